This design comes from an exercise in tuning for small area, a short achievable clock period and few clock cycles on the open sky130 flow, not from production work. RTL that was checked went through simulation tests only; none was proved equivalent to the original. Runs are listed by start time; runs that overlapped did not see each other's results, and the first one shown may already differ from the original design. The series may have gaps, and a smaller design here may also do less where the tests do not look. Only the layout flow was run in runs 10, 12 to 14, 17, 23, 26 and 27; the RTL was not checked for function there.

==> design/flow/design.v <==
`timescale 1ns / 1ps
module MTX_MUL( MP, ready, m1, m2, load, clk );
	input[7:0] m1, m2;
	input load, clk;
	output[17:0] MP;
	output ready;
	reg[1:0] current_state, current_col, current_row;
	reg[1:0] next_state;
	reg[127:0] A, B;
	reg[7:0] counter1, counter2;
	wire[7:0] row_1, row_2, row_3, row_4, col_1, col_2, col_3, col_4;
	reg[17:0] mp11, mp12, mp13, mp14, mp21, mp22, mp23, mp24;  
	reg[17:0] mp31, mp32, mp33, mp34, mp41, mp42, mp43, mp44;  
	reg[17:0] mp_sel;
	wire[17:0] rc_product;
	wire AB_load, mm_done, mp_sent;
	assign AB_load = ( counter1 == 8'h10 );
	assign mm_done = current_row[1] & current_row[0] & current_col[1] & current_col[0];
	assign mp_sent = ( counter2 == 8'h0F );
	always@( * )begin
		if( load ) next_state = 2'b00;
		else if( current_state == 2'b00 && AB_load ) next_state = 2'b01;
		else if( current_state == 2'b01 && mm_done ) next_state = 2'b10;
		else if( current_state == 2'b10 && mp_sent ) next_state = 2'b11;
		else next_state = current_state;
	end
	always@( posedge clk ) current_state <= next_state;
	always@( posedge clk )begin
		if( load ) begin  
			A <= { A[119:0], m1 };
			B <= { B[119:0], m2 };
			counter1 <= counter1 + 8'h01;
		end
		else begin
			counter1 <= 8'h00;
		end
	end
	always@( posedge clk )begin
		if( current_state != 2'b01 )begin
			current_row <= 2'b00;
			current_col <= 2'b00;
		end
		else begin
			current_col <= current_col + 2'b01;
			if( current_col == 2'b11 ) current_row <= current_row + 2'b01;
		end
	end
	assign row_1 = ( current_row == 2'b00 )? A[127:120] : ( current_row == 2'b01 )? A[95:88] :
	               ( current_row == 2'b10 )? A[63:56]   : A[31:24];
	assign row_2 = ( current_row == 2'b00 )? A[119:112] : ( current_row == 2'b01 )? A[87:80] :
	               ( current_row == 2'b10 )? A[55:48]   : A[23:16];
	assign row_3 = ( current_row == 2'b00 )? A[111:104] : ( current_row == 2'b01 )? A[79:72] :
	               ( current_row == 2'b10 )? A[47:40]   : A[15:8];
	assign row_4 = ( current_row == 2'b00 )? A[103:96]  : ( current_row == 2'b01 )? A[71:64] :
	               ( current_row == 2'b10 )? A[39:32]   : A[7:0];
	assign col_1 = ( current_col == 2'b00 )? B[127:120] : ( current_col == 2'b01 )? B[119:112] :
	               ( current_col == 2'b10 )? B[111:104] : B[103:96];
	assign col_2 = ( current_col == 2'b00 )? B[95:88]   : ( current_col == 2'b01 )? B[87:80] :
	               ( current_col == 2'b10 )? B[79:72]   : B[71:64];
	assign col_3 = ( current_col == 2'b00 )? B[63:56]   : ( current_col == 2'b01 )? B[55:48] :
	               ( current_col == 2'b10 )? B[47:40]   : B[39:32];
	assign col_4 = ( current_col == 2'b00 )? B[31:24]   : ( current_col == 2'b01 )? B[23:16] :
	               ( current_col == 2'b10 )? B[15:8]    : B[7:0];
	assign  rc_product = row_1*col_1 + row_2*col_2 + row_3*col_3 + row_4*col_4;
	always@( posedge clk )begin
		if( current_state == 2'b01 )begin
			case( { current_row, current_col } )
			4'b0000:  mp11 <= rc_product;
			4'b0001:  mp12 <= rc_product;
			4'b0010:  mp13 <= rc_product;
			4'b0011:  mp14 <= rc_product;
			4'b0100:  mp21 <= rc_product;
			4'b0101:  mp22 <= rc_product;
			4'b0110:  mp23 <= rc_product;
			4'b0111:  mp24 <= rc_product;
			4'b1000:  mp31 <= rc_product;
			4'b1001:  mp32 <= rc_product;
			4'b1010:  mp33 <= rc_product;
			4'b1011:  mp34 <= rc_product;
			4'b1100:  mp41 <= rc_product;
			4'b1101:  mp42 <= rc_product;
			4'b1110:  mp43 <= rc_product;
			default:  mp44 <= rc_product;
			endcase
		end
	end
	always@( posedge clk )begin
		if( current_state != 2'b10 ) counter2 <= 8'h00;
		else counter2 <= counter2 + 8'h01;
	end
	always@( * )begin
		case( counter2[3:0] )
		4'h0: mp_sel = mp11;
		4'h1: mp_sel = mp12;
		4'h2: mp_sel = mp13;
		4'h3: mp_sel = mp14;
		4'h4: mp_sel = mp21;
		4'h5: mp_sel = mp22;
		4'h6: mp_sel = mp23;
		4'h7: mp_sel = mp24;
		4'h8: mp_sel = mp31;
		4'h9: mp_sel = mp32;
		4'hA: mp_sel = mp33;
		4'hB: mp_sel = mp34;
		4'hC: mp_sel = mp41;
		4'hD: mp_sel = mp42;
		4'hE: mp_sel = mp43;
		default: mp_sel = mp44;
		endcase
	end
	assign ready = ( current_state == 2'b10 ) & ~load;
	assign MP = ready ? mp_sel : 18'h3FFFF;  
endmodule
==> design/flow/run.sh <==
#!/bin/bash
# synth_recipe.tcl (not shown) runs the flow's synth.tcl, then flattens the netlist and writes it again
# the make line also repeats each setting of config.mk as NAME=value (left out here)
make -C /OpenROAD-flow-scripts/flow DESIGN_CONFIG=/design/flow/config.mk WORK_HOME=/design/flow/orfs CLKGATE_MAP_FILE= SYNTH_SCRIPT=/design/flow/synth_recipe.tcl finish
==> design/flow/config.mk <==
export PLATFORM = sky130hd
export DESIGN_NAME = MTX_MUL
export DESIGN_NICKNAME = MTX_MUL
export VERILOG_FILES = /design/flow/design.v
export SDC_FILE = /design/flow/constraint.sdc
export NUM_CORES = 4
export LEC_CHECK = 0
export CAP_MARGIN = 20
export CORE_MARGIN = 2
export CORE_UTILIZATION = 40
export SLEW_MARGIN = 20
==> design/flow/constraint.sdc <==
create_clock -name core_clock -period 9.0 [get_ports {clk}]
set_input_delay 1.8000 -clock core_clock [delete_from_list [all_inputs] [get_ports {clk}]]
set_output_delay 1.8000 -clock core_clock [all_outputs]
set_load 0.01 [all_outputs]
==> results.sh, run 1 <==
export IMPL_grt_pass1_wl_mm=114
export IMPL_grt_use_total=0.191
export IMPL_drc=0
export IMPL_final_common_cell="edfxtp_1"
export IMPL_drive_above_1_share=0.117
export IMPL_worst_path_max_fanout=24
export IMPL_fin_hold_ws_ns=0.439
export IMPL_synth_area_um2=30800
export IMPL_crit_required_ns=9.23
export IMPL_holdPathEnd="A[18]"
export IMPL_die_x_um=282
export IMPL_skew_ns=0.0189
export IMPL_wl_met2_mm=36.5
export IMPL_grt_setup_unrepaired="true"
export IMPL_critical_path_slowest_cell="mux2i_1"
export IMPL_grt_antenna_before_repair=0
export IMPL_yosys_area_top_type_share=0.530
export IMPL_dp_hpwl_mm=50.6
export IMPL_drt_first_iter_violations=1637
export IMPL_clkTransAtPathRegs_ns=0.06
export IMPL_wl_per_cell_um=21.3
export IMPL_crit_type="flip-flop to flip-flop"
export IMPL_async_flop_share=0
export IMPL_die_height_um=282
export IMPL_highest_layer="met4"
export IMPL_synth_seq_cells=566
export IMPL_holdCritStartpoint="A[10]"
export IMPL_post_drt_via_cell_ratio=5.23
export IMPL_worst_hold_path_type="flip-flop to flip-flop"
export IMPL_r2r_slack_ns=0.40
export IMPL_cts_num_sinks=566
export IMPL_r2r_end="mp21[16]"
export IMPL_placed_cells=3379
export IMPL_first_pass_iters=5
export IMPL_tightest_slew_ns=1.07
export IMPL_cts_htree_levels=2
export IMPL_fin_crit_sh=0.955
export IMPL_cp_end_kind="flip-flop"
export IMPL_crit_arrival_ns=8.82
export IMPL_yosysWarnings=1
export IMPL_grt_max_degree=86
export IMPL_gp_congestion=0.896
export IMPL_clk_insertion_delay_late_ns=0.63
export IMPL_overflow=0
export IMPL_drv_slew=0
export IMPL_synthesis_instances=2310
export IMPL_die_area_um2=79300
export IMPL_clockRootBuffer="clkbuf_16"
export IMPL_antenna_violating_nets_post_route=0
export IMPL_core_rowCount=101
export IMPL_reg_largest_list="A (128), B (128)"
export IMPL_status="finished clean"
export IMPL_seq_area_frac_synth=0.545
export IMPL_synth_distinct_cells=67
export IMPL_synth_avg_cell_area_um2=13.3
export IMPL_cts_buffers_inserted=60
export IMPL_start_util=0.405
export IMPL_synth_area_top_cells="edfxtp_1 53%, fa_1 15%, ha_1 5.8%"
export IMPL_layout_common_cells="544 x edfxtp_1, 305 x inv_1, 224 x fa_1"
export IMPL_cts_tree="yes"
export IMPL_r2r_start="current_col[0]"
export IMPL_clock_path_buffers=3
export IMPL_pin_count=37
export IMPL_nFillCells=6885
export IMPL_wl_met3_mm=4.42
export IMPL_vias=18236
export IMPL_setup_viol=0
export IMPL_antenna_cells_inserted=0
export IMPL_whs_path_depth=0
export IMPL_wl_met1_mm=31.1
export IMPL_final_area_um2=34700
export IMPL_cts_hold_buf=0
export IMPL_fmax_ghz=0.116
export IMPL_io_buffers=36
export IMPL_finalCriticalPeriod_ns=8.60
export IMPL_fin_cells=3490
export IMPL_hold_violations=0
export IMPL_cp_cell_sequence="inv_1 > ha_2 > buf_12 > mux2i_1 > nor2_1 > fa_1 > fa_1 > inv_1 > fa_1 > fa_1 > inv_1 > fa_1 > fa_1 > fa_1 > fa_1 > ha_1 > o21ai_0 > o21ai_0 > nand3_1 > a221oi_1 > nand2_1"
export IMPL_ys_flop_type="edfxtp_1"
export IMPL_relSlewSlack=0.267
export IMPL_area_delta_synth_final_pct=12.6
export IMPL_worst_path_largest_cell_delay_ns=0.85
export IMPL_synth_top_cell_by_area="edfxtp_1"
export IMPL_grt_pass1_vias=19093
export IMPL_drt_total_wl_mm=74.4
export IMPL_coreArea_um2=76100
export IMPL_synth_edf_count=544
export IMPL_maxCapViolations=0
export IMPL_reg2reg_depth=21
export IMPL_final_nets=2796
export IMPL_post_dp_cell_area_um2=32800
export IMPL_path_common_cell="fa_1"
export IMPL_startpoint_type="flip-flop"
## metrics by stage
stage | TNS (ns) | utilization | setup WS (ns)
global route | -0.000867 | 0.456 | -0.000536
CTS | 0 | 0.456 | 0.197
floorplan | 0 | - | 0.206
detailed placement | 0 | 0.431 | 0.241
global placement | 0 | 0.431 | 0.435
finish | 0 | 0.456 | 0.405
## layout make-up
type	instances	area (µm²)	share of cell area
Tap cell	1030	1290	0.0372
Sequential cell	566	16800	0.484
Timing Repair Buffer	125	1070	0.0309
Multi-Input combinational cell	1352	12500	0.360
Inverter	306	1150	0.0331
Clock buffer	77	1570	0.0451
Clock inverter	34	333	0.00960
## synth_stat cells (all sizes together), types with 20 or more instances
cell type / instances
a21oi: 54
a221oi: 20
a22oi: 34
and3: 20
buf: 55
clkbuf: 31
dfxtp: 22
edfxtp: 544
fa: 224
ha: 143
inv: 305
mux2i: 122
nand2: 114
nand2b: 22
nand3: 25
nor2: 214
nor2b: 22
o21ai: 80
or2: 73
## layer usage
metal / global-route usage / vias to the layer above
li1: - / 8283
met4: 0.0618 / 0
met5: 0 / -
met1: 0.254 / 9291
met3: 0.0277 / 109
met2: 0.325 / 553
## critical path, delay by kind of cell (launching register included)
family,cells,cell delay (ns)
AO/OA/AOI/OAI,3,0.65
adder cells (fa/ha/maj),10,5.05
buffers and inverters,4,0.49
flip-flops,1,0.36
multiplexers,1,0.85
AND/OR/NAND/NOR,3,0.76
## worst max path at each step
| stage | to | slack [ns] | depth (start not counted) | start |
|---|---|---|---|---|
| after global placement | mp33[17] | 0.44 | 22 | current_col[0] |
| final | mp21[16] | 0.40 | 21 | current_col[0] |
| after floorplan | mp11[14] | 0.21 | 26 | current_col[0] |
| after global routing | mp23[16] | -0.0005 | 21 | current_col[0] |
| after CTS | mp23[17] | 0.20 | 21 | current_col[0] |
| after detailed placement | mp12[17] | 0.24 | 21 | current_col[0] |
## timing repair
item,CTS,global route
buffers inserted,0,0
setup endpoints to repair,0,16
resized for setup,0,4
## cell families after synthesis
group,after synthesis,synth area share
xor gates and xnor gates,22,0.00625
and+or+nand+nor,523,0.0791
adders and majority gates,367,0.204
DFF,566,0.545
buffers and inverters,392,0.0517
muxes,142,0.0473
AOI/OAI and AO/OA,298,0.0674
Testbench counts, summed over its fixed seeds: cycles 9,408.
Power of run 1 is not shown: default switching activity piles up to over one toggle a cycle in this logic, so the estimate is an artifact.
==> run 2: changes to the inputs <==
==> design/flow/design.v (replaced) <==
`timescale 1ns / 1ps
module MTX_MUL( MP, ready, m1, m2, load, clk );
	input[7:0] m1, m2;
	input load, clk;
	output[17:0] MP;
	output ready;
	reg [4:0] cnt;
	reg pl, run, rdy;
	wire [4:0] idx = ( load & ~pl ) ? 5'd0 : cnt;
	always @( posedge clk ) begin
		pl  <= load;
		cnt <= idx + 5'd1;
		run <= load | ( run & ( idx != 5'd31 ) );
		rdy <= run & ( idx >= 5'd15 ) & ( idx != 5'd31 );
	end
	reg [7:0] a [0:13];
	integer k;
	always @( posedge clk ) begin
		a[0] <= m1;
		for( k = 1; k < 14; k = k + 1 ) a[k] <= a[k-1];
	end
	reg [7:0] ar0, ar1, ar2, ar3;
	always @( posedge clk ) if( idx[1:0] == 2'b10 ) begin
		ar0 <= a[13];
		ar1 <= a[12];
		ar2 <= a[11];
		ar3 <= a[10];
	end
	reg [7:0] b0 [0:3];
	reg [7:0] b1 [0:3];
	reg [7:0] b2 [0:3];
	reg [7:0] b3 [0:3];
	wire ld = load;
	always @( posedge clk ) begin
		b0[0] <= ( ld && idx[3:2] == 2'd0 ) ? m2 : b0[3];
		b1[0] <= ( ld && idx[3:2] == 2'd1 ) ? m2 : b1[3];
		b2[0] <= ( ld && idx[3:2] == 2'd2 ) ? m2 : b2[3];
		b3[0] <= ( ld && idx[3:2] == 2'd3 ) ? m2 : b3[3];
		for( k = 1; k < 4; k = k + 1 ) begin
			b0[k] <= b0[k-1];
			b1[k] <= b1[k-1];
			b2[k] <= b2[k-1];
			b3[k] <= b3[k-1];
		end
	end
	reg [17:0] mp;
	always @( posedge clk )
		mp <= ar0 * b0[2] + ar1 * b1[2] + ar2 * b2[2] + ar3 * b3[2];
	assign ready = rdy & ~load;
	assign MP = mp;
endmodule
==> run 2 against run 1 <==
Net effect: utilization fell by 0.10 points; highest routed layer unchanged; critical path type unchanged; setup slack improved by 1.9 ns; critical endpoint is now mp[17]; flip-flop and latch count fell by 268; synthesized cell count fell by 42%; cell area fell by 48%; clock skew fell by 0.0045 ns; via count fell by 52%; first-iteration DRC count fell by 81%; wire length fell by 59%; sequential share of layout area fell by 13 points; clock-buffer cell count fell by 35.
==> results.sh, run 2 <==
export IMPL_status="finished clean"
export IMPL_finalCriticalPeriod_ns=6.74
export IMPL_synthAdderAreaFrac=0.387
export IMPL_die_x_um=203
export IMPL_synth_compound_area_frac=0.0136
export IMPL_final_common_cell="inv_1"
export IMPL_start_util=0.403
export IMPL_synth_area_um2=15900
export IMPL_synth_top_cell_by_area="dfxtp_1"
export IMPL_final_nets=1787
export IMPL_startpoint_type="flip-flop"
export IMPL_synthesis_instances=1344
export IMPL_area_delta_synth_final_pct=12.9
export IMPL_clock_path_buffers=3
export IMPL_synth_distinct_cells=31
export IMPL_worst_hold_path_type="flip-flop to flip-flop"
export IMPL_synth_xor_area_share=0.00881
export IMPL_clkTransAtPathRegs_ns=0.06
export IMPL_synth_most_common_cell="inv_1"
export IMPL_path_common_cell="fa_1"
export IMPL_antenna_violating_nets_post_route=0
export IMPL_cts_num_sinks=298
export IMPL_cp_end_kind="flip-flop"
export IMPL_setup_viol=0
export IMPL_synth_avg_cell_area_um2=11.8
export IMPL_core_rowCount=73
export IMPL_critical_path_slowest_cell="fa_1"
export IMPL_layout_common_cells="304 x inv_1, 266 x dfxtp_1, 224 x fa_1"
export IMPL_cp_cell_sequence="nand2_1 > fa_1 > inv_1 > fa_1 > inv_1 > fa_1 > inv_1 > fa_1 > fa_1 > fa_1 > fa_1 > fa_1 > ha_1 > o211ai_1 > a21oi_1 > nor2b_1 > o21ai_0 > nand3_1 > a21oi_1"
export IMPL_endpoint="mp[17]"
export IMPL_cpLargestDelayFamily="adder cells"
export IMPL_yosys_area_top_type_share=0.335
export IMPL_worst_path_max_fanout=9
export IMPL_crit_required_ns=9.49
export IMPL_reg2reg_depth=19
export IMPL_drt_total_wl_mm=30.6
export IMPL_crit_type="flip-flop to flip-flop"
export IMPL_die_area_um2=41400
export IMPL_r2r_start="b3[2][3]"
export IMPL_async_flop_share=0
export IMPL_maxCapViolations=0
export IMPL_tightest_slew_ns=0.673
export IMPL_dp_hpwl_mm=24.6
export IMPL_cts_hold_buf=0
export IMPL_synthTopCellsByCount="304 x inv_1, 266 x dfxtp_1, 224 x fa_1"
export IMPL_nFillCells=3685
export IMPL_antenna_cells_inserted=0
export IMPL_die_height_um=203
export IMPL_multi_input_area_um2=8470
export IMPL_tns_ns=0
export IMPL_r2r_end="mp[17]"
export IMPL_post_drt_via_cell_ratio=4.44
export IMPL_skew_ns=0.0144
export IMPL_crit_buf_inv=3
export IMPL_largest_register="a"
export IMPL_drive_above_1_share=0.0612
export IMPL_drc=0
export IMPL_crit_start="b3[2][3]"
export IMPL_regArea_um2=6290
export IMPL_r2r_slack_ns=2.26
export IMPL_wl_per_cell_um=15.6
export IMPL_cts_htree_levels=1
export IMPL_grt_setup_unrepaired="false"
export IMPL_cts_buffers_inserted=31
export IMPL_drt_first_iter_violations=317
export IMPL_synth_seq_cells=298
export IMPL_synth_simple_area_share=0.101
export IMPL_fin_crit_sh=0.748
export IMPL_first_pass_iters=5
export IMPL_synthMuxAreaShare=0.0227
export IMPL_largest_register_ffs=112
export IMPL_cts_resized=0
export IMPL_pin_count=37
export IMPL_io_buffers=36
export IMPL_yosysWarnings=6
export IMPL_hold_violations=0
export IMPL_cp_depth=19
export IMPL_grt_pass1_wl_mm=50.5
export IMPL_clockRootBuffer="clkbuf_16"
export IMPL_grt_use_total=0.158
export IMPL_worst_path_largest_cell_delay_ns=0.61
export IMPL_synth_top_family_by_area="adder cells"
export IMPL_fmax_ghz=0.148
export IMPL_drv_slew=0
export IMPL_grt_antenna_before_repair=0
export IMPL_cts_tree="yes"
export IMPL_relSlewSlack=0.550
export IMPL_seq_area_frac_synth=0.395
export IMPL_overflow=0
export IMPL_crit_arrival_ns=7.22
export IMPL_grt_max_degree=33
export IMPL_grt_pass1_vias=9384
export IMPL_cts_setup_buffers=0
export IMPL_vias=8716
export IMPL_ys_flop_type="dfxtp_1"
export IMPL_coreArea_um2=39500
export IMPL_gp_congestion=0.837
export IMPL_synth_area_top_cells="dfxtp_1 33%, fa_1 28%, ha_1 10%"
export IMPL_synth_edf_count=32
export IMPL_clk_insertion_delay_late_ns=0.57
[run 2: cell count changes in the layout (fill, tap and decap cells not counted), moves of 19 or more]
| cell | before | now |
|---|---|---|
| nand3_1 | 25 | 3 |
| or2_2 | 72 | 1 |
| a21oi_1 | 53 | 13 |
| buf_4 | 86 | 1 |
| a22o_1 | 19 | 0 |
| o21ai_0 | 80 | 8 |
| mux2i_1 | 119 | 0 |
| nor2_1 | 213 | 8 |
| dfxtp_1 | 20 | 266 |
| a221oi_1 | 19 | 0 |
| a22oi_1 | 34 | 0 |
| and2_1 | 11 | 166 |
| edfxtp_1 | 544 | 32 |
| clkbuf_16 | 60 | 33 |
[run 2: layout make-up]
type / instances / share of cell area
multi-input combinational: 740 / 0.472
sequential: 298 / 0.350
inverter: 304 / 0.0636
clock buffer: 42 / 0.0496
tap: 525 / 0.0366
timing repair buffer: 37 / 0.0205
clock inverter: 16 / 0.00767
[run 2: worst min path at each step]
stage | start | to | depth (start not counted)
3_3_place_gp | b1[0][4] | b1[1][4] | 0
3_5_place_dp | b0[1][3] | b0[2][3] | 0
4_1_cts | a[7][0] | a[8][0] | 0
5_1_grt | a[0][6] | a[1][6] | 0
6_report | a[7][0] | a[8][0] | 0
2_1_floorplan | a[9][0] | a[10][0] | 0
[run 2: stage by stage]
step           hold WS [ns]  cells  setup slack, ns   util  area (µm²)
6_report              0.318   1962             2.26  0.455       17900
5_1_grt               0.326   1962             1.91  0.455       17900
4_1_cts               0.323   1962             2.29  0.455       17900
3_5_place_dp          0.312   1904             2.32  0.429       16900
3_3_place_gp          0.310   1904             2.38  0.429       16900
2_1_floorplan         0.310   1344             2.95      -       15900
[run 2: per-layer routing]
layer  vias up  wire [µm]  GRT usage
li1       4168          -          -
met1      4371      13400      0.210
met2       139      15300      0.271
met3        38       1180     0.0236
met4         0        723     0.0394
met5         -          0          0
[run 2: logic make-up (layout without fill, tap and decap cells)]
family / count (synthesis) / count (layout)
mux: 32 / 32
xor+xnor: 16 / 16
simple gates: 300 / 300
buf+inv: 306 / 399
compound gates: 35 / 35
flops: 298 / 298
fa+ha+maj: 357 / 357
Testbench counts for the RTL of run 2, summed over its fixed seeds: cycles 6,144.
Power of run 2 is left out for the same reason.
==> run 3: changes to the inputs <==
==> design/flow/design.v (replaced) <==
`timescale 1ns / 1ps
module MTX_MUL( MP, ready, m1, m2, load, clk );
	input[7:0] m1, m2;
	input load, clk;
	output[17:0] MP;
	output ready;
	reg [4:0] cnt;
	reg pl, run, rdy;
	wire [4:0] idx = ( load & ~pl ) ? 5'd0 : cnt;
	always @( posedge clk ) begin
		pl  <= load;
		cnt <= idx + 5'd1;
		run <= load | ( run & ( idx != 5'd31 ) );
		rdy <= run & ( idx >= 5'd15 ) & ( idx != 5'd31 );
	end
	reg [7:0] a [0:11];
	integer k;
	always @( posedge clk ) begin
		a[0] <= m1;
		for( k = 1; k < 12; k = k + 1 ) a[k] <= a[k-1];
	end
	reg [7:0] ar0, ar1, ar2, ar3;
	always @( posedge clk ) begin
		if( idx[1:0] == 2'b00 ) begin
			ar0 <= a[11];
			ar1 <= a[10];
		end
		if( idx[1:0] == 2'b01 ) begin
			ar2 <= a[10];
			ar3 <= a[9];
		end
	end
	reg [7:0] b0 [0:3];
	reg [7:0] b1 [0:3];
	reg [7:0] b2 [0:3];
	reg [7:0] b3 [0:3];
	always @( posedge clk ) begin
		b0[0] <= ( load && idx[3:2] == 2'd0 ) ? m2 : b0[3];
		b1[0] <= ( load && idx[3:2] == 2'd1 ) ? m2 : b1[3];
		b2[0] <= ( load && idx[3:2] == 2'd2 ) ? m2 : b2[3];
		b3[0] <= ( load && idx[3:2] == 2'd3 ) ? m2 : b3[3];
		for( k = 1; k < 4; k = k + 1 ) begin
			b0[k] <= b0[k-1];
			b1[k] <= b1[k-1];
			b2[k] <= b2[k-1];
			b3[k] <= b3[k-1];
		end
	end
	wire [7:0] b0t = b0[0];
	wire [7:0] b1t = b1[0];
	wire [7:0] b2t = b2[1];
	wire [7:0] b3t = b3[1];
	reg [16:0] cs1a, cs1b;
	reg [17:0] cs2a, cs2b;
	reg [17:0] mp;
	wire s1_1, s1_2, s1_3, s1_4, s1_5, s1_6, s1_7, s1_8, s1_9, s1_10, s1_11, s1_12, s1_13, s1_14, s1_15, s1_16, s1_17, s1_18, s1_19, s1_20, s1_21, s1_22, s1_23, s1_24, s1_25, s1_26, s1_27, s1_28, s1_29, s1_30, s1_31, s1_32, s1_33, s1_34, s1_35, s1_36, s1_37, s1_38, s1_39, s1_40, s1_41, s1_42, s1_43, s1_44, s1_45, s1_46, s1_47, s1_48, s1_49, s1_50, s1_51, s1_52, s1_53, s1_54, s1_55, s1_56, s1_57, s1_58, s1_59, s1_60, s1_61, s1_62, s1_63, s1_64, s1_65, s1_66, s1_67, s1_68, s1_69, s1_70, s1_71, s1_72, s1_73, s1_74, s1_75, s1_76, s1_77, s1_78, s1_79, s1_80, s1_81, s1_82, s1_83, s1_84, s1_85, s1_86, s1_87, s1_88, s1_89, s1_90, s1_91, s1_92, s1_93, s1_94, s1_95, s1_96, s1_97, s1_98, s1_99, s1_100, s1_101, s1_102, s1_103, s1_104, s1_105, s1_106, s1_107, s1_108, s1_109, s1_110, s1_111, s1_112, s1_113, s1_114, s1_115, s1_116, s1_117, s1_118, s1_119, s1_120, s1_121, s1_122, s1_123, s1_124, s1_125, s1_126, s1_127, s1_128, s1_129, s1_130, s1_131, s1_132, s1_133, s1_134, s1_135, s1_136, s1_137, s1_138, s1_139, s1_140, s1_141, s1_142, s1_143, s1_144, s1_145, s1_146, s1_147, s1_148, s1_149, s1_150, s1_151, s1_152, s1_153, s1_154, s1_155, s1_156, s1_157, s1_158, s1_159, s1_160, s1_161, s1_162, s1_163, s1_164, s1_165, s1_166, s1_167, s1_168, s1_169, s1_170, s1_171, s1_172, s1_173, s1_174, s1_175, s1_176, s1_177, s1_178, s1_179, s1_180, s1_181, s1_182, s1_183, s1_184, s1_185, s1_186, s1_187, s1_188, s1_189, s1_190, s1_191, s1_192, s1_193, s1_194, s1_195, s1_196, s1_197, s1_198, s1_199, s1_200, s1_201, s1_202, s1_203, s1_204, s1_205, s1_206, s1_207, s1_208, s1_209, s1_210, s1_211, s1_212, s1_213, s1_214, s1_215, s1_216, s1_217, s1_218, s1_219, s1_220, s1_221, s1_222, s1_223, s1_224, s1_225, s1_226, s1_227, s1_228, s1_229, s1_230, s1_231, s1_232, s1_233, s1_234, s1_235, s1_236, s1_237, s1_238, s1_239, s1_240, s1_241, s1_242, s1_243, s1_244, s1_245, s1_246, s1_247, s1_248, s1_249, s1_250, s1_251, s1_252, s1_253, s1_254, s1_255, s1_256, s1_257, s1_258, s1_259, s1_260, s1_261, s1_262, s1_263, s1_264, s1_265, s1_266, s1_267, s1_268, s1_269, s1_270, s1_271, s1_272, s1_273, s1_274, s1_275, s1_276;
	assign s1_1 = (ar0[0] & b0t[6]) ^ (ar0[1] & b0t[5]);
	assign s1_2 = (ar0[0] & b0t[6]) & (ar0[1] & b0t[5]);
	assign s1_3 = (ar0[2] & b0t[4]) ^ (ar0[3] & b0t[3]);
	assign s1_4 = (ar0[2] & b0t[4]) & (ar0[3] & b0t[3]);
	assign s1_5 = (ar0[4] & b0t[2]) ^ (ar0[5] & b0t[1]);
	assign s1_6 = (ar0[4] & b0t[2]) & (ar0[5] & b0t[1]);
	assign s1_7 = (ar0[6] & b0t[0]) ^ (ar1[0] & b1t[6]);
	assign s1_8 = (ar0[6] & b0t[0]) & (ar1[0] & b1t[6]);
	assign s1_9 = (ar1[1] & b1t[5]) ^ (ar1[2] & b1t[4]);
	assign s1_10 = (ar1[1] & b1t[5]) & (ar1[2] & b1t[4]);
	assign s1_11 = (ar1[3] & b1t[3]) ^ (ar1[4] & b1t[2]);
	assign s1_12 = (ar1[3] & b1t[3]) & (ar1[4] & b1t[2]);
	assign s1_13 = (ar1[5] & b1t[1]) ^ (ar1[6] & b1t[0]);
	assign s1_14 = (ar1[5] & b1t[1]) & (ar1[6] & b1t[0]);
	assign s1_15 = (ar0[0] & b0t[7]) ^ (ar0[1] & b0t[6]) ^ (ar0[2] & b0t[5]);
	assign s1_16 = ((ar0[0] & b0t[7]) & (ar0[1] & b0t[6])) | ((ar0[0] & b0t[7]) & (ar0[2] & b0t[5])) | ((ar0[1] & b0t[6]) & (ar0[2] & b0t[5]));
	assign s1_17 = (ar0[3] & b0t[4]) ^ (ar0[4] & b0t[3]) ^ (ar0[5] & b0t[2]);
	assign s1_18 = ((ar0[3] & b0t[4]) & (ar0[4] & b0t[3])) | ((ar0[3] & b0t[4]) & (ar0[5] & b0t[2])) | ((ar0[4] & b0t[3]) & (ar0[5] & b0t[2]));
	assign s1_19 = (ar0[6] & b0t[1]) ^ (ar0[7] & b0t[0]) ^ (ar1[0] & b1t[7]);
	assign s1_20 = ((ar0[6] & b0t[1]) & (ar0[7] & b0t[0])) | ((ar0[6] & b0t[1]) & (ar1[0] & b1t[7])) | ((ar0[7] & b0t[0]) & (ar1[0] & b1t[7]));
	assign s1_21 = (ar1[1] & b1t[6]) ^ (ar1[2] & b1t[5]) ^ (ar1[3] & b1t[4]);
	assign s1_22 = ((ar1[1] & b1t[6]) & (ar1[2] & b1t[5])) | ((ar1[1] & b1t[6]) & (ar1[3] & b1t[4])) | ((ar1[2] & b1t[5]) & (ar1[3] & b1t[4]));
	assign s1_23 = (ar1[4] & b1t[3]) ^ (ar1[5] & b1t[2]) ^ (ar1[6] & b1t[1]);
	assign s1_24 = ((ar1[4] & b1t[3]) & (ar1[5] & b1t[2])) | ((ar1[4] & b1t[3]) & (ar1[6] & b1t[1])) | ((ar1[5] & b1t[2]) & (ar1[6] & b1t[1]));
	assign s1_25 = (ar0[1] & b0t[7]) ^ (ar0[2] & b0t[6]) ^ (ar0[3] & b0t[5]);
	assign s1_26 = ((ar0[1] & b0t[7]) & (ar0[2] & b0t[6])) | ((ar0[1] & b0t[7]) & (ar0[3] & b0t[5])) | ((ar0[2] & b0t[6]) & (ar0[3] & b0t[5]));
	assign s1_27 = (ar0[4] & b0t[4]) ^ (ar0[5] & b0t[3]) ^ (ar0[6] & b0t[2]);
	assign s1_28 = ((ar0[4] & b0t[4]) & (ar0[5] & b0t[3])) | ((ar0[4] & b0t[4]) & (ar0[6] & b0t[2])) | ((ar0[5] & b0t[3]) & (ar0[6] & b0t[2]));
	assign s1_29 = (ar0[7] & b0t[1]) ^ (ar1[1] & b1t[7]) ^ (ar1[2] & b1t[6]);
	assign s1_30 = ((ar0[7] & b0t[1]) & (ar1[1] & b1t[7])) | ((ar0[7] & b0t[1]) & (ar1[2] & b1t[6])) | ((ar1[1] & b1t[7]) & (ar1[2] & b1t[6]));
	assign s1_31 = (ar1[3] & b1t[5]) ^ (ar1[4] & b1t[4]) ^ (ar1[5] & b1t[3]);
	assign s1_32 = ((ar1[3] & b1t[5]) & (ar1[4] & b1t[4])) | ((ar1[3] & b1t[5]) & (ar1[5] & b1t[3])) | ((ar1[4] & b1t[4]) & (ar1[5] & b1t[3]));
	assign s1_33 = (ar1[6] & b1t[2]) ^ (ar1[7] & b1t[1]);
	assign s1_34 = (ar1[6] & b1t[2]) & (ar1[7] & b1t[1]);
	assign s1_35 = (ar0[2] & b0t[7]) ^ (ar0[3] & b0t[6]) ^ (ar0[4] & b0t[5]);
	assign s1_36 = ((ar0[2] & b0t[7]) & (ar0[3] & b0t[6])) | ((ar0[2] & b0t[7]) & (ar0[4] & b0t[5])) | ((ar0[3] & b0t[6]) & (ar0[4] & b0t[5]));
	assign s1_37 = (ar0[5] & b0t[4]) ^ (ar0[6] & b0t[3]) ^ (ar0[7] & b0t[2]);
	assign s1_38 = ((ar0[5] & b0t[4]) & (ar0[6] & b0t[3])) | ((ar0[5] & b0t[4]) & (ar0[7] & b0t[2])) | ((ar0[6] & b0t[3]) & (ar0[7] & b0t[2]));
	assign s1_39 = (ar1[2] & b1t[7]) ^ (ar1[3] & b1t[6]) ^ (ar1[4] & b1t[5]);
	assign s1_40 = ((ar1[2] & b1t[7]) & (ar1[3] & b1t[6])) | ((ar1[2] & b1t[7]) & (ar1[4] & b1t[5])) | ((ar1[3] & b1t[6]) & (ar1[4] & b1t[5]));
	assign s1_41 = (ar1[5] & b1t[4]) ^ (ar1[6] & b1t[3]);
	assign s1_42 = (ar1[5] & b1t[4]) & (ar1[6] & b1t[3]);
	assign s1_43 = (ar0[3] & b0t[7]) ^ (ar0[4] & b0t[6]);
	assign s1_44 = (ar0[3] & b0t[7]) & (ar0[4] & b0t[6]);
	assign s1_45 = (ar0[5] & b0t[5]) ^ (ar0[6] & b0t[4]);
	assign s1_46 = (ar0[5] & b0t[5]) & (ar0[6] & b0t[4]);
	assign s1_47 = (ar0[7] & b0t[3]) ^ (ar1[3] & b1t[7]);
	assign s1_48 = (ar0[7] & b0t[3]) & (ar1[3] & b1t[7]);
	assign s1_49 = (ar1[4] & b1t[6]) ^ (ar1[5] & b1t[5]);
	assign s1_50 = (ar1[4] & b1t[6]) & (ar1[5] & b1t[5]);
	assign s1_51 = (ar1[6] & b1t[4]) ^ (ar1[7] & b1t[3]);
	assign s1_52 = (ar1[6] & b1t[4]) & (ar1[7] & b1t[3]);
	assign s1_53 = (ar0[0] & b0t[4]) ^ (ar0[1] & b0t[3]);
	assign s1_54 = (ar0[0] & b0t[4]) & (ar0[1] & b0t[3]);
	assign s1_55 = (ar0[2] & b0t[2]) ^ (ar0[3] & b0t[1]);
	assign s1_56 = (ar0[2] & b0t[2]) & (ar0[3] & b0t[1]);
	assign s1_57 = (ar0[4] & b0t[0]) ^ (ar1[0] & b1t[4]);
	assign s1_58 = (ar0[4] & b0t[0]) & (ar1[0] & b1t[4]);
	assign s1_59 = (ar1[1] & b1t[3]) ^ (ar1[2] & b1t[2]);
	assign s1_60 = (ar1[1] & b1t[3]) & (ar1[2] & b1t[2]);
	assign s1_61 = (ar1[3] & b1t[1]) ^ (ar1[4] & b1t[0]);
	assign s1_62 = (ar1[3] & b1t[1]) & (ar1[4] & b1t[0]);
	assign s1_63 = (ar0[0] & b0t[5]) ^ (ar0[1] & b0t[4]) ^ (ar0[2] & b0t[3]);
	assign s1_64 = ((ar0[0] & b0t[5]) & (ar0[1] & b0t[4])) | ((ar0[0] & b0t[5]) & (ar0[2] & b0t[3])) | ((ar0[1] & b0t[4]) & (ar0[2] & b0t[3]));
	assign s1_65 = (ar0[3] & b0t[2]) ^ (ar0[4] & b0t[1]) ^ (ar0[5] & b0t[0]);
	assign s1_66 = ((ar0[3] & b0t[2]) & (ar0[4] & b0t[1])) | ((ar0[3] & b0t[2]) & (ar0[5] & b0t[0])) | ((ar0[4] & b0t[1]) & (ar0[5] & b0t[0]));
	assign s1_67 = (ar1[0] & b1t[5]) ^ (ar1[1] & b1t[4]) ^ (ar1[2] & b1t[3]);
	assign s1_68 = ((ar1[0] & b1t[5]) & (ar1[1] & b1t[4])) | ((ar1[0] & b1t[5]) & (ar1[2] & b1t[3])) | ((ar1[1] & b1t[4]) & (ar1[2] & b1t[3]));
	assign s1_69 = (ar1[3] & b1t[2]) ^ (ar1[4] & b1t[1]) ^ (ar1[5] & b1t[0]);
	assign s1_70 = ((ar1[3] & b1t[2]) & (ar1[4] & b1t[1])) | ((ar1[3] & b1t[2]) & (ar1[5] & b1t[0])) | ((ar1[4] & b1t[1]) & (ar1[5] & b1t[0]));
	assign s1_71 = s1_1 ^ s1_11 ^ s1_13;
	assign s1_72 = (s1_1 & s1_11) | (s1_1 & s1_13) | (s1_11 & s1_13);
	assign s1_73 = s1_3 ^ s1_5;
	assign s1_74 = s1_3 & s1_5;
	assign s1_75 = s1_7 ^ s1_9;
	assign s1_76 = s1_7 & s1_9;
	assign s1_77 = (ar1[7] & b1t[0]) ^ s1_10 ^ s1_12;
	assign s1_78 = ((ar1[7] & b1t[0]) & s1_10) | ((ar1[7] & b1t[0]) & s1_12) | (s1_10 & s1_12);
	assign s1_79 = s1_14 ^ s1_15 ^ s1_17;
	assign s1_80 = (s1_14 & s1_15) | (s1_14 & s1_17) | (s1_15 & s1_17);
	assign s1_81 = s1_19 ^ s1_2 ^ s1_21;
	assign s1_82 = (s1_19 & s1_2) | (s1_19 & s1_21) | (s1_2 & s1_21);
	assign s1_83 = s1_23 ^ s1_4 ^ s1_6;
	assign s1_84 = (s1_23 & s1_4) | (s1_23 & s1_6) | (s1_4 & s1_6);
	assign s1_85 = s1_16 ^ s1_18 ^ s1_20;
	assign s1_86 = (s1_16 & s1_18) | (s1_16 & s1_20) | (s1_18 & s1_20);
	assign s1_87 = s1_22 ^ s1_24 ^ s1_25;
	assign s1_88 = (s1_22 & s1_24) | (s1_22 & s1_25) | (s1_24 & s1_25);
	assign s1_89 = s1_27 ^ s1_29 ^ s1_31;
	assign s1_90 = (s1_27 & s1_29) | (s1_27 & s1_31) | (s1_29 & s1_31);
	assign s1_91 = (ar1[7] & b1t[2]) ^ s1_26 ^ s1_28;
	assign s1_92 = ((ar1[7] & b1t[2]) & s1_26) | ((ar1[7] & b1t[2]) & s1_28) | (s1_26 & s1_28);
	assign s1_93 = s1_30 ^ s1_32 ^ s1_34;
	assign s1_94 = (s1_30 & s1_32) | (s1_30 & s1_34) | (s1_32 & s1_34);
	assign s1_95 = s1_35 ^ s1_37 ^ s1_39;
	assign s1_96 = (s1_35 & s1_37) | (s1_35 & s1_39) | (s1_37 & s1_39);
	assign s1_97 = s1_36 ^ s1_38 ^ s1_40;
	assign s1_98 = (s1_36 & s1_38) | (s1_36 & s1_40) | (s1_38 & s1_40);
	assign s1_99 = s1_42 ^ s1_43 ^ s1_45;
	assign s1_100 = (s1_42 & s1_43) | (s1_42 & s1_45) | (s1_43 & s1_45);
	assign s1_101 = s1_47 ^ s1_49;
	assign s1_102 = s1_47 & s1_49;
	assign s1_103 = (ar0[4] & b0t[7]) ^ (ar0[5] & b0t[6]) ^ (ar0[6] & b0t[5]);
	assign s1_104 = ((ar0[4] & b0t[7]) & (ar0[5] & b0t[6])) | ((ar0[4] & b0t[7]) & (ar0[6] & b0t[5])) | ((ar0[5] & b0t[6]) & (ar0[6] & b0t[5]));
	assign s1_105 = (ar0[7] & b0t[4]) ^ (ar1[4] & b1t[7]) ^ (ar1[5] & b1t[6]);
	assign s1_106 = ((ar0[7] & b0t[4]) & (ar1[4] & b1t[7])) | ((ar0[7] & b0t[4]) & (ar1[5] & b1t[6])) | ((ar1[4] & b1t[7]) & (ar1[5] & b1t[6]));
	assign s1_107 = (ar1[6] & b1t[5]) ^ (ar1[7] & b1t[4]) ^ s1_44;
	assign s1_108 = ((ar1[6] & b1t[5]) & (ar1[7] & b1t[4])) | ((ar1[6] & b1t[5]) & s1_44) | ((ar1[7] & b1t[4]) & s1_44);
	assign s1_109 = s1_46 ^ s1_48 ^ s1_50;
	assign s1_110 = (s1_46 & s1_48) | (s1_46 & s1_50) | (s1_48 & s1_50);
	assign s1_111 = (ar0[5] & b0t[7]) ^ (ar0[6] & b0t[6]);
	assign s1_112 = (ar0[5] & b0t[7]) & (ar0[6] & b0t[6]);
	assign s1_113 = (ar0[7] & b0t[5]) ^ (ar1[5] & b1t[7]);
	assign s1_114 = (ar0[7] & b0t[5]) & (ar1[5] & b1t[7]);
	assign s1_115 = (ar1[6] & b1t[6]) ^ (ar1[7] & b1t[5]);
	assign s1_116 = (ar1[6] & b1t[6]) & (ar1[7] & b1t[5]);
	assign s1_117 = (ar0[0] & b0t[3]) ^ (ar0[1] & b0t[2]) ^ (ar0[2] & b0t[1]);
	assign s1_118 = ((ar0[0] & b0t[3]) & (ar0[1] & b0t[2])) | ((ar0[0] & b0t[3]) & (ar0[2] & b0t[1])) | ((ar0[1] & b0t[2]) & (ar0[2] & b0t[1]));
	assign s1_119 = (ar0[3] & b0t[0]) ^ (ar1[0] & b1t[3]);
	assign s1_120 = (ar0[3] & b0t[0]) & (ar1[0] & b1t[3]);
	assign s1_121 = (ar1[1] & b1t[2]) ^ (ar1[2] & b1t[1]);
	assign s1_122 = (ar1[1] & b1t[2]) & (ar1[2] & b1t[1]);
	assign s1_123 = s1_53 ^ s1_55 ^ s1_57;
	assign s1_124 = (s1_53 & s1_55) | (s1_53 & s1_57) | (s1_55 & s1_57);
	assign s1_125 = s1_59 ^ s1_61;
	assign s1_126 = s1_59 & s1_61;
	assign s1_127 = s1_54 ^ s1_56 ^ s1_58;
	assign s1_128 = (s1_54 & s1_56) | (s1_54 & s1_58) | (s1_56 & s1_58);
	assign s1_129 = s1_60 ^ s1_62 ^ s1_63;
	assign s1_130 = (s1_60 & s1_62) | (s1_60 & s1_63) | (s1_62 & s1_63);
	assign s1_131 = s1_65 ^ s1_67 ^ s1_69;
	assign s1_132 = (s1_65 & s1_67) | (s1_65 & s1_69) | (s1_67 & s1_69);
	assign s1_133 = s1_64 ^ s1_66 ^ s1_68;
	assign s1_134 = (s1_64 & s1_66) | (s1_64 & s1_68) | (s1_66 & s1_68);
	assign s1_135 = s1_70 ^ s1_71 ^ s1_73;
	assign s1_136 = (s1_70 & s1_71) | (s1_70 & s1_73) | (s1_71 & s1_73);
	assign s1_137 = s1_8 ^ s1_72 ^ s1_74;
	assign s1_138 = (s1_8 & s1_72) | (s1_8 & s1_74) | (s1_72 & s1_74);
	assign s1_139 = s1_76 ^ s1_77 ^ s1_79;
	assign s1_140 = (s1_76 & s1_77) | (s1_76 & s1_79) | (s1_77 & s1_79);
	assign s1_141 = s1_81 ^ s1_83;
	assign s1_142 = s1_81 & s1_83;
	assign s1_143 = s1_33 ^ s1_78 ^ s1_80;
	assign s1_144 = (s1_33 & s1_78) | (s1_33 & s1_80) | (s1_78 & s1_80);
	assign s1_145 = s1_82 ^ s1_84 ^ s1_85;
	assign s1_146 = (s1_82 & s1_84) | (s1_82 & s1_85) | (s1_84 & s1_85);
	assign s1_147 = s1_87 ^ s1_89;
	assign s1_148 = s1_87 & s1_89;
	assign s1_149 = s1_41 ^ s1_86 ^ s1_88;
	assign s1_150 = (s1_41 & s1_86) | (s1_41 & s1_88) | (s1_86 & s1_88);
	assign s1_151 = s1_90 ^ s1_91 ^ s1_93;
	assign s1_152 = (s1_90 & s1_91) | (s1_90 & s1_93) | (s1_91 & s1_93);
	assign s1_153 = s1_51 ^ s1_101 ^ s1_92;
	assign s1_154 = (s1_51 & s1_101) | (s1_51 & s1_92) | (s1_101 & s1_92);
	assign s1_155 = s1_94 ^ s1_96 ^ s1_97;
	assign s1_156 = (s1_94 & s1_96) | (s1_94 & s1_97) | (s1_96 & s1_97);
	assign s1_157 = s1_103 ^ s1_105 ^ s1_52;
	assign s1_158 = (s1_103 & s1_105) | (s1_103 & s1_52) | (s1_105 & s1_52);
	assign s1_159 = s1_100 ^ s1_102 ^ s1_107;
	assign s1_160 = (s1_100 & s1_102) | (s1_100 & s1_107) | (s1_102 & s1_107);
	assign s1_161 = s1_109 ^ s1_98;
	assign s1_162 = s1_109 & s1_98;
	assign s1_163 = s1_104 ^ s1_106 ^ s1_111;
	assign s1_164 = (s1_104 & s1_106) | (s1_104 & s1_111) | (s1_106 & s1_111);
	assign s1_165 = s1_113 ^ s1_115 ^ s1_108;
	assign s1_166 = (s1_113 & s1_115) | (s1_113 & s1_108) | (s1_115 & s1_108);
	assign s1_167 = (ar0[6] & b0t[7]) ^ (ar0[7] & b0t[6]) ^ (ar1[6] & b1t[7]);
	assign s1_168 = ((ar0[6] & b0t[7]) & (ar0[7] & b0t[6])) | ((ar0[6] & b0t[7]) & (ar1[6] & b1t[7])) | ((ar0[7] & b0t[6]) & (ar1[6] & b1t[7]));
	assign s1_169 = (ar1[7] & b1t[6]) ^ s1_112 ^ s1_114;
	assign s1_170 = ((ar1[7] & b1t[6]) & s1_112) | ((ar1[7] & b1t[6]) & s1_114) | (s1_112 & s1_114);
	assign s1_171 = (ar0[0] & b0t[2]) ^ (ar0[1] & b0t[1]) ^ (ar0[2] & b0t[0]);
	assign s1_172 = ((ar0[0] & b0t[2]) & (ar0[1] & b0t[1])) | ((ar0[0] & b0t[2]) & (ar0[2] & b0t[0])) | ((ar0[1] & b0t[1]) & (ar0[2] & b0t[0]));
	assign s1_173 = (ar1[0] & b1t[2]) ^ (ar1[1] & b1t[1]);
	assign s1_174 = (ar1[0] & b1t[2]) & (ar1[1] & b1t[1]);
	assign s1_175 = (ar1[3] & b1t[0]) ^ s1_117 ^ s1_119;
	assign s1_176 = ((ar1[3] & b1t[0]) & s1_117) | ((ar1[3] & b1t[0]) & s1_119) | (s1_117 & s1_119);
	assign s1_177 = s1_118 ^ s1_120 ^ s1_122;
	assign s1_178 = (s1_118 & s1_120) | (s1_118 & s1_122) | (s1_120 & s1_122);
	assign s1_179 = s1_123 ^ s1_125;
	assign s1_180 = s1_123 & s1_125;
	assign s1_181 = s1_124 ^ s1_126 ^ s1_127;
	assign s1_182 = (s1_124 & s1_126) | (s1_124 & s1_127) | (s1_126 & s1_127);
	assign s1_183 = s1_129 ^ s1_131;
	assign s1_184 = s1_129 & s1_131;
	assign s1_185 = s1_128 ^ s1_130 ^ s1_132;
	assign s1_186 = (s1_128 & s1_130) | (s1_128 & s1_132) | (s1_130 & s1_132);
	assign s1_187 = s1_133 ^ s1_75 ^ s1_135;
	assign s1_188 = (s1_133 & s1_75) | (s1_133 & s1_135) | (s1_75 & s1_135);
	assign s1_189 = s1_134 ^ s1_136 ^ s1_137;
	assign s1_190 = (s1_134 & s1_136) | (s1_134 & s1_137) | (s1_136 & s1_137);
	assign s1_191 = s1_139 ^ s1_141;
	assign s1_192 = s1_139 & s1_141;
	assign s1_193 = s1_138 ^ s1_140 ^ s1_142;
	assign s1_194 = (s1_138 & s1_140) | (s1_138 & s1_142) | (s1_140 & s1_142);
	assign s1_195 = s1_143 ^ s1_145 ^ s1_147;
	assign s1_196 = (s1_143 & s1_145) | (s1_143 & s1_147) | (s1_145 & s1_147);
	assign s1_197 = s1_95 ^ s1_144 ^ s1_146;
	assign s1_198 = (s1_95 & s1_144) | (s1_95 & s1_146) | (s1_144 & s1_146);
	assign s1_199 = s1_148 ^ s1_149 ^ s1_151;
	assign s1_200 = (s1_148 & s1_149) | (s1_148 & s1_151) | (s1_149 & s1_151);
	assign s1_201 = s1_99 ^ s1_150 ^ s1_152;
	assign s1_202 = (s1_99 & s1_150) | (s1_99 & s1_152) | (s1_150 & s1_152);
	assign s1_203 = s1_153 ^ s1_155;
	assign s1_204 = s1_153 & s1_155;
	assign s1_205 = s1_157 ^ s1_154 ^ s1_156;
	assign s1_206 = (s1_157 & s1_154) | (s1_157 & s1_156) | (s1_154 & s1_156);
	assign s1_207 = s1_159 ^ s1_161;
	assign s1_208 = s1_159 & s1_161;
	assign s1_209 = s1_110 ^ s1_158 ^ s1_163;
	assign s1_210 = (s1_110 & s1_158) | (s1_110 & s1_163) | (s1_158 & s1_163);
	assign s1_211 = s1_160 ^ s1_162 ^ s1_165;
	assign s1_212 = (s1_160 & s1_162) | (s1_160 & s1_165) | (s1_162 & s1_165);
	assign s1_213 = s1_116 ^ s1_167 ^ s1_164;
	assign s1_214 = (s1_116 & s1_167) | (s1_116 & s1_164) | (s1_167 & s1_164);
	assign s1_215 = s1_169 ^ s1_166;
	assign s1_216 = s1_169 & s1_166;
	assign s1_217 = (ar0[7] & b0t[7]) ^ (ar1[7] & b1t[7]) ^ s1_168;
	assign s1_218 = ((ar0[7] & b0t[7]) & (ar1[7] & b1t[7])) | ((ar0[7] & b0t[7]) & s1_168) | ((ar1[7] & b1t[7]) & s1_168);
	assign s1_219 = (ar0[0] & b0t[1]) ^ (ar0[1] & b0t[0]);
	assign s1_220 = (ar0[0] & b0t[1]) & (ar0[1] & b0t[0]);
	assign s1_221 = (ar1[0] & b1t[1]) ^ (ar1[1] & b1t[0]);
	assign s1_222 = (ar1[0] & b1t[1]) & (ar1[1] & b1t[0]);
	assign s1_223 = (ar1[2] & b1t[0]) ^ s1_171 ^ s1_173;
	assign s1_224 = ((ar1[2] & b1t[0]) & s1_171) | ((ar1[2] & b1t[0]) & s1_173) | (s1_171 & s1_173);
	assign s1_225 = s1_121 ^ s1_172 ^ s1_174;
	assign s1_226 = (s1_121 & s1_172) | (s1_121 & s1_174) | (s1_172 & s1_174);
	assign s1_227 = s1_176 ^ s1_177;
	assign s1_228 = s1_176 & s1_177;
	assign s1_229 = s1_178 ^ s1_180 ^ s1_181;
	assign s1_230 = (s1_178 & s1_180) | (s1_178 & s1_181) | (s1_180 & s1_181);
	assign s1_231 = s1_182 ^ s1_184 ^ s1_185;
	assign s1_232 = (s1_182 & s1_184) | (s1_182 & s1_185) | (s1_184 & s1_185);
	assign s1_233 = s1_186 ^ s1_188 ^ s1_189;
	assign s1_234 = (s1_186 & s1_188) | (s1_186 & s1_189) | (s1_188 & s1_189);
	assign s1_235 = s1_190 ^ s1_192 ^ s1_193;
	assign s1_236 = (s1_190 & s1_192) | (s1_190 & s1_193) | (s1_192 & s1_193);
	assign s1_237 = s1_194 ^ s1_196 ^ s1_197;
	assign s1_238 = (s1_194 & s1_196) | (s1_194 & s1_197) | (s1_196 & s1_197);
	assign s1_239 = s1_198 ^ s1_200 ^ s1_201;
	assign s1_240 = (s1_198 & s1_200) | (s1_198 & s1_201) | (s1_200 & s1_201);
	assign s1_241 = s1_202 ^ s1_204 ^ s1_205;
	assign s1_242 = (s1_202 & s1_204) | (s1_202 & s1_205) | (s1_204 & s1_205);
	assign s1_243 = s1_209 ^ s1_206 ^ s1_208;
	assign s1_244 = (s1_209 & s1_206) | (s1_209 & s1_208) | (s1_206 & s1_208);
	assign s1_245 = s1_210 ^ s1_213 ^ s1_212;
	assign s1_246 = (s1_210 & s1_213) | (s1_210 & s1_212) | (s1_213 & s1_212);
	assign s1_247 = s1_170 ^ s1_217 ^ s1_214;
	assign s1_248 = (s1_170 & s1_217) | (s1_170 & s1_214) | (s1_217 & s1_214);
	assign s1_249 = s1_220 ^ s1_222;
	assign s1_250 = s1_220 & s1_222;
	assign s1_251 = s1_175 ^ s1_224 ^ s1_225;
	assign s1_252 = (s1_175 & s1_224) | (s1_175 & s1_225) | (s1_224 & s1_225);
	assign s1_253 = s1_226 ^ s1_179 ^ s1_227;
	assign s1_254 = (s1_226 & s1_179) | (s1_226 & s1_227) | (s1_179 & s1_227);
	assign s1_255 = s1_183 ^ s1_228 ^ s1_229;
	assign s1_256 = (s1_183 & s1_228) | (s1_183 & s1_229) | (s1_228 & s1_229);
	assign s1_257 = s1_187 ^ s1_230 ^ s1_231;
	assign s1_258 = (s1_187 & s1_230) | (s1_187 & s1_231) | (s1_230 & s1_231);
	assign s1_259 = s1_191 ^ s1_232 ^ s1_233;
	assign s1_260 = (s1_191 & s1_232) | (s1_191 & s1_233) | (s1_232 & s1_233);
	assign s1_261 = s1_195 ^ s1_234 ^ s1_235;
	assign s1_262 = (s1_195 & s1_234) | (s1_195 & s1_235) | (s1_234 & s1_235);
	assign s1_263 = s1_199 ^ s1_236 ^ s1_237;
	assign s1_264 = (s1_199 & s1_236) | (s1_199 & s1_237) | (s1_236 & s1_237);
	assign s1_265 = s1_203 ^ s1_238 ^ s1_239;
	assign s1_266 = (s1_203 & s1_238) | (s1_203 & s1_239) | (s1_238 & s1_239);
	assign s1_267 = s1_207 ^ s1_240 ^ s1_241;
	assign s1_268 = (s1_207 & s1_240) | (s1_207 & s1_241) | (s1_240 & s1_241);
	assign s1_269 = s1_211 ^ s1_242 ^ s1_243;
	assign s1_270 = (s1_211 & s1_242) | (s1_211 & s1_243) | (s1_242 & s1_243);
	assign s1_271 = s1_215 ^ s1_244 ^ s1_245;
	assign s1_272 = (s1_215 & s1_244) | (s1_215 & s1_245) | (s1_244 & s1_245);
	assign s1_273 = s1_216 ^ s1_247 ^ s1_246;
	assign s1_274 = (s1_216 & s1_247) | (s1_216 & s1_246) | (s1_247 & s1_246);
	assign s1_275 = s1_218 ^ s1_248;
	assign s1_276 = s1_218 & s1_248;
	wire [16:0] s1a = {s1_276, s1_275, s1_272, s1_270, s1_268, s1_266, s1_264, s1_262, s1_260, s1_258, s1_256, s1_254, s1_252, s1_250, s1_223, s1_219, (ar0[0] & b0t[0])};
	wire [16:0] s1b = {1'b0, s1_274, s1_273, s1_271, s1_269, s1_267, s1_265, s1_263, s1_261, s1_259, s1_257, s1_255, s1_253, s1_251, s1_249, s1_221, (ar1[0] & b1t[0])};
	wire s2_1, s2_2, s2_3, s2_4, s2_5, s2_6, s2_7, s2_8, s2_9, s2_10, s2_11, s2_12, s2_13, s2_14, s2_15, s2_16, s2_17, s2_18, s2_19, s2_20, s2_21, s2_22, s2_23, s2_24, s2_25, s2_26, s2_27, s2_28, s2_29, s2_30, s2_31, s2_32, s2_33, s2_34, s2_35, s2_36, s2_37, s2_38, s2_39, s2_40, s2_41, s2_42, s2_43, s2_44, s2_45, s2_46, s2_47, s2_48, s2_49, s2_50, s2_51, s2_52, s2_53, s2_54, s2_55, s2_56, s2_57, s2_58, s2_59, s2_60, s2_61, s2_62, s2_63, s2_64, s2_65, s2_66, s2_67, s2_68, s2_69, s2_70, s2_71, s2_72, s2_73, s2_74, s2_75, s2_76, s2_77, s2_78, s2_79, s2_80, s2_81, s2_82, s2_83, s2_84, s2_85, s2_86, s2_87, s2_88, s2_89, s2_90, s2_91, s2_92, s2_93, s2_94, s2_95, s2_96, s2_97, s2_98, s2_99, s2_100, s2_101, s2_102, s2_103, s2_104, s2_105, s2_106, s2_107, s2_108, s2_109, s2_110, s2_111, s2_112, s2_113, s2_114, s2_115, s2_116, s2_117, s2_118, s2_119, s2_120, s2_121, s2_122, s2_123, s2_124, s2_125, s2_126, s2_127, s2_128, s2_129, s2_130, s2_131, s2_132, s2_133, s2_134, s2_135, s2_136, s2_137, s2_138, s2_139, s2_140, s2_141, s2_142, s2_143, s2_144, s2_145, s2_146, s2_147, s2_148, s2_149, s2_150, s2_151, s2_152, s2_153, s2_154, s2_155, s2_156, s2_157, s2_158, s2_159, s2_160, s2_161, s2_162, s2_163, s2_164, s2_165, s2_166, s2_167, s2_168, s2_169, s2_170, s2_171, s2_172, s2_173, s2_174, s2_175, s2_176, s2_177, s2_178, s2_179, s2_180, s2_181, s2_182, s2_183, s2_184, s2_185, s2_186, s2_187, s2_188, s2_189, s2_190, s2_191, s2_192, s2_193, s2_194, s2_195, s2_196, s2_197, s2_198, s2_199, s2_200, s2_201, s2_202, s2_203, s2_204, s2_205, s2_206, s2_207, s2_208, s2_209, s2_210, s2_211, s2_212, s2_213, s2_214, s2_215, s2_216, s2_217, s2_218, s2_219, s2_220, s2_221, s2_222, s2_223, s2_224, s2_225, s2_226, s2_227, s2_228, s2_229, s2_230, s2_231, s2_232, s2_233, s2_234, s2_235, s2_236, s2_237, s2_238, s2_239, s2_240, s2_241, s2_242, s2_243, s2_244, s2_245, s2_246, s2_247, s2_248, s2_249, s2_250, s2_251, s2_252, s2_253, s2_254, s2_255, s2_256, s2_257, s2_258, s2_259, s2_260, s2_261, s2_262, s2_263, s2_264, s2_265, s2_266, s2_267, s2_268, s2_269, s2_270, s2_271, s2_272, s2_273, s2_274, s2_275, s2_276, s2_277, s2_278, s2_279, s2_280, s2_281, s2_282, s2_283, s2_284, s2_285, s2_286, s2_287, s2_288, s2_289, s2_290, s2_291, s2_292, s2_293, s2_294, s2_295, s2_296, s2_297, s2_298, s2_299, s2_300, s2_301, s2_302, s2_303, s2_304, s2_305, s2_306, s2_307, s2_308, s2_309, s2_310, s2_311, s2_312, s2_313, s2_314, s2_315, s2_316, s2_317, s2_318, s2_319, s2_320, s2_321, s2_322, s2_323, s2_324, s2_325, s2_326, s2_327, s2_328, s2_329, s2_330, s2_331, s2_332, s2_333, s2_334, s2_335, s2_336, s2_337, s2_338, s2_339, s2_340, s2_341, s2_342, s2_343, s2_344;
	assign s2_1 = (ar2[0] & b2t[5]) ^ (ar2[1] & b2t[4]);
	assign s2_2 = (ar2[0] & b2t[5]) & (ar2[1] & b2t[4]);
	assign s2_3 = (ar2[2] & b2t[3]) ^ (ar2[3] & b2t[2]);
	assign s2_4 = (ar2[2] & b2t[3]) & (ar2[3] & b2t[2]);
	assign s2_5 = (ar2[4] & b2t[1]) ^ (ar2[5] & b2t[0]);
	assign s2_6 = (ar2[4] & b2t[1]) & (ar2[5] & b2t[0]);
	assign s2_7 = (ar3[0] & b3t[5]) ^ (ar3[1] & b3t[4]);
	assign s2_8 = (ar3[0] & b3t[5]) & (ar3[1] & b3t[4]);
	assign s2_9 = (ar3[2] & b3t[3]) ^ (ar3[3] & b3t[2]);
	assign s2_10 = (ar3[2] & b3t[3]) & (ar3[3] & b3t[2]);
	assign s2_11 = (ar3[4] & b3t[1]) ^ (ar3[5] & b3t[0]);
	assign s2_12 = (ar3[4] & b3t[1]) & (ar3[5] & b3t[0]);
	assign s2_13 = cs1a[5] ^ cs1b[5];
	assign s2_14 = cs1a[5] & cs1b[5];
	assign s2_15 = (ar2[0] & b2t[6]) ^ (ar2[1] & b2t[5]) ^ (ar2[2] & b2t[4]);
	assign s2_16 = ((ar2[0] & b2t[6]) & (ar2[1] & b2t[5])) | ((ar2[0] & b2t[6]) & (ar2[2] & b2t[4])) | ((ar2[1] & b2t[5]) & (ar2[2] & b2t[4]));
	assign s2_17 = (ar2[3] & b2t[3]) ^ (ar2[4] & b2t[2]) ^ (ar2[5] & b2t[1]);
	assign s2_18 = ((ar2[3] & b2t[3]) & (ar2[4] & b2t[2])) | ((ar2[3] & b2t[3]) & (ar2[5] & b2t[1])) | ((ar2[4] & b2t[2]) & (ar2[5] & b2t[1]));
	assign s2_19 = (ar2[6] & b2t[0]) ^ (ar3[0] & b3t[6]) ^ (ar3[1] & b3t[5]);
	assign s2_20 = ((ar2[6] & b2t[0]) & (ar3[0] & b3t[6])) | ((ar2[6] & b2t[0]) & (ar3[1] & b3t[5])) | ((ar3[0] & b3t[6]) & (ar3[1] & b3t[5]));
	assign s2_21 = (ar3[2] & b3t[4]) ^ (ar3[3] & b3t[3]) ^ (ar3[4] & b3t[2]);
	assign s2_22 = ((ar3[2] & b3t[4]) & (ar3[3] & b3t[3])) | ((ar3[2] & b3t[4]) & (ar3[4] & b3t[2])) | ((ar3[3] & b3t[3]) & (ar3[4] & b3t[2]));
	assign s2_23 = (ar3[5] & b3t[1]) ^ (ar3[6] & b3t[0]) ^ cs1a[6];
	assign s2_24 = ((ar3[5] & b3t[1]) & (ar3[6] & b3t[0])) | ((ar3[5] & b3t[1]) & cs1a[6]) | ((ar3[6] & b3t[0]) & cs1a[6]);
	assign s2_25 = (ar2[0] & b2t[7]) ^ (ar2[1] & b2t[6]) ^ (ar2[2] & b2t[5]);
	assign s2_26 = ((ar2[0] & b2t[7]) & (ar2[1] & b2t[6])) | ((ar2[0] & b2t[7]) & (ar2[2] & b2t[5])) | ((ar2[1] & b2t[6]) & (ar2[2] & b2t[5]));
	assign s2_27 = (ar2[3] & b2t[4]) ^ (ar2[4] & b2t[3]) ^ (ar2[5] & b2t[2]);
	assign s2_28 = ((ar2[3] & b2t[4]) & (ar2[4] & b2t[3])) | ((ar2[3] & b2t[4]) & (ar2[5] & b2t[2])) | ((ar2[4] & b2t[3]) & (ar2[5] & b2t[2]));
	assign s2_29 = (ar2[6] & b2t[1]) ^ (ar2[7] & b2t[0]) ^ (ar3[0] & b3t[7]);
	assign s2_30 = ((ar2[6] & b2t[1]) & (ar2[7] & b2t[0])) | ((ar2[6] & b2t[1]) & (ar3[0] & b3t[7])) | ((ar2[7] & b2t[0]) & (ar3[0] & b3t[7]));
	assign s2_31 = (ar3[1] & b3t[6]) ^ (ar3[2] & b3t[5]) ^ (ar3[3] & b3t[4]);
	assign s2_32 = ((ar3[1] & b3t[6]) & (ar3[2] & b3t[5])) | ((ar3[1] & b3t[6]) & (ar3[3] & b3t[4])) | ((ar3[2] & b3t[5]) & (ar3[3] & b3t[4]));
	assign s2_33 = (ar3[4] & b3t[3]) ^ (ar3[5] & b3t[2]) ^ (ar3[6] & b3t[1]);
	assign s2_34 = ((ar3[4] & b3t[3]) & (ar3[5] & b3t[2])) | ((ar3[4] & b3t[3]) & (ar3[6] & b3t[1])) | ((ar3[5] & b3t[2]) & (ar3[6] & b3t[1]));
	assign s2_35 = (ar3[7] & b3t[0]) ^ cs1a[7] ^ cs1b[7];
	assign s2_36 = ((ar3[7] & b3t[0]) & cs1a[7]) | ((ar3[7] & b3t[0]) & cs1b[7]) | (cs1a[7] & cs1b[7]);
	assign s2_37 = (ar2[1] & b2t[7]) ^ (ar2[2] & b2t[6]) ^ (ar2[3] & b2t[5]);
	assign s2_38 = ((ar2[1] & b2t[7]) & (ar2[2] & b2t[6])) | ((ar2[1] & b2t[7]) & (ar2[3] & b2t[5])) | ((ar2[2] & b2t[6]) & (ar2[3] & b2t[5]));
	assign s2_39 = (ar2[4] & b2t[4]) ^ (ar2[5] & b2t[3]) ^ (ar2[6] & b2t[2]);
	assign s2_40 = ((ar2[4] & b2t[4]) & (ar2[5] & b2t[3])) | ((ar2[4] & b2t[4]) & (ar2[6] & b2t[2])) | ((ar2[5] & b2t[3]) & (ar2[6] & b2t[2]));
	assign s2_41 = (ar2[7] & b2t[1]) ^ (ar3[1] & b3t[7]) ^ (ar3[2] & b3t[6]);
	assign s2_42 = ((ar2[7] & b2t[1]) & (ar3[1] & b3t[7])) | ((ar2[7] & b2t[1]) & (ar3[2] & b3t[6])) | ((ar3[1] & b3t[7]) & (ar3[2] & b3t[6]));
	assign s2_43 = (ar3[3] & b3t[5]) ^ (ar3[4] & b3t[4]) ^ (ar3[5] & b3t[3]);
	assign s2_44 = ((ar3[3] & b3t[5]) & (ar3[4] & b3t[4])) | ((ar3[3] & b3t[5]) & (ar3[5] & b3t[3])) | ((ar3[4] & b3t[4]) & (ar3[5] & b3t[3]));
	assign s2_45 = (ar3[6] & b3t[2]) ^ (ar3[7] & b3t[1]) ^ cs1a[8];
	assign s2_46 = ((ar3[6] & b3t[2]) & (ar3[7] & b3t[1])) | ((ar3[6] & b3t[2]) & cs1a[8]) | ((ar3[7] & b3t[1]) & cs1a[8]);
	assign s2_47 = (ar2[2] & b2t[7]) ^ (ar2[3] & b2t[6]) ^ (ar2[4] & b2t[5]);
	assign s2_48 = ((ar2[2] & b2t[7]) & (ar2[3] & b2t[6])) | ((ar2[2] & b2t[7]) & (ar2[4] & b2t[5])) | ((ar2[3] & b2t[6]) & (ar2[4] & b2t[5]));
	assign s2_49 = (ar2[5] & b2t[4]) ^ (ar2[6] & b2t[3]) ^ (ar2[7] & b2t[2]);
	assign s2_50 = ((ar2[5] & b2t[4]) & (ar2[6] & b2t[3])) | ((ar2[5] & b2t[4]) & (ar2[7] & b2t[2])) | ((ar2[6] & b2t[3]) & (ar2[7] & b2t[2]));
	assign s2_51 = (ar3[2] & b3t[7]) ^ (ar3[3] & b3t[6]) ^ (ar3[4] & b3t[5]);
	assign s2_52 = ((ar3[2] & b3t[7]) & (ar3[3] & b3t[6])) | ((ar3[2] & b3t[7]) & (ar3[4] & b3t[5])) | ((ar3[3] & b3t[6]) & (ar3[4] & b3t[5]));
	assign s2_53 = (ar3[5] & b3t[4]) ^ (ar3[6] & b3t[3]) ^ (ar3[7] & b3t[2]);
	assign s2_54 = ((ar3[5] & b3t[4]) & (ar3[6] & b3t[3])) | ((ar3[5] & b3t[4]) & (ar3[7] & b3t[2])) | ((ar3[6] & b3t[3]) & (ar3[7] & b3t[2]));
	assign s2_55 = cs1a[9] ^ cs1b[9];
	assign s2_56 = cs1a[9] & cs1b[9];
	assign s2_57 = (ar2[3] & b2t[7]) ^ (ar2[4] & b2t[6]) ^ (ar2[5] & b2t[5]);
	assign s2_58 = ((ar2[3] & b2t[7]) & (ar2[4] & b2t[6])) | ((ar2[3] & b2t[7]) & (ar2[5] & b2t[5])) | ((ar2[4] & b2t[6]) & (ar2[5] & b2t[5]));
	assign s2_59 = (ar2[6] & b2t[4]) ^ (ar2[7] & b2t[3]) ^ (ar3[3] & b3t[7]);
	assign s2_60 = ((ar2[6] & b2t[4]) & (ar2[7] & b2t[3])) | ((ar2[6] & b2t[4]) & (ar3[3] & b3t[7])) | ((ar2[7] & b2t[3]) & (ar3[3] & b3t[7]));
	assign s2_61 = (ar3[4] & b3t[6]) ^ (ar3[5] & b3t[5]) ^ (ar3[6] & b3t[4]);
	assign s2_62 = ((ar3[4] & b3t[6]) & (ar3[5] & b3t[5])) | ((ar3[4] & b3t[6]) & (ar3[6] & b3t[4])) | ((ar3[5] & b3t[5]) & (ar3[6] & b3t[4]));
	assign s2_63 = (ar3[7] & b3t[3]) ^ cs1a[10];
	assign s2_64 = (ar3[7] & b3t[3]) & cs1a[10];
	assign s2_65 = (ar2[4] & b2t[7]) ^ (ar2[5] & b2t[6]);
	assign s2_66 = (ar2[4] & b2t[7]) & (ar2[5] & b2t[6]);
	assign s2_67 = (ar2[6] & b2t[5]) ^ (ar2[7] & b2t[4]);
	assign s2_68 = (ar2[6] & b2t[5]) & (ar2[7] & b2t[4]);
	assign s2_69 = (ar3[4] & b3t[7]) ^ (ar3[5] & b3t[6]);
	assign s2_70 = (ar3[4] & b3t[7]) & (ar3[5] & b3t[6]);
	assign s2_71 = (ar3[6] & b3t[5]) ^ (ar3[7] & b3t[4]);
	assign s2_72 = (ar3[6] & b3t[5]) & (ar3[7] & b3t[4]);
	assign s2_73 = cs1a[11] ^ cs1b[11];
	assign s2_74 = cs1a[11] & cs1b[11];
	assign s2_75 = (ar2[0] & b2t[3]) ^ (ar2[1] & b2t[2]);
	assign s2_76 = (ar2[0] & b2t[3]) & (ar2[1] & b2t[2]);
	assign s2_77 = (ar2[2] & b2t[1]) ^ (ar2[3] & b2t[0]);
	assign s2_78 = (ar2[2] & b2t[1]) & (ar2[3] & b2t[0]);
	assign s2_79 = (ar3[0] & b3t[3]) ^ (ar3[1] & b3t[2]);
	assign s2_80 = (ar3[0] & b3t[3]) & (ar3[1] & b3t[2]);
	assign s2_81 = (ar3[2] & b3t[1]) ^ (ar3[3] & b3t[0]);
	assign s2_82 = (ar3[2] & b3t[1]) & (ar3[3] & b3t[0]);
	assign s2_83 = cs1a[3] ^ cs1b[3];
	assign s2_84 = cs1a[3] & cs1b[3];
	assign s2_85 = (ar2[0] & b2t[4]) ^ (ar2[1] & b2t[3]) ^ (ar2[2] & b2t[2]);
	assign s2_86 = ((ar2[0] & b2t[4]) & (ar2[1] & b2t[3])) | ((ar2[0] & b2t[4]) & (ar2[2] & b2t[2])) | ((ar2[1] & b2t[3]) & (ar2[2] & b2t[2]));
	assign s2_87 = (ar2[3] & b2t[1]) ^ (ar2[4] & b2t[0]) ^ (ar3[0] & b3t[4]);
	assign s2_88 = ((ar2[3] & b2t[1]) & (ar2[4] & b2t[0])) | ((ar2[3] & b2t[1]) & (ar3[0] & b3t[4])) | ((ar2[4] & b2t[0]) & (ar3[0] & b3t[4]));
	assign s2_89 = (ar3[1] & b3t[3]) ^ (ar3[2] & b3t[2]) ^ (ar3[3] & b3t[1]);
	assign s2_90 = ((ar3[1] & b3t[3]) & (ar3[2] & b3t[2])) | ((ar3[1] & b3t[3]) & (ar3[3] & b3t[1])) | ((ar3[2] & b3t[2]) & (ar3[3] & b3t[1]));
	assign s2_91 = (ar3[4] & b3t[0]) ^ cs1a[4] ^ cs1b[4];
	assign s2_92 = ((ar3[4] & b3t[0]) & cs1a[4]) | ((ar3[4] & b3t[0]) & cs1b[4]) | (cs1a[4] & cs1b[4]);
	assign s2_93 = s2_1 ^ s2_11 ^ s2_13;
	assign s2_94 = (s2_1 & s2_11) | (s2_1 & s2_13) | (s2_11 & s2_13);
	assign s2_95 = s2_3 ^ s2_5;
	assign s2_96 = s2_3 & s2_5;
	assign s2_97 = s2_7 ^ s2_9;
	assign s2_98 = s2_7 & s2_9;
	assign s2_99 = cs1b[6] ^ s2_10 ^ s2_12;
	assign s2_100 = (cs1b[6] & s2_10) | (cs1b[6] & s2_12) | (s2_10 & s2_12);
	assign s2_101 = s2_14 ^ s2_15 ^ s2_17;
	assign s2_102 = (s2_14 & s2_15) | (s2_14 & s2_17) | (s2_15 & s2_17);
	assign s2_103 = s2_19 ^ s2_2 ^ s2_21;
	assign s2_104 = (s2_19 & s2_2) | (s2_19 & s2_21) | (s2_2 & s2_21);
	assign s2_105 = s2_23 ^ s2_4 ^ s2_6;
	assign s2_106 = (s2_23 & s2_4) | (s2_23 & s2_6) | (s2_4 & s2_6);
	assign s2_107 = s2_16 ^ s2_18 ^ s2_20;
	assign s2_108 = (s2_16 & s2_18) | (s2_16 & s2_20) | (s2_18 & s2_20);
	assign s2_109 = s2_22 ^ s2_24 ^ s2_25;
	assign s2_110 = (s2_22 & s2_24) | (s2_22 & s2_25) | (s2_24 & s2_25);
	assign s2_111 = s2_27 ^ s2_29 ^ s2_31;
	assign s2_112 = (s2_27 & s2_29) | (s2_27 & s2_31) | (s2_29 & s2_31);
	assign s2_113 = s2_33 ^ s2_35;
	assign s2_114 = s2_33 & s2_35;
	assign s2_115 = cs1b[8] ^ s2_26 ^ s2_28;
	assign s2_116 = (cs1b[8] & s2_26) | (cs1b[8] & s2_28) | (s2_26 & s2_28);
	assign s2_117 = s2_30 ^ s2_32 ^ s2_34;
	assign s2_118 = (s2_30 & s2_32) | (s2_30 & s2_34) | (s2_32 & s2_34);
	assign s2_119 = s2_36 ^ s2_37 ^ s2_39;
	assign s2_120 = (s2_36 & s2_37) | (s2_36 & s2_39) | (s2_37 & s2_39);
	assign s2_121 = s2_41 ^ s2_43 ^ s2_45;
	assign s2_122 = (s2_41 & s2_43) | (s2_41 & s2_45) | (s2_43 & s2_45);
	assign s2_123 = s2_38 ^ s2_40 ^ s2_42;
	assign s2_124 = (s2_38 & s2_40) | (s2_38 & s2_42) | (s2_40 & s2_42);
	assign s2_125 = s2_44 ^ s2_46 ^ s2_47;
	assign s2_126 = (s2_44 & s2_46) | (s2_44 & s2_47) | (s2_46 & s2_47);
	assign s2_127 = s2_49 ^ s2_51 ^ s2_53;
	assign s2_128 = (s2_49 & s2_51) | (s2_49 & s2_53) | (s2_51 & s2_53);
	assign s2_129 = cs1b[10] ^ s2_48 ^ s2_50;
	assign s2_130 = (cs1b[10] & s2_48) | (cs1b[10] & s2_50) | (s2_48 & s2_50);
	assign s2_131 = s2_52 ^ s2_54 ^ s2_56;
	assign s2_132 = (s2_52 & s2_54) | (s2_52 & s2_56) | (s2_54 & s2_56);
	assign s2_133 = s2_57 ^ s2_59 ^ s2_61;
	assign s2_134 = (s2_57 & s2_59) | (s2_57 & s2_61) | (s2_59 & s2_61);
	assign s2_135 = s2_58 ^ s2_60 ^ s2_62;
	assign s2_136 = (s2_58 & s2_60) | (s2_58 & s2_62) | (s2_60 & s2_62);
	assign s2_137 = s2_64 ^ s2_65 ^ s2_67;
	assign s2_138 = (s2_64 & s2_65) | (s2_64 & s2_67) | (s2_65 & s2_67);
	assign s2_139 = s2_69 ^ s2_71;
	assign s2_140 = s2_69 & s2_71;
	assign s2_141 = (ar2[5] & b2t[7]) ^ (ar2[6] & b2t[6]) ^ (ar2[7] & b2t[5]);
	assign s2_142 = ((ar2[5] & b2t[7]) & (ar2[6] & b2t[6])) | ((ar2[5] & b2t[7]) & (ar2[7] & b2t[5])) | ((ar2[6] & b2t[6]) & (ar2[7] & b2t[5]));
	assign s2_143 = (ar3[5] & b3t[7]) ^ (ar3[6] & b3t[6]) ^ (ar3[7] & b3t[5]);
	assign s2_144 = ((ar3[5] & b3t[7]) & (ar3[6] & b3t[6])) | ((ar3[5] & b3t[7]) & (ar3[7] & b3t[5])) | ((ar3[6] & b3t[6]) & (ar3[7] & b3t[5]));
	assign s2_145 = cs1a[12] ^ cs1b[12] ^ s2_66;
	assign s2_146 = (cs1a[12] & cs1b[12]) | (cs1a[12] & s2_66) | (cs1b[12] & s2_66);
	assign s2_147 = s2_68 ^ s2_70 ^ s2_72;
	assign s2_148 = (s2_68 & s2_70) | (s2_68 & s2_72) | (s2_70 & s2_72);
	assign s2_149 = (ar2[6] & b2t[7]) ^ (ar2[7] & b2t[6]);
	assign s2_150 = (ar2[6] & b2t[7]) & (ar2[7] & b2t[6]);
	assign s2_151 = (ar3[6] & b3t[7]) ^ (ar3[7] & b3t[6]);
	assign s2_152 = (ar3[6] & b3t[7]) & (ar3[7] & b3t[6]);
	assign s2_153 = cs1a[13] ^ cs1b[13];
	assign s2_154 = cs1a[13] & cs1b[13];
	assign s2_155 = (ar2[0] & b2t[2]) ^ (ar2[1] & b2t[1]) ^ (ar2[2] & b2t[0]);
	assign s2_156 = ((ar2[0] & b2t[2]) & (ar2[1] & b2t[1])) | ((ar2[0] & b2t[2]) & (ar2[2] & b2t[0])) | ((ar2[1] & b2t[1]) & (ar2[2] & b2t[0]));
	assign s2_157 = (ar3[0] & b3t[2]) ^ (ar3[1] & b3t[1]);
	assign s2_158 = (ar3[0] & b3t[2]) & (ar3[1] & b3t[1]);
	assign s2_159 = (ar3[2] & b3t[0]) ^ cs1a[2];
	assign s2_160 = (ar3[2] & b3t[0]) & cs1a[2];
	assign s2_161 = s2_75 ^ s2_77 ^ s2_79;
	assign s2_162 = (s2_75 & s2_77) | (s2_75 & s2_79) | (s2_77 & s2_79);
	assign s2_163 = s2_81 ^ s2_83;
	assign s2_164 = s2_81 & s2_83;
	assign s2_165 = s2_76 ^ s2_78 ^ s2_80;
	assign s2_166 = (s2_76 & s2_78) | (s2_76 & s2_80) | (s2_78 & s2_80);
	assign s2_167 = s2_82 ^ s2_84 ^ s2_85;
	assign s2_168 = (s2_82 & s2_84) | (s2_82 & s2_85) | (s2_84 & s2_85);
	assign s2_169 = s2_87 ^ s2_89 ^ s2_91;
	assign s2_170 = (s2_87 & s2_89) | (s2_87 & s2_91) | (s2_89 & s2_91);
	assign s2_171 = s2_86 ^ s2_88 ^ s2_90;
	assign s2_172 = (s2_86 & s2_88) | (s2_86 & s2_90) | (s2_88 & s2_90);
	assign s2_173 = s2_92 ^ s2_93 ^ s2_95;
	assign s2_174 = (s2_92 & s2_93) | (s2_92 & s2_95) | (s2_93 & s2_95);
	assign s2_175 = s2_8 ^ s2_101 ^ s2_103;
	assign s2_176 = (s2_8 & s2_101) | (s2_8 & s2_103) | (s2_101 & s2_103);
	assign s2_177 = s2_105 ^ s2_94 ^ s2_96;
	assign s2_178 = (s2_105 & s2_94) | (s2_105 & s2_96) | (s2_94 & s2_96);
	assign s2_179 = s2_98 ^ s2_99;
	assign s2_180 = s2_98 & s2_99;
	assign s2_181 = s2_100 ^ s2_102 ^ s2_104;
	assign s2_182 = (s2_100 & s2_102) | (s2_100 & s2_104) | (s2_102 & s2_104);
	assign s2_183 = s2_106 ^ s2_107 ^ s2_109;
	assign s2_184 = (s2_106 & s2_107) | (s2_106 & s2_109) | (s2_107 & s2_109);
	assign s2_185 = s2_111 ^ s2_113;
	assign s2_186 = s2_111 & s2_113;
	assign s2_187 = s2_108 ^ s2_110 ^ s2_112;
	assign s2_188 = (s2_108 & s2_110) | (s2_108 & s2_112) | (s2_110 & s2_112);
	assign s2_189 = s2_114 ^ s2_115 ^ s2_117;
	assign s2_190 = (s2_114 & s2_115) | (s2_114 & s2_117) | (s2_115 & s2_117);
	assign s2_191 = s2_119 ^ s2_121;
	assign s2_192 = s2_119 & s2_121;
	assign s2_193 = s2_55 ^ s2_116 ^ s2_118;
	assign s2_194 = (s2_55 & s2_116) | (s2_55 & s2_118) | (s2_116 & s2_118);
	assign s2_195 = s2_120 ^ s2_122 ^ s2_123;
	assign s2_196 = (s2_120 & s2_122) | (s2_120 & s2_123) | (s2_122 & s2_123);
	assign s2_197 = s2_125 ^ s2_127;
	assign s2_198 = s2_125 & s2_127;
	assign s2_199 = s2_63 ^ s2_124 ^ s2_126;
	assign s2_200 = (s2_63 & s2_124) | (s2_63 & s2_126) | (s2_124 & s2_126);
	assign s2_201 = s2_128 ^ s2_129 ^ s2_131;
	assign s2_202 = (s2_128 & s2_129) | (s2_128 & s2_131) | (s2_129 & s2_131);
	assign s2_203 = s2_73 ^ s2_130 ^ s2_132;
	assign s2_204 = (s2_73 & s2_130) | (s2_73 & s2_132) | (s2_130 & s2_132);
	assign s2_205 = s2_134 ^ s2_135 ^ s2_137;
	assign s2_206 = (s2_134 & s2_135) | (s2_134 & s2_137) | (s2_135 & s2_137);
	assign s2_207 = s2_141 ^ s2_143 ^ s2_74;
	assign s2_208 = (s2_141 & s2_143) | (s2_141 & s2_74) | (s2_143 & s2_74);
	assign s2_209 = s2_136 ^ s2_138 ^ s2_140;
	assign s2_210 = (s2_136 & s2_138) | (s2_136 & s2_140) | (s2_138 & s2_140);
	assign s2_211 = s2_145 ^ s2_147;
	assign s2_212 = s2_145 & s2_147;
	assign s2_213 = s2_142 ^ s2_144 ^ s2_149;
	assign s2_214 = (s2_142 & s2_144) | (s2_142 & s2_149) | (s2_144 & s2_149);
	assign s2_215 = s2_151 ^ s2_153 ^ s2_146;
	assign s2_216 = (s2_151 & s2_153) | (s2_151 & s2_146) | (s2_153 & s2_146);
	assign s2_217 = (ar2[7] & b2t[7]) ^ (ar3[7] & b3t[7]) ^ cs1a[14];
	assign s2_218 = ((ar2[7] & b2t[7]) & (ar3[7] & b3t[7])) | ((ar2[7] & b2t[7]) & cs1a[14]) | ((ar3[7] & b3t[7]) & cs1a[14]);
	assign s2_219 = cs1b[14] ^ s2_150 ^ s2_152;
	assign s2_220 = (cs1b[14] & s2_150) | (cs1b[14] & s2_152) | (s2_150 & s2_152);
	assign s2_221 = (ar2[0] & b2t[1]) ^ (ar2[1] & b2t[0]) ^ (ar3[0] & b3t[1]);
	assign s2_222 = ((ar2[0] & b2t[1]) & (ar2[1] & b2t[0])) | ((ar2[0] & b2t[1]) & (ar3[0] & b3t[1])) | ((ar2[1] & b2t[0]) & (ar3[0] & b3t[1]));
	assign s2_223 = (ar3[1] & b3t[0]) ^ cs1a[1];
	assign s2_224 = (ar3[1] & b3t[0]) & cs1a[1];
	assign s2_225 = cs1b[2] ^ s2_155 ^ s2_157;
	assign s2_226 = (cs1b[2] & s2_155) | (cs1b[2] & s2_157) | (s2_155 & s2_157);
	assign s2_227 = s2_156 ^ s2_158 ^ s2_160;
	assign s2_228 = (s2_156 & s2_158) | (s2_156 & s2_160) | (s2_158 & s2_160);
	assign s2_229 = s2_161 ^ s2_163;
	assign s2_230 = s2_161 & s2_163;
	assign s2_231 = s2_162 ^ s2_164 ^ s2_165;
	assign s2_232 = (s2_162 & s2_164) | (s2_162 & s2_165) | (s2_164 & s2_165);
	assign s2_233 = s2_167 ^ s2_169;
	assign s2_234 = s2_167 & s2_169;
	assign s2_235 = s2_166 ^ s2_168 ^ s2_170;
	assign s2_236 = (s2_166 & s2_168) | (s2_166 & s2_170) | (s2_168 & s2_170);
	assign s2_237 = s2_171 ^ s2_97 ^ s2_173;
	assign s2_238 = (s2_171 & s2_97) | (s2_171 & s2_173) | (s2_97 & s2_173);
	assign s2_239 = s2_172 ^ s2_174 ^ s2_175;
	assign s2_240 = (s2_172 & s2_174) | (s2_172 & s2_175) | (s2_174 & s2_175);
	assign s2_241 = s2_177 ^ s2_179;
	assign s2_242 = s2_177 & s2_179;
	assign s2_243 = s2_176 ^ s2_178 ^ s2_180;
	assign s2_244 = (s2_176 & s2_178) | (s2_176 & s2_180) | (s2_178 & s2_180);
	assign s2_245 = s2_181 ^ s2_183 ^ s2_185;
	assign s2_246 = (s2_181 & s2_183) | (s2_181 & s2_185) | (s2_183 & s2_185);
	assign s2_247 = s2_182 ^ s2_184 ^ s2_186;
	assign s2_248 = (s2_182 & s2_184) | (s2_182 & s2_186) | (s2_184 & s2_186);
	assign s2_249 = s2_187 ^ s2_189 ^ s2_191;
	assign s2_250 = (s2_187 & s2_189) | (s2_187 & s2_191) | (s2_189 & s2_191);
	assign s2_251 = s2_188 ^ s2_190 ^ s2_192;
	assign s2_252 = (s2_188 & s2_190) | (s2_188 & s2_192) | (s2_190 & s2_192);
	assign s2_253 = s2_193 ^ s2_195 ^ s2_197;
	assign s2_254 = (s2_193 & s2_195) | (s2_193 & s2_197) | (s2_195 & s2_197);
	assign s2_255 = s2_133 ^ s2_194 ^ s2_196;
	assign s2_256 = (s2_133 & s2_194) | (s2_133 & s2_196) | (s2_194 & s2_196);
	assign s2_257 = s2_198 ^ s2_199 ^ s2_201;
	assign s2_258 = (s2_198 & s2_199) | (s2_198 & s2_201) | (s2_199 & s2_201);
	assign s2_259 = s2_139 ^ s2_200 ^ s2_202;
	assign s2_260 = (s2_139 & s2_200) | (s2_139 & s2_202) | (s2_200 & s2_202);
	assign s2_261 = s2_203 ^ s2_205;
	assign s2_262 = s2_203 & s2_205;
	assign s2_263 = s2_207 ^ s2_204 ^ s2_206;
	assign s2_264 = (s2_207 & s2_204) | (s2_207 & s2_206) | (s2_204 & s2_206);
	assign s2_265 = s2_209 ^ s2_211;
	assign s2_266 = s2_209 & s2_211;
	assign s2_267 = s2_148 ^ s2_208 ^ s2_213;
	assign s2_268 = (s2_148 & s2_208) | (s2_148 & s2_213) | (s2_208 & s2_213);
	assign s2_269 = s2_210 ^ s2_212 ^ s2_215;
	assign s2_270 = (s2_210 & s2_212) | (s2_210 & s2_215) | (s2_212 & s2_215);
	assign s2_271 = s2_154 ^ s2_217 ^ s2_214;
	assign s2_272 = (s2_154 & s2_217) | (s2_154 & s2_214) | (s2_217 & s2_214);
	assign s2_273 = s2_219 ^ s2_216;
	assign s2_274 = s2_219 & s2_216;
	assign s2_275 = cs1a[15] ^ cs1b[15] ^ s2_218;
	assign s2_276 = (cs1a[15] & cs1b[15]) | (cs1a[15] & s2_218) | (cs1b[15] & s2_218);
	assign s2_277 = (ar2[0] & b2t[0]) ^ (ar3[0] & b3t[0]);
	assign s2_278 = (ar2[0] & b2t[0]) & (ar3[0] & b3t[0]);
	assign s2_279 = cs1a[0] ^ cs1b[0];
	assign s2_280 = cs1a[0] & cs1b[0];
	assign s2_281 = cs1b[1] ^ s2_221 ^ s2_223;
	assign s2_282 = (cs1b[1] & s2_221) | (cs1b[1] & s2_223) | (s2_221 & s2_223);
	assign s2_283 = s2_159 ^ s2_222 ^ s2_224;
	assign s2_284 = (s2_159 & s2_222) | (s2_159 & s2_224) | (s2_222 & s2_224);
	assign s2_285 = s2_226 ^ s2_227;
	assign s2_286 = s2_226 & s2_227;
	assign s2_287 = s2_228 ^ s2_230 ^ s2_231;
	assign s2_288 = (s2_228 & s2_230) | (s2_228 & s2_231) | (s2_230 & s2_231);
	assign s2_289 = s2_232 ^ s2_234 ^ s2_235;
	assign s2_290 = (s2_232 & s2_234) | (s2_232 & s2_235) | (s2_234 & s2_235);
	assign s2_291 = s2_236 ^ s2_238 ^ s2_239;
	assign s2_292 = (s2_236 & s2_238) | (s2_236 & s2_239) | (s2_238 & s2_239);
	assign s2_293 = s2_240 ^ s2_242 ^ s2_243;
	assign s2_294 = (s2_240 & s2_242) | (s2_240 & s2_243) | (s2_242 & s2_243);
	assign s2_295 = s2_244 ^ s2_246 ^ s2_247;
	assign s2_296 = (s2_244 & s2_246) | (s2_244 & s2_247) | (s2_246 & s2_247);
	assign s2_297 = s2_248 ^ s2_250 ^ s2_251;
	assign s2_298 = (s2_248 & s2_250) | (s2_248 & s2_251) | (s2_250 & s2_251);
	assign s2_299 = s2_252 ^ s2_254 ^ s2_255;
	assign s2_300 = (s2_252 & s2_254) | (s2_252 & s2_255) | (s2_254 & s2_255);
	assign s2_301 = s2_256 ^ s2_258 ^ s2_259;
	assign s2_302 = (s2_256 & s2_258) | (s2_256 & s2_259) | (s2_258 & s2_259);
	assign s2_303 = s2_260 ^ s2_262 ^ s2_263;
	assign s2_304 = (s2_260 & s2_262) | (s2_260 & s2_263) | (s2_262 & s2_263);
	assign s2_305 = s2_267 ^ s2_264 ^ s2_266;
	assign s2_306 = (s2_267 & s2_264) | (s2_267 & s2_266) | (s2_264 & s2_266);
	assign s2_307 = s2_268 ^ s2_271 ^ s2_270;
	assign s2_308 = (s2_268 & s2_271) | (s2_268 & s2_270) | (s2_271 & s2_270);
	assign s2_309 = s2_220 ^ s2_275 ^ s2_272;
	assign s2_310 = (s2_220 & s2_275) | (s2_220 & s2_272) | (s2_275 & s2_272);
	assign s2_311 = cs1a[16] ^ cs1b[16];
	assign s2_312 = cs1a[16] & cs1b[16];
	assign s2_313 = s2_278 ^ s2_280;
	assign s2_314 = s2_278 & s2_280;
	assign s2_315 = s2_225 ^ s2_282 ^ s2_283;
	assign s2_316 = (s2_225 & s2_282) | (s2_225 & s2_283) | (s2_282 & s2_283);
	assign s2_317 = s2_284 ^ s2_229 ^ s2_285;
	assign s2_318 = (s2_284 & s2_229) | (s2_284 & s2_285) | (s2_229 & s2_285);
	assign s2_319 = s2_233 ^ s2_286 ^ s2_287;
	assign s2_320 = (s2_233 & s2_286) | (s2_233 & s2_287) | (s2_286 & s2_287);
	assign s2_321 = s2_237 ^ s2_288 ^ s2_289;
	assign s2_322 = (s2_237 & s2_288) | (s2_237 & s2_289) | (s2_288 & s2_289);
	assign s2_323 = s2_241 ^ s2_290 ^ s2_291;
	assign s2_324 = (s2_241 & s2_290) | (s2_241 & s2_291) | (s2_290 & s2_291);
	assign s2_325 = s2_245 ^ s2_292 ^ s2_293;
	assign s2_326 = (s2_245 & s2_292) | (s2_245 & s2_293) | (s2_292 & s2_293);
	assign s2_327 = s2_249 ^ s2_294 ^ s2_295;
	assign s2_328 = (s2_249 & s2_294) | (s2_249 & s2_295) | (s2_294 & s2_295);
	assign s2_329 = s2_253 ^ s2_296 ^ s2_297;
	assign s2_330 = (s2_253 & s2_296) | (s2_253 & s2_297) | (s2_296 & s2_297);
	assign s2_331 = s2_257 ^ s2_298 ^ s2_299;
	assign s2_332 = (s2_257 & s2_298) | (s2_257 & s2_299) | (s2_298 & s2_299);
	assign s2_333 = s2_261 ^ s2_300 ^ s2_301;
	assign s2_334 = (s2_261 & s2_300) | (s2_261 & s2_301) | (s2_300 & s2_301);
	assign s2_335 = s2_265 ^ s2_302 ^ s2_303;
	assign s2_336 = (s2_265 & s2_302) | (s2_265 & s2_303) | (s2_302 & s2_303);
	assign s2_337 = s2_269 ^ s2_304 ^ s2_305;
	assign s2_338 = (s2_269 & s2_304) | (s2_269 & s2_305) | (s2_304 & s2_305);
	assign s2_339 = s2_273 ^ s2_306 ^ s2_307;
	assign s2_340 = (s2_273 & s2_306) | (s2_273 & s2_307) | (s2_306 & s2_307);
	assign s2_341 = s2_274 ^ s2_309 ^ s2_308;
	assign s2_342 = (s2_274 & s2_309) | (s2_274 & s2_308) | (s2_309 & s2_308);
	assign s2_343 = s2_311 ^ s2_276 ^ s2_310;
	assign s2_344 = (s2_311 & s2_276) | (s2_311 & s2_310) | (s2_276 & s2_310);
	wire [17:0] s2a = {s2_312, s2_343, s2_340, s2_338, s2_336, s2_334, s2_332, s2_330, s2_328, s2_326, s2_324, s2_322, s2_320, s2_318, s2_316, s2_314, s2_281, s2_277};
	wire [17:0] s2b = {s2_344, s2_342, s2_341, s2_339, s2_337, s2_335, s2_333, s2_331, s2_329, s2_327, s2_325, s2_323, s2_321, s2_319, s2_317, s2_315, s2_313, s2_279};
	always @( posedge clk ) begin
		cs1a <= s1a;
		cs1b <= s1b;
		cs2a <= s2a;
		cs2b <= s2b;
		mp <= cs2a + cs2b;
	end
	assign ready = rdy & ~load;
	assign MP = mp;
endmodule
==> run 3 against run 2 <==
Net effect: still clean on timing, DRC and antenna; critical path depth down 16; hold slack got worse by 0.0025 ns; clock-buffer cell count increased by 5; register-to-register slack gained 2.7 ns; cell area increased by 5.3%; setup slack improved by 1.9 ns; die area is 4.9% higher; via count increased by 4.4%; wire length rose by 3.6%; flip-flop and latch count increased by 52; first-iteration DRC count up 25%.
==> results.sh, run 3 <==
export IMPL_grt_max_degree=17
export IMPL_r2r_start="ar0[2]"
export IMPL_synthesis_instances=1372
export IMPL_grt_setup_unrepaired="false"
export IMPL_synth_area_um2=16700
export IMPL_placed_cells=1935
export IMPL_skew_ns=0.0142
export IMPL_synth_seq_cells=350
export IMPL_vias=9098
export IMPL_crit_required_ns=7.20
export IMPL_synthTopCellsByCount="318 x dfxtp_1, 284 x inv_1, 222 x fa_1"
export IMPL_async_flop_share=0
export IMPL_startpoint_type="primary input"
export IMPL_synth_most_common_cell="dfxtp_1"
export IMPL_drc=0
export IMPL_fin_crit_sh=0.540
export IMPL_area_delta_synth_final_pct=13.2
export IMPL_post_dp_cell_area_um2=17700
export IMPL_path_common_cell="clkdlybuf4s50_1"
export IMPL_cts_tree="yes"
export IMPL_setup_viol=0
export IMPL_regArea_um2=7330
export IMPL_holdCritStartpoint="b3[0][3]"
export IMPL_cts_setup_buffers=0
export IMPL_fin_cells=2000
export IMPL_post_drt_via_cell_ratio=4.55
export IMPL_synth_avg_cell_area_um2=12.2
export IMPL_hold_violations=0
export IMPL_cpLargestDelayFamily="buffers and inverters"
export IMPL_cp_end_kind="output port"
export IMPL_synth_distinct_cells=41
export IMPL_status="finished clean"
export IMPL_crit_buf_inv=2
export IMPL_drv_slew=0
export IMPL_post_route_util=0.461
export IMPL_multi_input_area_um2=8280
export IMPL_coreArea_um2=41000
export IMPL_grt_antenna_before_repair=0
export IMPL_cts_num_sinks=350
export IMPL_drive_above_1_share=0.0634
export IMPL_synth_edf_count=32
export IMPL_final_common_cell="dfxtp_1"
export IMPL_yosys_area_top_type_share=0.381
export IMPL_maxCapViolations=0
export IMPL_tns_ns=0
export IMPL_synth_area_top_cells="dfxtp_1 38%, fa_1 27%, ha_1 8.2%"
export IMPL_first_pass_iters=4
export IMPL_final_area_um2=18900
export IMPL_start_util=0.407
export IMPL_worst_hold_path_type="flip-flop to flip-flop"
export IMPL_critical_path_slowest_cell="clkdlybuf4s50_1"
export IMPL_grt_pass1_wl_mm=53.5
export IMPL_worst_path_max_fanout=8
export IMPL_cp_cell_sequence="clkdlybuf4s50_1 > nor2b_1 > clkdlybuf4s50_1"
export IMPL_wl_per_cell_um=15.9
export IMPL_tightest_slew_ns=0.835
export IMPL_yosysWarnings=6
export IMPL_core_rowCount=74
export IMPL_synth_top_cell_by_area="dfxtp_1"
export IMPL_die_x_um=208
export IMPL_layout_common_cells="318 x dfxtp_1, 284 x inv_1, 222 x fa_1"
export IMPL_relSlewSlack=0.444
export IMPL_nFillCells=3774
export IMPL_crit_arrival_ns=3.06
export IMPL_overflow=0
export IMPL_antenna_violating_nets_post_route=0
export IMPL_die_area_um2=43400
export IMPL_antenna_cells_inserted=0
export IMPL_crit_type="primary input to output port"
export IMPL_die_height_um=208
export IMPL_worst_path_largest_cell_delay_ns=0.55
export IMPL_cts_htree_levels=2
export IMPL_final_nets=1791
export IMPL_grt_use_total=0.159
export IMPL_grt_pass1_vias=10318
export IMPL_pin_count=37
export IMPL_clockRootBuffer="clkbuf_16"
export IMPL_largest_register="a"
export IMPL_clkTransAtPathRegs_ns=0.07
export IMPL_finalCriticalPeriod_ns=4.86
export IMPL_crit_start="load"
export IMPL_cts_resized=0
export IMPL_cts_buffers_inserted=36
export IMPL_largest_register_ffs=96
export IMPL_dp_hpwl_mm=24.4
export IMPL_fmax_ghz=0.206
export IMPL_seq_area_frac_synth=0.439
export IMPL_io_buffers=36
export IMPL_drt_first_iter_violations=397
export IMPL_clock_path_buffers=3
export IMPL_cts_hold_buf=0
export IMPL_drt_total_wl_mm=31.7
export IMPL_clk_insertion_delay_late_ns=0.53
export IMPL_gp_congestion=0.849
export IMPL_ys_flop_type="dfxtp_1"
==> run 3: changes by cell type in the layout (fill, tap and decap cells not counted), moves of 3 or more <==
cell / change
clkbuf_16: +3
nand2_1: -4
bufinv_16: +3
and2_1: +10
a21oi_1: +3
inv_6: -3
dfxtp_1: +52
nor2_1: +5
ha_1: -23
inv_1: -20
==> run 3: per-layer routing <==
layer  routed length, µm  share of wire  vias up  track usage
met5                   0              0        -            0
met4                 771          0.024        0       0.0437
met3                1290          0.041       48       0.0284
met2               15900           0.50      151        0.282
met1               13800           0.44     4619        0.198
li1                    -              -     4280            -
==> run 3: logic make-up (layout without fill, tap and decap cells) <==
family | count (synthesis) | in the layout | share of synthesized area
flip-flops | 350 | 350 | 0.439
adder cells (fa/ha/maj) | 332 | 332 | 0.349
multiplexers | 33 | 33 | 0.0222
XOR/XNOR | 15 | 15 | 0.00787
AO/OA/AOI/OAI | 37 | 37 | 0.0146
buffers and inverters | 289 | 385 | 0.0654
AND/OR/NAND/NOR | 316 | 316 | 0.103
==> run 3: area by class of cell <==
type | instances | area share
Sequential cell | 350 | 0.388
Multi-Input combinational cell | 733 | 0.438
Clock inverter | 18 | 0.0117
Timing Repair Buffer | 36 | 0.0191
Clock buffer | 47 | 0.0520
Inverter | 284 | 0.0564
Tap cell | 532 | 0.0352
==> run 3: worst paths after layout <==
check / end / depth (start not counted) / slack (ns)
hold / removal: b3[1][3] / 0 / 0.32
hold reg to reg: b3[1][3] / 0 / 0.32
setup / recovery: ready / 3 / 4.14
setup reg to reg: cs1b[8] / 11 / 4.93
==> run 3: stage by stage <==
step	hold slack, ns	setup slack [ns]
after detailed placement	0.312	4.16
after floorplan	0.310	5.06
final	0.315	4.14
after global routing	0.323	4.06
after global placement	0.310	4.19
after CTS	0.311	4.13
==> run 3: worst register-to-register path: stages (launching register included) <==
cell and delay (ns):
edfxtp_1 0.52, and2_1 0.22, fa_1 0.54, inv_1 0.05, fa_1 0.51, inv_1 0.07
fa_1 0.45, fa_1 0.51, inv_1 0.05, fa_1 0.53, inv_1 0.06, fa_1 0.46
Testbench counts for the RTL of run 3, summed over its fixed seeds: cycles 6,144.
Power of run 3 is not shown: the default activity estimate is doubtful for this run.
==> run 4: changes to the inputs <==
--- a/design/flow/config.mk
+++ b/design/flow/config.mk
@@ -7,2 +7,3 @@
 export LEC_CHECK = 0
+export ABC_CLOCK_PERIOD_IN_PS = 4000
 export CAP_MARGIN = 20
@@ -10,2 +11,3 @@
 export CORE_UTILIZATION = 40
+export SETUP_SLACK_MARGIN = 4.9
 export SLEW_MARGIN = 20
==> run 4 against run 3 <==
Net effect: still clean; global-route usage hardly changed; hold slack hardly changed; register-to-register slack better by 0.13 ns; final cell count is 0.65% higher; wire length is 0.30% higher; highest routed layer unchanged.
==> results.sh, run 4 <==
export IMPL_synth_area_um2=16700
export IMPL_grt_max_degree=17
export IMPL_synth_edf_count=32
export IMPL_drive_above_1_share=0.0763
export IMPL_synth_most_common_cell="dfxtp_1"
export IMPL_fin_crit_sh=0.444
export IMPL_die_area_um2=43400
export IMPL_cts_tree="yes"
export IMPL_worst_path_max_fanout=8
export IMPL_grt_pass1_wl_mm=53.6
export IMPL_synth_top_cell_by_area="dfxtp_1"
export IMPL_yosys_area_top_type_share=0.381
export IMPL_drt_first_iter_violations=369
export IMPL_synthesis_instances=1372
export IMPL_seq_area_frac_synth=0.439
export IMPL_grt_setup_unrepaired="true"
export IMPL_final_common_cell="dfxtp_1"
export IMPL_setup_viol=0
export IMPL_r2r_start="ar0[5]"
export IMPL_crit_required_ns=7.20
export IMPL_vias=9194
export IMPL_clkTransAtPathRegs_ns=0.07
export IMPL_drc=0
export IMPL_yosysWarnings=6
export IMPL_final_nets=1804
export IMPL_die_x_um=208
export IMPL_startpoint_type="primary input"
export IMPL_clockRootBuffer="clkbuf_16"
export IMPL_worst_hold_path_type="flip-flop to flip-flop"
export IMPL_die_height_um=208
export IMPL_start_util=0.407
export IMPL_overflow=0
export IMPL_clk_insertion_delay_late_ns=0.53
export IMPL_largest_register="a"
export IMPL_grt_antenna_before_repair=0
export IMPL_crit_start="load"
export IMPL_ys_flop_type="dfxtp_1"
export IMPL_crit_type="primary input to output port"
export IMPL_antenna_violating_nets_post_route=0
export IMPL_skew_ns=0.0147
export IMPL_gp_congestion=0.849
export IMPL_synth_seq_cells=350
export IMPL_tightest_slew_ns=0.816
export IMPL_synth_avg_cell_area_um2=12.2
export IMPL_hold_violations=0
export IMPL_tns_ns=0
export IMPL_cts_buffers_inserted=36
export IMPL_fmax_ghz=0.250
export IMPL_cts_hold_buf=0
export IMPL_post_drt_via_cell_ratio=4.57
export IMPL_core_rowCount=74
export IMPL_cp_end_kind="output port"
export IMPL_relSlewSlack=0.456
export IMPL_synth_area_top_cells="dfxtp_1 38%, fa_1 27%, ha_1 8.2%"
export IMPL_drt_total_wl_mm=31.8
export IMPL_wl_per_cell_um=15.8
export IMPL_antenna_cells_inserted=0
export IMPL_synthTopCellsByCount="318 x dfxtp_1, 284 x inv_1, 222 x fa_1"
export IMPL_coreArea_um2=41000
export IMPL_grt_pass1_vias=10327
export IMPL_area_delta_synth_final_pct=13.8
export IMPL_finalCriticalPeriod_ns=4.00
export IMPL_largest_register_ffs=96
export IMPL_async_flop_share=0
export IMPL_io_buffers=36
export IMPL_crit_arrival_ns=2.20
export IMPL_grt_use_total=0.159
export IMPL_first_pass_iters=6
export IMPL_drv_slew=0
export IMPL_clock_path_buffers=3
export IMPL_layout_common_cells="314 x dfxtp_1, 284 x inv_1, 222 x fa_1"
export IMPL_maxCapViolations=0
export IMPL_dp_hpwl_mm=24.4
export IMPL_status="finished clean"
export IMPL_holdCritStartpoint="b3[0][3]"
export IMPL_synth_distinct_cells=41
export IMPL_cts_num_sinks=350
export IMPL_cts_htree_levels=2
export IMPL_pin_count=37
-- run 4: cell counts after synthesis --
Identical to the previous run, type by type.
-- run 4: cell type report --
cell class / instances / area, µm²
clock buffers: 47 / 982
clock inverters: 18 / 221
fillers: 3761 / 22000
inverters: 284 / 1070
multi-input cells: 733 / 8280
flip-flops and latches: 350 / 7330
well taps: 532 / 666
repair buffers: 49 / 448
-- run 4: metal layers --
layer	track usage	routed length, µm
met1	0.198	13800
met2	0.282	15900
met3	0.0284	1300
met4	0.0437	799
met5	0	0
-- run 4: kinds of logic (layout without fill, tap and decap cells) --
kind of cell | after synthesis | in the layout | synth area share
xor+xnor | 15 | 15 | 0.00787
fa+ha+maj | 332 | 332 | 0.349
compound gates | 37 | 37 | 0.0146
buf+inv | 289 | 398 | 0.0654
simple gates | 316 | 316 | 0.103
flops | 350 | 350 | 0.439
mux | 33 | 33 | 0.0222
-- run 4: through the flow --
step	std cells	hold WS (ns)	area [µm²]	setup slack, ns	utilization
final	2013	0.315	19000	5.00	0.463
after global routing	2013	0.323	19000	4.89	0.463
after CTS	2001	0.311	18900	4.91	0.461
after detailed placement	1935	0.312	17700	4.16	0.431
after global placement	1935	0.310	17700	4.19	0.431
after floorplan	1372	0.310	16700	5.06	-
-- run 4: timing repair --
action	4_1_cts	5_1_grt
cloned	0	0
resized for setup	8	5
buffers inserted	1	12
pin swaps	0	1
endpoints found under the setup margin	2	3
-- run 4: critical path, cell delays in order --
cell	delay, ns
buf_2	0.14
nor2b_1	0.12
buf_2	0.14
-- run 4: path summary, 6_finish.rpt --
path / to / slack (ns) / depth (start not counted)
max: ready / 5.00 / 3
min: b3[1][3] / 0.32 / 0
max reg2reg: cs1b[8] / 5.06 / 10
min reg2reg: b3[1][3] / 0.32 / 0
Power of run 4 is not shown: the default activity estimate is doubtful for this run.
==> run 5: changes to the inputs <==
==> design/flow/design.v (replaced) <==
`timescale 1ns / 1ps
module MTX_MUL( MP, ready, m1, m2, load, clk );
	input[7:0] m1, m2;
	input load, clk;
	output[17:0] MP;
	output ready;
	reg [4:0] cnt;
	reg pl, run, rdy;
	wire [4:0] idx = ( load & ~pl ) ? 5'd0 : cnt;
	always @( posedge clk ) begin
		pl  <= load;
		cnt <= idx + 5'd1;
		run <= load | ( run & ( idx != 5'd31 ) );
		rdy <= run & ( idx >= 5'd15 ) & ( idx != 5'd31 );
	end
	reg [7:0] a [0:11];
	integer k;
	always @( posedge clk ) begin
		a[0] <= m1;
		for( k = 1; k < 12; k = k + 1 ) a[k] <= a[k-1];
	end
	reg [7:0] ar0, ar1, ar2, ar3;
	always @( posedge clk ) begin
		if( idx[1:0] == 2'b00 ) begin
			ar0 <= a[11];
			ar1 <= a[10];
		end
		if( idx[1:0] == 2'b01 ) begin
			ar2 <= a[10];
			ar3 <= a[9];
		end
	end
	reg [7:0] b0 [0:3];
	reg [7:0] b1 [0:3];
	reg [7:0] b2 [0:3];
	reg [7:0] b3 [0:3];
	always @( posedge clk ) begin
		b0[0] <= ( load && idx[3:2] == 2'd0 ) ? m2 : b0[3];
		b1[0] <= ( load && idx[3:2] == 2'd1 ) ? m2 : b1[3];
		b2[0] <= ( load && idx[3:2] == 2'd2 ) ? m2 : b2[3];
		b3[0] <= ( load && idx[3:2] == 2'd3 ) ? m2 : b3[3];
		for( k = 1; k < 4; k = k + 1 ) begin
			b0[k] <= b0[k-1];
			b1[k] <= b1[k-1];
			b2[k] <= b2[k-1];
			b3[k] <= b3[k-1];
		end
	end
	wire [7:0] b0t = b0[0];
	wire [7:0] b1t = b1[0];
	wire [7:0] b2t = b2[1];
	wire [7:0] b3t = b3[1];
	reg [16:0] cs1a, cs1b;
	reg [17:0] cs2a, cs2b;
	reg [17:0] mp;
	wire s1_1, s1_2, s1_3, s1_4, s1_5, s1_6, s1_7, s1_8, s1_9, s1_10, s1_11, s1_12, s1_13, s1_14, s1_15, s1_16, s1_17, s1_18, s1_19, s1_20, s1_21, s1_22, s1_23, s1_24, s1_25, s1_26, s1_27, s1_28, s1_29, s1_30, s1_31, s1_32, s1_33, s1_34, s1_35, s1_36, s1_37, s1_38, s1_39, s1_40, s1_41, s1_42, s1_43, s1_44, s1_45, s1_46, s1_47, s1_48, s1_49, s1_50, s1_51, s1_52, s1_53, s1_54, s1_55, s1_56, s1_57, s1_58, s1_59, s1_60, s1_61, s1_62, s1_63, s1_64, s1_65, s1_66, s1_67, s1_68, s1_69, s1_70, s1_71, s1_72, s1_73, s1_74, s1_75, s1_76, s1_77, s1_78, s1_79, s1_80, s1_81, s1_82, s1_83, s1_84, s1_85, s1_86, s1_87, s1_88, s1_89, s1_90, s1_91, s1_92, s1_93, s1_94, s1_95, s1_96, s1_97, s1_98, s1_99, s1_100, s1_101, s1_102, s1_103, s1_104, s1_105, s1_106, s1_107, s1_108, s1_109, s1_110, s1_111, s1_112, s1_113, s1_114, s1_115, s1_116, s1_117, s1_118, s1_119, s1_120, s1_121, s1_122, s1_123, s1_124, s1_125, s1_126, s1_127, s1_128, s1_129, s1_130, s1_131, s1_132, s1_133, s1_134, s1_135, s1_136, s1_137, s1_138, s1_139, s1_140, s1_141, s1_142, s1_143, s1_144, s1_145, s1_146, s1_147, s1_148, s1_149, s1_150, s1_151, s1_152, s1_153, s1_154, s1_155, s1_156, s1_157, s1_158, s1_159, s1_160, s1_161, s1_162, s1_163, s1_164, s1_165, s1_166, s1_167, s1_168, s1_169, s1_170, s1_171, s1_172, s1_173, s1_174, s1_175, s1_176, s1_177, s1_178, s1_179, s1_180, s1_181, s1_182, s1_183, s1_184, s1_185, s1_186, s1_187, s1_188, s1_189, s1_190, s1_191, s1_192, s1_193, s1_194, s1_195, s1_196, s1_197, s1_198, s1_199, s1_200, s1_201, s1_202, s1_203, s1_204, s1_205, s1_206, s1_207, s1_208, s1_209, s1_210;
	MTX_FA u_s1_1 ( .a( ~( ar0[0] & b0t[6] ) ), .b( ~( ar0[1] & b0t[5] ) ), .c( 1'b1 ), .s( s1_1 ), .co( s1_2 ) );
	MTX_FA u_s1_3 ( .a( ~( ar0[0] & b0t[7] ) ), .b( ~( ar0[1] & b0t[6] ) ), .c( ~( ar0[2] & b0t[5] ) ), .s( s1_3 ), .co( s1_4 ) );
	MTX_FA u_s1_5 ( .a( ~( ar0[3] & b0t[4] ) ), .b( ~( ar0[4] & b0t[3] ) ), .c( ~( ar0[5] & b0t[2] ) ), .s( s1_5 ), .co( s1_6 ) );
	MTX_FA u_s1_7 ( .a( ~( ar0[1] & b0t[7] ) ), .b( ~( ar0[2] & b0t[6] ) ), .c( ~( ar0[3] & b0t[5] ) ), .s( s1_7 ), .co( s1_8 ) );
	MTX_FA u_s1_9 ( .a( ~( ar0[4] & b0t[4] ) ), .b( ~( ar0[5] & b0t[3] ) ), .c( 1'b1 ), .s( s1_9 ), .co( s1_10 ) );
	MTX_FA u_s1_11 ( .a( ~( ar0[2] & b0t[7] ) ), .b( ~( ar0[3] & b0t[6] ) ), .c( 1'b1 ), .s( s1_11 ), .co( s1_12 ) );
	MTX_FA u_s1_13 ( .a( ~( ar0[0] & b0t[4] ) ), .b( ~( ar0[1] & b0t[3] ) ), .c( 1'b1 ), .s( s1_13 ), .co( s1_14 ) );
	MTX_FA u_s1_15 ( .a( ~( ar0[0] & b0t[5] ) ), .b( ~( ar0[1] & b0t[4] ) ), .c( ~( ar0[2] & b0t[3] ) ), .s( s1_15 ), .co( s1_16 ) );
	MTX_FA u_s1_17 ( .a( ~( ar0[3] & b0t[2] ) ), .b( ~( ar0[4] & b0t[1] ) ), .c( ~( ar0[5] & b0t[0] ) ), .s( s1_17 ), .co( s1_18 ) );
	MTX_FA u_s1_19 ( .a( ~( ar0[2] & b0t[4] ) ), .b( ~( ar0[3] & b0t[3] ) ), .c( ~( ar0[4] & b0t[2] ) ), .s( s1_19 ), .co( s1_20 ) );
	MTX_FA u_s1_21 ( .a( ~( ar0[5] & b0t[1] ) ), .b( ~( ar0[6] & b0t[0] ) ), .c( ~( ar1[0] & b1t[6] ) ), .s( s1_21 ), .co( s1_22 ) );
	MTX_FA u_s1_23 ( .a( ~( ar1[1] & b1t[5] ) ), .b( ~( ar1[2] & b1t[4] ) ), .c( ~( ar1[3] & b1t[3] ) ), .s( s1_23 ), .co( s1_24 ) );
	MTX_FA u_s1_25 ( .a( ~( ar0[6] & b0t[1] ) ), .b( ~( ar0[7] & b0t[0] ) ), .c( ~( ar1[0] & b1t[7] ) ), .s( s1_25 ), .co( s1_26 ) );
	MTX_FA u_s1_27 ( .a( ~( ar1[1] & b1t[6] ) ), .b( ~( ar1[2] & b1t[5] ) ), .c( ~( ar1[3] & b1t[4] ) ), .s( s1_27 ), .co( s1_28 ) );
	MTX_FA u_s1_29 ( .a( ~( ar1[4] & b1t[3] ) ), .b( ~( ar1[5] & b1t[2] ) ), .c( ~( ar1[6] & b1t[1] ) ), .s( s1_29 ), .co( s1_30 ) );
	MTX_FA u_s1_31 ( .a( ~( ar1[7] & b1t[0] ) ), .b( s1_2 ), .c( 1'b1 ), .s( s1_31 ), .co( s1_32 ) );
	MTX_FA u_s1_33 ( .a( ~( ar0[6] & b0t[2] ) ), .b( ~( ar0[7] & b0t[1] ) ), .c( ~( ar1[1] & b1t[7] ) ), .s( s1_33 ), .co( s1_34 ) );
	MTX_FA u_s1_35 ( .a( ~( ar1[2] & b1t[6] ) ), .b( ~( ar1[3] & b1t[5] ) ), .c( ~( ar1[4] & b1t[4] ) ), .s( s1_35 ), .co( s1_36 ) );
	MTX_FA u_s1_37 ( .a( ~( ar1[5] & b1t[3] ) ), .b( ~( ar1[6] & b1t[2] ) ), .c( ~( ar1[7] & b1t[1] ) ), .s( s1_37 ), .co( s1_38 ) );
	MTX_FA u_s1_39 ( .a( s1_4 ), .b( s1_6 ), .c( s1_7 ), .s( s1_39 ), .co( s1_40 ) );
	MTX_FA u_s1_41 ( .a( ~( ar0[4] & b0t[5] ) ), .b( ~( ar0[5] & b0t[4] ) ), .c( ~( ar0[6] & b0t[3] ) ), .s( s1_41 ), .co( s1_42 ) );
	MTX_FA u_s1_43 ( .a( ~( ar0[7] & b0t[2] ) ), .b( ~( ar1[2] & b1t[7] ) ), .c( ~( ar1[3] & b1t[6] ) ), .s( s1_43 ), .co( s1_44 ) );
	MTX_FA u_s1_45 ( .a( ~( ar1[4] & b1t[5] ) ), .b( ~( ar1[5] & b1t[4] ) ), .c( ~( ar1[6] & b1t[3] ) ), .s( s1_45 ), .co( s1_46 ) );
	MTX_FA u_s1_47 ( .a( ~( ar1[7] & b1t[2] ) ), .b( s1_10 ), .c( s1_11 ), .s( s1_47 ), .co( s1_48 ) );
	MTX_FA u_s1_49 ( .a( ~( ar0[3] & b0t[7] ) ), .b( ~( ar0[4] & b0t[6] ) ), .c( ~( ar0[5] & b0t[5] ) ), .s( s1_49 ), .co( s1_50 ) );
	MTX_FA u_s1_51 ( .a( ~( ar0[6] & b0t[4] ) ), .b( ~( ar0[7] & b0t[3] ) ), .c( ~( ar1[3] & b1t[7] ) ), .s( s1_51 ), .co( s1_52 ) );
	MTX_FA u_s1_53 ( .a( ~( ar1[4] & b1t[6] ) ), .b( ~( ar1[5] & b1t[5] ) ), .c( ~( ar1[6] & b1t[4] ) ), .s( s1_53 ), .co( s1_54 ) );
	MTX_FA u_s1_55 ( .a( ~( ar0[4] & b0t[7] ) ), .b( ~( ar0[5] & b0t[6] ) ), .c( ~( ar0[6] & b0t[5] ) ), .s( s1_55 ), .co( s1_56 ) );
	MTX_FA u_s1_57 ( .a( ~( ar0[0] & b0t[3] ) ), .b( ~( ar0[1] & b0t[2] ) ), .c( ~( ar0[2] & b0t[1] ) ), .s( s1_57 ), .co( s1_58 ) );
	MTX_FA u_s1_59 ( .a( ~( ar0[2] & b0t[2] ) ), .b( ~( ar0[3] & b0t[1] ) ), .c( ~( ar0[4] & b0t[0] ) ), .s( s1_59 ), .co( s1_60 ) );
	MTX_FA u_s1_61 ( .a( ~( ar1[0] & b1t[4] ) ), .b( ~( ar1[1] & b1t[3] ) ), .c( ~( ar1[2] & b1t[2] ) ), .s( s1_61 ), .co( s1_62 ) );
	MTX_FA u_s1_63 ( .a( ~( ar1[0] & b1t[5] ) ), .b( ~( ar1[1] & b1t[4] ) ), .c( ~( ar1[2] & b1t[3] ) ), .s( s1_63 ), .co( s1_64 ) );
	MTX_FA u_s1_65 ( .a( ~( ar1[3] & b1t[2] ) ), .b( ~( ar1[4] & b1t[1] ) ), .c( ~( ar1[5] & b1t[0] ) ), .s( s1_65 ), .co( s1_66 ) );
	MTX_FA u_s1_67 ( .a( s1_14 ), .b( s1_15 ), .c( 1'b1 ), .s( s1_67 ), .co( s1_68 ) );
	MTX_FA u_s1_69 ( .a( ~( ar1[4] & b1t[2] ) ), .b( ~( ar1[5] & b1t[1] ) ), .c( ~( ar1[6] & b1t[0] ) ), .s( s1_69 ), .co( s1_70 ) );
	MTX_FA u_s1_71 ( .a( s1_1 ), .b( s1_16 ), .c( s1_18 ), .s( s1_71 ), .co( s1_72 ) );
	MTX_FA u_s1_73 ( .a( s1_19 ), .b( s1_21 ), .c( s1_23 ), .s( s1_73 ), .co( s1_74 ) );
	MTX_FA u_s1_75 ( .a( s1_20 ), .b( s1_22 ), .c( s1_24 ), .s( s1_75 ), .co( s1_76 ) );
	MTX_FA u_s1_77 ( .a( s1_25 ), .b( s1_27 ), .c( s1_29 ), .s( s1_77 ), .co( s1_78 ) );
	MTX_FA u_s1_79 ( .a( s1_3 ), .b( s1_5 ), .c( s1_31 ), .s( s1_79 ), .co( s1_80 ) );
	MTX_FA u_s1_81 ( .a( s1_26 ), .b( s1_28 ), .c( s1_30 ), .s( s1_81 ), .co( s1_82 ) );
	MTX_FA u_s1_83 ( .a( s1_33 ), .b( s1_35 ), .c( s1_37 ), .s( s1_83 ), .co( s1_84 ) );
	MTX_FA u_s1_85 ( .a( s1_9 ), .b( s1_32 ), .c( s1_39 ), .s( s1_85 ), .co( s1_86 ) );
	MTX_FA u_s1_87 ( .a( s1_34 ), .b( s1_36 ), .c( s1_38 ), .s( s1_87 ), .co( s1_88 ) );
	MTX_FA u_s1_89 ( .a( s1_41 ), .b( s1_43 ), .c( s1_45 ), .s( s1_89 ), .co( s1_90 ) );
	MTX_FA u_s1_91 ( .a( s1_8 ), .b( s1_40 ), .c( s1_47 ), .s( s1_91 ), .co( s1_92 ) );
	MTX_FA u_s1_93 ( .a( ~( ar1[7] & b1t[3] ) ), .b( s1_12 ), .c( s1_42 ), .s( s1_93 ), .co( s1_94 ) );
	MTX_FA u_s1_95 ( .a( s1_44 ), .b( s1_46 ), .c( s1_49 ), .s( s1_95 ), .co( s1_96 ) );
	MTX_FA u_s1_97 ( .a( s1_51 ), .b( s1_53 ), .c( s1_48 ), .s( s1_97 ), .co( s1_98 ) );
	MTX_FA u_s1_99 ( .a( ~( ar0[7] & b0t[4] ) ), .b( ~( ar1[4] & b1t[7] ) ), .c( ~( ar1[5] & b1t[6] ) ), .s( s1_99 ), .co( s1_100 ) );
	MTX_FA u_s1_101 ( .a( ~( ar1[6] & b1t[5] ) ), .b( ~( ar1[7] & b1t[4] ) ), .c( s1_50 ), .s( s1_101 ), .co( s1_102 ) );
	MTX_FA u_s1_103 ( .a( s1_52 ), .b( s1_54 ), .c( s1_55 ), .s( s1_103 ), .co( s1_104 ) );
	MTX_FA u_s1_105 ( .a( ~( ar0[5] & b0t[7] ) ), .b( ~( ar0[6] & b0t[6] ) ), .c( ~( ar0[7] & b0t[5] ) ), .s( s1_105 ), .co( s1_106 ) );
	MTX_FA u_s1_107 ( .a( ~( ar1[5] & b1t[7] ) ), .b( ~( ar1[6] & b1t[6] ) ), .c( ~( ar1[7] & b1t[5] ) ), .s( s1_107 ), .co( s1_108 ) );
	MTX_FA u_s1_109 ( .a( ~( ar0[0] & b0t[2] ) ), .b( ~( ar0[1] & b0t[1] ) ), .c( ~( ar0[2] & b0t[0] ) ), .s( s1_109 ), .co( s1_110 ) );
	MTX_FA u_s1_111 ( .a( ~( ar0[3] & b0t[0] ) ), .b( ~( ar1[0] & b1t[3] ) ), .c( ~( ar1[1] & b1t[2] ) ), .s( s1_111 ), .co( s1_112 ) );
	MTX_FA u_s1_113 ( .a( ~( ar1[2] & b1t[1] ) ), .b( ~( ar1[3] & b1t[0] ) ), .c( 1'b1 ), .s( s1_113 ), .co( s1_114 ) );
	MTX_FA u_s1_115 ( .a( ~( ar1[3] & b1t[1] ) ), .b( ~( ar1[4] & b1t[0] ) ), .c( s1_13 ), .s( s1_115 ), .co( s1_116 ) );
	MTX_FA u_s1_117 ( .a( s1_58 ), .b( s1_59 ), .c( s1_61 ), .s( s1_117 ), .co( s1_118 ) );
	MTX_FA u_s1_119 ( .a( s1_17 ), .b( s1_60 ), .c( s1_62 ), .s( s1_119 ), .co( s1_120 ) );
	MTX_FA u_s1_121 ( .a( s1_63 ), .b( s1_65 ), .c( s1_67 ), .s( s1_121 ), .co( s1_122 ) );
	MTX_FA u_s1_123 ( .a( s1_64 ), .b( s1_66 ), .c( s1_69 ), .s( s1_123 ), .co( s1_124 ) );
	MTX_FA u_s1_125 ( .a( s1_68 ), .b( s1_71 ), .c( s1_73 ), .s( s1_125 ), .co( s1_126 ) );
	MTX_FA u_s1_127 ( .a( s1_70 ), .b( s1_72 ), .c( s1_74 ), .s( s1_127 ), .co( s1_128 ) );
	MTX_FA u_s1_129 ( .a( s1_75 ), .b( s1_77 ), .c( s1_79 ), .s( s1_129 ), .co( s1_130 ) );
	MTX_FA u_s1_131 ( .a( s1_76 ), .b( s1_78 ), .c( s1_81 ), .s( s1_131 ), .co( s1_132 ) );
	MTX_FA u_s1_133 ( .a( s1_83 ), .b( s1_80 ), .c( s1_85 ), .s( s1_133 ), .co( s1_134 ) );
	MTX_FA u_s1_135 ( .a( s1_82 ), .b( s1_84 ), .c( s1_87 ), .s( s1_135 ), .co( s1_136 ) );
	MTX_FA u_s1_137 ( .a( s1_89 ), .b( s1_86 ), .c( s1_91 ), .s( s1_137 ), .co( s1_138 ) );
	MTX_FA u_s1_139 ( .a( s1_88 ), .b( s1_90 ), .c( s1_93 ), .s( s1_139 ), .co( s1_140 ) );
	MTX_FA u_s1_141 ( .a( s1_95 ), .b( s1_92 ), .c( s1_97 ), .s( s1_141 ), .co( s1_142 ) );
	MTX_FA u_s1_143 ( .a( s1_99 ), .b( s1_101 ), .c( s1_103 ), .s( s1_143 ), .co( s1_144 ) );
	MTX_FA u_s1_145 ( .a( s1_94 ), .b( s1_96 ), .c( s1_98 ), .s( s1_145 ), .co( s1_146 ) );
	MTX_FA u_s1_147 ( .a( s1_100 ), .b( s1_105 ), .c( s1_107 ), .s( s1_147 ), .co( s1_148 ) );
	MTX_FA u_s1_149 ( .a( s1_56 ), .b( s1_102 ), .c( s1_104 ), .s( s1_149 ), .co( s1_150 ) );
	MTX_FA u_s1_151 ( .a( ~( ar0[6] & b0t[7] ) ), .b( ~( ar0[7] & b0t[6] ) ), .c( ~( ar1[6] & b1t[7] ) ), .s( s1_151 ), .co( s1_152 ) );
	MTX_FA u_s1_153 ( .a( ~( ar1[7] & b1t[6] ) ), .b( s1_106 ), .c( s1_108 ), .s( s1_153 ), .co( s1_154 ) );
	MTX_FA u_s1_155 ( .a( ~( ar0[0] & b0t[1] ) ), .b( ~( ar0[1] & b0t[0] ) ), .c( 1'b1 ), .s( s1_155 ), .co( s1_156 ) );
	MTX_FA u_s1_157 ( .a( ~( ar1[0] & b1t[2] ) ), .b( ~( ar1[1] & b1t[1] ) ), .c( ~( ar1[2] & b1t[0] ) ), .s( s1_157 ), .co( s1_158 ) );
	MTX_FA u_s1_159 ( .a( s1_110 ), .b( s1_111 ), .c( s1_113 ), .s( s1_159 ), .co( s1_160 ) );
	MTX_FA u_s1_161 ( .a( s1_112 ), .b( s1_114 ), .c( s1_115 ), .s( s1_161 ), .co( s1_162 ) );
	MTX_FA u_s1_163 ( .a( s1_116 ), .b( s1_118 ), .c( s1_119 ), .s( s1_163 ), .co( s1_164 ) );
	MTX_FA u_s1_165 ( .a( s1_120 ), .b( s1_123 ), .c( s1_122 ), .s( s1_165 ), .co( s1_166 ) );
	MTX_FA u_s1_167 ( .a( s1_124 ), .b( s1_126 ), .c( s1_127 ), .s( s1_167 ), .co( s1_168 ) );
	MTX_FA u_s1_169 ( .a( s1_128 ), .b( s1_131 ), .c( s1_130 ), .s( s1_169 ), .co( s1_170 ) );
	MTX_FA u_s1_171 ( .a( s1_132 ), .b( s1_135 ), .c( s1_134 ), .s( s1_171 ), .co( s1_172 ) );
	MTX_FA u_s1_173 ( .a( s1_136 ), .b( s1_139 ), .c( s1_138 ), .s( s1_173 ), .co( s1_174 ) );
	MTX_FA u_s1_175 ( .a( s1_140 ), .b( s1_143 ), .c( s1_142 ), .s( s1_175 ), .co( s1_176 ) );
	MTX_FA u_s1_177 ( .a( s1_147 ), .b( s1_144 ), .c( s1_149 ), .s( s1_177 ), .co( s1_178 ) );
	MTX_FA u_s1_179 ( .a( s1_151 ), .b( s1_148 ), .c( s1_153 ), .s( s1_179 ), .co( s1_180 ) );
	MTX_FA u_s1_181 ( .a( ~( ar0[7] & b0t[7] ) ), .b( ~( ar1[7] & b1t[7] ) ), .c( s1_152 ), .s( s1_181 ), .co( s1_182 ) );
	MTX_FA u_s1_183 ( .a( ~( ar1[0] & b1t[1] ) ), .b( ~( ar1[1] & b1t[0] ) ), .c( 1'b1 ), .s( s1_183 ), .co( s1_184 ) );
	MTX_FA u_s1_185 ( .a( s1_109 ), .b( s1_156 ), .c( s1_157 ), .s( s1_185 ), .co( s1_186 ) );
	MTX_FA u_s1_187 ( .a( s1_158 ), .b( s1_57 ), .c( s1_159 ), .s( s1_187 ), .co( s1_188 ) );
	MTX_FA u_s1_189 ( .a( s1_117 ), .b( s1_160 ), .c( s1_161 ), .s( s1_189 ), .co( s1_190 ) );
	MTX_FA u_s1_191 ( .a( s1_121 ), .b( s1_162 ), .c( s1_163 ), .s( s1_191 ), .co( s1_192 ) );
	MTX_FA u_s1_193 ( .a( s1_125 ), .b( s1_164 ), .c( s1_165 ), .s( s1_193 ), .co( s1_194 ) );
	MTX_FA u_s1_195 ( .a( s1_129 ), .b( s1_166 ), .c( s1_167 ), .s( s1_195 ), .co( s1_196 ) );
	MTX_FA u_s1_197 ( .a( s1_133 ), .b( s1_168 ), .c( s1_169 ), .s( s1_197 ), .co( s1_198 ) );
	MTX_FA u_s1_199 ( .a( s1_137 ), .b( s1_170 ), .c( s1_171 ), .s( s1_199 ), .co( s1_200 ) );
	MTX_FA u_s1_201 ( .a( s1_141 ), .b( s1_172 ), .c( s1_173 ), .s( s1_201 ), .co( s1_202 ) );
	MTX_FA u_s1_203 ( .a( s1_145 ), .b( s1_174 ), .c( s1_175 ), .s( s1_203 ), .co( s1_204 ) );
	MTX_FA u_s1_205 ( .a( s1_146 ), .b( s1_177 ), .c( s1_176 ), .s( s1_205 ), .co( s1_206 ) );
	MTX_FA u_s1_207 ( .a( s1_150 ), .b( s1_179 ), .c( s1_178 ), .s( s1_207 ), .co( s1_208 ) );
	MTX_FA u_s1_209 ( .a( s1_154 ), .b( s1_181 ), .c( s1_180 ), .s( s1_209 ), .co( s1_210 ) );
	wire [16:0] s1a = { 1'b1, s1_182, s1_209, s1_207, s1_205, s1_203, s1_201, s1_199, s1_197, s1_195, s1_193, s1_191, s1_189, s1_187, s1_185, s1_155, ~( ar0[0] & b0t[0] ) };
	wire [16:0] s1b = { 1'b1, s1_210, s1_208, s1_206, s1_204, s1_202, s1_200, s1_198, s1_196, s1_194, s1_192, s1_190, s1_188, s1_186, s1_184, s1_183, ~( ar1[0] & b1t[0] ) };
	wire s2_1, s2_2, s2_3, s2_4, s2_5, s2_6, s2_7, s2_8, s2_9, s2_10, s2_11, s2_12, s2_13, s2_14, s2_15, s2_16, s2_17, s2_18, s2_19, s2_20, s2_21, s2_22, s2_23, s2_24, s2_25, s2_26, s2_27, s2_28, s2_29, s2_30, s2_31, s2_32, s2_33, s2_34, s2_35, s2_36, s2_37, s2_38, s2_39, s2_40, s2_41, s2_42, s2_43, s2_44, s2_45, s2_46, s2_47, s2_48, s2_49, s2_50, s2_51, s2_52, s2_53, s2_54, s2_55, s2_56, s2_57, s2_58, s2_59, s2_60, s2_61, s2_62, s2_63, s2_64, s2_65, s2_66, s2_67, s2_68, s2_69, s2_70, s2_71, s2_72, s2_73, s2_74, s2_75, s2_76, s2_77, s2_78, s2_79, s2_80, s2_81, s2_82, s2_83, s2_84, s2_85, s2_86, s2_87, s2_88, s2_89, s2_90, s2_91, s2_92, s2_93, s2_94, s2_95, s2_96, s2_97, s2_98, s2_99, s2_100, s2_101, s2_102, s2_103, s2_104, s2_105, s2_106, s2_107, s2_108, s2_109, s2_110, s2_111, s2_112, s2_113, s2_114, s2_115, s2_116, s2_117, s2_118, s2_119, s2_120, s2_121, s2_122, s2_123, s2_124, s2_125, s2_126, s2_127, s2_128, s2_129, s2_130, s2_131, s2_132, s2_133, s2_134, s2_135, s2_136, s2_137, s2_138, s2_139, s2_140, s2_141, s2_142, s2_143, s2_144, s2_145, s2_146, s2_147, s2_148, s2_149, s2_150, s2_151, s2_152, s2_153, s2_154, s2_155, s2_156, s2_157, s2_158, s2_159, s2_160, s2_161, s2_162, s2_163, s2_164, s2_165, s2_166, s2_167, s2_168, s2_169, s2_170, s2_171, s2_172, s2_173, s2_174, s2_175, s2_176, s2_177, s2_178, s2_179, s2_180, s2_181, s2_182, s2_183, s2_184, s2_185, s2_186, s2_187, s2_188, s2_189, s2_190, s2_191, s2_192, s2_193, s2_194, s2_195, s2_196, s2_197, s2_198, s2_199, s2_200, s2_201, s2_202, s2_203, s2_204, s2_205, s2_206, s2_207, s2_208, s2_209, s2_210, s2_211, s2_212, s2_213, s2_214, s2_215, s2_216, s2_217, s2_218, s2_219, s2_220, s2_221, s2_222, s2_223, s2_224, s2_225, s2_226, s2_227, s2_228, s2_229, s2_230, s2_231, s2_232, s2_233, s2_234, s2_235, s2_236, s2_237, s2_238, s2_239, s2_240, s2_241, s2_242, s2_243, s2_244, s2_245, s2_246, s2_247, s2_248, s2_249, s2_250, s2_251, s2_252, s2_253, s2_254, s2_255, s2_256, s2_257, s2_258, s2_259, s2_260, s2_261, s2_262, s2_263, s2_264, s2_265, s2_266, s2_267, s2_268, s2_269, s2_270, s2_271, s2_272, s2_273, s2_274;
	MTX_FA u_s2_1 ( .a( cs1a[5] ), .b( cs1b[5] ), .c( 1'b1 ), .s( s2_1 ), .co( s2_2 ) );
	MTX_FA u_s2_3 ( .a( cs1a[6] ), .b( cs1b[6] ), .c( ~( ar2[0] & b2t[6] ) ), .s( s2_3 ), .co( s2_4 ) );
	MTX_FA u_s2_5 ( .a( ~( ar2[1] & b2t[5] ) ), .b( ~( ar2[2] & b2t[4] ) ), .c( ~( ar2[3] & b2t[3] ) ), .s( s2_5 ), .co( s2_6 ) );
	MTX_FA u_s2_7 ( .a( cs1a[7] ), .b( cs1b[7] ), .c( ~( ar2[0] & b2t[7] ) ), .s( s2_7 ), .co( s2_8 ) );
	MTX_FA u_s2_9 ( .a( ~( ar2[1] & b2t[6] ) ), .b( ~( ar2[2] & b2t[5] ) ), .c( ~( ar2[3] & b2t[4] ) ), .s( s2_9 ), .co( s2_10 ) );
	MTX_FA u_s2_11 ( .a( ~( ar2[4] & b2t[3] ) ), .b( ~( ar2[5] & b2t[2] ) ), .c( ~( ar2[6] & b2t[1] ) ), .s( s2_11 ), .co( s2_12 ) );
	MTX_FA u_s2_13 ( .a( ~( ar2[7] & b2t[0] ) ), .b( ~( ar3[0] & b3t[7] ) ), .c( 1'b1 ), .s( s2_13 ), .co( s2_14 ) );
	MTX_FA u_s2_15 ( .a( cs1a[8] ), .b( cs1b[8] ), .c( ~( ar2[1] & b2t[7] ) ), .s( s2_15 ), .co( s2_16 ) );
	MTX_FA u_s2_17 ( .a( ~( ar2[2] & b2t[6] ) ), .b( ~( ar2[3] & b2t[5] ) ), .c( ~( ar2[4] & b2t[4] ) ), .s( s2_17 ), .co( s2_18 ) );
	MTX_FA u_s2_19 ( .a( ~( ar2[5] & b2t[3] ) ), .b( ~( ar2[6] & b2t[2] ) ), .c( ~( ar2[7] & b2t[1] ) ), .s( s2_19 ), .co( s2_20 ) );
	MTX_FA u_s2_21 ( .a( ~( ar3[1] & b3t[7] ) ), .b( ~( ar3[2] & b3t[6] ) ), .c( 1'b1 ), .s( s2_21 ), .co( s2_22 ) );
	MTX_FA u_s2_23 ( .a( cs1a[9] ), .b( cs1b[9] ), .c( ~( ar2[2] & b2t[7] ) ), .s( s2_23 ), .co( s2_24 ) );
	MTX_FA u_s2_25 ( .a( ~( ar2[3] & b2t[6] ) ), .b( ~( ar2[4] & b2t[5] ) ), .c( ~( ar2[5] & b2t[4] ) ), .s( s2_25 ), .co( s2_26 ) );
	MTX_FA u_s2_27 ( .a( ~( ar2[6] & b2t[3] ) ), .b( ~( ar2[7] & b2t[2] ) ), .c( 1'b1 ), .s( s2_27 ), .co( s2_28 ) );
	MTX_FA u_s2_29 ( .a( cs1a[10] ), .b( cs1b[10] ), .c( ~( ar2[3] & b2t[7] ) ), .s( s2_29 ), .co( s2_30 ) );
	MTX_FA u_s2_31 ( .a( cs1a[3] ), .b( cs1b[3] ), .c( 1'b1 ), .s( s2_31 ), .co( s2_32 ) );
	MTX_FA u_s2_33 ( .a( cs1a[4] ), .b( cs1b[4] ), .c( ~( ar2[0] & b2t[4] ) ), .s( s2_33 ), .co( s2_34 ) );
	MTX_FA u_s2_35 ( .a( ~( ar2[1] & b2t[3] ) ), .b( ~( ar2[2] & b2t[2] ) ), .c( ~( ar2[3] & b2t[1] ) ), .s( s2_35 ), .co( s2_36 ) );
	MTX_FA u_s2_37 ( .a( ~( ar2[0] & b2t[5] ) ), .b( ~( ar2[1] & b2t[4] ) ), .c( ~( ar2[2] & b2t[3] ) ), .s( s2_37 ), .co( s2_38 ) );
	MTX_FA u_s2_39 ( .a( ~( ar2[3] & b2t[2] ) ), .b( ~( ar2[4] & b2t[1] ) ), .c( ~( ar2[5] & b2t[0] ) ), .s( s2_39 ), .co( s2_40 ) );
	MTX_FA u_s2_41 ( .a( ~( ar3[0] & b3t[5] ) ), .b( ~( ar3[1] & b3t[4] ) ), .c( ~( ar3[2] & b3t[3] ) ), .s( s2_41 ), .co( s2_42 ) );
	MTX_FA u_s2_43 ( .a( ~( ar2[4] & b2t[2] ) ), .b( ~( ar2[5] & b2t[1] ) ), .c( ~( ar2[6] & b2t[0] ) ), .s( s2_43 ), .co( s2_44 ) );
	MTX_FA u_s2_45 ( .a( ~( ar3[0] & b3t[6] ) ), .b( ~( ar3[1] & b3t[5] ) ), .c( ~( ar3[2] & b3t[4] ) ), .s( s2_45 ), .co( s2_46 ) );
	MTX_FA u_s2_47 ( .a( ~( ar3[3] & b3t[3] ) ), .b( ~( ar3[4] & b3t[2] ) ), .c( ~( ar3[5] & b3t[1] ) ), .s( s2_47 ), .co( s2_48 ) );
	MTX_FA u_s2_49 ( .a( ~( ar3[6] & b3t[0] ) ), .b( s2_2 ), .c( 1'b1 ), .s( s2_49 ), .co( s2_50 ) );
	MTX_FA u_s2_51 ( .a( ~( ar3[1] & b3t[6] ) ), .b( ~( ar3[2] & b3t[5] ) ), .c( ~( ar3[3] & b3t[4] ) ), .s( s2_51 ), .co( s2_52 ) );
	MTX_FA u_s2_53 ( .a( ~( ar3[4] & b3t[3] ) ), .b( ~( ar3[5] & b3t[2] ) ), .c( ~( ar3[6] & b3t[1] ) ), .s( s2_53 ), .co( s2_54 ) );
	MTX_FA u_s2_55 ( .a( ~( ar3[7] & b3t[0] ) ), .b( s2_11 ), .c( s2_13 ), .s( s2_55 ), .co( s2_56 ) );
	MTX_FA u_s2_57 ( .a( s2_4 ), .b( s2_6 ), .c( s2_7 ), .s( s2_57 ), .co( s2_58 ) );
	MTX_FA u_s2_59 ( .a( ~( ar3[3] & b3t[5] ) ), .b( ~( ar3[4] & b3t[4] ) ), .c( ~( ar3[5] & b3t[3] ) ), .s( s2_59 ), .co( s2_60 ) );
	MTX_FA u_s2_61 ( .a( ~( ar3[6] & b3t[2] ) ), .b( ~( ar3[7] & b3t[1] ) ), .c( s2_10 ), .s( s2_61 ), .co( s2_62 ) );
	MTX_FA u_s2_63 ( .a( s2_12 ), .b( s2_14 ), .c( s2_15 ), .s( s2_63 ), .co( s2_64 ) );
	MTX_FA u_s2_65 ( .a( s2_17 ), .b( s2_19 ), .c( s2_21 ), .s( s2_65 ), .co( s2_66 ) );
	MTX_FA u_s2_67 ( .a( ~( ar3[2] & b3t[7] ) ), .b( ~( ar3[3] & b3t[6] ) ), .c( ~( ar3[4] & b3t[5] ) ), .s( s2_67 ), .co( s2_68 ) );
	MTX_FA u_s2_69 ( .a( ~( ar3[5] & b3t[4] ) ), .b( ~( ar3[6] & b3t[3] ) ), .c( ~( ar3[7] & b3t[2] ) ), .s( s2_69 ), .co( s2_70 ) );
	MTX_FA u_s2_71 ( .a( s2_16 ), .b( s2_18 ), .c( s2_20 ), .s( s2_71 ), .co( s2_72 ) );
	MTX_FA u_s2_73 ( .a( s2_22 ), .b( s2_23 ), .c( s2_25 ), .s( s2_73 ), .co( s2_74 ) );
	MTX_FA u_s2_75 ( .a( ~( ar2[4] & b2t[6] ) ), .b( ~( ar2[5] & b2t[5] ) ), .c( ~( ar2[6] & b2t[4] ) ), .s( s2_75 ), .co( s2_76 ) );
	MTX_FA u_s2_77 ( .a( ~( ar2[7] & b2t[3] ) ), .b( ~( ar3[3] & b3t[7] ) ), .c( ~( ar3[4] & b3t[6] ) ), .s( s2_77 ), .co( s2_78 ) );
	MTX_FA u_s2_79 ( .a( ~( ar3[5] & b3t[5] ) ), .b( ~( ar3[6] & b3t[4] ) ), .c( ~( ar3[7] & b3t[3] ) ), .s( s2_79 ), .co( s2_80 ) );
	MTX_FA u_s2_81 ( .a( s2_24 ), .b( s2_26 ), .c( s2_28 ), .s( s2_81 ), .co( s2_82 ) );
	MTX_FA u_s2_83 ( .a( cs1a[11] ), .b( cs1b[11] ), .c( ~( ar2[4] & b2t[7] ) ), .s( s2_83 ), .co( s2_84 ) );
	MTX_FA u_s2_85 ( .a( ~( ar2[5] & b2t[6] ) ), .b( ~( ar2[6] & b2t[5] ) ), .c( ~( ar2[7] & b2t[4] ) ), .s( s2_85 ), .co( s2_86 ) );
	MTX_FA u_s2_87 ( .a( ~( ar3[4] & b3t[7] ) ), .b( ~( ar3[5] & b3t[6] ) ), .c( ~( ar3[6] & b3t[5] ) ), .s( s2_87 ), .co( s2_88 ) );
	MTX_FA u_s2_89 ( .a( cs1a[12] ), .b( cs1b[12] ), .c( ~( ar2[5] & b2t[7] ) ), .s( s2_89 ), .co( s2_90 ) );
	MTX_FA u_s2_91 ( .a( cs1a[2] ), .b( cs1b[2] ), .c( ~( ar2[0] & b2t[2] ) ), .s( s2_91 ), .co( s2_92 ) );
	MTX_FA u_s2_93 ( .a( ~( ar2[0] & b2t[3] ) ), .b( ~( ar2[1] & b2t[2] ) ), .c( ~( ar2[2] & b2t[1] ) ), .s( s2_93 ), .co( s2_94 ) );
	MTX_FA u_s2_95 ( .a( ~( ar2[3] & b2t[0] ) ), .b( ~( ar3[0] & b3t[3] ) ), .c( ~( ar3[1] & b3t[2] ) ), .s( s2_95 ), .co( s2_96 ) );
	MTX_FA u_s2_97 ( .a( ~( ar2[4] & b2t[0] ) ), .b( ~( ar3[0] & b3t[4] ) ), .c( ~( ar3[1] & b3t[3] ) ), .s( s2_97 ), .co( s2_98 ) );
	MTX_FA u_s2_99 ( .a( ~( ar3[2] & b3t[2] ) ), .b( ~( ar3[3] & b3t[1] ) ), .c( ~( ar3[4] & b3t[0] ) ), .s( s2_99 ), .co( s2_100 ) );
	MTX_FA u_s2_101 ( .a( s2_32 ), .b( s2_33 ), .c( 1'b1 ), .s( s2_101 ), .co( s2_102 ) );
	MTX_FA u_s2_103 ( .a( ~( ar3[3] & b3t[2] ) ), .b( ~( ar3[4] & b3t[1] ) ), .c( ~( ar3[5] & b3t[0] ) ), .s( s2_103 ), .co( s2_104 ) );
	MTX_FA u_s2_105 ( .a( s2_1 ), .b( s2_34 ), .c( s2_36 ), .s( s2_105 ), .co( s2_106 ) );
	MTX_FA u_s2_107 ( .a( s2_37 ), .b( s2_39 ), .c( s2_41 ), .s( s2_107 ), .co( s2_108 ) );
	MTX_FA u_s2_109 ( .a( s2_3 ), .b( s2_38 ), .c( s2_40 ), .s( s2_109 ), .co( s2_110 ) );
	MTX_FA u_s2_111 ( .a( s2_42 ), .b( s2_43 ), .c( s2_45 ), .s( s2_111 ), .co( s2_112 ) );
	MTX_FA u_s2_113 ( .a( s2_47 ), .b( s2_5 ), .c( s2_49 ), .s( s2_113 ), .co( s2_114 ) );
	MTX_FA u_s2_115 ( .a( s2_44 ), .b( s2_46 ), .c( s2_48 ), .s( s2_115 ), .co( s2_116 ) );
	MTX_FA u_s2_117 ( .a( s2_51 ), .b( s2_53 ), .c( s2_9 ), .s( s2_117 ), .co( s2_118 ) );
	MTX_FA u_s2_119 ( .a( s2_50 ), .b( s2_55 ), .c( s2_57 ), .s( s2_119 ), .co( s2_120 ) );
	MTX_FA u_s2_121 ( .a( s2_52 ), .b( s2_54 ), .c( s2_59 ), .s( s2_121 ), .co( s2_122 ) );
	MTX_FA u_s2_123 ( .a( s2_8 ), .b( s2_56 ), .c( s2_58 ), .s( s2_123 ), .co( s2_124 ) );
	MTX_FA u_s2_125 ( .a( s2_61 ), .b( s2_63 ), .c( s2_65 ), .s( s2_125 ), .co( s2_126 ) );
	MTX_FA u_s2_127 ( .a( s2_27 ), .b( s2_60 ), .c( s2_67 ), .s( s2_127 ), .co( s2_128 ) );
	MTX_FA u_s2_129 ( .a( s2_69 ), .b( s2_62 ), .c( s2_64 ), .s( s2_129 ), .co( s2_130 ) );
	MTX_FA u_s2_131 ( .a( s2_66 ), .b( s2_71 ), .c( s2_73 ), .s( s2_131 ), .co( s2_132 ) );
	MTX_FA u_s2_133 ( .a( s2_29 ), .b( s2_68 ), .c( s2_70 ), .s( s2_133 ), .co( s2_134 ) );
	MTX_FA u_s2_135 ( .a( s2_75 ), .b( s2_77 ), .c( s2_79 ), .s( s2_135 ), .co( s2_136 ) );
	MTX_FA u_s2_137 ( .a( s2_72 ), .b( s2_74 ), .c( s2_81 ), .s( s2_137 ), .co( s2_138 ) );
	MTX_FA u_s2_139 ( .a( ~( ar3[7] & b3t[4] ) ), .b( s2_30 ), .c( s2_76 ), .s( s2_139 ), .co( s2_140 ) );
	MTX_FA u_s2_141 ( .a( s2_78 ), .b( s2_80 ), .c( s2_83 ), .s( s2_141 ), .co( s2_142 ) );
	MTX_FA u_s2_143 ( .a( s2_85 ), .b( s2_87 ), .c( s2_82 ), .s( s2_143 ), .co( s2_144 ) );
	MTX_FA u_s2_145 ( .a( ~( ar2[6] & b2t[6] ) ), .b( ~( ar2[7] & b2t[5] ) ), .c( ~( ar3[5] & b3t[7] ) ), .s( s2_145 ), .co( s2_146 ) );
	MTX_FA u_s2_147 ( .a( ~( ar3[6] & b3t[6] ) ), .b( ~( ar3[7] & b3t[5] ) ), .c( s2_84 ), .s( s2_147 ), .co( s2_148 ) );
	MTX_FA u_s2_149 ( .a( s2_86 ), .b( s2_88 ), .c( s2_89 ), .s( s2_149 ), .co( s2_150 ) );
	MTX_FA u_s2_151 ( .a( cs1a[13] ), .b( cs1b[13] ), .c( ~( ar2[6] & b2t[7] ) ), .s( s2_151 ), .co( s2_152 ) );
	MTX_FA u_s2_153 ( .a( ~( ar2[7] & b2t[6] ) ), .b( ~( ar3[6] & b3t[7] ) ), .c( ~( ar3[7] & b3t[6] ) ), .s( s2_153 ), .co( s2_154 ) );
	MTX_FA u_s2_155 ( .a( cs1a[1] ), .b( cs1b[1] ), .c( ~( ar2[0] & b2t[1] ) ), .s( s2_155 ), .co( s2_156 ) );
	MTX_FA u_s2_157 ( .a( ~( ar2[1] & b2t[1] ) ), .b( ~( ar2[2] & b2t[0] ) ), .c( ~( ar3[0] & b3t[2] ) ), .s( s2_157 ), .co( s2_158 ) );
	MTX_FA u_s2_159 ( .a( ~( ar3[1] & b3t[1] ) ), .b( ~( ar3[2] & b3t[0] ) ), .c( 1'b1 ), .s( s2_159 ), .co( s2_160 ) );
	MTX_FA u_s2_161 ( .a( ~( ar3[2] & b3t[1] ) ), .b( ~( ar3[3] & b3t[0] ) ), .c( s2_31 ), .s( s2_161 ), .co( s2_162 ) );
	MTX_FA u_s2_163 ( .a( s2_92 ), .b( s2_93 ), .c( s2_95 ), .s( s2_163 ), .co( s2_164 ) );
	MTX_FA u_s2_165 ( .a( s2_35 ), .b( s2_94 ), .c( s2_96 ), .s( s2_165 ), .co( s2_166 ) );
	MTX_FA u_s2_167 ( .a( s2_97 ), .b( s2_99 ), .c( s2_101 ), .s( s2_167 ), .co( s2_168 ) );
	MTX_FA u_s2_169 ( .a( s2_100 ), .b( s2_103 ), .c( s2_98 ), .s( s2_169 ), .co( s2_170 ) );
	MTX_FA u_s2_171 ( .a( s2_102 ), .b( s2_105 ), .c( s2_107 ), .s( s2_171 ), .co( s2_172 ) );
	MTX_FA u_s2_173 ( .a( s2_104 ), .b( s2_106 ), .c( s2_108 ), .s( s2_173 ), .co( s2_174 ) );
	MTX_FA u_s2_175 ( .a( s2_109 ), .b( s2_111 ), .c( s2_113 ), .s( s2_175 ), .co( s2_176 ) );
	MTX_FA u_s2_177 ( .a( s2_110 ), .b( s2_112 ), .c( s2_115 ), .s( s2_177 ), .co( s2_178 ) );
	MTX_FA u_s2_179 ( .a( s2_117 ), .b( s2_114 ), .c( s2_119 ), .s( s2_179 ), .co( s2_180 ) );
	MTX_FA u_s2_181 ( .a( s2_116 ), .b( s2_118 ), .c( s2_121 ), .s( s2_181 ), .co( s2_182 ) );
	MTX_FA u_s2_183 ( .a( s2_120 ), .b( s2_123 ), .c( s2_125 ), .s( s2_183 ), .co( s2_184 ) );
	MTX_FA u_s2_185 ( .a( s2_122 ), .b( s2_127 ), .c( s2_124 ), .s( s2_185 ), .co( s2_186 ) );
	MTX_FA u_s2_187 ( .a( s2_126 ), .b( s2_129 ), .c( s2_131 ), .s( s2_187 ), .co( s2_188 ) );
	MTX_FA u_s2_189 ( .a( s2_128 ), .b( s2_133 ), .c( s2_135 ), .s( s2_189 ), .co( s2_190 ) );
	MTX_FA u_s2_191 ( .a( s2_130 ), .b( s2_132 ), .c( s2_137 ), .s( s2_191 ), .co( s2_192 ) );
	MTX_FA u_s2_193 ( .a( s2_134 ), .b( s2_136 ), .c( s2_139 ), .s( s2_193 ), .co( s2_194 ) );
	MTX_FA u_s2_195 ( .a( s2_141 ), .b( s2_138 ), .c( s2_143 ), .s( s2_195 ), .co( s2_196 ) );
	MTX_FA u_s2_197 ( .a( s2_145 ), .b( s2_140 ), .c( s2_142 ), .s( s2_197 ), .co( s2_198 ) );
	MTX_FA u_s2_199 ( .a( s2_147 ), .b( s2_149 ), .c( s2_144 ), .s( s2_199 ), .co( s2_200 ) );
	MTX_FA u_s2_201 ( .a( s2_146 ), .b( s2_151 ), .c( s2_153 ), .s( s2_201 ), .co( s2_202 ) );
	MTX_FA u_s2_203 ( .a( s2_90 ), .b( s2_148 ), .c( s2_150 ), .s( s2_203 ), .co( s2_204 ) );
	MTX_FA u_s2_205 ( .a( cs1a[14] ), .b( cs1b[14] ), .c( ~( ar2[7] & b2t[7] ) ), .s( s2_205 ), .co( s2_206 ) );
	MTX_FA u_s2_207 ( .a( ~( ar3[7] & b3t[7] ) ), .b( s2_152 ), .c( s2_154 ), .s( s2_207 ), .co( s2_208 ) );
	MTX_FA u_s2_209 ( .a( cs1a[0] ), .b( cs1b[0] ), .c( 1'b1 ), .s( s2_209 ), .co( s2_210 ) );
	MTX_FA u_s2_211 ( .a( ~( ar2[1] & b2t[0] ) ), .b( ~( ar3[0] & b3t[1] ) ), .c( ~( ar3[1] & b3t[0] ) ), .s( s2_211 ), .co( s2_212 ) );
	MTX_FA u_s2_213 ( .a( s2_156 ), .b( s2_157 ), .c( s2_159 ), .s( s2_213 ), .co( s2_214 ) );
	MTX_FA u_s2_215 ( .a( s2_158 ), .b( s2_160 ), .c( s2_161 ), .s( s2_215 ), .co( s2_216 ) );
	MTX_FA u_s2_217 ( .a( s2_162 ), .b( s2_164 ), .c( s2_165 ), .s( s2_217 ), .co( s2_218 ) );
	MTX_FA u_s2_219 ( .a( s2_166 ), .b( s2_169 ), .c( s2_168 ), .s( s2_219 ), .co( s2_220 ) );
	MTX_FA u_s2_221 ( .a( s2_170 ), .b( s2_172 ), .c( s2_173 ), .s( s2_221 ), .co( s2_222 ) );
	MTX_FA u_s2_223 ( .a( s2_174 ), .b( s2_177 ), .c( s2_176 ), .s( s2_223 ), .co( s2_224 ) );
	MTX_FA u_s2_225 ( .a( s2_178 ), .b( s2_181 ), .c( s2_180 ), .s( s2_225 ), .co( s2_226 ) );
	MTX_FA u_s2_227 ( .a( s2_182 ), .b( s2_184 ), .c( s2_185 ), .s( s2_227 ), .co( s2_228 ) );
	MTX_FA u_s2_229 ( .a( s2_189 ), .b( s2_186 ), .c( s2_188 ), .s( s2_229 ), .co( s2_230 ) );
	MTX_FA u_s2_231 ( .a( s2_190 ), .b( s2_193 ), .c( s2_192 ), .s( s2_231 ), .co( s2_232 ) );
	MTX_FA u_s2_233 ( .a( s2_194 ), .b( s2_197 ), .c( s2_196 ), .s( s2_233 ), .co( s2_234 ) );
	MTX_FA u_s2_235 ( .a( s2_201 ), .b( s2_198 ), .c( s2_203 ), .s( s2_235 ), .co( s2_236 ) );
	MTX_FA u_s2_237 ( .a( s2_205 ), .b( s2_202 ), .c( s2_207 ), .s( s2_237 ), .co( s2_238 ) );
	MTX_FA u_s2_239 ( .a( cs1a[15] ), .b( cs1b[15] ), .c( s2_206 ), .s( s2_239 ), .co( s2_240 ) );
	MTX_FA u_s2_241 ( .a( ~( ar2[0] & b2t[0] ) ), .b( ~( ar3[0] & b3t[0] ) ), .c( 1'b1 ), .s( s2_241 ), .co( s2_242 ) );
	MTX_FA u_s2_243 ( .a( s2_155 ), .b( s2_210 ), .c( s2_211 ), .s( s2_243 ), .co( s2_244 ) );
	MTX_FA u_s2_245 ( .a( s2_212 ), .b( s2_91 ), .c( s2_213 ), .s( s2_245 ), .co( s2_246 ) );
	MTX_FA u_s2_247 ( .a( s2_163 ), .b( s2_214 ), .c( s2_215 ), .s( s2_247 ), .co( s2_248 ) );
	MTX_FA u_s2_249 ( .a( s2_167 ), .b( s2_216 ), .c( s2_217 ), .s( s2_249 ), .co( s2_250 ) );
	MTX_FA u_s2_251 ( .a( s2_171 ), .b( s2_218 ), .c( s2_219 ), .s( s2_251 ), .co( s2_252 ) );
	MTX_FA u_s2_253 ( .a( s2_175 ), .b( s2_220 ), .c( s2_221 ), .s( s2_253 ), .co( s2_254 ) );
	MTX_FA u_s2_255 ( .a( s2_179 ), .b( s2_222 ), .c( s2_223 ), .s( s2_255 ), .co( s2_256 ) );
	MTX_FA u_s2_257 ( .a( s2_183 ), .b( s2_224 ), .c( s2_225 ), .s( s2_257 ), .co( s2_258 ) );
	MTX_FA u_s2_259 ( .a( s2_187 ), .b( s2_226 ), .c( s2_227 ), .s( s2_259 ), .co( s2_260 ) );
	MTX_FA u_s2_261 ( .a( s2_191 ), .b( s2_228 ), .c( s2_229 ), .s( s2_261 ), .co( s2_262 ) );
	MTX_FA u_s2_263 ( .a( s2_195 ), .b( s2_230 ), .c( s2_231 ), .s( s2_263 ), .co( s2_264 ) );
	MTX_FA u_s2_265 ( .a( s2_199 ), .b( s2_232 ), .c( s2_233 ), .s( s2_265 ), .co( s2_266 ) );
	MTX_FA u_s2_267 ( .a( s2_200 ), .b( s2_235 ), .c( s2_234 ), .s( s2_267 ), .co( s2_268 ) );
	MTX_FA u_s2_269 ( .a( s2_204 ), .b( s2_237 ), .c( s2_236 ), .s( s2_269 ), .co( s2_270 ) );
	MTX_FA u_s2_271 ( .a( s2_208 ), .b( s2_239 ), .c( s2_238 ), .s( s2_271 ), .co( s2_272 ) );
	MTX_FA u_s2_273 ( .a( cs1a[16] ), .b( cs1b[16] ), .c( s2_240 ), .s( s2_273 ), .co( s2_274 ) );
	wire [17:0] s2a = { s2_274, s2_273, s2_271, s2_269, s2_267, s2_265, s2_263, s2_261, s2_259, s2_257, s2_255, s2_253, s2_251, s2_249, s2_247, s2_245, s2_243, s2_209 };
	wire [17:0] s2b = { 1'b1, s2_272, s2_270, s2_268, s2_266, s2_264, s2_262, s2_260, s2_258, s2_256, s2_254, s2_252, s2_250, s2_248, s2_246, s2_244, s2_242, s2_241 };
	always @( posedge clk ) begin
		cs1a <= s1a;
		cs1b <= s1b;
		cs2a <= s2a;
		cs2b <= s2b;
		mp <= ~( cs2a + cs2b + 18'd1 );
	end
	assign ready = rdy & ~load;
	assign MP = mp;
endmodule
module MTX_FA( a, b, c, s, co );
	input a, b, c;
	output s, co;
	assign s = a ^ b ^ c;
	assign co = ( a & b ) | ( a & c ) | ( b & c );
endmodule
module MTX_HAN( a, b, s, co );
	input a, b;
	output s, co;
	assign s = ~( a ^ b );
	assign co = a | b;
endmodule
--- a/design/flow/config.mk
+++ b/design/flow/config.mk
@@ -13 +13,3 @@
 export SLEW_MARGIN = 20
+export SYNTH_HIERARCHICAL = 1
+export SYNTH_MINIMUM_KEEP_SIZE = 0
==> run 5 against run 4 <==
Net effect: critical path type unchanged; setup slack better by 0.022 ns; flip-flop and latch count shrank 1; via count is 16% lower; maximum frequency rose by 0.55%.
==> results.sh, run 5 <==
export IMPL_post_place_ws_ns=4.17
export IMPL_drv_slew=0
export IMPL_worst_path_max_fanout=8
export IMPL_synthesis_instances=1087
export IMPL_synth_area_top_cells="dfxtp_1 43%, fa_1 33%, nand2_1 6.8%"
export IMPL_finalCriticalPeriod_ns=3.98
export IMPL_grt_max_degree=17
export IMPL_path_common_cell="buf_2"
export IMPL_vias=7732
export IMPL_drt_total_wl_mm=27.9
export IMPL_cp_cell_sequence="buf_2 > nor2b_1 > buf_2"
export IMPL_placed_cells=1542
export IMPL_synth_top_cell_by_area="dfxtp_1"
export IMPL_area_delta_synth_final_pct=13.8
export IMPL_synth_area_um2=14800
export IMPL_coreArea_um2=36500
export IMPL_status="finished clean"
export IMPL_cts_tree="yes"
export IMPL_async_flop_share=0
export IMPL_drt_first_iter_violations=302
export IMPL_die_area_um2=38500
export IMPL_synth_seq_cells=349
export IMPL_yosysWarnings=12
export IMPL_ys_flop_type="dfxtp_1"
export IMPL_grt_antenna_before_repair=0
export IMPL_first_pass_iters=5
export IMPL_clock_path_buffers=3
export IMPL_post_route_util=0.460
export IMPL_critical_path_slowest_cell="buf_2"
export IMPL_startpoint_type="primary input"
export IMPL_worst_path_largest_cell_delay_ns=0.14
export IMPL_overflow=0
export IMPL_setup_viol=0
export IMPL_relSlewSlack=0.360
export IMPL_cts_htree_levels=2
export IMPL_tns_ns=0
export IMPL_wl_per_cell_um=17.3
export IMPL_reg2reg_depth=7
export IMPL_crit_arrival_ns=2.18
export IMPL_gp_congestion=0.843
export IMPL_cts_hold_buf=0
export IMPL_synth_distinct_cells=43
export IMPL_fin_crit_sh=0.442
export IMPL_clk_insertion_delay_late_ns=0.53
export IMPL_crit_type="primary input to output port"
export IMPL_drive_above_1_share=0.0876
export IMPL_grt_pass1_vias=8907
export IMPL_cts_num_sinks=349
export IMPL_setup_ws_ns=5.02
export IMPL_drc=0
export IMPL_post_drt_via_cell_ratio=4.81
export IMPL_whs_path_depth=0
export IMPL_grt_setup_unrepaired="false"
export IMPL_pin_count=37
export IMPL_skew_ns=0.0198
export IMPL_maxCapViolations=0
export IMPL_die_x_um=196
export IMPL_clkTransAtPathRegs_ns=0.06
export IMPL_seq_area_frac_synth=0.495
export IMPL_largest_register_ffs=96
export IMPL_crit_required_ns=7.20
export IMPL_synth_edf_count=32
export IMPL_start_util=0.404
export IMPL_antenna_cells_inserted=0
export IMPL_cp_end_kind="output port"
export IMPL_grt_pass1_wl_mm=46.4
export IMPL_worst_hold_path_type="flip-flop to flip-flop"
export IMPL_die_height_um=196
export IMPL_synth_avg_cell_area_um2=13.6
export IMPL_antenna_violating_nets_post_route=0
export IMPL_grt_use_total=0.158
export IMPL_yosys_area_top_type_share=0.430
export IMPL_dp_hpwl_mm=20.6
export IMPL_synth_most_common_cell="dfxtp_1"
export IMPL_tightest_slew_ns=0.957
export IMPL_synthTopCellsByCount="317 x dfxtp_1, 268 x nand2_1, 243 x fa_1"
export IMPL_largest_register="a"
export IMPL_hold_violations=0
export IMPL_clockRootBuffer="clkbuf_16"
export IMPL_fmax_ghz=0.251
export IMPL_layout_common_cells="317 x dfxtp_1, 268 x nand2_1, 243 x fa_1"
export IMPL_final_nets=1396
export IMPL_core_rowCount=70
export IMPL_cts_buffers_inserted=37
export IMPL_io_buffers=36
export IMPL_fin_cells=1609
export IMPL_final_common_cell="dfxtp_1"
run 5: cell types whose count changed after synthesis, moves of 4 or more:
cell / delta
nor2_1: -8
a21oi_1: -5
ha_1: -88
nand2_1: +169
and2_1: -175
fa_1: +21
inv_1: -274
clkbuf_1: +64
a21o_1: +4
run 5: Yosys stat by module (local to each module, per instance):
module	area [µm²]	flip-flops and latches	copies in the design
MTX_FA	20.0	0	242
MTX_MUL	9930	349	1
run 5: final timing paths:
path | from | to | slack (ns)
worst max register to register | b3[1][6] | cs2a[9] | 5.20
worst min-delay path | a[3][2] | a[4][2] | 0.32
worst max-delay path | load | ready | 5.02
worst min register to register | a[3][2] | a[4][2] | 0.32
run 5: worst max-delay path: cells and delay by family:
family	cells	cell delay [ns]
and+or+nand+nor	1	0.11
buffers and inverters	2	0.27
run 5: per-layer routing:
layer  up-vias  GRT usage  part of all wire
li1       3441          -                 -
met1      4049      0.186              0.40
met2       192      0.284              0.52
met3        50     0.0328             0.048
met4         0     0.0578             0.028
met5         -          0                 0
run 5: timing repair:
item | CTS | global route
setup endpoints to repair | 1 | 1
setup buffers | 0 | 0
gates resized for setup | 7 | 1
pin swaps | 0 | 0
run 5: cell type report:
cell class | instances | area (µm²)
multi-input cells | 679 | 7240
clock inverters | 18 | 240
well taps | 468 | 586
flip-flops and latches | 349 | 7310
fillers | 3236 | 19700
clock buffers | 49 | 1050
repair buffers | 36 | 350
inverters | 10 | 37.5
run 5: cell families (layout without fill, tap and decap cells):
kind of cell | after synthesis | count (layout) | share of synthesized area
compound gates | 46 | 46 | 0.0225
xor+xnor | 15 | 15 | 0.00889
fa+ha+maj | 265 | 265 | 0.348
buf+inv | 79 | 113 | 0.0202
flops | 349 | 349 | 0.495
mux | 33 | 33 | 0.0251
other cells | 1 | 21 | 0.000254
simple gates | 299 | 299 | 0.0803
run 5: through the flow:
stage / hold WS (ns) / cell area [µm²]
after floorplan: 0.310 / 14800
after global placement: 0.310 / 15500
after detailed placement: 0.312 / 15500
after CTS: 0.323 / 16800
after global routing: 0.324 / 16800
final: 0.323 / 16800
Testbench counts for the RTL of run 5, summed over its fixed seeds: cycles 6,144.
Power of run 5 is not shown: the default activity estimate is doubtful for this run.
==> run 6: changes to the inputs <==
==> design/flow/design.v (replaced) <==
`timescale 1ns / 1ps
module MTX_MUL( MP, ready, m1, m2, load, clk );
	input[7:0] m1, m2;
	input load, clk;
	output[17:0] MP;
	output ready;
	reg [4:0] cnt;
	reg pl, run, rdy;
	wire [4:0] idx = ( load & ~pl ) ? 5'd0 : cnt;
	always @( posedge clk ) begin
		pl  <= load;
		cnt <= idx + 5'd1;
		run <= load | ( run & ( idx != 5'd31 ) );
		rdy <= run & ( idx >= 5'd15 ) & ( idx != 5'd31 );
	end
	reg [7:0] a [0:11];
	integer k;
	always @( posedge clk ) begin
		a[0] <= m1;
		for( k = 1; k < 12; k = k + 1 ) a[k] <= a[k-1];
	end
	reg [7:0] ar0, ar1, ar2, ar3;
	always @( posedge clk ) begin
		if( idx[1:0] == 2'b00 ) begin
			ar0 <= a[11];
			ar1 <= a[10];
		end
		if( idx[1:0] == 2'b01 ) begin
			ar2 <= a[10];
			ar3 <= a[9];
		end
	end
	reg [7:0] b0 [0:3];
	reg [7:0] b1 [0:3];
	reg [7:0] b2 [0:3];
	reg [7:0] b3 [0:3];
	always @( posedge clk ) begin
		b0[0] <= ( load && idx[3:2] == 2'd0 ) ? m2 : b0[3];
		b1[0] <= ( load && idx[3:2] == 2'd1 ) ? m2 : b1[3];
		b2[0] <= ( load && idx[3:2] == 2'd2 ) ? m2 : b2[3];
		b3[0] <= ( load && idx[3:2] == 2'd3 ) ? m2 : b3[3];
		for( k = 1; k < 4; k = k + 1 ) begin
			b0[k] <= b0[k-1];
			b1[k] <= b1[k-1];
			b2[k] <= b2[k-1];
			b3[k] <= b3[k-1];
		end
	end
	wire [7:0] b0t = b0[0];
	wire [7:0] b1t = b1[0];
	wire [7:0] b2t = b2[1];
	wire [7:0] b3t = b3[1];
	reg [16:0] cs1a, cs1b;
	reg [17:0] cs2a, cs2b;
	reg [17:0] mp;
	wire s1_1, s1_2, s1_3, s1_4, s1_5, s1_6, s1_7, s1_8, s1_9, s1_10, s1_11, s1_12, s1_13, s1_14, s1_15, s1_16, s1_17, s1_18, s1_19, s1_20, s1_21, s1_22, s1_23, s1_24, s1_25, s1_26, s1_27, s1_28, s1_29, s1_30, s1_31, s1_32, s1_33, s1_34, s1_35, s1_36, s1_37, s1_38, s1_39, s1_40, s1_41, s1_42, s1_43, s1_44, s1_45, s1_46, s1_47, s1_48, s1_49, s1_50, s1_51, s1_52, s1_53, s1_54, s1_55, s1_56, s1_57, s1_58, s1_59, s1_60, s1_61, s1_62, s1_63, s1_64, s1_65, s1_66, s1_67, s1_68, s1_69, s1_70, s1_71, s1_72, s1_73, s1_74, s1_75, s1_76, s1_77, s1_78, s1_79, s1_80, s1_81, s1_82, s1_83, s1_84, s1_85, s1_86, s1_87, s1_88, s1_89, s1_90, s1_91, s1_92, s1_93, s1_94, s1_95, s1_96, s1_97, s1_98, s1_99, s1_100, s1_101, s1_102, s1_103, s1_104, s1_105, s1_106, s1_107, s1_108, s1_109, s1_110, s1_111, s1_112, s1_113, s1_114, s1_115, s1_116, s1_117, s1_118, s1_119, s1_120, s1_121, s1_122, s1_123, s1_124, s1_125, s1_126, s1_127, s1_128, s1_129, s1_130, s1_131, s1_132, s1_133, s1_134, s1_135, s1_136, s1_137, s1_138, s1_139, s1_140, s1_141, s1_142, s1_143, s1_144, s1_145, s1_146, s1_147, s1_148, s1_149, s1_150, s1_151, s1_152, s1_153, s1_154, s1_155, s1_156, s1_157, s1_158, s1_159, s1_160, s1_161, s1_162, s1_163, s1_164, s1_165, s1_166, s1_167, s1_168, s1_169, s1_170, s1_171, s1_172, s1_173, s1_174, s1_175, s1_176, s1_177, s1_178, s1_179, s1_180, s1_181, s1_182, s1_183, s1_184, s1_185, s1_186, s1_187, s1_188, s1_189, s1_190, s1_191, s1_192, s1_193, s1_194, s1_195, s1_196, s1_197, s1_198, s1_199, s1_200, s1_201, s1_202, s1_203, s1_204, s1_205, s1_206, s1_207, s1_208, s1_209, s1_210;
	MTX_HA u_s1_1 ( .a( ( ar0[0] & b0t[6] ) ), .b( ( ar0[1] & b0t[5] ) ), .s( s1_1 ), .co( s1_2 ) );
	MTX_FA u_s1_3 ( .a( ( ar0[0] & b0t[7] ) ), .b( ( ar0[1] & b0t[6] ) ), .c( ( ar0[2] & b0t[5] ) ), .s( s1_3 ), .co( s1_4 ) );
	MTX_FA u_s1_5 ( .a( ( ar0[3] & b0t[4] ) ), .b( ( ar0[4] & b0t[3] ) ), .c( ( ar0[5] & b0t[2] ) ), .s( s1_5 ), .co( s1_6 ) );
	MTX_FA u_s1_7 ( .a( ( ar0[1] & b0t[7] ) ), .b( ( ar0[2] & b0t[6] ) ), .c( ( ar0[3] & b0t[5] ) ), .s( s1_7 ), .co( s1_8 ) );
	MTX_HA u_s1_9 ( .a( ( ar0[4] & b0t[4] ) ), .b( ( ar0[5] & b0t[3] ) ), .s( s1_9 ), .co( s1_10 ) );
	MTX_HA u_s1_11 ( .a( ( ar0[2] & b0t[7] ) ), .b( ( ar0[3] & b0t[6] ) ), .s( s1_11 ), .co( s1_12 ) );
	MTX_HA u_s1_13 ( .a( ( ar0[0] & b0t[4] ) ), .b( ( ar0[1] & b0t[3] ) ), .s( s1_13 ), .co( s1_14 ) );
	MTX_FA u_s1_15 ( .a( ( ar0[0] & b0t[5] ) ), .b( ( ar0[1] & b0t[4] ) ), .c( ( ar0[2] & b0t[3] ) ), .s( s1_15 ), .co( s1_16 ) );
	MTX_FA u_s1_17 ( .a( ( ar0[3] & b0t[2] ) ), .b( ( ar0[4] & b0t[1] ) ), .c( ( ar0[5] & b0t[0] ) ), .s( s1_17 ), .co( s1_18 ) );
	MTX_FA u_s1_19 ( .a( ( ar0[2] & b0t[4] ) ), .b( ( ar0[3] & b0t[3] ) ), .c( ( ar0[4] & b0t[2] ) ), .s( s1_19 ), .co( s1_20 ) );
	MTX_FA u_s1_21 ( .a( ( ar0[5] & b0t[1] ) ), .b( ( ar0[6] & b0t[0] ) ), .c( ( ar1[0] & b1t[6] ) ), .s( s1_21 ), .co( s1_22 ) );
	MTX_FA u_s1_23 ( .a( ( ar1[1] & b1t[5] ) ), .b( ( ar1[2] & b1t[4] ) ), .c( ( ar1[3] & b1t[3] ) ), .s( s1_23 ), .co( s1_24 ) );
	MTX_FA u_s1_25 ( .a( ( ar0[6] & b0t[1] ) ), .b( ( ar0[7] & b0t[0] ) ), .c( ( ar1[0] & b1t[7] ) ), .s( s1_25 ), .co( s1_26 ) );
	MTX_FA u_s1_27 ( .a( ( ar1[1] & b1t[6] ) ), .b( ( ar1[2] & b1t[5] ) ), .c( ( ar1[3] & b1t[4] ) ), .s( s1_27 ), .co( s1_28 ) );
	MTX_FA u_s1_29 ( .a( ( ar1[4] & b1t[3] ) ), .b( ( ar1[5] & b1t[2] ) ), .c( ( ar1[6] & b1t[1] ) ), .s( s1_29 ), .co( s1_30 ) );
	MTX_HA u_s1_31 ( .a( ( ar1[7] & b1t[0] ) ), .b( s1_2 ), .s( s1_31 ), .co( s1_32 ) );
	MTX_FA u_s1_33 ( .a( ( ar0[6] & b0t[2] ) ), .b( ( ar0[7] & b0t[1] ) ), .c( ( ar1[1] & b1t[7] ) ), .s( s1_33 ), .co( s1_34 ) );
	MTX_FA u_s1_35 ( .a( ( ar1[2] & b1t[6] ) ), .b( ( ar1[3] & b1t[5] ) ), .c( ( ar1[4] & b1t[4] ) ), .s( s1_35 ), .co( s1_36 ) );
	MTX_FA u_s1_37 ( .a( ( ar1[5] & b1t[3] ) ), .b( ( ar1[6] & b1t[2] ) ), .c( ( ar1[7] & b1t[1] ) ), .s( s1_37 ), .co( s1_38 ) );
	MTX_FA u_s1_39 ( .a( s1_4 ), .b( s1_6 ), .c( s1_7 ), .s( s1_39 ), .co( s1_40 ) );
	MTX_FA u_s1_41 ( .a( ( ar0[4] & b0t[5] ) ), .b( ( ar0[5] & b0t[4] ) ), .c( ( ar0[6] & b0t[3] ) ), .s( s1_41 ), .co( s1_42 ) );
	MTX_FA u_s1_43 ( .a( ( ar0[7] & b0t[2] ) ), .b( ( ar1[2] & b1t[7] ) ), .c( ( ar1[3] & b1t[6] ) ), .s( s1_43 ), .co( s1_44 ) );
	MTX_FA u_s1_45 ( .a( ( ar1[4] & b1t[5] ) ), .b( ( ar1[5] & b1t[4] ) ), .c( ( ar1[6] & b1t[3] ) ), .s( s1_45 ), .co( s1_46 ) );
	MTX_FA u_s1_47 ( .a( ( ar1[7] & b1t[2] ) ), .b( s1_10 ), .c( s1_11 ), .s( s1_47 ), .co( s1_48 ) );
	MTX_FA u_s1_49 ( .a( ( ar0[3] & b0t[7] ) ), .b( ( ar0[4] & b0t[6] ) ), .c( ( ar0[5] & b0t[5] ) ), .s( s1_49 ), .co( s1_50 ) );
	MTX_FA u_s1_51 ( .a( ( ar0[6] & b0t[4] ) ), .b( ( ar0[7] & b0t[3] ) ), .c( ( ar1[3] & b1t[7] ) ), .s( s1_51 ), .co( s1_52 ) );
	MTX_FA u_s1_53 ( .a( ( ar1[4] & b1t[6] ) ), .b( ( ar1[5] & b1t[5] ) ), .c( ( ar1[6] & b1t[4] ) ), .s( s1_53 ), .co( s1_54 ) );
	MTX_FA u_s1_55 ( .a( ( ar0[4] & b0t[7] ) ), .b( ( ar0[5] & b0t[6] ) ), .c( ( ar0[6] & b0t[5] ) ), .s( s1_55 ), .co( s1_56 ) );
	MTX_FA u_s1_57 ( .a( ( ar0[0] & b0t[3] ) ), .b( ( ar0[1] & b0t[2] ) ), .c( ( ar0[2] & b0t[1] ) ), .s( s1_57 ), .co( s1_58 ) );
	MTX_FA u_s1_59 ( .a( ( ar0[2] & b0t[2] ) ), .b( ( ar0[3] & b0t[1] ) ), .c( ( ar0[4] & b0t[0] ) ), .s( s1_59 ), .co( s1_60 ) );
	MTX_FA u_s1_61 ( .a( ( ar1[0] & b1t[4] ) ), .b( ( ar1[1] & b1t[3] ) ), .c( ( ar1[2] & b1t[2] ) ), .s( s1_61 ), .co( s1_62 ) );
	MTX_FA u_s1_63 ( .a( ( ar1[0] & b1t[5] ) ), .b( ( ar1[1] & b1t[4] ) ), .c( ( ar1[2] & b1t[3] ) ), .s( s1_63 ), .co( s1_64 ) );
	MTX_FA u_s1_65 ( .a( ( ar1[3] & b1t[2] ) ), .b( ( ar1[4] & b1t[1] ) ), .c( ( ar1[5] & b1t[0] ) ), .s( s1_65 ), .co( s1_66 ) );
	MTX_HA u_s1_67 ( .a( s1_14 ), .b( s1_15 ), .s( s1_67 ), .co( s1_68 ) );
	MTX_FA u_s1_69 ( .a( ( ar1[4] & b1t[2] ) ), .b( ( ar1[5] & b1t[1] ) ), .c( ( ar1[6] & b1t[0] ) ), .s( s1_69 ), .co( s1_70 ) );
	MTX_FA u_s1_71 ( .a( s1_1 ), .b( s1_16 ), .c( s1_18 ), .s( s1_71 ), .co( s1_72 ) );
	MTX_FA u_s1_73 ( .a( s1_19 ), .b( s1_21 ), .c( s1_23 ), .s( s1_73 ), .co( s1_74 ) );
	MTX_FA u_s1_75 ( .a( s1_20 ), .b( s1_22 ), .c( s1_24 ), .s( s1_75 ), .co( s1_76 ) );
	MTX_FA u_s1_77 ( .a( s1_25 ), .b( s1_27 ), .c( s1_29 ), .s( s1_77 ), .co( s1_78 ) );
	MTX_FA u_s1_79 ( .a( s1_3 ), .b( s1_5 ), .c( s1_31 ), .s( s1_79 ), .co( s1_80 ) );
	MTX_FA u_s1_81 ( .a( s1_26 ), .b( s1_28 ), .c( s1_30 ), .s( s1_81 ), .co( s1_82 ) );
	MTX_FA u_s1_83 ( .a( s1_33 ), .b( s1_35 ), .c( s1_37 ), .s( s1_83 ), .co( s1_84 ) );
	MTX_FA u_s1_85 ( .a( s1_9 ), .b( s1_32 ), .c( s1_39 ), .s( s1_85 ), .co( s1_86 ) );
	MTX_FA u_s1_87 ( .a( s1_34 ), .b( s1_36 ), .c( s1_38 ), .s( s1_87 ), .co( s1_88 ) );
	MTX_FA u_s1_89 ( .a( s1_41 ), .b( s1_43 ), .c( s1_45 ), .s( s1_89 ), .co( s1_90 ) );
	MTX_FA u_s1_91 ( .a( s1_8 ), .b( s1_40 ), .c( s1_47 ), .s( s1_91 ), .co( s1_92 ) );
	MTX_FA u_s1_93 ( .a( ( ar1[7] & b1t[3] ) ), .b( s1_12 ), .c( s1_42 ), .s( s1_93 ), .co( s1_94 ) );
	MTX_FA u_s1_95 ( .a( s1_44 ), .b( s1_46 ), .c( s1_49 ), .s( s1_95 ), .co( s1_96 ) );
	MTX_FA u_s1_97 ( .a( s1_51 ), .b( s1_53 ), .c( s1_48 ), .s( s1_97 ), .co( s1_98 ) );
	MTX_FA u_s1_99 ( .a( ( ar0[7] & b0t[4] ) ), .b( ( ar1[4] & b1t[7] ) ), .c( ( ar1[5] & b1t[6] ) ), .s( s1_99 ), .co( s1_100 ) );
	MTX_FA u_s1_101 ( .a( ( ar1[6] & b1t[5] ) ), .b( ( ar1[7] & b1t[4] ) ), .c( s1_50 ), .s( s1_101 ), .co( s1_102 ) );
	MTX_FA u_s1_103 ( .a( s1_52 ), .b( s1_54 ), .c( s1_55 ), .s( s1_103 ), .co( s1_104 ) );
	MTX_FA u_s1_105 ( .a( ( ar0[5] & b0t[7] ) ), .b( ( ar0[6] & b0t[6] ) ), .c( ( ar0[7] & b0t[5] ) ), .s( s1_105 ), .co( s1_106 ) );
	MTX_FA u_s1_107 ( .a( ( ar1[5] & b1t[7] ) ), .b( ( ar1[6] & b1t[6] ) ), .c( ( ar1[7] & b1t[5] ) ), .s( s1_107 ), .co( s1_108 ) );
	MTX_FA u_s1_109 ( .a( ( ar0[0] & b0t[2] ) ), .b( ( ar0[1] & b0t[1] ) ), .c( ( ar0[2] & b0t[0] ) ), .s( s1_109 ), .co( s1_110 ) );
	MTX_FA u_s1_111 ( .a( ( ar0[3] & b0t[0] ) ), .b( ( ar1[0] & b1t[3] ) ), .c( ( ar1[1] & b1t[2] ) ), .s( s1_111 ), .co( s1_112 ) );
	MTX_HA u_s1_113 ( .a( ( ar1[2] & b1t[1] ) ), .b( ( ar1[3] & b1t[0] ) ), .s( s1_113 ), .co( s1_114 ) );
	MTX_FA u_s1_115 ( .a( ( ar1[3] & b1t[1] ) ), .b( ( ar1[4] & b1t[0] ) ), .c( s1_13 ), .s( s1_115 ), .co( s1_116 ) );
	MTX_FA u_s1_117 ( .a( s1_58 ), .b( s1_59 ), .c( s1_61 ), .s( s1_117 ), .co( s1_118 ) );
	MTX_FA u_s1_119 ( .a( s1_17 ), .b( s1_60 ), .c( s1_62 ), .s( s1_119 ), .co( s1_120 ) );
	MTX_FA u_s1_121 ( .a( s1_63 ), .b( s1_65 ), .c( s1_67 ), .s( s1_121 ), .co( s1_122 ) );
	MTX_FA u_s1_123 ( .a( s1_64 ), .b( s1_66 ), .c( s1_69 ), .s( s1_123 ), .co( s1_124 ) );
	MTX_FA u_s1_125 ( .a( s1_68 ), .b( s1_71 ), .c( s1_73 ), .s( s1_125 ), .co( s1_126 ) );
	MTX_FA u_s1_127 ( .a( s1_70 ), .b( s1_72 ), .c( s1_74 ), .s( s1_127 ), .co( s1_128 ) );
	MTX_FA u_s1_129 ( .a( s1_75 ), .b( s1_77 ), .c( s1_79 ), .s( s1_129 ), .co( s1_130 ) );
	MTX_FA u_s1_131 ( .a( s1_76 ), .b( s1_78 ), .c( s1_81 ), .s( s1_131 ), .co( s1_132 ) );
	MTX_FA u_s1_133 ( .a( s1_83 ), .b( s1_80 ), .c( s1_85 ), .s( s1_133 ), .co( s1_134 ) );
	MTX_FA u_s1_135 ( .a( s1_82 ), .b( s1_84 ), .c( s1_87 ), .s( s1_135 ), .co( s1_136 ) );
	MTX_FA u_s1_137 ( .a( s1_89 ), .b( s1_86 ), .c( s1_91 ), .s( s1_137 ), .co( s1_138 ) );
	MTX_FA u_s1_139 ( .a( s1_88 ), .b( s1_90 ), .c( s1_93 ), .s( s1_139 ), .co( s1_140 ) );
	MTX_FA u_s1_141 ( .a( s1_95 ), .b( s1_92 ), .c( s1_97 ), .s( s1_141 ), .co( s1_142 ) );
	MTX_FA u_s1_143 ( .a( s1_99 ), .b( s1_101 ), .c( s1_103 ), .s( s1_143 ), .co( s1_144 ) );
	MTX_FA u_s1_145 ( .a( s1_94 ), .b( s1_96 ), .c( s1_98 ), .s( s1_145 ), .co( s1_146 ) );
	MTX_FA u_s1_147 ( .a( s1_100 ), .b( s1_105 ), .c( s1_107 ), .s( s1_147 ), .co( s1_148 ) );
	MTX_FA u_s1_149 ( .a( s1_56 ), .b( s1_102 ), .c( s1_104 ), .s( s1_149 ), .co( s1_150 ) );
	MTX_FA u_s1_151 ( .a( ( ar0[6] & b0t[7] ) ), .b( ( ar0[7] & b0t[6] ) ), .c( ( ar1[6] & b1t[7] ) ), .s( s1_151 ), .co( s1_152 ) );
	MTX_FA u_s1_153 ( .a( ( ar1[7] & b1t[6] ) ), .b( s1_106 ), .c( s1_108 ), .s( s1_153 ), .co( s1_154 ) );
	MTX_HA u_s1_155 ( .a( ( ar0[0] & b0t[1] ) ), .b( ( ar0[1] & b0t[0] ) ), .s( s1_155 ), .co( s1_156 ) );
	MTX_FA u_s1_157 ( .a( ( ar1[0] & b1t[2] ) ), .b( ( ar1[1] & b1t[1] ) ), .c( ( ar1[2] & b1t[0] ) ), .s( s1_157 ), .co( s1_158 ) );
	MTX_FA u_s1_159 ( .a( s1_110 ), .b( s1_111 ), .c( s1_113 ), .s( s1_159 ), .co( s1_160 ) );
	MTX_FA u_s1_161 ( .a( s1_112 ), .b( s1_114 ), .c( s1_115 ), .s( s1_161 ), .co( s1_162 ) );
	MTX_FA u_s1_163 ( .a( s1_116 ), .b( s1_118 ), .c( s1_119 ), .s( s1_163 ), .co( s1_164 ) );
	MTX_FA u_s1_165 ( .a( s1_120 ), .b( s1_123 ), .c( s1_122 ), .s( s1_165 ), .co( s1_166 ) );
	MTX_FA u_s1_167 ( .a( s1_124 ), .b( s1_126 ), .c( s1_127 ), .s( s1_167 ), .co( s1_168 ) );
	MTX_FA u_s1_169 ( .a( s1_128 ), .b( s1_131 ), .c( s1_130 ), .s( s1_169 ), .co( s1_170 ) );
	MTX_FA u_s1_171 ( .a( s1_132 ), .b( s1_135 ), .c( s1_134 ), .s( s1_171 ), .co( s1_172 ) );
	MTX_FA u_s1_173 ( .a( s1_136 ), .b( s1_139 ), .c( s1_138 ), .s( s1_173 ), .co( s1_174 ) );
	MTX_FA u_s1_175 ( .a( s1_140 ), .b( s1_143 ), .c( s1_142 ), .s( s1_175 ), .co( s1_176 ) );
	MTX_FA u_s1_177 ( .a( s1_147 ), .b( s1_144 ), .c( s1_149 ), .s( s1_177 ), .co( s1_178 ) );
	MTX_FA u_s1_179 ( .a( s1_151 ), .b( s1_148 ), .c( s1_153 ), .s( s1_179 ), .co( s1_180 ) );
	MTX_FA u_s1_181 ( .a( ( ar0[7] & b0t[7] ) ), .b( ( ar1[7] & b1t[7] ) ), .c( s1_152 ), .s( s1_181 ), .co( s1_182 ) );
	MTX_HA u_s1_183 ( .a( ( ar1[0] & b1t[1] ) ), .b( ( ar1[1] & b1t[0] ) ), .s( s1_183 ), .co( s1_184 ) );
	MTX_FA u_s1_185 ( .a( s1_109 ), .b( s1_156 ), .c( s1_157 ), .s( s1_185 ), .co( s1_186 ) );
	MTX_FA u_s1_187 ( .a( s1_158 ), .b( s1_57 ), .c( s1_159 ), .s( s1_187 ), .co( s1_188 ) );
	MTX_FA u_s1_189 ( .a( s1_117 ), .b( s1_160 ), .c( s1_161 ), .s( s1_189 ), .co( s1_190 ) );
	MTX_FA u_s1_191 ( .a( s1_121 ), .b( s1_162 ), .c( s1_163 ), .s( s1_191 ), .co( s1_192 ) );
	MTX_FA u_s1_193 ( .a( s1_125 ), .b( s1_164 ), .c( s1_165 ), .s( s1_193 ), .co( s1_194 ) );
	MTX_FA u_s1_195 ( .a( s1_129 ), .b( s1_166 ), .c( s1_167 ), .s( s1_195 ), .co( s1_196 ) );
	MTX_FA u_s1_197 ( .a( s1_133 ), .b( s1_168 ), .c( s1_169 ), .s( s1_197 ), .co( s1_198 ) );
	MTX_FA u_s1_199 ( .a( s1_137 ), .b( s1_170 ), .c( s1_171 ), .s( s1_199 ), .co( s1_200 ) );
	MTX_FA u_s1_201 ( .a( s1_141 ), .b( s1_172 ), .c( s1_173 ), .s( s1_201 ), .co( s1_202 ) );
	MTX_FA u_s1_203 ( .a( s1_145 ), .b( s1_174 ), .c( s1_175 ), .s( s1_203 ), .co( s1_204 ) );
	MTX_FA u_s1_205 ( .a( s1_146 ), .b( s1_177 ), .c( s1_176 ), .s( s1_205 ), .co( s1_206 ) );
	MTX_FA u_s1_207 ( .a( s1_150 ), .b( s1_179 ), .c( s1_178 ), .s( s1_207 ), .co( s1_208 ) );
	MTX_FA u_s1_209 ( .a( s1_154 ), .b( s1_181 ), .c( s1_180 ), .s( s1_209 ), .co( s1_210 ) );
	wire [16:0] s1a = { 1'b0, s1_182, s1_209, s1_207, s1_205, s1_203, s1_201, s1_199, s1_197, s1_195, s1_193, s1_191, s1_189, s1_187, s1_185, s1_155, ( ar0[0] & b0t[0] ) };
	wire [16:0] s1b = { 1'b0, s1_210, s1_208, s1_206, s1_204, s1_202, s1_200, s1_198, s1_196, s1_194, s1_192, s1_190, s1_188, s1_186, s1_184, s1_183, ( ar1[0] & b1t[0] ) };
	wire s2_1, s2_2, s2_3, s2_4, s2_5, s2_6, s2_7, s2_8, s2_9, s2_10, s2_11, s2_12, s2_13, s2_14, s2_15, s2_16, s2_17, s2_18, s2_19, s2_20, s2_21, s2_22, s2_23, s2_24, s2_25, s2_26, s2_27, s2_28, s2_29, s2_30, s2_31, s2_32, s2_33, s2_34, s2_35, s2_36, s2_37, s2_38, s2_39, s2_40, s2_41, s2_42, s2_43, s2_44, s2_45, s2_46, s2_47, s2_48, s2_49, s2_50, s2_51, s2_52, s2_53, s2_54, s2_55, s2_56, s2_57, s2_58, s2_59, s2_60, s2_61, s2_62, s2_63, s2_64, s2_65, s2_66, s2_67, s2_68, s2_69, s2_70, s2_71, s2_72, s2_73, s2_74, s2_75, s2_76, s2_77, s2_78, s2_79, s2_80, s2_81, s2_82, s2_83, s2_84, s2_85, s2_86, s2_87, s2_88, s2_89, s2_90, s2_91, s2_92, s2_93, s2_94, s2_95, s2_96, s2_97, s2_98, s2_99, s2_100, s2_101, s2_102, s2_103, s2_104, s2_105, s2_106, s2_107, s2_108, s2_109, s2_110, s2_111, s2_112, s2_113, s2_114, s2_115, s2_116, s2_117, s2_118, s2_119, s2_120, s2_121, s2_122, s2_123, s2_124, s2_125, s2_126, s2_127, s2_128, s2_129, s2_130, s2_131, s2_132, s2_133, s2_134, s2_135, s2_136, s2_137, s2_138, s2_139, s2_140, s2_141, s2_142, s2_143, s2_144, s2_145, s2_146, s2_147, s2_148, s2_149, s2_150, s2_151, s2_152, s2_153, s2_154, s2_155, s2_156, s2_157, s2_158, s2_159, s2_160, s2_161, s2_162, s2_163, s2_164, s2_165, s2_166, s2_167, s2_168, s2_169, s2_170, s2_171, s2_172, s2_173, s2_174, s2_175, s2_176, s2_177, s2_178, s2_179, s2_180, s2_181, s2_182, s2_183, s2_184, s2_185, s2_186, s2_187, s2_188, s2_189, s2_190, s2_191, s2_192, s2_193, s2_194, s2_195, s2_196, s2_197, s2_198, s2_199, s2_200, s2_201, s2_202, s2_203, s2_204, s2_205, s2_206, s2_207, s2_208, s2_209, s2_210, s2_211, s2_212, s2_213, s2_214, s2_215, s2_216, s2_217, s2_218, s2_219, s2_220, s2_221, s2_222, s2_223, s2_224, s2_225, s2_226, s2_227, s2_228, s2_229, s2_230, s2_231, s2_232, s2_233, s2_234, s2_235, s2_236, s2_237, s2_238, s2_239, s2_240, s2_241, s2_242, s2_243, s2_244, s2_245, s2_246, s2_247, s2_248, s2_249, s2_250, s2_251, s2_252, s2_253, s2_254, s2_255, s2_256, s2_257, s2_258, s2_259, s2_260, s2_261, s2_262, s2_263, s2_264, s2_265, s2_266, s2_267, s2_268, s2_269, s2_270, s2_271, s2_272, s2_273, s2_274;
	MTX_HA u_s2_1 ( .a( ( ar2[0] & b2t[5] ) ), .b( ( ar2[1] & b2t[4] ) ), .s( s2_1 ), .co( s2_2 ) );
	MTX_FA u_s2_3 ( .a( ( ar2[0] & b2t[6] ) ), .b( ( ar2[1] & b2t[5] ) ), .c( ( ar2[2] & b2t[4] ) ), .s( s2_3 ), .co( s2_4 ) );
	MTX_FA u_s2_5 ( .a( ( ar2[3] & b2t[3] ) ), .b( ( ar2[4] & b2t[2] ) ), .c( ( ar2[5] & b2t[1] ) ), .s( s2_5 ), .co( s2_6 ) );
	MTX_FA u_s2_7 ( .a( ( ar2[0] & b2t[7] ) ), .b( ( ar2[1] & b2t[6] ) ), .c( ( ar2[2] & b2t[5] ) ), .s( s2_7 ), .co( s2_8 ) );
	MTX_FA u_s2_9 ( .a( ( ar2[3] & b2t[4] ) ), .b( ( ar2[4] & b2t[3] ) ), .c( ( ar2[5] & b2t[2] ) ), .s( s2_9 ), .co( s2_10 ) );
	MTX_FA u_s2_11 ( .a( ( ar2[6] & b2t[1] ) ), .b( ( ar2[7] & b2t[0] ) ), .c( ( ar3[0] & b3t[7] ) ), .s( s2_11 ), .co( s2_12 ) );
	MTX_HA u_s2_13 ( .a( ( ar3[1] & b3t[6] ) ), .b( ( ar3[2] & b3t[5] ) ), .s( s2_13 ), .co( s2_14 ) );
	MTX_FA u_s2_15 ( .a( ( ar2[1] & b2t[7] ) ), .b( ( ar2[2] & b2t[6] ) ), .c( ( ar2[3] & b2t[5] ) ), .s( s2_15 ), .co( s2_16 ) );
	MTX_FA u_s2_17 ( .a( ( ar2[4] & b2t[4] ) ), .b( ( ar2[5] & b2t[3] ) ), .c( ( ar2[6] & b2t[2] ) ), .s( s2_17 ), .co( s2_18 ) );
	MTX_FA u_s2_19 ( .a( ( ar2[7] & b2t[1] ) ), .b( ( ar3[1] & b3t[7] ) ), .c( ( ar3[2] & b3t[6] ) ), .s( s2_19 ), .co( s2_20 ) );
	MTX_HA u_s2_21 ( .a( ( ar3[3] & b3t[5] ) ), .b( ( ar3[4] & b3t[4] ) ), .s( s2_21 ), .co( s2_22 ) );
	MTX_FA u_s2_23 ( .a( ( ar2[2] & b2t[7] ) ), .b( ( ar2[3] & b2t[6] ) ), .c( ( ar2[4] & b2t[5] ) ), .s( s2_23 ), .co( s2_24 ) );
	MTX_FA u_s2_25 ( .a( ( ar2[5] & b2t[4] ) ), .b( ( ar2[6] & b2t[3] ) ), .c( ( ar2[7] & b2t[2] ) ), .s( s2_25 ), .co( s2_26 ) );
	MTX_HA u_s2_27 ( .a( ( ar3[2] & b3t[7] ) ), .b( ( ar3[3] & b3t[6] ) ), .s( s2_27 ), .co( s2_28 ) );
	MTX_FA u_s2_29 ( .a( ( ar2[3] & b2t[7] ) ), .b( ( ar2[4] & b2t[6] ) ), .c( ( ar2[5] & b2t[5] ) ), .s( s2_29 ), .co( s2_30 ) );
	MTX_HA u_s2_31 ( .a( ( ar2[0] & b2t[3] ) ), .b( ( ar2[1] & b2t[2] ) ), .s( s2_31 ), .co( s2_32 ) );
	MTX_FA u_s2_33 ( .a( ( ar2[0] & b2t[4] ) ), .b( ( ar2[1] & b2t[3] ) ), .c( ( ar2[2] & b2t[2] ) ), .s( s2_33 ), .co( s2_34 ) );
	MTX_FA u_s2_35 ( .a( ( ar2[3] & b2t[1] ) ), .b( ( ar2[4] & b2t[0] ) ), .c( ( ar3[0] & b3t[4] ) ), .s( s2_35 ), .co( s2_36 ) );
	MTX_FA u_s2_37 ( .a( ( ar2[2] & b2t[3] ) ), .b( ( ar2[3] & b2t[2] ) ), .c( ( ar2[4] & b2t[1] ) ), .s( s2_37 ), .co( s2_38 ) );
	MTX_FA u_s2_39 ( .a( ( ar2[5] & b2t[0] ) ), .b( ( ar3[0] & b3t[5] ) ), .c( ( ar3[1] & b3t[4] ) ), .s( s2_39 ), .co( s2_40 ) );
	MTX_FA u_s2_41 ( .a( ( ar3[2] & b3t[3] ) ), .b( ( ar3[3] & b3t[2] ) ), .c( ( ar3[4] & b3t[1] ) ), .s( s2_41 ), .co( s2_42 ) );
	MTX_FA u_s2_43 ( .a( ( ar2[6] & b2t[0] ) ), .b( ( ar3[0] & b3t[6] ) ), .c( ( ar3[1] & b3t[5] ) ), .s( s2_43 ), .co( s2_44 ) );
	MTX_FA u_s2_45 ( .a( ( ar3[2] & b3t[4] ) ), .b( ( ar3[3] & b3t[3] ) ), .c( ( ar3[4] & b3t[2] ) ), .s( s2_45 ), .co( s2_46 ) );
	MTX_FA u_s2_47 ( .a( ( ar3[5] & b3t[1] ) ), .b( ( ar3[6] & b3t[0] ) ), .c( cs1a[6] ), .s( s2_47 ), .co( s2_48 ) );
	MTX_HA u_s2_49 ( .a( cs1b[6] ), .b( s2_2 ), .s( s2_49 ), .co( s2_50 ) );
	MTX_FA u_s2_51 ( .a( ( ar3[3] & b3t[4] ) ), .b( ( ar3[4] & b3t[3] ) ), .c( ( ar3[5] & b3t[2] ) ), .s( s2_51 ), .co( s2_52 ) );
	MTX_FA u_s2_53 ( .a( ( ar3[6] & b3t[1] ) ), .b( ( ar3[7] & b3t[0] ) ), .c( cs1a[7] ), .s( s2_53 ), .co( s2_54 ) );
	MTX_FA u_s2_55 ( .a( cs1b[7] ), .b( s2_11 ), .c( s2_13 ), .s( s2_55 ), .co( s2_56 ) );
	MTX_FA u_s2_57 ( .a( s2_4 ), .b( s2_6 ), .c( s2_7 ), .s( s2_57 ), .co( s2_58 ) );
	MTX_FA u_s2_59 ( .a( ( ar3[5] & b3t[3] ) ), .b( ( ar3[6] & b3t[2] ) ), .c( ( ar3[7] & b3t[1] ) ), .s( s2_59 ), .co( s2_60 ) );
	MTX_FA u_s2_61 ( .a( cs1a[8] ), .b( cs1b[8] ), .c( s2_10 ), .s( s2_61 ), .co( s2_62 ) );
	MTX_FA u_s2_63 ( .a( s2_12 ), .b( s2_14 ), .c( s2_15 ), .s( s2_63 ), .co( s2_64 ) );
	MTX_FA u_s2_65 ( .a( s2_17 ), .b( s2_19 ), .c( s2_21 ), .s( s2_65 ), .co( s2_66 ) );
	MTX_FA u_s2_67 ( .a( ( ar3[4] & b3t[5] ) ), .b( ( ar3[5] & b3t[4] ) ), .c( ( ar3[6] & b3t[3] ) ), .s( s2_67 ), .co( s2_68 ) );
	MTX_FA u_s2_69 ( .a( ( ar3[7] & b3t[2] ) ), .b( cs1a[9] ), .c( cs1b[9] ), .s( s2_69 ), .co( s2_70 ) );
	MTX_FA u_s2_71 ( .a( s2_16 ), .b( s2_18 ), .c( s2_20 ), .s( s2_71 ), .co( s2_72 ) );
	MTX_FA u_s2_73 ( .a( s2_22 ), .b( s2_23 ), .c( s2_25 ), .s( s2_73 ), .co( s2_74 ) );
	MTX_FA u_s2_75 ( .a( ( ar2[6] & b2t[4] ) ), .b( ( ar2[7] & b2t[3] ) ), .c( ( ar3[3] & b3t[7] ) ), .s( s2_75 ), .co( s2_76 ) );
	MTX_FA u_s2_77 ( .a( ( ar3[4] & b3t[6] ) ), .b( ( ar3[5] & b3t[5] ) ), .c( ( ar3[6] & b3t[4] ) ), .s( s2_77 ), .co( s2_78 ) );
	MTX_FA u_s2_79 ( .a( ( ar3[7] & b3t[3] ) ), .b( cs1a[10] ), .c( cs1b[10] ), .s( s2_79 ), .co( s2_80 ) );
	MTX_FA u_s2_81 ( .a( s2_24 ), .b( s2_26 ), .c( s2_28 ), .s( s2_81 ), .co( s2_82 ) );
	MTX_FA u_s2_83 ( .a( ( ar2[4] & b2t[7] ) ), .b( ( ar2[5] & b2t[6] ) ), .c( ( ar2[6] & b2t[5] ) ), .s( s2_83 ), .co( s2_84 ) );
	MTX_FA u_s2_85 ( .a( ( ar2[7] & b2t[4] ) ), .b( ( ar3[4] & b3t[7] ) ), .c( ( ar3[5] & b3t[6] ) ), .s( s2_85 ), .co( s2_86 ) );
	MTX_FA u_s2_87 ( .a( ( ar3[6] & b3t[5] ) ), .b( ( ar3[7] & b3t[4] ) ), .c( cs1a[11] ), .s( s2_87 ), .co( s2_88 ) );
	MTX_FA u_s2_89 ( .a( ( ar2[5] & b2t[7] ) ), .b( ( ar2[6] & b2t[6] ) ), .c( ( ar2[7] & b2t[5] ) ), .s( s2_89 ), .co( s2_90 ) );
	MTX_FA u_s2_91 ( .a( ( ar2[0] & b2t[2] ) ), .b( ( ar2[1] & b2t[1] ) ), .c( ( ar2[2] & b2t[0] ) ), .s( s2_91 ), .co( s2_92 ) );
	MTX_FA u_s2_93 ( .a( ( ar2[2] & b2t[1] ) ), .b( ( ar2[3] & b2t[0] ) ), .c( ( ar3[0] & b3t[3] ) ), .s( s2_93 ), .co( s2_94 ) );
	MTX_FA u_s2_95 ( .a( ( ar3[1] & b3t[2] ) ), .b( ( ar3[2] & b3t[1] ) ), .c( ( ar3[3] & b3t[0] ) ), .s( s2_95 ), .co( s2_96 ) );
	MTX_FA u_s2_97 ( .a( ( ar3[1] & b3t[3] ) ), .b( ( ar3[2] & b3t[2] ) ), .c( ( ar3[3] & b3t[1] ) ), .s( s2_97 ), .co( s2_98 ) );
	MTX_FA u_s2_99 ( .a( ( ar3[4] & b3t[0] ) ), .b( cs1a[4] ), .c( cs1b[4] ), .s( s2_99 ), .co( s2_100 ) );
	MTX_HA u_s2_101 ( .a( s2_32 ), .b( s2_33 ), .s( s2_101 ), .co( s2_102 ) );
	MTX_FA u_s2_103 ( .a( ( ar3[5] & b3t[0] ) ), .b( cs1a[5] ), .c( cs1b[5] ), .s( s2_103 ), .co( s2_104 ) );
	MTX_FA u_s2_105 ( .a( s2_1 ), .b( s2_34 ), .c( s2_36 ), .s( s2_105 ), .co( s2_106 ) );
	MTX_FA u_s2_107 ( .a( s2_37 ), .b( s2_39 ), .c( s2_41 ), .s( s2_107 ), .co( s2_108 ) );
	MTX_FA u_s2_109 ( .a( s2_3 ), .b( s2_38 ), .c( s2_40 ), .s( s2_109 ), .co( s2_110 ) );
	MTX_FA u_s2_111 ( .a( s2_42 ), .b( s2_43 ), .c( s2_45 ), .s( s2_111 ), .co( s2_112 ) );
	MTX_FA u_s2_113 ( .a( s2_47 ), .b( s2_5 ), .c( s2_49 ), .s( s2_113 ), .co( s2_114 ) );
	MTX_FA u_s2_115 ( .a( s2_44 ), .b( s2_46 ), .c( s2_48 ), .s( s2_115 ), .co( s2_116 ) );
	MTX_FA u_s2_117 ( .a( s2_51 ), .b( s2_53 ), .c( s2_9 ), .s( s2_117 ), .co( s2_118 ) );
	MTX_FA u_s2_119 ( .a( s2_50 ), .b( s2_55 ), .c( s2_57 ), .s( s2_119 ), .co( s2_120 ) );
	MTX_FA u_s2_121 ( .a( s2_52 ), .b( s2_54 ), .c( s2_59 ), .s( s2_121 ), .co( s2_122 ) );
	MTX_FA u_s2_123 ( .a( s2_8 ), .b( s2_56 ), .c( s2_58 ), .s( s2_123 ), .co( s2_124 ) );
	MTX_FA u_s2_125 ( .a( s2_61 ), .b( s2_63 ), .c( s2_65 ), .s( s2_125 ), .co( s2_126 ) );
	MTX_FA u_s2_127 ( .a( s2_27 ), .b( s2_60 ), .c( s2_67 ), .s( s2_127 ), .co( s2_128 ) );
	MTX_FA u_s2_129 ( .a( s2_69 ), .b( s2_62 ), .c( s2_64 ), .s( s2_129 ), .co( s2_130 ) );
	MTX_FA u_s2_131 ( .a( s2_66 ), .b( s2_71 ), .c( s2_73 ), .s( s2_131 ), .co( s2_132 ) );
	MTX_FA u_s2_133 ( .a( s2_29 ), .b( s2_68 ), .c( s2_70 ), .s( s2_133 ), .co( s2_134 ) );
	MTX_FA u_s2_135 ( .a( s2_75 ), .b( s2_77 ), .c( s2_79 ), .s( s2_135 ), .co( s2_136 ) );
	MTX_FA u_s2_137 ( .a( s2_72 ), .b( s2_74 ), .c( s2_81 ), .s( s2_137 ), .co( s2_138 ) );
	MTX_FA u_s2_139 ( .a( cs1b[11] ), .b( s2_30 ), .c( s2_76 ), .s( s2_139 ), .co( s2_140 ) );
	MTX_FA u_s2_141 ( .a( s2_78 ), .b( s2_80 ), .c( s2_83 ), .s( s2_141 ), .co( s2_142 ) );
	MTX_FA u_s2_143 ( .a( s2_85 ), .b( s2_87 ), .c( s2_82 ), .s( s2_143 ), .co( s2_144 ) );
	MTX_FA u_s2_145 ( .a( ( ar3[5] & b3t[7] ) ), .b( ( ar3[6] & b3t[6] ) ), .c( ( ar3[7] & b3t[5] ) ), .s( s2_145 ), .co( s2_146 ) );
	MTX_FA u_s2_147 ( .a( cs1a[12] ), .b( cs1b[12] ), .c( s2_84 ), .s( s2_147 ), .co( s2_148 ) );
	MTX_FA u_s2_149 ( .a( s2_86 ), .b( s2_88 ), .c( s2_89 ), .s( s2_149 ), .co( s2_150 ) );
	MTX_FA u_s2_151 ( .a( ( ar2[6] & b2t[7] ) ), .b( ( ar2[7] & b2t[6] ) ), .c( ( ar3[6] & b3t[7] ) ), .s( s2_151 ), .co( s2_152 ) );
	MTX_FA u_s2_153 ( .a( ( ar3[7] & b3t[6] ) ), .b( cs1a[13] ), .c( cs1b[13] ), .s( s2_153 ), .co( s2_154 ) );
	MTX_FA u_s2_155 ( .a( ( ar2[0] & b2t[1] ) ), .b( ( ar2[1] & b2t[0] ) ), .c( ( ar3[0] & b3t[1] ) ), .s( s2_155 ), .co( s2_156 ) );
	MTX_FA u_s2_157 ( .a( ( ar3[0] & b3t[2] ) ), .b( ( ar3[1] & b3t[1] ) ), .c( ( ar3[2] & b3t[0] ) ), .s( s2_157 ), .co( s2_158 ) );
	MTX_HA u_s2_159 ( .a( cs1a[2] ), .b( cs1b[2] ), .s( s2_159 ), .co( s2_160 ) );
	MTX_FA u_s2_161 ( .a( cs1a[3] ), .b( cs1b[3] ), .c( s2_31 ), .s( s2_161 ), .co( s2_162 ) );
	MTX_FA u_s2_163 ( .a( s2_92 ), .b( s2_93 ), .c( s2_95 ), .s( s2_163 ), .co( s2_164 ) );
	MTX_FA u_s2_165 ( .a( s2_35 ), .b( s2_94 ), .c( s2_96 ), .s( s2_165 ), .co( s2_166 ) );
	MTX_FA u_s2_167 ( .a( s2_97 ), .b( s2_99 ), .c( s2_101 ), .s( s2_167 ), .co( s2_168 ) );
	MTX_FA u_s2_169 ( .a( s2_100 ), .b( s2_103 ), .c( s2_98 ), .s( s2_169 ), .co( s2_170 ) );
	MTX_FA u_s2_171 ( .a( s2_102 ), .b( s2_105 ), .c( s2_107 ), .s( s2_171 ), .co( s2_172 ) );
	MTX_FA u_s2_173 ( .a( s2_104 ), .b( s2_106 ), .c( s2_108 ), .s( s2_173 ), .co( s2_174 ) );
	MTX_FA u_s2_175 ( .a( s2_109 ), .b( s2_111 ), .c( s2_113 ), .s( s2_175 ), .co( s2_176 ) );
	MTX_FA u_s2_177 ( .a( s2_110 ), .b( s2_112 ), .c( s2_115 ), .s( s2_177 ), .co( s2_178 ) );
	MTX_FA u_s2_179 ( .a( s2_117 ), .b( s2_114 ), .c( s2_119 ), .s( s2_179 ), .co( s2_180 ) );
	MTX_FA u_s2_181 ( .a( s2_116 ), .b( s2_118 ), .c( s2_121 ), .s( s2_181 ), .co( s2_182 ) );
	MTX_FA u_s2_183 ( .a( s2_120 ), .b( s2_123 ), .c( s2_125 ), .s( s2_183 ), .co( s2_184 ) );
	MTX_FA u_s2_185 ( .a( s2_122 ), .b( s2_127 ), .c( s2_124 ), .s( s2_185 ), .co( s2_186 ) );
	MTX_FA u_s2_187 ( .a( s2_126 ), .b( s2_129 ), .c( s2_131 ), .s( s2_187 ), .co( s2_188 ) );
	MTX_FA u_s2_189 ( .a( s2_128 ), .b( s2_133 ), .c( s2_135 ), .s( s2_189 ), .co( s2_190 ) );
	MTX_FA u_s2_191 ( .a( s2_130 ), .b( s2_132 ), .c( s2_137 ), .s( s2_191 ), .co( s2_192 ) );
	MTX_FA u_s2_193 ( .a( s2_134 ), .b( s2_136 ), .c( s2_139 ), .s( s2_193 ), .co( s2_194 ) );
	MTX_FA u_s2_195 ( .a( s2_141 ), .b( s2_138 ), .c( s2_143 ), .s( s2_195 ), .co( s2_196 ) );
	MTX_FA u_s2_197 ( .a( s2_145 ), .b( s2_140 ), .c( s2_142 ), .s( s2_197 ), .co( s2_198 ) );
	MTX_FA u_s2_199 ( .a( s2_147 ), .b( s2_149 ), .c( s2_144 ), .s( s2_199 ), .co( s2_200 ) );
	MTX_FA u_s2_201 ( .a( s2_146 ), .b( s2_151 ), .c( s2_153 ), .s( s2_201 ), .co( s2_202 ) );
	MTX_FA u_s2_203 ( .a( s2_90 ), .b( s2_148 ), .c( s2_150 ), .s( s2_203 ), .co( s2_204 ) );
	MTX_FA u_s2_205 ( .a( ( ar2[7] & b2t[7] ) ), .b( ( ar3[7] & b3t[7] ) ), .c( cs1a[14] ), .s( s2_205 ), .co( s2_206 ) );
	MTX_FA u_s2_207 ( .a( cs1b[14] ), .b( s2_152 ), .c( s2_154 ), .s( s2_207 ), .co( s2_208 ) );
	MTX_HA u_s2_209 ( .a( ( ar2[0] & b2t[0] ) ), .b( ( ar3[0] & b3t[0] ) ), .s( s2_209 ), .co( s2_210 ) );
	MTX_FA u_s2_211 ( .a( ( ar3[1] & b3t[0] ) ), .b( cs1a[1] ), .c( cs1b[1] ), .s( s2_211 ), .co( s2_212 ) );
	MTX_FA u_s2_213 ( .a( s2_156 ), .b( s2_157 ), .c( s2_159 ), .s( s2_213 ), .co( s2_214 ) );
	MTX_FA u_s2_215 ( .a( s2_158 ), .b( s2_160 ), .c( s2_161 ), .s( s2_215 ), .co( s2_216 ) );
	MTX_FA u_s2_217 ( .a( s2_162 ), .b( s2_164 ), .c( s2_165 ), .s( s2_217 ), .co( s2_218 ) );
	MTX_FA u_s2_219 ( .a( s2_166 ), .b( s2_169 ), .c( s2_168 ), .s( s2_219 ), .co( s2_220 ) );
	MTX_FA u_s2_221 ( .a( s2_170 ), .b( s2_172 ), .c( s2_173 ), .s( s2_221 ), .co( s2_222 ) );
	MTX_FA u_s2_223 ( .a( s2_174 ), .b( s2_177 ), .c( s2_176 ), .s( s2_223 ), .co( s2_224 ) );
	MTX_FA u_s2_225 ( .a( s2_178 ), .b( s2_181 ), .c( s2_180 ), .s( s2_225 ), .co( s2_226 ) );
	MTX_FA u_s2_227 ( .a( s2_182 ), .b( s2_184 ), .c( s2_185 ), .s( s2_227 ), .co( s2_228 ) );
	MTX_FA u_s2_229 ( .a( s2_189 ), .b( s2_186 ), .c( s2_188 ), .s( s2_229 ), .co( s2_230 ) );
	MTX_FA u_s2_231 ( .a( s2_190 ), .b( s2_193 ), .c( s2_192 ), .s( s2_231 ), .co( s2_232 ) );
	MTX_FA u_s2_233 ( .a( s2_194 ), .b( s2_197 ), .c( s2_196 ), .s( s2_233 ), .co( s2_234 ) );
	MTX_FA u_s2_235 ( .a( s2_201 ), .b( s2_198 ), .c( s2_203 ), .s( s2_235 ), .co( s2_236 ) );
	MTX_FA u_s2_237 ( .a( s2_205 ), .b( s2_202 ), .c( s2_207 ), .s( s2_237 ), .co( s2_238 ) );
	MTX_FA u_s2_239 ( .a( cs1a[15] ), .b( cs1b[15] ), .c( s2_206 ), .s( s2_239 ), .co( s2_240 ) );
	MTX_HA u_s2_241 ( .a( cs1a[0] ), .b( cs1b[0] ), .s( s2_241 ), .co( s2_242 ) );
	MTX_FA u_s2_243 ( .a( s2_155 ), .b( s2_210 ), .c( s2_211 ), .s( s2_243 ), .co( s2_244 ) );
	MTX_FA u_s2_245 ( .a( s2_212 ), .b( s2_91 ), .c( s2_213 ), .s( s2_245 ), .co( s2_246 ) );
	MTX_FA u_s2_247 ( .a( s2_163 ), .b( s2_214 ), .c( s2_215 ), .s( s2_247 ), .co( s2_248 ) );
	MTX_FA u_s2_249 ( .a( s2_167 ), .b( s2_216 ), .c( s2_217 ), .s( s2_249 ), .co( s2_250 ) );
	MTX_FA u_s2_251 ( .a( s2_171 ), .b( s2_218 ), .c( s2_219 ), .s( s2_251 ), .co( s2_252 ) );
	MTX_FA u_s2_253 ( .a( s2_175 ), .b( s2_220 ), .c( s2_221 ), .s( s2_253 ), .co( s2_254 ) );
	MTX_FA u_s2_255 ( .a( s2_179 ), .b( s2_222 ), .c( s2_223 ), .s( s2_255 ), .co( s2_256 ) );
	MTX_FA u_s2_257 ( .a( s2_183 ), .b( s2_224 ), .c( s2_225 ), .s( s2_257 ), .co( s2_258 ) );
	MTX_FA u_s2_259 ( .a( s2_187 ), .b( s2_226 ), .c( s2_227 ), .s( s2_259 ), .co( s2_260 ) );
	MTX_FA u_s2_261 ( .a( s2_191 ), .b( s2_228 ), .c( s2_229 ), .s( s2_261 ), .co( s2_262 ) );
	MTX_FA u_s2_263 ( .a( s2_195 ), .b( s2_230 ), .c( s2_231 ), .s( s2_263 ), .co( s2_264 ) );
	MTX_FA u_s2_265 ( .a( s2_199 ), .b( s2_232 ), .c( s2_233 ), .s( s2_265 ), .co( s2_266 ) );
	MTX_FA u_s2_267 ( .a( s2_200 ), .b( s2_235 ), .c( s2_234 ), .s( s2_267 ), .co( s2_268 ) );
	MTX_FA u_s2_269 ( .a( s2_204 ), .b( s2_237 ), .c( s2_236 ), .s( s2_269 ), .co( s2_270 ) );
	MTX_FA u_s2_271 ( .a( s2_208 ), .b( s2_239 ), .c( s2_238 ), .s( s2_271 ), .co( s2_272 ) );
	MTX_FA u_s2_273 ( .a( cs1a[16] ), .b( cs1b[16] ), .c( s2_240 ), .s( s2_273 ), .co( s2_274 ) );
	wire [17:0] s2a = { s2_274, s2_273, s2_271, s2_269, s2_267, s2_265, s2_263, s2_261, s2_259, s2_257, s2_255, s2_253, s2_251, s2_249, s2_247, s2_245, s2_243, s2_209 };
	wire [17:0] s2b = { 1'b0, s2_272, s2_270, s2_268, s2_266, s2_264, s2_262, s2_260, s2_258, s2_256, s2_254, s2_252, s2_250, s2_248, s2_246, s2_244, s2_242, s2_241 };
	always @( posedge clk ) begin
		cs1a <= s1a;
		cs1b <= s1b;
		cs2a <= s2a;
		cs2b <= s2b;
		mp <= cs2a + cs2b;
	end
	assign ready = rdy & ~load;
	assign MP = mp;
endmodule
module MTX_FA( a, b, c, s, co );
	input a, b, c;
	output s, co;
	assign s = a ^ b ^ c;
	assign co = ( a & b ) | ( a & c ) | ( b & c );
endmodule
module MTX_HA( a, b, s, co );
	input a, b;
	output s, co;
	assign s = a ^ b;
	assign co = a & b;
endmodule
==> run 6 against run 5 <==
Net effect: hold slack lost 0.0051 ns; clock skew fell by 0.0057 ns; setup slack gained 0.0054 ns; critical path depth unchanged; wire length increased by 2.2%; utilization is 0.78 points higher; cell area grew 2.4%; sequential share of layout area decreased by 1.0 points; final cell count decreased by 1.1%; critical endpoint unchanged; highest routed layer unchanged.
==> results.sh, run 6 <==
export IMPL_status="finished clean"
export IMPL_yosys_area_top_type_share=0.423
export IMPL_grt_use_total=0.156
export IMPL_ys_flop_type="dfxtp_1"
export IMPL_seq_area_frac_synth=0.488
export IMPL_cts_tree="yes"
export IMPL_setup_viol=0
export IMPL_start_util=0.407
export IMPL_area_delta_synth_final_pct=14.9
export IMPL_io_buffers=36
export IMPL_die_x_um=198
export IMPL_coreArea_um2=36800
export IMPL_cts_htree_levels=2
export IMPL_cts_buffers_inserted=37
export IMPL_synth_most_common_cell="dfxtp_1"
export IMPL_grt_pass1_wl_mm=45.5
export IMPL_first_pass_iters=4
export IMPL_overflow=0
export IMPL_wl_met2_mm=14.1
export IMPL_synthTopCellsByCount="317 x dfxtp_1, 256 x and2_1, 224 x fa_1"
export IMPL_synth_edf_count=32
export IMPL_cts_num_sinks=349
export IMPL_tightest_slew_ns=0.845
export IMPL_regArea_um2=7310
export IMPL_yosysWarnings=12
export IMPL_cp_end_kind="output port"
export IMPL_antenna_cells_inserted=0
export IMPL_maxCapViolations=0
export IMPL_fmax_ghz=0.252
export IMPL_grt_antenna_before_repair=0
export IMPL_crit_type="primary input to output port"
export IMPL_antenna_violating_nets_post_route=0
export IMPL_wl_per_cell_um=17.9
export IMPL_pin_count=37
export IMPL_drt_first_iter_violations=342
export IMPL_startpoint_type="primary input"
export IMPL_wl_met1_mm=12.3
export IMPL_clk_insertion_delay_late_ns=0.55
export IMPL_cp_cell_sequence="buf_2 > nor2b_1 > buf_2"
export IMPL_async_flop_share=0
export IMPL_final_common_cell="dfxtp_1"
export IMPL_worst_hold_path_type="flip-flop to flip-flop"
export IMPL_clockRootBuffer="clkbuf_16"
export IMPL_grt_max_degree=17
export IMPL_largest_register_ffs=96
export IMPL_drive_above_1_share=0.0917
export IMPL_multi_input_area_um2=7640
export IMPL_cts_setup_buffers=0
export IMPL_drt_total_wl_mm=28.5
export IMPL_final_nets=1378
export IMPL_nFillCells=3253
export IMPL_grt_pass1_vias=8121
export IMPL_die_height_um=198
export IMPL_synth_area_um2=15000
export IMPL_cts_hold_buf=0
export IMPL_largest_register="a"
export IMPL_synthesis_instances=1022
export IMPL_clkTransAtPathRegs_ns=0.06
export IMPL_synth_top_cell_by_area="dfxtp_1"
export IMPL_tns_ns=0
export IMPL_post_drt_via_cell_ratio=4.75
export IMPL_skew_ns=0.0141
export IMPL_finalCriticalPeriod_ns=3.97
export IMPL_synth_distinct_cells=42
export IMPL_crit_required_ns=7.20
export IMPL_path_common_cell="buf_2"
export IMPL_wl_met3_mm=1.27
export IMPL_highest_layer="met4"
export IMPL_synth_seq_cells=349
export IMPL_relSlewSlack=0.437
export IMPL_worst_path_max_fanout=8
export IMPL_worst_path_largest_cell_delay_ns=0.14
export IMPL_crit_buf_inv=2
export IMPL_die_area_um2=39000
export IMPL_drv_slew=0
export IMPL_grt_setup_unrepaired="false"
export IMPL_fin_hold_ws_ns=0.318
export IMPL_clock_path_buffers=3
export IMPL_crit_arrival_ns=2.17
export IMPL_drc=0
export IMPL_layout_common_cells="317 x dfxtp_1, 256 x and2_1, 224 x fa_1"
export IMPL_cpLargestDelayFamily="buffers and inverters"
export IMPL_fin_crit_sh=0.441
export IMPL_synth_avg_cell_area_um2=14.7
export IMPL_vias=7551
export IMPL_critical_path_slowest_cell="buf_2"
export IMPL_dp_hpwl_mm=21.6
export IMPL_hold_violations=0
export IMPL_gp_congestion=0.843
export IMPL_core_rowCount=70
export IMPL_synth_area_top_cells="dfxtp_1 42%, fa_1 30%, and2_1 11%"
[run 6: final cells by class]
cell class,count,area share
clock buffers,46,0.0593
clock inverters,21,0.0166
inverters,10,0.00218
multi-input cells,661,0.443
flip-flops and latches,349,0.424
well taps,468,0.0340
repair buffers,36,0.0203
[run 6: through the flow]
stage | instances | cell area, µm² | utilization | setup slack [ns]
global route | 1591 | 17200 | 0.468 | 5.00
detailed placement | 1524 | 15900 | 0.433 | 4.18
global placement | 1524 | 15900 | 0.433 | 4.18
CTS | 1591 | 17200 | 0.468 | 4.91
finish | 1591 | 17200 | 0.468 | 5.03
floorplan | 1023 | 15000 | - | 5.06
[run 6: logic make-up (layout without fill, tap and decap cells)]
group / count (synthesis) / in the layout / share of synthesized area
simple gates: 296 / 296 / 0.121
flops: 349 / 349 / 0.488
buf+inv: 13 / 113 / 0.00326
compound gates: 50 / 50 / 0.0212
other cells: 1 / 2 / 0.000250
xor+xnor: 16 / 16 / 0.00935
fa+ha+maj: 265 / 265 / 0.333
mux: 32 / 32 / 0.0240
[run 6: timing repair]
item,4_1_cts,5_1_grt
endpoints found under the setup margin,1,1
hold endpoints to repair,0,0
resized for setup,7,1
[run 6: final timing paths]
kind                 start        to  depth (start not counted)  slack (ns)
setup reg to reg    ar2[4]   cs2a[9]                          7        5.27
hold reg to reg   b3[0][2]  b3[1][2]                          0        0.32
hold / removal    b3[0][2]  b3[1][2]                          0        0.32
setup / recovery      load     ready                          3        5.03
[run 6: per-layer routing]
metal / vias up / global-route usage
met1: 3921 / 0.202
met4: 0 / 0.0596
met5: - / 0
met3: 50 / 0.0348
li1: 3442 / -
met2: 138 / 0.257
[run 6: Yosys stat by module, one instance, submodules excluded]
module,cell area [µm²],flops+latches,times used,cells inside
MTX_MUL,10300,349,1,780
MTX_HA,12.5,0,19,1
MTX_FA,20.0,0,223,1
Testbench counts for the RTL of run 6, summed over its fixed seeds: cycles 6,144.
Power of run 6 is not shown: the default activity estimate is doubtful for this run.
==> run 7: changes to the inputs <==
==> design/flow/design.v: back to that of run 5 <==
--- a/design/flow/config.mk
+++ b/design/flow/config.mk
@@ -10,3 +10,3 @@
 export CORE_MARGIN = 2
-export CORE_UTILIZATION = 40
+export CORE_UTILIZATION = 65
 export SETUP_SLACK_MARGIN = 4.9
==> run 7 against run 6 <==
Net effect: still clean on timing, DRC and antenna; clock-buffer cell count is 2 higher; clock skew is 0.012 ns higher; synthesized area is 1.5% lower; setup slack better by 0.0023 ns; utilization is 26 points higher; highest routed layer unchanged; wire length is 4.7% lower; critical path type unchanged; final cell count is 11% lower.
==> results.sh, run 7 <==
export IMPL_status="finished clean"
export IMPL_cp_end_kind="output port"
export IMPL_gp_congestion=0.896
export IMPL_antenna_violating_nets_post_route=0
export IMPL_async_flop_share=0
export IMPL_pin_count=37
export IMPL_coreArea_um2=22500
export IMPL_drt_total_wl_mm=27.2
export IMPL_synth_top_cell_by_area="dfxtp_1"
export IMPL_die_area_um2=23900
export IMPL_overflow=0
export IMPL_cts_tree="yes"
export IMPL_post_place_ws_ns=4.17
export IMPL_synth_area_um2=14800
export IMPL_setup_ws_ns=5.03
export IMPL_drive_above_1_share=0.0829
export IMPL_die_x_um=155
export IMPL_post_dp_cell_area_um2=15300
export IMPL_worst_path_max_fanout=8
export IMPL_worst_hold_path_type="flip-flop to flip-flop"
export IMPL_relSlewSlack=0.419
export IMPL_antenna_cells_inserted=0
export IMPL_tightest_slew_ns=0.866
export IMPL_start_util=0.656
export IMPL_area_delta_synth_final_pct=11.3
export IMPL_grt_setup_unrepaired="false"
export IMPL_clockRootBuffer="clkbuf_16"
export IMPL_cts_hold_buf=0
export IMPL_maxCapViolations=0
export IMPL_wl_per_cell_um=19.2
export IMPL_synthTopCellsByCount="317 x dfxtp_1, 268 x nand2_1, 243 x fa_1"
export IMPL_crit_arrival_ns=2.17
export IMPL_cts_buffers_inserted=34
export IMPL_io_buffers=36
export IMPL_clock_path_buffers=3
export IMPL_crit_required_ns=7.20
export IMPL_synth_avg_cell_area_um2=13.6
export IMPL_placed_cells=1359
export IMPL_first_pass_iters=5
export IMPL_yosys_area_top_type_share=0.430
export IMPL_finalCriticalPeriod_ns=3.97
export IMPL_hold_violations=0
export IMPL_final_nets=1393
export IMPL_drc=0
export IMPL_synth_seq_cells=349
export IMPL_grt_pass1_vias=8611
export IMPL_reg2reg_depth=7
export IMPL_setup_viol=0
export IMPL_dp_hpwl_mm=19.8
export IMPL_largest_register_ffs=96
export IMPL_grt_max_degree=18
export IMPL_tns_ns=0
export IMPL_synth_most_common_cell="dfxtp_1"
export IMPL_post_drt_via_cell_ratio=5.44
export IMPL_seq_area_frac_synth=0.495
export IMPL_clkTransAtPathRegs_ns=0.06
export IMPL_ys_flop_type="dfxtp_1"
export IMPL_synthesis_instances=1087
export IMPL_clk_insertion_delay_late_ns=0.52
export IMPL_final_area_um2=16400
export IMPL_yosysWarnings=12
export IMPL_synth_area_top_cells="dfxtp_1 43%, fa_1 33%, nand2_1 6.8%"
export IMPL_startpoint_type="primary input"
export IMPL_grt_pass1_wl_mm=45.0
export IMPL_cts_num_sinks=349
export IMPL_grt_use_total=0.248
export IMPL_skew_ns=0.0260
export IMPL_largest_register="a"
export IMPL_vias=7717
export IMPL_fin_crit_sh=0.441
export IMPL_core_rowCount=55
export IMPL_synth_distinct_cells=43
export IMPL_final_common_cell="dfxtp_1"
export IMPL_whs_path_depth=0
export IMPL_crit_type="primary input to output port"
export IMPL_fmax_ghz=0.252
export IMPL_die_height_um=155
export IMPL_cts_htree_levels=2
export IMPL_grt_antenna_before_repair=0
export IMPL_synth_edf_count=32
export IMPL_fin_cells=1419
export IMPL_drv_slew=0
export IMPL_drt_first_iter_violations=368
export IMPL_layout_common_cells="317 x dfxtp_1, 268 x nand2_1, 243 x fa_1"
-- run 7: changes by cell type after synthesis, sizes merged, moves of 5 or more --
cell and delta:
and2 -255, nand2 +255, clkbuf +64, fa +19, ha -19, a21o +7, a21oi -6, o21ai -5
-- run 7: through the flow --
| step | hold WS (ns) | utilization |
|---|---|---|
| after global routing | 0.328 | 0.730 |
| after detailed placement | 0.312 | 0.680 |
| after floorplan | 0.310 | - |
| after CTS | 0.319 | 0.731 |
| after global placement | 0.310 | 0.680 |
| final | 0.319 | 0.730 |
-- run 7: cells by family after synthesis --
group / after synthesis / synth area share
adder cells (fa/ha/maj): 265 / 0.348
other: 1 / 0.000254
AND/OR/NAND/NOR: 299 / 0.0803
buffers and inverters: 79 / 0.0202
flip-flops: 349 / 0.495
XOR/XNOR: 15 / 0.00889
AO/OA/AOI/OAI: 46 / 0.0225
multiplexers: 33 / 0.0251
-- run 7: Yosys stat by module (local to each module, per instance) --
| module | flip-flops and latches | times used |
|---|---|---|
| MTX_FA | 0 | 242 |
| MTX_MUL | 349 | 1 |
-- run 7: worst paths after layout --
path,startpoint,endpoint,slack (ns)
max,load,ready,5.03
min,b3[0][3],b3[1][3],0.32
max reg2reg,b2[1][6],cs2a[9],5.21
min reg2reg,b3[0][3],b3[1][3],0.32
-- run 7: area by class of cell --
type	instances	area, µm²
multi-input cells	679	7240
inverters	10	37.5
flip-flops and latches	349	7310
well taps	285	357
clock buffers	48	1010
clock inverters	12	141
repair buffers	36	350
fillers	1522	6060
-- run 7: critical path, cell delays in order --
cell and delay, ns:
buf_2 0.14, nor2b_1 0.10, buf_2 0.13
-- run 7: repair_timing --
| item | CTS | global route |
|---|---|---|
| resized for setup | 7 | 1 |
| setup buffers | 0 | 0 |
| endpoints found under the setup margin | 1 | 1 |
-- run 7: per-layer routing --
| metal | share of wire | track usage | vias up |
|---|---|---|---|
| met3 | 0.051 | 0.0412 | 69 |
| met4 | 0.035 | 0.0930 | 0 |
| met1 | 0.40 | 0.313 | 3995 |
| met2 | 0.52 | 0.436 | 232 |
| met5 | 0 | 0 | - |
| li1 | - | - | 3421 |
Testbench counts for the RTL of run 7, summed over its fixed seeds: cycles 6,144.
Power of run 7 is not shown: the default activity estimate is doubtful for this run.
==> run 8: changes to the inputs <==
--- a/design/flow/config.mk
+++ b/design/flow/config.mk
@@ -10,3 +10,6 @@
 export CORE_MARGIN = 2
-export CORE_UTILIZATION = 65
+export CORE_UTILIZATION = 75
+export CTS_BUF_LIST = sky130_fd_sc_hd__clkbuf_8
+export CTS_CLUSTER_DIAMETER = 50
+export CTS_CLUSTER_SIZE = 20
 export SETUP_SLACK_MARGIN = 4.9
==> run 8 against run 7 <==
Net effect: still clean; die area decreased by 13%; flip-flop and latch count stayed put; hold slack lost 0.0067 ns; synthesized cell count unchanged; global-route usage grew 4.1 points; non-clock buffer count is the same; maximum frequency fell by 2.4%; wire length grew 2.1%; critical endpoint unchanged; largest cell class unchanged.
==> results.sh, run 8 <==
export IMPL_cts_hold_buf=0
export IMPL_cts_resized=7
export IMPL_clk_insertion_delay_late_ns=0.62
export IMPL_largest_register_ffs=96
export IMPL_r2r_slack_ns=5.20
export IMPL_cts_num_sinks=349
export IMPL_drt_first_iter_violations=583
export IMPL_synthTopCellsByCount="317 x dfxtp_1, 268 x nand2_1, 243 x fa_1"
export IMPL_worst_hold_path_type="flip-flop to flip-flop"
export IMPL_grt_pass1_vias=8685
export IMPL_crit_arrival_ns=2.27
export IMPL_die_height_um=144
export IMPL_vias=7871
export IMPL_final_area_um2=15800
export IMPL_fmax_ghz=0.246
export IMPL_yosys_area_top_type_share=0.430
export IMPL_drt_total_wl_mm=27.7
export IMPL_wl_per_cell_um=20.0
export IMPL_area_delta_synth_final_pct=7.24
export IMPL_drv_slew=0
export IMPL_pin_count=37
export IMPL_r2r_start="b2[1][5]"
export IMPL_holdCritStartpoint="b0[2][1]"
export IMPL_finalCriticalPeriod_ns=4.07
export IMPL_synth_avg_cell_area_um2=13.6
export IMPL_synth_area_um2=14800
export IMPL_final_common_cell="dfxtp_1"
export IMPL_antenna_violating_nets_post_route=0
export IMPL_synth_most_common_cell="dfxtp_1"
export IMPL_startpoint_type="primary input"
export IMPL_fin_crit_sh=0.452
export IMPL_cts_tree="yes"
export IMPL_core_rowCount=51
export IMPL_nFillCells=1115
export IMPL_gp_congestion=0.889
export IMPL_drc=0
export IMPL_final_nets=1386
export IMPL_cts_setup_buffers=0
export IMPL_hold_violations=0
export IMPL_reg2reg_depth=7
export IMPL_synth_top_cell_by_area="dfxtp_1"
export IMPL_synth_seq_cells=349
export IMPL_whs_path_depth=0
export IMPL_crit_required_ns=7.20
export IMPL_skew_ns=0.0499
export IMPL_async_flop_share=0
export IMPL_synth_edf_count=32
export IMPL_io_buffers=36
export IMPL_regArea_um2=7310
export IMPL_maxCapViolations=0
export IMPL_holdPathEnd="b0[3][1]"
export IMPL_cts_buffers_inserted=27
export IMPL_post_dp_cell_area_um2=15300
export IMPL_synthesis_instances=1087
export IMPL_relSlewSlack=0.445
export IMPL_dp_hpwl_mm=21.1
export IMPL_clock_path_buffers=3
export IMPL_tns_ns=0
export IMPL_ys_flop_type="dfxtp_1"
export IMPL_setup_viol=0
export IMPL_tightest_slew_ns=0.833
export IMPL_drive_above_1_share=0.0723
export IMPL_synth_area_top_cells="dfxtp_1 43%, fa_1 33%, nand2_1 6.8%"
export IMPL_crit_type="primary input to output port"
export IMPL_first_pass_iters=6
export IMPL_cts_htree_levels=1
export IMPL_die_x_um=144
export IMPL_cp_end_kind="output port"
export IMPL_clockRootBuffer="clkbuf_8"
export IMPL_status="finished clean"
export IMPL_grt_use_total=0.289
export IMPL_grt_max_degree=22
export IMPL_clkTransAtPathRegs_ns=0.11
export IMPL_r2r_end="cs2a[9]"
export IMPL_coreArea_um2=19400
export IMPL_worst_path_max_fanout=8
export IMPL_grt_pass1_wl_mm=44.5
export IMPL_multi_input_area_um2=7240
export IMPL_die_area_um2=20800
export IMPL_grt_setup_unrepaired="false"
export IMPL_grt_antenna_before_repair=0
export IMPL_overflow=0
export IMPL_start_util=0.761
export IMPL_largest_register="a"
export IMPL_seq_area_frac_synth=0.495
export IMPL_post_drt_via_cell_ratio=5.68
export IMPL_yosysWarnings=12
export IMPL_layout_common_cells="317 x dfxtp_1, 268 x nand2_1, 243 x fa_1"
export IMPL_synth_distinct_cells=43
export IMPL_antenna_cells_inserted=0
==> run 8: cells by family (layout without fill, tap and decap cells) <==
kind of cell / after synthesis / after routing / synth area share
simple gates: 299 / 299 / 0.0803
flops: 349 / 349 / 0.495
mux: 33 / 33 / 0.0251
xor+xnor: 15 / 15 / 0.00889
buf+inv: 79 / 93 / 0.0202
other cells: 1 / 21 / 0.000254
compound gates: 46 / 46 / 0.0225
fa+ha+maj: 265 / 265 / 0.348
==> run 8: layout make-up <==
cell class	instances	area share
repair buffers	36	0.0225
well taps	265	0.0209
inverters	10	0.00237
clock buffers	28	0.0243
flip-flops and latches	349	0.461
clock inverters	19	0.0115
multi-input cells	679	0.457
==> run 8: worst max path at each step <==
| stage | start | endpoint | slack (ns) | depth (start not counted) |
|---|---|---|---|---|
| after detailed placement | load | ready | 4.18 | 3 |
| after floorplan | load | ready | 5.06 | 2 |
| after global placement | load | ready | 4.21 | 3 |
| after global routing | load | ready | 4.91 | 3 |
| after CTS | load | ready | 4.92 | 3 |
| final | load | ready | 4.93 | 3 |
==> run 8: through the flow <==
stage               setup WS, ns  hold slack, ns  cells  utilization
global route                4.91           0.319   1386        0.817
floorplan                   5.06           0.310   1107            -
finish                      4.93           0.313   1386        0.817
detailed placement          4.18           0.312   1339        0.787
CTS                         4.92           0.323   1386        0.817
global placement            4.21           0.310   1339        0.787
==> run 8: worst max-delay path, cell delays in order <==
cell	delay [ns]
buf_2	0.14
nor2b_1	0.11
clkdlybuf4s15_2	0.22
==> run 8: per-layer routing <==
metal / GRT usage / vias up / part of all wire
met5: 0 / - / 0
met4: 0.157 / 0 / 0.061
met3: 0.0480 / 99 / 0.057
met2: 0.494 / 337 / 0.51
met1: 0.358 / 4031 / 0.37
li1: - / 3404 / -
==> run 8: per-module statistics from Yosys (local to each module, per instance) <==
module   copies in the design  cells inside  cell area [µm²]  flip-flops and latches
MTX_MUL                     1           845             9930                     349
MTX_FA                    242             1             20.0                       0
Power of run 8 is not shown: the default activity estimate is doubtful for this run.
==> run 9: changes to the inputs <==
--- a/design/flow/config.mk
+++ b/design/flow/config.mk
@@ -11,5 +11,4 @@
 export CORE_UTILIZATION = 75
-export CTS_BUF_LIST = sky130_fd_sc_hd__clkbuf_8
-export CTS_CLUSTER_DIAMETER = 50
-export CTS_CLUSTER_SIZE = 20
+export CTS_BUF_LIST = sky130_fd_sc_hd__clkbuf_4 sky130_fd_sc_hd__clkbuf_8 sky130_fd_sc_hd__clkbuf_16
+export CTS_CLUSTER_SIZE = 16
 export SETUP_SLACK_MARGIN = 4.9
==> run 9 against run 8 <==
Net effect: maximum frequency is 2.0% higher; critical path depth unchanged; still clean; synthesized area unchanged; final cell count up 0.65%; critical endpoint unchanged; sequential share of layout area shrank 1.5 points; utilization up 2.7 points; hold slack better by 0.0099 ns; clock skew fell by 0.036 ns.
==> results.sh, run 9 <==
export IMPL_largest_register="a"
export IMPL_gp_congestion=0.889
export IMPL_die_x_um=144
export IMPL_worst_path_max_fanout=8
export IMPL_synth_most_common_cell="dfxtp_1"
export IMPL_seq_area_frac_synth=0.495
export IMPL_synth_edf_count=32
export IMPL_vias=8040
export IMPL_clockRootBuffer="clkbuf_16"
export IMPL_synth_distinct_cells=43
export IMPL_status="finished clean"
export IMPL_cts_hold_buf=0
export IMPL_multi_input_area_um2=7240
export IMPL_clock_path_buffers=3
export IMPL_placed_cells=1339
export IMPL_final_common_cell="dfxtp_1"
export IMPL_grt_pass1_vias=8985
export IMPL_drv_slew=0
export IMPL_nFillCells=990
export IMPL_coreArea_um2=19400
export IMPL_grt_use_total=0.310
export IMPL_synth_area_um2=14800
export IMPL_post_place_ws_ns=4.18
export IMPL_drc=0
export IMPL_antenna_cells_inserted=0
export IMPL_synthesis_instances=1087
export IMPL_grt_max_degree=18
export IMPL_antenna_violating_nets_post_route=0
export IMPL_drt_first_iter_violations=537
export IMPL_largest_register_ffs=96
export IMPL_gr_usage_met3=0.0533
export IMPL_layout_common_cells="317 x dfxtp_1, 268 x nand2_1, 243 x fa_1"
export IMPL_io_buffers=36
export IMPL_startpoint_type="primary input"
export IMPL_setup_ws_ns=5.01
export IMPL_clk_insertion_delay_late_ns=0.56
export IMPL_cp_end_kind="output port"
export IMPL_synthTopCellsByCount="317 x dfxtp_1, 268 x nand2_1, 243 x fa_1"
export IMPL_dp_hpwl_mm=21.1
export IMPL_path_common_cell="buf_2"
export IMPL_cts_tree="yes"
export IMPL_drt_total_wl_mm=29.7
export IMPL_overflow=0
export IMPL_tightest_slew_ns=0.831
export IMPL_r2r_start="b2[1][5]"
export IMPL_final_nets=1389
export IMPL_cpLargestDelayFamily="buffers and inverters"
export IMPL_r2r_slack_ns=5.21
export IMPL_crit_required_ns=7.20
export IMPL_reg2reg_depth=7
export IMPL_use_met1=0.373
export IMPL_worst_path_largest_cell_delay_ns=0.15
export IMPL_cts_buffers_inserted=30
export IMPL_crit_arrival_ns=2.19
export IMPL_fin_crit_sh=0.444
export IMPL_core_rowCount=51
export IMPL_fmax_ghz=0.250
export IMPL_ys_flop_type="dfxtp_1"
export IMPL_first_pass_iters=5
export IMPL_tns_ns=0
export IMPL_drive_above_1_share=0.0850
export IMPL_async_flop_share=0
export IMPL_synth_avg_cell_area_um2=13.6
export IMPL_crit_start="load"
export IMPL_finalCriticalPeriod_ns=3.99
export IMPL_maxCapViolations=0
export IMPL_pin_count=37
export IMPL_post_drt_via_cell_ratio=5.76
export IMPL_fin_cells=1395
export IMPL_worst_hold_path_type="flip-flop to flip-flop"
export IMPL_die_height_um=144
export IMPL_yosysWarnings=12
export IMPL_r2r_end="cs2a[9]"
export IMPL_cts_htree_levels=1
export IMPL_wl_per_cell_um=21.3
export IMPL_cp_cell_sequence="buf_2 > nor2b_1 > buf_2"
export IMPL_relSlewSlack=0.446
export IMPL_endpoint="ready"
export IMPL_synth_seq_cells=349
export IMPL_cp_depth=3
export IMPL_critical_path_slowest_cell="buf_2"
export IMPL_synth_top_cell_by_area="dfxtp_1"
export IMPL_grt_antenna_before_repair=0
export IMPL_hold_violations=0
export IMPL_crit_type="primary input to output port"
export IMPL_clkTransAtPathRegs_ns=0.07
export IMPL_die_area_um2=20800
export IMPL_start_util=0.761
export IMPL_crit_buf_inv=2
export IMPL_grt_busiest_layer="met2"
export IMPL_area_delta_synth_final_pct=10.8
export IMPL_grtUsageMet2=0.542
export IMPL_cts_num_sinks=349
export IMPL_grt_setup_unrepaired="false"
export IMPL_grt_pass1_wl_mm=47.1
export IMPL_holdCritStartpoint="a[7][4]"
export IMPL_setup_viol=0
export IMPL_synth_area_top_cells="dfxtp_1 43%, fa_1 33%, nand2_1 6.8%"
export IMPL_skew_ns=0.0144
export IMPL_regArea_um2=7310
export IMPL_yosys_area_top_type_share=0.430
[run 9: cell counts after synthesis]
Identical to the previous run, type by type.
[run 9: cell families after synthesis]
family                     synth area share
xor gates and xnor gates            0.00889
AOI/OAI and AO/OA                    0.0225
buffers and inverters                0.0202
adders and majority gates             0.348
other                              0.000254
muxes                                0.0251
DFF                                   0.495
and+or+nand+nor                      0.0803
[run 9: metrics by stage]
| step | area [µm²] | hold slack, ns | util |
|---|---|---|---|
| 5_1_grt | 16400 | 0.324 | 0.844 |
| 6_report | 16400 | 0.323 | 0.844 |
| 4_1_cts | 16400 | 0.323 | 0.844 |
| 3_3_place_gp | 15300 | 0.310 | 0.787 |
| 3_5_place_dp | 15300 | 0.312 | 0.787 |
| 2_1_floorplan | 14800 | 0.310 | - |
[run 9: what timing repair did]
action | 4_1_cts | 5_1_grt
buffers inserted | 0 | 0
endpoints found under the hold margin | 0 | 0
setup endpoints to repair | 1 | 1
gates resized for setup | 7 | 1
pin swaps | 0 | 0
[run 9: final cells by class]
class                           count  area share
Multi-Input combinational cell    679       0.442
Clock buffer                       44      0.0560
Inverter                           10     0.00229
Tap cell                          265      0.0203
Timing Repair Buffer               36      0.0214
Sequential cell                   349       0.446
Clock inverter                     12      0.0112
[run 9: worst min path at each step]
stage               end  slack [ns]  depth (start not counted)
6_report        a[8][4]        0.32                          0
5_1_grt         a[7][1]        0.32                          0
4_1_cts         a[8][4]        0.32                          0
3_5_place_dp   b2[3][3]        0.31                          0
3_3_place_gp    a[8][0]        0.31                          0
2_1_floorplan   a[1][0]        0.31                          0
[run 9: metal layers]
layer / share of wire / wire length (µm) / vias up
met3: 0.063 / 1870 / 108
met4: 0.057 / 1700 / 0
li1: - / - / 3421
met1: 0.36 / 10800 / 4121
met5: 0 / 0 / -
met2: 0.52 / 15400 / 390
[run 9: modules after synthesis, one instance, submodules excluded]
module	times used	area, µm²	cells inside
MTX_MUL	1	9930	845
MTX_FA	242	20.0	1
Power of run 9 is not shown: the default activity estimate is doubtful for this run.
==> run 10: changes to the inputs <==
--- a/design/flow/design.v
+++ b/design/flow/design.v
@@ -7,3 +7,3 @@
 	reg [4:0] cnt;
-	reg pl, run, rdy;
+	reg pl, run, rdyn;
 	wire [4:0] idx = ( load & ~pl ) ? 5'd0 : cnt;
@@ -13,5 +13,5 @@
 		run <= load | ( run & ( idx != 5'd31 ) );
-		rdy <= run & ( idx >= 5'd15 ) & ( idx != 5'd31 );
+		rdyn <= ~( run & ( idx >= 5'd15 ) & ( idx != 5'd31 ) );
 	end
-	reg [7:0] a [0:11];
+	reg [7:0] a [0:12];
 	integer k;
@@ -19,3 +19,3 @@
 		a[0] <= m1;
-		for( k = 1; k < 12; k = k + 1 ) a[k] <= a[k-1];
+		for( k = 1; k < 13; k = k + 1 ) a[k] <= a[k-1];
 	end
@@ -23,9 +23,9 @@
 	always @( posedge clk ) begin
-		if( idx[1:0] == 2'b00 ) begin
-			ar0 <= a[11];
-			ar1 <= a[10];
-		end
 		if( idx[1:0] == 2'b01 ) begin
-			ar2 <= a[10];
-			ar3 <= a[9];
+			ar0 <= a[12];
+			ar1 <= a[11];
+		end
+		if( idx[1:0] == 2'b10 ) begin
+			ar2 <= a[11];
+			ar3 <= a[10];
 		end
@@ -48,9 +48,8 @@
 	end
-	wire [7:0] b0t = b0[0];
-	wire [7:0] b1t = b1[0];
-	wire [7:0] b2t = b2[1];
-	wire [7:0] b3t = b3[1];
+	wire [7:0] b0t = b0[1];
+	wire [7:0] b1t = b1[1];
+	wire [7:0] b2t = b2[2];
+	wire [7:0] b3t = b3[2];
 	reg [16:0] cs1a, cs1b;
 	reg [17:0] cs2a, cs2b;
-	reg [17:0] mp;
 	wire s1_1, s1_2, s1_3, s1_4, s1_5, s1_6, s1_7, s1_8, s1_9, s1_10, s1_11, s1_12, s1_13, s1_14, s1_15, s1_16, s1_17, s1_18, s1_19, s1_20, s1_21, s1_22, s1_23, s1_24, s1_25, s1_26, s1_27, s1_28, s1_29, s1_30, s1_31, s1_32, s1_33, s1_34, s1_35, s1_36, s1_37, s1_38, s1_39, s1_40, s1_41, s1_42, s1_43, s1_44, s1_45, s1_46, s1_47, s1_48, s1_49, s1_50, s1_51, s1_52, s1_53, s1_54, s1_55, s1_56, s1_57, s1_58, s1_59, s1_60, s1_61, s1_62, s1_63, s1_64, s1_65, s1_66, s1_67, s1_68, s1_69, s1_70, s1_71, s1_72, s1_73, s1_74, s1_75, s1_76, s1_77, s1_78, s1_79, s1_80, s1_81, s1_82, s1_83, s1_84, s1_85, s1_86, s1_87, s1_88, s1_89, s1_90, s1_91, s1_92, s1_93, s1_94, s1_95, s1_96, s1_97, s1_98, s1_99, s1_100, s1_101, s1_102, s1_103, s1_104, s1_105, s1_106, s1_107, s1_108, s1_109, s1_110, s1_111, s1_112, s1_113, s1_114, s1_115, s1_116, s1_117, s1_118, s1_119, s1_120, s1_121, s1_122, s1_123, s1_124, s1_125, s1_126, s1_127, s1_128, s1_129, s1_130, s1_131, s1_132, s1_133, s1_134, s1_135, s1_136, s1_137, s1_138, s1_139, s1_140, s1_141, s1_142, s1_143, s1_144, s1_145, s1_146, s1_147, s1_148, s1_149, s1_150, s1_151, s1_152, s1_153, s1_154, s1_155, s1_156, s1_157, s1_158, s1_159, s1_160, s1_161, s1_162, s1_163, s1_164, s1_165, s1_166, s1_167, s1_168, s1_169, s1_170, s1_171, s1_172, s1_173, s1_174, s1_175, s1_176, s1_177, s1_178, s1_179, s1_180, s1_181, s1_182, s1_183, s1_184, s1_185, s1_186, s1_187, s1_188, s1_189, s1_190, s1_191, s1_192, s1_193, s1_194, s1_195, s1_196, s1_197, s1_198, s1_199, s1_200, s1_201, s1_202, s1_203, s1_204, s1_205, s1_206, s1_207, s1_208, s1_209, s1_210;
@@ -308,6 +307,5 @@
 		cs2b <= s2b;
-		mp <= ~( cs2a + cs2b + 18'd1 );
 	end
-	assign ready = rdy & ~load;
-	assign MP = mp;
+	assign ready = ~( rdyn | load );
+	assign MP = ~( cs2a + cs2b + 18'd1 );
 endmodule
--- a/design/flow/config.mk
+++ b/design/flow/config.mk
@@ -11,5 +11,6 @@
 export CORE_UTILIZATION = 75
-export CTS_BUF_LIST = sky130_fd_sc_hd__clkbuf_4 sky130_fd_sc_hd__clkbuf_8 sky130_fd_sc_hd__clkbuf_16
-export CTS_CLUSTER_SIZE = 16
-export SETUP_SLACK_MARGIN = 4.9
+export CTS_BUF_LIST = sky130_fd_sc_hd__clkbuf_8
+export CTS_CLUSTER_DIAMETER = 50
+export CTS_CLUSTER_SIZE = 20
+export SETUP_SLACK_MARGIN = 5.0
 export SLEW_MARGIN = 20
==> run 10 against run 9 <==
Net effect: still clean; critical path depth increased by 9; wire length shrank 1.9%; setup slack worse by 0.44 ns; sequential share of layout area down 0.50 points; synthesized area is 1.4% lower; highest routed layer unchanged.
==> results.sh, run 10 <==
export IMPL_synthMuxAreaShare=0.0247
export IMPL_start_util=0.771
export IMPL_hold_violations=0
export IMPL_setup_viol=0
export IMPL_maxCapViolations=0
export IMPL_die_area_um2=20600
export IMPL_die_x_um=143
export IMPL_seq_area_frac_synth=0.488
export IMPL_cp_end_kind="output port"
export IMPL_grt_setup_unrepaired="true"
export IMPL_layout_common_cells="300 x dfxtp_1, 267 x nand2_1, 242 x fa_1"
export IMPL_relSlewSlack=0.449
export IMPL_grt_pass1_wl_mm=46.4
export IMPL_holdCritStartpoint="a[5][5]"
export IMPL_cts_buffers_inserted=26
export IMPL_fin_crit_sh=0.493
export IMPL_crit_arrival_ns=2.63
export IMPL_reg2reg_depth=7
export IMPL_ys_flop_type="dfxtp_1"
export IMPL_area_delta_synth_final_pct=10.6
export IMPL_worst_path_max_fanout=3
export IMPL_fin_cells=1397
export IMPL_yosys_area_top_type_share=0.422
export IMPL_synth_avg_cell_area_um2=13.5
export IMPL_crit_required_ns=7.20
export IMPL_final_common_cell="dfxtp_1"
export IMPL_skew_ns=0.0399
export IMPL_synthAdderAreaFrac=0.353
export IMPL_placed_cells=1330
export IMPL_startpoint_type="flip-flop"
export IMPL_cts_tree="yes"
export IMPL_async_flop_share=0
export IMPL_drv_slew=0
export IMPL_yosysWarnings=12
export IMPL_pin_count=37
export IMPL_crit_start="cs2a[0]"
export IMPL_first_pass_iters=7
export IMPL_r2r_start="b3[2][7]"
export IMPL_drt_first_iter_violations=588
export IMPL_core_rowCount=50
export IMPL_gp_congestion=0.901
export IMPL_clk_insertion_delay_late_ns=0.60
export IMPL_synth_seq_cells=339
export IMPL_synth_compound_area_frac=0.0222
export IMPL_cts_htree_levels=1
export IMPL_post_drt_via_cell_ratio=5.73
export IMPL_clock_path_buffers=3
export IMPL_grt_pass1_vias=9037
export IMPL_clkTransAtPathRegs_ns=0.12
export IMPL_antenna_violating_nets_post_route=0
export IMPL_finalCriticalPeriod_ns=4.43
export IMPL_final_nets=1400
export IMPL_wl_per_cell_um=20.9
export IMPL_setup_ws_ns=4.57
export IMPL_die_height_um=143
export IMPL_synth_top_family_by_area="adder cells"
export IMPL_drive_above_1_share=0.141
export IMPL_tns_ns=0
export IMPL_fmax_ghz=0.226
export IMPL_tightest_slew_ns=0.826
export IMPL_antenna_cells_inserted=0
export IMPL_largest_register_ffs=104
export IMPL_dp_hpwl_mm=20.6
export IMPL_synthesis_instances=1081
export IMPL_grt_use_total=0.304
export IMPL_cts_num_sinks=339
export IMPL_drc=0
export IMPL_synth_area_top_cells="dfxtp_1 42%, fa_1 33%, nand2_1 7.0%"
export IMPL_status="finished clean"
export IMPL_synth_xor_area_share=0.00962
export IMPL_crit_type="flip-flop to output port"
export IMPL_post_place_ws_ns=4.17
export IMPL_synth_simple_area_share=0.0824
export IMPL_synth_distinct_cells=40
export IMPL_synth_area_um2=14600
export IMPL_whs_path_depth=0
export IMPL_io_buffers=36
export IMPL_drt_total_wl_mm=29.1
export IMPL_synth_top_cell_by_area="dfxtp_1"
export IMPL_grt_antenna_before_repair=0
export IMPL_overflow=0
export IMPL_coreArea_um2=18900
export IMPL_largest_register="a"
export IMPL_synthTopCellsByCount="307 x dfxtp_1, 271 x nand2_1, 243 x fa_1"
export IMPL_synth_most_common_cell="dfxtp_1"
export IMPL_grt_max_degree=22
export IMPL_worst_hold_path_type="flip-flop to flip-flop"
export IMPL_clockRootBuffer="clkbuf_8"
export IMPL_synth_edf_count=32
export IMPL_vias=8006
[run 10: changes by cell type after synthesis, moves of 4 or more]
| cell | change |
|---|---|
| o21ai_0 | -4 |
| a21oi_2 | +6 |
| o21ai_1 | +6 |
| a21o_1 | -4 |
| dfxtp_1 | -10 |
[run 10: critical path, stage by stage, from the launching register on]
cell and delay (ns):
dfxtp_2 0.33, inv_2 0.07, ha_4 0.14, inv_2 0.03
fa_2 0.36, nand3_2 0.10, nand2_4 0.07, buf_4 0.14
a21oi_4 0.15, o21ai_2 0.10, a31oi_1 0.17, xor2_1 0.16
clkdlybuf4s15_2 0.24
[run 10: timing repair]
item                                    CTS  global route
pin swaps                                20            23
endpoints found under the setup margin   18            14
buffers inserted                          9            10
hold buffers                              0             0
gates resized for setup                 102            32
[run 10: area by class of cell]
type	count	area, µm²
Clock buffer	29	399
Clock inverter	19	203
Fill cell	887	2770
Inverter	11	41.3
Multi-Input combinational cell	684	7590
Sequential cell	339	7120
Tap cell	260	325
Timing Repair Buffer	55	448
[run 10: per-module statistics from Yosys, one instance, submodules excluded]
module   cells  cell area (µm²)
MTX_FA       1             20.0
MTX_MUL    839             9730
[run 10: per-stage QoR]
stage	utilization	area, µm²	hold slack, ns
6_report	0.853	16100	0.321
5_1_grt	0.853	16100	0.322
3_3_place_gp	0.798	15100	0.310
2_1_floorplan	-	14600	0.310
4_1_cts	0.842	15900	0.326
3_5_place_dp	0.798	15100	0.312
[run 10: cells by family after synthesis]
kind of cell             count (synthesis)
flip-flops                             339
XOR/XNOR                                16
multiplexers                            32
AO/OA/AOI/OAI                           46
buffers and inverters                   78
adder cells (fa/ha/maj)                265
AND/OR/NAND/NOR                        304
other                                    1
[run 10: path summary, 6_finish.rpt]
path,to,slack [ns]
worst min register to register,a[6][5],0.32
worst min-delay path,a[6][5],0.32
worst max-delay path,MP[12],4.57
worst max register to register,cs2a[9],5.17
[run 10: per-layer routing]
metal | part of all wire | vias to the layer above | global-route usage
met5 | 0 | - | 0
met4 | 0.048 | 0 | 0.137
met3 | 0.056 | 100 | 0.0430
met2 | 0.53 | 368 | 0.538
met1 | 0.37 | 4109 | 0.377
li1 | - | 3429 | -
Power of run 10 is not shown: the default activity estimate is doubtful for this run.
==> run 11: changes to the inputs <==
==> design/flow/design.v: back to that of run 5 <==
==> run 11 against run 10 <==
Net effect: still clean; clock skew rose by 0.010 ns; first-iteration DRC count fell by 0.85%; setup slack improved by 0.46 ns; critical path type is now primary input to output port.
==> results.sh, run 11 <==
export IMPL_synth_avg_cell_area_um2=13.6
export IMPL_use_met1=0.358
export IMPL_grt_antenna_before_repair=0
export IMPL_crit_type="primary input to output port"
export IMPL_antenna_cells_inserted=0
export IMPL_drt_first_iter_violations=583
export IMPL_post_drt_via_cell_ratio=5.68
export IMPL_synth_edf_count=32
export IMPL_fmax_ghz=0.252
export IMPL_cts_buffers_inserted=27
export IMPL_largest_register_ffs=96
export IMPL_grt_setup_unrepaired="false"
export IMPL_grt_pass1_wl_mm=44.5
export IMPL_grt_pass1_vias=8685
export IMPL_layout_common_cells="317 x dfxtp_1, 268 x nand2_1, 243 x fa_1"
export IMPL_worst_hold_path_type="flip-flop to flip-flop"
export IMPL_relSlewSlack=0.445
export IMPL_dp_hpwl_mm=21.1
export IMPL_critical_path_slowest_cell="buf_2"
export IMPL_synthesis_instances=1087
export IMPL_synth_most_common_cell="dfxtp_1"
export IMPL_cpLargestDelayFamily="buffers and inverters"
export IMPL_crit_arrival_ns=2.17
export IMPL_clkTransAtPathRegs_ns=0.11
export IMPL_path_common_cell="buf_2"
export IMPL_async_flop_share=0
export IMPL_yosysWarnings=12
export IMPL_die_x_um=144
export IMPL_grt_busiest_layer="met2"
export IMPL_hold_violations=0
export IMPL_core_rowCount=51
export IMPL_synth_distinct_cells=43
export IMPL_final_common_cell="dfxtp_1"
export IMPL_drive_above_1_share=0.0723
export IMPL_cts_num_sinks=349
export IMPL_startpoint_type="primary input"
export IMPL_ys_flop_type="dfxtp_1"
export IMPL_die_area_um2=20800
export IMPL_r2r_slack_ns=5.20
export IMPL_area_delta_synth_final_pct=7.20
export IMPL_pin_count=37
export IMPL_synthTopCellsByCount="317 x dfxtp_1, 268 x nand2_1, 243 x fa_1"
export IMPL_cts_htree_levels=1
export IMPL_tightest_slew_ns=0.833
export IMPL_worst_path_largest_cell_delay_ns=0.14
export IMPL_synth_area_top_cells="dfxtp_1 43%, fa_1 33%, nand2_1 6.8%"
export IMPL_setup_viol=0
export IMPL_seq_area_frac_synth=0.495
export IMPL_overflow=0
export IMPL_die_height_um=144
export IMPL_crit_required_ns=7.20
export IMPL_synth_seq_cells=349
export IMPL_clockRootBuffer="clkbuf_8"
export IMPL_drv_slew=0
export IMPL_drc=0
export IMPL_tns_ns=0
export IMPL_fin_hold_ws_ns=0.313
export IMPL_final_nets=1386
export IMPL_grtUsageMet2=0.494
export IMPL_cts_setup_buffers=0
export IMPL_finalCriticalPeriod_ns=3.97
export IMPL_synth_top_cell_by_area="dfxtp_1"
export IMPL_coreArea_um2=19400
export IMPL_status="finished clean"
export IMPL_crit_buf_inv=2
export IMPL_grt_max_degree=22
export IMPL_cp_end_kind="output port"
export IMPL_skew_ns=0.0499
export IMPL_maxCapViolations=0
export IMPL_clk_insertion_delay_late_ns=0.62
export IMPL_gr_usage_met3=0.0480
export IMPL_gp_congestion=0.889
export IMPL_yosys_area_top_type_share=0.430
export IMPL_grt_use_total=0.289
export IMPL_vias=7871
export IMPL_drt_total_wl_mm=27.7
export IMPL_start_util=0.761
export IMPL_clock_path_buffers=3
export IMPL_wl_per_cell_um=20.0
export IMPL_cts_tree="yes"
export IMPL_antenna_violating_nets_post_route=0
export IMPL_largest_register="a"
export IMPL_fin_crit_sh=0.441
export IMPL_io_buffers=36
export IMPL_worst_path_max_fanout=8
export IMPL_first_pass_iters=6
export IMPL_cp_cell_sequence="buf_2 > nor2b_1 > buf_2"
export IMPL_synth_area_um2=14800
run 11: changes by cell type after synthesis, sizes merged, moves of 4 or more:
cell / previous run / this run
a21o: 4 / 8
nand2: 272 / 268
a21oi: 15 / 11
dfxtp: 307 / 317
run 11: final timing paths:
check / startpoint / endpoint / depth (start not counted)
worst max-delay path: load / ready / 3
worst max register to register: b2[1][5] / cs2a[9] / 7
worst min register to register: b0[2][1] / b0[3][1] / 0
worst min-delay path: b0[2][1] / b0[3][1] / 0
run 11: cell families after synthesis:
family | share of synthesized area
AO/OA/AOI/OAI | 0.0225
other | 0.000254
multiplexers | 0.0251
XOR/XNOR | 0.00889
adder cells (fa/ha/maj) | 0.348
buffers and inverters | 0.0202
AND/OR/NAND/NOR | 0.0803
flip-flops | 0.495
run 11: modules after synthesis (local to each module, per instance):
module	cells inside	area [µm²]	flops+latches	times used
MTX_FA	1	20.0	0	242
MTX_MUL	845	9930	349	1
run 11: metal layers:
| layer | part of all wire | wire [µm] |
|---|---|---|
| met1 | 0.37 | 10400 |
| met2 | 0.51 | 14100 |
| met3 | 0.057 | 1580 |
| met4 | 0.061 | 1710 |
| met5 | 0 | 0 |
run 11: what timing repair did:
item / in CTS / in global routing
endpoints found under the setup margin: 1 / 0
gates resized for setup: 8 / 0
hold buffers: 0 / 0
run 11: area by class of cell:
type	instances	area, µm²
multi-input combinational	679	7240
tap	265	332
timing repair buffer	36	350
inverter	10	37.5
clock buffer	28	385
sequential	349	7310
clock inverter	19	183
fill	1117	3560
run 11: per-stage QoR:
step	utilization	setup WS (ns)	area [µm²]	cells
2_1_floorplan	-	5.06	14800	1107
3_3_place_gp	0.787	4.21	15300	1339
3_5_place_dp	0.787	4.18	15300	1339
4_1_cts	0.816	5.03	15800	1386
5_1_grt	0.816	5.00	15800	1386
6_report	0.816	5.03	15800	1386
Testbench counts for the RTL of run 11, summed over its fixed seeds: cycles 6,144.
Power of run 11 is not shown: the default activity estimate is doubtful for this run.
==> run 12: changes to the inputs <==
--- a/design/flow/design.v
+++ b/design/flow/design.v
@@ -7,3 +7,3 @@
 	reg [4:0] cnt;
-	reg pl, run, rdy;
+	reg pl, run, rdyn;
 	wire [4:0] idx = ( load & ~pl ) ? 5'd0 : cnt;
@@ -13,3 +13,3 @@
 		run <= load | ( run & ( idx != 5'd31 ) );
-		rdy <= run & ( idx >= 5'd15 ) & ( idx != 5'd31 );
+		rdyn <= ~( run & ( idx >= 5'd15 ) & ( idx != 5'd31 ) );
 	end
@@ -310,3 +310,3 @@
 	end
-	assign ready = rdy & ~load;
+	assign ready = ~( rdyn | load );
 	assign MP = mp;
==> run 12 against run 11 <==
Net effect: still clean on timing, DRC and antenna; maximum frequency is 0.39% higher; setup slack better by 0.016 ns; wire length shrank 4.3%.
==> results.sh, run 12 <==
export IMPL_skew_ns=0.0279
export IMPL_worst_path_max_fanout=8
export IMPL_grt_pass1_vias=8354
export IMPL_synth_edf_count=32
export IMPL_drv_slew=0
export IMPL_hold_violations=0
export IMPL_drive_above_1_share=0.0747
export IMPL_vias=7747
export IMPL_holdCritStartpoint="b2[2][3]"
export IMPL_crit_buf_inv=2
export IMPL_critical_path_slowest_cell="buf_2"
export IMPL_reg2reg_depth=7
export IMPL_largest_register_ffs=96
export IMPL_post_drt_via_cell_ratio=5.58
export IMPL_synth_most_common_cell="dfxtp_1"
export IMPL_final_common_cell="dfxtp_1"
export IMPL_core_rowCount=51
export IMPL_path_common_cell="buf_2"
export IMPL_synth_top_cell_by_area="dfxtp_1"
export IMPL_clkTransAtPathRegs_ns=0.10
export IMPL_crit_arrival_ns=2.15
export IMPL_cts_setup_buffers=0
export IMPL_drt_total_wl_mm=26.5
export IMPL_io_buffers=36
export IMPL_synthesis_instances=1087
export IMPL_clock_path_buffers=3
export IMPL_grt_max_degree=22
export IMPL_die_height_um=144
export IMPL_seq_area_frac_synth=0.495
export IMPL_final_nets=1387
export IMPL_yosys_area_top_type_share=0.430
export IMPL_crit_type="primary input to output port"
export IMPL_grt_antenna_before_repair=0
export IMPL_clockRootBuffer="clkbuf_8"
export IMPL_r2r_slack_ns=5.22
export IMPL_status="finished clean"
export IMPL_worst_hold_path_type="flip-flop to flip-flop"
export IMPL_pin_count=37
export IMPL_drc=0
export IMPL_tightest_slew_ns=0.861
export IMPL_grt_use_total=0.279
export IMPL_cpLargestDelayFamily="buffers and inverters"
export IMPL_maxCapViolations=0
export IMPL_r2r_start="b2[1][6]"
export IMPL_regArea_um2=7310
export IMPL_start_util=0.761
export IMPL_setup_viol=0
export IMPL_cts_buffers_inserted=28
export IMPL_dp_hpwl_mm=20.2
export IMPL_startpoint_type="primary input"
export IMPL_fin_crit_sh=0.439
export IMPL_gp_congestion=0.887
export IMPL_crit_required_ns=7.20
export IMPL_layout_common_cells="317 x dfxtp_1, 268 x nand2_1, 243 x fa_1"
export IMPL_multi_input_area_um2=7230
export IMPL_wl_per_cell_um=19.1
export IMPL_cp_end_kind="output port"
export IMPL_finalCriticalPeriod_ns=3.95
export IMPL_grt_setup_unrepaired="false"
export IMPL_relSlewSlack=0.423
export IMPL_overflow=0
export IMPL_holdPathEnd="b2[3][3]"
export IMPL_antenna_cells_inserted=0
export IMPL_yosysWarnings=12
export IMPL_largest_register="a"
export IMPL_ys_flop_type="dfxtp_1"
export IMPL_area_delta_synth_final_pct=7.40
export IMPL_cts_htree_levels=1
export IMPL_cts_tree="yes"
export IMPL_clk_insertion_delay_late_ns=0.59
export IMPL_synth_area_top_cells="dfxtp_1 43%, fa_1 33%, nand2_1 6.8%"
export IMPL_fmax_ghz=0.253
export IMPL_tns_ns=0
export IMPL_nFillCells=1079
export IMPL_cp_cell_sequence="buf_2 > nor2_1 > buf_2"
export IMPL_async_flop_share=0
export IMPL_first_pass_iters=5
export IMPL_coreArea_um2=19400
export IMPL_grt_pass1_wl_mm=43.0
export IMPL_r2r_end="cs2a[9]"
export IMPL_synthTopCellsByCount="317 x dfxtp_1, 268 x nand2_1, 243 x fa_1"
export IMPL_synth_seq_cells=349
export IMPL_worst_path_largest_cell_delay_ns=0.14
export IMPL_synth_distinct_cells=44
export IMPL_synth_avg_cell_area_um2=13.6
export IMPL_cts_num_sinks=349
export IMPL_die_area_um2=20800
export IMPL_antenna_violating_nets_post_route=0
export IMPL_whs_path_depth=0
export IMPL_die_x_um=144
export IMPL_synth_area_um2=14800
export IMPL_drt_first_iter_violations=515
## run 12: through the flow
| step | utilization | cells | hold slack [ns] | setup slack, ns | instance area [µm²] |
|---|---|---|---|---|---|
| global route | 0.817 | 1389 | 0.324 | 5.01 | 15900 |
| finish | 0.817 | 1389 | 0.327 | 5.05 | 15900 |
| CTS | 0.817 | 1389 | 0.328 | 5.03 | 15900 |
| detailed placement | 0.787 | 1339 | 0.312 | 4.19 | 15300 |
| floorplan | - | 1107 | 0.310 | 5.07 | 14800 |
| global placement | 0.787 | 1339 | 0.310 | 4.20 | 15300 |
## run 12: worst max path at each step
| stage | start | endpoint | slack, ns | cells past startpoint |
|---|---|---|---|---|
| 6_report | load | ready | 5.05 | 3 |
| 5_1_grt | load | ready | 5.01 | 3 |
| 4_1_cts | load | ready | 5.03 | 3 |
| 3_5_place_dp | load | ready | 4.19 | 3 |
| 3_3_place_gp | load | ready | 4.20 | 3 |
| 2_1_floorplan | load | ready | 5.07 | 2 |
## run 12: kinds of logic after synthesis
logic type / after synthesis / share of synthesized area
DFF: 349 / 0.495
and+or+nand+nor: 296 / 0.0787
adders and majority gates: 265 / 0.348
buffers and inverters: 81 / 0.0208
AOI/OAI and AO/OA: 47 / 0.0233
muxes: 33 / 0.0251
xor gates and xnor gates: 15 / 0.00890
other: 1 / 0.000254
## run 12: timing repair
action                     4_1_cts  5_1_grt
gates resized for setup          8        0
cloned                           0        0
setup endpoints to repair        1        1
pin swaps                        0        1
hold buffers                     0        0
## run 12: layout make-up
| class | count | share of cell area |
|---|---|---|
| Sequential cell | 349 | 0.461 |
| Multi-Input combinational cell | 677 | 0.456 |
| Clock buffer | 28 | 0.0243 |
| Timing Repair Buffer | 36 | 0.0221 |
| Tap cell | 265 | 0.0209 |
| Clock inverter | 22 | 0.0133 |
| Inverter | 12 | 0.00284 |
## run 12: layer usage
| metal | wire (µm) | share of wire | global-route usage |
|---|---|---|---|
| met3 | 1380 | 0.052 | 0.0387 |
| met2 | 13600 | 0.51 | 0.476 |
| met4 | 1220 | 0.046 | 0.113 |
| met1 | 10400 | 0.39 | 0.367 |
| met5 | 0 | 0 | 0 |
## run 12: per-module statistics from Yosys, one instance, submodules excluded
module | cell area (µm²) | cells
MTX_FA | 20.0 | 1
MTX_MUL | 9920 | 845
Power of run 12 is not shown: the default activity estimate is doubtful for this run.
==> run 13: changes to the inputs <==
==> design/flow/flow/run.sh (new file) <==
#!/bin/bash
# The standard layout (standard.sh), with two changes: ports are buffered with
# buf_1 instead of the default buffer, and CTS uses clkbuf_8 sink clusters
# without dummy loads. Each tool's output goes to flow.log here.
set -euo pipefail
bash standard.sh \
  "BUFFER_PORTS_ARGS=-buffer_cell sky130_fd_sc_hd__buf_1" \
  "CTS_ARGS=-sink_clustering_enable -repair_clock_nets -sink_clustering_size 20 -sink_clustering_max_diameter 50 -buf_list sky130_fd_sc_hd__clkbuf_8 -dont_use_dummy_load" \
  finish > flow.log 2>&1
==> design/flow/standard.sh (new file) <==
#!/bin/bash
# synth_recipe.tcl (not shown) runs the flow's synth.tcl, then flattens the netlist and writes it again
# the make line also repeats each setting of config.mk as NAME=value (left out here)
make -C /OpenROAD-flow-scripts/flow DESIGN_CONFIG=/design/flow/config.mk WORK_HOME=/design/flow/orfs CLKGATE_MAP_FILE= SYNTH_SCRIPT=/design/flow/synth_recipe.tcl "${@:-finish}"
removed: design/flow/run.sh
==> run 13 against run 12 <==
Net effect: synthesized area unchanged; maximum frequency down 0.71%; setup slack worse by 0.028 ns; critical path depth unchanged; sequential share of layout area up 1.3 points; first-iteration DRC count up 5.2%; critical endpoint unchanged; non-clock buffer count unchanged; critical path type unchanged.
==> results.sh, run 13 <==
export IMPL_post_drt_via_cell_ratio=5.59
export IMPL_crit_type="primary input to output port"
export IMPL_gp_congestion=0.896
export IMPL_pin_count=37
export IMPL_cts_hold_buf=0
export IMPL_synth_edf_count=32
export IMPL_clk_insertion_delay_late_ns=0.58
export IMPL_startpoint_type="primary input"
export IMPL_synthesis_instances=1087
export IMPL_cts_tree="yes"
export IMPL_clkTransAtPathRegs_ns=0.10
export IMPL_post_place_ws_ns=4.96
export IMPL_fmax_ghz=0.251
export IMPL_reg2reg_depth=7
export IMPL_maxCapViolations=0
export IMPL_first_pass_iters=5
export IMPL_grt_pass1_vias=8344
export IMPL_coreArea_um2=19400
export IMPL_synth_compound_area_frac=0.0233
export IMPL_synth_distinct_cells=44
export IMPL_die_area_um2=20800
export IMPL_async_flop_share=0
export IMPL_r2r_end="cs2a[9]"
export IMPL_synth_xor_area_share=0.00890
export IMPL_largest_register="a"
export IMPL_area_delta_synth_final_pct=4.43
export IMPL_drt_first_iter_violations=542
export IMPL_core_rowCount=51
export IMPL_crit_required_ns=7.20
export IMPL_die_height_um=144
export IMPL_final_common_cell="dfxtp_1"
export IMPL_synth_seq_cells=349
export IMPL_drive_above_1_share=0.0609
export IMPL_antenna_violating_nets_post_route=0
export IMPL_setup_ws_ns=5.02
export IMPL_synth_area_um2=14800
export IMPL_ys_flop_type="dfxtp_1"
export IMPL_hold_violations=0
export IMPL_drt_total_wl_mm=26.2
export IMPL_synth_top_cell_by_area="dfxtp_1"
export IMPL_holdCritStartpoint="b2[2][0]"
export IMPL_io_buffers=36
export IMPL_fin_crit_sh=0.443
export IMPL_cpLargestDelayFamily="buffers and inverters"
export IMPL_cts_buffers_inserted=27
export IMPL_r2r_start="b2[1][6]"
export IMPL_synth_most_common_cell="dfxtp_1"
export IMPL_final_nets=1386
export IMPL_synth_simple_area_share=0.0787
export IMPL_overflow=0
export IMPL_vias=7637
export IMPL_grt_antenna_before_repair=0
export IMPL_start_util=0.761
export IMPL_wl_per_cell_um=19.2
export IMPL_holdPathEnd="b2[3][0]"
export IMPL_crit_arrival_ns=2.18
export IMPL_worst_hold_path_type="flip-flop to flip-flop"
export IMPL_skew_ns=0.0649
export IMPL_cp_depth=3
export IMPL_antenna_cells_inserted=0
export IMPL_synthMuxAreaShare=0.0251
export IMPL_cts_setup_buffers=0
export IMPL_grt_max_degree=21
export IMPL_relSlewSlack=0.352
export IMPL_cts_num_sinks=349
export IMPL_synthAdderAreaFrac=0.348
export IMPL_synth_avg_cell_area_um2=13.6
export IMPL_whs_path_depth=0
export IMPL_layout_common_cells="317 x dfxtp_1, 268 x nand2_1, 243 x fa_1"
export IMPL_seq_area_frac_synth=0.495
export IMPL_yosys_area_top_type_share=0.430
export IMPL_synthTopCellsByCount="317 x dfxtp_1, 268 x nand2_1, 243 x fa_1"
export IMPL_cp_cell_sequence="buf_2 > nor2_1 > clkbuf_2"
export IMPL_status="finished clean"
export IMPL_clock_path_buffers=3
export IMPL_cp_end_kind="output port"
export IMPL_grt_use_total=0.278
export IMPL_dp_hpwl_mm=20.1
export IMPL_die_x_um=144
export IMPL_r2r_slack_ns=5.23
export IMPL_synth_area_top_cells="dfxtp_1 43%, fa_1 33%, nand2_1 6.8%"
export IMPL_crit_buf_inv=2
export IMPL_drv_slew=0
export IMPL_worst_path_largest_cell_delay_ns=0.14
export IMPL_critical_path_slowest_cell="buf_2"
export IMPL_setup_viol=0
export IMPL_clockRootBuffer="clkbuf_8"
export IMPL_nFillCells=1164
export IMPL_grt_setup_unrepaired="false"
export IMPL_synth_top_family_by_area="adder cells"
export IMPL_grt_pass1_wl_mm=42.9
export IMPL_cts_htree_levels=1
export IMPL_drc=0
export IMPL_finalCriticalPeriod_ns=3.98
export IMPL_worst_path_max_fanout=8
export IMPL_largest_register_ffs=96
export IMPL_tns_ns=0
export IMPL_tightest_slew_ns=0.972
export IMPL_yosysWarnings=12
-- run 13: through the flow --
stage	instance area [µm²]	utilization	hold slack (ns)	instances
after CTS	15400	0.795	0.258	1366
after global placement	15000	0.776	0.310	1339
final	15400	0.795	0.265	1366
after global routing	15400	0.795	0.251	1366
after detailed placement	15000	0.776	0.312	1339
after floorplan	14800	-	0.310	1107
-- run 13: per-layer routing --
layer,GRT usage,vias up,part of all wire
met1,0.367,3916,0.39
li1,-,3384,-
met5,0,-,0
met4,0.112,0,0.044
met2,0.476,265,0.51
met3,0.0371,72,0.050
-- run 13: kinds of logic after synthesis --
logic type	after synthesis
DFF	349
and+or+nand+nor	296
adders and majority gates	265
buffers and inverters	81
AOI/OAI and AO/OA	47
muxes	33
xor gates and xnor gates	15
other	1
-- run 13: per-module statistics from Yosys, one instance, submodules excluded --
module   flip-flops and latches  times used  cell area [µm²]
MTX_FA                        0         242             20.0
MTX_MUL                     349           1             9920
-- run 13: how the worst max path moves through the flow --
stage               start  slack (ns)  endpoint
floorplan            load        5.07     ready
global placement     load        4.97     ready
detailed placement   load        4.96     ready
CTS                  load        5.01     ready
global route         load        4.98     ready
finish               load        5.02     ready
-- run 13: timing repair --
item | CTS | global route
pin swaps | 0 | 0
gates resized for setup | 1 | 1
setup endpoints to repair | 1 | 1
-- run 13: final cells by class --
cell class | instances | area (µm²) | area share
Clock buffer | 27 | 372 | 0.0241
Inverter | 12 | 45.0 | 0.00292
Multi-Input combinational cell | 677 | 7230 | 0.469
Sequential cell | 349 | 7310 | 0.474
Tap cell | 265 | 332 | 0.0215
Timing Repair Buffer | 36 | 138 | 0.00893
Power of run 13 is not shown: the default activity estimate is doubtful for this run.
==> run 14: changes to the inputs <==
--- a/design/flow/flow/run.sh
+++ b/design/flow/flow/run.sh
@@ -7,3 +7,3 @@
   "BUFFER_PORTS_ARGS=-buffer_cell sky130_fd_sc_hd__buf_1" \
-  "CTS_ARGS=-sink_clustering_enable -repair_clock_nets -sink_clustering_size 20 -sink_clustering_max_diameter 50 -buf_list sky130_fd_sc_hd__clkbuf_8 -dont_use_dummy_load" \
+  "CTS_ARGS=-sink_clustering_enable -repair_clock_nets -sink_clustering_size 16 -sink_clustering_max_diameter 50 -buf_list {sky130_fd_sc_hd__clkbuf_4 sky130_fd_sc_hd__clkbuf_8} -dont_use_dummy_load" \
   finish > flow.log 2>&1
--- a/design/flow/config.mk
+++ b/design/flow/config.mk
@@ -10,3 +10,3 @@
 export CORE_MARGIN = 2
-export CORE_UTILIZATION = 75
+export CORE_UTILIZATION = 85
 export CTS_BUF_LIST = sky130_fd_sc_hd__clkbuf_8
==> run 14 against run 13 <==
Net effect: the run now fails in detailed placement; synthesized area unchanged; synthesized cell count unchanged.
==> results.sh, run 14 <==
export IMPL_pin_count=37
export IMPL_lastStage="detailed placement"
export IMPL_synthesis_instances=1087
export IMPL_start_util=0.863
export IMPL_synth_seq_cells=349
export IMPL_status="aborted with a tool error"
export IMPL_synth_avg_cell_area_um2=13.6
export IMPL_synthTopCellsByCount="317 x dfxtp_1, 268 x nand2_1, 243 x fa_1"
export IMPL_dp_hpwl_mm=24.0
export IMPL_die_height_um=136
export IMPL_yosys_area_top_type_share=0.430
export IMPL_ys_flop_type="dfxtp_1"
export IMPL_synth_edf_count=32
export IMPL_synth_area_um2=14800
export IMPL_synth_distinct_cells=44
export IMPL_io_buffers=36
export IMPL_die_x_um=136
export IMPL_first_error="[ERROR DPL-0033] detailed placement checks failed during check placement."
export IMPL_yosysWarnings=12
export IMPL_synth_area_top_cells="dfxtp_1 43%, fa_1 33%, nand2_1 6.8%"
export IMPL_synth_top_cell_by_area="dfxtp_1"
export IMPL_gp_congestion=0.939
export IMPL_async_flop_share=0
export IMPL_synth_most_common_cell="dfxtp_1"
export IMPL_core_rowCount=48
export IMPL_seq_area_frac_synth=0.495
-- run 14: cell counts after synthesis --
No cell type changed its count.
-- run 14: metrics by stage --
stage	instances	worst slack [ns]	cell area, µm²
3_3_place_gp	1299	4.98	15000
2_1_floorplan	1107	5.07	14800
-- run 14: cells by family after synthesis --
group / share of synthesized area
and+or+nand+nor: 0.0787
buffers and inverters: 0.0208
muxes: 0.0251
AOI/OAI and AO/OA: 0.0233
xor gates and xnor gates: 0.00890
adders and majority gates: 0.348
other: 0.000254
DFF: 0.495
-- run 14: how the worst min path moves through the flow --
stage / startpoint / end / slack, ns / cells after the start
after floorplan: a[0][0] / a[1][0] / 0.31 / 0
after global placement: b1[2][4] / b1[3][4] / 0.31 / 0
-- run 14: per-module statistics from Yosys, one instance, submodules excluded --
module | cells inside | cell area (µm²)
MTX_FA | 1 | 20.0
MTX_MUL | 845 | 9920
--- run 15: outline of the changes from run 14 ---
design/flow/design.v: 325 -> 381 lines; modules unchanged: 2
  MTX_MUL: edited, 312 -> 368 lines, shown in part
==> module MTX_MUL as of run 15, first 54 of 368 lines <==
module MTX_MUL( MP, ready, m1, m2, load, clk );
	input[7:0] m1, m2;
	input load, clk;
	output[17:0] MP;
	output ready;
	reg [4:0] cnt;
	reg pl, run, rdyn;
	wire [4:0] idx = ( load & ~pl ) ? 5'd0 : cnt;
	always @( posedge clk ) begin
		pl  <= load;
		cnt <= idx + 5'd1;
		run <= load | ( run & ( idx != 5'd31 ) );
		rdyn <= ~( run & ( idx >= 5'd15 ) & ( idx != 5'd31 ) );
	end
	reg [7:0] a [0:11];
	integer k;
	always @( posedge clk ) begin
		a[0] <= m1;
		for( k = 1; k < 12; k = k + 1 ) a[k] <= a[k-1];
	end
	reg [7:0] ar0, ar1, ar2, ar3;
	always @( posedge clk ) begin
		if( idx[1:0] == 2'b00 ) begin
			ar0 <= a[11];
			ar1 <= a[10];
		end
		if( idx[1:0] == 2'b01 ) begin
			ar2 <= a[10];
			ar3 <= a[9];
		end
	end
	reg [7:0] b0 [0:3];
	reg [7:0] b1 [0:3];
	reg [7:0] b2 [0:3];
	reg [7:0] b3 [0:3];
	always @( posedge clk ) begin
		b0[0] <= ( load && idx[3:2] == 2'd0 ) ? m2 : b0[3];
		b1[0] <= ( load && idx[3:2] == 2'd1 ) ? m2 : b1[3];
		b2[0] <= ( load && idx[3:2] == 2'd2 ) ? m2 : b2[3];
		b3[0] <= ( load && idx[3:2] == 2'd3 ) ? m2 : b3[3];
		for( k = 1; k < 4; k = k + 1 ) begin
			b0[k] <= b0[k-1];
			b1[k] <= b1[k-1];
			b2[k] <= b2[k-1];
			b3[k] <= b3[k-1];
		end
	end
	wire [7:0] b0t = b0[0];
	wire [7:0] b1t = b1[0];
	wire [7:0] b2t = b2[1];
	wire [7:0] b3t = b3[1];
	reg [16:0] cs1a, cs1b;
	reg [17:0] cs2a, cs2b;
	reg [17:0] mp;
==> design/flow/flow/run.sh (replaced) <==
#!/bin/bash
# The standard layout (standard.sh), with two changes: ports are buffered with
# buf_1 instead of the default buffer, and CTS uses clkbuf_8 sink clusters
# without dummy loads. Each tool's output goes to flow.log here.
set -euo pipefail
bash standard.sh \
  "BUFFER_PORTS_ARGS=-buffer_cell sky130_fd_sc_hd__buf_1" \
  "CTS_ARGS=-sink_clustering_enable -repair_clock_nets -sink_clustering_size 20 -sink_clustering_max_diameter 50 -buf_list sky130_fd_sc_hd__clkbuf_8 -dont_use_dummy_load" \
  finish > flow.log 2>&1
--- a/design/flow/config.mk
+++ b/design/flow/config.mk
@@ -10,3 +10,3 @@
 export CORE_MARGIN = 2
-export CORE_UTILIZATION = 85
+export CORE_UTILIZATION = 75
 export CTS_BUF_LIST = sky130_fd_sc_hd__clkbuf_8
==> run 15 against run 14 <==
Net effect: now clean on timing, DRC and antenna; synthesized cell count fell by 2.2%; synthesized area fell by 1.3%.
==> results.sh, run 15 <==
export IMPL_holdPathEnd="b2[3][4]"
export IMPL_clock_path_buffers=3
export IMPL_grt_setup_unrepaired="false"
export IMPL_die_height_um=143
export IMPL_reg2reg_depth=7
export IMPL_overflow=0
export IMPL_holdCritStartpoint="b2[2][4]"
export IMPL_synth_avg_cell_area_um2=13.7
export IMPL_multi_input_area_um2=7070
export IMPL_dp_hpwl_mm=19.6
export IMPL_ys_flop_type="dfxtp_1"
export IMPL_crit_required_ns=7.20
export IMPL_yosys_area_top_type_share=0.433
export IMPL_cp_cell_sequence="buf_2 > nor2_1 > buf_2"
export IMPL_die_x_um=143
export IMPL_tns_ns=0
export IMPL_start_util=0.772
export IMPL_cpLargestDelayFamily="buffers and inverters"
export IMPL_startpoint_type="primary input"
export IMPL_area_delta_synth_final_pct=4.37
export IMPL_crit_type="primary input to output port"
export IMPL_drt_first_iter_violations=516
export IMPL_cts_num_sinks=347
export IMPL_die_area_um2=20600
export IMPL_layout_common_cells="315 x dfxtp_1, 265 x nand2_1, 244 x fa_1"
export IMPL_worst_path_largest_cell_delay_ns=0.14
export IMPL_synthTopCellsByCount="315 x dfxtp_1, 265 x nand2_1, 244 x fa_1"
export IMPL_finalCriticalPeriod_ns=3.98
export IMPL_status="finished clean"
export IMPL_grt_use_total=0.280
export IMPL_clockRootBuffer="clkbuf_8"
export IMPL_synth_top_cell_by_area="dfxtp_1"
export IMPL_crit_buf_inv=2
export IMPL_synth_edf_count=32
export IMPL_grt_max_degree=21
export IMPL_yosysWarnings=12
export IMPL_synthesis_instances=1063
export IMPL_cp_end_kind="output port"
export IMPL_antenna_violating_nets_post_route=0
export IMPL_final_common_cell="dfxtp_1"
export IMPL_grt_pass1_vias=8469
export IMPL_fin_crit_sh=0.442
export IMPL_whs_path_depth=0
export IMPL_largest_register_ffs=96
export IMPL_grt_antenna_before_repair=0
export IMPL_r2r_slack_ns=5.18
export IMPL_relSlewSlack=0.364
export IMPL_cts_tree="yes"
export IMPL_r2r_start="ar0[1]"
export IMPL_maxCapViolations=0
export IMPL_synth_most_common_cell="dfxtp_1"
export IMPL_synth_area_top_cells="dfxtp_1 43%, fa_1 34%, nand2_1 6.8%"
export IMPL_nFillCells=1090
export IMPL_drive_above_1_share=0.0613
export IMPL_worst_hold_path_type="flip-flop to flip-flop"
export IMPL_drv_slew=0
export IMPL_crit_arrival_ns=2.18
export IMPL_pin_count=37
export IMPL_cts_buffers_inserted=26
export IMPL_clk_insertion_delay_late_ns=0.58
export IMPL_skew_ns=0.0666
export IMPL_hold_violations=0
export IMPL_synth_distinct_cells=42
export IMPL_io_buffers=36
export IMPL_drc=0
export IMPL_largest_register="a"
export IMPL_path_common_cell="buf_2"
export IMPL_synth_area_um2=14600
export IMPL_cts_htree_levels=1
export IMPL_r2r_end="cs1a[9]"
export IMPL_antenna_cells_inserted=0
export IMPL_final_nets=1361
export IMPL_first_pass_iters=5
export IMPL_async_flop_share=0
export IMPL_post_drt_via_cell_ratio=5.62
export IMPL_gp_congestion=0.924
export IMPL_synth_seq_cells=347
export IMPL_core_rowCount=50
export IMPL_critical_path_slowest_cell="buf_2"
export IMPL_tightest_slew_ns=0.948
export IMPL_drt_total_wl_mm=25.9
export IMPL_seq_area_frac_synth=0.498
export IMPL_vias=7502
export IMPL_grt_pass1_wl_mm=43.0
export IMPL_setup_viol=0
export IMPL_clkTransAtPathRegs_ns=0.11
export IMPL_wl_per_cell_um=19.4
export IMPL_coreArea_um2=18900
export IMPL_fmax_ghz=0.251
export IMPL_worst_path_max_fanout=8
export IMPL_regArea_um2=7270
==> run 15: worst max path at each step <==
stage / startpoint / end / slack, ns / depth (start not counted)
6_report: load / ready / 5.02 / 3
5_1_grt: load / ready / 5.00 / 3
4_1_cts: load / ready / 5.02 / 3
3_5_place_dp: load / ready / 4.94 / 3
3_3_place_gp: load / ready / 4.97 / 3
2_1_floorplan: load / ready / 5.07 / 2
==> run 15: cells by family after synthesis <==
| group | synth area share |
|---|---|
| AO/OA/AOI/OAI | 0.0157 |
| XOR/XNOR | 0.00661 |
| adder cells (fa/ha/maj) | 0.353 |
| buffers and inverters | 0.0214 |
| flip-flops | 0.498 |
| multiplexers | 0.0247 |
| other | 0.000257 |
| AND/OR/NAND/NOR | 0.0799 |
==> run 15: worst reg2reg max path, stage by stage (launching register included) <==
cell,delay [ns]
edfxtp_1,0.58
nand2_1,0.15
fa_1,0.59
fa_1,0.46
fa_1,0.49
fa_1,0.42
fa_1,0.54
fa_1,0.40
==> run 15: modules after synthesis, one instance, submodules excluded <==
module	copies in the design	cells	area (µm²)	flops+latches
MTX_FA	240	1	20.0	0
MTX_MUL	1	823	9780	347
==> run 15: layout make-up <==
| type | count | area share |
|---|---|---|
| Clock buffer | 26 | 0.0235 |
| Inverter | 17 | 0.00419 |
| Timing Repair Buffer | 36 | 0.00904 |
| Multi-Input combinational cell | 650 | 0.464 |
| Tap cell | 260 | 0.0214 |
| Sequential cell | 347 | 0.478 |
==> run 15: repair_timing <==
| action | 4_1_cts | 5_1_grt |
|---|---|---|
| hold buffers | 0 | 0 |
| setup endpoints to repair | 1 | 0 |
| resized for setup | 2 | 0 |
| endpoints found under the hold margin | 0 | 0 |
| buffers inserted | 0 | 0 |
==> run 15: stage by stage <==
stage / std cells / setup WS, ns / utilization / instance area, µm² / hold WS, ns
after global placement: 1310 / 4.97 / 0.786 / 14900 / 0.310
after CTS: 1336 / 5.02 / 0.805 / 15200 / 0.303
after detailed placement: 1310 / 4.94 / 0.786 / 14900 / 0.312
final: 1336 / 5.02 / 0.805 / 15200 / 0.305
after floorplan: 1080 / 5.07 / - / 14600 / 0.310
after global routing: 1336 / 5.00 / 0.805 / 15200 / 0.293
==> run 15: layer usage <==
layer / share of wire / GRT usage / vias up
li1: - / - / 3273
met1: 0.38 / 0.360 / 3852
met2: 0.51 / 0.473 / 297
met3: 0.069 / 0.0566 / 80
met4: 0.044 / 0.112 / 0
met5: 0 / 0 / -
Testbench counts for the RTL of run 15, summed over its fixed seeds: cycles 6,144.
Power of run 15 is not shown: the default activity estimate is doubtful for this run.
==> run 16: changes to the inputs <==
--- a/design/flow/flow/run.sh
+++ b/design/flow/flow/run.sh
@@ -7,3 +7,3 @@
   "BUFFER_PORTS_ARGS=-buffer_cell sky130_fd_sc_hd__buf_1" \
-  "CTS_ARGS=-sink_clustering_enable -repair_clock_nets -sink_clustering_size 20 -sink_clustering_max_diameter 50 -buf_list sky130_fd_sc_hd__clkbuf_8 -dont_use_dummy_load" \
+  "CTS_ARGS=-sink_clustering_enable -repair_clock_nets -sink_clustering_size 10 -sink_clustering_max_diameter 35 -buf_list sky130_fd_sc_hd__clkbuf_4 -dont_use_dummy_load" \
   finish > flow.log 2>&1
--- a/design/flow/config.mk
+++ b/design/flow/config.mk
@@ -10,3 +10,3 @@
 export CORE_MARGIN = 2
-export CORE_UTILIZATION = 75
+export CORE_UTILIZATION = 80
 export CTS_BUF_LIST = sky130_fd_sc_hd__clkbuf_8
==> run 16 against run 15 <==
Net effect: clock skew is 0.026 ns higher; wire length is 4.5% higher; global-route usage is 2.5 points higher; non-clock buffer count stayed put; setup slack better by 0.0049 ns; maximum frequency is 0.12% higher; critical path depth stayed put; critical endpoint unchanged; flip-flop and latch count stayed put; cell area is 0.32% lower; final cell count is 0.75% lower; first-iteration DRC count is 16% higher; die area is 6.1% lower.
==> results.sh, run 16 <==
export IMPL_wl_per_cell_um=20.4
export IMPL_yosysWarnings=12
export IMPL_clk_insertion_delay_late_ns=0.69
export IMPL_worst_path_largest_cell_delay_ns=0.14
export IMPL_relSlewSlack=0.397
export IMPL_synth_distinct_cells=42
export IMPL_status="finished clean"
export IMPL_fin_crit_sh=0.441
export IMPL_gp_congestion=0.943
export IMPL_synth_seq_cells=347
export IMPL_die_x_um=139
export IMPL_worst_path_max_fanout=8
export IMPL_synth_top_cell_by_area="dfxtp_1"
export IMPL_drc=0
export IMPL_grt_max_degree=17
export IMPL_final_common_cell="dfxtp_1"
export IMPL_grt_setup_unrepaired="false"
export IMPL_synth_area_top_cells="dfxtp_1 43%, fa_1 34%, nand2_1 6.8%"
export IMPL_start_util=0.814
export IMPL_overflow=0
export IMPL_cts_num_sinks=347
export IMPL_worst_hold_path_type="flip-flop to flip-flop"
export IMPL_drv_slew=0
export IMPL_die_area_um2=19300
export IMPL_setup_viol=0
export IMPL_cp_end_kind="output port"
export IMPL_tns_ns=0
export IMPL_post_drt_via_cell_ratio=5.87
export IMPL_cts_tree="yes"
export IMPL_io_buffers=36
export IMPL_drt_total_wl_mm=27.1
export IMPL_crit_required_ns=7.20
export IMPL_synth_avg_cell_area_um2=13.7
export IMPL_area_delta_synth_final_pct=4.03
export IMPL_clock_path_buffers=3
export IMPL_skew_ns=0.0929
export IMPL_seq_area_frac_synth=0.498
export IMPL_vias=7783
export IMPL_finalCriticalPeriod_ns=3.97
export IMPL_synthesis_instances=1063
export IMPL_crit_arrival_ns=2.17
export IMPL_coreArea_um2=17900
export IMPL_hold_violations=0
export IMPL_clockRootBuffer="clkbuf_4"
export IMPL_grt_use_total=0.305
export IMPL_layout_common_cells="315 x dfxtp_1, 265 x nand2_1, 244 x fa_1"
export IMPL_largest_register="a"
export IMPL_grt_antenna_before_repair=1
export IMPL_die_height_um=139
export IMPL_async_flop_share=0
export IMPL_fmax_ghz=0.252
export IMPL_critical_path_slowest_cell="buf_2"
export IMPL_crit_type="primary input to output port"
export IMPL_antenna_violating_nets_post_route=0
export IMPL_synth_area_um2=14600
export IMPL_synth_most_common_cell="dfxtp_1"
export IMPL_drive_above_1_share=0.0785
export IMPL_maxCapViolations=0
export IMPL_cts_buffers_inserted=46
export IMPL_startpoint_type="primary input"
export IMPL_dp_hpwl_mm=20.2
export IMPL_drt_first_iter_violations=597
export IMPL_cp_cell_sequence="buf_2 > nor2_1 > clkbuf_2"
export IMPL_largest_register_ffs=96
export IMPL_tightest_slew_ns=0.901
export IMPL_cts_htree_levels=2
export IMPL_yosys_area_top_type_share=0.433
export IMPL_ys_flop_type="dfxtp_1"
export IMPL_clkTransAtPathRegs_ns=0.10
export IMPL_grt_pass1_wl_mm=44.7
export IMPL_final_nets=1381
export IMPL_synthTopCellsByCount="315 x dfxtp_1, 265 x nand2_1, 244 x fa_1"
export IMPL_synth_edf_count=32
export IMPL_core_rowCount=49
export IMPL_first_pass_iters=7
export IMPL_cts_hold_buf=0
export IMPL_grt_pass1_vias=8903
export IMPL_pin_count=37
## run 16: kinds of logic after synthesis
group / synth area share
compound gates: 0.0157
xor+xnor: 0.00661
fa+ha+maj: 0.353
buf+inv: 0.0214
flops: 0.498
mux: 0.0247
other cells: 0.000257
simple gates: 0.0799
## run 16: final cells by class
cell class                      count  area [µm²]
Tap cell                          229         287
Sequential cell                   347        7270
Inverter                           17        63.8
Fill cell                         848        2730
Timing Repair Buffer               36         138
Clock buffer                       46         345
Antenna cell                        1        2.50
Multi-Input combinational cell    650        7070
## run 16: path summary, 6_finish.rpt
check	start	to	slack [ns]	cells past startpoint
hold reg to reg	b3[2][6]	b3[3][6]	0.29	0
hold / removal	b3[2][6]	b3[3][6]	0.29	0
setup reg to reg	ar0[4]	cs1a[9]	5.19	7
setup / recovery	load	ready	5.03	3
## run 16: what timing repair did
action                     4_1_cts  5_1_grt
resized for setup                1        1
setup endpoints to repair        1        1
setup buffers                    0        0
## run 16: per-module statistics from Yosys, one instance, submodules excluded
module | flops+latches | times used | cells inside
MTX_MUL | 347 | 1 | 823
MTX_FA | 0 | 240 | 1
## run 16: per-layer routing
| layer | track usage | part of all wire |
|---|---|---|
| met5 | 0 | 0 |
| met4 | 0.152 | 0.050 |
| met3 | 0.0635 | 0.074 |
| met2 | 0.517 | 0.51 |
| met1 | 0.380 | 0.37 |
## run 16: critical path, delay by kind of cell
kind,cells,cell delay (ns)
buffers and inverters,2,0.27
AND/OR/NAND/NOR,1,0.10
## run 16: metrics by stage
step	instances	area [µm²]	utilization	worst slack, ns	hold WS [ns]
final	1326	15200	0.847	5.03	0.286
after global routing	1326	15200	0.847	5.01	0.296
after CTS	1325	15200	0.847	5.01	0.278
after detailed placement	1279	14800	0.828	4.96	0.312
after global placement	1279	14800	0.828	4.98	0.310
after floorplan	1080	14600	-	5.07	0.310
Power of run 16 is not shown: the default activity estimate is doubtful for this run.
==> run 17: changes to the inputs <==
--- a/design/flow/design.v
+++ b/design/flow/design.v
@@ -7,9 +7,8 @@
 	reg [4:0] cnt;
-	reg pl, run, rdyn;
+	reg pl, rdyn;
 	wire [4:0] idx = ( load & ~pl ) ? 5'd0 : cnt;
 	always @( posedge clk ) begin
-		pl  <= load;
-		cnt <= idx + 5'd1;
-		run <= load | ( run & ( idx != 5'd31 ) );
-		rdyn <= ~( run & ( idx >= 5'd15 ) & ( idx != 5'd31 ) );
+		pl <= load;
+		if( load | ( cnt != 5'd31 ) ) cnt <= idx + 5'd1;
+		rdyn <= ~( ( idx >= 5'd15 ) & ( idx != 5'd31 ) );
 	end
@@ -37,6 +36,6 @@
 	always @( posedge clk ) begin
-		b0[0] <= ( load && idx[3:2] == 2'd0 ) ? m2 : b0[3];
-		b1[0] <= ( load && idx[3:2] == 2'd1 ) ? m2 : b1[3];
-		b2[0] <= ( load && idx[3:2] == 2'd2 ) ? m2 : b2[3];
-		b3[0] <= ( load && idx[3:2] == 2'd3 ) ? m2 : b3[3];
+		b0[0] <= ( idx[4:2] == 3'd0 ) ? m2 : b0[3];
+		b1[0] <= ( idx[4:2] == 3'd1 ) ? m2 : b1[3];
+		b2[0] <= ( idx[4:2] == 3'd2 ) ? m2 : b2[3];
+		b3[0] <= ( idx[4:2] == 3'd3 ) ? m2 : b3[3];
 		for( k = 1; k < 4; k = k + 1 ) begin
--- a/design/flow/flow/run.sh
+++ b/design/flow/flow/run.sh
@@ -2,3 +2,3 @@
 # The standard layout (standard.sh), with two changes: ports are buffered with
-# buf_1 instead of the default buffer, and CTS uses clkbuf_8 sink clusters
+# buf_1 instead of the default buffer, and CTS uses small clkbuf_4 sink clusters
 # without dummy loads. Each tool's output goes to flow.log here.
==> run 17 against run 16 <==
Net effect: still clean on timing, DRC and antenna; maximum frequency shrank 0.22%; utilization is essentially flat; clock skew shrank 0.025 ns; sequential share of layout area is essentially flat; critical path depth is the same; final cell count shrank 0.15%; die area grew 0.48%; critical endpoint unchanged.
==> results.sh, run 17 <==
export IMPL_clkTransAtPathRegs_ns=0.09
export IMPL_cts_buffers_inserted=46
export IMPL_drc=0
export IMPL_layout_common_cells="309 x dfxtp_1, 267 x nand2_1, 244 x fa_1"
export IMPL_synthTopCellsByCount="309 x dfxtp_1, 267 x nand2_1, 244 x fa_1"
export IMPL_synth_avg_cell_area_um2=13.8
export IMPL_grt_pass1_vias=9131
export IMPL_grt_use_total=0.316
export IMPL_die_height_um=139
export IMPL_ys_flop_type="dfxtp_1"
export IMPL_cp_end_kind="output port"
export IMPL_area_delta_synth_final_pct=3.91
export IMPL_fin_crit_sh=0.442
export IMPL_start_util=0.816
export IMPL_r2r_slack_ns=5.22
export IMPL_seq_area_frac_synth=0.498
export IMPL_first_pass_iters=5
export IMPL_startpoint_type="primary input"
export IMPL_fmax_ghz=0.251
export IMPL_antenna_violating_nets_post_route=0
export IMPL_synth_edf_count=37
export IMPL_io_buffers=36
export IMPL_status="finished clean"
export IMPL_drt_first_iter_violations=550
export IMPL_multi_input_area_um2=7110
export IMPL_grt_max_degree=17
export IMPL_gp_congestion=0.900
export IMPL_nFillCells=886
export IMPL_grt_antenna_before_repair=1
export IMPL_skew_ns=0.0675
export IMPL_drv_slew=0
export IMPL_hold_violations=0
export IMPL_post_route_util=0.848
export IMPL_wl_per_cell_um=21.2
export IMPL_dp_hpwl_mm=20.9
export IMPL_maxCapViolations=0
export IMPL_synth_seq_cells=346
export IMPL_async_flop_share=0
export IMPL_overflow=0
export IMPL_cts_tree="yes"
export IMPL_vias=7791
export IMPL_drt_total_wl_mm=28.1
export IMPL_synth_area_top_cells="dfxtp_1 42%, fa_1 33%, edfxtp_1 7.6%"
export IMPL_cts_num_sinks=346
export IMPL_regArea_um2=7300
export IMPL_clock_path_buffers=3
export IMPL_clk_insertion_delay_late_ns=0.65
export IMPL_synthesis_instances=1062
export IMPL_grt_setup_unrepaired="false"
export IMPL_crit_required_ns=7.20
export IMPL_pin_count=37
export IMPL_crit_arrival_ns=2.18
export IMPL_grt_pass1_wl_mm=46.4
export IMPL_core_rowCount=49
export IMPL_coreArea_um2=18000
export IMPL_crit_type="primary input to output port"
export IMPL_final_nets=1377
export IMPL_tns_ns=0
export IMPL_synth_top_cell_by_area="dfxtp_1"
export IMPL_finalCriticalPeriod_ns=3.98
export IMPL_synth_area_um2=14700
export IMPL_synth_most_common_cell="dfxtp_1"
export IMPL_yosysWarnings=12
export IMPL_worst_hold_path_type="flip-flop to flip-flop"
export IMPL_synth_distinct_cells=46
export IMPL_die_x_um=139
export IMPL_cts_htree_levels=2
export IMPL_worst_path_max_fanout=5
export IMPL_post_drt_via_cell_ratio=5.88
export IMPL_final_common_cell="dfxtp_1"
export IMPL_largest_register_ffs=96
export IMPL_yosys_area_top_type_share=0.422
export IMPL_relSlewSlack=0.331
export IMPL_cts_setup_buffers=0
export IMPL_setup_viol=0
export IMPL_tightest_slew_ns=0.999
export IMPL_clockRootBuffer="clkbuf_4"
export IMPL_drive_above_1_share=0.0832
export IMPL_die_area_um2=19400
export IMPL_largest_register="a"
## run 17: critical path, cell delays in order
cell and delay, ns:
buf_1 0.11, nor2_1 0.12, buf_2 0.15
## run 17: cell type report
class	count	area share
Antenna cell	1	0.000164
Timing Repair Buffer	36	0.00896
Tap cell	229	0.0188
Multi-Input combinational cell	652	0.467
Clock buffer	46	0.0227
Sequential cell	346	0.479
Inverter	14	0.00345
## run 17: through the flow
| stage | instances | cell area [µm²] | worst slack [ns] | hold WS (ns) |
|---|---|---|---|---|
| after floorplan | 1079 | 14700 | 5.23 | 0.310 |
| after global placement | 1277 | 14900 | 5.03 | 0.310 |
| after detailed placement | 1277 | 14900 | 4.99 | 0.312 |
| after CTS | 1323 | 15200 | 5.02 | 0.276 |
| after global routing | 1324 | 15200 | 5.00 | 0.278 |
| final | 1324 | 15200 | 5.02 | 0.278 |
## run 17: timing repair
| item | CTS | global route |
|---|---|---|
| setup endpoints to repair | 1 | 0 |
| hold buffers | 0 | 0 |
| resized for setup | 1 | 0 |
## run 17: Yosys stat by module, one instance, submodules excluded
module   flip-flops and latches  cell area [µm²]
MTX_FA                        0             20.0
MTX_MUL                     346             9850
## run 17: path summary, 6_finish.rpt
| path | start | end | cells past startpoint |
|---|---|---|---|
| worst min register to register | b1[2][4] | b1[3][4] | 0 |
| worst min-delay path | b1[2][4] | b1[3][4] | 0 |
| worst max-delay path | load | ready | 3 |
| worst max register to register | b0[0][4] | cs1a[11] | 7 |
## run 17: cells by family (layout without fill, tap and decap cells)
family | after synthesis | in the layout | synth area share
AO/OA/AOI/OAI | 28 | 28 | 0.0145
buffers and inverters | 81 | 96 | 0.0214
AND/OR/NAND/NOR | 298 | 298 | 0.0839
adder cells (fa/ha/maj) | 263 | 263 | 0.350
flip-flops | 346 | 346 | 0.498
XOR/XNOR | 13 | 13 | 0.00777
multiplexers | 32 | 32 | 0.0246
other | 1 | 19 | 0.000256
## run 17: routing by layer
layer  GRT usage  vias to the layer above  share of wire
li1            -                     3325              -
met1       0.387                     3976           0.36
met2       0.536                      373           0.52
met3      0.0647                      117          0.063
met4       0.171                        0          0.059
met5           0                        -              0
Power of run 17 is left out: the tool's default activity adds up to more than one toggle a clock period on the data nets, which glitch-free logic cannot reach.
==> run 18: changes to the inputs <==
--- a/design/flow/design.v
+++ b/design/flow/design.v
@@ -7,8 +7,9 @@
 	reg [4:0] cnt;
-	reg pl, rdyn;
+	reg pl, run, rdyn;
 	wire [4:0] idx = ( load & ~pl ) ? 5'd0 : cnt;
 	always @( posedge clk ) begin
-		pl <= load;
-		if( load | ( cnt != 5'd31 ) ) cnt <= idx + 5'd1;
-		rdyn <= ~( ( idx >= 5'd15 ) & ( idx != 5'd31 ) );
+		pl  <= load;
+		cnt <= idx + 5'd1;
+		run <= load | ( run & ( idx != 5'd31 ) );
+		rdyn <= ~( run & ( idx >= 5'd15 ) & ( idx != 5'd31 ) );
 	end
@@ -36,6 +37,6 @@
 	always @( posedge clk ) begin
-		b0[0] <= ( idx[4:2] == 3'd0 ) ? m2 : b0[3];
-		b1[0] <= ( idx[4:2] == 3'd1 ) ? m2 : b1[3];
-		b2[0] <= ( idx[4:2] == 3'd2 ) ? m2 : b2[3];
-		b3[0] <= ( idx[4:2] == 3'd3 ) ? m2 : b3[3];
+		b0[0] <= ( load && idx[3:2] == 2'd0 ) ? m2 : b0[3];
+		b1[0] <= ( load && idx[3:2] == 2'd1 ) ? m2 : b1[3];
+		b2[0] <= ( load && idx[3:2] == 2'd2 ) ? m2 : b2[3];
+		b3[0] <= ( load && idx[3:2] == 2'd3 ) ? m2 : b3[3];
 		for( k = 1; k < 4; k = k + 1 ) begin
==> design/flow/flow/run.sh (replaced) <==
#!/bin/bash
# The standard layout (standard.sh), with two changes: ports are buffered with
# buf_1 instead of the default buffer, and CTS uses clkbuf_8 sink clusters
# without dummy loads. Each tool's output goes to flow.log here.
set -euo pipefail
bash standard.sh \
  "BUFFER_PORTS_ARGS=-buffer_cell sky130_fd_sc_hd__buf_1" \
  "CTS_ARGS=-sink_clustering_enable -repair_clock_nets -sink_clustering_size 20 -sink_clustering_max_diameter 50 -buf_list sky130_fd_sc_hd__clkbuf_8 -dont_use_dummy_load" \
  SETUP_SLACK_MARGIN=5.1 finish > flow.log 2>&1
--- a/design/flow/config.mk
+++ b/design/flow/config.mk
@@ -10,3 +10,3 @@
 export CORE_MARGIN = 2
-export CORE_UTILIZATION = 80
+export CORE_UTILIZATION = 75
 export CTS_BUF_LIST = sky130_fd_sc_hd__clkbuf_8
==> run 18 against run 17 <==
Net effect: still clean on timing, DRC and antenna; register-to-register slack worse by 0.02 ns; hold slack lost 0.012 ns; first-iteration DRC count is 28% lower; cell area increased by 0.41%; final cell count rose by 1.4%; maximum frequency rose by 2.4%; utilization is 3.8 points lower; sequential share of layout area is 0.35 points lower; wire length down 8.6%; clock skew decreased by 0.0018 ns; non-clock buffer count increased by 7; setup slack better by 0.093 ns.
==> results.sh, run 18 <==
export IMPL_coreArea_um2=18900
export IMPL_antenna_violating_nets_post_route=0
export IMPL_grt_antenna_before_repair=0
export IMPL_clock_path_buffers=3
export IMPL_drc=0
export IMPL_worst_path_max_fanout=8
export IMPL_maxCapViolations=0
export IMPL_tns_ns=0
export IMPL_grt_max_degree=21
export IMPL_dp_hpwl_mm=19.7
export IMPL_clk_insertion_delay_late_ns=0.57
export IMPL_fin_hold_ws_ns=0.266
export IMPL_synth_most_common_cell="dfxtp_1"
export IMPL_tightest_slew_ns=0.864
export IMPL_crit_arrival_ns=2.09
export IMPL_final_common_cell="dfxtp_1"
export IMPL_skew_ns=0.0657
export IMPL_synthTopCellsByCount="315 x dfxtp_1, 265 x nand2_1, 244 x fa_1"
export IMPL_wl_per_cell_um=19.1
export IMPL_cp_end_kind="output port"
export IMPL_antenna_cells_inserted=0
export IMPL_largest_register_ffs=96
export IMPL_status="finished clean"
export IMPL_multi_input_area_um2=7070
export IMPL_regArea_um2=7270
export IMPL_synth_top_cell_by_area="dfxtp_1"
export IMPL_largest_register="a"
export IMPL_synth_area_um2=14600
export IMPL_area_delta_synth_final_pct=4.86
export IMPL_cts_num_sinks=347
export IMPL_cts_hold_buf=0
export IMPL_core_rowCount=50
export IMPL_synthesis_instances=1063
export IMPL_die_x_um=143
export IMPL_cts_buffers_inserted=26
export IMPL_clkTransAtPathRegs_ns=0.11
export IMPL_crit_required_ns=7.20
export IMPL_synth_edf_count=32
export IMPL_die_area_um2=20600
export IMPL_fin_crit_sh=0.432
export IMPL_relSlewSlack=0.424
export IMPL_vias=7503
export IMPL_drive_above_1_share=0.0729
export IMPL_cts_tree="yes"
export IMPL_io_buffers=36
export IMPL_grt_use_total=0.274
export IMPL_async_flop_share=0
export IMPL_finalCriticalPeriod_ns=3.89
export IMPL_drt_total_wl_mm=25.7
export IMPL_yosysWarnings=12
export IMPL_gp_congestion=0.914
export IMPL_grt_pass1_wl_mm=42.2
export IMPL_post_drt_via_cell_ratio=5.59
export IMPL_drt_first_iter_violations=394
export IMPL_synth_seq_cells=347
export IMPL_yosys_area_top_type_share=0.433
export IMPL_synth_avg_cell_area_um2=13.7
export IMPL_fmax_ghz=0.257
export IMPL_synth_area_top_cells="dfxtp_1 43%, fa_1 34%, nand2_1 6.8%"
export IMPL_final_nets=1368
export IMPL_nFillCells=1110
export IMPL_synth_distinct_cells=42
export IMPL_layout_common_cells="310 x dfxtp_1, 265 x nand2_1, 244 x fa_1"
export IMPL_setup_viol=0
export IMPL_ys_flop_type="dfxtp_1"
export IMPL_drv_slew=0
export IMPL_start_util=0.772
export IMPL_worst_hold_path_type="flip-flop to flip-flop"
export IMPL_grt_pass1_vias=8204
export IMPL_cts_htree_levels=1
export IMPL_seq_area_frac_synth=0.498
export IMPL_crit_type="primary input to output port"
export IMPL_first_pass_iters=5
export IMPL_die_height_um=143
export IMPL_startpoint_type="primary input"
export IMPL_pin_count=37
export IMPL_grt_setup_unrepaired="true"
export IMPL_overflow=0
export IMPL_clockRootBuffer="clkbuf_8"
export IMPL_hold_violations=0
==> run 18: changes by cell type after synthesis, moves of 2 or more <==
cell      change
dfxtp_1       +6
edfxtp_1      -5
inv_1         +3
mux2_1        +3
mux2_2        -3
clkbuf_1      +2
ha_1          +2
nand2_1       -2
nand4_1       +2
nor4b_4       -2
o21ai_0       +2
==> run 18: stage by stage <==
| stage | instances | instance area [µm²] | setup slack [ns] | utilization |
|---|---|---|---|---|
| CTS | 1336 | 15200 | 5.10 | 0.806 |
| global placement | 1310 | 14900 | 4.99 | 0.786 |
| global route | 1343 | 15300 | 5.09 | 0.809 |
| detailed placement | 1310 | 14900 | 4.97 | 0.786 |
| finish | 1343 | 15300 | 5.11 | 0.809 |
| floorplan | 1080 | 14600 | 5.12 | - |
==> run 18: final cells by class <==
class	count	area share
timing repair buffer	43	0.0131
multi-input combinational	650	0.462
inverter	17	0.00417
sequential	347	0.476
clock buffer	26	0.0234
tap	260	0.0213
==> run 18: kinds of logic (layout without fill, tap and decap cells) <==
family,after synthesis,in the layout,synth area share
mux,32,32,0.0247
simple gates,294,294,0.0799
xor+xnor,11,11,0.00661
flops,347,347,0.498
other cells,1,18,0.000257
compound gates,30,30,0.0157
buf+inv,83,86,0.0214
fa+ha+maj,265,265,0.353
==> run 18: per-module statistics from Yosys (local to each module, per instance) <==
module | cells | flops+latches | cell area [µm²]
MTX_FA | 1 | 0 | 20.0
MTX_MUL | 823 | 347 | 9780
==> run 18: metal layers <==
| layer | vias to the layer above | share of wire | track usage |
|---|---|---|---|
| li1 | 3288 | - | - |
| met1 | 3868 | 0.39 | 0.360 |
| met2 | 276 | 0.52 | 0.467 |
| met3 | 71 | 0.052 | 0.0430 |
| met4 | 0 | 0.042 | 0.107 |
| met5 | - | 0 | 0 |
==> run 18: final timing paths <==
check / from / endpoint / slack [ns] / depth (start not counted)
worst max-delay path: load / ready / 5.11 / 3
worst min-delay path: b1[1][3] / b1[2][3] / 0.27 / 0
worst max register to register: ar3[0] / cs2a[8] / 5.20 / 7
worst min register to register: b1[1][3] / b1[2][3] / 0.27 / 0
==> run 18: worst max-delay path, stage by stage <==
cell and delay (ns):
buf_8 0.11, nor2_2 0.06, buf_2 0.12
==> run 18: what timing repair did <==
| action | CTS | global route |
|---|---|---|
| buffers inserted | 0 | 7 |
| endpoints found under the setup margin | 1 | 4 |
| resized for setup | 4 | 6 |
| gates cloned | 0 | 0 |
| endpoints found under the hold margin | 0 | 0 |
Testbench counts for the RTL of run 18, summed over its fixed seeds: cycles 6,144.
Power of run 18 is not shown: the default activity estimate is doubtful for this run.
==> run 19: changes to the inputs <==
--- a/design/flow/design.v
+++ b/design/flow/design.v
@@ -92,12 +92,16 @@
 	MTX_FA u_s1_71 ( .a( s1_16 ), .b( s1_18 ), .c( s1_19 ), .s( s1_71 ), .co( s1_72 ) );
-	MTX_FA u_s1_73 ( .a( s1_21 ), .b( s1_23 ), .c( 1'b1 ), .s( s1_73 ), .co( s1_74 ) );
+	MTX_XNOR u_s1_73 ( .a( s1_21 ), .b( s1_23 ), .y( s1_73 ) );
+	MTX_OR u_s1_74 ( .a( s1_21 ), .b( s1_23 ), .y( s1_74 ) );
 	MTX_FA u_s1_75 ( .a( s1_20 ), .b( s1_22 ), .c( s1_24 ), .s( s1_75 ), .co( s1_76 ) );
 	MTX_FA u_s1_77 ( .a( s1_25 ), .b( s1_27 ), .c( s1_29 ), .s( s1_77 ), .co( s1_78 ) );
-	MTX_FA u_s1_79 ( .a( s1_5 ), .b( s1_31 ), .c( 1'b1 ), .s( s1_79 ), .co( s1_80 ) );
+	MTX_XNOR u_s1_79 ( .a( s1_5 ), .b( s1_31 ), .y( s1_79 ) );
+	MTX_OR u_s1_80 ( .a( s1_5 ), .b( s1_31 ), .y( s1_80 ) );
 	MTX_FA u_s1_81 ( .a( s1_26 ), .b( s1_28 ), .c( s1_30 ), .s( s1_81 ), .co( s1_82 ) );
 	MTX_FA u_s1_83 ( .a( s1_33 ), .b( s1_35 ), .c( s1_32 ), .s( s1_83 ), .co( s1_84 ) );
-	MTX_FA u_s1_85 ( .a( s1_37 ), .b( s1_39 ), .c( 1'b1 ), .s( s1_85 ), .co( s1_86 ) );
+	MTX_XNOR u_s1_85 ( .a( s1_37 ), .b( s1_39 ), .y( s1_85 ) );
+	MTX_OR u_s1_86 ( .a( s1_37 ), .b( s1_39 ), .y( s1_86 ) );
 	MTX_FA u_s1_87 ( .a( s1_34 ), .b( s1_36 ), .c( s1_41 ), .s( s1_87 ), .co( s1_88 ) );
 	MTX_FA u_s1_89 ( .a( s1_43 ), .b( s1_45 ), .c( s1_38 ), .s( s1_89 ), .co( s1_90 ) );
-	MTX_FA u_s1_91 ( .a( s1_40 ), .b( s1_47 ), .c( 1'b1 ), .s( s1_91 ), .co( s1_92 ) );
+	MTX_XNOR u_s1_91 ( .a( s1_40 ), .b( s1_47 ), .y( s1_91 ) );
+	MTX_OR u_s1_92 ( .a( s1_40 ), .b( s1_47 ), .y( s1_92 ) );
 	MTX_FA u_s1_93 ( .a( ~( ar1[7] & b1t[3] ) ), .b( s1_12 ), .c( s1_42 ), .s( s1_93 ), .co( s1_94 ) );
@@ -114,5 +118,7 @@
 	MTX_FA u_s1_115 ( .a( ~( ar1[4] & b1t[0] ) ), .b( s1_13 ), .c( s1_58 ), .s( s1_115 ), .co( s1_116 ) );
-	MTX_FA u_s1_117 ( .a( s1_59 ), .b( s1_61 ), .c( 1'b1 ), .s( s1_117 ), .co( s1_118 ) );
+	MTX_XNOR u_s1_117 ( .a( s1_59 ), .b( s1_61 ), .y( s1_117 ) );
+	MTX_OR u_s1_118 ( .a( s1_59 ), .b( s1_61 ), .y( s1_118 ) );
 	MTX_FA u_s1_119 ( .a( s1_60 ), .b( s1_62 ), .c( s1_63 ), .s( s1_119 ), .co( s1_120 ) );
-	MTX_FA u_s1_121 ( .a( s1_65 ), .b( s1_67 ), .c( 1'b1 ), .s( s1_121 ), .co( s1_122 ) );
+	MTX_XNOR u_s1_121 ( .a( s1_65 ), .b( s1_67 ), .y( s1_121 ) );
+	MTX_OR u_s1_122 ( .a( s1_65 ), .b( s1_67 ), .y( s1_122 ) );
 	MTX_FA u_s1_123 ( .a( s1_64 ), .b( s1_66 ), .c( s1_68 ), .s( s1_123 ), .co( s1_124 ) );
@@ -148,3 +154,4 @@
 	MTX_FA u_s1_183 ( .a( s1_109 ), .b( s1_156 ), .c( s1_157 ), .s( s1_183 ), .co( s1_184 ) );
-	MTX_FA u_s1_185 ( .a( s1_158 ), .b( s1_159 ), .c( 1'b1 ), .s( s1_185 ), .co( s1_186 ) );
+	MTX_XNOR u_s1_185 ( .a( s1_158 ), .b( s1_159 ), .y( s1_185 ) );
+	MTX_OR u_s1_186 ( .a( s1_158 ), .b( s1_159 ), .y( s1_186 ) );
 	MTX_FA u_s1_187 ( .a( s1_117 ), .b( s1_160 ), .c( s1_161 ), .s( s1_187 ), .co( s1_188 ) );
@@ -216,15 +223,20 @@
 	MTX_FA u_s2_105 ( .a( s2_34 ), .b( s2_36 ), .c( s2_37 ), .s( s2_105 ), .co( s2_106 ) );
-	MTX_FA u_s2_107 ( .a( s2_39 ), .b( s2_41 ), .c( 1'b1 ), .s( s2_107 ), .co( s2_108 ) );
+	MTX_XNOR u_s2_107 ( .a( s2_39 ), .b( s2_41 ), .y( s2_107 ) );
+	MTX_OR u_s2_108 ( .a( s2_39 ), .b( s2_41 ), .y( s2_108 ) );
 	MTX_FA u_s2_109 ( .a( s2_38 ), .b( s2_40 ), .c( s2_42 ), .s( s2_109 ), .co( s2_110 ) );
 	MTX_FA u_s2_111 ( .a( s2_43 ), .b( s2_45 ), .c( s2_47 ), .s( s2_111 ), .co( s2_112 ) );
-	MTX_FA u_s2_113 ( .a( s2_5 ), .b( s2_49 ), .c( 1'b1 ), .s( s2_113 ), .co( s2_114 ) );
+	MTX_XNOR u_s2_113 ( .a( s2_5 ), .b( s2_49 ), .y( s2_113 ) );
+	MTX_OR u_s2_114 ( .a( s2_5 ), .b( s2_49 ), .y( s2_114 ) );
 	MTX_FA u_s2_115 ( .a( s2_44 ), .b( s2_46 ), .c( s2_48 ), .s( s2_115 ), .co( s2_116 ) );
 	MTX_FA u_s2_117 ( .a( s2_51 ), .b( s2_53 ), .c( s2_50 ), .s( s2_117 ), .co( s2_118 ) );
-	MTX_FA u_s2_119 ( .a( s2_55 ), .b( s2_57 ), .c( 1'b1 ), .s( s2_119 ), .co( s2_120 ) );
+	MTX_XNOR u_s2_119 ( .a( s2_55 ), .b( s2_57 ), .y( s2_119 ) );
+	MTX_OR u_s2_120 ( .a( s2_55 ), .b( s2_57 ), .y( s2_120 ) );
 	MTX_FA u_s2_121 ( .a( s2_52 ), .b( s2_54 ), .c( s2_59 ), .s( s2_121 ), .co( s2_122 ) );
 	MTX_FA u_s2_123 ( .a( s2_56 ), .b( s2_58 ), .c( s2_61 ), .s( s2_123 ), .co( s2_124 ) );
-	MTX_FA u_s2_125 ( .a( s2_63 ), .b( s2_65 ), .c( 1'b1 ), .s( s2_125 ), .co( s2_126 ) );
+	MTX_XNOR u_s2_125 ( .a( s2_63 ), .b( s2_65 ), .y( s2_125 ) );
+	MTX_OR u_s2_126 ( .a( s2_63 ), .b( s2_65 ), .y( s2_126 ) );
 	MTX_FA u_s2_127 ( .a( s2_60 ), .b( s2_67 ), .c( s2_62 ), .s( s2_127 ), .co( s2_128 ) );
 	MTX_FA u_s2_129 ( .a( s2_64 ), .b( s2_66 ), .c( s2_69 ), .s( s2_129 ), .co( s2_130 ) );
-	MTX_FA u_s2_131 ( .a( s2_71 ), .b( s2_73 ), .c( 1'b1 ), .s( s2_131 ), .co( s2_132 ) );
+	MTX_XNOR u_s2_131 ( .a( s2_71 ), .b( s2_73 ), .y( s2_131 ) );
+	MTX_OR u_s2_132 ( .a( s2_71 ), .b( s2_73 ), .y( s2_132 ) );
 	MTX_FA u_s2_133 ( .a( s2_29 ), .b( s2_68 ), .c( s2_75 ), .s( s2_133 ), .co( s2_134 ) );
@@ -244,5 +256,7 @@
 	MTX_FA u_s2_161 ( .a( ~( ar3[3] & b3t[0] ) ), .b( s2_31 ), .c( s2_92 ), .s( s2_161 ), .co( s2_162 ) );
-	MTX_FA u_s2_163 ( .a( s2_93 ), .b( s2_95 ), .c( 1'b1 ), .s( s2_163 ), .co( s2_164 ) );
+	MTX_XNOR u_s2_163 ( .a( s2_93 ), .b( s2_95 ), .y( s2_163 ) );
+	MTX_OR u_s2_164 ( .a( s2_93 ), .b( s2_95 ), .y( s2_164 ) );
 	MTX_FA u_s2_165 ( .a( s2_94 ), .b( s2_96 ), .c( s2_97 ), .s( s2_165 ), .co( s2_166 ) );
-	MTX_FA u_s2_167 ( .a( s2_99 ), .b( s2_101 ), .c( 1'b1 ), .s( s2_167 ), .co( s2_168 ) );
+	MTX_XNOR u_s2_167 ( .a( s2_99 ), .b( s2_101 ), .y( s2_167 ) );
+	MTX_OR u_s2_168 ( .a( s2_99 ), .b( s2_101 ), .y( s2_168 ) );
 	MTX_FA u_s2_169 ( .a( s2_100 ), .b( s2_98 ), .c( s2_102 ), .s( s2_169 ), .co( s2_170 ) );
@@ -284,3 +298,4 @@
 	MTX_FA u_s2_241 ( .a( s2_155 ), .b( s2_210 ), .c( s2_211 ), .s( s2_241 ), .co( s2_242 ) );
-	MTX_FA u_s2_243 ( .a( s2_212 ), .b( s2_213 ), .c( 1'b1 ), .s( s2_243 ), .co( s2_244 ) );
+	MTX_XNOR u_s2_243 ( .a( s2_212 ), .b( s2_213 ), .y( s2_243 ) );
+	MTX_OR u_s2_244 ( .a( s2_212 ), .b( s2_213 ), .y( s2_244 ) );
 	MTX_FA u_s2_245 ( .a( s2_163 ), .b( s2_214 ), .c( s2_215 ), .s( s2_245 ), .co( s2_246 ) );
@@ -375,7 +390,11 @@
 endmodule
-module MTX_HAN( a, b, s, co );
+module MTX_XNOR( a, b, y );
 	input a, b;
-	output s, co;
-	assign s = ~( a ^ b );
-	assign co = a | b;
+	output y;
+	assign y = ~( a ^ b );
+endmodule
+module MTX_OR( a, b, y );
+	input a, b;
+	output y;
+	assign y = a | b;
 endmodule
--- a/design/flow/flow/run.sh
+++ b/design/flow/flow/run.sh
@@ -8,2 +8,2 @@
   "CTS_ARGS=-sink_clustering_enable -repair_clock_nets -sink_clustering_size 20 -sink_clustering_max_diameter 50 -buf_list sky130_fd_sc_hd__clkbuf_8 -dont_use_dummy_load" \
-  SETUP_SLACK_MARGIN=5.1 finish > flow.log 2>&1
+  SETUP_SLACK_MARGIN=5.2 finish > flow.log 2>&1
==> run 19 against run 18 <==
Net effect: cell area down 0.17%; setup slack worse by 0.0030 ns; sequential share of layout area up 0.11 points; via count up 2.5%.
==> results.sh, run 19 <==
export IMPL_die_height_um=143
export IMPL_layout_common_cells="307 x dfxtp_1, 263 x nand2_1, 229 x fa_1"
export IMPL_start_util=0.770
export IMPL_yosys_area_top_type_share=0.435
export IMPL_cts_num_sinks=347
export IMPL_crit_required_ns=7.20
export IMPL_drv_slew=0
export IMPL_coreArea_um2=18800
export IMPL_io_buffers=36
export IMPL_clkTransAtPathRegs_ns=0.10
export IMPL_cts_tree="yes"
export IMPL_area_delta_synth_final_pct=5.22
export IMPL_grt_pass1_vias=8391
export IMPL_setup_viol=0
export IMPL_core_rowCount=50
export IMPL_crit_type="primary input to output port"
export IMPL_highest_layer="met4"
export IMPL_synth_distinct_cells=43
export IMPL_die_area_um2=20500
export IMPL_die_x_um=143
export IMPL_worst_path_max_fanout=8
export IMPL_wl_per_cell_um=19.4
export IMPL_synth_area_um2=14500
export IMPL_nFillCells=1075
export IMPL_cts_htree_levels=1
export IMPL_status="finished clean"
export IMPL_tightest_slew_ns=0.907
export IMPL_drive_above_1_share=0.0868
export IMPL_drt_total_wl_mm=26.3
export IMPL_first_pass_iters=7
export IMPL_startpoint_type="primary input"
export IMPL_ys_flop_type="dfxtp_1"
export IMPL_overflow=0
export IMPL_seq_area_frac_synth=0.501
export IMPL_final_nets=1364
export IMPL_dp_hpwl_mm=19.7
export IMPL_synth_edf_count=32
export IMPL_grt_setup_unrepaired="true"
export IMPL_cts_hold_buf=0
export IMPL_fmax_ghz=0.257
export IMPL_worst_hold_path_type="flip-flop to flip-flop"
export IMPL_clockRootBuffer="clkbuf_8"
export IMPL_r2r_slack_ns=5.28
export IMPL_tns_ns=0
export IMPL_drc=0
export IMPL_post_drt_via_cell_ratio=5.68
export IMPL_synth_seq_cells=347
export IMPL_gp_congestion=0.918
export IMPL_cp_end_kind="output port"
export IMPL_antenna_violating_nets_post_route=0
export IMPL_async_flop_share=0
export IMPL_largest_register="a"
export IMPL_crit_arrival_ns=2.09
export IMPL_fin_crit_sh=0.432
export IMPL_synthesis_instances=1078
export IMPL_skew_ns=0.0848
export IMPL_yosysWarnings=12
export IMPL_grt_pass1_wl_mm=42.3
export IMPL_synth_avg_cell_area_um2=13.5
export IMPL_clock_path_buffers=3
export IMPL_grt_max_degree=21
export IMPL_hold_violations=0
export IMPL_finalCriticalPeriod_ns=3.89
export IMPL_final_common_cell="dfxtp_1"
export IMPL_cts_buffers_inserted=27
export IMPL_grt_antenna_before_repair=0
export IMPL_synth_most_common_cell="dfxtp_1"
export IMPL_synth_top_cell_by_area="dfxtp_1"
export IMPL_synthTopCellsByCount="315 x dfxtp_1, 265 x nand2_1, 229 x fa_1"
export IMPL_grt_use_total=0.276
export IMPL_maxCapViolations=0
export IMPL_clk_insertion_delay_late_ns=0.60
export IMPL_wl_met1_mm=9.96
export IMPL_pin_count=37
export IMPL_largest_register_ffs=96
export IMPL_wl_met3_mm=1.51
export IMPL_wl_met2_mm=13.6
export IMPL_vias=7689
export IMPL_antenna_cells_inserted=0
export IMPL_relSlewSlack=0.393
export IMPL_synth_area_top_cells="dfxtp_1 43%, fa_1 32%, nand2_1 6.9%"
export IMPL_drt_first_iter_violations=500
run 19: path summary, 6_finish.rpt:
kind	start	cells after the start	to
max	load	3	ready
min	b0[1][5]	0	b0[2][5]
max reg2reg	ar2[5]	7	cs2a[9]
min reg2reg	b0[1][5]	0	b0[2][5]
run 19: routing by layer:
metal / vias to the layer above / global-route usage
met4: 0 / 0.106
met3: 83 / 0.0423
met1: 3953 / 0.350
met5: - / 0
met2: 314 / 0.486
li1: 3339 / -
run 19: final cells by class:
class,instances,area [µm²],area share
clock buffer,27,372,0.0243
inverter,17,63.8,0.00418
multi-input combinational,650,6950,0.455
sequential,347,7280,0.477
tap,260,325,0.0213
timing repair buffer,53,278,0.0182
run 19: worst max-delay path, cell delays in order:
cell    delay [ns]
buf_6         0.11
nor2_4        0.08
buf_6         0.10
run 19: stage by stage:
stage / hold slack (ns) / utilization / setup slack, ns / cell area (µm²) / cells
CTS: 0.278 / 0.803 / 5.11 / 15100 / 1337
detailed placement: 0.312 / 0.782 / 4.95 / 14700 / 1310
global route: 0.278 / 0.810 / 5.08 / 15300 / 1354
global placement: 0.310 / 0.782 / 4.97 / 14700 / 1310
floorplan: 0.310 / - / 5.18 / 14500 / 1080
finish: 0.273 / 0.810 / 5.11 / 15300 / 1354
run 19: Yosys stat by module (local to each module, per instance):
module    cells inside  copies in the design  flops+latches  cell area (µm²)
MTX_MUL            823                     1            347             9780
MTX_OR               1                    15              0             6.26
MTX_FA               1                   225              0             20.0
MTX_XNOR             1                    15              0             8.76
run 19: logic make-up (layout without fill, tap and decap cells):
family	Yosys count	count (layout)	share of synthesized area
flip-flops	347	347	0.501
AND/OR/NAND/NOR	309	309	0.0868
adder cells (fa/ha/maj)	250	250	0.334
buffers and inverters	83	97	0.0215
multiplexers	32	32	0.0248
AO/OA/AOI/OAI	30	30	0.0158
XOR/XNOR	26	26	0.0157
other	1	3	0.000259
run 19: repair_timing:
action / 4_1_cts / 5_1_grt
gates resized for setup: 5 / 10
endpoints found under the setup margin: 1 / 7
pin swaps: 0 / 1
setup buffers: 0 / 17
Testbench counts for the RTL of run 19, summed over its fixed seeds: cycles 6,144.
Power of run 19 is not shown: the default activity estimate is doubtful for this run.
==> run 20: changes to the inputs <==
--- a/design/flow/flow/run.sh
+++ b/design/flow/flow/run.sh
@@ -8,2 +8,2 @@
   "CTS_ARGS=-sink_clustering_enable -repair_clock_nets -sink_clustering_size 20 -sink_clustering_max_diameter 50 -buf_list sky130_fd_sc_hd__clkbuf_8 -dont_use_dummy_load" \
-  SETUP_SLACK_MARGIN=5.2 finish > flow.log 2>&1
+  SETUP_SLACK_MARGIN=5.35 finish > flow.log 2>&1
==> run 20 against run 19 <==
Net effect: setup slack worse by 0.0010 ns; highest routed layer unchanged; non-clock buffer count is 12 higher; hold slack got worse by 0.0097 ns; utilization increased by 0.59 points; final cell count rose by 0.89%; synthesized area unchanged; critical endpoint unchanged.
==> results.sh, run 20 <==
export IMPL_status="finished clean"
export IMPL_drc=0
export IMPL_die_area_um2=20500
export IMPL_drive_above_1_share=0.107
export IMPL_startpoint_type="primary input"
export IMPL_yosys_area_top_type_share=0.435
export IMPL_drt_total_wl_mm=26.5
export IMPL_r2r_start="ar2[4]"
export IMPL_wl_met3_mm=1.61
export IMPL_antenna_violating_nets_post_route=0
export IMPL_largest_register_ffs=96
export IMPL_final_common_cell="dfxtp_1"
export IMPL_nFillCells=1051
export IMPL_fin_crit_sh=0.433
export IMPL_clk_insertion_delay_late_ns=0.60
export IMPL_synthesis_instances=1078
export IMPL_dp_hpwl_mm=19.7
export IMPL_reg2reg_depth=8
export IMPL_highest_layer="met4"
export IMPL_worst_path_max_fanout=8
export IMPL_grt_antenna_before_repair=0
export IMPL_worst_path_largest_cell_delay_ns=0.11
export IMPL_whs_path_depth=0
export IMPL_cp_cell_sequence="buf_6 > nor2_4 > buf_6"
export IMPL_critical_path_slowest_cell="buf_6"
export IMPL_maxCapViolations=0
export IMPL_antenna_cells_inserted=0
export IMPL_multi_input_area_um2=6960
export IMPL_tightest_slew_ns=0.912
export IMPL_cts_hold_buf=0
export IMPL_tns_ns=0
export IMPL_layout_common_cells="300 x dfxtp_1, 265 x nand2_1, 223 x fa_1"
export IMPL_worst_hold_path_type="flip-flop to flip-flop"
export IMPL_ys_flop_type="dfxtp_1"
export IMPL_post_drt_via_cell_ratio=5.68
export IMPL_cts_tree="yes"
export IMPL_yosysWarnings=12
export IMPL_cts_htree_levels=1
export IMPL_wl_met2_mm=13.7
export IMPL_io_buffers=36
export IMPL_core_rowCount=50
export IMPL_synth_edf_count=32
export IMPL_relSlewSlack=0.390
export IMPL_seq_area_frac_synth=0.501
export IMPL_largest_register="a"
export IMPL_overflow=0
export IMPL_synth_area_um2=14500
export IMPL_crit_type="primary input to output port"
export IMPL_r2r_slack_ns=5.36
export IMPL_first_pass_iters=5
export IMPL_final_nets=1376
export IMPL_wl_met1_mm=9.96
export IMPL_grt_pass1_wl_mm=42.7
export IMPL_coreArea_um2=18800
export IMPL_gp_congestion=0.918
export IMPL_synth_area_top_cells="dfxtp_1 43%, fa_1 32%, nand2_1 6.9%"
export IMPL_clkTransAtPathRegs_ns=0.10
export IMPL_synth_avg_cell_area_um2=13.5
export IMPL_drt_first_iter_violations=521
export IMPL_vias=7764
export IMPL_finalCriticalPeriod_ns=3.89
export IMPL_crit_start="load"
export IMPL_die_height_um=143
export IMPL_cts_num_sinks=347
export IMPL_pin_count=37
export IMPL_synth_seq_cells=347
export IMPL_fmax_ghz=0.257
export IMPL_synth_most_common_cell="dfxtp_1"
export IMPL_endpoint="ready"
export IMPL_crit_arrival_ns=2.09
export IMPL_async_flop_share=0
export IMPL_r2r_end="cs2a[9]"
export IMPL_die_x_um=143
export IMPL_grt_max_degree=21
export IMPL_synth_top_cell_by_area="dfxtp_1"
export IMPL_wl_per_cell_um=19.4
export IMPL_grt_use_total=0.278
export IMPL_clockRootBuffer="clkbuf_8"
export IMPL_crit_required_ns=7.20
export IMPL_start_util=0.770
export IMPL_synthTopCellsByCount="315 x dfxtp_1, 265 x nand2_1, 229 x fa_1"
export IMPL_cp_end_kind="output port"
export IMPL_skew_ns=0.0906
export IMPL_clock_path_buffers=3
export IMPL_area_delta_synth_final_pct=5.99
export IMPL_setup_viol=0
export IMPL_grt_pass1_vias=8500
export IMPL_drv_slew=0
export IMPL_grt_setup_unrepaired="true"
export IMPL_regArea_um2=7290
export IMPL_path_common_cell="buf_6"
export IMPL_cts_buffers_inserted=27
export IMPL_synth_distinct_cells=43
export IMPL_hold_violations=0
run 20: cell counts after synthesis:
No cell type changed its count.
run 20: worst min path at each step:
stage,from,end,slack (ns)
floorplan,a[0][0],a[1][0],0.31
global placement,b0[1][6],b0[2][6],0.31
detailed placement,a[5][4],a[6][4],0.31
CTS,b2[2][4],b2[3][4],0.28
global route,b0[1][5],b0[2][5],0.27
finish,b0[1][5],b0[2][5],0.26
run 20: metal layers:
metal  global-route usage  vias to the layer above
met1                0.349                     3960
li1                     -                     3369
met3               0.0453                       86
met2                0.487                      349
met4                0.114                        0
met5                    0                        -
run 20: per-stage QoR:
step	util	setup slack, ns	hold slack [ns]	instances	area [µm²]
3_3_place_gp	0.782	4.97	0.310	1310	14700
4_1_cts	0.811	5.11	0.278	1355	15300
2_1_floorplan	-	5.18	0.310	1080	14500
5_1_grt	0.816	5.08	0.274	1366	15400
6_report	0.816	5.11	0.263	1366	15400
3_5_place_dp	0.782	4.95	0.312	1310	14700
run 20: timing repair:
action / 4_1_cts / 5_1_grt
buffers inserted: 18 / 11
setup endpoints to repair: 7 / 12
pin swaps: 0 / 3
resized for setup: 14 / 13
run 20: kinds of logic after synthesis:
family                     count (synthesis)  synth area share
adders and majority gates                250             0.334
xor gates and xnor gates                  26            0.0157
other                                      1          0.000259
DFF                                      347             0.501
muxes                                     32            0.0248
AOI/OAI and AO/OA                         30            0.0158
buffers and inverters                     83            0.0215
and+or+nand+nor                          309            0.0868
run 20: final cells by class:
cell class,count,share of cell area
multi-input cells,650,0.453
repair buffers,65,0.0239
clock buffers,27,0.0242
inverters,17,0.00415
well taps,260,0.0212
flip-flops and latches,347,0.474
run 20: critical path: cells and delay by family:
| kind | cells | cell delay, ns |
|---|---|---|
| buffers and inverters | 2 | 0.21 |
| AND/OR/NAND/NOR | 1 | 0.08 |
run 20: Yosys stat by module, one instance, submodules excluded:
module | cells | flops+latches | cell area, µm²
MTX_XNOR | 1 | 0 | 8.76
MTX_FA | 1 | 0 | 20.0
MTX_MUL | 823 | 347 | 9780
MTX_OR | 1 | 0 | 6.26
Power of run 20 is not shown: the default activity estimate is doubtful for this run.
==> run 21: changes to the inputs <==
==> design/flow/flow/run.sh (replaced) <==
#!/bin/bash
# The standard layout (standard.sh), with three changes: ports are buffered with
# buf_1 instead of the default buffer; CTS uses clkbuf_8 sink clusters without
# dummy loads; and timing repair aims at 5.1 ns of setup slack (a 3.9 ns period),
# the clock itself staying at the design's period.
# make's output goes to flow.log here; each ORFS step also keeps its own log
# under orfs/logs/.
set -euo pipefail
bash standard.sh \
  "BUFFER_PORTS_ARGS=-buffer_cell sky130_fd_sc_hd__buf_1" \
  "CTS_ARGS=-sink_clustering_enable -repair_clock_nets -sink_clustering_size 20 -sink_clustering_max_diameter 50 -buf_list sky130_fd_sc_hd__clkbuf_8 -dont_use_dummy_load" \
  SETUP_SLACK_MARGIN=5.1 \
  finish > flow.log 2>&1
==> run 21 against run 20 <==
Net effect: still clean; utilization is 1.3 points lower; die area unchanged; register-to-register slack lost 0.11 ns; clock-buffer cell count decreased by 1; clock skew fell by 0.0087 ns; non-clock buffer count down 28; via count fell by 3.2%; first-iteration DRC count fell by 16%; critical path type unchanged; largest cell class unchanged.
==> results.sh, run 21 <==
export IMPL_holdPathEnd="b0[2][3]"
export IMPL_grt_pass1_wl_mm=42.8
export IMPL_gp_congestion=0.909
export IMPL_hold_violations=0
export IMPL_synth_avg_cell_area_um2=13.5
export IMPL_fmax_ghz=0.257
export IMPL_coreArea_um2=18800
export IMPL_maxCapViolations=0
export IMPL_die_area_um2=20500
export IMPL_cp_end_kind="output port"
export IMPL_synth_distinct_cells=43
export IMPL_cts_tree="yes"
export IMPL_antenna_violating_nets_post_route=0
export IMPL_clock_path_buffers=3
export IMPL_tightest_slew_ns=0.938
export IMPL_r2r_start="ar2[4]"
export IMPL_grt_use_total=0.280
export IMPL_crit_arrival_ns=2.09
export IMPL_relSlewSlack=0.373
export IMPL_die_height_um=143
export IMPL_core_rowCount=50
export IMPL_worst_hold_path_type="flip-flop to flip-flop"
export IMPL_synth_seq_cells=347
export IMPL_finalCriticalPeriod_ns=3.89
export IMPL_post_drt_via_cell_ratio=5.62
export IMPL_grt_pass1_vias=8428
export IMPL_cts_buffers_inserted=26
export IMPL_io_buffers=36
export IMPL_final_nets=1347
export IMPL_clkTransAtPathRegs_ns=0.11
export IMPL_whs_path_depth=0
export IMPL_clockRootBuffer="clkbuf_8"
export IMPL_fin_crit_sh=0.432
export IMPL_drv_slew=0
export IMPL_drt_total_wl_mm=26.1
export IMPL_area_delta_synth_final_pct=4.27
export IMPL_yosys_area_top_type_share=0.435
export IMPL_cts_htree_levels=1
export IMPL_pin_count=37
export IMPL_reg2reg_depth=7
export IMPL_synth_top_cell_by_area="dfxtp_1"
export IMPL_drc=0
export IMPL_seq_area_frac_synth=0.501
export IMPL_grt_setup_unrepaired="true"
export IMPL_setup_viol=0
export IMPL_dp_hpwl_mm=19.9
export IMPL_ys_flop_type="dfxtp_1"
export IMPL_layout_common_cells="313 x dfxtp_1, 265 x nand2_1, 229 x fa_1"
export IMPL_wl_per_cell_um=19.6
export IMPL_synth_most_common_cell="dfxtp_1"
export IMPL_drive_above_1_share=0.0650
export IMPL_cts_num_sinks=347
export IMPL_synthesis_instances=1078
export IMPL_synthTopCellsByCount="315 x dfxtp_1, 265 x nand2_1, 229 x fa_1"
export IMPL_status="finished clean"
export IMPL_cts_hold_buf=0
export IMPL_yosysWarnings=12
export IMPL_die_x_um=143
export IMPL_async_flop_share=0
export IMPL_start_util=0.770
export IMPL_vias=7513
export IMPL_largest_register="a"
export IMPL_tns_ns=0
export IMPL_worst_path_max_fanout=2
export IMPL_startpoint_type="primary input"
export IMPL_antenna_cells_inserted=0
export IMPL_crit_type="primary input to output port"
export IMPL_holdCritStartpoint="b0[1][3]"
export IMPL_synth_area_top_cells="dfxtp_1 43%, fa_1 32%, nand2_1 6.9%"
export IMPL_synth_area_um2=14500
export IMPL_final_common_cell="dfxtp_1"
export IMPL_largest_register_ffs=96
export IMPL_grt_max_degree=21
export IMPL_first_pass_iters=5
export IMPL_synth_edf_count=32
export IMPL_crit_required_ns=7.20
export IMPL_skew_ns=0.0820
export IMPL_r2r_slack_ns=5.25
export IMPL_overflow=0
export IMPL_clk_insertion_delay_late_ns=0.58
export IMPL_r2r_end="cs2a[9]"
export IMPL_grt_antenna_before_repair=0
export IMPL_drt_first_iter_violations=438
run 21: cell counts after synthesis:
Identical to the previous run, type by type.
run 21: metrics by stage:
| step | cells | hold WS, ns | utilization | setup WS [ns] | cell area, µm² |
|---|---|---|---|---|---|
| CTS | 1337 | 0.262 | 0.803 | 5.10 | 15100 |
| detailed placement | 1310 | 0.312 | 0.782 | 4.96 | 14700 |
| finish | 1337 | 0.262 | 0.803 | 5.11 | 15100 |
| global placement | 1310 | 0.310 | 0.782 | 4.99 | 14700 |
| global route | 1337 | 0.254 | 0.803 | 5.10 | 15100 |
| floorplan | 1080 | 0.310 | - | 5.12 | 14500 |
run 21: worst max-delay path, cell delays in order:
cell and delay, ns:
buf_12 0.10, nor2_4 0.08, buf_6 0.11
run 21: logic make-up (layout without fill, tap and decap cells):
| kind of cell | Yosys count | count (layout) | share of synthesized area |
|---|---|---|---|
| fa+ha+maj | 250 | 250 | 0.334 |
| flops | 347 | 347 | 0.501 |
| mux | 32 | 32 | 0.0248 |
| other cells | 1 | 3 | 0.000259 |
| simple gates | 309 | 309 | 0.0868 |
| buf+inv | 83 | 80 | 0.0215 |
| xor+xnor | 26 | 26 | 0.0157 |
| compound gates | 30 | 30 | 0.0158 |
run 21: per-layer routing:
layer | share of wire | global-route usage
met1 | 0.38 | 0.356
met2 | 0.52 | 0.485
met3 | 0.060 | 0.0429
met4 | 0.043 | 0.119
met5 | 0 | 0
run 21: how the worst max path moves through the flow:
stage / startpoint / end / slack [ns] / depth (start not counted)
finish: load / ready / 5.11 / 3
global route: load / ready / 5.10 / 3
CTS: load / ready / 5.10 / 3
detailed placement: load / ready / 4.96 / 3
global placement: load / ready / 4.99 / 3
floorplan: load / ready / 5.12 / 2
run 21: per-module statistics from Yosys (local to each module, per instance):
module	copies in the design	flops+latches	area [µm²]	cells
MTX_XNOR	15	0	8.76	1
MTX_OR	15	0	6.26	1
MTX_FA	225	0	20.0	1
MTX_MUL	1	347	9780	823
run 21: area by class of cell:
cell class | count | area (µm²)
fillers | 1060 | 3710
flip-flops and latches | 347 | 7270
multi-input cells | 650 | 6940
well taps | 260 | 325
inverters | 17 | 63.8
clock buffers | 26 | 358
repair buffers | 37 | 166
run 21: timing repair:
item                                    4_1_cts  5_1_grt
setup buffers                                 1        0
endpoints found under the setup margin        1        2
resized for setup                             8        2
pin swaps                                     1        1
Power of run 21 is not shown: the default activity estimate is doubtful for this run.
==> run 22: changes to the inputs <==
--- a/design/flow/design.v
+++ b/design/flow/design.v
@@ -169,3 +169,3 @@
 	wire [16:0] s1b = { 1'b1, s1_208, s1_206, s1_204, s1_202, s1_200, s1_198, s1_196, s1_194, s1_192, s1_190, s1_188, s1_186, s1_184, 1'b1, s1_155, ~( ar1[0] & b1t[0] ) };
-	wire s2_1, s2_2, s2_3, s2_4, s2_5, s2_6, s2_7, s2_8, s2_9, s2_10, s2_11, s2_12, s2_13, s2_14, s2_15, s2_16, s2_17, s2_18, s2_19, s2_20, s2_21, s2_22, s2_23, s2_24, s2_25, s2_26, s2_27, s2_28, s2_29, s2_30, s2_31, s2_32, s2_33, s2_34, s2_35, s2_36, s2_37, s2_38, s2_39, s2_40, s2_41, s2_42, s2_43, s2_44, s2_45, s2_46, s2_47, s2_48, s2_49, s2_50, s2_51, s2_52, s2_53, s2_54, s2_55, s2_56, s2_57, s2_58, s2_59, s2_60, s2_61, s2_62, s2_63, s2_64, s2_65, s2_66, s2_67, s2_68, s2_69, s2_70, s2_71, s2_72, s2_73, s2_74, s2_75, s2_76, s2_77, s2_78, s2_79, s2_80, s2_81, s2_82, s2_83, s2_84, s2_85, s2_86, s2_87, s2_88, s2_89, s2_90, s2_91, s2_92, s2_93, s2_94, s2_95, s2_96, s2_97, s2_98, s2_99, s2_100, s2_101, s2_102, s2_103, s2_104, s2_105, s2_106, s2_107, s2_108, s2_109, s2_110, s2_111, s2_112, s2_113, s2_114, s2_115, s2_116, s2_117, s2_118, s2_119, s2_120, s2_121, s2_122, s2_123, s2_124, s2_125, s2_126, s2_127, s2_128, s2_129, s2_130, s2_131, s2_132, s2_133, s2_134, s2_135, s2_136, s2_137, s2_138, s2_139, s2_140, s2_141, s2_142, s2_143, s2_144, s2_145, s2_146, s2_147, s2_148, s2_149, s2_150, s2_151, s2_152, s2_153, s2_154, s2_155, s2_156, s2_157, s2_158, s2_159, s2_160, s2_161, s2_162, s2_163, s2_164, s2_165, s2_166, s2_167, s2_168, s2_169, s2_170, s2_171, s2_172, s2_173, s2_174, s2_175, s2_176, s2_177, s2_178, s2_179, s2_180, s2_181, s2_182, s2_183, s2_184, s2_185, s2_186, s2_187, s2_188, s2_189, s2_190, s2_191, s2_192, s2_193, s2_194, s2_195, s2_196, s2_197, s2_198, s2_199, s2_200, s2_201, s2_202, s2_203, s2_204, s2_205, s2_206, s2_207, s2_208, s2_209, s2_210, s2_211, s2_212, s2_213, s2_214, s2_215, s2_216, s2_217, s2_218, s2_219, s2_220, s2_221, s2_222, s2_223, s2_224, s2_225, s2_226, s2_227, s2_228, s2_229, s2_230, s2_231, s2_232, s2_233, s2_234, s2_235, s2_236, s2_237, s2_238, s2_239, s2_240, s2_241, s2_242, s2_243, s2_244, s2_245, s2_246, s2_247, s2_248, s2_249, s2_250, s2_251, s2_252, s2_253, s2_254, s2_255, s2_256, s2_257, s2_258, s2_259, s2_260, s2_261, s2_262, s2_263, s2_264, s2_265, s2_266, s2_267, s2_268, s2_269, s2_270, s2_271, s2_272;
+	wire s2_1, s2_2, s2_3, s2_4, s2_5, s2_6, s2_7, s2_8, s2_9, s2_10, s2_11, s2_12, s2_13, s2_14, s2_15, s2_16, s2_17, s2_18, s2_19, s2_20, s2_21, s2_22, s2_23, s2_24, s2_25, s2_26, s2_27, s2_28, s2_29, s2_30, s2_31, s2_32, s2_33, s2_34, s2_35, s2_36, s2_37, s2_38, s2_39, s2_40, s2_41, s2_42, s2_43, s2_44, s2_45, s2_46, s2_47, s2_48, s2_49, s2_50, s2_51, s2_52, s2_53, s2_54, s2_55, s2_56, s2_57, s2_58, s2_59, s2_60, s2_61, s2_62, s2_63, s2_64, s2_65, s2_66, s2_67, s2_68, s2_69, s2_70, s2_71, s2_72, s2_73, s2_74, s2_75, s2_76, s2_77, s2_78, s2_79, s2_80, s2_81, s2_82, s2_83, s2_84, s2_85, s2_86, s2_87, s2_88, s2_89, s2_90, s2_91, s2_92, s2_93, s2_94, s2_95, s2_96, s2_97, s2_98, s2_99, s2_100, s2_101, s2_102, s2_103, s2_104, s2_105, s2_106, s2_107, s2_108, s2_109, s2_110, s2_111, s2_112, s2_113, s2_114, s2_115, s2_116, s2_117, s2_118, s2_119, s2_120, s2_121, s2_122, s2_123, s2_124, s2_125, s2_126, s2_127, s2_128, s2_129, s2_130, s2_131, s2_132, s2_133, s2_134, s2_135, s2_136, s2_137, s2_138, s2_139, s2_140, s2_141, s2_142, s2_143, s2_144, s2_145, s2_146, s2_147, s2_148, s2_149, s2_150, s2_151, s2_152, s2_153, s2_154, s2_155, s2_156, s2_157, s2_158, s2_159, s2_160, s2_161, s2_162, s2_163, s2_164, s2_165, s2_166, s2_167, s2_168, s2_169, s2_170, s2_171, s2_172, s2_173, s2_174, s2_175, s2_176, s2_177, s2_178, s2_179, s2_180, s2_181, s2_182, s2_183, s2_184, s2_185, s2_186, s2_187, s2_188, s2_189, s2_190, s2_191, s2_192, s2_193, s2_194, s2_195, s2_196, s2_197, s2_198, s2_199, s2_200, s2_201, s2_202, s2_203, s2_204, s2_205, s2_206, s2_207, s2_208, s2_209, s2_210, s2_211, s2_212, s2_213, s2_214, s2_215, s2_216, s2_217, s2_218, s2_219, s2_220, s2_221, s2_222, s2_223, s2_224, s2_225, s2_226, s2_227, s2_228, s2_229, s2_230, s2_231, s2_232, s2_233, s2_234, s2_235, s2_236, s2_237, s2_238, s2_239, s2_240, s2_241, s2_242, s2_243, s2_244, s2_245, s2_246, s2_247, s2_248, s2_249, s2_250, s2_251, s2_252, s2_253, s2_254, s2_255, s2_256, s2_257, s2_258, s2_259, s2_260, s2_261, s2_262, s2_263, s2_264;
 	MTX_FA u_s2_1 ( .a( cs1a[5] ), .b( cs1b[5] ), .c( ~( ar2[0] & b2t[5] ) ), .s( s2_1 ), .co( s2_2 ) );
@@ -215,3 +215,3 @@
 	MTX_FA u_s2_89 ( .a( cs1a[12] ), .b( cs1b[12] ), .c( ~( ar2[5] & b2t[7] ) ), .s( s2_89 ), .co( s2_90 ) );
-	MTX_FA u_s2_91 ( .a( cs1a[2] ), .b( cs1b[2] ), .c( ~( ar2[0] & b2t[2] ) ), .s( s2_91 ), .co( s2_92 ) );
+	MTX_FA u_s2_91 ( .a( cs1a[2] ), .b( ~( ar2[0] & b2t[2] ) ), .c( ~( ar2[1] & b2t[1] ) ), .s( s2_91 ), .co( s2_92 ) );
 	MTX_FA u_s2_93 ( .a( ~( ar2[1] & b2t[2] ) ), .b( ~( ar2[2] & b2t[1] ) ), .c( ~( ar2[3] & b2t[0] ) ), .s( s2_93 ), .co( s2_94 ) );
@@ -253,65 +253,59 @@
 	MTX_FA u_s2_155 ( .a( cs1a[1] ), .b( cs1b[1] ), .c( ~( ar2[0] & b2t[1] ) ), .s( s2_155 ), .co( s2_156 ) );
-	MTX_FA u_s2_157 ( .a( ~( ar2[1] & b2t[1] ) ), .b( ~( ar2[2] & b2t[0] ) ), .c( ~( ar3[0] & b3t[2] ) ), .s( s2_157 ), .co( s2_158 ) );
-	MTX_FA u_s2_159 ( .a( ~( ar3[1] & b3t[1] ) ), .b( ~( ar3[2] & b3t[0] ) ), .c( s2_91 ), .s( s2_159 ), .co( s2_160 ) );
-	MTX_FA u_s2_161 ( .a( ~( ar3[3] & b3t[0] ) ), .b( s2_31 ), .c( s2_92 ), .s( s2_161 ), .co( s2_162 ) );
-	MTX_XNOR u_s2_163 ( .a( s2_93 ), .b( s2_95 ), .y( s2_163 ) );
-	MTX_OR u_s2_164 ( .a( s2_93 ), .b( s2_95 ), .y( s2_164 ) );
-	MTX_FA u_s2_165 ( .a( s2_94 ), .b( s2_96 ), .c( s2_97 ), .s( s2_165 ), .co( s2_166 ) );
-	MTX_XNOR u_s2_167 ( .a( s2_99 ), .b( s2_101 ), .y( s2_167 ) );
-	MTX_OR u_s2_168 ( .a( s2_99 ), .b( s2_101 ), .y( s2_168 ) );
-	MTX_FA u_s2_169 ( .a( s2_100 ), .b( s2_98 ), .c( s2_102 ), .s( s2_169 ), .co( s2_170 ) );
-	MTX_FA u_s2_171 ( .a( s2_103 ), .b( s2_105 ), .c( s2_107 ), .s( s2_171 ), .co( s2_172 ) );
-	MTX_FA u_s2_173 ( .a( s2_104 ), .b( s2_106 ), .c( s2_108 ), .s( s2_173 ), .co( s2_174 ) );
-	MTX_FA u_s2_175 ( .a( s2_109 ), .b( s2_111 ), .c( s2_113 ), .s( s2_175 ), .co( s2_176 ) );
-	MTX_FA u_s2_177 ( .a( s2_110 ), .b( s2_112 ), .c( s2_115 ), .s( s2_177 ), .co( s2_178 ) );
-	MTX_FA u_s2_179 ( .a( s2_114 ), .b( s2_117 ), .c( s2_119 ), .s( s2_179 ), .co( s2_180 ) );
-	MTX_FA u_s2_181 ( .a( s2_116 ), .b( s2_121 ), .c( s2_118 ), .s( s2_181 ), .co( s2_182 ) );
-	MTX_FA u_s2_183 ( .a( s2_120 ), .b( s2_123 ), .c( s2_125 ), .s( s2_183 ), .co( s2_184 ) );
-	MTX_FA u_s2_185 ( .a( s2_122 ), .b( s2_124 ), .c( s2_126 ), .s( s2_185 ), .co( s2_186 ) );
-	MTX_FA u_s2_187 ( .a( s2_127 ), .b( s2_129 ), .c( s2_131 ), .s( s2_187 ), .co( s2_188 ) );
-	MTX_FA u_s2_189 ( .a( s2_133 ), .b( s2_128 ), .c( s2_130 ), .s( s2_189 ), .co( s2_190 ) );
-	MTX_FA u_s2_191 ( .a( s2_132 ), .b( s2_135 ), .c( s2_137 ), .s( s2_191 ), .co( s2_192 ) );
-	MTX_FA u_s2_193 ( .a( s2_134 ), .b( s2_139 ), .c( s2_141 ), .s( s2_193 ), .co( s2_194 ) );
-	MTX_FA u_s2_195 ( .a( s2_136 ), .b( s2_138 ), .c( s2_143 ), .s( s2_195 ), .co( s2_196 ) );
-	MTX_FA u_s2_197 ( .a( s2_145 ), .b( s2_140 ), .c( s2_142 ), .s( s2_197 ), .co( s2_198 ) );
-	MTX_FA u_s2_199 ( .a( s2_147 ), .b( s2_149 ), .c( s2_144 ), .s( s2_199 ), .co( s2_200 ) );
-	MTX_FA u_s2_201 ( .a( s2_146 ), .b( s2_151 ), .c( s2_153 ), .s( s2_201 ), .co( s2_202 ) );
-	MTX_FA u_s2_203 ( .a( s2_90 ), .b( s2_148 ), .c( s2_150 ), .s( s2_203 ), .co( s2_204 ) );
-	MTX_FA u_s2_205 ( .a( cs1a[14] ), .b( cs1b[14] ), .c( ~( ar2[7] & b2t[7] ) ), .s( s2_205 ), .co( s2_206 ) );
-	MTX_FA u_s2_207 ( .a( ~( ar3[7] & b3t[7] ) ), .b( s2_152 ), .c( s2_154 ), .s( s2_207 ), .co( s2_208 ) );
-	MTX_FA u_s2_209 ( .a( cs1a[0] ), .b( cs1b[0] ), .c( ~( ar2[0] & b2t[0] ) ), .s( s2_209 ), .co( s2_210 ) );
-	MTX_FA u_s2_211 ( .a( ~( ar2[1] & b2t[0] ) ), .b( ~( ar3[0] & b3t[1] ) ), .c( ~( ar3[1] & b3t[0] ) ), .s( s2_211 ), .co( s2_212 ) );
-	MTX_FA u_s2_213 ( .a( s2_156 ), .b( s2_157 ), .c( s2_159 ), .s( s2_213 ), .co( s2_214 ) );
-	MTX_FA u_s2_215 ( .a( s2_158 ), .b( s2_160 ), .c( s2_161 ), .s( s2_215 ), .co( s2_216 ) );
-	MTX_FA u_s2_217 ( .a( s2_162 ), .b( s2_164 ), .c( s2_165 ), .s( s2_217 ), .co( s2_218 ) );
-	MTX_FA u_s2_219 ( .a( s2_166 ), .b( s2_168 ), .c( s2_169 ), .s( s2_219 ), .co( s2_220 ) );
-	MTX_FA u_s2_221 ( .a( s2_170 ), .b( s2_172 ), .c( s2_173 ), .s( s2_221 ), .co( s2_222 ) );
-	MTX_FA u_s2_223 ( .a( s2_174 ), .b( s2_177 ), .c( s2_176 ), .s( s2_223 ), .co( s2_224 ) );
-	MTX_FA u_s2_225 ( .a( s2_178 ), .b( s2_180 ), .c( s2_181 ), .s( s2_225 ), .co( s2_226 ) );
-	MTX_FA u_s2_227 ( .a( s2_182 ), .b( s2_184 ), .c( s2_185 ), .s( s2_227 ), .co( s2_228 ) );
-	MTX_FA u_s2_229 ( .a( s2_186 ), .b( s2_188 ), .c( s2_189 ), .s( s2_229 ), .co( s2_230 ) );
-	MTX_FA u_s2_231 ( .a( s2_193 ), .b( s2_190 ), .c( s2_192 ), .s( s2_231 ), .co( s2_232 ) );
-	MTX_FA u_s2_233 ( .a( s2_194 ), .b( s2_197 ), .c( s2_196 ), .s( s2_233 ), .co( s2_234 ) );
-	MTX_FA u_s2_235 ( .a( s2_201 ), .b( s2_198 ), .c( s2_203 ), .s( s2_235 ), .co( s2_236 ) );
-	MTX_FA u_s2_237 ( .a( s2_205 ), .b( s2_202 ), .c( s2_207 ), .s( s2_237 ), .co( s2_238 ) );
-	MTX_FA u_s2_239 ( .a( cs1a[15] ), .b( cs1b[15] ), .c( s2_206 ), .s( s2_239 ), .co( s2_240 ) );
-	MTX_FA u_s2_241 ( .a( s2_155 ), .b( s2_210 ), .c( s2_211 ), .s( s2_241 ), .co( s2_242 ) );
+	MTX_FA u_s2_157 ( .a( ~( ar2[2] & b2t[0] ) ), .b( ~( ar3[0] & b3t[2] ) ), .c( ~( ar3[1] & b3t[1] ) ), .s( s2_157 ), .co( s2_158 ) );
+	MTX_FA u_s2_159 ( .a( ~( ar3[3] & b3t[0] ) ), .b( s2_31 ), .c( s2_92 ), .s( s2_159 ), .co( s2_160 ) );
+	MTX_FA u_s2_161 ( .a( s2_94 ), .b( s2_96 ), .c( s2_97 ), .s( s2_161 ), .co( s2_162 ) );
+	MTX_FA u_s2_163 ( .a( s2_100 ), .b( s2_98 ), .c( s2_102 ), .s( s2_163 ), .co( s2_164 ) );
+	MTX_FA u_s2_165 ( .a( s2_103 ), .b( s2_105 ), .c( s2_107 ), .s( s2_165 ), .co( s2_166 ) );
+	MTX_FA u_s2_167 ( .a( s2_104 ), .b( s2_106 ), .c( s2_108 ), .s( s2_167 ), .co( s2_168 ) );
+	MTX_FA u_s2_169 ( .a( s2_109 ), .b( s2_111 ), .c( s2_113 ), .s( s2_169 ), .co( s2_170 ) );
+	MTX_FA u_s2_171 ( .a( s2_110 ), .b( s2_112 ), .c( s2_115 ), .s( s2_171 ), .co( s2_172 ) );
+	MTX_FA u_s2_173 ( .a( s2_114 ), .b( s2_117 ), .c( s2_119 ), .s( s2_173 ), .co( s2_174 ) );
+	MTX_FA u_s2_175 ( .a( s2_116 ), .b( s2_121 ), .c( s2_118 ), .s( s2_175 ), .co( s2_176 ) );
+	MTX_FA u_s2_177 ( .a( s2_120 ), .b( s2_123 ), .c( s2_125 ), .s( s2_177 ), .co( s2_178 ) );
+	MTX_FA u_s2_179 ( .a( s2_122 ), .b( s2_124 ), .c( s2_126 ), .s( s2_179 ), .co( s2_180 ) );
+	MTX_FA u_s2_181 ( .a( s2_127 ), .b( s2_129 ), .c( s2_131 ), .s( s2_181 ), .co( s2_182 ) );
+	MTX_FA u_s2_183 ( .a( s2_133 ), .b( s2_128 ), .c( s2_130 ), .s( s2_183 ), .co( s2_184 ) );
+	MTX_FA u_s2_185 ( .a( s2_132 ), .b( s2_135 ), .c( s2_137 ), .s( s2_185 ), .co( s2_186 ) );
+	MTX_FA u_s2_187 ( .a( s2_134 ), .b( s2_139 ), .c( s2_141 ), .s( s2_187 ), .co( s2_188 ) );
+	MTX_FA u_s2_189 ( .a( s2_136 ), .b( s2_138 ), .c( s2_143 ), .s( s2_189 ), .co( s2_190 ) );
+	MTX_FA u_s2_191 ( .a( s2_145 ), .b( s2_140 ), .c( s2_142 ), .s( s2_191 ), .co( s2_192 ) );
+	MTX_FA u_s2_193 ( .a( s2_147 ), .b( s2_149 ), .c( s2_144 ), .s( s2_193 ), .co( s2_194 ) );
+	MTX_FA u_s2_195 ( .a( s2_146 ), .b( s2_151 ), .c( s2_153 ), .s( s2_195 ), .co( s2_196 ) );
+	MTX_FA u_s2_197 ( .a( s2_90 ), .b( s2_148 ), .c( s2_150 ), .s( s2_197 ), .co( s2_198 ) );
+	MTX_FA u_s2_199 ( .a( cs1a[14] ), .b( cs1b[14] ), .c( ~( ar2[7] & b2t[7] ) ), .s( s2_199 ), .co( s2_200 ) );
+	MTX_FA u_s2_201 ( .a( ~( ar3[7] & b3t[7] ) ), .b( s2_152 ), .c( s2_154 ), .s( s2_201 ), .co( s2_202 ) );
+	MTX_FA u_s2_203 ( .a( cs1a[0] ), .b( cs1b[0] ), .c( ~( ar2[0] & b2t[0] ) ), .s( s2_203 ), .co( s2_204 ) );
+	MTX_FA u_s2_205 ( .a( ~( ar2[1] & b2t[0] ) ), .b( ~( ar3[0] & b3t[1] ) ), .c( ~( ar3[1] & b3t[0] ) ), .s( s2_205 ), .co( s2_206 ) );
+	MTX_FA u_s2_207 ( .a( ~( ar3[2] & b3t[0] ) ), .b( s2_156 ), .c( s2_157 ), .s( s2_207 ), .co( s2_208 ) );
+	MTX_FA u_s2_209 ( .a( s2_158 ), .b( s2_93 ), .c( s2_95 ), .s( s2_209 ), .co( s2_210 ) );
+	MTX_FA u_s2_211 ( .a( s2_99 ), .b( s2_101 ), .c( s2_160 ), .s( s2_211 ), .co( s2_212 ) );
+	MTX_FA u_s2_213 ( .a( s2_162 ), .b( s2_163 ), .c( s2_165 ), .s( s2_213 ), .co( s2_214 ) );
+	MTX_FA u_s2_215 ( .a( s2_164 ), .b( s2_166 ), .c( s2_167 ), .s( s2_215 ), .co( s2_216 ) );
+	MTX_FA u_s2_217 ( .a( s2_168 ), .b( s2_171 ), .c( s2_170 ), .s( s2_217 ), .co( s2_218 ) );
+	MTX_FA u_s2_219 ( .a( s2_172 ), .b( s2_174 ), .c( s2_175 ), .s( s2_219 ), .co( s2_220 ) );
+	MTX_FA u_s2_221 ( .a( s2_176 ), .b( s2_178 ), .c( s2_179 ), .s( s2_221 ), .co( s2_222 ) );
+	MTX_FA u_s2_223 ( .a( s2_180 ), .b( s2_182 ), .c( s2_183 ), .s( s2_223 ), .co( s2_224 ) );
+	MTX_FA u_s2_225 ( .a( s2_187 ), .b( s2_184 ), .c( s2_186 ), .s( s2_225 ), .co( s2_226 ) );
+	MTX_FA u_s2_227 ( .a( s2_188 ), .b( s2_191 ), .c( s2_190 ), .s( s2_227 ), .co( s2_228 ) );
+	MTX_FA u_s2_229 ( .a( s2_195 ), .b( s2_192 ), .c( s2_197 ), .s( s2_229 ), .co( s2_230 ) );
+	MTX_FA u_s2_231 ( .a( s2_199 ), .b( s2_196 ), .c( s2_201 ), .s( s2_231 ), .co( s2_232 ) );
+	MTX_FA u_s2_233 ( .a( cs1a[15] ), .b( cs1b[15] ), .c( s2_200 ), .s( s2_233 ), .co( s2_234 ) );
+	MTX_FA u_s2_235 ( .a( s2_155 ), .b( s2_204 ), .c( s2_205 ), .s( s2_235 ), .co( s2_236 ) );
+	MTX_FA u_s2_237 ( .a( s2_206 ), .b( s2_91 ), .c( s2_207 ), .s( s2_237 ), .co( s2_238 ) );
+	MTX_FA u_s2_239 ( .a( s2_159 ), .b( s2_208 ), .c( s2_209 ), .s( s2_239 ), .co( s2_240 ) );
+	MTX_FA u_s2_241 ( .a( s2_161 ), .b( s2_210 ), .c( s2_211 ), .s( s2_241 ), .co( s2_242 ) );
 	MTX_XNOR u_s2_243 ( .a( s2_212 ), .b( s2_213 ), .y( s2_243 ) );
 	MTX_OR u_s2_244 ( .a( s2_212 ), .b( s2_213 ), .y( s2_244 ) );
-	MTX_FA u_s2_245 ( .a( s2_163 ), .b( s2_214 ), .c( s2_215 ), .s( s2_245 ), .co( s2_246 ) );
-	MTX_FA u_s2_247 ( .a( s2_167 ), .b( s2_216 ), .c( s2_217 ), .s( s2_247 ), .co( s2_248 ) );
-	MTX_FA u_s2_249 ( .a( s2_171 ), .b( s2_218 ), .c( s2_219 ), .s( s2_249 ), .co( s2_250 ) );
-	MTX_FA u_s2_251 ( .a( s2_175 ), .b( s2_220 ), .c( s2_221 ), .s( s2_251 ), .co( s2_252 ) );
-	MTX_FA u_s2_253 ( .a( s2_179 ), .b( s2_222 ), .c( s2_223 ), .s( s2_253 ), .co( s2_254 ) );
-	MTX_FA u_s2_255 ( .a( s2_183 ), .b( s2_224 ), .c( s2_225 ), .s( s2_255 ), .co( s2_256 ) );
-	MTX_FA u_s2_257 ( .a( s2_187 ), .b( s2_226 ), .c( s2_227 ), .s( s2_257 ), .co( s2_258 ) );
-	MTX_FA u_s2_259 ( .a( s2_191 ), .b( s2_228 ), .c( s2_229 ), .s( s2_259 ), .co( s2_260 ) );
-	MTX_FA u_s2_261 ( .a( s2_195 ), .b( s2_230 ), .c( s2_231 ), .s( s2_261 ), .co( s2_262 ) );
-	MTX_FA u_s2_263 ( .a( s2_199 ), .b( s2_232 ), .c( s2_233 ), .s( s2_263 ), .co( s2_264 ) );
-	MTX_FA u_s2_265 ( .a( s2_200 ), .b( s2_235 ), .c( s2_234 ), .s( s2_265 ), .co( s2_266 ) );
-	MTX_FA u_s2_267 ( .a( s2_204 ), .b( s2_237 ), .c( s2_236 ), .s( s2_267 ), .co( s2_268 ) );
-	MTX_FA u_s2_269 ( .a( s2_208 ), .b( s2_239 ), .c( s2_238 ), .s( s2_269 ), .co( s2_270 ) );
-	MTX_FA u_s2_271 ( .a( cs1a[16] ), .b( cs1b[16] ), .c( s2_240 ), .s( s2_271 ), .co( s2_272 ) );
-	wire [17:0] s2a = { s2_272, s2_271, s2_269, s2_267, s2_265, s2_263, s2_261, s2_259, s2_257, s2_255, s2_253, s2_251, s2_249, s2_247, s2_245, s2_243, s2_241, ~( ar3[0] & b3t[0] ) };
-	wire [17:0] s2b = { 1'b1, s2_270, s2_268, s2_266, s2_264, s2_262, s2_260, s2_258, s2_256, s2_254, s2_252, s2_250, s2_248, s2_246, s2_244, s2_242, 1'b1, s2_209 };
+	MTX_FA u_s2_245 ( .a( s2_169 ), .b( s2_214 ), .c( s2_215 ), .s( s2_245 ), .co( s2_246 ) );
+	MTX_FA u_s2_247 ( .a( s2_173 ), .b( s2_216 ), .c( s2_217 ), .s( s2_247 ), .co( s2_248 ) );
+	MTX_FA u_s2_249 ( .a( s2_177 ), .b( s2_218 ), .c( s2_219 ), .s( s2_249 ), .co( s2_250 ) );
+	MTX_FA u_s2_251 ( .a( s2_181 ), .b( s2_220 ), .c( s2_221 ), .s( s2_251 ), .co( s2_252 ) );
+	MTX_FA u_s2_253 ( .a( s2_185 ), .b( s2_222 ), .c( s2_223 ), .s( s2_253 ), .co( s2_254 ) );
+	MTX_FA u_s2_255 ( .a( s2_189 ), .b( s2_224 ), .c( s2_225 ), .s( s2_255 ), .co( s2_256 ) );
+	MTX_FA u_s2_257 ( .a( s2_193 ), .b( s2_226 ), .c( s2_227 ), .s( s2_257 ), .co( s2_258 ) );
+	MTX_FA u_s2_259 ( .a( s2_194 ), .b( s2_229 ), .c( s2_228 ), .s( s2_259 ), .co( s2_260 ) );
+	MTX_FA u_s2_261 ( .a( s2_198 ), .b( s2_231 ), .c( s2_230 ), .s( s2_261 ), .co( s2_262 ) );
+	MTX_FA u_s2_263 ( .a( s2_202 ), .b( s2_233 ), .c( s2_232 ), .s( s2_263 ), .co( s2_264 ) );
+	wire [17:0] s2a = { 1'b1, s2_234, s2_263, s2_261, s2_259, s2_257, s2_255, s2_253, s2_251, s2_249, s2_247, s2_245, s2_243, s2_241, s2_239, s2_237, s2_235, ~( ar3[0] & b3t[0] ) };
+	wire [17:0] s2b = { 1'b1, s2_264, s2_262, s2_260, s2_258, s2_256, s2_254, s2_252, s2_250, s2_248, s2_246, s2_244, s2_242, s2_240, s2_238, s2_236, 1'b1, s2_203 };
 	wire pg0_1, pg0_3, pp0_3, pg0_5, pp0_5, pg0_7, pp0_7, pg0_9, pp0_9, pg0_11, pp0_11, pg0_13, pp0_13, pg0_15, pp0_15, pg0_17, pp0_17, pg1_2, pg1_3, pg1_6, pp1_6, pg1_7, pp1_7, pg1_10, pp1_10, pg1_11, pp1_11, pg1_14, pp1_14, pg1_15, pp1_15, pg2_4, pg2_5, pg2_6, pg2_7, pg2_12, pp2_12, pg2_13, pp2_13, pg2_14, pp2_14, pg2_15, pp2_15, pg3_8, pg3_9, pg3_10, pg3_11, pg3_12, pg3_13, pg3_14, pg3_15, pg4_16, pg4_17;
==> run 22 against run 21 <==
Net effect: cell area decreased by 1.2%; sequential share of layout area increased by 0.43 points; global-route usage decreased by 0.30 points; hold slack improved by 0.013 ns; synthesized cell count decreased by 0.74%; highest routed layer unchanged; setup slack about the same; die area decreased by 0.64%; critical path type unchanged; via count decreased by 0.84%; clock-buffer cell count decreased by 1; maximum frequency about the same; still clean.
==> results.sh, run 22 <==
export IMPL_synth_seq_cells=346
export IMPL_worst_path_max_fanout=8
export IMPL_vias=7450
export IMPL_gp_congestion=0.915
export IMPL_cts_htree_levels=1
export IMPL_synth_edf_count=32
export IMPL_status="finished clean"
export IMPL_yosys_area_top_type_share=0.436
export IMPL_setup_viol=0
export IMPL_crit_arrival_ns=2.09
export IMPL_layout_common_cells="312 x dfxtp_1, 265 x nand2_1, 227 x fa_1"
export IMPL_cts_num_sinks=346
export IMPL_yosysWarnings=12
export IMPL_first_pass_iters=5
export IMPL_maxCapViolations=0
export IMPL_synth_most_common_cell="dfxtp_1"
export IMPL_die_height_um=143
export IMPL_clkTransAtPathRegs_ns=0.10
export IMPL_seq_area_frac_synth=0.503
export IMPL_coreArea_um2=18800
export IMPL_skew_ns=0.0795
export IMPL_cts_tree="yes"
export IMPL_post_drt_via_cell_ratio=5.74
export IMPL_synth_area_top_cells="dfxtp_1 44%, fa_1 32%, nand2_1 6.9%"
export IMPL_core_rowCount=50
export IMPL_tns_ns=0
export IMPL_drt_total_wl_mm=25.8
export IMPL_fmax_ghz=0.257
export IMPL_clock_path_buffers=3
export IMPL_start_util=0.768
export IMPL_antenna_violating_nets_post_route=0
export IMPL_area_delta_synth_final_pct=3.74
export IMPL_gr_usage_met3=0.0483
export IMPL_pin_count=37
export IMPL_cp_end_kind="output port"
export IMPL_clk_insertion_delay_late_ns=0.59
export IMPL_clockRootBuffer="clkbuf_8"
export IMPL_drc=0
export IMPL_grt_pass1_vias=8282
export IMPL_io_buffers=36
export IMPL_ys_flop_type="dfxtp_1"
export IMPL_largest_register_ffs=96
export IMPL_worst_hold_path_type="flip-flop to flip-flop"
export IMPL_synth_area_um2=14400
export IMPL_die_x_um=143
export IMPL_finalCriticalPeriod_ns=3.89
export IMPL_grt_busiest_layer="met2"
export IMPL_synthesis_instances=1070
export IMPL_grt_antenna_before_repair=0
export IMPL_crit_type="primary input to output port"
export IMPL_overflow=0
export IMPL_grt_setup_unrepaired="true"
export IMPL_dp_hpwl_mm=19.6
export IMPL_synth_avg_cell_area_um2=13.5
export IMPL_drt_first_iter_violations=413
export IMPL_grt_use_total=0.277
export IMPL_synth_distinct_cells=44
export IMPL_startpoint_type="primary input"
export IMPL_cts_setup_buffers=0
export IMPL_final_nets=1333
export IMPL_grt_pass1_wl_mm=41.9
export IMPL_drive_above_1_share=0.0667
export IMPL_cts_buffers_inserted=25
export IMPL_synthTopCellsByCount="314 x dfxtp_1, 265 x nand2_1, 227 x fa_1"
export IMPL_largest_register="a"
export IMPL_use_met1=0.355
export IMPL_crit_required_ns=7.20
export IMPL_die_area_um2=20300
export IMPL_grt_max_degree=21
export IMPL_wl_per_cell_um=19.8
export IMPL_fin_crit_sh=0.432
export IMPL_hold_violations=0
export IMPL_async_flop_share=0
export IMPL_nFillCells=1071
export IMPL_grtUsageMet2=0.461
export IMPL_relSlewSlack=0.324
export IMPL_synth_top_cell_by_area="dfxtp_1"
export IMPL_drv_slew=0
export IMPL_antenna_cells_inserted=0
export IMPL_tightest_slew_ns=1.01
export IMPL_cts_hold_buf=0
export IMPL_final_common_cell="dfxtp_1"
run 22: cell count changes after synthesis, sizes merged, moves of 2 or more:
cell and delta:
buf +2, clkbuf -2, fa -2, or2 -2, xnor2 -2
run 22: layout make-up:
class,instances,area [µm²],area share
flip-flops and latches,346,7250,0.485
multi-input cells,640,6850,0.458
clock buffers,25,344,0.0230
well taps,234,293,0.0196
repair buffers,36,148,0.00988
inverters,18,67.6,0.00452
run 22: Yosys stat by module (local to each module, per instance):
module    times used  cells
MTX_OR            13      1
MTX_MUL            1    821
MTX_FA           223      1
MTX_XNOR          13      1
run 22: metrics by stage:
stage / area, µm² / hold WS (ns) / setup WS (ns) / utilization / cells
after detailed placement: 14600 / 0.312 / 4.95 / 0.777 / 1274
after CTS: 14900 / 0.277 / 5.10 / 0.796 / 1299
final: 14900 / 0.275 / 5.11 / 0.797 / 1299
after global placement: 14600 / 0.310 / 4.97 / 0.777 / 1274
after floorplan: 14400 / 0.310 / 5.12 / - / 1070
after global routing: 14900 / 0.268 / 5.09 / 0.797 / 1299
run 22: metal layers:
metal,part of all wire,vias to the layer above
li1,-,3280
met1,0.39,3816
met2,0.50,270
met3,0.056,84
met4,0.055,0
met5,0,-
run 22: logic make-up after synthesis:
group	Yosys count	synth area share
AND/OR/NAND/NOR	307	0.0864
AO/OA/AOI/OAI	30	0.0161
multiplexers	32	0.0250
flip-flops	346	0.503
buffers and inverters	84	0.0221
XOR/XNOR	23	0.0140
adder cells (fa/ha/maj)	248	0.334
run 22: timing repair:
action,in CTS,in global routing
hold endpoints to repair,0,0
gates resized for setup,4,3
pin swaps,1,0
setup endpoints to repair,1,2
run 22: path summary, 6_finish.rpt:
| check | endpoint | startpoint | slack [ns] | depth (start not counted) |
|---|---|---|---|---|
| worst max-delay path | ready | load | 5.11 | 3 |
| worst min register to register | b0[2][7] | b0[1][7] | 0.28 | 0 |
| worst min-delay path | b0[2][7] | b0[1][7] | 0.28 | 0 |
| worst max register to register | cs2a[9] | b2[1][2] | 5.24 | 7 |
run 22: critical path, stage by stage:
cell and delay (ns):
buf_8 0.11, nor2_2 0.06, buf_2 0.12
Testbench counts for the RTL of run 22, summed over its fixed seeds: cycles 6,144.
Power of run 22 is not shown: the default activity estimate is doubtful for this run.
==> run 23: changes to the inputs <==
--- a/design/flow/design.v
+++ b/design/flow/design.v
@@ -15,3 +15,3 @@
 	end
-	reg [7:0] a [0:11];
+	reg [7:0] a [0:12];
 	integer k;
@@ -19,3 +19,3 @@
 		a[0] <= m1;
-		for( k = 1; k < 12; k = k + 1 ) a[k] <= a[k-1];
+		for( k = 1; k < 13; k = k + 1 ) a[k] <= a[k-1];
 	end
@@ -23,9 +23,9 @@
 	always @( posedge clk ) begin
-		if( idx[1:0] == 2'b00 ) begin
-			ar0 <= a[11];
-			ar1 <= a[10];
-		end
 		if( idx[1:0] == 2'b01 ) begin
-			ar2 <= a[10];
-			ar3 <= a[9];
+			ar0 <= a[12];
+			ar1 <= a[11];
+		end
+		if( idx[1:0] == 2'b10 ) begin
+			ar2 <= a[11];
+			ar3 <= a[10];
 		end
@@ -48,9 +48,8 @@
 	end
-	wire [7:0] b0t = b0[0];
-	wire [7:0] b1t = b1[0];
-	wire [7:0] b2t = b2[1];
-	wire [7:0] b3t = b3[1];
+	wire [7:0] b0t = b0[1];
+	wire [7:0] b1t = b1[1];
+	wire [7:0] b2t = b2[2];
+	wire [7:0] b3t = b3[2];
 	reg [16:0] cs1a, cs1b;
 	reg [17:0] cs2a, cs2b;
-	reg [17:0] mp;
 	wire s1_1, s1_2, s1_3, s1_4, s1_5, s1_6, s1_7, s1_8, s1_9, s1_10, s1_11, s1_12, s1_13, s1_14, s1_15, s1_16, s1_17, s1_18, s1_19, s1_20, s1_21, s1_22, s1_23, s1_24, s1_25, s1_26, s1_27, s1_28, s1_29, s1_30, s1_31, s1_32, s1_33, s1_34, s1_35, s1_36, s1_37, s1_38, s1_39, s1_40, s1_41, s1_42, s1_43, s1_44, s1_45, s1_46, s1_47, s1_48, s1_49, s1_50, s1_51, s1_52, s1_53, s1_54, s1_55, s1_56, s1_57, s1_58, s1_59, s1_60, s1_61, s1_62, s1_63, s1_64, s1_65, s1_66, s1_67, s1_68, s1_69, s1_70, s1_71, s1_72, s1_73, s1_74, s1_75, s1_76, s1_77, s1_78, s1_79, s1_80, s1_81, s1_82, s1_83, s1_84, s1_85, s1_86, s1_87, s1_88, s1_89, s1_90, s1_91, s1_92, s1_93, s1_94, s1_95, s1_96, s1_97, s1_98, s1_99, s1_100, s1_101, s1_102, s1_103, s1_104, s1_105, s1_106, s1_107, s1_108, s1_109, s1_110, s1_111, s1_112, s1_113, s1_114, s1_115, s1_116, s1_117, s1_118, s1_119, s1_120, s1_121, s1_122, s1_123, s1_124, s1_125, s1_126, s1_127, s1_128, s1_129, s1_130, s1_131, s1_132, s1_133, s1_134, s1_135, s1_136, s1_137, s1_138, s1_139, s1_140, s1_141, s1_142, s1_143, s1_144, s1_145, s1_146, s1_147, s1_148, s1_149, s1_150, s1_151, s1_152, s1_153, s1_154, s1_155, s1_156, s1_157, s1_158, s1_159, s1_160, s1_161, s1_162, s1_163, s1_164, s1_165, s1_166, s1_167, s1_168, s1_169, s1_170, s1_171, s1_172, s1_173, s1_174, s1_175, s1_176, s1_177, s1_178, s1_179, s1_180, s1_181, s1_182, s1_183, s1_184, s1_185, s1_186, s1_187, s1_188, s1_189, s1_190, s1_191, s1_192, s1_193, s1_194, s1_195, s1_196, s1_197, s1_198, s1_199, s1_200, s1_201, s1_202, s1_203, s1_204, s1_205, s1_206, s1_207, s1_208;
@@ -373,6 +372,5 @@
 		cs2b <= s2b;
-		mp <= ~fsum;
 	end
 	assign ready = ~( rdyn | load );
-	assign MP = mp;
+	assign MP = ~fsum;
 endmodule
==> run 23 against run 22 <==
Net effect: setup slack worse by 0.68 ns; wire length up 1.9%; utilization increased by 1.1 points; critical path depth increased by 7; sequential share of layout area shrank 1.6 points; via count up 0.79%; first-iteration DRC count rose by 9.4%; register-to-register slack is essentially flat; die area shrank 1.5%; clock-buffer cell count grew 1; still clean on timing, DRC and antenna; synthesized cell count is 1.0% lower; maximum frequency is 15% lower.
==> results.sh, run 23 <==
export IMPL_fmax_ghz=0.219
export IMPL_seq_area_frac_synth=0.497
export IMPL_tns_ns=0
export IMPL_synth_area_um2=14200
export IMPL_holdCritStartpoint="b2[0][4]"
export IMPL_drt_first_iter_violations=452
export IMPL_synthesis_instances=1059
export IMPL_post_route_util=0.807
export IMPL_clkTransAtPathRegs_ns=0.11
export IMPL_r2r_end="cs2a[10]"
export IMPL_cts_buffers_inserted=26
export IMPL_first_pass_iters=5
export IMPL_status="finished clean"
export IMPL_skew_ns=0.0660
export IMPL_cts_htree_levels=1
export IMPL_antenna_violating_nets_post_route=0
export IMPL_clockRootBuffer="clkbuf_8"
export IMPL_drc=0
export IMPL_cp_end_kind="output port"
export IMPL_crit_type="flip-flop to output port"
export IMPL_core_rowCount=50
export IMPL_crit_buf_inv=2
export IMPL_nFillCells=1019
export IMPL_final_nets=1335
export IMPL_layout_common_cells="294 x dfxtp_1, 264 x nand2_1, 225 x fa_1"
export IMPL_r2r_start="b2[2][7]"
export IMPL_crit_arrival_ns=2.78
export IMPL_cpLargestDelayFamily="adder cells"
export IMPL_r2r_slack_ns=5.24
export IMPL_gp_congestion=0.937
export IMPL_die_area_um2=20000
export IMPL_start_util=0.761
export IMPL_finalCriticalPeriod_ns=4.58
export IMPL_synthTopCellsByCount="304 x dfxtp_1, 265 x nand2_1, 227 x fa_1"
export IMPL_die_height_um=142
export IMPL_holdPathEnd="b2[1][4]"
export IMPL_drive_above_1_share=0.118
export IMPL_largest_register_ffs=104
export IMPL_cts_tree="yes"
export IMPL_startpoint_type="flip-flop"
export IMPL_synth_area_top_cells="dfxtp_1 43%, fa_1 32%, nand2_1 7.0%"
export IMPL_die_x_um=142
export IMPL_synth_edf_count=32
export IMPL_reg2reg_depth=7
export IMPL_synth_distinct_cells=37
export IMPL_critical_path_slowest_cell="fa_1"
export IMPL_synth_top_cell_by_area="dfxtp_1"
export IMPL_cts_hold_buf=0
export IMPL_cts_num_sinks=336
export IMPL_drv_slew=0
export IMPL_grt_pass1_vias=8439
export IMPL_maxCapViolations=0
export IMPL_coreArea_um2=18600
export IMPL_yosys_area_top_type_share=0.429
export IMPL_area_delta_synth_final_pct=6.05
export IMPL_antenna_cells_inserted=0
export IMPL_worst_path_largest_cell_delay_ns=0.49
export IMPL_clk_insertion_delay_late_ns=0.56
export IMPL_ys_flop_type="dfxtp_1"
export IMPL_synth_seq_cells=336
export IMPL_cp_cell_sequence="inv_2 > ha_4 > ha_4 > nand2b_4 > a211oi_4 > nor2_4 > o311ai_4 > a21oi_2 > fa_1 > buf_2"
export IMPL_async_flop_share=0
export IMPL_relSlewSlack=0.376
export IMPL_final_common_cell="dfxtp_1"
export IMPL_synth_most_common_cell="dfxtp_1"
export IMPL_clock_path_buffers=3
export IMPL_grt_pass1_wl_mm=43.0
export IMPL_grt_setup_unrepaired="true"
export IMPL_yosysWarnings=12
export IMPL_drt_total_wl_mm=26.3
export IMPL_synth_avg_cell_area_um2=13.4
export IMPL_worst_hold_path_type="flip-flop to flip-flop"
export IMPL_wl_per_cell_um=20.2
export IMPL_largest_register="a"
export IMPL_setup_viol=0
export IMPL_hold_violations=0
export IMPL_grt_max_degree=21
export IMPL_fin_crit_sh=0.508
export IMPL_vias=7509
export IMPL_dp_hpwl_mm=19.9
export IMPL_io_buffers=36
export IMPL_tightest_slew_ns=0.936
export IMPL_grt_antenna_before_repair=0
export IMPL_whs_path_depth=0
export IMPL_grt_use_total=0.284
export IMPL_post_drt_via_cell_ratio=5.77
export IMPL_pin_count=37
export IMPL_overflow=0
export IMPL_crit_required_ns=7.20
export IMPL_worst_path_max_fanout=2
export IMPL_path_common_cell="ha_4"
-- run 23: cell count changes after synthesis, sizes merged, moves of 2 or more --
cell    before  now
clkbuf      64   66
nand2b       3    5
dfxtp      314  304
buf          2    0
-- run 23: layer usage --
metal	GRT usage	vias up	part of all wire
met2	0.493	283	0.51
met1	0.361	3891	0.39
met5	0	-	0
met4	0.114	0	0.040
met3	0.0483	72	0.054
li1	-	3263	-
-- run 23: Yosys stat by module (local to each module, per instance) --
module    cell area (µm²)  flops+latches  times used  cells inside
MTX_FA               20.0              0         223             1
MTX_MUL              9530            336           1           810
MTX_OR               6.26              0          13             1
MTX_XNOR             8.76              0          13             1
-- run 23: kinds of logic (layout without fill, tap and decap cells) --
family	after synthesis	count (layout)	share of synthesized area
compound gates	30	30	0.0155
fa+ha+maj	248	248	0.339
xor+xnor	23	23	0.0142
simple gates	305	305	0.0871
mux	32	32	0.0254
buf+inv	85	93	0.0225
flops	336	336	0.497
-- run 23: worst max path at each step --
stage               cells past startpoint  slack [ns]    start  endpoint
detailed placement                     10        4.67  cs2a[0]    MP[16]
floorplan                               9        5.12  cs2a[0]    MP[16]
global placement                       10        4.77  cs2a[0]    MP[16]
CTS                                    10        4.30  cs2a[0]    MP[16]
global route                           12        4.32  cs2a[0]     MP[8]
finish                                 10        4.42  cs2a[0]    MP[16]
-- run 23: cell type report --
class                           instances  area (µm²)  share of cell area
Sequential cell                       336        7060               0.469
Tap cell                              234         293              0.0195
Timing Repair Buffer                   48         272              0.0180
Multi-Input combinational cell        638        7000               0.465
Clock buffer                           26         358              0.0238
Inverter                               19        71.3             0.00474
-- run 23: timing repair --
item                                    CTS  global route
resized for setup                        44            20
endpoints found under the setup margin   15            19
pin swaps                                 9             8
buffers inserted                          9             3
cloned                                    0             0
-- run 23: per-stage QoR --
step / worst slack, ns / std cells / hold slack (ns) / instance area (µm²)
5_1_grt: 4.32 / 1301 / 0.245 / 15000
4_1_cts: 4.30 / 1298 / 0.254 / 15000
6_report: 4.42 / 1301 / 0.251 / 15000
3_5_place_dp: 4.67 / 1263 / 0.312 / 14400
2_1_floorplan: 5.12 / 1059 / 0.310 / 14200
3_3_place_gp: 4.77 / 1263 / 0.310 / 14400
Power of run 23 is not shown: the default activity estimate is doubtful for this run.
==> run 24: changes to the inputs <==
==> design/flow/design.v: back to that of run 22 <==
--- a/design/flow/flow/run.sh
+++ b/design/flow/flow/run.sh
@@ -11,3 +11,3 @@
   "CTS_ARGS=-sink_clustering_enable -repair_clock_nets -sink_clustering_size 20 -sink_clustering_max_diameter 50 -buf_list sky130_fd_sc_hd__clkbuf_8 -dont_use_dummy_load" \
-  SETUP_SLACK_MARGIN=5.1 \
+  SETUP_SLACK_MARGIN=5.05 \
   finish > flow.log 2>&1
==> run 24 against run 23 <==
Net effect: clock skew increased by 0.0067 ns; setup slack improved by 0.66 ns; sequential share of layout area increased by 1.5 points; flip-flop and latch count increased by 10; cell area decreased by 0.62%; critical path depth decreased by 7; hold slack improved by 0.040 ns; register-to-register slack got worse by 0.04 ns; wire length decreased by 3.1%; die area increased by 1.5%; clock-buffer cell count unchanged; critical endpoint is now ready; largest cell class unchanged.
==> results.sh, run 24 <==
export IMPL_cts_tree="yes"
export IMPL_synth_avg_cell_area_um2=13.5
export IMPL_dp_hpwl_mm=19.4
export IMPL_final_common_cell="dfxtp_1"
export IMPL_largest_register_ffs=96
export IMPL_wl_per_cell_um=19.6
export IMPL_grt_use_total=0.273
export IMPL_grt_max_degree=21
export IMPL_cts_num_sinks=346
export IMPL_yosys_area_top_type_share=0.436
export IMPL_synth_top_cell_by_area="dfxtp_1"
export IMPL_status="finished clean"
export IMPL_vias=7437
export IMPL_overflow=0
export IMPL_antenna_violating_nets_post_route=0
export IMPL_start_util=0.768
export IMPL_worst_path_max_fanout=8
export IMPL_relSlewSlack=0.384
export IMPL_nFillCells=1110
export IMPL_synthTopCellsByCount="314 x dfxtp_1, 265 x nand2_1, 227 x fa_1"
export IMPL_reg2reg_depth=7
export IMPL_grt_antenna_before_repair=0
export IMPL_gp_congestion=0.927
export IMPL_drt_first_iter_violations=457
export IMPL_crit_required_ns=7.20
export IMPL_seq_area_frac_synth=0.503
export IMPL_die_area_um2=20300
export IMPL_drt_total_wl_mm=25.5
export IMPL_area_delta_synth_final_pct=3.79
export IMPL_startpoint_type="primary input"
export IMPL_clk_insertion_delay_late_ns=0.58
export IMPL_yosysWarnings=12
export IMPL_drc=0
export IMPL_synth_most_common_cell="dfxtp_1"
export IMPL_crit_type="primary input to output port"
export IMPL_pin_count=37
export IMPL_synth_edf_count=32
export IMPL_grt_pass1_vias=8229
export IMPL_cp_cell_sequence="buf_6 > nor2_2 > buf_2"
export IMPL_fin_cells=1300
export IMPL_synth_distinct_cells=44
export IMPL_crit_arrival_ns=2.12
export IMPL_die_height_um=143
export IMPL_coreArea_um2=18800
export IMPL_worst_hold_path_type="flip-flop to flip-flop"
export IMPL_synthesis_instances=1070
export IMPL_placed_cells=1274
export IMPL_ys_flop_type="dfxtp_1"
export IMPL_finalCriticalPeriod_ns=3.92
export IMPL_setup_viol=0
export IMPL_clock_path_buffers=3
export IMPL_drv_slew=0
export IMPL_multi_input_area_um2=6850
export IMPL_post_drt_via_cell_ratio=5.72
export IMPL_drive_above_1_share=0.0657
export IMPL_critical_path_slowest_cell="buf_2"
export IMPL_synth_area_um2=14400
export IMPL_whs_path_depth=0
export IMPL_grt_pass1_wl_mm=41.7
export IMPL_die_x_um=143
export IMPL_async_flop_share=0
export IMPL_regArea_um2=7250
export IMPL_fmax_ghz=0.255
export IMPL_synth_area_top_cells="dfxtp_1 44%, fa_1 32%, nand2_1 6.9%"
export IMPL_hold_violations=0
export IMPL_layout_common_cells="314 x dfxtp_1, 265 x nand2_1, 227 x fa_1"
export IMPL_cts_buffers_inserted=26
export IMPL_cp_end_kind="output port"
export IMPL_grt_setup_unrepaired="false"
export IMPL_worst_path_largest_cell_delay_ns=0.13
export IMPL_io_buffers=36
export IMPL_maxCapViolations=0
export IMPL_final_nets=1334
export IMPL_cts_htree_levels=1
export IMPL_clockRootBuffer="clkbuf_8"
export IMPL_skew_ns=0.0728
export IMPL_tightest_slew_ns=0.919
export IMPL_synth_seq_cells=346
export IMPL_clkTransAtPathRegs_ns=0.11
export IMPL_antenna_cells_inserted=0
export IMPL_largest_register="a"
export IMPL_tns_ns=0
export IMPL_core_rowCount=50
export IMPL_first_pass_iters=5
export IMPL_fin_crit_sh=0.435
[run 24: cell count changes in the layout (fill, tap and decap cells not counted), sizes merged, moves of 2 or more]
| cell | delta |
|---|---|
| buf | -10 |
| clkbuf | -2 |
| dfxtp | +10 |
| nand2b | -2 |
[run 24: repair_timing]
| action | in CTS | in global routing |
|---|---|---|
| pin swaps | 1 | 0 |
| setup endpoints to repair | 1 | 1 |
| hold buffers | 0 | 0 |
| resized for setup | 4 | 1 |
| buffers inserted | 0 | 0 |
[run 24: layout make-up]
| type | count | share of cell area |
|---|---|---|
| repair buffers | 36 | 0.00962 |
| multi-input cells | 640 | 0.458 |
| inverters | 18 | 0.00452 |
| clock buffers | 26 | 0.0239 |
| flip-flops and latches | 346 | 0.485 |
| well taps | 234 | 0.0196 |
[run 24: logic make-up after synthesis]
logic type      count (synthesis)  synth area share
simple gates                  307            0.0864
fa+ha+maj                     248             0.334
flops                         346             0.503
xor+xnor                       23            0.0140
mux                            32            0.0250
compound gates                 30            0.0161
buf+inv                        84            0.0221
[run 24: Yosys stat by module, one instance, submodules excluded]
module    flops+latches  cells inside  times used  cell area [µm²]
MTX_FA                0             1         223             20.0
MTX_MUL             346           821           1             9750
MTX_OR                0             1          13             6.26
MTX_XNOR              0             1          13             8.76
[run 24: per-stage QoR]
step                utilization  hold WS, ns  setup slack [ns]  cell area (µm²)
CTS                       0.797        0.292              5.07            15000
global placement          0.777        0.310              4.98            14600
floorplan                     -        0.310              5.08            14400
global route              0.797        0.299              5.06            15000
finish                    0.797        0.291              5.08            15000
detailed placement        0.777        0.312              4.92            14600
[run 24: worst paths after layout]
kind	from	end	slack (ns)
worst max-delay path	load	ready	5.08
worst min-delay path	b3[2][4]	b3[3][4]	0.29
worst max register to register	b2[1][0]	cs2a[9]	5.20
worst min register to register	b3[2][4]	b3[3][4]	0.29
[run 24: worst max-delay path, delay by kind of cell]
| kind | cells | cell delay (ns) |
|---|---|---|
| buffers and inverters | 2 | 0.24 |
| AND/OR/NAND/NOR | 1 | 0.07 |
[run 24: metal layers]
layer	vias to the layer above	part of all wire	GRT usage
li1	3281	-	-
met1	3806	0.39	0.355
met2	280	0.52	0.478
met3	70	0.061	0.0409
met4	0	0.034	0.0938
met5	-	0	0
Testbench counts for the RTL of run 24, summed over its fixed seeds: cycles 6,144.
Power of run 24 is not shown: the default activity estimate is doubtful for this run.
==> run 25: changes to the inputs <==
--- a/design/flow/flow/run.sh
+++ b/design/flow/flow/run.sh
@@ -11,3 +11,3 @@
   "CTS_ARGS=-sink_clustering_enable -repair_clock_nets -sink_clustering_size 20 -sink_clustering_max_diameter 50 -buf_list sky130_fd_sc_hd__clkbuf_8 -dont_use_dummy_load" \
-  SETUP_SLACK_MARGIN=5.05 \
+  SETUP_SLACK_MARGIN=5.15 \
   finish > flow.log 2>&1
==> run 25 against run 24 <==
Net effect: still clean on timing, DRC and antenna; cell area increased by 0.12%; global-route usage increased by 0.25 points; wire length increased by 1.6%; register-to-register slack better by 0.03 ns; clock skew grew 0.016 ns; via count increased by 0.70%; synthesized cell count unchanged; first-iteration DRC count rose by 8.8%; critical path type unchanged.
==> results.sh, run 25 <==
export IMPL_hold_violations=0
export IMPL_r2r_end="cs2a[9]"
export IMPL_gp_congestion=0.931
export IMPL_tns_ns=0
export IMPL_post_place_ws_ns=4.95
export IMPL_dp_hpwl_mm=19.9
export IMPL_grt_antenna_before_repair=0
export IMPL_async_flop_share=0
export IMPL_final_nets=1334
export IMPL_clk_insertion_delay_late_ns=0.59
export IMPL_clockRootBuffer="clkbuf_8"
export IMPL_cp_end_kind="output port"
export IMPL_synth_seq_cells=346
export IMPL_synth_top_cell_by_area="dfxtp_1"
export IMPL_post_drt_via_cell_ratio=5.76
export IMPL_setup_viol=0
export IMPL_finalCriticalPeriod_ns=3.87
export IMPL_synth_edf_count=32
export IMPL_pin_count=37
export IMPL_crit_start="load"
export IMPL_r2r_start="b2[1][5]"
export IMPL_synth_distinct_cells=44
export IMPL_grt_use_total=0.276
export IMPL_layout_common_cells="311 x dfxtp_1, 265 x nand2_1, 227 x fa_1"
export IMPL_cts_num_sinks=346
export IMPL_drv_slew=0
export IMPL_worst_hold_path_type="flip-flop to flip-flop"
export IMPL_die_area_um2=20300
export IMPL_start_util=0.768
export IMPL_synth_area_um2=14400
export IMPL_fin_crit_sh=0.430
export IMPL_holdPathEnd="b2[1][2]"
export IMPL_clkTransAtPathRegs_ns=0.10
export IMPL_coreArea_um2=18800
export IMPL_seq_area_frac_synth=0.503
export IMPL_drt_total_wl_mm=25.9
export IMPL_antenna_cells_inserted=0
export IMPL_r2r_slack_ns=5.23
export IMPL_yosysWarnings=12
export IMPL_drc=0
export IMPL_core_rowCount=50
export IMPL_die_x_um=143
export IMPL_setup_ws_ns=5.13
export IMPL_largest_register_ffs=96
export IMPL_synth_avg_cell_area_um2=13.5
export IMPL_cts_htree_levels=1
export IMPL_synthesis_instances=1070
export IMPL_reg2reg_depth=7
export IMPL_yosys_area_top_type_share=0.436
export IMPL_status="finished clean"
export IMPL_relSlewSlack=0.360
export IMPL_tightest_slew_ns=0.956
export IMPL_ys_flop_type="dfxtp_1"
export IMPL_area_delta_synth_final_pct=3.92
export IMPL_startpoint_type="primary input"
export IMPL_grt_max_degree=21
export IMPL_synth_most_common_cell="dfxtp_1"
export IMPL_nFillCells=1080
export IMPL_grt_pass1_vias=8325
export IMPL_cts_hold_buf=0
export IMPL_overflow=0
export IMPL_wl_per_cell_um=19.9
export IMPL_first_pass_iters=5
export IMPL_largest_register="a"
export IMPL_fmax_ghz=0.258
export IMPL_synthTopCellsByCount="314 x dfxtp_1, 265 x nand2_1, 227 x fa_1"
export IMPL_clock_path_buffers=3
export IMPL_cts_buffers_inserted=25
export IMPL_worst_path_max_fanout=2
export IMPL_grt_setup_unrepaired="true"
export IMPL_vias=7489
export IMPL_drt_first_iter_violations=497
export IMPL_skew_ns=0.0889
export IMPL_drive_above_1_share=0.0685
export IMPL_crit_required_ns=7.20
export IMPL_die_height_um=143
export IMPL_cts_tree="yes"
export IMPL_crit_type="primary input to output port"
export IMPL_holdCritStartpoint="b2[0][2]"
export IMPL_grt_pass1_wl_mm=41.8
export IMPL_crit_arrival_ns=2.07
export IMPL_final_common_cell="dfxtp_1"
export IMPL_synth_area_top_cells="dfxtp_1 44%, fa_1 32%, nand2_1 6.9%"
export IMPL_antenna_violating_nets_post_route=0
export IMPL_whs_path_depth=0
export IMPL_maxCapViolations=0
export IMPL_io_buffers=36
## run 25: how the worst max path moves through the flow
stage                        to  slack [ns]  cells after the start
after floorplan           ready        5.16                      2
after global placement    ready        4.96                      3
after detailed placement  ready        4.95                      3
after CTS                 ready        5.12                      3
after global routing      ready        5.12                      3
final                     ready        5.13                      3
## run 25: area by class of cell
type / count / area (µm²) / share of cell area
inverters: 18 / 67.6 / 0.00451
multi-input cells: 640 / 6850 / 0.458
flip-flops and latches: 346 / 7250 / 0.484
well taps: 234 / 293 / 0.0196
repair buffers: 37 / 166 / 0.0111
clock buffers: 25 / 344 / 0.0230
## run 25: metal layers
layer	vias to the layer above	global-route usage	wire length [µm]
li1	3283	-	-
met1	3810	0.340	9620
met2	305	0.478	13400
met3	91	0.0436	1540
met4	0	0.138	1340
met5	-	0	0
## run 25: worst max-delay path, stage by stage
cell and delay [ns]:
buf_12 0.10, nor2_4 0.07, buf_6 0.10
## run 25: cells by family (layout without fill, tap and decap cells)
| group | count (synthesis) | count (layout) | share of synthesized area |
|---|---|---|---|
| flip-flops | 346 | 346 | 0.503 |
| AND/OR/NAND/NOR | 307 | 307 | 0.0864 |
| adder cells (fa/ha/maj) | 248 | 248 | 0.334 |
| buffers and inverters | 84 | 80 | 0.0221 |
| multiplexers | 32 | 32 | 0.0250 |
| AO/OA/AOI/OAI | 30 | 30 | 0.0161 |
| XOR/XNOR | 23 | 23 | 0.0140 |
## run 25: per-stage QoR
step	hold WS (ns)	instances	util	cell area, µm²
CTS	0.263	1299	0.797	15000
floorplan	0.310	1070	-	14400
finish	0.268	1300	0.798	15000
detailed placement	0.312	1274	0.778	14600
global placement	0.310	1274	0.778	14600
global route	0.254	1300	0.798	15000
## run 25: modules after synthesis, one instance, submodules excluded
| module | flip-flops and latches | area [µm²] | times used |
|---|---|---|---|
| MTX_FA | 0 | 20.0 | 223 |
| MTX_MUL | 346 | 9750 | 1 |
| MTX_OR | 0 | 6.26 | 13 |
| MTX_XNOR | 0 | 8.76 | 13 |
## run 25: timing repair
| action | in CTS | in global routing |
|---|---|---|
| resized for setup | 5 | 5 |
| endpoints found under the hold margin | 0 | 0 |
| endpoints found under the setup margin | 1 | 4 |
| gates cloned | 0 | 0 |
| setup buffers | 0 | 1 |
Power of run 25 is not shown: the default activity estimate is doubtful for this run.
--- run 26: outline of the changes from run 25 ---
design/flow/design.v: 394 -> 382 lines; modules unchanged: 3
  MTX_MUL: edited, 377 -> 365 lines, shown in part
==> module MTX_MUL as of run 26, first 51 of 365 lines <==
module MTX_MUL( MP, ready, m1, m2, load, clk );
	input[7:0] m1, m2;
	input load, clk;
	output[17:0] MP;
	output ready;
	reg [4:0] cnt;
	reg pl, run, rdyn;
	wire [4:0] idx = ( load & ~pl ) ? 5'd0 : cnt;
	always @( posedge clk ) begin
		pl  <= load;
		cnt <= idx + 5'd1;
		run <= load | ( run & ( idx != 5'd31 ) );
		rdyn <= ~( run & ( idx >= 5'd15 ) & ( idx != 5'd31 ) );
	end
	reg [7:0] a [0:11];
	integer k;
	always @( posedge clk ) begin
		a[0] <= m1;
		for( k = 1; k < 12; k = k + 1 ) a[k] <= a[k-1];
	end
	reg [7:0] ar0, ar1, ar2, ar3;
	always @( posedge clk ) begin
		if( idx[1:0] == 2'b00 ) begin
			ar0 <= a[11];
			ar1 <= a[10];
		end
		if( idx[1:0] == 2'b01 ) begin
			ar2 <= a[10];
			ar3 <= a[9];
		end
	end
	reg [7:0] b0 [0:3];
	reg [7:0] b1 [0:3];
	reg [7:0] b2 [0:3];
	reg [7:0] b3 [0:3];
	always @( posedge clk ) begin
		b0[0] <= ( load && idx[3:2] == 2'd0 ) ? m2 : b0[3];
		b1[0] <= ( load && idx[3:2] == 2'd1 ) ? m2 : b1[3];
		b2[0] <= ( load && idx[3:2] == 2'd2 ) ? m2 : b2[3];
		b3[0] <= ( load && idx[3:2] == 2'd3 ) ? m2 : b3[3];
		for( k = 1; k < 4; k = k + 1 ) begin
			b0[k] <= b0[k-1];
			b1[k] <= b1[k-1];
			b2[k] <= b2[k-1];
			b3[k] <= b3[k-1];
		end
	end
	wire [7:0] b0t = b0[0];
	wire [7:0] b1t = b1[0];
	wire [7:0] b2t = b2[1];
	wire [7:0] b3t = b3[1];
--- a/design/flow/flow/run.sh
+++ b/design/flow/flow/run.sh
@@ -3,3 +3,3 @@
 # buf_1 instead of the default buffer; CTS uses clkbuf_8 sink clusters without
-# dummy loads; and timing repair aims at 5.1 ns of setup slack (a 3.9 ns period),
+# dummy loads; and timing repair aims at 5.15 ns of setup slack (a 3.85 ns period),
 # the clock itself staying at the design's period.
==> run 26 against run 25 <==
Net effect: still clean; clock-buffer cell count rose by 2; synthesized area shrank 0.37%; register-to-register slack better by 0.05 ns; wire length decreased by 1.7%; utilization decreased by 0.080 points; setup slack got worse by 0.033 ns; critical path type unchanged; highest routed layer unchanged.
==> results.sh, run 26 <==
export IMPL_finalCriticalPeriod_ns=3.90
export IMPL_seq_area_frac_synth=0.496
export IMPL_grt_use_total=0.272
export IMPL_antenna_cells_inserted=0
export IMPL_synthTopCellsByCount="308 x dfxtp_1, 264 x nand2_1, 231 x fa_1"
export IMPL_die_height_um=142
export IMPL_async_flop_share=0
export IMPL_fmax_ghz=0.256
export IMPL_start_util=0.765
export IMPL_drt_total_wl_mm=25.4
export IMPL_cts_num_sinks=340
export IMPL_synth_area_top_cells="dfxtp_1 43%, fa_1 32%, nand2_1 6.9%"
export IMPL_fin_crit_sh=0.434
export IMPL_overflow=0
export IMPL_vias=7272
export IMPL_r2r_start="ar3[2]"
export IMPL_first_pass_iters=5
export IMPL_crit_buf_inv=2
export IMPL_grt_setup_unrepaired="true"
export IMPL_synth_avg_cell_area_um2=13.5
export IMPL_tns_ns=0
export IMPL_drv_slew=0
export IMPL_drive_above_1_share=0.0743
export IMPL_status="finished clean"
export IMPL_area_delta_synth_final_pct=4.20
export IMPL_largest_register_ffs=96
export IMPL_yosys_area_top_type_share=0.429
export IMPL_cts_tree="yes"
export IMPL_crit_type="primary input to output port"
export IMPL_crit_arrival_ns=2.10
export IMPL_r2r_end="cs2[24]"
export IMPL_skew_ns=0.0811
export IMPL_post_drt_via_cell_ratio=5.61
export IMPL_core_rowCount=50
export IMPL_layout_common_cells="304 x dfxtp_1, 264 x nand2_1, 231 x fa_1"
export IMPL_yosysWarnings=12
export IMPL_holdPathEnd="b1[3][1]"
export IMPL_maxCapViolations=0
export IMPL_whs_path_depth=0
export IMPL_clockRootBuffer="clkbuf_8"
export IMPL_grt_pass1_vias=8028
export IMPL_ys_flop_type="dfxtp_1"
export IMPL_final_nets=1329
export IMPL_antenna_violating_nets_post_route=0
export IMPL_critical_path_slowest_cell="buf_6"
export IMPL_clkTransAtPathRegs_ns=0.10
export IMPL_pin_count=37
export IMPL_coreArea_um2=18800
export IMPL_cts_buffers_inserted=27
export IMPL_cp_end_kind="output port"
export IMPL_grt_pass1_wl_mm=41.1
export IMPL_startpoint_type="primary input"
export IMPL_final_common_cell="dfxtp_1"
export IMPL_clk_insertion_delay_late_ns=0.60
export IMPL_synthesis_instances=1064
export IMPL_dp_hpwl_mm=19.2
export IMPL_synth_seq_cells=340
export IMPL_io_buffers=36
export IMPL_crit_required_ns=7.20
export IMPL_die_x_um=142
export IMPL_nFillCells=1089
export IMPL_tightest_slew_ns=0.848
export IMPL_holdCritStartpoint="b1[2][1]"
export IMPL_grt_antenna_before_repair=0
export IMPL_drc=0
export IMPL_cts_htree_levels=1
export IMPL_die_area_um2=20300
export IMPL_relSlewSlack=0.435
export IMPL_synth_most_common_cell="dfxtp_1"
export IMPL_drt_first_iter_violations=461
export IMPL_cp_cell_sequence="buf_12 > nor2_4 > buf_6"
export IMPL_synth_edf_count=32
export IMPL_worst_path_largest_cell_delay_ns=0.11
export IMPL_r2r_slack_ns=5.28
export IMPL_synth_area_um2=14400
export IMPL_cpLargestDelayFamily="buffers and inverters"
export IMPL_cts_hold_buf=0
export IMPL_synth_distinct_cells=38
export IMPL_clock_path_buffers=3
export IMPL_setup_viol=0
export IMPL_grt_max_degree=21
export IMPL_reg2reg_depth=7
export IMPL_wl_per_cell_um=19.6
export IMPL_synth_top_cell_by_area="dfxtp_1"
export IMPL_largest_register="a"
export IMPL_worst_hold_path_type="flip-flop to flip-flop"
export IMPL_gp_congestion=0.883
export IMPL_hold_violations=0
export IMPL_worst_path_max_fanout=2
-- run 26: changes by cell type after synthesis, moves of 4 or more --
| cell | previous run | this run |
|---|---|---|
| dfxtp_1 | 314 | 308 |
| ha_1 | 21 | 15 |
| inv_1 | 17 | 23 |
| fa_1 | 227 | 231 |
| or2_1 | 13 | 18 |
-- run 26: layout make-up --
class	instances	area (µm²)	area share
clock buffer	27	372	0.0248
inverter	23	86.3	0.00577
multi-input combinational	634	6900	0.461
sequential	340	7130	0.477
tap	234	293	0.0196
timing repair buffer	39	181	0.0121
-- run 26: kinds of logic after synthesis --
logic type,synth area share
flops,0.496
simple gates,0.0927
fa+ha+maj,0.335
buf+inv,0.0238
mux,0.0251
compound gates,0.0127
xor+xnor,0.0140
-- run 26: routing by layer --
metal  part of all wire  wire, µm  GRT usage
met1               0.40     10100      0.348
met2               0.51     13100      0.477
met3              0.055      1400     0.0458
met4              0.033       840     0.0954
met5                  0         0          0
-- run 26: through the flow --
stage | setup slack [ns] | utilization | cells | area [µm²] | hold WS (ns)
after global placement | 4.74 | 0.775 | 1267 | 14500 | 0.310
after CTS | 5.08 | 0.796 | 1295 | 14900 | 0.251
final | 5.10 | 0.797 | 1297 | 15000 | 0.249
after global routing | 5.09 | 0.797 | 1297 | 15000 | 0.259
after floorplan | 5.17 | - | 1064 | 14400 | 0.310
after detailed placement | 4.70 | 0.775 | 1267 | 14500 | 0.312
-- run 26: how the worst max path moves through the flow --
stage / to / slack [ns] / from / depth (start not counted)
2_1_floorplan: ready / 5.17 / load / 2
3_3_place_gp: ready / 4.74 / load / 3
3_5_place_dp: ready / 4.70 / load / 3
4_1_cts: ready / 5.08 / load / 3
5_1_grt: ready / 5.09 / load / 3
6_report: ready / 5.10 / load / 3
-- run 26: modules after synthesis (local to each module, per instance) --
module,times used,flops+latches,cell area (µm²),cells
MTX_OR,18,0,6.26,1
MTX_MUL,1,340,9560,802
MTX_FA,226,0,20.0,1
MTX_XNOR,18,0,8.76,1
-- run 26: repair_timing --
item / in CTS / in global routing
resized for setup: 7 / 4
pin swaps: 1 / 1
endpoints found under the setup margin: 1 / 4
buffers inserted: 1 / 2
Power of run 26 is not shown: the default activity estimate is doubtful for this run.
==> run 27: changes to the inputs <==
--- a/design/flow/flow/run.sh
+++ b/design/flow/flow/run.sh
@@ -11,3 +11,3 @@
   "CTS_ARGS=-sink_clustering_enable -repair_clock_nets -sink_clustering_size 20 -sink_clustering_max_diameter 50 -buf_list sky130_fd_sc_hd__clkbuf_8 -dont_use_dummy_load" \
-  SETUP_SLACK_MARGIN=5.15 \
+  SETUP_SLACK_MARGIN=5.25 \
   finish > flow.log 2>&1
==> run 27 against run 26 <==
Net effect: still clean on timing, DRC and antenna; synthesized cell count did not move; hold slack improved by 0.034 ns; final cell count rose by 0.77%; wire length fell by 1.0%; clock-buffer cell count fell by 1; via count rose by 1.5%; flip-flop and latch count did not move; setup slack improved by 0.020 ns; utilization rose by 0.41 points; register-to-register slack improved by 0.05 ns; critical endpoint unchanged.
==> results.sh, run 27 <==
export IMPL_drive_above_1_share=0.0885
export IMPL_largest_register_ffs=96
export IMPL_r2r_start="ar2[5]"
export IMPL_clkTransAtPathRegs_ns=0.08
export IMPL_grt_setup_unrepaired="true"
export IMPL_tns_ns=0
export IMPL_critical_path_slowest_cell="buf_6"
export IMPL_cp_cell_sequence="buf_12 > nor2_4 > buf_6"
export IMPL_vias=7381
export IMPL_crit_start="load"
export IMPL_cp_end_kind="output port"
export IMPL_clock_path_buffers=3
export IMPL_post_drt_via_cell_ratio=5.65
export IMPL_synth_top_cell_by_area="dfxtp_1"
export IMPL_final_nets=1339
export IMPL_worst_hold_path_type="flip-flop to flip-flop"
export IMPL_grt_pass1_wl_mm=41.3
export IMPL_regArea_um2=7140
export IMPL_reg2reg_depth=7
export IMPL_layout_common_cells="299 x dfxtp_1, 263 x nand2_1, 231 x fa_1"
export IMPL_maxCapViolations=0
export IMPL_setup_viol=0
export IMPL_synthesis_instances=1064
export IMPL_first_pass_iters=5
export IMPL_antenna_violating_nets_post_route=0
export IMPL_synth_most_common_cell="dfxtp_1"
export IMPL_synth_seq_cells=340
export IMPL_cts_num_sinks=340
export IMPL_io_buffers=36
export IMPL_coreArea_um2=18800
export IMPL_fmax_ghz=0.258
export IMPL_gp_congestion=0.888
export IMPL_fin_hold_ws_ns=0.283
export IMPL_crit_arrival_ns=2.08
export IMPL_antenna_cells_inserted=0
export IMPL_grt_use_total=0.272
export IMPL_drc=0
export IMPL_clockRootBuffer="clkbuf_8"
export IMPL_relSlewSlack=0.428
export IMPL_crit_type="primary input to output port"
export IMPL_overflow=0
export IMPL_synthTopCellsByCount="308 x dfxtp_1, 264 x nand2_1, 231 x fa_1"
export IMPL_grt_antenna_before_repair=0
export IMPL_grt_pass1_vias=8185
export IMPL_core_rowCount=50
export IMPL_tightest_slew_ns=0.857
export IMPL_synth_avg_cell_area_um2=13.5
export IMPL_whs_path_depth=0
export IMPL_cpLargestDelayFamily="buffers and inverters"
export IMPL_die_area_um2=20300
export IMPL_drt_total_wl_mm=25.2
export IMPL_startpoint_type="primary input"
export IMPL_hold_violations=0
export IMPL_synth_area_um2=14400
export IMPL_cp_depth=3
export IMPL_area_delta_synth_final_pct=4.74
export IMPL_crit_buf_inv=2
export IMPL_finalCriticalPeriod_ns=3.88
export IMPL_fin_cells=1307
export IMPL_placed_cells=1267
export IMPL_yosysWarnings=12
export IMPL_seq_area_frac_synth=0.496
export IMPL_status="finished clean"
export IMPL_holdCritStartpoint="b2[2][5]"
export IMPL_drv_slew=0
export IMPL_worst_path_max_fanout=2
export IMPL_nFillCells=1059
export IMPL_die_x_um=142
export IMPL_skew_ns=0.0691
export IMPL_largest_register="a"
export IMPL_final_common_cell="dfxtp_1"
export IMPL_synth_area_top_cells="dfxtp_1 43%, fa_1 32%, nand2_1 6.9%"
export IMPL_post_route_util=0.801
export IMPL_yosys_area_top_type_share=0.429
export IMPL_start_util=0.765
export IMPL_drt_first_iter_violations=543
export IMPL_clk_insertion_delay_late_ns=0.57
export IMPL_die_height_um=142
export IMPL_fin_crit_sh=0.431
export IMPL_grt_max_degree=21
export IMPL_cts_buffers_inserted=26
export IMPL_wl_per_cell_um=19.3
export IMPL_async_flop_share=0
export IMPL_pin_count=37
export IMPL_dp_hpwl_mm=19.1
export IMPL_crit_required_ns=7.20
export IMPL_synth_distinct_cells=38
export IMPL_ys_flop_type="dfxtp_1"
export IMPL_worst_path_largest_cell_delay_ns=0.11
export IMPL_cts_tree="yes"
export IMPL_multi_input_area_um2=6900
export IMPL_cts_htree_levels=1
export IMPL_synth_edf_count=32
run 27: cell counts after synthesis:
Identical to the previous run, type by type.
run 27: worst paths after layout:
kind / end / slack [ns]
max reg2reg: cs2[24] / 5.33
min: b2[3][5] / 0.28
max: ready / 5.12
min reg2reg: b2[3][5] / 0.28
run 27: cells by family (layout without fill, tap and decap cells):
kind of cell    after synthesis  count (layout)  synth area share
flops                       340             340             0.496
simple gates                308             308            0.0927
fa+ha+maj                   246             246             0.335
buf+inv                      90              99            0.0238
mux                          32              32            0.0251
compound gates               25              25            0.0127
xor+xnor                     23              23            0.0140
run 27: layout make-up:
type | instances | area share
sequential | 340 | 0.475
multi-input combinational | 634 | 0.459
clock buffer | 26 | 0.0238
tap | 234 | 0.0195
timing repair buffer | 50 | 0.0176
inverter | 23 | 0.00574
run 27: metrics by stage:
step | setup WS (ns) | cell area [µm²]
6_report | 5.12 | 15000
5_1_grt | 5.11 | 15000
4_1_cts | 5.09 | 14900
3_5_place_dp | 4.69 | 14500
3_3_place_gp | 4.73 | 14500
2_1_floorplan | 5.18 | 14400
run 27: timing repair:
action                     4_1_cts  5_1_grt
hold buffers                     0        0
buffers inserted                 1       13
setup endpoints to repair        2        6
resized for setup                8        9
pin swaps                        1        2
run 27: modules after synthesis (local to each module, per instance):
| module | times used | cells | cell area, µm² |
|---|---|---|---|
| MTX_MUL | 1 | 802 | 9560 |
| MTX_FA | 226 | 1 | 20.0 |
| MTX_XNOR | 18 | 1 | 8.76 |
| MTX_OR | 18 | 1 | 6.26 |
run 27: layer usage:
metal	wire length, µm	GRT usage	vias to the layer above
met4	1180	0.116	0
li1	-	-	3272
met3	1330	0.0515	69
met2	12800	0.467	251
met5	0	0	-
met1	9840	0.343	3789
Power of run 27 is not shown: the default activity estimate is doubtful for this run.
==> run 28: changes to the inputs <==
--- a/design/flow/design.v
+++ b/design/flow/design.v
@@ -7,9 +7,9 @@
 	reg [4:0] cnt;
-	reg pl, run, rdyn;
-	wire [4:0] idx = ( load & ~pl ) ? 5'd0 : cnt;
+	reg pl, rdyn;
+	wire first = load & ~pl;
+	wire [4:0] idx = first ? 5'd0 : cnt;
 	always @( posedge clk ) begin
-		pl  <= load;
-		cnt <= idx + 5'd1;
-		run <= load | ( run & ( idx != 5'd31 ) );
-		rdyn <= ~( run & ( idx >= 5'd15 ) & ( idx != 5'd31 ) );
+		pl <= load;
+		if( first | ( cnt != 5'd31 ) ) cnt <= idx + 5'd1;
+		rdyn <= ~( ( idx >= 5'd15 ) & ( idx != 5'd31 ) );
 	end
@@ -37,6 +37,6 @@
 	always @( posedge clk ) begin
-		b0[0] <= ( load && idx[3:2] == 2'd0 ) ? m2 : b0[3];
-		b1[0] <= ( load && idx[3:2] == 2'd1 ) ? m2 : b1[3];
-		b2[0] <= ( load && idx[3:2] == 2'd2 ) ? m2 : b2[3];
-		b3[0] <= ( load && idx[3:2] == 2'd3 ) ? m2 : b3[3];
+		b0[0] <= ( idx[4:2] == 3'd0 ) ? m2 : b0[3];
+		b1[0] <= ( idx[4:2] == 3'd1 ) ? m2 : b1[3];
+		b2[0] <= ( idx[4:2] == 3'd2 ) ? m2 : b2[3];
+		b3[0] <= ( idx[4:2] == 3'd3 ) ? m2 : b3[3];
 		for( k = 1; k < 4; k = k + 1 ) begin
==> run 28 against run 27 <==
Net effect: sequential share of layout area increased by 0.15 points; synthesized cell count down 0.66%; clock-buffer cell count stayed put; critical path depth is the same; first-iteration DRC count down 11%; flip-flop and latch count decreased by 1; wire length increased by 1.2%; clock skew is 0.028 ns higher; critical path type unchanged.
==> results.sh, run 28 <==
export IMPL_status="finished clean"
export IMPL_crit_start="load"
export IMPL_die_area_um2=20200
export IMPL_synth_area_um2=14300
export IMPL_grt_setup_unrepaired="true"
export IMPL_ys_flop_type="dfxtp_1"
export IMPL_cts_num_sinks=339
export IMPL_tightest_slew_ns=0.896
export IMPL_drc=0
export IMPL_r2r_start="ar2[5]"
export IMPL_final_common_cell="dfxtp_1"
export IMPL_dp_hpwl_mm=19.0
export IMPL_post_place_ws_ns=5.01
export IMPL_yosys_area_top_type_share=0.422
export IMPL_drv_slew=0
export IMPL_synth_avg_cell_area_um2=13.6
export IMPL_drt_total_wl_mm=25.5
export IMPL_regArea_um2=7170
export IMPL_cts_tree="yes"
export IMPL_synth_edf_count=37
export IMPL_crit_required_ns=7.20
export IMPL_seq_area_frac_synth=0.500
export IMPL_clock_path_buffers=3
export IMPL_post_drt_via_cell_ratio=5.63
export IMPL_synthTopCellsByCount="302 x dfxtp_1, 266 x nand2_1, 231 x fa_1"
export IMPL_setup_viol=0
export IMPL_post_dp_cell_area_um2=14500
export IMPL_grt_pass1_wl_mm=41.7
export IMPL_synth_area_top_cells="dfxtp_1 42%, fa_1 32%, edfxtp_1 7.8%"
export IMPL_holdCritStartpoint="b2[2][3]"
export IMPL_whs_path_depth=0
export IMPL_largest_register="a"
export IMPL_tns_ns=0
export IMPL_grt_use_total=0.274
export IMPL_grt_antenna_before_repair=0
export IMPL_drt_first_iter_violations=484
export IMPL_wl_per_cell_um=19.5
export IMPL_worst_path_max_fanout=2
export IMPL_worst_hold_path_type="flip-flop to flip-flop"
export IMPL_grt_pass1_vias=8149
export IMPL_crit_type="primary input to output port"
export IMPL_holdPathEnd="b2[3][3]"
export IMPL_synthesis_instances=1057
export IMPL_antenna_violating_nets_post_route=0
export IMPL_setup_ws_ns=5.12
export IMPL_yosysWarnings=12
export IMPL_clkTransAtPathRegs_ns=0.11
export IMPL_synth_top_cell_by_area="dfxtp_1"
export IMPL_layout_common_cells="291 x dfxtp_1, 266 x nand2_1, 231 x fa_1"
export IMPL_final_area_um2=15100
export IMPL_overflow=0
export IMPL_first_pass_iters=6
export IMPL_hold_violations=0
export IMPL_grt_max_degree=21
export IMPL_cp_end_kind="output port"
export IMPL_multi_input_area_um2=6860
export IMPL_gp_congestion=0.900
export IMPL_cts_buffers_inserted=26
export IMPL_fmax_ghz=0.258
export IMPL_coreArea_um2=18700
export IMPL_synth_seq_cells=339
export IMPL_io_buffers=36
export IMPL_cts_htree_levels=1
export IMPL_relSlewSlack=0.403
export IMPL_die_x_um=142
export IMPL_maxCapViolations=0
export IMPL_start_util=0.766
export IMPL_pin_count=37
export IMPL_antenna_cells_inserted=0
export IMPL_async_flop_share=0
export IMPL_reg2reg_depth=7
export IMPL_cts_hold_buf=0
export IMPL_synth_distinct_cells=38
export IMPL_clockRootBuffer="clkbuf_8"
export IMPL_area_delta_synth_final_pct=5.09
export IMPL_fin_crit_sh=0.431
export IMPL_vias=7361
export IMPL_nFillCells=1061
export IMPL_drive_above_1_share=0.0895
export IMPL_final_nets=1337
export IMPL_startpoint_type="primary input"
export IMPL_largest_register_ffs=96
export IMPL_skew_ns=0.0971
export IMPL_synth_most_common_cell="dfxtp_1"
export IMPL_core_rowCount=50
export IMPL_clk_insertion_delay_late_ns=0.59
export IMPL_crit_arrival_ns=2.08
export IMPL_r2r_slack_ns=5.34
export IMPL_die_height_um=142
export IMPL_finalCriticalPeriod_ns=3.88
export IMPL_r2r_end="cs2[23]"
==> run 28: worst max path at each step <==
stage | to
floorplan | ready
global placement | ready
detailed placement | ready
CTS | ready
global route | ready
finish | ready
==> run 28: through the flow <==
stage / instances / util / hold WS, ns
floorplan: 1057 / - / 0.310
global placement: 1262 / 0.776 / 0.310
detailed placement: 1262 / 0.776 / 0.312
CTS: 1289 / 0.796 / 0.270
global route: 1307 / 0.805 / 0.286
finish: 1307 / 0.805 / 0.268
==> run 28: metal layers <==
metal	vias up	wire length, µm	GRT usage	part of all wire
met4	0	962	0.101	0.038
met2	234	12800	0.466	0.50
met1	3797	10200	0.362	0.40
met3	66	1440	0.0461	0.057
met5	-	0	0	0
li1	3264	-	-	-
==> run 28: modules after synthesis, one instance, submodules excluded <==
module	flip-flops and latches	copies in the design	cells	cell area [µm²]
MTX_MUL	339	1	795	9530
MTX_FA	0	226	1	20.0
MTX_XNOR	0	18	1	8.76
MTX_OR	0	18	1	6.26
==> run 28: critical path, cell delays in order <==
cell and delay [ns]:
buf_8 0.10, nor2_4 0.07, buf_6 0.10
==> run 28: kinds of logic after synthesis <==
family,share of synthesized area
XOR/XNOR,0.0147
flip-flops,0.500
buffers and inverters,0.0225
AO/OA/AOI/OAI,0.0100
AND/OR/NAND/NOR,0.0912
multiplexers,0.0279
adder cells (fa/ha/maj),0.334
==> run 28: cell type report <==
| type | instances | area share |
|---|---|---|
| Multi-Input combinational cell | 634 | 0.455 |
| Clock buffer | 26 | 0.0238 |
| Tap cell | 234 | 0.0194 |
| Timing Repair Buffer | 55 | 0.0205 |
| Inverter | 19 | 0.00474 |
| Sequential cell | 339 | 0.476 |
==> run 28: what timing repair did <==
| item | CTS | global route |
|---|---|---|
| pin swaps | 1 | 1 |
| setup endpoints to repair | 1 | 9 |
| gates resized for setup | 7 | 11 |
| gates cloned | 0 | 0 |
| setup buffers | 1 | 18 |
Testbench counts for the RTL of run 28, summed over its fixed seeds: cycles 6,144.
Power of run 28 is not shown: default switching activity piles up to over one toggle a cycle in this logic, so the estimate is an artifact.
==> run 29: changes to the inputs <==
--- a/design/flow/flow/run.sh
+++ b/design/flow/flow/run.sh
@@ -11,3 +11,3 @@
   "CTS_ARGS=-sink_clustering_enable -repair_clock_nets -sink_clustering_size 20 -sink_clustering_max_diameter 50 -buf_list sky130_fd_sc_hd__clkbuf_8 -dont_use_dummy_load" \
-  SETUP_SLACK_MARGIN=5.25 \
+  SETUP_SLACK_MARGIN=5.15 \
   finish > flow.log 2>&1
==> run 29 against run 28 <==
Net effect: still clean on timing, DRC and antenna; wire length is 2.0% higher; critical path depth unchanged; synthesized area unchanged; synthesized cell count is the same; flip-flop and latch count stayed put; utilization shrank 0.77 points; global-route usage rose by 0.65 points; non-clock buffer count shrank 18; clock skew fell by 0.019 ns; setup slack got worse by 0.021 ns; cell area shrank 0.96%; critical path type unchanged.
==> results.sh, run 29 <==
export IMPL_grt_max_degree=21
export IMPL_drive_above_1_share=0.0672
export IMPL_synthTopCellsByCount="302 x dfxtp_1, 266 x nand2_1, 231 x fa_1"
export IMPL_overflow=0
export IMPL_tightest_slew_ns=0.904
export IMPL_drt_total_wl_mm=26.0
export IMPL_synth_edf_count=37
export IMPL_fmax_ghz=0.257
export IMPL_r2r_slack_ns=5.27
export IMPL_crit_arrival_ns=2.10
export IMPL_worst_path_largest_cell_delay_ns=0.11
export IMPL_crit_buf_inv=2
export IMPL_clk_insertion_delay_late_ns=0.59
export IMPL_first_pass_iters=5
export IMPL_clockRootBuffer="clkbuf_8"
export IMPL_worst_hold_path_type="flip-flop to flip-flop"
export IMPL_r2r_start="ar2[7]"
export IMPL_whs_path_depth=0
export IMPL_worst_path_max_fanout=3
export IMPL_pin_count=37
export IMPL_area_delta_synth_final_pct=4.09
export IMPL_vias=7314
export IMPL_synth_seq_cells=339
export IMPL_status="finished clean"
export IMPL_synth_area_um2=14300
export IMPL_cp_end_kind="output port"
export IMPL_grt_use_total=0.281
export IMPL_reg2reg_depth=7
export IMPL_synth_top_cell_by_area="dfxtp_1"
export IMPL_synth_area_top_cells="dfxtp_1 42%, fa_1 32%, edfxtp_1 7.8%"
export IMPL_synth_distinct_cells=38
export IMPL_nFillCells=1083
export IMPL_seq_area_frac_synth=0.500
export IMPL_relSlewSlack=0.398
export IMPL_largest_register_ffs=96
export IMPL_finalCriticalPeriod_ns=3.90
export IMPL_r2r_end="cs2[23]"
export IMPL_antenna_violating_nets_post_route=0
export IMPL_drc=0
export IMPL_start_util=0.766
export IMPL_drt_first_iter_violations=502
export IMPL_synth_most_common_cell="dfxtp_1"
export IMPL_skew_ns=0.0784
export IMPL_clock_path_buffers=3
export IMPL_startpoint_type="primary input"
export IMPL_wl_per_cell_um=20.1
export IMPL_dp_hpwl_mm=19.4
export IMPL_crit_required_ns=7.20
export IMPL_final_nets=1320
export IMPL_cts_num_sinks=339
export IMPL_cts_buffers_inserted=27
export IMPL_cts_tree="yes"
export IMPL_holdCritStartpoint="b2[2][4]"
export IMPL_antenna_cells_inserted=0
export IMPL_post_drt_via_cell_ratio=5.67
export IMPL_die_x_um=142
export IMPL_largest_register="a"
export IMPL_core_rowCount=50
export IMPL_grt_pass1_wl_mm=42.2
export IMPL_yosys_area_top_type_share=0.422
export IMPL_cts_hold_buf=0
export IMPL_synthesis_instances=1057
export IMPL_grt_setup_unrepaired="true"
export IMPL_die_height_um=142
export IMPL_ys_flop_type="dfxtp_1"
export IMPL_fin_crit_sh=0.433
export IMPL_synth_avg_cell_area_um2=13.6
export IMPL_clkTransAtPathRegs_ns=0.11
export IMPL_gp_congestion=0.898
export IMPL_maxCapViolations=0
export IMPL_layout_common_cells="299 x dfxtp_1, 266 x nand2_1, 231 x fa_1"
export IMPL_final_common_cell="dfxtp_1"
export IMPL_drv_slew=0
export IMPL_grt_antenna_before_repair=0
export IMPL_crit_type="primary input to output port"
export IMPL_async_flop_share=0
export IMPL_hold_violations=0
export IMPL_cts_htree_levels=1
export IMPL_grt_pass1_vias=8218
export IMPL_cp_cell_sequence="buf_8 > nor2_4 > buf_6"
export IMPL_cpLargestDelayFamily="buffers and inverters"
export IMPL_tns_ns=0
export IMPL_critical_path_slowest_cell="buf_6"
export IMPL_setup_viol=0
export IMPL_holdPathEnd="b2[3][4]"
export IMPL_coreArea_um2=18700
export IMPL_yosysWarnings=12
export IMPL_die_area_um2=20200
export IMPL_io_buffers=36
==> run 29: cell counts after synthesis <==
No cell type changed its count.
==> run 29: how the worst max path moves through the flow <==
stage / start / to / cells past startpoint
floorplan: load / ready / 1
global placement: load / ready / 3
detailed placement: load / ready / 3
CTS: load / ready / 3
global route: load / ready / 3
finish: load / ready / 3
==> run 29: stage by stage <==
stage / worst slack [ns] / util / area (µm²) / hold WS [ns] / cells
6_report: 5.10 / 0.797 / 14900 / 0.266 / 1290
5_1_grt: 5.10 / 0.797 / 14900 / 0.266 / 1290
4_1_cts: 5.12 / 0.797 / 14900 / 0.268 / 1289
3_5_place_dp: 5.00 / 0.775 / 14500 / 0.312 / 1262
3_3_place_gp: 5.04 / 0.775 / 14500 / 0.310 / 1262
2_1_floorplan: 5.23 / - / 14300 / 0.310 / 1057
==> run 29: cell type report <==
cell class / count / area (µm²) / area share
clock buffers: 27 / 372 / 0.0249
inverters: 19 / 71.3 / 0.00478
multi-input cells: 634 / 6860 / 0.460
flip-flops and latches: 339 / 7160 / 0.480
well taps: 234 / 293 / 0.0196
repair buffers: 37 / 161 / 0.0108
==> run 29: per-layer routing <==
metal  track usage  vias to the layer above  wire (µm)
li1              -                     3237          -
met1         0.360                     3727      10200
met2         0.487                      287      13200
met3        0.0427                       63       1520
met4         0.113                        0       1030
met5             0                        -          0
==> run 29: what timing repair did <==
item | 4_1_cts | 5_1_grt
pin swaps | 1 | 0
setup buffers | 0 | 1
endpoints found under the setup margin | 1 | 3
resized for setup | 7 | 3
==> run 29: kinds of logic after synthesis <==
| logic type | Yosys count | share of synthesized area |
|---|---|---|
| simple gates | 311 | 0.0912 |
| fa+ha+maj | 244 | 0.334 |
| flops | 339 | 0.500 |
| xor+xnor | 24 | 0.0147 |
| buf+inv | 84 | 0.0225 |
| compound gates | 22 | 0.0100 |
| mux | 33 | 0.0279 |
==> run 29: modules after synthesis (local to each module, per instance) <==
module	times used	flip-flops and latches	area, µm²	cells
MTX_MUL	1	339	9530	795
MTX_FA	226	0	20.0	1
MTX_XNOR	18	0	8.76	1
MTX_OR	18	0	6.26	1
Power of run 29 is left out for the same reason.

what the ideal ports hide:
No port has a modelled driver above. Below, the same layouts with a new extraction and two added sets of constraints.
Step 1 sets driving cells, clkbuf_16 on the clock port and buf_2 on the other inputs (assumed; they add their load-dependent delay and slew).
Step 2 also shifts input and output timing later by t, the mid clock arrival at the registers, as if the neighbouring blocks saw the same clock.
a / b / c = ideal / step 1 / step 2; a / b = the first two.
| run | shift t [ns] | setup slack, ns | clock arrival spread, ns | pins driven straight from the clock port |
|---|---|---|---|---|
| run 1 | 0.688 | 0.405 / 0.405 / 0.405 | 0.019 / 0.019 | 1 |
| run 2 | 0.611 | 2.264 / 2.264 / 2.264 | 0.016 / 0.016 | 1 |
| run 3 | 0.570 | 4.141 / 4.115 / 4.115 | 0.017 / 0.018 | 1 |
| run 4 | 0.570 | 5.000 / 4.977 / 4.977 | 0.018 / 0.018 | 1 |
| run 5 | 0.577 | 5.022 / 5.003 / 5.003 | 0.020 / 0.020 | 1 |
| run 6 | 0.595 | 5.027 / 5.008 / 5.008 | 0.015 / 0.015 | 1 |
| run 7 | 0.558 | 5.030 / 5.011 / 5.011 | 0.027 / 0.027 | 1 |
| run 8 | 0.633 | 4.930 / 4.909 / 4.909 | 0.051 / 0.050 | 1 |
| run 9 | 0.596 | 5.008 / 4.987 / 4.987 | 0.016 / 0.016 | 1 |
| run 10 | 0.621 | 4.565 / 4.520 / 5.018 | 0.042 / 0.042 | 1 |
| run 11 | 0.633 | 5.030 / 5.009 / 5.009 | 0.051 / 0.050 | 1 |
| run 12 | 0.617 | 5.046 / 5.025 / 5.025 | 0.030 / 0.030 | 1 |
| run 13 | 0.588 | 5.017 / 5.000 / 5.000 | 0.065 / 0.065 | 1 |
| run 15 | 0.590 | 5.023 / 5.004 / 5.004 | 0.067 / 0.066 | 1 |
| run 16 | 0.693 | 5.028 / 5.002 / 5.002 | 0.094 / 0.094 | 1 |
| run 17 | 0.652 | 5.019 / 4.997 / 4.997 | 0.073 / 0.072 | 1 |
| run 18 | 0.579 | 5.111 / 5.070 / 5.070 | 0.066 / 0.066 | 1 |
| run 19 | 0.597 | 5.108 / 5.077 / 5.077 | 0.086 / 0.085 | 1 |
| run 20 | 0.602 | 5.107 / 5.076 / 5.076 | 0.091 / 0.091 | 1 |
| run 21 | 0.585 | 5.109 / 5.058 / 5.058 | 0.084 / 0.084 | 1 |
| run 22 | 0.598 | 5.109 / 5.068 / 5.068 | 0.080 / 0.080 | 1 |
| run 23 | 0.566 | 4.425 / 4.385 / 4.950 | 0.067 / 0.067 | 1 |
| run 24 | 0.586 | 5.084 / 5.053 / 5.053 | 0.073 / 0.073 | 1 |
| run 25 | 0.590 | 5.131 / 5.085 / 5.085 | 0.089 / 0.089 | 1 |
| run 26 | 0.599 | 5.098 / 5.049 / 5.049 | 0.081 / 0.081 | 1 |
| run 27 | 0.583 | 5.118 / 5.073 / 5.073 | 0.071 / 0.072 | 1 |
| run 28 | 0.584 | 5.124 / 5.085 / 5.085 | 0.097 / 0.097 | 1 |
| run 29 | 0.597 | 5.102 / 5.065 / 5.065 | 0.079 / 0.079 | 1 |
After both steps setup and hold are still met in every run listed. The setup slack of run 21, which loses most, moves by -0.051 ns with the drivers and by -0.051 ns with both steps.
